Context: an optimization exercise on an open-source flow, tuned for small area. The choices shown serve that exercise and are no tape-out recipe.
RTL that was checked went through simulation tests only; none was proved equivalent to the original.
Order is by start time. A run may have started before the one above it ended, and the first run may already hold edits.
The series may have gaps, and a smaller design here may also do less where the tests do not look.
Function not checked in runs 3 to 5, 8 to 13, 18, 19 and 25: the RTL went through the layout flow alone.
In runs 15 to 29 the design's own scripts or RTL, not TritonCTS, make the clock network.
The flow treats the clock pin as an ideal source. Dropping or thinning the clock tree relies on that and would not hold on a real chip.

File: flow/design.v
module debouncer (
    input wire i_clk,   
    input wire i_rst,   
    output wire o_rst
  );
  reg r_rst;
  reg rst_en;
  reg [15:0] r_debouncer_counter;
  assign o_rst = rst_en;
  always @( posedge i_clk ) begin
    r_rst <= i_rst; 
    if(r_rst == 0) begin
      rst_en <= 1;
      r_debouncer_counter <= 65535;
    end else if(rst_en) begin
      if ( r_debouncer_counter == 0) begin
        r_debouncer_counter <= 65535;
        rst_en <= 0;
      end else begin
        r_debouncer_counter <= r_debouncer_counter - 1;
      end
    end
  end
endmodule
module const_frequency_divider 
 #(parameter C_BITS = 8, C_N = 16, C_OFFSET = 0) (
    input wire i_clk,   
    input wire i_rst,
    output reg o_clk
  );
  reg [C_BITS-1:0] r_counter;
  always @(posedge i_clk) begin
    if (i_rst) begin
      r_counter <= (C_N >> 1) - 1;
      o_clk <= 0;
    end else begin
      if(r_counter == 1) begin
        r_counter <= (C_N / 2);
        o_clk <= ~o_clk;
      end else begin 
        r_counter <= r_counter - 1;
      end
    end
  end
endmodule
module var_frequency_divider #(parameter C_BITS = 8) (
    input wire i_clk,   
    input wire i_rst,
    input wire [C_BITS-1:0] i_N,
    output reg o_clk
  );
  reg [C_BITS-1:0] r_counter;
  reg [C_BITS-1:0] last_N;
  wire [C_BITS-2:0] r_div;
  assign r_div = (i_N >> 1);
  always @(posedge i_clk) begin
    last_N <= i_N;
    if((last_N != i_N) || i_rst) begin
      r_counter <= r_div - 1;
      o_clk <= 0;
    end else begin
      if(r_counter == 1) begin
        r_counter <= r_div;
        o_clk <= ~o_clk;
      end else begin 
        r_counter <= r_counter - 1;
      end
    end
    end
endmodule
module var_time_interval #(parameter C_BITS = 8) (
    input i_clk,   
    input i_rst,     
    input i_en,
    input [C_BITS-1:0] i_f,      
    output o_timer
  );
  reg r_state;
  reg[C_BITS-1:0] r_pwn_counter;
  reg[C_BITS-1:0] last_f;
  assign o_timer = r_state && i_en;
  always @(posedge i_clk) begin
      last_f <= i_f;
      if((last_f != i_f) || i_rst) begin
        r_pwn_counter <= i_f - 1;
        r_state <= 0;
      end else begin
        if(r_pwn_counter == 1) begin
          r_state <= ~r_state;
          r_pwn_counter <= r_state ? i_f - 1: 1;
        end else begin
          r_pwn_counter <= r_pwn_counter - 1;
        end
      end          
  end
endmodule
module var_pwm_module 
#(parameter C_RES = 8)(
		input i_clk,   
		input i_rst,   
		input i_en,
		input [C_RES-1:0] i_duty_cycle,
		output wire o_clk
	);
	wire [C_RES-1:0] w_duty_cycle;
	assign w_duty_cycle = i_duty_cycle == 0 ? 1 : i_duty_cycle;
	wire [C_RES-1:0] w_comp_duty_cycle;
	assign w_comp_duty_cycle = ~w_duty_cycle;
	reg r_state;
	reg[C_RES-1:0] r_pwn_counter;
	reg[C_RES-1:0] r_last_duty_cycle;
	assign o_clk = r_state && i_en;
	always @(posedge i_clk) begin    
		if (i_rst) begin
			r_state <= 0;
			r_pwn_counter <= 1;
			r_last_duty_cycle <= 1;
		end else begin
		r_last_duty_cycle <= w_duty_cycle;
		if(r_last_duty_cycle != w_duty_cycle) begin
			r_pwn_counter <= w_comp_duty_cycle - 1;
			r_state <= 0;
		end else begin
			if(r_pwn_counter == 1) begin
				r_state <= ~r_state;
				r_pwn_counter <= r_state ? w_comp_duty_cycle : w_duty_cycle;
			end else begin
				r_pwn_counter <= r_pwn_counter - 1;
			end
		end     
		end
	end
endmodule
module lcd_driver (
		input wire i_clk,				 
		input wire i_rst,				 
		input  wire [7:0] i_data_in,	 
		output reg [9:0] o_addr_out,	 
		output wire o_ready,			 
		input wire i_standby,			 
		output reg o_rst,					 
		output reg o_rw,					 
		output wire o_en,						 
		output reg[7:0] o_lcd_d	 
	);
localparam c_INIT        = 4'b0000;
localparam c_INIT_WRITE  = 4'b0001;
localparam c_STANDBY     = 4'b0010;
localparam c_WAIT        = 4'b0011;
localparam c_READ		 = 4'b0100;
reg [3:0] r_state;
reg [3:0] r_prog_counter;
localparam LINE_SET    = 8'b11000000;   
localparam FUNC_SET    = 8'b00111000;   
localparam CURSOR_SET  = 8'b00011100;   
localparam DISPLAY_SET = 8'b00001110;   
localparam ENTRY_SET   = 8'b00000110;   
localparam HOME_SET    = 8'b00000010;   
localparam CLEAR_SET   = 8'b00000001;   
localparam SIZE_BUFFER = 16;
localparam [(8*SIZE_BUFFER-1):0] r_buffer = "Hello world, uwu";
reg [7:0] r_curr_pos;
wire w_curr_line;
assign w_curr_line = r_curr_pos[6];
localparam C_CLK_FREQ = 50000;
localparam C_LCD_FREQ = C_CLK_FREQ;
localparam C_TIMER_LENGTH = 28;
localparam C_INT_37US = C_LCD_FREQ/5000;    
localparam C_INT_1MS52 = C_LCD_FREQ/200; 
localparam C_INT_5S = C_LCD_FREQ*5;
localparam C_INT_1S = C_LCD_FREQ*1;
localparam C_REFRESH_RATE = C_LCD_FREQ/25;
reg [C_TIMER_LENGTH-1:0] r_timer_freq;
wire w_timer_en, w_code_en;
wire r_toggle;
var_frequency_divider #(C_TIMER_LENGTH) m_fq (i_clk, i_rst, r_timer_freq, r_toggle);
var_time_interval     #(C_TIMER_LENGTH) m_ti (i_clk, i_rst, 1, r_timer_freq, w_code_en);
assign o_ready = (r_state == c_READ) ;
assign o_en = ~r_toggle;
always @(posedge i_clk) begin
	o_rw <= 0;
	if (i_rst) begin
		o_rst <= 0;
		o_lcd_d <= 8'b00000000;
		r_state <= c_INIT;
		r_prog_counter <= 4'b1111;
		r_timer_freq <= C_INT_1S;
		r_curr_pos <= 0;
	end else begin
		if(w_code_en) begin
			case (r_state)
			c_INIT : begin
				o_rst <= 0;
				o_addr_out <= 0;
				case (r_prog_counter)
					4'b1111: begin
						o_lcd_d <= CLEAR_SET;
						r_timer_freq <= C_INT_1MS52;
					end 4'b1110: begin
						o_lcd_d <= FUNC_SET;
						r_timer_freq <= C_INT_37US;
					end 4'b1101: begin
						o_lcd_d <= DISPLAY_SET;
						r_timer_freq <= C_INT_37US;
					end 4'b1100: begin
						o_lcd_d <= ENTRY_SET;
						r_timer_freq <= C_INT_37US;
					end default: begin
						o_lcd_d <= 0;
						r_timer_freq <= C_INT_37US;
					end
				endcase	
				if (r_prog_counter == 4'b1100) begin
					r_state <= c_INIT_WRITE;
					r_prog_counter <= 4'b1111;
				end else begin
					r_prog_counter <= r_prog_counter - 1;
				end
			end c_INIT_WRITE : begin
				o_rst <= 1;
				o_addr_out <= 0;
				o_lcd_d <= r_buffer[r_prog_counter*8+: 8];
				r_timer_freq <= C_INT_37US;
				r_curr_pos <= r_curr_pos + 1;
				if (r_prog_counter == 0) begin
					r_prog_counter <= 4'b1111;
					r_state <= c_WAIT;
				end else begin
					r_prog_counter <= r_prog_counter - 1;
				end
			end c_WAIT : begin
				r_curr_pos <= 8'b00000000;
				o_rst <= 0;
				o_addr_out <= 0;
		  		if(r_prog_counter ==  4'b1111) begin
		  			o_lcd_d <= 0;
		  			r_timer_freq <= C_INT_1S;
		  			r_prog_counter <= 4'b1110;
		  		end else begin
		  			r_prog_counter <= 4'b1111;
		  			o_lcd_d <= CLEAR_SET;
		  			r_timer_freq <= C_INT_1MS52;
		  			r_state <= i_standby ? c_STANDBY : c_READ;
		  		end
		  	end c_STANDBY: begin
		  		o_rst <= 0;
		  		o_lcd_d <= 0;
		  		r_timer_freq <= C_INT_5S;
		  		o_addr_out <= 0;
			end c_READ: begin
				case (r_prog_counter)
					4'b1111: begin
						o_rst <= 0;
						o_lcd_d <= 0;
						r_timer_freq <= C_INT_37US;
						o_addr_out <= {2'b00, r_curr_pos};
					end 4'b1110: begin
						o_rst <= 1;
						o_lcd_d <= i_data_in;
						r_timer_freq <= C_INT_37US;
					end 4'b1101: begin
						o_rst <= 0;
						if(r_curr_pos == 31) begin
							o_lcd_d <= HOME_SET;
							r_curr_pos <= 0;
							r_timer_freq <= C_REFRESH_RATE;
						end else if(r_curr_pos == 15) begin
							o_lcd_d <= LINE_SET;
							r_curr_pos <= r_curr_pos + 1;
							r_timer_freq <= C_INT_37US;
						end else begin
							o_lcd_d <= 0;
							r_curr_pos <= r_curr_pos + 1;
							r_timer_freq <= C_INT_37US;
						end
					end default: begin
						o_rst <= 0;
						o_lcd_d <= 0;
						r_timer_freq <= C_INT_37US;
					end
				endcase	
				if (r_prog_counter == 4'b1101) begin
					r_prog_counter <= 4'b1111;
				end else begin
					r_prog_counter <= r_prog_counter - 1;
				end
			end
			endcase 
		end
	end
end
endmodule
module weather_box (
	input clk,
	input rst_n,
	output[7:0]led,
	output [9:0] lcd_ram_addr,
	output lcd_ram_en,
	input  [7:0] lcd_ram_data,
	output LCD_RS,
	output LCD_RW,
	output LCD_EN,
	output[7:0] LCD_D
	);
wire rst;
wire w_half_sec_sq;
wire pwm_clk;
debouncer inst_rst_debouncer(clk, rst_n, rst);
const_frequency_divider #(32, 25000) inst_divider(clk, rst, w_half_sec_sq);
wire w_lcd_en, w_not_lcd_en;
wire [9:0] w_lcd_addr_out;
wire [7:0] w_lcd_data_in;
assign lcd_ram_addr = w_lcd_addr_out;
assign lcd_ram_en = w_lcd_en;
assign w_lcd_data_in = lcd_ram_data;
lcd_driver inst_lcd_driver
	(
		.i_clk      (clk),
		.i_rst      (rst),
		.i_data_in  ( w_lcd_data_in ),
		.o_addr_out ( w_lcd_addr_out ),
		.o_ready    ( w_lcd_en ),
		.i_standby  (1'b0),
		.o_rst      (LCD_RS),
		.o_rw       (LCD_RW),
		.o_en       (LCD_EN),
		.o_lcd_d    (LCD_D)
	);
reg[7:0] r_duty_cycle;
localparam [7:0] duty_cycle_low = 8'b00010000;
wire w_flashy;
reg r_flashy_last;
wire [7:0] led0, led1, led2, led3, led4, led5, led6, led7;
const_frequency_divider #(32, 10000) inst_divider_01(clk, rst, w_flashy);
assign led0 = r_duty_cycle % 8'b00100000;
var_pwm_module pwm_00(clk, rst, 1'b1, led0, led[0]);
assign led1 = (r_duty_cycle - 5) % 8'b00100000 ;
var_pwm_module pwm_01(clk, rst, 1'b1, led1, led[1]);
assign led2 = (r_duty_cycle - 10) % 8'b00100000 ;
var_pwm_module pwm_02(clk, rst, 1'b1, led2, led[2]);
assign led3 = (r_duty_cycle - 15) % 8'b00100000 ;
var_pwm_module pwm_03(clk, rst, 1'b1, led3, led[3]);
assign led4 = (r_duty_cycle - 20) % 8'b00100000 ;
var_pwm_module pwm_04(clk, rst, 1'b1, led4, led[4]);
assign led5 = (r_duty_cycle - 25) % 8'b00100000 ;
var_pwm_module pwm_05(clk, rst, 1'b1, led5, led[5]);
assign led[6] = 0;
var_pwm_module pwm_07(clk, rst, w_half_sec_sq, duty_cycle_low, led[7]);
always @(posedge clk) begin
	r_flashy_last <= w_flashy;
	if(rst) begin
		r_duty_cycle <= 8'b00100000;
	end else if(w_flashy && !r_flashy_last) begin
		if(r_duty_cycle == 0) begin
			r_duty_cycle <= 8'b00100000;
		end else begin
			r_duty_cycle <= r_duty_cycle - 1;
		end
	end
end
endmodule
File: flow/run.sh
#!/bin/bash
# synth_recipe.tcl (not shown) runs the flow's synth.tcl, then flattens the netlist and writes it again
# the make line also repeats each setting of config.mk as NAME=value (left out here)
make -C /OpenROAD-flow-scripts/flow DESIGN_CONFIG=/design/flow/config.mk WORK_HOME=/design/flow/orfs CLKGATE_MAP_FILE= SYNTH_SCRIPT=/design/flow/synth_recipe.tcl finish
File: flow/config.mk
export PLATFORM = sky130hd
export DESIGN_NAME = weather_box
export DESIGN_NICKNAME = weather_box
export VERILOG_FILES = /design/flow/design.v
export SDC_FILE = /design/flow/constraint.sdc
export NUM_CORES = 4
export LEC_CHECK = 0
export CAP_MARGIN = 20
export CORE_MARGIN = 2
export CORE_UTILIZATION = 40
export SLEW_MARGIN = 20
File: flow/constraint.sdc
create_clock -name core_clock -period 10.0 [get_ports {clk}]
set_input_delay 2.0000 -clock core_clock [delete_from_list [all_inputs] [get_ports {clk}]]
set_output_delay 2.0000 -clock core_clock [all_outputs]
set_load 0.01 [all_outputs]
==> impl_results.rst, run 1 <==
.. list-table::
   :header-rows: 1

   * - Metric
     - Value
   * - TritonCTS Sinks
     - 296
   * - Number of post-CTS setup repair buffers
     - 0
   * - Final max-slew violation count
     - 0
   * - Core region area
     - 0.0387 mm^2
   * - Final critical delay including setup and external delays
     - 4570 ps
   * - Most common cell after layout, fill and taps aside
     - sky130_fd_sc_hd__dfxtp_1
   * - Number of instances in the synthesized netlist
     - 1873
   * - # nets final
     - 1916
   * - Mean post-synth cell area
     - 8.42 um^2
   * - Vias in the first global route
     - 12200
   * - Routability Congestion
     - 0.836
   * - Type of the setup path with the least slack
     - register to primary output
   * - Detailed-route vias per instance
     - 5.32
   * - GRT overflow
     - 0
   * - Cell at the root of the clock tree
     - sky130_fd_sc_hd__clkbuf_16
   * - Remaining antenna violation count
     - 0
   * - Largest net degree at the start of global routing
     - 48
   * - Number of H-tree levels
     - 2
   * - Cell area after synthesis
     - 0.0158 mm^2
   * - Number of flops mapped to enable cells by yosys
     - 8
   * - Number of gates given a new drive strength after cts
     - 0
   * - Family with the most delay on the worst path
     - flip-flops
   * - Total buffers and inverters traversed by the critical path
     - 2
   * - Final setup viols
     - 0
   * - Routed wire per std cell
     - 14.8 um
   * - Initial core utilization
     - 40.7%
   * - Via count
     - 12800
   * - Overall die height
     - 203 um
   * - Number of search-and-repair iterations in the first detailed-routing pass
     - 5
   * - Primary flip-flop cell chosen by synthesis mapping
     - sky130_fd_sc_hd__dfxtp_1
   * - Number of core rows
     - 72
   * - Final Hold Viols
     - 0
   * - Count of state elements after synthesis
     - 296
   * - Total CTS buffers
     - 36
   * - Class of the tightest hold or removal check
     - register to register
   * - Critical-path cell list
     - or3b_2 > inv_1 > clkdlybuf4s50_1
   * - Area growth from synthesis to final layout
     - 11.7%
   * - GRT Util Overall
     - 17.1%
   * - Worst endpoint required time
     - 8000 ps
   * - Rel. slew slack
     - 39.2%
   * - Measured slew at the worst slew-check pin
     - 904 ps
   * - Result of the run
     - finished clean
   * - Total wirelength of the detailed-routed design
     - 35.5 mm
   * - # IOs
     - 40
   * - Clock latency at the later pin of the worst-skew pair
     - 540 ps
   * - Floorplan die area
     - 0.0410 mm^2
   * - Register clock-pin slew on the reported worst setup and hold paths
     - 60 ps
   * - Number of port buffers
     - 35
   * - Arrival @ worst endpoint
     - 2570 ps
   * - Fin Clk Skew
     - 14.7 ps
   * - Fraction of final layout cells with drive strength greater than 1
     - 5.32%
   * - Antenna violations before repair
     - 1
   * - Met1 wire length
     - 17.0 mm
   * - Sequential fraction of the synthesis area
     - 38.1%
   * - Smallest hold slack
     - 366 ps
   * - Worst setup SP type
     - register
   * - Width of the die
     - 203 um
   * - Slowest cell delay on critical path
     - 730 ps
   * - Highest-delay cell along the critical path
     - sky130_fd_sc_hd__dfxtp_1
   * - Sum of met2 wire segment lengths after detailed routing
     - 16.4 mm
   * - Number of design-rule violations left by the first detailed-router iteration
     - 700
   * - Number of design rule violations left after detail routing
     - 0
   * - Wire length of the first global-routing pass
     - 59.8 mm
   * - Maximum buffer depth of the clock tree
     - 3
   * - CP Max Fanout
     - 22
   * - Setup repair after global routing missed its margin
     - no
   * - Critical Path End Type
     - primary output
   * - Achievable frequency
     - 0.219 GHz
   * - Share of flip-flops with an asynchronous set or reset
     - 0%
   * - Share of the clock period used by the worst path
     - 45.7%
   * - Yosys warns
     - 9
   * - Setup TNS Final
     - 0 ps
   * - Met3 WL
     - 1.27 mm
   * - CTS tree
     - yes
   * - Top Layer Used
     - met4
   * - Count of hold-fix buffers inserted at cts
     - 0
   * - Max Cap Viol
     - 0
   * - Commonest non-fill, non-tap cells in the layout
     - sky130_fd_sc_hd__dfxtp_1, sky130_fd_sc_hd__nor2_1, sky130_fd_sc_hd__nand2_1, sky130_fd_sc_hd__xnor2_1, sky130_fd_sc_hd__xor2_1
   * - Post-synth cell types
     - 80
   * - HPWL after DPL
     - 24.0 mm
[worst paths after layout]
path / from / end / slack (ps) / depth (start not counted)
worst max-delay path: inst_lcd_driver.r_state[2]$_SDFFE_PP0P_ / lcd_ram_en / 5430 / 3
worst min-delay path: inst_divider_01.o_clk$_SDFFE_PP0P_ / r_flashy_last$_DFF_P_ / 370 / 0
worst max register to register: r_duty_cycle[3]$_SDFFE_PP0P_ / pwm_04.r_pwn_counter[0]$_SDFF_PP1_ / 6100 / 8
worst min register to register: inst_divider_01.o_clk$_SDFFE_PP0P_ / r_flashy_last$_DFF_P_ / 370 / 0
[per-layer routing]
metal  vias to the layer above  GRT usage [%]
li1                       6497              -
met1                      6025           22.7
met2                       195           28.4
met3                        52           3.10
met4                         0           4.95
met5                         -              0
[registers in the layout, indices dropped and copies added, names as in the netlist, 9 cells and up]
signal	cells
inst_divider.r_counter	32
inst_divider_01.r_counter	32
inst_lcd_driver.m_fq.r_counter	28
inst_lcd_driver.m_ti.r_pwn_counter	28
inst_rst_debouncer.r_debouncer_counter	16
inst_lcd_driver.m_ti.last_f	9
inst_lcd_driver.r_timer_freq	9
[cells by family (layout without fill, tap and decap cells)]
| logic type | after synthesis | in the layout | synth area share [%] |
|---|---|---|---|
| other | 1 | 5 | 0.0238 |
| adders and majority gates | 51 | 51 | 4.05 |
| and+or+nand+nor | 751 | 751 | 23.8 |
| DFF | 296 | 296 | 38.1 |
| AOI/OAI and AO/OA | 338 | 338 | 13.8 |
| buffers and inverters | 161 | 165 | 4.37 |
| muxes | 14 | 14 | 0.929 |
| xor gates and xnor gates | 261 | 261 | 14.9 |
[metrics by stage]
stage               setup slack, ps  cells  area, um^2  utilization, %
CTS                            5450   2397       17600            45.4
floorplan                      6800   1876       15800               -
detailed placement             6030   2334       16400            42.3
global placement               5970   2334       16400            42.3
finish                         5430   2399       17600            45.5
global route                   5370   2398       17600            45.5
[worst register-to-register path, delay by kind of cell (launching register included)]
family          cells  cell delay [ps]
fa+ha+maj           1              420
compound gates      2              360
xor+xnor            2              660
flops               1              910
simple gates        2              860
buf+inv             1              540
[cell usage after synthesis, drive strengths merged, types with 9 or more instances]
master,n,area [um^2]
o21a,9,67.6
and3,21,131
a31oi,16,100
nor2b,14,87.6
nand2,157,589
xor2,105,920
nand3b,16,120
o21ai,82,410
clkbuf,75,282
a211oi,21,158
nor3,78,390
nand4,11,68.8
o22ai,33,231
nor4b,14,144
o31ai,11,82.6
mux2i,9,90.1
or4,22,173
nor2,231,867
dfxtp,288,5770
inv,53,199
a21oi,88,444
buf,30,198
nor4,42,263
or3,33,211
and2,16,100
nor3b,9,67.6
xnor2,151,1320
nand2b,25,156
nand3,41,205
ha,51,638
[layout make-up]
cell class / count / area [um^2]
fill: 3801 / 21100
multi-input combinational: 1419 / 9110
sequential: 296 / 6010
clock buffer: 51 / 1090
tap: 518 / 648
timing repair buffer: 46 / 437
inverter: 56 / 210
clock inverter: 12 / 103
antenna: 1 / 2.50
Power of run 1 is not shown: the default activity estimate is doubtful for this run.
==> run 2: changes to the inputs <==
==> flow/design.v (replaced) <==
module weather_box (
	input clk,
	input rst_n,
	output [7:0] led,
	output [9:0] lcd_ram_addr,
	output lcd_ram_en,
	input  [7:0] lcd_ram_data,
	output LCD_RS,
	output LCD_RW,
	output LCD_EN,
	output [7:0] LCD_D
	);
reg r_rst;
reg rst;
reg [15:0] r_t;
wire w_t_zero = (r_t == 16'd0);
wire w_step = w_t_zero & ~rst;      
reg r_mode;           
reg [4:0] r_s;        
reg [1:0] r_p;        
reg [7:0] r_data;     
reg r_en;             
localparam P_E = 2'd0;  
localparam P_B = 2'd1;  
localparam P_C = 2'd2;  
localparam P_A = 2'd3;  
wire w_last = (r_s == 5'd31);
reg [15:0] w_load;
always @(*) begin
	if (!r_mode) begin
		case (r_s)
			5'd21:   w_load = 16'd250;
			5'd20:   w_load = 16'd10;
			5'd1:    w_load = 16'd50000;
			5'd0:    w_load = 16'd250;
			default: w_load = 16'd9;
		endcase
	end else begin
		case (r_p)
			P_E:     w_load = 16'd10;
			P_A:     w_load = w_last ? 16'd10 : 16'd9;
			P_C:     w_load = w_last ? 16'd2000 : 16'd9;
			default: w_load = 16'd9;
		endcase
	end
end
reg [15:0] w_half1;
always @(*) begin
	if (!r_mode) begin
		case (r_s)
			5'd21, 5'd0: w_half1 = 16'd25001;
			5'd20:       w_half1 = 16'd126;
			default:     w_half1 = 16'd6;
		endcase
	end else begin
		case (r_p)
			P_E:     w_half1 = 16'd126;
			P_A:     w_half1 = w_last ? 16'd1001 : 16'd6;
			default: w_half1 = 16'd6;
		endcase
	end
end
always @(posedge clk) begin
	r_rst <= rst_n;
	if (!r_rst) begin
		rst <= 1'b1;
		r_t <= 16'hffff;
	end else if (w_t_zero) begin
		rst <= 1'b0;
		r_t <= rst ? 16'd49999 : w_load;
	end else begin
		r_t <= r_t - 16'd1;
	end
end
always @(posedge clk) begin
	if (rst)
		r_en <= 1'b1;
	else if (r_t == 16'd1)
		r_en <= 1'b1;
	else if (r_t == w_half1)
		r_en <= 1'b0;
end
always @(posedge clk) begin
	if (rst) begin
		r_mode <= 1'b0;
		r_s <= 5'd21;
		r_p <= P_E;
	end else if (w_step) begin
		if (!r_mode) begin
			if (r_s == 5'd0)
				r_mode <= 1'b1;
			else
				r_s <= r_s - 5'd1;
			r_p <= P_E;
		end else begin
			case (r_p)
				P_E: r_p <= P_B;
				P_A: begin r_p <= P_B; r_s <= r_s + 5'd1; end
				P_B: r_p <= P_C;
				default: r_p <= P_A;
			endcase
		end
	end
end
always @(posedge clk)
	if (w_step && r_mode && r_p == P_B)
		r_data <= lcd_ram_data;
reg [7:0] w_rom;
always @(*) begin
	case (r_s)
		5'd20: w_rom = 8'h01;
		5'd19: w_rom = 8'h38;
		5'd18: w_rom = 8'h0e;
		5'd17: w_rom = 8'h06;
		5'd16: w_rom = "H";
		5'd15: w_rom = "e";
		5'd14: w_rom = "l";
		5'd13: w_rom = "l";
		5'd12: w_rom = "o";
		5'd11: w_rom = " ";
		5'd10: w_rom = "w";
		5'd9:  w_rom = "o";
		5'd8:  w_rom = "r";
		5'd7:  w_rom = "l";
		5'd6:  w_rom = "d";
		5'd5:  w_rom = ",";
		5'd4:  w_rom = " ";
		5'd3:  w_rom = "u";
		5'd2:  w_rom = "w";
		5'd1:  w_rom = "u";
		default: w_rom = 8'h00;
	endcase
end
reg [7:0] w_d;
always @(*) begin
	if (!r_mode)
		w_d = w_rom;
	else begin
		case (r_p)
			P_E: w_d = 8'h01;
			P_B: w_d = 8'h00;
			P_C: w_d = r_data;
			default: w_d = w_last ? 8'h02 : (r_s == 5'd15) ? 8'hc0 : 8'h00;
		endcase
	end
end
assign LCD_D = w_d;
assign LCD_RS = r_mode ? (r_p == P_C) : (r_s != 5'd0 && r_s <= 5'd16);
assign LCD_RW = 1'b0;
assign LCD_EN = r_en;
assign lcd_ram_en = r_mode;
assign lcd_ram_addr = {5'b00000, r_s};
reg [11:0] r_c;       
reg [7:0] r_x;        
reg [2:0] r_y;        
reg r_half;           
reg [7:0] r_v;        
reg [7:0] r_w;        
reg r_first;          
wire w_tick = (r_c == 12'd0);
wire [5:0] w_duty = r_x[7:2];
wire w_restart = (r_c == 12'd2499) && (r_x[1:0] == 2'd3) && !w_duty[5];
always @(posedge clk) begin
	if (rst) begin
		r_c <= 12'd2499;
		r_x <= 8'd129;
		r_y <= 3'd0;
		r_half <= 1'b0;
		r_v <= 8'd254;
		r_w <= 8'd254;
		r_first <= 1'b1;
	end else begin
		r_c <= w_tick ? 12'd2499 : r_c - 12'd1;
		if (w_tick) begin
			r_x <= (r_x == 8'd0) ? 8'd131 : r_x - 8'd1;
			r_y <= (r_y == 3'd4) ? 3'd0 : r_y + 3'd1;
		end
		if (r_c == 12'd1 && r_y == 3'd4)
			r_half <= ~r_half;
		if (w_restart) begin
			r_v <= 8'd253;
			r_first <= 1'b0;
		end else
			r_v <= (r_v == 8'd0) ? 8'd254 : r_v - 8'd1;
		r_w <= (r_w == 8'd0) ? 8'd254 : r_w - 8'd1;
	end
end
wire w_low = (r_v[7:5] == 3'd0);
wire w_hit = r_first ? (r_v == 8'd253) : (r_v == 8'd55);
genvar i;
generate
	for (i = 0; i < 6; i = i + 1) begin : g_led
		wire [4:0] a = w_duty[4:0] - (5 * i);
		wire special = (i == 0) ? (w_duty == 6'd0 || w_duty == 6'd32)
		                        : (w_duty == 5 * i);
		assign led[i] = special ? ((i == 0) ? w_hit : (r_v == 8'd55))
		                        : (w_low && (r_v[4:0] < a));
	end
endgenerate
assign led[6] = 1'b0;
assign led[7] = r_half && (r_w[7:4] == 4'd0);
endmodule
==> run 2 against run 1 <==
Net effect:
- hold slack gained 90 ps
- maximum frequency shrank 9.5%
- first-iteration DRC count shrank 54%
- sequential cell count shrank 213
- global-route usage grew 0.30 points
==> impl_results.rst, run 2 <==
.. list-table::
   :header-rows: 1

   * - Metric
     - Value
   * - Count of state elements after synthesis
     - 83 (-72%)
   * - Cell types with the largest area share after synthesis
     - sky130_fd_sc_hd__dfxtp_1, sky130_fd_sc_hd__ha_1, sky130_fd_sc_hd__xnor2_1, sky130_fd_sc_hd__nand2_1, sky130_fd_sc_hd__edfxtp_1
   * - Type of the setup path with the least slack
     - register to primary output
   * - Clock latency at the later pin of the worst-skew pair
     - 340 ps (-200 ps)
   * - Final max-slew violation count
     - 0 (unchanged)
   * - Final critical delay including setup and external delays
     - 5050 ps (+482 ps)
   * - HPWL after DPL
     - 9.06 mm (-62%)
   * - Total wirelength of the detailed-routed design
     - 12.2 mm (-66%)
   * - Most common cell after layout, fill and taps aside
     - sky130_fd_sc_hd__dfxtp_1
   * - CTS tree
     - yes
   * - Vias in the first global route
     - 4431 (-64%)
   * - Floorplan die area
     - 0.0148 mm^2 (-64%)
   * - # nets final
     - 752 (-61%)
   * - Yosys warns
     - 1 (-8)
   * - Top register by number of flip-flops
     - r_t
   * - Largest net degree at the start of global routing
     - 40 (-17%)
   * - Cell at the root of the clock tree
     - sky130_fd_sc_hd__clkbuf_16
   * - Remaining antenna violation count
     - 0 (unchanged)
   * - Class of the tightest hold or removal check
     - register to register
   * - Sum of met2 wire segment lengths after detailed routing
     - 5.69 mm (-65%)
   * - Area growth from synthesis to final layout
     - 13.6%
   * - Cell type with the largest total area after synthesis
     - sky130_fd_sc_hd__dfxtp_1
   * - Arrival @ worst endpoint
     - 3050 ps (+480 ps)
   * - Wire length of the first global-routing pass
     - 20.9 mm (-65%)
   * - Number of instances in the synthesized netlist
     - 646 (-66%)
   * - Critical-path cell list
     - inv_1 > ha_1 > xnor2_1 > inv_1 > ha_1 > a21oi_1 > nor2b_1 > o21ai_0 > nand4b_1 > o21ai_0 > clkdlybuf4s50_1
   * - Routed wire per std cell
     - 14.3 um (-3.5%)
   * - Overall die height
     - 122 um (-40%)
   * - Final Hold Viols
     - 0 (unchanged)
   * - TritonCTS Sinks
     - 83 (-72%)
   * - Number of flops mapped to enable cells by yosys
     - 8 (unchanged)
   * - Max Cap Viol
     - 0 (unchanged)
   * - Setup repair after global routing missed its margin
     - no
   * - Met1 wire length
     - 5.91 mm (-65%)
   * - Primary flip-flop cell chosen by synthesis mapping
     - sky130_fd_sc_hd__dfxtp_1
   * - Commonest non-fill, non-tap cells in the layout
     - sky130_fd_sc_hd__dfxtp_1, sky130_fd_sc_hd__ha_1, sky130_fd_sc_hd__nand2_1, sky130_fd_sc_hd__nor2_1, sky130_fd_sc_hd__xnor2_1
   * - Achievable frequency
     - 0.198 GHz (-9.5%)
   * - Measured slew at the worst slew-check pin
     - 780 ps (-125 ps)
   * - CP Max Fanout
     - 12 (-45%)
   * - Number of post-CTS setup repair buffers
     - 0 (unchanged)
   * - Filler cells
     - 1285 (-66%)
   * - Cell area after synthesis
     - 0.00554 mm^2 (-65%)
   * - Post-placement cell count
     - 836 (-64%)
   * - Routability Congestion
     - 0.878 (+5.0%)
   * - Critical Path End Type
     - primary output
   * - Biggest registers after layout
     - r_t: 16 flops, r_c: 12 flops
   * - Met3 WL
     - 335 um (-74%)
   * - Number of H-tree levels
     - 3 (+1)
   * - Number of design-rule violations left by the first detailed-router iteration
     - 322 (-54%)
   * - Detailed-route vias per instance
     - 5.27 (-0.97%)
   * - Highest-delay cell along the critical path
     - sky130_fd_sc_hd__clkdlybuf4s50_1
   * - Antenna violations before repair
     - 0 (-1)
   * - Fin Clk Skew
     - 7.93 ps (-6.78 ps)
   * - Slowest cell delay on critical path
     - 560 ps (-170 ps)
   * - Share of the clock period used by the worst path
     - 50.5% (+4.8 points)
   * - Register clock-pin slew on the reported worst setup and hold paths
     - 60 ps (about the same)
   * - Count of hold-fix buffers inserted at cts
     - 0 (unchanged)
   * - Worst endpoint required time
     - 8000 ps (about the same)
   * - Most frequent cell after synthesis
     - sky130_fd_sc_hd__dfxtp_1
   * - Rel. slew slack
     - 47.6% (+8.5 points)
   * - Core region area
     - 0.0134 mm^2 (-65%)
   * - Fraction of final layout cells with drive strength greater than 1
     - 6.21% (+0.89 points)
   * - Most used standard cells in the synthesized netlist
     - sky130_fd_sc_hd__dfxtp_1, sky130_fd_sc_hd__ha_1, sky130_fd_sc_hd__nand2_1
   * - Width of the die
     - 122 um (-40%)
   * - Total CTS buffers
     - 9 (-75%)
   * - Number of design rule violations left after detail routing
     - 0 (unchanged)
   * - # IOs
     - 40 (unchanged)
   * - Worst setup SP type
     - register
   * - Setup TNS Final
     - 0 ps (unchanged)
   * - Maximum buffer depth of the clock tree
     - 2 (-1)
   * - Mean post-synth cell area
     - 8.57 um^2 (+1.8%)
   * - Final non-filler cell area
     - 0.00629 mm^2 (-64%)
   * - Ant. Diodes
     - 0 (-1)
   * - Number of port buffers
     - 32 (-8.6%)
   * - GRT overflow
     - 0 (unchanged)
   * - Area share of the largest cell type after synthesis
     - 27.1% (-9.5 points)
   * - GRT Util Overall
     - 17.4% (+0.30 points)
   * - Via count
     - 4491 (-65%)
   * - Number of gates given a new drive strength after cts
     - 0 (unchanged)
   * - Placement Cell Area
     - 0.00597 mm^2 (-64%)
   * - Share of flip-flops with an asynchronous set or reset
     - 0% (unchanged)
   * - Result of the run
     - finished clean
   * - Initial core utilization
     - 41.3% (+0.62 points)
   * - Sequential fraction of the synthesis area
     - 31.5% (-6.6 points)
   * - Number of search-and-repair iterations in the first detailed-routing pass
     - 5 (unchanged)
   * - Post-layout instance count excluding filler cells
     - 852 (-64%)
   * - Number of core rows
     - 42 (-42%)
   * - Post-synth cell types
     - 76 (-5.0%)
   * - Max FFs per register
     - 16
   * - Final setup viols
     - 0 (unchanged)
   * - Top Layer Used
     - met4
-- run 2: final timing paths --
path	from	end	slack (ps)	cells past startpoint
max	r_x[2]$_SDFFE_PP0P_	led[1]	4950	11
min	r_c[0]$_SDFF_PP1_	r_c[0]$_SDFF_PP1_	460	1
max reg2reg	r_s[0]$_SDFFE_PP1N_	w_rom[0]$_DFF_P_	6590	14
min reg2reg	r_c[0]$_SDFF_PP1_	r_c[0]$_SDFF_PP1_	460	1
-- run 2: area by class of cell --
cell class	count	area, um^2	area share [%]
multi-input cells	506	3530	56.1
flip-flops and latches	83	1740	27.7
repair buffers	34	335	5.33
clock buffers	10	229	3.64
well taps	176	220	3.50
inverters	37	146	2.33
clock inverters	6	88.8	1.41
-- run 2: worst max-delay path: cells and delay by family (launching register included) --
family | cells | cell delay [ps]
fa+ha+maj | 2 | 600
compound gates | 3 | 390
buf+inv | 3 | 790
xor+xnor | 1 | 240
flops | 1 | 540
simple gates | 2 | 160
-- run 2: logic make-up after synthesis --
family | synth area share (%)
other cells | 0.0677
flops | 31.5
buf+inv | 5.31
fa+ha+maj | 16.0
compound gates | 13.3
mux | 1.22
simple gates | 23.5
xor+xnor | 9.18
-- run 2: stage by stage --
step | hold slack [ps] | worst slack [ps] | utilization [%]
after floorplan | 396 | 5880 | -
after global placement | 435 | 5370 | 44.5
after detailed placement | 447 | 5310 | 44.5
after CTS | 459 | 4950 | 46.9
after global routing | 474 | 4690 | 46.9
final | 457 | 4950 | 46.9
-- run 2: per-layer routing --
layer,global-route usage (%),up-vias
met4,5.10,0
met3,4.49,22
met5,0,-
met2,27.9,72
met1,23.1,2098
li1,-,2299
Power of run 2 is not shown: the default activity estimate is doubtful for this run.
==> run 3: changes to the inputs <==
==> flow/design.v (replaced) <==
module weather_box (
	input clk,
	input rst_n,
	output [7:0] led,
	output [9:0] lcd_ram_addr,
	output lcd_ram_en,
	input  [7:0] lcd_ram_data,
	output LCD_RS,
	output LCD_RW,
	output LCD_EN,
	output [7:0] LCD_D
	);
reg r_rst;
reg rst;
reg [15:0] r_t;
wire w_t_low0 = (r_t[14:0] == 15'd0);
wire w_t_zero = w_t_low0 & ~r_t[15];    
wire w_t_one  = w_t_low0 &  r_t[15];    
wire w_t_fb = r_t[15] ^ r_t[13] ^ r_t[12] ^ r_t[10] ^ w_t_low0;
wire w_step = w_t_zero & ~rst;          
reg r_mode;           
reg [4:0] r_s;        
reg [1:0] r_p;        
reg [7:0] r_data;     
reg r_en;             
localparam P_E = 2'd0;  
localparam P_B = 2'd1;  
localparam P_C = 2'd2;  
localparam P_A = 2'd3;  
wire w_last = (r_s == 5'd31);
reg [15:0] w_load;
always @(*) begin
	if (!r_mode) begin
		case (r_s)
			5'd10:   w_load = 16'h79d6;
			5'd11:   w_load = 16'h2f40;
			5'd30:   w_load = 16'h4ae3;
			5'd31:   w_load = 16'h79d6;
			default: w_load = 16'h5e80;
		endcase
	end else begin
		case (r_p)
			P_E:     w_load = 16'h2f40;
			P_A:     w_load = w_last ? 16'h2f40 : 16'h5e80;
			P_C:     w_load = w_last ? 16'hd30e : 16'h5e80;
			default: w_load = 16'h5e80;
		endcase
	end
end
wire w_n_long = !r_mode && (r_s == 5'd10 || r_s == 5'd31);
wire w_n_250  = (!r_mode && r_s == 5'd11) || (r_mode && r_p == P_E);
wire w_n_2000 = r_mode && r_p == P_A && w_last;
wire w_half_hit = w_n_long ? (r_t[0] & r_t[1] & ~r_t[2] & r_t[3] & ~r_t[4] & ~r_t[5] & r_t[6] & r_t[7] & ~r_t[8] & r_t[9] & ~r_t[10] & r_t[11] & r_t[12] & r_t[13] & r_t[14] & r_t[15]) :
                  w_n_250  ? (r_t[0] & ~r_t[1] & ~r_t[3] & r_t[5] & ~r_t[7] & r_t[10]) :
                  w_n_2000 ? (r_t[0] & ~r_t[1] & r_t[2] & ~r_t[4] & ~r_t[7] & ~r_t[9] & r_t[12] & ~r_t[13] & ~r_t[14]) :
                             (r_t[10] & ~r_t[11]);
always @(posedge clk) begin
	r_rst <= rst_n;
	if (!r_rst) begin
		rst <= 1'b1;
		r_t <= 16'h0001;
	end else if (w_t_zero) begin
		rst <= 1'b0;
		r_t <= rst ? 16'h95c6 : w_load;
	end else begin
		r_t <= {r_t[14:0], w_t_fb};
	end
end
always @(posedge clk) begin
	if (rst)
		r_en <= 1'b1;
	else if (w_t_one)
		r_en <= 1'b1;
	else if (w_half_hit)
		r_en <= 1'b0;
end
always @(posedge clk) begin
	if (rst) begin
		r_mode <= 1'b0;
		r_s <= 5'd10;
		r_p <= P_E;
	end else if (w_step) begin
		if (!r_mode) begin
			if (r_s == 5'd31)
				r_mode <= 1'b1;
			r_s <= r_s + 5'd1;
			r_p <= P_E;
		end else begin
			case (r_p)
				P_E: r_p <= P_B;
				P_A: begin r_p <= P_B; r_s <= r_s + 5'd1; end
				P_B: r_p <= P_C;
				default: r_p <= P_A;
			endcase
		end
	end
end
always @(posedge clk)
	if (w_step && r_mode && r_p == P_B)
		r_data <= lcd_ram_data;
reg [7:0] w_rom;
always @(*) begin
	case (r_s)
		5'd11: w_rom = 8'h01;
		5'd12: w_rom = 8'h38;
		5'd13: w_rom = 8'h0e;
		5'd14: w_rom = 8'h06;
		5'd15: w_rom = "H";
		5'd16: w_rom = "e";
		5'd17: w_rom = "l";
		5'd18: w_rom = "l";
		5'd19: w_rom = "o";
		5'd20: w_rom = " ";
		5'd21: w_rom = "w";
		5'd22: w_rom = "o";
		5'd23: w_rom = "r";
		5'd24: w_rom = "l";
		5'd25: w_rom = "d";
		5'd26: w_rom = ",";
		5'd27: w_rom = " ";
		5'd28: w_rom = "u";
		5'd29: w_rom = "w";
		5'd30: w_rom = "u";
		default: w_rom = 8'h00;
	endcase
end
reg [7:0] w_d;
always @(*) begin
	if (!r_mode)
		w_d = w_rom;
	else begin
		case (r_p)
			P_E: w_d = 8'h01;
			P_B: w_d = 8'h00;
			P_C: w_d = r_data;
			default: w_d = w_last ? 8'h02 : (r_s == 5'd15) ? 8'hc0 : 8'h00;
		endcase
	end
end
assign LCD_D = w_d;
assign LCD_RS = r_mode ? (r_p == P_C) : (r_s >= 5'd15 && r_s <= 5'd30);
assign LCD_RW = 1'b0;
assign LCD_EN = r_en;
assign lcd_ram_en = r_mode;
assign lcd_ram_addr = {5'b00000, r_s};
reg [11:0] r_c;       
reg [7:0] r_x;        
reg [2:0] r_y;        
reg r_half;           
reg [7:0] r_v;        
reg [7:0] r_w;        
reg r_first;          
wire w_c_low0 = (r_c[10:0] == 11'd0);
wire w_tick = w_c_low0 & ~r_c[11];
wire w_c_one = w_c_low0 & r_c[11];
wire w_c_fb = r_c[11] ^ r_c[5] ^ r_c[3] ^ r_c[0] ^ w_c_low0;
wire [5:0] w_duty = r_x[7:2];
wire w_x_zero = (r_x == 8'd0);
wire w_restart = w_tick && (r_x[1:0] == 2'd0) && !w_x_zero;
always @(posedge clk) begin
	if (rst) begin
		r_x <= 8'd129;
		r_y <= 3'd0;
		r_half <= 1'b0;
		r_first <= 1'b1;
	end else begin
		if (w_tick) begin
			r_x <= w_x_zero ? 8'd131 : r_x - 8'd1;
			r_y <= (r_y == 3'd4) ? 3'd0 : r_y + 3'd1;
		end
		if (w_c_one && r_y == 3'd4)
			r_half <= ~r_half;
		if (w_restart)
			r_first <= 1'b0;
	end
	r_c <= (rst || w_tick) ? 12'hed1 : {r_c[10:0], w_c_fb};
	r_v <= (rst || w_restart || r_v == 8'd0) ? 8'd254 : r_v - 8'd1;
	r_w <= (rst || r_w == 8'd0) ? 8'd254 : r_w - 8'd1;
end
wire w_low = (r_v[7:5] == 3'd0);
wire w_hit = r_first ? (r_v == 8'd253) : (r_v == 8'd55);
wire w_hit55 = (r_v == 8'd55);
wire [4:0] w_d5 = w_duty[4:0];
wire signed [6:0] w_sd = $signed({2'b00, r_v[4:0]}) - $signed({2'b00, w_d5});
genvar i;
generate
	for (i = 0; i < 6; i = i + 1) begin : g_led
		wire b = (w_d5 < 5 * i);
		wire normal = b ? (w_sd < 32 - 5 * i) : (w_sd < -5 * i);
		wire special = (i == 0) ? (w_d5 == 5'd0) : (w_duty == 5 * i);
		assign led[i] = (w_low && normal) || (special && ((i == 0) ? w_hit : w_hit55));
	end
endgenerate
assign led[6] = 1'b0;
assign led[7] = r_half && (r_w[7:4] == 4'd0);
endmodule
--- a/flow/config.mk
+++ b/flow/config.mk
@@ -9,3 +9,4 @@
 export CORE_MARGIN = 2
 export CORE_UTILIZATION = 40
+export CTS_BUF_LIST = sky130_fd_sc_hd__clkbuf_8
 export SLEW_MARGIN = 20
==> run 3 against run 2 <==
Net effect:
- sequential cell count did not move
- global-route usage fell by 1.5 points
- die area fell by 17%
- register-to-register slack improved by 260 ps
- worst setup slack got worse by 300 ps
- clock-buffer cell count fell by 1
- hold slack got worse by 12 ps
- wire length fell by 21%
==> impl_results.rst, run 3 <==
.. list-table::
   :header-rows: 1

   * - Metric
     - Value
   * - Result of the run
     - finished clean
   * - Measured slew at the worst slew-check pin
     - 851 ps (+71.5 ps)
   * - Max FFs per register
     - 16 (unchanged)
   * - Remaining antenna violation count
     - 0 (unchanged)
   * - Biggest registers after layout
     - r_t: 16 flops, r_c: 12 flops
   * - Wire length of the first global-routing pass
     - 16.3 mm (-22%)
   * - Top register by number of flip-flops
     - r_t
   * - Initial core utilization
     - 40.5% (-0.77 points)
   * - Number of design rule violations left after detail routing
     - 0 (unchanged)
   * - Clock latency at the later pin of the worst-skew pair
     - 360 ps (+20 ps)
   * - Yosys warns
     - 1 (unchanged)
   * - # nets final
     - 600 (-20%)
   * - Number of H-tree levels
     - 3 (unchanged)
   * - Register clock-pin slew on the reported worst setup and hold paths
     - 90 ps (+30 ps)
   * - Critical Path End Type
     - primary output
   * - Routed wire per std cell
     - 13.6 um (-4.8%)
   * - Arrival @ worst endpoint
     - 3350 ps (+300 ps)
   * - Share of flip-flops with an asynchronous set or reset
     - 0% (unchanged)
   * - Vias in the first global route
     - 3481 (-21%)
   * - Antenna violations before repair
     - 0 (unchanged)
   * - Mean post-synth cell area
     - 8.46 um^2 (-1.2%)
   * - Largest net degree at the start of global routing
     - 27 (-33%)
   * - Core region area
     - 0.0113 mm^2 (-16%)
   * - Count of state elements after synthesis
     - 83 (unchanged)
   * - Cell at the root of the clock tree
     - sky130_fd_sc_hd__clkbuf_8
   * - Share of the clock period used by the worst path
     - 53.5% (+3.0 points)
   * - Setup repair after global routing missed its margin
     - no
   * - Most common cell after layout, fill and taps aside
     - sky130_fd_sc_hd__dfxtp_1
   * - Total CTS buffers
     - 9 (unchanged)
   * - Ant. Diodes
     - 0 (unchanged)
   * - Maximum buffer depth of the clock tree
     - 2 (unchanged)
   * - Overall die height
     - 111 um (-8.8%)
   * - Count of hold-fix buffers inserted at cts
     - 0 (unchanged)
   * - Number of instances in the synthesized netlist
     - 540 (-16%)
   * - Rel. slew slack
     - 41.6% (-6.0 points)
   * - Final max-slew violation count
     - 0 (unchanged)
   * - Fraction of final layout cells with drive strength greater than 1
     - 5.48% (-0.74 points)
   * - Via count
     - 3774 (-16%)
   * - Area share of the largest cell type after synthesis
     - 32.8% (+5.7 points)
   * - Achievable frequency
     - 0.187 GHz (-5.6%)
   * - CTS tree
     - yes
   * - Detailed-route vias per instance
     - 5.32 (+0.98%)
   * - Number of post-CTS setup repair buffers
     - 0 (unchanged)
   * - Number of gates given a new drive strength after cts
     - 0 (unchanged)
   * - Total wirelength of the detailed-routed design
     - 9.64 mm (-21%)
   * - Number of search-and-repair iterations in the first detailed-routing pass
     - 4 (-1)
   * - Primary flip-flop cell chosen by synthesis mapping
     - sky130_fd_sc_hd__dfxtp_1
   * - Worst endpoint required time
     - 8000 ps (about the same)
   * - GRT Util Overall
     - 15.9% (-1.5 points)
   * - # IOs
     - 40 (unchanged)
   * - Number of flops mapped to enable cells by yosys
     - 8 (unchanged)
   * - Floorplan die area
     - 0.0123 mm^2 (-17%)
   * - Most used standard cells in the synthesized netlist
     - sky130_fd_sc_hd__dfxtp_1, sky130_fd_sc_hd__nand2_1, sky130_fd_sc_hd__nor2_1
   * - Number of design-rule violations left by the first detailed-router iteration
     - 122 (-62%)
   * - Post-synth cell types
     - 65 (-14%)
   * - HPWL after DPL
     - 7.01 mm (-23%)
   * - Routability Congestion
     - 0.873 (-0.55%)
   * - Number of core rows
     - 39 (-7.1%)
   * - Sequential fraction of the synthesis area
     - 38.1% (+6.6 points)
   * - Worst setup SP type
     - register
   * - Number of port buffers
     - 32 (unchanged)
   * - Final setup viols
     - 0 (unchanged)
   * - Most frequent cell after synthesis
     - sky130_fd_sc_hd__dfxtp_1
   * - Max Cap Viol
     - 0 (unchanged)
   * - Setup TNS Final
     - 0 ps (unchanged)
   * - Fin Clk Skew
     - 12.8 ps (+4.87 ps)
   * - Final critical delay including setup and external delays
     - 5350 ps (+301 ps)
   * - Cell types with the largest area share after synthesis
     - sky130_fd_sc_hd__dfxtp_1, sky130_fd_sc_hd__ha_1, sky130_fd_sc_hd__edfxtp_1, sky130_fd_sc_hd__nand2_1, sky130_fd_sc_hd__a21oi_1
   * - TritonCTS Sinks
     - 83 (unchanged)
   * - Cell type with the largest total area after synthesis
     - sky130_fd_sc_hd__dfxtp_1
   * - Final Hold Viols
     - 0 (unchanged)
   * - CP Max Fanout
     - 11 (-1)
   * - GRT overflow
     - 0 (unchanged)
   * - Width of the die
     - 111 um (-8.8%)
   * - Class of the tightest hold or removal check
     - register to register
   * - Commonest non-fill, non-tap cells in the layout
     - sky130_fd_sc_hd__dfxtp_1, sky130_fd_sc_hd__nand2_1, sky130_fd_sc_hd__nor2_1, sky130_fd_sc_hd__a21oi_1, sky130_fd_sc_hd__inv_1
   * - Cell area after synthesis
     - 0.00457 mm^2 (-17%)
   * - Type of the setup path with the least slack
     - register to primary output
   * - Area growth from synthesis to final layout
     - 13.2%
-- run 3: cell count changes after synthesis, sizes merged, moves of 7 or more --
cell    change
ha         -43
xnor2      -25
nor2       -19
nand2      -15
nor2b      +11
o21ai      -10
nor3        -8
o21a        +8
nand4b      -7
xor2        -7
-- run 3: path summary, 6_finish.rpt --
path	end	startpoint	slack, ps	cells after the start
setup / recovery	led[4]	r_x[2]$_SDFFE_PP0P_	4650	11
hold / removal	r_c[9]$_SDFF_PP1_	r_c[8]$_SDFF_PP0_	440	1
hold reg to reg	r_c[9]$_SDFF_PP1_	r_c[8]$_SDFF_PP0_	440	1
setup reg to reg	w_rom[0]$_DFF_P_	r_p[0]$_SDFFE_PP0N_	6850	8
-- run 3: through the flow --
step | cells | instance area (um^2) | util, % | hold slack, ps | worst slack, ps
finish | 709 | 5170 | 45.9 | 445 | 4650
detailed placement | 693 | 4950 | 43.9 | 427 | 5010
CTS | 709 | 5170 | 45.9 | 450 | 4610
global placement | 693 | 4950 | 43.9 | 424 | 5100
floorplan | 546 | 4590 | - | 416 | 5690
global route | 709 | 5170 | 45.9 | 469 | 4370
-- run 3: cells by family after synthesis --
group | synth area share [%]
buffers and inverters | 6.35
other | 0.0820
flip-flops | 38.1
adder cells (fa/ha/maj) | 8.98
AND/OR/NAND/NOR | 25.3
multiplexers | 1.64
XOR/XNOR | 4.98
AO/OA/AOI/OAI | 14.6
-- run 3: metal layers --
metal | track usage, % | wire length [um] | up-vias
met2 | 25.6 | 4330 | 85
li1 | - | - | 1900
met5 | 0 | 0 | -
met1 | 21.3 | 4780 | 1775
met4 | 6.17 | 161 | 0
met3 | 2.73 | 356 | 14
-- run 3: final cells by class --
class | instances | area, um^2
Clock inverter | 7 | 103
Clock buffer | 9 | 124
Sequential cell | 83 | 1740
Fill cell | 1079 | 6100
Tap cell | 143 | 179
Timing Repair Buffer | 34 | 335
Inverter | 34 | 130
Multi-Input combinational cell | 399 | 2560
-- run 3: worst max-delay path, cell delays in order, from the launching register on --
cell and delay (ps):
sky130_fd_sc_hd__dfxtp_1 510, sky130_fd_sc_hd__ha_1 230, sky130_fd_sc_hd__inv_1 50, sky130_fd_sc_hd__fa_1 390
sky130_fd_sc_hd__nand2_1 80, sky130_fd_sc_hd__nand2_1 50, sky130_fd_sc_hd__a21oi_1 170, sky130_fd_sc_hd__xor2_1 310
sky130_fd_sc_hd__o21ai_0 160, sky130_fd_sc_hd__maj3_1 340, sky130_fd_sc_hd__o22ai_1 150, sky130_fd_sc_hd__clkdlybuf4s50_1 560
Power of run 3 is not shown: the default activity estimate is doubtful for this run.
==> run 4: changes to the inputs <==
--- a/flow/design.v
+++ b/flow/design.v
@@ -96,33 +96,25 @@
 	end
 end
-always @(posedge clk)
-	if (w_step && r_mode && r_p == P_B)
-		r_data <= lcd_ram_data;
-reg [7:0] w_rom;
-always @(*) begin
-	case (r_s)
-		5'd11: w_rom = 8'h01;
-		5'd12: w_rom = 8'h38;
-		5'd13: w_rom = 8'h0e;
-		5'd14: w_rom = 8'h06;
-		5'd15: w_rom = "H";
-		5'd16: w_rom = "e";
-		5'd17: w_rom = "l";
-		5'd18: w_rom = "l";
-		5'd19: w_rom = "o";
-		5'd20: w_rom = " ";
-		5'd21: w_rom = "w";
-		5'd22: w_rom = "o";
-		5'd23: w_rom = "r";
-		5'd24: w_rom = "l";
-		5'd25: w_rom = "d";
-		5'd26: w_rom = ",";
-		5'd27: w_rom = " ";
-		5'd28: w_rom = "u";
-		5'd29: w_rom = "w";
-		5'd30: w_rom = "u";
-		default: w_rom = 8'h00;
-	endcase
-end
+wire [7:0] w_rom =
+	({8{r_s == 5'd11}} & 8'h01) |
+	({8{r_s == 5'd12}} & 8'h38) |
+	({8{r_s == 5'd13}} & 8'h0e) |
+	({8{r_s == 5'd14}} & 8'h06) |
+	({8{r_s == 5'd15}} & 8'h48) |
+	({8{r_s == 5'd16}} & 8'h65) |
+	({8{r_s == 5'd17}} & 8'h6c) |
+	({8{r_s == 5'd18}} & 8'h6c) |
+	({8{r_s == 5'd19}} & 8'h6f) |
+	({8{r_s == 5'd20}} & 8'h20) |
+	({8{r_s == 5'd21}} & 8'h77) |
+	({8{r_s == 5'd22}} & 8'h6f) |
+	({8{r_s == 5'd23}} & 8'h72) |
+	({8{r_s == 5'd24}} & 8'h6c) |
+	({8{r_s == 5'd25}} & 8'h64) |
+	({8{r_s == 5'd26}} & 8'h2c) |
+	({8{r_s == 5'd27}} & 8'h20) |
+	({8{r_s == 5'd28}} & 8'h75) |
+	({8{r_s == 5'd29}} & 8'h77) |
+	({8{r_s == 5'd30}} & 8'h75);
 reg [7:0] w_d;
 always @(*) begin
@@ -138,4 +130,7 @@
 	end
 end
+always @(posedge clk)
+	if (w_step && r_mode && r_p == P_B)
+		r_data <= lcd_ram_data;
 assign LCD_D = w_d;
 assign LCD_RS = r_mode ? (r_p == P_C) : (r_s >= 5'd15 && r_s <= 5'd30);
@@ -179,15 +174,21 @@
 end
 wire w_low = (r_v[7:5] == 3'd0);
-wire w_hit = r_first ? (r_v == 8'd253) : (r_v == 8'd55);
+wire w_v_zero = (r_v == 8'd0);
 wire w_hit55 = (r_v == 8'd55);
+wire w_hit0 = r_first ? (r_v == 8'd253) : w_hit55;
 wire [4:0] w_d5 = w_duty[4:0];
-wire signed [6:0] w_sd = $signed({2'b00, r_v[4:0]}) - $signed({2'b00, w_d5});
+wire [4:0] w_vd = r_v[4:0] - w_d5;
+reg [5:0] r_on;
 genvar i;
 generate
 	for (i = 0; i < 6; i = i + 1) begin : g_led
-		wire b = (w_d5 < 5 * i);
-		wire normal = b ? (w_sd < 32 - 5 * i) : (w_sd < -5 * i);
+		wire set = w_low && (w_vd == ((32 - 5 * i) % 32));
+		always @(posedge clk)
+			if (rst || w_v_zero)
+				r_on[i] <= 1'b0;
+			else if (set)
+				r_on[i] <= 1'b1;
 		wire special = (i == 0) ? (w_d5 == 5'd0) : (w_duty == 5 * i);
-		assign led[i] = (w_low && normal) || (special && ((i == 0) ? w_hit : w_hit55));
+		assign led[i] = r_on[i] || (special && ((i == 0) ? w_hit0 : w_hit55));
 	end
 endgenerate
--- a/flow/config.mk
+++ b/flow/config.mk
@@ -10,3 +10,4 @@
 export CORE_UTILIZATION = 40
 export CTS_BUF_LIST = sky130_fd_sc_hd__clkbuf_8
+export CTS_CLUSTER_SIZE = 20
 export SLEW_MARGIN = 20
==> run 4 against run 3 <==
Net effect:
- still clean on timing, DRC and antenna
- global-route usage grew 1.8 points
- register-to-register slack gained 90 ps
- cell area shrank 3.7%
- critical path type unchanged
- highest routed layer unchanged
==> impl_results.rst, run 4 <==
.. list-table::
   :header-rows: 1

   * - Metric
     - Value
   * - Result of the run
     - finished clean
   * - Final Hold Viols
     - 0 (unchanged)
   * - Overall die height
     - 109 um (-1.3%)
   * - Cell at the root of the clock tree
     - sky130_fd_sc_hd__clkbuf_8
   * - Total wirelength of the detailed-routed design
     - 10.1 mm (+4.7%)
   * - Cell types with the largest area share after synthesis
     - sky130_fd_sc_hd__dfxtp_1, sky130_fd_sc_hd__ha_1, sky130_fd_sc_hd__edfxtp_1, sky130_fd_sc_hd__nand2_1, sky130_fd_sc_hd__xnor2_1
   * - Pre-CTS setup slack
     - 5260 ps (+249 ps)
   * - Top register by number of flip-flops
     - r_t
   * - Worst setup SP type
     - register
   * - Total CTS buffers
     - 9 (unchanged)
   * - Clock latency at the later pin of the worst-skew pair
     - 370 ps (about the same)
   * - Routed wire per std cell
     - 14.8 um (+9.0%)
   * - Routability Congestion
     - 0.921 (+5.5%)
   * - Cell type with the largest total area after synthesis
     - sky130_fd_sc_hd__dfxtp_1
   * - Detailed-route vias per instance
     - 5.62 (+5.6%)
   * - Filler cells
     - 1086 (+0.65%)
   * - Initial core utilization
     - 41.0% (+0.50 points)
   * - Commonest non-fill, non-tap cells in the layout
     - sky130_fd_sc_hd__dfxtp_1, sky130_fd_sc_hd__nand2_1, sky130_fd_sc_hd__nor2_1, sky130_fd_sc_hd__clkdlybuf4s50_1, sky130_fd_sc_hd__inv_1
   * - Layout Utilization
     - 45.9% (+0.050 points)
   * - TritonCTS Sinks
     - 82 (-1.2%)
   * - Family with the most delay on the worst path
     - simple AND/OR/NAND/NOR gates
   * - Rel. slew slack
     - 46.0% (+4.4 points)
   * - Remaining antenna violation count
     - 0 (unchanged)
   * - # nets final
     - 570 (-5.0%)
   * - Setup TNS Final
     - 0 ps (unchanged)
   * - Most frequent cell after synthesis
     - sky130_fd_sc_hd__dfxtp_1
   * - Critical Path End Type
     - primary output
   * - Sequential fraction of the synthesis area
     - 38.7% (+0.59 points)
   * - Share of the clock period used by the worst path
     - 51.3% (-2.2 points)
   * - Max Cap Viol
     - 0 (unchanged)
   * - Number of post-CTS setup repair buffers
     - 0 (unchanged)
   * - Number of core rows
     - 38 (-2.6%)
   * - CP Max Fanout
     - 6 (-5)
   * - Type of the setup path with the least slack
     - register to primary output
   * - Final worst setup slack
     - 4870 ps (+220 ps)
   * - Final critical delay including setup and external delays
     - 5130 ps (-220 ps)
   * - # IOs
     - 40 (unchanged)
   * - Number of design-rule violations left by the first detailed-router iteration
     - 244 (+100%)
   * - Area share of the largest cell type after synthesis
     - 33.3% (+0.45 points)
   * - Biggest registers after layout
     - r_t: 16 flops, r_c: 12 flops
   * - Count of state elements after synthesis
     - 82 (-1.2%)
   * - Number of flops mapped to enable cells by yosys
     - 8 (unchanged)
   * - Post-synth cell types
     - 66 (+1.5%)
   * - Fraction of final layout cells with drive strength greater than 1
     - 5.55% (+0.068 points)
   * - Antenna violations before repair
     - 0 (unchanged)
   * - GRT Util Overall
     - 17.7% (+1.8 points)
   * - Yosys warns
     - 1 (unchanged)
   * - Area growth from synthesis to final layout
     - 12.0%
   * - Final max-slew violation count
     - 0 (unchanged)
   * - Smallest hold slack
     - 449 ps (+3.75 ps)
   * - Vias in the first global route
     - 3524 (+1.2%)
   * - Number of gates given a new drive strength after cts
     - 0 (unchanged)
   * - Most used standard cells in the synthesized netlist
     - sky130_fd_sc_hd__dfxtp_1, sky130_fd_sc_hd__nand2_1, sky130_fd_sc_hd__nor2_1
   * - Slowest cell delay on critical path
     - 600 ps (+40 ps)
   * - Share of flip-flops with an asynchronous set or reset
     - 0% (unchanged)
   * - Number of design rule violations left after detail routing
     - 0 (unchanged)
   * - CTS tree
     - yes
   * - Primary flip-flop cell chosen by synthesis mapping
     - sky130_fd_sc_hd__dfxtp_1
   * - Number of instances in the synthesized netlist
     - 523 (-3.1%)
   * - Setup repair after global routing missed its margin
     - no
   * - Arrival @ worst endpoint
     - 3130 ps (-220 ps)
   * - Total buffers and inverters traversed by the critical path
     - 1 (-1)
   * - Core region area
     - 0.0108 mm^2 (-3.8%)
   * - Achievable frequency
     - 0.195 GHz (+4.3%)
   * - Highest-delay cell along the critical path
     - sky130_fd_sc_hd__or4b_2
   * - Number of search-and-repair iterations in the first detailed-routing pass
     - 5 (+1)
   * - Fin Clk Skew
     - 11.9 ps (-0.891 ps)
   * - Floorplan die area
     - 0.0120 mm^2 (-2.6%)
   * - Class of the tightest hold or removal check
     - register to register
   * - Cell area after synthesis
     - 0.00445 mm^2 (-2.7%)
   * - Via count
     - 3829 (+1.5%)
   * - Number of port buffers
     - 32 (unchanged)
   * - Maximum buffer depth of the clock tree
     - 2 (unchanged)
   * - Critical-path cell list
     - ha_1 > or4b_2 > nor3_1 > nor4b_1 > a31o_2 > clkdlybuf4s50_1
   * - Most common cell after layout, fill and taps aside
     - sky130_fd_sc_hd__dfxtp_1
   * - Count of hold-fix buffers inserted at cts
     - 0 (unchanged)
   * - HPWL after DPL
     - 7.20 mm (+2.7%)
   * - Register clock-pin slew on the reported worst setup and hold paths
     - 90 ps (about the same)
   * - Measured slew at the worst slew-check pin
     - 809 ps (-42.3 ps)
   * - Ant. Diodes
     - 0 (unchanged)
   * - Max FFs per register
     - 16 (unchanged)
   * - Number of H-tree levels
     - 3 (unchanged)
   * - Wire length of the first global-routing pass
     - 16.6 mm (+1.7%)
   * - Width of the die
     - 109 um (-1.3%)
   * - Final setup viols
     - 0 (unchanged)
   * - Largest net degree at the start of global routing
     - 39 (+44%)
   * - Sequential cell area
     - 0.00172 mm^2 (-1.1%)
   * - Mean post-synth cell area
     - 8.51 um^2 (+0.51%)
   * - GRT overflow
     - 0 (unchanged)
   * - Worst endpoint required time
     - 8000 ps (about the same)
   * - Multi-input logic area
     - 0.00246 mm^2 (-4.1%)
## run 4: cell count changes in the layout (fill, tap and decap cells not counted), sizes merged, moves of 5 or more
cell and delta:
a21oi -11, a31oi +5, ha -5, mux2i -6, nand2 -6, nand2b -5
nor2b -7, nor4 +8, o31ai +5
## run 4: path summary, 6_finish.rpt
path	slack, ps	to	cells past startpoint	from
min	450	r_c[10]$_SDFF_PP1_	1	r_c[9]$_SDFF_PP1_
max reg2reg	6940	r_data[7]$_DFFE_PP_	4	r_t[2]$_SDFF_PN0_
max	4870	led[3]	6	r_v[1]$_SDFF_PP1_
min reg2reg	450	r_c[10]$_SDFF_PP1_	1	r_c[9]$_SDFF_PP1_
## run 4: worst register-to-register path, stage by stage, from the launching register on
cell and delay, ps:
sky130_fd_sc_hd__dfxtp_1 330, sky130_fd_sc_hd__or4_1 560, sky130_fd_sc_hd__or4_1 730, sky130_fd_sc_hd__nor3_1 600, sky130_fd_sc_hd__and3_1 510
## run 4: area by class of cell
class,count,share of cell area (%)
Clock buffer,9,2.49
Inverter,30,2.26
Tap cell,140,3.52
Multi-Input combinational cell,379,49.3
Clock inverter,7,1.11
Timing Repair Buffer,34,6.73
Sequential cell,82,34.6
## run 4: metrics by stage
step	area, um^2	instances
final	4980	681
after global routing	4980	681
after CTS	4980	681
after detailed placement	4800	665
after global placement	4800	665
after floorplan	4470	529
## run 4: cells by family after synthesis
family / count (synthesis) / synth area share, %
simple gates: 196 / 23.3
compound gates: 127 / 19.4
flops: 82 / 38.7
buf+inv: 68 / 6.58
fa+ha+maj: 24 / 6.92
xor+xnor: 24 / 4.72
other cells: 1 / 0.0843
mux: 1 / 0.253
## run 4: layer usage
layer | part of all wire [%] | vias to the layer above | track usage [%]
met5 | 0 | - | 0
met4 | 1.9 | 0 | 8.05
met3 | 4.4 | 17 | 3.62
met2 | 46 | 96 | 27.3
met1 | 48 | 1810 | 23.8
li1 | - | 1906 | -
Power of run 4 is not shown: the default activity estimate is doubtful for this run.
==> run 5: changes to the inputs <==
--- a/flow/config.mk
+++ b/flow/config.mk
@@ -9,5 +9,5 @@
 export CORE_MARGIN = 2
 export CORE_UTILIZATION = 40
-export CTS_BUF_LIST = sky130_fd_sc_hd__clkbuf_8
-export CTS_CLUSTER_SIZE = 20
+export CTS_BUF_LIST = sky130_fd_sc_hd__clkbuf_16
+export CTS_CLUSTER_SIZE = 40
 export SLEW_MARGIN = 20
==> run 5 against run 4 <==
Net effect:
- synthesized area unchanged
- sequential share of layout area decreased by 0.69 points
- still clean
- global-route usage grew 0.075 points
- non-clock buffer count unchanged
- maximum frequency increased by 0.66%
- via count decreased by 0.44%
- first-iteration DRC count is 0.82% lower
==> impl_results.rst, run 5 <==
.. list-table::
   :header-rows: 1

   * - Metric
     - Value
   * - Most frequent cell after synthesis
     - sky130_fd_sc_hd__dfxtp_1
   * - GRT Util Overall
     - 17.8% (+0.075 points)
   * - TritonCTS Sinks
     - 82 (unchanged)
   * - Primary flip-flop cell chosen by synthesis mapping
     - sky130_fd_sc_hd__dfxtp_1
   * - Critical Path End Type
     - primary output
   * - Number of post-CTS setup repair buffers
     - 0 (unchanged)
   * - Number of flops mapped to enable cells by yosys
     - 8 (unchanged)
   * - Cell at the root of the clock tree
     - sky130_fd_sc_hd__clkbuf_16
   * - Final setup viols
     - 0 (unchanged)
   * - Setup repair after global routing missed its margin
     - no
   * - Via count
     - 3812 (-0.44%)
   * - Core region area
     - 0.0108 mm^2 (unchanged)
   * - Setup TNS Final
     - 0 ps (unchanged)
   * - Register clock-pin slew on the reported worst setup and hold paths
     - 60 ps (-30 ps)
   * - Result of the run
     - finished clean
   * - Biggest registers after layout
     - r_t: 16 flops, r_c: 12 flops
   * - Area growth from synthesis to final layout
     - 14.2%
   * - Initial core utilization
     - 41.0% (unchanged)
   * - Final non-filler cell area
     - 0.00508 mm^2 (+2.0%)
   * - Number of gates given a new drive strength after cts
     - 0 (unchanged)
   * - # IOs
     - 40 (unchanged)
   * - Worst setup SP type
     - register
   * - GRT overflow
     - 0 (unchanged)
   * - # nets final
     - 570 (unchanged)
   * - Pre-CTS setup slack
     - 5260 ps (unchanged)
   * - Rel. slew slack
     - 44.1% (-1.9 points)
   * - Routability Congestion
     - 0.921 (unchanged)
   * - Cell types with the largest area share after synthesis
     - sky130_fd_sc_hd__dfxtp_1, sky130_fd_sc_hd__ha_1, sky130_fd_sc_hd__edfxtp_1, sky130_fd_sc_hd__nand2_1, sky130_fd_sc_hd__xnor2_1
   * - Most common cell after layout, fill and taps aside
     - sky130_fd_sc_hd__dfxtp_1
   * - Maximum buffer depth of the clock tree
     - 2 (unchanged)
   * - Post-synth cell types
     - 66 (unchanged)
   * - Wire length of the first global-routing pass
     - 16.7 mm (+0.63%)
   * - Number of design-rule violations left by the first detailed-router iteration
     - 242 (-0.82%)
   * - Antenna violations before repair
     - 0 (unchanged)
   * - Total wirelength of the detailed-routed design
     - 10.1 mm (+0.37%)
   * - Class of the tightest hold or removal check
     - register to register
   * - Area share of the largest cell type after synthesis
     - 33.3% (unchanged)
   * - Final worst setup slack
     - 4900 ps (+33.6 ps)
   * - Count of state elements after synthesis
     - 82 (unchanged)
   * - Total CTS buffers
     - 9 (unchanged)
   * - Fin Clk Skew
     - 8.15 ps (-3.75 ps)
   * - Final Hold Viols
     - 0 (unchanged)
   * - Max Cap Viol
     - 0 (unchanged)
   * - Final max-slew violation count
     - 0 (unchanged)
   * - Number of instances in the synthesized netlist
     - 523 (unchanged)
   * - Mean post-synth cell area
     - 8.51 um^2 (unchanged)
   * - Width of the die
     - 109 um (unchanged)
   * - Most used standard cells in the synthesized netlist
     - sky130_fd_sc_hd__dfxtp_1, sky130_fd_sc_hd__nand2_1, sky130_fd_sc_hd__nor2_1
   * - Top register by number of flip-flops
     - r_t
   * - Clock latency at the later pin of the worst-skew pair
     - 350 ps (-20 ps)
   * - Arrival @ worst endpoint
     - 3100 ps (-30 ps)
   * - Share of the clock period used by the worst path
     - 51.0% (-0.34 points)
   * - Final critical delay including setup and external delays
     - 5100 ps (-33.6 ps)
   * - Number of H-tree levels
     - 3 (unchanged)
   * - Measured slew at the worst slew-check pin
     - 837 ps (+28.1 ps)
   * - Cell type with the largest total area after synthesis
     - sky130_fd_sc_hd__dfxtp_1
   * - Count of hold-fix buffers inserted at cts
     - 0 (unchanged)
   * - Largest net degree at the start of global routing
     - 39 (unchanged)
   * - Cell area after synthesis
     - 0.00445 mm^2 (unchanged)
   * - Overall die height
     - 109 um (unchanged)
   * - Routed wire per std cell
     - 14.9 um (+0.37%)
   * - CP Max Fanout
     - 6 (unchanged)
   * - Number of search-and-repair iterations in the first detailed-routing pass
     - 5 (unchanged)
   * - Type of the setup path with the least slack
     - register to primary output
   * - Sequential fraction of the synthesis area
     - 38.7% (unchanged)
   * - Placement Cell Area
     - 0.00480 mm^2 (unchanged)
   * - Vias in the first global route
     - 3538 (+0.40%)
   * - HPWL after DPL
     - 7.20 mm (unchanged)
   * - Max FFs per register
     - 16 (unchanged)
   * - Fraction of final layout cells with drive strength greater than 1
     - 5.55% (unchanged)
   * - Number of core rows
     - 38 (unchanged)
   * - Remaining antenna violation count
     - 0 (unchanged)
   * - CTS tree
     - yes
   * - Commonest non-fill, non-tap cells in the layout
     - sky130_fd_sc_hd__dfxtp_1, sky130_fd_sc_hd__nand2_1, sky130_fd_sc_hd__nor2_1, sky130_fd_sc_hd__clkdlybuf4s50_1, sky130_fd_sc_hd__inv_1
   * - Share of flip-flops with an asynchronous set or reset
     - 0% (unchanged)
   * - Ant. Diodes
     - 0 (unchanged)
   * - Worst endpoint required time
     - 8000 ps (about the same)
   * - Floorplan die area
     - 0.0120 mm^2 (unchanged)
   * - Number of design rule violations left after detail routing
     - 0 (unchanged)
   * - Yosys warns
     - 1 (unchanged)
   * - Detailed-route vias per instance
     - 5.60 (-0.44%)
   * - Achievable frequency
     - 0.196 GHz (+0.66%)
   * - Number of port buffers
     - 32 (unchanged)
## run 5: cell counts after synthesis
No cell type changed its count.
## run 5: cell type report
type / instances / area [um^2]
Sequential cell: 82 / 1720
Inverter: 30 / 113
Clock inverter: 7 / 55.1
Multi-Input combinational cell: 379 / 2460
Timing Repair Buffer: 34 / 335
Fill cell: 1071 / 5760
Clock buffer: 9 / 225
Tap cell: 140 / 175
## run 5: path summary, 6_finish.rpt
path / endpoint / slack (ps) / startpoint / cells after the start
max: led[3] / 4900 / r_v[1]$_SDFF_PP1_ / 6
min: r_c[11]$_SDFF_PP1_ / 440 / r_c[10]$_SDFF_PP1_ / 1
max reg2reg: r_data[5]$_DFFE_PP_ / 6960 / r_t[2]$_SDFF_PN0_ / 4
min reg2reg: r_c[11]$_SDFF_PP1_ / 440 / r_c[10]$_SDFF_PP1_ / 1
## run 5: logic make-up after synthesis
| group | after synthesis | share of synthesized area (%) |
|---|---|---|
| other | 1 | 0.0843 |
| buffers and inverters | 68 | 6.58 |
| adders and majority gates | 24 | 6.92 |
| muxes | 1 | 0.253 |
| xor gates and xnor gates | 24 | 4.72 |
| AOI/OAI and AO/OA | 127 | 19.4 |
| and+or+nand+nor | 196 | 23.3 |
| DFF | 82 | 38.7 |
## run 5: metal layers
layer  global-route usage [%]  vias to the layer above  part of all wire [%]
met5                        0                        -                     0
met4                     7.69                        0                   1.8
met3                     3.62                       12                   4.2
met2                     27.7                       85                    46
met1                     23.9                     1804                    48
li1                         -                     1911                     -
## run 5: metrics by stage
step	util (%)	std cells	hold WS [ps]
after floorplan	-	529	416
after global placement	44.3	665	425
after detailed placement	44.3	665	434
after CTS	46.9	681	444
after global routing	46.9	681	468
final	46.9	681	439
## run 5: worst max-delay path: stages, from the launching register on
cell and delay (ps):
sky130_fd_sc_hd__dfxtp_1 440, sky130_fd_sc_hd__ha_1 180, sky130_fd_sc_hd__or4b_2 600, sky130_fd_sc_hd__nor3_1 390, sky130_fd_sc_hd__nor4b_1 410, sky130_fd_sc_hd__a31o_2 210, sky130_fd_sc_hd__clkdlybuf4s50_1 530
Power of run 5 is not shown: the default activity estimate is doubtful for this run.
==> run 6: changes to the inputs <==
--- a/flow/design.v
+++ b/flow/design.v
@@ -15,8 +15,6 @@
 reg [15:0] r_t;
 wire w_t_low0 = (r_t[14:0] == 15'd0);
-wire w_t_zero = w_t_low0 & ~r_t[15];    
-wire w_t_one  = w_t_low0 &  r_t[15];    
+wire w_t_zero = w_t_low0 & ~r_t[15];
 wire w_t_fb = r_t[15] ^ r_t[13] ^ r_t[12] ^ r_t[10] ^ w_t_low0;
-wire w_step = w_t_zero & ~rst;          
 reg r_mode;           
 reg [4:0] r_s;        
@@ -29,30 +27,13 @@
 localparam P_A = 2'd3;  
 wire w_last = (r_s == 5'd31);
-reg [15:0] w_load;
-always @(*) begin
-	if (!r_mode) begin
-		case (r_s)
-			5'd10:   w_load = 16'h79d6;
-			5'd11:   w_load = 16'h2f40;
-			5'd30:   w_load = 16'h4ae3;
-			5'd31:   w_load = 16'h79d6;
-			default: w_load = 16'h5e80;
-		endcase
-	end else begin
-		case (r_p)
-			P_E:     w_load = 16'h2f40;
-			P_A:     w_load = w_last ? 16'h2f40 : 16'h5e80;
-			P_C:     w_load = w_last ? 16'hd30e : 16'h5e80;
-			default: w_load = 16'h5e80;
-		endcase
-	end
-end
-wire w_n_long = !r_mode && (r_s == 5'd10 || r_s == 5'd31);
+wire w_n_long = !r_mode && (r_s == 5'd10 || r_s == 5'd31);          
 wire w_n_250  = (!r_mode && r_s == 5'd11) || (r_mode && r_p == P_E);
 wire w_n_2000 = r_mode && r_p == P_A && w_last;
-wire w_half_hit = w_n_long ? (r_t[0] & r_t[1] & ~r_t[2] & r_t[3] & ~r_t[4] & ~r_t[5] & r_t[6] & r_t[7] & ~r_t[8] & r_t[9] & ~r_t[10] & r_t[11] & r_t[12] & r_t[13] & r_t[14] & r_t[15]) :
-                  w_n_250  ? (r_t[0] & ~r_t[1] & ~r_t[3] & r_t[5] & ~r_t[7] & r_t[10]) :
-                  w_n_2000 ? (r_t[0] & ~r_t[1] & r_t[2] & ~r_t[4] & ~r_t[7] & ~r_t[9] & r_t[12] & ~r_t[13] & ~r_t[14]) :
-                             (r_t[10] & ~r_t[11]);
+wire w_chg = !r_mode ? (r_s == 5'd10 || r_s == 5'd11 || r_s == 5'd30 || r_s == 5'd31)
+                     : (r_p == P_E || ((r_p == P_A || r_p == P_C) && w_last));
+wire w_end  = w_n_long ? (~r_t[0] & r_t[1] & r_t[2] & r_t[3] & ~r_t[4] & ~r_t[5] & ~r_t[6] & ~r_t[7] & r_t[8] & ~r_t[9] & ~r_t[10] & ~r_t[11] & r_t[12] & r_t[13] & ~r_t[14]) : w_n_250 ? (~r_t[0] & ~r_t[5] & ~r_t[7] & ~r_t[8] & ~r_t[9] & r_t[14]) : w_n_2000 ? (r_t[0] & ~r_t[3] & ~r_t[4] & ~r_t[5] & ~r_t[8] & r_t[9] & r_t[10] & ~r_t[14] & r_t[15]) : r_t[10];
+wire w_pre  = w_n_long ? (r_t[0] & r_t[1] & r_t[2] & ~r_t[3] & ~r_t[4] & ~r_t[5] & ~r_t[6] & r_t[7] & ~r_t[8] & ~r_t[9] & ~r_t[10] & r_t[11] & r_t[12] & ~r_t[13] & r_t[14] & r_t[15]) : w_n_250 ? (r_t[0] & r_t[1] & ~r_t[2] & ~r_t[4] & ~r_t[7] & ~r_t[8] & r_t[13]) : w_n_2000 ? (~r_t[0] & ~r_t[2] & ~r_t[3] & ~r_t[4] & r_t[8] & ~r_t[11] & ~r_t[13] & r_t[14] & ~r_t[15]) : r_t[9];
+wire w_fall = w_n_long ? (r_t[0] & ~r_t[1] & ~r_t[2] & r_t[3] & r_t[4] & ~r_t[5] & r_t[6] & ~r_t[7] & ~r_t[8] & ~r_t[9] & ~r_t[10] & ~r_t[11] & r_t[12] & ~r_t[13] & r_t[14] & ~r_t[15]) : w_n_250 ? (~r_t[2] & r_t[3] & ~r_t[5] & r_t[6] & ~r_t[13] & r_t[15]) : w_n_2000 ? (~r_t[1] & ~r_t[4] & r_t[5] & ~r_t[11] & r_t[12] & ~r_t[13] & r_t[14] & ~r_t[15]) : r_t[4];
+wire w_step = w_end & ~rst;
 always @(posedge clk) begin
 	r_rst <= rst_n;
@@ -60,7 +41,9 @@
 		rst <= 1'b1;
 		r_t <= 16'h0001;
-	end else if (w_t_zero) begin
+	end else if (rst && w_t_zero) begin
 		rst <= 1'b0;
-		r_t <= rst ? 16'h95c6 : w_load;
+		r_t <= 16'h0002;
+	end else if (w_step) begin
+		r_t <= w_chg ? 16'h0001 : 16'h0002;
 	end else begin
 		r_t <= {r_t[14:0], w_t_fb};
@@ -70,7 +53,7 @@
 	if (rst)
 		r_en <= 1'b1;
-	else if (w_t_one)
+	else if (w_pre)
 		r_en <= 1'b1;
-	else if (w_half_hit)
+	else if (w_fall)
 		r_en <= 1'b0;
 end
--- a/flow/config.mk
+++ b/flow/config.mk
@@ -9,5 +9,4 @@
 export CORE_MARGIN = 2
 export CORE_UTILIZATION = 40
-export CTS_BUF_LIST = sky130_fd_sc_hd__clkbuf_16
-export CTS_CLUSTER_SIZE = 40
+export CTS_BUF_LIST = sky130_fd_sc_hd__clkbuf_8
 export SLEW_MARGIN = 20
==> run 6 against run 5 <==
Net effect:
- wire length fell by 11%
- cell area fell by 3.4%
- global-route usage decreased by 1.4 points
- synthesized area is 2.4% lower
- register-to-register slack barely moved
- cell count is 3.7% lower
- utilization is 1.0 points lower
- clock skew increased by 3.1 ps
- maximum frequency is 2.0% higher
- via count shrank 9.8%
- hold slack improved by 3.3 ps
- synthesized cell count down 5.7%
- critical path type unchanged
==> impl_results.rst, run 6 <==
.. list-table::
   :header-rows: 1

   * - Metric
     - Value
   * - Maximum buffer depth of the clock tree
     - 2 (unchanged)
   * - Slowest cell delay on critical path
     - 610 ps (about the same)
   * - Post-synth cell types
     - 67 (+1.5%)
   * - Cell area after synthesis
     - 0.00434 mm^2 (-2.4%)
   * - Floorplan die area
     - 0.0117 mm^2 (-2.4%)
   * - # IOs
     - 40 (unchanged)
   * - Most frequent cell after synthesis
     - sky130_fd_sc_hd__dfxtp_1
   * - Max Cap Viol
     - 0 (unchanged)
   * - Routed wire per std cell
     - 13.7 um (-7.8%)
   * - Worst setup SP type
     - register
   * - GRT overflow
     - 0 (unchanged)
   * - Overall die height
     - 108 um (-1.2%)
   * - Worst endpoint required time
     - 8000 ps (about the same)
   * - Fraction of final layout cells with drive strength greater than 1
     - 5.62% (+0.075 points)
   * - Yosys warns
     - 1 (unchanged)
   * - Type of the setup path with the least slack
     - register to primary output
   * - Share of flip-flops with an asynchronous set or reset
     - 0% (unchanged)
   * - Share of the clock period used by the worst path
     - 50.0% (-0.99 points)
   * - Clock latency at the later pin of the worst-skew pair
     - 350 ps (about the same)
   * - Via count
     - 3438 (-9.8%)
   * - Primary flip-flop cell chosen by synthesis mapping
     - sky130_fd_sc_hd__dfxtp_1
   * - Number of port buffers
     - 32 (unchanged)
   * - Cell types with the largest area share after synthesis
     - sky130_fd_sc_hd__dfxtp_1, sky130_fd_sc_hd__ha_1, sky130_fd_sc_hd__edfxtp_1, sky130_fd_sc_hd__xnor2_1, sky130_fd_sc_hd__nand2_1
   * - Class of the tightest hold or removal check
     - register to register
   * - Antenna violations before repair
     - 0 (unchanged)
   * - Core region area
     - 0.0107 mm^2 (-1.3%)
   * - Family with the most delay on the worst path
     - simple AND/OR/NAND/NOR gates
   * - Setup TNS Final
     - 0 ps (unchanged)
   * - Total buffers and inverters traversed by the critical path
     - 1 (unchanged)
   * - Number of flops mapped to enable cells by yosys
     - 8 (unchanged)
   * - Number of design rule violations left after detail routing
     - 0 (unchanged)
   * - Rel. slew slack
     - 45.2% (+1.1 points)
   * - Cell at the root of the clock tree
     - sky130_fd_sc_hd__clkbuf_8
   * - Area share of the largest cell type after synthesis
     - 34.1% (+0.84 points)
   * - Initial core utilization
     - 40.6% (-0.47 points)
   * - Final max-slew violation count
     - 0 (unchanged)
   * - Highest-delay cell along the critical path
     - sky130_fd_sc_hd__or4b_2
   * - Most used standard cells in the synthesized netlist
     - sky130_fd_sc_hd__dfxtp_1, sky130_fd_sc_hd__nand2_1, sky130_fd_sc_hd__nor2_1
   * - Register clock-pin slew on the reported worst setup and hold paths
     - 90 ps (+30 ps)
   * - Total CTS buffers
     - 9 (unchanged)
   * - Final setup viols
     - 0 (unchanged)
   * - Vias in the first global route
     - 3339 (-5.6%)
   * - Wire length of the first global-routing pass
     - 15.6 mm (-6.6%)
   * - Top register by number of flip-flops
     - r_t
   * - Post-layout instance count excluding filler cells
     - 656 (-3.7%)
   * - Cell type with the largest total area after synthesis
     - sky130_fd_sc_hd__dfxtp_1
   * - Number of gates given a new drive strength after cts
     - 0 (unchanged)
   * - Critical-path cell list
     - ha_1 > or4b_2 > nor3_1 > nand2_1 > o41ai_1 > clkdlybuf4s50_1
   * - Measured slew at the worst slew-check pin
     - 820 ps (-16.7 ps)
   * - Count of hold-fix buffers inserted at cts
     - 0 (unchanged)
   * - TritonCTS Sinks
     - 82 (unchanged)
   * - Largest net degree at the start of global routing
     - 29 (-26%)
   * - Area growth from synthesis to final layout
     - 13.1%
   * - CTS tree
     - yes
   * - Most common cell after layout, fill and taps aside
     - sky130_fd_sc_hd__dfxtp_1
   * - Number of instances in the synthesized netlist
     - 493 (-5.7%)
   * - Fin Clk Skew
     - 11.2 ps (+3.05 ps)
   * - Remaining antenna violation count
     - 0 (unchanged)
   * - GRT Util Overall
     - 16.4% (-1.4 points)
   * - Setup repair after global routing missed its margin
     - no
   * - Ant. Diodes
     - 0 (unchanged)
   * - Post-placement cell count
     - 640 (-3.8%)
   * - Routability Congestion
     - 0.892 (-3.2%)
   * - Mean post-synth cell area
     - 8.80 um^2 (+3.5%)
   * - HPWL after DPL
     - 6.30 mm (-12%)
   * - Final critical delay including setup and external delays
     - 5000 ps (-99.0 ps)
   * - Number of design-rule violations left by the first detailed-router iteration
     - 153 (-37%)
   * - Arrival @ worst endpoint
     - 3000 ps (-100 ps)
   * - Biggest registers after layout
     - r_t: 16 flops, r_c: 12 flops
   * - Sequential fraction of the synthesis area
     - 39.7% (+0.97 points)
   * - Achievable frequency
     - 0.200 GHz (+2.0%)
   * - Number of post-CTS setup repair buffers
     - 0 (unchanged)
   * - Number of core rows
     - 38 (unchanged)
   * - Final Hold Viols
     - 0 (unchanged)
   * - CP Max Fanout
     - 5 (-1)
   * - Critical Path End Type
     - primary output
   * - Max FFs per register
     - 16 (unchanged)
   * - Width of the die
     - 108 um (-1.2%)
   * - Number of search-and-repair iterations in the first detailed-routing pass
     - 4 (-1)
   * - Detailed-route vias per instance
     - 5.24 (-6.4%)
   * - Result of the run
     - finished clean
   * - Number of H-tree levels
     - 3 (unchanged)
   * - Commonest non-fill, non-tap cells in the layout
     - sky130_fd_sc_hd__dfxtp_1, sky130_fd_sc_hd__nand2_1, sky130_fd_sc_hd__nor2_1, sky130_fd_sc_hd__clkdlybuf4s50_1, sky130_fd_sc_hd__inv_1
   * - # nets final
     - 545 (-4.4%)
   * - Total wirelength of the detailed-routed design
     - 8.99 mm (-11%)
   * - Count of state elements after synthesis
     - 82 (unchanged)
run 6: worst register-to-register path, cell delays in order (launching register included):
cell,delay (ps)
sky130_fd_sc_hd__dfxtp_1,380
sky130_fd_sc_hd__ha_1,360
sky130_fd_sc_hd__and3_1,260
sky130_fd_sc_hd__ha_1,230
sky130_fd_sc_hd__and3_1,240
sky130_fd_sc_hd__o21ai_1,120
sky130_fd_sc_hd__nand3_2,150
sky130_fd_sc_hd__a211oi_4,480
sky130_fd_sc_hd__and3_1,480
run 6: through the flow:
stage          setup WS, ps  hold WS (ps)  utilization (%)  cell area [um^2]
2_1_floorplan          5940           376                -              4360
3_3_place_gp           5400           405             44.1              4720
3_5_place_dp           5370           403             44.1              4720
4_1_cts                4970           434             45.8              4900
5_1_grt                4770           448             45.9              4910
6_report               5000           443             45.9              4910
run 6: per-layer routing:
metal	track usage, %	up-vias	wire length (um)
met1	22.6	1611	4530
met5	0	-	0
met3	3.38	9	296
met2	25.4	55	4060
met4	6.04	0	104
li1	-	1763	-
run 6: layout make-up:
type	count	area [um^2]
Inverter	25	93.8
Fill cell	1050	5790
Clock inverter	5	37.5
Clock buffer	11	151
Multi-Input combinational cell	360	2400
Timing Repair Buffer	33	328
Sequential cell	82	1720
Tap cell	140	175
run 6: path summary, 6_finish.rpt:
check                                         start             endpoint  slack [ps]  cells past startpoint
worst min-delay path                  r_rst$_DFF_P_     rst$_SDFFE_PN1P_         440                      1
worst max-delay path              r_v[1]$_SDFF_PP1_               led[5]        5000                      6
worst min register to register        r_rst$_DFF_P_     rst$_SDFFE_PN1P_         440                      1
worst max register to register  r_s[0]$_SDFFE_PP0P_  r_data[1]$_DFFE_PP_        6970                      8
run 6: kinds of logic (layout without fill, tap and decap cells):
group,count (synthesis),in the layout,synth area share [%]
multiplexers,2,2,0.461
flip-flops,82,82,39.7
XOR/XNOR,29,29,5.85
AND/OR/NAND/NOR,200,200,25.4
adder cells (fa/ha/maj),24,24,7.09
buffers and inverters,57,74,5.62
other,1,7,0.0864
AO/OA/AOI/OAI,98,98,15.9
Power of run 6 is not shown: the default activity estimate is doubtful for this run.
==> run 7: changes to the inputs <==
==> flow/flow/run.sh (new file) <==
#!/bin/bash
# Layout: the standard flow (standard.sh), with two changes to how the
# layout is built: port buffers use the smallest buffer, and clock tree
# synthesis uses clkbuf_8/16 without dummy loads.
set -euo pipefail
cat >> config.mk <<'CFG'
export BUFFER_PORTS_ARGS = -buffer_cell sky130_fd_sc_hd__buf_1
export CTS_ARGS = -sink_clustering_enable -repair_clock_nets -dont_use_dummy_load -buf_list {sky130_fd_sc_hd__clkbuf_8 sky130_fd_sc_hd__clkbuf_16}
CFG
bash standard.sh > standard.log 2>&1
==> flow/standard.sh (new file) <==
#!/bin/bash
# synth_recipe.tcl (not shown) runs the flow's synth.tcl, then flattens the netlist and writes it again
# the make line also repeats each setting of config.mk as NAME=value (left out here)
make -C /OpenROAD-flow-scripts/flow DESIGN_CONFIG=/design/flow/config.mk WORK_HOME=/design/flow/orfs CLKGATE_MAP_FILE= SYNTH_SCRIPT=/design/flow/synth_recipe.tcl "${@:-finish}"
--- a/flow/config.mk
+++ b/flow/config.mk
@@ -9,4 +9,5 @@
 export CORE_MARGIN = 2
 export CORE_UTILIZATION = 40
-export CTS_BUF_LIST = sky130_fd_sc_hd__clkbuf_8
 export SLEW_MARGIN = 20
+export BUFFER_PORTS_ARGS = -buffer_cell sky130_fd_sc_hd__buf_1
+export CTS_ARGS = -sink_clustering_enable -repair_clock_nets -dont_use_dummy_load -buf_list {sky130_fd_sc_hd__clkbuf_8 sky130_fd_sc_hd__clkbuf_16}
removed: flow/run.sh
==> run 7 against run 6 <==
Net effect:
- still clean
- non-clock buffer count up 1
- cell area down 5.3%
- die area unchanged
- maximum frequency up 8.4%
- clock-buffer cell count down 2
- synthesized cell count unchanged
- cell count down 0.91%
- clock skew up 8.1 ps
- synthesized area unchanged
- highest routed layer unchanged
==> impl_results.rst, run 7 <==
.. list-table::
   :header-rows: 1

   * - Metric
     - Value
   * - Most common cell after layout, fill and taps aside
     - sky130_fd_sc_hd__dfxtp_1
   * - Cell area after synthesis
     - 0.00434 mm^2 (unchanged)
   * - Count of state elements after synthesis
     - 82 (unchanged)
   * - Share of the clock period used by the worst path
     - 46.1% (-3.9 points)
   * - Final max-slew violation count
     - 0 (unchanged)
   * - Arrival @ worst endpoint
     - 2610 ps (-390 ps)
   * - Detailed-route vias per instance
     - 5.32 (+1.5%)
   * - Smallest hold slack
     - 439 ps (-3.44 ps)
   * - Number of search-and-repair iterations in the first detailed-routing pass
     - 6 (+2)
   * - Number of design rule violations left after detail routing
     - 0 (unchanged)
   * - Number of instances in the synthesized netlist
     - 493 (unchanged)
   * - Via count
     - 3459 (+0.61%)
   * - Reg2reg end
     - r_data[6]$_DFFE_PP_
   * - Most used standard cells in the synthesized netlist
     - sky130_fd_sc_hd__dfxtp_1, sky130_fd_sc_hd__nand2_1, sky130_fd_sc_hd__nor2_1
   * - Top register by number of flip-flops
     - r_t
   * - Worst endpoint required time
     - 8000 ps (about the same)
   * - Max Cap Viol
     - 0 (unchanged)
   * - CTS tree
     - yes
   * - Final Hold Viols
     - 0 (unchanged)
   * - Final setup viols
     - 0 (unchanged)
   * - Remaining antenna violation count
     - 0 (unchanged)
   * - Floorplan die area
     - 0.0117 mm^2 (unchanged)
   * - Worst setup SP type
     - register
   * - Mean post-synth cell area
     - 8.80 um^2 (unchanged)
   * - GRT Util Overall
     - 16.7% (+0.28 points)
   * - Number of gates given a new drive strength after cts
     - 0 (unchanged)
   * - Cell type with the largest total area after synthesis
     - sky130_fd_sc_hd__dfxtp_1
   * - # IOs
     - 40 (unchanged)
   * - Total CTS buffers
     - 9 (unchanged)
   * - CP Max Fanout
     - 5 (unchanged)
   * - Result of the run
     - finished clean
   * - Class of the tightest hold or removal check
     - register to register
   * - Multi-input logic area
     - 0.00240 mm^2 (-0.10%)
   * - Fraction of final layout cells with drive strength greater than 1
     - 4.31% (-1.3 points)
   * - Post-synth cell types
     - 67 (unchanged)
   * - GRT overflow
     - 0 (unchanged)
   * - Ant. Diodes
     - 0 (unchanged)
   * - # nets final
     - 546 (+0.18%)
   * - Commonest non-fill, non-tap cells in the layout
     - sky130_fd_sc_hd__dfxtp_1, sky130_fd_sc_hd__nand2_1, sky130_fd_sc_hd__nor2_1, sky130_fd_sc_hd__buf_1, sky130_fd_sc_hd__inv_1
   * - Sequential cell area
     - 0.00172 mm^2 (unchanged)
   * - Wire length of the first global-routing pass
     - 15.5 mm (-0.71%)
   * - Routed wire per std cell
     - 14.0 um (+2.1%)
   * - Max FFs per register
     - 16 (unchanged)
   * - Number of post-CTS setup repair buffers
     - 0 (unchanged)
   * - Register-to-Register Setup Slack
     - 7010 ps (+40 ps)
   * - Register clock-pin slew on the reported worst setup and hold paths
     - 70 ps (-20 ps)
   * - Cell at the root of the clock tree
     - sky130_fd_sc_hd__clkbuf_8
   * - Setup TNS Final
     - 0 ps (unchanged)
   * - Count of hold-fix buffers inserted at cts
     - 0 (unchanged)
   * - Beginning of the critical path
     - r_v[1]$_SDFF_PP1_
   * - Pre-CTS setup slack
     - 5740 ps (+373 ps)
   * - Post-layout instance count excluding filler cells
     - 650 (-0.91%)
   * - Setup repair after global routing missed its margin
     - no
   * - Number of design-rule violations left by the first detailed-router iteration
     - 158 (+3.3%)
   * - Primary flip-flop cell chosen by synthesis mapping
     - sky130_fd_sc_hd__dfxtp_1
   * - Count of cells along the worst register-to-register path
     - 8 (unchanged)
   * - HPWL after DPL
     - 6.45 mm (+2.4%)
   * - Initial core utilization
     - 40.6% (unchanged)
   * - Type of the setup path with the least slack
     - register to primary output
   * - Routability Congestion
     - 0.840 (-5.9%)
   * - Cell types with the largest area share after synthesis
     - sky130_fd_sc_hd__dfxtp_1, sky130_fd_sc_hd__ha_1, sky130_fd_sc_hd__edfxtp_1, sky130_fd_sc_hd__xnor2_1, sky130_fd_sc_hd__nand2_1
   * - Post-placement cell count
     - 641 (+0.16%)
   * - Antenna violations before repair
     - 0 (unchanged)
   * - Measured slew at the worst slew-check pin
     - 810 ps (-10.1 ps)
   * - Overall die height
     - 108 um (unchanged)
   * - Area growth from synthesis to final layout
     - 7.06%
   * - Final worst setup slack
     - 5390 ps (+386 ps)
   * - Clock latency at the later pin of the worst-skew pair
     - 350 ps (about the same)
   * - Final critical delay including setup and external delays
     - 4610 ps (-386 ps)
   * - Most frequent cell after synthesis
     - sky130_fd_sc_hd__dfxtp_1
   * - Number of flops mapped to enable cells by yosys
     - 8 (unchanged)
   * - Biggest registers after layout
     - r_t: 16 flops, r_c: 12 flops
   * - Achievable frequency
     - 0.217 GHz (+8.4%)
   * - Critical Path End Type
     - primary output
   * - Filler cells
     - 1075 (+2.4%)
   * - Hold Path Cell Cnt
     - 1 (unchanged)
   * - Share of flip-flops with an asynchronous set or reset
     - 0% (unchanged)
   * - Fin Clk Skew
     - 19.3 ps (+8.13 ps)
   * - Vias in the first global route
     - 3228 (-3.3%)
   * - Maximum buffer depth of the clock tree
     - 2 (unchanged)
   * - Rel. slew slack
     - 45.9% (+0.67 points)
   * - Yosys warns
     - 1 (unchanged)
   * - Number of core rows
     - 38 (unchanged)
   * - Largest net degree at the start of global routing
     - 29 (unchanged)
   * - Startpoint of the most critical register-to-register path
     - r_s[0]$_SDFFE_PP0P_
   * - Sequential fraction of the synthesis area
     - 39.7% (unchanged)
   * - Width of the die
     - 108 um (unchanged)
   * - Total wirelength of the detailed-routed design
     - 9.10 mm (+1.2%)
   * - Area share of the largest cell type after synthesis
     - 34.1% (unchanged)
   * - Capture point of the worst path
     - led[5]
   * - Number of H-tree levels
     - 3 (unchanged)
   * - TritonCTS Sinks
     - 82 (unchanged)
   * - Number of port buffers
     - 32 (unchanged)
   * - Core region area
     - 0.0107 mm^2 (unchanged)
run 7: critical path: stages (launching register included):
cell and delay, ps:
sky130_fd_sc_hd__dfxtp_1 420, sky130_fd_sc_hd__ha_1 180, sky130_fd_sc_hd__or4b_2 610, sky130_fd_sc_hd__nor3_1 450
sky130_fd_sc_hd__nand2_1 110, sky130_fd_sc_hd__o41ai_1 300, sky130_fd_sc_hd__buf_1 190
run 7: cells by family (layout without fill, tap and decap cells):
logic type,after synthesis,in the layout,synth area share (%)
AO/OA/AOI/OAI,98,98,15.9
XOR/XNOR,29,29,5.85
adder cells (fa/ha/maj),24,24,7.09
buffers and inverters,57,68,5.62
flip-flops,82,82,39.7
multiplexers,2,2,0.461
other,1,7,0.0864
AND/OR/NAND/NOR,200,200,25.4
run 7: worst min-delay path by stage:
stage	start	to
after floorplan	r_rst$_DFF_P_	rst$_SDFFE_PN1P_
after global placement	r_rst$_DFF_P_	rst$_SDFFE_PN1P_
after detailed placement	r_rst$_DFF_P_	rst$_SDFFE_PN1P_
after CTS	r_rst$_DFF_P_	rst$_SDFFE_PN1P_
after global routing	r_rst$_DFF_P_	rst$_SDFFE_PN1P_
final	r_c[9]$_SDFF_PP1_	r_c[10]$_SDFF_PP1_
run 7: routing by layer:
layer	vias to the layer above	wire [um]	global-route usage (%)
met3	11	346	3.86
met4	0	125	6.04
met1	1634	4490	22.6
met2	58	4130	26.0
met5	-	0	0
li1	1756	-	-
run 7: layout make-up:
| cell class | instances | share of cell area (%) |
|---|---|---|
| Sequential cell | 82 | 37.0 |
| Inverter | 25 | 2.02 |
| Timing Repair Buffer | 34 | 2.91 |
| Clock buffer | 9 | 2.67 |
| Multi-Input combinational cell | 360 | 51.6 |
| Tap cell | 140 | 3.77 |
run 7: metrics by stage:
| stage | cell area [um^2] | utilization, % |
|---|---|---|
| 2_1_floorplan | 4360 | - |
| 3_3_place_gp | 4520 | 42.3 |
| 3_5_place_dp | 4520 | 42.3 |
| 4_1_cts | 4650 | 43.4 |
| 5_1_grt | 4650 | 43.4 |
| 6_report | 4650 | 43.4 |
Power of run 7 is not shown: the default activity estimate is doubtful for this run.
==> run 8: changes to the inputs <==
--- a/flow/design.v
+++ b/flow/design.v
@@ -128,4 +128,5 @@
 reg [7:0] r_v;        
 reg [7:0] r_w;        
+reg r_win;            
 reg r_first;          
 wire w_c_low0 = (r_c[10:0] == 11'd0);
@@ -154,8 +155,10 @@
 	r_c <= (rst || w_tick) ? 12'hed1 : {r_c[10:0], w_c_fb};
 	r_v <= (rst || w_restart || r_v == 8'd0) ? 8'd254 : r_v - 8'd1;
-	r_w <= (rst || r_w == 8'd0) ? 8'd254 : r_w - 8'd1;
+	r_w <= rst ? 8'h02 : {r_w[6:0], r_w[7] ^ r_w[5] ^ r_w[4] ^ r_w[3]};
+	r_win <= !rst && (r_w == 8'h17 || (r_win && r_w[7:1] != 7'd0));
 end
 wire w_low = (r_v[7:5] == 3'd0);
-wire w_v_zero = (r_v == 8'd0);
+wire w_v5_zero = (r_v[4:0] == 5'd0);
+wire w_v_zero = w_low && w_v5_zero;
 wire w_hit55 = (r_v == 8'd55);
 wire w_hit0 = r_first ? (r_v == 8'd253) : w_hit55;
@@ -168,8 +171,5 @@
 		wire set = w_low && (w_vd == ((32 - 5 * i) % 32));
 		always @(posedge clk)
-			if (rst || w_v_zero)
-				r_on[i] <= 1'b0;
-			else if (set)
-				r_on[i] <= 1'b1;
+			r_on[i] <= !rst && w_low && !w_v5_zero && (set || r_on[i]);
 		wire special = (i == 0) ? (w_d5 == 5'd0) : (w_duty == 5 * i);
 		assign led[i] = r_on[i] || (special && ((i == 0) ? w_hit0 : w_hit55));
@@ -177,4 +177,4 @@
 endgenerate
 assign led[6] = 1'b0;
-assign led[7] = r_half && (r_w[7:4] == 4'd0);
+assign led[7] = r_half && r_win;
 endmodule
==> flow/flow/run.sh (replaced) <==
#!/bin/bash
# Layout: the standard flow (standard.sh) with two changes to how the
# layout is built: port buffers use the smallest buffer (buf_1), and clock
# tree synthesis uses its own buffer list and clustering, without dummy loads.
set -euo pipefail
cat >> config.mk <<'CFG'
export BUFFER_PORTS_ARGS = -buffer_cell sky130_fd_sc_hd__buf_1
export CTS_ARGS = -sink_clustering_enable -repair_clock_nets -dont_use_dummy_load -sink_clustering_size 40 -sink_clustering_max_diameter 400 -buf_list {sky130_fd_sc_hd__clkbuf_16}
CFG
bash standard.sh > standard.log 2>&1
--- a/flow/config.mk
+++ b/flow/config.mk
@@ -11,3 +11,3 @@
 export SLEW_MARGIN = 20
 export BUFFER_PORTS_ARGS = -buffer_cell sky130_fd_sc_hd__buf_1
-export CTS_ARGS = -sink_clustering_enable -repair_clock_nets -dont_use_dummy_load -buf_list {sky130_fd_sc_hd__clkbuf_8 sky130_fd_sc_hd__clkbuf_16}
+export CTS_ARGS = -sink_clustering_enable -repair_clock_nets -dont_use_dummy_load -sink_clustering_size 40 -sink_clustering_max_diameter 400 -buf_list {sky130_fd_sc_hd__clkbuf_16}
==> run 8 against run 7 <==
Net effect:
- register-to-register slack worse by 160 ps
- hold slack worse by 2.8 ps
- worst setup slack better by 140 ps
- wire length is 4.1% lower
- sequential cell count is 1 higher
- critical path depth is 3 higher
- clock skew is 3.5 ps lower
- maximum frequency is 3.1% higher
- global-route usage is 0.96 points lower
- die area is 0.48% lower
- critical path type unchanged
- highest routed layer unchanged
==> impl_results.rst, run 8 <==
.. list-table::
   :header-rows: 1

   * - Metric
     - Value
   * - Result of the run
     - finished clean
   * - Beginning of the critical path
     - r_s[1]$_SDFFE_PP1P_
   * - Maximum buffer depth of the clock tree
     - 2 (unchanged)
   * - Most common cell after layout, fill and taps aside
     - sky130_fd_sc_hd__dfxtp_1
   * - Commonest non-fill, non-tap cells in the layout
     - sky130_fd_sc_hd__dfxtp_1, sky130_fd_sc_hd__nor2_1, sky130_fd_sc_hd__nand2_1, sky130_fd_sc_hd__buf_1, sky130_fd_sc_hd__inv_1
   * - Worst setup SP type
     - register
   * - Fraction of final layout cells with drive strength greater than 1
     - 4.35% (+0.034 points)
   * - Final critical delay including setup and external delays
     - 4480 ps (-137 ps)
   * - Yosys warns
     - 1 (unchanged)
   * - Placement Cell Area
     - 0.00449 mm^2 (-0.83%)
   * - Number of flops mapped to enable cells by yosys
     - 8 (unchanged)
   * - Most used standard cells in the synthesized netlist
     - sky130_fd_sc_hd__dfxtp_1, sky130_fd_sc_hd__nor2_1, sky130_fd_sc_hd__nand2_1
   * - Top register by number of flip-flops
     - r_t
   * - Cell at the root of the clock tree
     - sky130_fd_sc_hd__clkbuf_16
   * - Final max-slew violation count
     - 0 (unchanged)
   * - Number of post-CTS setup repair buffers
     - 0 (unchanged)
   * - Final worst setup slack
     - 5520 ps (+137 ps)
   * - Width of the die
     - 108 um (-0.24%)
   * - Number of search-and-repair iterations in the first detailed-routing pass
     - 5 (-1)
   * - Wire length of the first global-routing pass
     - 14.7 mm (-4.7%)
   * - CTS tree
     - yes
   * - Number of port buffers
     - 32 (unchanged)
   * - Detailed-route vias per instance
     - 5.37 (+0.84%)
   * - Class of the tightest hold or removal check
     - register to register
   * - Cell types with the largest area share after synthesis
     - sky130_fd_sc_hd__dfxtp_1, sky130_fd_sc_hd__ha_1, sky130_fd_sc_hd__edfxtp_1, sky130_fd_sc_hd__nor2_1, sky130_fd_sc_hd__xnor2_1
   * - Worst min-delay path startpoint
     - r_rst$_DFF_P_
   * - Fin Clk Skew
     - 15.9 ps (-3.48 ps)
   * - Remaining antenna violation count
     - 0 (unchanged)
   * - Clock latency at the later pin of the worst-skew pair
     - 330 ps (-20 ps)
   * - Critical Path End Type
     - primary output
   * - Antenna violations before repair
     - 0 (unchanged)
   * - Floorplan die area
     - 0.0116 mm^2 (-0.48%)
   * - Biggest registers after layout
     - r_t: 16 flops, r_c: 12 flops
   * - Final non-filler cell area
     - 0.00471 mm^2 (+1.4%)
   * - Number of design rule violations left after detail routing
     - 0 (unchanged)
   * - Ant. Diodes
     - 0 (unchanged)
   * - Total CTS buffers
     - 9 (unchanged)
   * - CP Max Fanout
     - 8 (+3)
   * - Filler cells
     - 1002 (-6.8%)
   * - Layout Utilization
     - 45.2% (+1.8 points)
   * - Startpoint of the most critical register-to-register path
     - r_s[0]$_SDFFE_PP0P_
   * - Mean post-synth cell area
     - 8.89 um^2 (+0.94%)
   * - Setup TNS Final
     - 0 ps (unchanged)
   * - TritonCTS Sinks
     - 83 (+1.2%)
   * - Setup repair after global routing missed its margin
     - no
   * - GRT overflow
     - 0 (unchanged)
   * - Most frequent cell after synthesis
     - sky130_fd_sc_hd__dfxtp_1
   * - # IOs
     - 40 (unchanged)
   * - Post-synth cell types
     - 67 (unchanged)
   * - Area share of the largest cell type after synthesis
     - 34.8% (+0.63 points)
   * - Routability Congestion
     - 0.892 (+6.3%)
   * - Initial core utilization
     - 41.5% (+0.89 points)
   * - Count of hold-fix buffers inserted at cts
     - 0 (unchanged)
   * - Routed wire per std cell
     - 13.6 um (-2.9%)
   * - GRT Util Overall
     - 15.7% (-0.96 points)
   * - Arrival @ worst endpoint
     - 2480 ps (-130 ps)
   * - Number of instances in the synthesized netlist
     - 486 (-1.4%)
   * - Largest net degree at the start of global routing
     - 37 (+28%)
   * - Total wirelength of the detailed-routed design
     - 8.72 mm (-4.1%)
   * - Rel. slew slack
     - 43.6% (-2.3 points)
   * - Overall die height
     - 108 um (-0.24%)
   * - Via count
     - 3445 (-0.40%)
   * - Vias in the first global route
     - 3163 (-2.0%)
   * - Sequential fraction of the synthesis area
     - 40.3% (+0.66 points)
   * - Cell type with the largest total area after synthesis
     - sky130_fd_sc_hd__dfxtp_1
   * - Measured slew at the worst slew-check pin
     - 845 ps (+34.8 ps)
   * - HPWL after DPL
     - 6.30 mm (-2.3%)
   * - Share of flip-flops with an asynchronous set or reset
     - 0% (unchanged)
   * - Final setup viols
     - 0 (unchanged)
   * - Number of core rows
     - 37 (-2.6%)
   * - Primary flip-flop cell chosen by synthesis mapping
     - sky130_fd_sc_hd__dfxtp_1
   * - Worst endpoint required time
     - 8000 ps (about the same)
   * - Pre-CTS setup slack
     - 5890 ps (+148 ps)
   * - Share of the clock period used by the worst path
     - 44.8% (-1.4 points)
   * - Achievable frequency
     - 0.223 GHz (+3.1%)
   * - Core region area
     - 0.0104 mm^2 (-2.6%)
   * - Number of H-tree levels
     - 3 (unchanged)
   * - Max Cap Viol
     - 0 (unchanged)
   * - Count of state elements after synthesis
     - 83 (+1.2%)
   * - # nets final
     - 541 (-0.92%)
   * - Type of the setup path with the least slack
     - register to primary output
   * - Cell area after synthesis
     - 0.00432 mm^2 (-0.49%)
   * - Register clock-pin slew on the reported worst setup and hold paths
     - 60 ps (about the same)
   * - Final Hold Viols
     - 0 (unchanged)
   * - Number of gates given a new drive strength after cts
     - 0 (unchanged)
   * - Max FFs per register
     - 16 (unchanged)
   * - Area growth from synthesis to final layout
     - 9.07%
   * - Number of design-rule violations left by the first detailed-router iteration
     - 232 (+47%)
==> run 8: final timing paths <==
path	slack (ps)	depth (start not counted)	to
max	5520	9	LCD_D[3]
min	440	1	rst$_SDFFE_PN1P_
max reg2reg	6850	10	r_t[15]$_SDFF_PP0_
min reg2reg	440	1	rst$_SDFFE_PN1P_
==> run 8: final cells by class <==
cell class	count	area (um^2)	area share, %
Multi-Input combinational cell	355	2340	49.8
Timing Repair Buffer	34	135	2.87
Inverter	25	93.8	1.99
Clock buffer	9	225	4.78
Sequential cell	83	1740	37.0
Tap cell	136	170	3.61
==> run 8: critical path: stages (launching register included) <==
cell and delay (ps):
sky130_fd_sc_hd__dfxtp_1 380, sky130_fd_sc_hd__inv_1 130, sky130_fd_sc_hd__ha_1 290, sky130_fd_sc_hd__o21ba_2 230, sky130_fd_sc_hd__o21ai_0 140, sky130_fd_sc_hd__a21oi_1 90
sky130_fd_sc_hd__a41o_1 220, sky130_fd_sc_hd__a2111oi_0 430, sky130_fd_sc_hd__a21oi_1 70, sky130_fd_sc_hd__buf_1 160
==> run 8: logic make-up after synthesis <==
logic type,share of synthesized area (%)
mux,0.232
fa+ha+maj,6.84
other cells,0.0868
compound gates,16.3
simple gates,25.1
buf+inv,5.91
flops,40.3
xor+xnor,5.27
==> run 8: metal layers <==
metal | vias to the layer above | GRT usage, % | part of all wire (%)
met4 | 0 | 7.33 | 2.1
met3 | 16 | 2.78 | 3.1
met2 | 79 | 24.5 | 45
met5 | - | 0 | 0
li1 | 1752 | - | -
met1 | 1598 | 21.1 | 49
==> run 8: metrics by stage <==
step | std cells | hold WS [ps]
2_1_floorplan | 492 | 385
3_3_place_gp | 633 | 421
3_5_place_dp | 633 | 428
4_1_cts | 642 | 446
5_1_grt | 642 | 456
6_report | 642 | 436
Power of run 8 is not shown: the default activity estimate is doubtful for this run.
==> run 9: changes to the inputs <==
--- a/flow/flow/run.sh
+++ b/flow/flow/run.sh
@@ -6,5 +6,5 @@
 cat >> config.mk <<'CFG'
 export BUFFER_PORTS_ARGS = -buffer_cell sky130_fd_sc_hd__buf_1
-export CTS_ARGS = -sink_clustering_enable -repair_clock_nets -dont_use_dummy_load -sink_clustering_size 40 -sink_clustering_max_diameter 400 -buf_list {sky130_fd_sc_hd__clkbuf_16}
+export CTS_ARGS = -sink_clustering_enable -repair_clock_nets -dont_use_dummy_load -sink_clustering_size 25 -sink_clustering_max_diameter 400 -buf_list {sky130_fd_sc_hd__clkbuf_8}
 CFG
 bash standard.sh > standard.log 2>&1
--- a/flow/config.mk
+++ b/flow/config.mk
@@ -11,3 +11,3 @@
 export SLEW_MARGIN = 20
 export BUFFER_PORTS_ARGS = -buffer_cell sky130_fd_sc_hd__buf_1
-export CTS_ARGS = -sink_clustering_enable -repair_clock_nets -dont_use_dummy_load -sink_clustering_size 40 -sink_clustering_max_diameter 400 -buf_list {sky130_fd_sc_hd__clkbuf_16}
+export CTS_ARGS = -sink_clustering_enable -repair_clock_nets -dont_use_dummy_load -sink_clustering_size 25 -sink_clustering_max_diameter 400 -buf_list {sky130_fd_sc_hd__clkbuf_8}
==> run 9 against run 8 <==
Net effect:
- non-clock buffer count did not move
- cell area shrank 2.2%
- wire length decreased by 0.44%
- critical endpoint unchanged
- critical path depth is the same
- via count is 0.32% lower
- still clean
- register-to-register slack about the same
- critical path type unchanged
- synthesized area unchanged
- cell count did not move
- maximum frequency decreased by 0.86%
==> impl_results.rst, run 9 <==
.. list-table::
   :header-rows: 1

   * - Metric
     - Value
   * - Fraction of final layout cells with drive strength greater than 1
     - 4.35% (unchanged)
   * - Area growth from synthesis to final layout
     - 6.72%
   * - Final Hold Viols
     - 0 (unchanged)
   * - Number of instances in the synthesized netlist
     - 486 (unchanged)
   * - Number of core rows
     - 37 (unchanged)
   * - Achievable frequency
     - 0.222 GHz (-0.86%)
   * - # IOs
     - 40 (unchanged)
   * - Register-to-Register Setup Slack
     - 6850 ps (about the same)
   * - Number of search-and-repair iterations in the first detailed-routing pass
     - 6 (+1)
   * - Maximum buffer depth of the clock tree
     - 2 (unchanged)
   * - # nets final
     - 541 (unchanged)
   * - Remaining antenna violation count
     - 0 (unchanged)
   * - Class of the tightest hold or removal check
     - register to register
   * - Routed wire per std cell
     - 13.5 um (-0.44%)
   * - Wire length of the first global-routing pass
     - 14.8 mm (+0.24%)
   * - Family with the most delay on the worst path
     - compound AO/OA/AOI/OAI gates
   * - Most common cell after layout, fill and taps aside
     - sky130_fd_sc_hd__dfxtp_1
   * - Most used standard cells in the synthesized netlist
     - sky130_fd_sc_hd__dfxtp_1, sky130_fd_sc_hd__nor2_1, sky130_fd_sc_hd__nand2_1
   * - Dominant combinational cell family by area after synthesis
     - simple AND/OR/NAND/NOR gates
   * - Area share of the largest cell type after synthesis
     - 34.8% (unchanged)
   * - Total wirelength of the detailed-routed design
     - 8.69 mm (-0.44%)
   * - Critical-path cell list
     - inv_1 > ha_1 > o21ba_2 > o21ai_0 > a21oi_1 > a41o_1 > a2111oi_0 > a21oi_1 > buf_1
   * - Number of H-tree levels
     - 3 (unchanged)
   * - Final critical delay including setup and external delays
     - 4510 ps (+38.7 ps)
   * - Worst setup SP type
     - register
   * - Fin Clk Skew
     - 24.7 ps (+8.87 ps)
   * - Critical Path End Type
     - primary output
   * - Clock latency at the later pin of the worst-skew pair
     - 350 ps (+20 ps)
   * - Overall die height
     - 108 um (unchanged)
   * - Type of the setup path with the least slack
     - register to primary output
   * - Mean post-synth cell area
     - 8.89 um^2 (unchanged)
   * - GRT Util Overall
     - 15.7% (+0.025 points)
   * - Highest-delay cell along the critical path
     - sky130_fd_sc_hd__a2111oi_0
   * - Commonest non-fill, non-tap cells in the layout
     - sky130_fd_sc_hd__dfxtp_1, sky130_fd_sc_hd__nor2_1, sky130_fd_sc_hd__nand2_1, sky130_fd_sc_hd__buf_1, sky130_fd_sc_hd__inv_1
   * - Top register by number of flip-flops
     - r_t
   * - Result of the run
     - finished clean
   * - Number of design-rule violations left by the first detailed-router iteration
     - 238 (+2.6%)
   * - Detailed-route vias per instance
     - 5.35 (-0.32%)
   * - Final max-slew violation count
     - 0 (unchanged)
   * - Share of flip-flops with an asynchronous set or reset
     - 0% (unchanged)
   * - Multiplexer area fraction after synthesis
     - 0.232% (unchanged)
   * - Largest net degree at the start of global routing
     - 37 (unchanged)
   * - Post-Synth Simple-Gate Area
     - 25.1% (unchanged)
   * - Sequential fraction of the synthesis area
     - 40.3% (unchanged)
   * - Most frequent cell after synthesis
     - sky130_fd_sc_hd__dfxtp_1
   * - Count of state elements after synthesis
     - 83 (unchanged)
   * - Post-synth cell types
     - 67 (unchanged)
   * - Setup TNS Final
     - 0 ps (unchanged)
   * - Area share of xor/xnor cells in the synthesized design
     - 5.27% (unchanged)
   * - Register clock-pin slew on the reported worst setup and hold paths
     - 80 ps (+20 ps)
   * - Vias in the first global route
     - 3172 (+0.28%)
   * - Number of flops mapped to enable cells by yosys
     - 8 (unchanged)
   * - Number of gates given a new drive strength after cts
     - 0 (unchanged)
   * - TritonCTS Sinks
     - 83 (unchanged)
   * - Number of post-CTS setup repair buffers
     - 0 (unchanged)
   * - Cell occurring most often along the worst timing path
     - sky130_fd_sc_hd__a21oi_1
   * - Rel. slew slack
     - 42.5% (-1.1 points)
   * - Floorplan die area
     - 0.0116 mm^2 (unchanged)
   * - Slowest cell delay on critical path
     - 440 ps (about the same)
   * - GRT overflow
     - 0 (unchanged)
   * - Primary flip-flop cell chosen by synthesis mapping
     - sky130_fd_sc_hd__dfxtp_1
   * - Number of design rule violations left after detail routing
     - 0 (unchanged)
   * - Via count
     - 3434 (-0.32%)
   * - HPWL after DPL
     - 6.30 mm (unchanged)
   * - Number of port buffers
     - 32 (unchanged)
   * - Initial core utilization
     - 41.5% (unchanged)
   * - Yosys warns
     - 1 (unchanged)
   * - Sequential cell area
     - 0.00174 mm^2 (unchanged)
   * - Setup repair after global routing missed its margin
     - no
   * - Cell type with the largest total area after synthesis
     - sky130_fd_sc_hd__dfxtp_1
   * - Multi-input logic area
     - 0.00234 mm^2 (unchanged)
   * - Final setup viols
     - 0 (unchanged)
   * - Total CTS buffers
     - 9 (unchanged)
   * - Cell at the root of the clock tree
     - sky130_fd_sc_hd__clkbuf_8
   * - Max FFs per register
     - 16 (unchanged)
   * - Share of the clock period used by the worst path
     - 45.1% (+0.39 points)
   * - Antenna violations before repair
     - 0 (unchanged)
   * - Width of the die
     - 108 um (unchanged)
   * - Worst endpoint required time
     - 8000 ps (about the same)
   * - Measured slew at the worst slew-check pin
     - 862 ps (+16.7 ps)
   * - Cell area after synthesis
     - 0.00432 mm^2 (unchanged)
   * - Cell types with the largest area share after synthesis
     - sky130_fd_sc_hd__dfxtp_1, sky130_fd_sc_hd__ha_1, sky130_fd_sc_hd__edfxtp_1, sky130_fd_sc_hd__nor2_1, sky130_fd_sc_hd__xnor2_1
   * - CTS tree
     - yes
   * - Arrival @ worst endpoint
     - 2510 ps (+30 ps)
   * - CP Max Fanout
     - 8 (unchanged)
   * - Filler cells
     - 1018 (+1.6%)
   * - Arithmetic-cell share of the synthesized area counting full adders, half adders and majority gates
     - 6.84% (unchanged)
   * - Compound-Gate Fraction of Synth Area
     - 16.3% (unchanged)
   * - Ant. Diodes
     - 0 (unchanged)
   * - Max Cap Viol
     - 0 (unchanged)
   * - Core region area
     - 0.0104 mm^2 (unchanged)
   * - Count of hold-fix buffers inserted at cts
     - 0 (unchanged)
   * - Routability Congestion
     - 0.892 (unchanged)
   * - Biggest registers after layout
     - r_t: 16 flops, r_c: 12 flops
   * - Total buffers and inverters traversed by the critical path
     - 2 (unchanged)
## run 9: cell counts after synthesis
Identical to the previous run, type by type.
## run 9: logic make-up after synthesis
family | Yosys count
AOI/OAI and AO/OA | 100
xor gates and xnor gates | 26
muxes | 1
other | 1
adders and majority gates | 23
and+or+nand+nor | 198
buffers and inverters | 54
DFF | 83
## run 9: final cells by class
class	count	area share [%]
well taps	136	3.69
inverters	25	2.04
repair buffers	34	2.93
multi-input cells	355	50.9
flip-flops and latches	83	37.8
clock buffers	9	2.69
## run 9: metrics by stage
step	utilization (%)	area, um^2	hold slack [ps]	setup WS (ps)	cells
after CTS	44.3	4610	443	5470	642
final	44.3	4610	433	5490	642
after global placement	43.1	4490	421	5980	633
after floorplan	-	4340	385	6140	492
after detailed placement	43.1	4490	428	5890	633
after global routing	44.3	4610	452	5230	642
## run 9: layer usage
metal | GRT usage (%) | wire, um | up-vias
met5 | 0 | 0 | -
met3 | 2.42 | 324 | 17
met4 | 7.60 | 208 | 0
met2 | 24.5 | 3900 | 84
met1 | 21.3 | 4250 | 1585
li1 | - | - | 1748
## run 9: worst reg2reg max path, cell delays in order (launching register included)
cell and delay [ps]:
sky130_fd_sc_hd__dfxtp_1 430, sky130_fd_sc_hd__ha_1 380, sky130_fd_sc_hd__inv_1 140, sky130_fd_sc_hd__nor2_1 160, sky130_fd_sc_hd__ha_1 260, sky130_fd_sc_hd__and3_1 260, sky130_fd_sc_hd__a21boi_0 190, sky130_fd_sc_hd__and3b_1 210
sky130_fd_sc_hd__o211a_1 360, sky130_fd_sc_hd__nor3b_4 490, sky130_fd_sc_hd__and2_1 190
## run 9: path summary, 6_finish.rpt
| check | from | to | cells after the start |
|---|---|---|---|
| min reg2reg | r_rst$_DFF_P_ | rst$_SDFFE_PN1P_ | 1 |
| max reg2reg | r_s[0]$_SDFFE_PP0P_ | r_t[13]$_SDFF_PP0_ | 10 |
| min | r_rst$_DFF_P_ | rst$_SDFFE_PN1P_ | 1 |
| max | r_s[1]$_SDFFE_PP1P_ | LCD_D[3] | 9 |
Power of run 9 is not shown: the default activity estimate is doubtful for this run.
==> run 10: changes to the inputs <==
--- a/flow/flow/run.sh
+++ b/flow/flow/run.sh
@@ -6,5 +6,5 @@
 cat >> config.mk <<'CFG'
 export BUFFER_PORTS_ARGS = -buffer_cell sky130_fd_sc_hd__buf_1
-export CTS_ARGS = -sink_clustering_enable -repair_clock_nets -dont_use_dummy_load -sink_clustering_size 25 -sink_clustering_max_diameter 400 -buf_list {sky130_fd_sc_hd__clkbuf_8}
+export CTS_ARGS = -repair_clock_nets -dont_use_dummy_load -buf_list {sky130_fd_sc_hd__clkbuf_16}
 CFG
 bash standard.sh > standard.log 2>&1
--- a/flow/config.mk
+++ b/flow/config.mk
@@ -11,3 +11,3 @@
 export SLEW_MARGIN = 20
 export BUFFER_PORTS_ARGS = -buffer_cell sky130_fd_sc_hd__buf_1
-export CTS_ARGS = -sink_clustering_enable -repair_clock_nets -dont_use_dummy_load -sink_clustering_size 25 -sink_clustering_max_diameter 400 -buf_list {sky130_fd_sc_hd__clkbuf_8}
+export CTS_ARGS = -repair_clock_nets -dont_use_dummy_load -buf_list {sky130_fd_sc_hd__clkbuf_16}
==> run 10 against run 9 <==
Net effect:
- still clean
- register-to-register slack hardly changed
- sequential cell count stayed put
- cell area is 2.2% higher
- critical path depth stayed put
- global-route usage hardly changed
- first-iteration DRC count is 2.5% lower
- synthesized area stayed put
- clock-buffer cell count stayed put
- non-clock buffer count stayed put
- via count is 0.32% higher
- wire length is 0.44% higher
- synthesized cell count stayed put
- critical path type unchanged
- largest cell class unchanged
- highest routed layer unchanged
==> impl_results.rst, run 10 <==
.. list-table::
   :header-rows: 1

   * - Metric
     - Value
   * - Result of the run
     - finished clean
   * - Cell occurring most often along the worst timing path
     - sky130_fd_sc_hd__a21oi_1
   * - Biggest registers after layout
     - r_t: 16 flops, r_c: 12 flops
   * - CTS tree
     - yes
   * - Critical-path cell list
     - inv_1 > ha_1 > o21ba_2 > o21ai_0 > a21oi_1 > a41o_1 > a2111oi_0 > a21oi_1 > buf_1
   * - Cell at the root of the clock tree
     - sky130_fd_sc_hd__clkbuf_16
   * - Layout Utilization
     - 45.2% (+0.97 points)
   * - Slowest cell delay on critical path
     - 430 ps (about the same)
   * - Cell area after synthesis
     - 0.00432 mm^2 (unchanged)
   * - Worst setup SP type
     - register
   * - Max FFs per register
     - 16 (unchanged)
   * - Highest-delay cell along the critical path
     - sky130_fd_sc_hd__a2111oi_0
   * - Core region area
     - 0.0104 mm^2 (unchanged)
   * - Overall die height
     - 108 um (unchanged)
   * - Number of search-and-repair iterations in the first detailed-routing pass
     - 5 (-1)
   * - Width of the die
     - 108 um (unchanged)
   * - Measured slew at the worst slew-check pin
     - 845 ps (-16.7 ps)
   * - Class of the tightest hold or removal check
     - register to register
   * - Type of the setup path with the least slack
     - register to primary output
   * - Clock latency at the later pin of the worst-skew pair
     - 330 ps (-20 ps)
   * - Number of port buffers
     - 32 (unchanged)
   * - Count of state elements after synthesis
     - 83 (unchanged)
   * - Count of hold-fix buffers inserted at cts
     - 0 (unchanged)
   * - Final setup viols
     - 0 (unchanged)
   * - Post-synth cell types
     - 67 (unchanged)
   * - Pre-CTS setup slack
     - 5890 ps (unchanged)
   * - Worst endpoint required time
     - 8000 ps (about the same)
   * - Critical Path End Type
     - primary output
   * - Share of flip-flops with an asynchronous set or reset
     - 0% (unchanged)
   * - Setup TNS Final
     - 0 ps (unchanged)
   * - Cell type with the largest total area after synthesis
     - sky130_fd_sc_hd__dfxtp_1
   * - Share of the clock period used by the worst path
     - 44.8% (-0.39 points)
   * - Commonest non-fill, non-tap cells in the layout
     - sky130_fd_sc_hd__dfxtp_1, sky130_fd_sc_hd__nor2_1, sky130_fd_sc_hd__nand2_1, sky130_fd_sc_hd__buf_1, sky130_fd_sc_hd__inv_1
   * - Yosys warns
     - 1 (unchanged)
   * - Routed wire per std cell
     - 13.6 um (+0.44%)
   * - Family with the most delay on the worst path
     - compound AO/OA/AOI/OAI gates
   * - Detailed-route vias per instance
     - 5.37 (+0.32%)
   * - Final max-slew violation count
     - 0 (unchanged)
   * - Number of H-tree levels
     - 3 (unchanged)
   * - Antenna violations before repair
     - 0 (unchanged)
   * - Final critical delay including setup and external delays
     - 4480 ps (-38.7 ps)
   * - Maximum buffer depth of the clock tree
     - 2 (unchanged)
   * - Primary flip-flop cell chosen by synthesis mapping
     - sky130_fd_sc_hd__dfxtp_1
   * - Routability Congestion
     - 0.892 (unchanged)
   * - Max Cap Viol
     - 0 (unchanged)
   * - Arrival @ worst endpoint
     - 2480 ps (-30 ps)
   * - Mean post-synth cell area
     - 8.89 um^2 (unchanged)
   * - Final Hold Viols
     - 0 (unchanged)
   * - Register clock-pin slew on the reported worst setup and hold paths
     - 60 ps (-20 ps)
   * - Number of flops mapped to enable cells by yosys
     - 8 (unchanged)
   * - Area share of the largest cell type after synthesis
     - 34.8% (unchanged)
   * - Fraction of final layout cells with drive strength greater than 1
     - 4.35% (unchanged)
   * - Top register by number of flip-flops
     - r_t
   * - Sequential fraction of the synthesis area
     - 40.3% (unchanged)
   * - Post-placement cell count
     - 633 (unchanged)
   * - Achievable frequency
     - 0.223 GHz (+0.86%)
   * - Cell types with the largest area share after synthesis
     - sky130_fd_sc_hd__dfxtp_1, sky130_fd_sc_hd__ha_1, sky130_fd_sc_hd__edfxtp_1, sky130_fd_sc_hd__nor2_1, sky130_fd_sc_hd__xnor2_1
   * - Ant. Diodes
     - 0 (unchanged)
   * - Total wirelength of the detailed-routed design
     - 8.72 mm (+0.44%)
   * - Number of core rows
     - 37 (unchanged)
   * - HPWL after DPL
     - 6.30 mm (unchanged)
   * - Number of post-CTS setup repair buffers
     - 0 (unchanged)
   * - Rel. slew slack
     - 43.6% (+1.1 points)
   * - # nets final
     - 541 (unchanged)
   * - Number of design rule violations left after detail routing
     - 0 (unchanged)
   * - Remaining antenna violation count
     - 0 (unchanged)
   * - Number of design-rule violations left by the first detailed-router iteration
     - 232 (-2.5%)
   * - CP Max Fanout
     - 8 (unchanged)
   * - Largest net degree at the start of global routing
     - 37 (unchanged)
   * - Number of instances in the synthesized netlist
     - 486 (unchanged)
   * - Area growth from synthesis to final layout
     - 9.07%
   * - Floorplan die area
     - 0.0116 mm^2 (unchanged)
   * - Setup repair after global routing missed its margin
     - no
   * - Vias in the first global route
     - 3163 (-0.28%)
   * - Most used standard cells in the synthesized netlist
     - sky130_fd_sc_hd__dfxtp_1, sky130_fd_sc_hd__nor2_1, sky130_fd_sc_hd__nand2_1
   * - Total CTS buffers
     - 9 (unchanged)
   * - Most common cell after layout, fill and taps aside
     - sky130_fd_sc_hd__dfxtp_1
   * - Most frequent cell after synthesis
     - sky130_fd_sc_hd__dfxtp_1
   * - Number of gates given a new drive strength after cts
     - 0 (unchanged)
   * - Total buffers and inverters traversed by the critical path
     - 2 (unchanged)
   * - Initial core utilization
     - 41.5% (unchanged)
   * - Wire length of the first global-routing pass
     - 14.7 mm (-0.24%)
   * - Fin Clk Skew
     - 15.9 ps (-8.87 ps)
   * - GRT overflow
     - 0 (unchanged)
   * - # IOs
     - 40 (unchanged)
   * - Final worst setup slack
     - 5520 ps (+38.7 ps)
   * - GRT Util Overall
     - 15.7% (-0.025 points)
   * - TritonCTS Sinks
     - 83 (unchanged)
   * - Post-layout instance count excluding filler cells
     - 642 (unchanged)
   * - Via count
     - 3445 (+0.32%)
## run 10: cells by family after synthesis
logic type	after synthesis	synth area share [%]
AO/OA/AOI/OAI	100	16.3
XOR/XNOR	26	5.27
adder cells (fa/ha/maj)	23	6.84
buffers and inverters	54	5.91
flip-flops	83	40.3
multiplexers	1	0.232
other	1	0.0868
AND/OR/NAND/NOR	198	25.1
## run 10: layer usage
layer  part of all wire, %  global-route usage (%)  up-vias
li1                      -                       -     1752
met1                    49                    21.1     1598
met2                    45                    24.5       79
met3                   3.1                    2.78       16
met4                   2.1                    7.33        0
met5                     0                       0        -
## run 10: per-stage QoR
step	instance area (um^2)	hold slack [ps]
final	4710	436
after floorplan	4340	385
after CTS	4710	446
after global routing	4710	456
after global placement	4490	421
after detailed placement	4490	428
## run 10: worst reg2reg max path: stages (launching register included)
cell and delay [ps]:
sky130_fd_sc_hd__dfxtp_1 420, sky130_fd_sc_hd__ha_1 380, sky130_fd_sc_hd__inv_1 140, sky130_fd_sc_hd__nor2_1 160
sky130_fd_sc_hd__ha_1 260, sky130_fd_sc_hd__and3_1 260, sky130_fd_sc_hd__a21boi_0 190, sky130_fd_sc_hd__and3b_1 210
sky130_fd_sc_hd__o211a_1 360, sky130_fd_sc_hd__nor3b_4 490, sky130_fd_sc_hd__and2_1 200
## run 10: final timing paths
| kind | start | to | slack [ps] | cells past startpoint |
|---|---|---|---|---|
| max | r_s[1]$_SDFFE_PP1P_ | LCD_D[3] | 5520 | 9 |
| min | r_rst$_DFF_P_ | rst$_SDFFE_PN1P_ | 440 | 1 |
| max reg2reg | r_s[0]$_SDFFE_PP0P_ | r_t[15]$_SDFF_PP0_ | 6850 | 10 |
| min reg2reg | r_rst$_DFF_P_ | rst$_SDFFE_PN1P_ | 440 | 1 |
## run 10: cell type report
| class | count | area [um^2] |
|---|---|---|
| Clock buffer | 9 | 225 |
| Fill cell | 1002 | 5710 |
| Sequential cell | 83 | 1740 |
| Inverter | 25 | 93.8 |
| Tap cell | 136 | 170 |
| Multi-Input combinational cell | 355 | 2340 |
| Timing Repair Buffer | 34 | 135 |
Power of run 10 is not shown: the default activity estimate is doubtful for this run.
==> run 11: changes to the inputs <==
--- a/flow/flow/run.sh
+++ b/flow/flow/run.sh
@@ -6,5 +6,5 @@
 cat >> config.mk <<'CFG'
 export BUFFER_PORTS_ARGS = -buffer_cell sky130_fd_sc_hd__buf_1
-export CTS_ARGS = -repair_clock_nets -dont_use_dummy_load -buf_list {sky130_fd_sc_hd__clkbuf_16}
+export CTS_ARGS = -sink_clustering_enable -sink_clustering_size 80 -sink_clustering_max_diameter 1000 -sink_clustering_levels 1 -repair_clock_nets -dont_use_dummy_load -buf_list {sky130_fd_sc_hd__clkbuf_16}
 CFG
 bash standard.sh > standard.log 2>&1
--- a/flow/config.mk
+++ b/flow/config.mk
@@ -11,3 +11,3 @@
 export SLEW_MARGIN = 20
 export BUFFER_PORTS_ARGS = -buffer_cell sky130_fd_sc_hd__buf_1
-export CTS_ARGS = -repair_clock_nets -dont_use_dummy_load -buf_list {sky130_fd_sc_hd__clkbuf_16}
+export CTS_ARGS = -sink_clustering_enable -sink_clustering_size 80 -sink_clustering_max_diameter 1000 -sink_clustering_levels 1 -repair_clock_nets -dont_use_dummy_load -buf_list {sky130_fd_sc_hd__clkbuf_16}
==> run 11 against run 10 <==
Net effect:
- cell area unchanged
- non-clock buffer count unchanged
- first-iteration DRC count unchanged
- highest routed layer unchanged
- worst setup slack unchanged
- utilization unchanged
- still clean on timing, DRC and antenna
- hold slack unchanged
- critical path depth unchanged
- maximum frequency unchanged
- synthesized cell count unchanged
- sequential share of layout area unchanged
==> impl_results.rst, run 11 <==
.. list-table::
   :header-rows: 1

   * - Metric
     - Value
   * - # nets final
     - 541 (unchanged)
   * - Share of the clock period used by the worst path
     - 44.8% (unchanged)
   * - Count of hold-fix buffers inserted at cts
     - 0 (unchanged)
   * - Number of gates given a new drive strength after cts
     - 0 (unchanged)
   * - Highest-delay cell along the critical path
     - sky130_fd_sc_hd__a2111oi_0
   * - Worst setup SP type
     - register
   * - Register clock-pin slew on the reported worst setup and hold paths
     - 60 ps (about the same)
   * - Detailed-route vias per instance
     - 5.37 (unchanged)
   * - Cell type with the largest total area after synthesis
     - sky130_fd_sc_hd__dfxtp_1
   * - Final setup viols
     - 0 (unchanged)
   * - Count of state elements after synthesis
     - 83 (unchanged)
   * - Number of design rule violations left after detail routing
     - 0 (unchanged)
   * - Critical-path cell list
     - inv_1 > ha_1 > o21ba_2 > o21ai_0 > a21oi_1 > a41o_1 > a2111oi_0 > a21oi_1 > buf_1
   * - Achievable frequency
     - 0.223 GHz (unchanged)
   * - Floorplan die area
     - 0.0116 mm^2 (unchanged)
   * - Slowest cell delay on critical path
     - 430 ps (about the same)
   * - Area share of the largest cell type after synthesis
     - 34.8% (unchanged)
   * - Final max-slew violation count
     - 0 (unchanged)
   * - Cell at the root of the clock tree
     - sky130_fd_sc_hd__clkbuf_16
   * - Area growth from synthesis to final layout
     - 9.07% (unchanged)
   * - Sequential cell area
     - 0.00174 mm^2 (unchanged)
   * - Number of core rows
     - 37 (unchanged)
   * - Arrival @ worst endpoint
     - 2480 ps (about the same)
   * - Number of design-rule violations left by the first detailed-router iteration
     - 232 (unchanged)
   * - Number of instances in the synthesized netlist
     - 486 (unchanged)
   * - GRT overflow
     - 0 (unchanged)
   * - Wire length of the first global-routing pass
     - 14.7 mm (unchanged)
   * - CP Max Fanout
     - 8 (unchanged)
   * - Biggest registers after layout
     - r_t: 16 flops, r_c: 12 flops
   * - Total wirelength of the detailed-routed design
     - 8.72 mm (unchanged)
   * - Maximum buffer depth of the clock tree
     - 2 (unchanged)
   * - Final Hold Viols
     - 0 (unchanged)
   * - Cell area after synthesis
     - 0.00432 mm^2 (unchanged)
   * - Cell types with the largest area share after synthesis
     - sky130_fd_sc_hd__dfxtp_1, sky130_fd_sc_hd__ha_1, sky130_fd_sc_hd__edfxtp_1, sky130_fd_sc_hd__nor2_1, sky130_fd_sc_hd__xnor2_1
   * - Filler cells
     - 1002 (unchanged)
   * - # IOs
     - 40 (unchanged)
   * - GRT Util Overall
     - 15.7% (unchanged)
   * - Type of the setup path with the least slack
     - register to primary output
   * - Core region area
     - 0.0104 mm^2 (unchanged)
   * - Remaining antenna violation count
     - 0 (unchanged)
   * - Yosys warns
     - 1 (unchanged)
   * - Rel. slew slack
     - 43.6% (unchanged)
   * - Width of the die
     - 108 um (unchanged)
   * - Post-synth cell types
     - 67 (unchanged)
   * - Ant. Diodes
     - 0 (unchanged)
   * - Result of the run
     - finished clean
   * - Primary flip-flop cell chosen by synthesis mapping
     - sky130_fd_sc_hd__dfxtp_1
   * - HPWL after DPL
     - 6.30 mm (unchanged)
   * - Via count
     - 3445 (unchanged)
   * - Critical Path End Type
     - primary output
   * - Fraction of final layout cells with drive strength greater than 1
     - 4.35% (unchanged)
   * - Class of the tightest hold or removal check
     - register to register
   * - Final critical delay including setup and external delays
     - 4480 ps (unchanged)
   * - Number of port buffers
     - 32 (unchanged)
   * - Routability Congestion
     - 0.892 (unchanged)
   * - Most common cell after layout, fill and taps aside
     - sky130_fd_sc_hd__dfxtp_1
   * - Routed wire per std cell
     - 13.6 um (unchanged)
   * - Most frequent cell after synthesis
     - sky130_fd_sc_hd__dfxtp_1
   * - Number of post-CTS setup repair buffers
     - 0 (unchanged)
   * - TritonCTS Sinks
     - 83 (unchanged)
   * - Measured slew at the worst slew-check pin
     - 845 ps (unchanged)
   * - Multi-input logic area
     - 0.00234 mm^2 (unchanged)
   * - Sequential fraction of the synthesis area
     - 40.3% (unchanged)
   * - Overall die height
     - 108 um (unchanged)
   * - CTS tree
     - yes
   * - Most used standard cells in the synthesized netlist
     - sky130_fd_sc_hd__dfxtp_1, sky130_fd_sc_hd__nor2_1, sky130_fd_sc_hd__nand2_1
   * - Initial core utilization
     - 41.5% (unchanged)
   * - Number of H-tree levels
     - 3 (unchanged)
   * - Share of flip-flops with an asynchronous set or reset
     - 0% (unchanged)
   * - Worst endpoint required time
     - 8000 ps (about the same)
   * - Max FFs per register
     - 16 (unchanged)
   * - Commonest non-fill, non-tap cells in the layout
     - sky130_fd_sc_hd__dfxtp_1, sky130_fd_sc_hd__nor2_1, sky130_fd_sc_hd__nand2_1, sky130_fd_sc_hd__buf_1, sky130_fd_sc_hd__inv_1
   * - Cell occurring most often along the worst timing path
     - sky130_fd_sc_hd__a21oi_1
   * - Top register by number of flip-flops
     - r_t
   * - Number of flops mapped to enable cells by yosys
     - 8 (unchanged)
   * - Vias in the first global route
     - 3163 (unchanged)
   * - Fin Clk Skew
     - 15.9 ps (unchanged)
   * - Setup repair after global routing missed its margin
     - no
   * - Clock latency at the later pin of the worst-skew pair
     - 330 ps (about the same)
   * - Mean post-synth cell area
     - 8.89 um^2 (unchanged)
   * - Antenna violations before repair
     - 0 (unchanged)
   * - Total CTS buffers
     - 9 (unchanged)
   * - Max Cap Viol
     - 0 (unchanged)
   * - Setup TNS Final
     - 0 ps (unchanged)
   * - Number of search-and-repair iterations in the first detailed-routing pass
     - 5 (unchanged)
   * - Largest net degree at the start of global routing
     - 37 (unchanged)
-- run 11: metal layers --
metal / global-route usage, % / vias up / share of wire, %
li1: - / 1752 / -
met1: 21.1 / 1598 / 49
met2: 24.5 / 79 / 45
met3: 2.78 / 16 / 3.1
met4: 7.33 / 0 / 2.1
met5: 0 / - / 0
-- run 11: metrics by stage --
stage / utilization (%) / setup slack (ps) / cell area (um^2) / cells / hold slack [ps]
2_1_floorplan: - / 6140 / 4340 / 492 / 385
3_5_place_dp: 43.1 / 5890 / 4490 / 633 / 428
5_1_grt: 45.2 / 5260 / 4710 / 642 / 456
4_1_cts: 45.2 / 5500 / 4710 / 642 / 446
3_3_place_gp: 43.1 / 5980 / 4490 / 633 / 421
6_report: 45.2 / 5520 / 4710 / 642 / 436
-- run 11: logic make-up (layout without fill, tap and decap cells) --
group,count (synthesis),after routing,share of synthesized area (%)
AO/OA/AOI/OAI,100,100,16.3
XOR/XNOR,26,26,5.27
adder cells (fa/ha/maj),23,23,6.84
buffers and inverters,54,68,5.91
flip-flops,83,83,40.3
multiplexers,1,1,0.232
other,1,7,0.0868
AND/OR/NAND/NOR,198,198,25.1
-- run 11: worst max-delay path, delay by kind of cell, from the launching register on --
kind | cells | cell delay (ps)
AO/OA/AOI/OAI | 6 | 1180
flip-flops | 1 | 380
buffers and inverters | 2 | 290
adder cells (fa/ha/maj) | 1 | 290
-- run 11: area by class of cell --
cell class,count,area share (%)
flip-flops and latches,83,37.0
multi-input cells,355,49.8
inverters,25,1.99
clock buffers,9,4.78
repair buffers,34,2.87
well taps,136,3.61
-- run 11: worst paths after layout --
check | end | cells past startpoint | start | slack (ps)
worst min register to register | rst$_SDFFE_PN1P_ | 1 | r_rst$_DFF_P_ | 440
worst min-delay path | rst$_SDFFE_PN1P_ | 1 | r_rst$_DFF_P_ | 440
worst max-delay path | LCD_D[3] | 9 | r_s[1]$_SDFFE_PP1P_ | 5520
worst max register to register | r_t[15]$_SDFF_PP0_ | 10 | r_s[0]$_SDFFE_PP0P_ | 6850
Power of run 11 is not shown: the default activity estimate is doubtful for this run.
==> run 12: changes to the inputs <==
--- a/flow/design.v
+++ b/flow/design.v
@@ -22,8 +22,8 @@
 reg [7:0] r_data;     
 reg r_en;             
-localparam P_E = 2'd0;  
-localparam P_B = 2'd1;  
-localparam P_C = 2'd2;  
-localparam P_A = 2'd3;  
+localparam P_E = 2'd2;  
+localparam P_B = 2'd3;  
+localparam P_C = 2'd0;  
+localparam P_A = 2'd1;  
 wire w_last = (r_s == 5'd31);
 wire w_n_long = !r_mode && (r_s == 5'd10 || r_s == 5'd31);          
@@ -32,8 +32,8 @@
 wire w_chg = !r_mode ? (r_s == 5'd10 || r_s == 5'd11 || r_s == 5'd30 || r_s == 5'd31)
                      : (r_p == P_E || ((r_p == P_A || r_p == P_C) && w_last));
-wire w_end  = w_n_long ? (~r_t[0] & r_t[1] & r_t[2] & r_t[3] & ~r_t[4] & ~r_t[5] & ~r_t[6] & ~r_t[7] & r_t[8] & ~r_t[9] & ~r_t[10] & ~r_t[11] & r_t[12] & r_t[13] & ~r_t[14]) : w_n_250 ? (~r_t[0] & ~r_t[5] & ~r_t[7] & ~r_t[8] & ~r_t[9] & r_t[14]) : w_n_2000 ? (r_t[0] & ~r_t[3] & ~r_t[4] & ~r_t[5] & ~r_t[8] & r_t[9] & r_t[10] & ~r_t[14] & r_t[15]) : r_t[10];
 wire w_pre  = w_n_long ? (r_t[0] & r_t[1] & r_t[2] & ~r_t[3] & ~r_t[4] & ~r_t[5] & ~r_t[6] & r_t[7] & ~r_t[8] & ~r_t[9] & ~r_t[10] & r_t[11] & r_t[12] & ~r_t[13] & r_t[14] & r_t[15]) : w_n_250 ? (r_t[0] & r_t[1] & ~r_t[2] & ~r_t[4] & ~r_t[7] & ~r_t[8] & r_t[13]) : w_n_2000 ? (~r_t[0] & ~r_t[2] & ~r_t[3] & ~r_t[4] & r_t[8] & ~r_t[11] & ~r_t[13] & r_t[14] & ~r_t[15]) : r_t[9];
 wire w_fall = w_n_long ? (r_t[0] & ~r_t[1] & ~r_t[2] & r_t[3] & r_t[4] & ~r_t[5] & r_t[6] & ~r_t[7] & ~r_t[8] & ~r_t[9] & ~r_t[10] & ~r_t[11] & r_t[12] & ~r_t[13] & r_t[14] & ~r_t[15]) : w_n_250 ? (~r_t[2] & r_t[3] & ~r_t[5] & r_t[6] & ~r_t[13] & r_t[15]) : w_n_2000 ? (~r_t[1] & ~r_t[4] & r_t[5] & ~r_t[11] & r_t[12] & ~r_t[13] & r_t[14] & ~r_t[15]) : r_t[4];
-wire w_step = w_end & ~rst;
+reg r_end;             
+wire w_step = r_end & ~rst;
 always @(posedge clk) begin
 	r_rst <= rst_n;
@@ -50,4 +50,6 @@
 	end
 end
+always @(posedge clk)
+	r_end <= w_pre;
 always @(posedge clk) begin
 	if (rst)
==> flow/flow/run.sh (replaced) <==
#!/bin/bash
# Layout: the standard flow (standard.sh) with two changes to how the
# layout is built: port buffers use the smallest buffer (buf_1), and clock
# tree synthesis uses its own buffer list, without dummy loads.
set -euo pipefail
cat >> config.mk <<'CFG'
export BUFFER_PORTS_ARGS = -buffer_cell sky130_fd_sc_hd__buf_1
export CTS_ARGS = -sink_clustering_enable -repair_clock_nets -dont_use_dummy_load -root_buf sky130_fd_sc_hd__clkbuf_16 -buf_list {sky130_fd_sc_hd__clkbuf_4}
CFG
bash standard.sh > standard.log 2>&1
--- a/flow/config.mk
+++ b/flow/config.mk
@@ -11,3 +11,3 @@
 export SLEW_MARGIN = 20
 export BUFFER_PORTS_ARGS = -buffer_cell sky130_fd_sc_hd__buf_1
-export CTS_ARGS = -sink_clustering_enable -sink_clustering_size 80 -sink_clustering_max_diameter 1000 -sink_clustering_levels 1 -repair_clock_nets -dont_use_dummy_load -buf_list {sky130_fd_sc_hd__clkbuf_16}
+export CTS_ARGS = -sink_clustering_enable -repair_clock_nets -dont_use_dummy_load -root_buf sky130_fd_sc_hd__clkbuf_16 -buf_list {sky130_fd_sc_hd__clkbuf_4}
==> run 12 against run 11 <==
Net effect:
- hold slack better by 7.8 ps
- synthesized area about the same
- critical path depth down 2
- non-clock buffer count down 1
- cell area up 0.42%
- register-to-register slack better by 660 ps
- die area about the same
- maximum frequency down 1.9%
- cell count up 0.93%
- largest cell class unchanged
- highest routed layer unchanged
==> impl_results.rst, run 12 <==
.. list-table::
   :header-rows: 1

   * - Metric
     - Value
   * - Max Cap Viol
     - 0 (unchanged)
   * - Total wirelength of the detailed-routed design
     - 9.00 mm (+3.2%)
   * - Maximum buffer depth of the clock tree
     - 2 (unchanged)
   * - Count of cells along the worst register-to-register path
     - 7 (-3)
   * - Type of the setup path with the least slack
     - register to primary output
   * - Max FFs per register
     - 16 (unchanged)
   * - Number of gates given a new drive strength after cts
     - 0 (unchanged)
   * - Number of core rows
     - 37 (unchanged)
   * - Routability Congestion
     - 0.895 (+0.35%)
   * - TritonCTS Sinks
     - 84 (+1.2%)
   * - Register clock-pin slew on the reported worst setup and hold paths
     - 50 ps (about the same)
   * - Result of the run
     - finished clean
   * - Final max-slew violation count
     - 0 (unchanged)
   * - Placement Cell Area
     - 0.00451 mm^2 (+0.45%)
   * - Post-layout instance count excluding filler cells
     - 648 (+0.93%)
   * - Ant. Diodes
     - 0 (unchanged)
   * - Overall die height
     - 108 um (about the same)
   * - Core region area
     - 0.0104 mm^2 (unchanged)
   * - Number of flops mapped to enable cells by yosys
     - 8 (unchanged)
   * - Number of port buffers
     - 32 (unchanged)
   * - Cell type with the largest total area after synthesis
     - sky130_fd_sc_hd__dfxtp_1
   * - Class of the tightest hold or removal check
     - register to register
   * - Cell at the root of the clock tree
     - sky130_fd_sc_hd__clkbuf_16
   * - Mean post-synth cell area
     - 8.77 um^2 (-1.3%)
   * - Total CTS buffers
     - 9 (unchanged)
   * - Setup repair after global routing missed its margin
     - no
   * - Post-synth cell types
     - 61 (-9.0%)
   * - Final Hold Viols
     - 0 (unchanged)
   * - Share of the clock period used by the worst path
     - 45.6% (+0.89 points)
   * - Worst setup SP type
     - register
   * - HPWL after DPL
     - 6.41 mm (+1.6%)
   * - Arrival @ worst endpoint
     - 2560 ps (+80 ps)
   * - Reg2reg end
     - r_en$_SDFFE_PP1P_
   * - Most used standard cells in the synthesized netlist
     - sky130_fd_sc_hd__dfxtp_1, sky130_fd_sc_hd__nand2_1, sky130_fd_sc_hd__nor2_1
   * - Final non-filler cell area
     - 0.00473 mm^2 (+0.42%)
   * - Antenna violations before repair
     - 0 (unchanged)
   * - Number of search-and-repair iterations in the first detailed-routing pass
     - 5 (unchanged)
   * - Rel. slew slack
     - 46.7% (+3.1 points)
   * - Filler cells
     - 1014 (+1.2%)
   * - Layout Utilization
     - 45.4% (+0.19 points)
   * - Sequential fraction of the synthesis area
     - 40.8% (+0.43 points)
   * - Endpoint of the worst hold-timing path
     - rst$_SDFFE_PN1P_
   * - Setup TNS Final
     - 0 ps (unchanged)
   * - Number of post-CTS setup repair buffers
     - 0 (unchanged)
   * - Floorplan die area
     - 0.0117 mm^2 (about the same)
   * - Worst min-delay path startpoint
     - r_rst$_DFF_P_
   * - Number of instances in the synthesized netlist
     - 493 (+1.4%)
   * - CTS tree
     - yes
   * - Sequential cell area
     - 0.00176 mm^2 (+1.1%)
   * - Top register by number of flip-flops
     - r_t
   * - Clock latency at the later pin of the worst-skew pair
     - 330 ps (about the same)
   * - Detailed-route vias per instance
     - 5.43 (+1.1%)
   * - Remaining antenna violation count
     - 0 (unchanged)
   * - Final setup viols
     - 0 (unchanged)
   * - Multi-input logic area
     - 0.00236 mm^2 (+0.64%)
   * - Critical Path End Type
     - primary output
   * - Number of design rule violations left after detail routing
     - 0 (unchanged)
   * - Register-to-Register Setup Slack
     - 7510 ps (+660 ps)
   * - CP Max Fanout
     - 13 (+5)
   * - GRT Util Overall
     - 16.3% (+0.59 points)
   * - Initial core utilization
     - 41.5% (about the same)
   * - Number of design-rule violations left by the first detailed-router iteration
     - 218 (-6.0%)
   * - Hold Path Cell Cnt
     - 1 (unchanged)
   * - Area growth from synthesis to final layout
     - 9.44%
   * - Startpoint of the most critical register-to-register path
     - r_s[2]$_SDFFE_PP0P_
   * - Final critical delay including setup and external delays
     - 4560 ps (+89.0 ps)
   * - Achievable frequency
     - 0.219 GHz (-1.9%)
   * - Via count
     - 3517 (+2.1%)
   * - Count of hold-fix buffers inserted at cts
     - 0 (unchanged)
   * - # IOs
     - 40 (unchanged)
   * - Vias in the first global route
     - 3338 (+5.5%)
   * - Number of H-tree levels
     - 3 (unchanged)
   * - Yosys warns
     - 1 (unchanged)
   * - # nets final
     - 546 (+0.92%)
   * - Largest net degree at the start of global routing
     - 41 (+11%)
   * - Wire length of the first global-routing pass
     - 15.4 mm (+4.5%)
   * - Share of flip-flops with an asynchronous set or reset
     - 0% (unchanged)
   * - Cell types with the largest area share after synthesis
     - sky130_fd_sc_hd__dfxtp_1, sky130_fd_sc_hd__ha_1, sky130_fd_sc_hd__edfxtp_1, sky130_fd_sc_hd__xnor2_1, sky130_fd_sc_hd__nand2_1
   * - Fin Clk Skew
     - 11.2 ps (-4.68 ps)
   * - Most common cell after layout, fill and taps aside
     - sky130_fd_sc_hd__dfxtp_1
   * - Commonest non-fill, non-tap cells in the layout
     - sky130_fd_sc_hd__dfxtp_1, sky130_fd_sc_hd__nand2_1, sky130_fd_sc_hd__nor2_1, sky130_fd_sc_hd__buf_1, sky130_fd_sc_hd__inv_1
   * - Post-placement cell count
     - 639 (+0.95%)
   * - GRT overflow
     - 0 (unchanged)
   * - Area share of the largest cell type after synthesis
     - 35.2% (+0.43 points)
   * - Biggest registers after layout
     - r_t: 16 flops, r_c: 12 flops
   * - Width of the die
     - 108 um (about the same)
   * - Primary flip-flop cell chosen by synthesis mapping
     - sky130_fd_sc_hd__dfxtp_1
   * - Measured slew at the worst slew-check pin
     - 796 ps (-48.8 ps)
   * - Fraction of final layout cells with drive strength greater than 1
     - 4.30% (-0.051 points)
   * - Routed wire per std cell
     - 13.9 um (+2.2%)
   * - Count of state elements after synthesis
     - 84 (+1.2%)
   * - Most frequent cell after synthesis
     - sky130_fd_sc_hd__dfxtp_1
   * - Cell area after synthesis
     - 0.00432 mm^2 (about the same)
   * - Worst endpoint required time
     - 8000 ps (about the same)
## run 12: logic make-up (layout without fill, tap and decap cells)
| family | count (synthesis) | after routing | share of synthesized area, % |
|---|---|---|---|
| AO/OA/AOI/OAI | 100 | 100 | 15.9 |
| XOR/XNOR | 26 | 26 | 5.27 |
| adder cells (fa/ha/maj) | 22 | 22 | 6.54 |
| buffers and inverters | 52 | 65 | 5.18 |
| flip-flops | 84 | 84 | 40.8 |
| multiplexers | 2 | 2 | 0.521 |
| other | 1 | 7 | 0.0867 |
| AND/OR/NAND/NOR | 206 | 206 | 25.8 |
## run 12: worst max-delay path, stage by stage, from the launching register on
cell                       delay, ps
sky130_fd_sc_hd__dfxtp_1         450
sky130_fd_sc_hd__ha_1            470
sky130_fd_sc_hd__nor2_1          140
sky130_fd_sc_hd__or2_2           290
sky130_fd_sc_hd__a221oi_1        430
sky130_fd_sc_hd__nor4_1          110
sky130_fd_sc_hd__a31oi_1         180
sky130_fd_sc_hd__buf_1           170
## run 12: worst max path at each step
stage / start / end / slack, ps / cells after the start
after floorplan: r_s[2]$_SDFFE_PP0P_ / LCD_RS / 6140 / 7
final: r_s[1]$_SDFFE_PP1P_ / LCD_D[6] / 5440 / 7
after CTS: r_s[1]$_SDFFE_PP1P_ / LCD_D[6] / 5440 / 7
after global placement: r_s[1]$_SDFFE_PP1P_ / LCD_D[6] / 5890 / 7
after detailed placement: r_s[1]$_SDFFE_PP1P_ / LCD_D[6] / 5800 / 7
after global routing: r_s[1]$_SDFFE_PP1P_ / LCD_D[2] / 5190 / 7
## run 12: area by class of cell
type | instances | area share, %
multi-input cells | 363 | 49.9
flip-flops and latches | 84 | 37.2
clock buffers | 9 | 4.76
well taps | 136 | 3.60
repair buffers | 33 | 2.70
inverters | 23 | 1.82
## run 12: per-stage QoR
| stage | setup slack, ps | hold WS [ps] |
|---|---|---|
| after CTS | 5440 | 448 |
| after global placement | 5890 | 426 |
| after global routing | 5190 | 468 |
| after detailed placement | 5800 | 434 |
| final | 5440 | 444 |
| after floorplan | 6140 | 396 |
## run 12: per-layer routing
layer	routed length, um	part of all wire (%)	global-route usage, %
met1	4330	48	21.1
met2	4200	47	26.4
met3	381	4.2	4.34
met4	85	0.94	5.59
met5	0	0	0
Power of run 12 is not shown: the default activity estimate is doubtful for this run.
==> run 13: changes to the inputs <==
--- a/flow/flow/run.sh
+++ b/flow/flow/run.sh
@@ -6,5 +6,5 @@
 cat >> config.mk <<'CFG'
 export BUFFER_PORTS_ARGS = -buffer_cell sky130_fd_sc_hd__buf_1
-export CTS_ARGS = -sink_clustering_enable -repair_clock_nets -dont_use_dummy_load -root_buf sky130_fd_sc_hd__clkbuf_16 -buf_list {sky130_fd_sc_hd__clkbuf_4}
+export CTS_ARGS = -sink_clustering_enable -repair_clock_nets -dont_use_dummy_load -root_buf sky130_fd_sc_hd__clkbuf_16 -buf_list {sky130_fd_sc_hd__clkbuf_2}
 CFG
 bash standard.sh > standard.log 2>&1
--- a/flow/config.mk
+++ b/flow/config.mk
@@ -11,3 +11,3 @@
 export SLEW_MARGIN = 20
 export BUFFER_PORTS_ARGS = -buffer_cell sky130_fd_sc_hd__buf_1
-export CTS_ARGS = -sink_clustering_enable -repair_clock_nets -dont_use_dummy_load -root_buf sky130_fd_sc_hd__clkbuf_16 -buf_list {sky130_fd_sc_hd__clkbuf_4}
+export CTS_ARGS = -sink_clustering_enable -repair_clock_nets -dont_use_dummy_load -root_buf sky130_fd_sc_hd__clkbuf_16 -buf_list {sky130_fd_sc_hd__clkbuf_2}
==> run 13 against run 12 <==
Net effect:
- still clean on timing, DRC and antenna
- via count unchanged
- die area unchanged
- wire length unchanged
- non-clock buffer count is the same
- maximum frequency unchanged
- cell count did not move
- sequential cell count unchanged
- utilization stayed put
- hold slack did not move
- cell area is the same
- first-iteration DRC count did not move
- critical path type unchanged
==> impl_results.rst, run 13 <==
.. list-table::
   :header-rows: 1

   * - Metric
     - Value
   * - Count of state elements after synthesis
     - 84 (unchanged)
   * - Max Cap Viol
     - 0 (unchanged)
   * - Total CTS buffers
     - 9 (unchanged)
   * - Total buffers and inverters traversed by the critical path
     - 1 (unchanged)
   * - Worst path depth
     - 7 (unchanged)
   * - Hold Path Cell Cnt
     - 1 (unchanged)
   * - Pre-CTS setup slack
     - 5800 ps (unchanged)
   * - Final max-slew violation count
     - 0 (unchanged)
   * - Number of H-tree levels
     - 3 (unchanged)
   * - GRT overflow
     - 0 (unchanged)
   * - Class of the tightest hold or removal check
     - register to register
   * - Number of gates given a new drive strength after cts
     - 0 (unchanged)
   * - Clock latency at the later pin of the worst-skew pair
     - 330 ps (about the same)
   * - Yosys warns
     - 1 (unchanged)
   * - Worst endpoint required time
     - 8000 ps (about the same)
   * - Number of flops mapped to enable cells by yosys
     - 8 (unchanged)
   * - Biggest registers after layout
     - r_t: 16 flops, r_c: 12 flops
   * - Mean post-synth cell area
     - 8.77 um^2 (unchanged)
   * - Largest net degree at the start of global routing
     - 41 (unchanged)
   * - Max FFs per register
     - 16 (unchanged)
   * - Arrival @ worst endpoint
     - 2560 ps (about the same)
   * - Primary flip-flop cell chosen by synthesis mapping
     - sky130_fd_sc_hd__dfxtp_1
   * - Most common cell after layout, fill and taps aside
     - sky130_fd_sc_hd__dfxtp_1
   * - Number of search-and-repair iterations in the first detailed-routing pass
     - 5 (unchanged)
   * - Wire length of the first global-routing pass
     - 15.4 mm (unchanged)
   * - Post-placement cell count
     - 639 (unchanged)
   * - Commonest non-fill, non-tap cells in the layout
     - sky130_fd_sc_hd__dfxtp_1, sky130_fd_sc_hd__nand2_1, sky130_fd_sc_hd__nor2_1, sky130_fd_sc_hd__buf_1, sky130_fd_sc_hd__inv_1
   * - Count of cells along the worst register-to-register path
     - 7 (unchanged)
   * - Reg2reg end
     - r_en$_SDFFE_PP1P_
   * - Type of the setup path with the least slack
     - register to primary output
   * - Final Hold Viols
     - 0 (unchanged)
   * - Register clock-pin slew on the reported worst setup and hold paths
     - 50 ps (about the same)
   * - Total wirelength of the detailed-routed design
     - 9.00 mm (unchanged)
   * - Sequential fraction of the synthesis area
     - 40.8% (unchanged)
   * - Beginning of the critical path
     - r_s[1]$_SDFFE_PP1P_
   * - Width of the die
     - 108 um (unchanged)
   * - Startpoint of the most critical register-to-register path
     - r_s[2]$_SDFFE_PP0P_
   * - Number of instances in the synthesized netlist
     - 493 (unchanged)
   * - Post-synth cell types
     - 61 (unchanged)
   * - Number of post-CTS setup repair buffers
     - 0 (unchanged)
   * - # IOs
     - 40 (unchanged)
   * - Cell type with the largest total area after synthesis
     - sky130_fd_sc_hd__dfxtp_1
   * - Area growth from synthesis to final layout
     - 9.44% (unchanged)
   * - Number of port buffers
     - 32 (unchanged)
   * - Cell types with the largest area share after synthesis
     - sky130_fd_sc_hd__dfxtp_1, sky130_fd_sc_hd__ha_1, sky130_fd_sc_hd__edfxtp_1, sky130_fd_sc_hd__xnor2_1, sky130_fd_sc_hd__nand2_1
   * - Setup repair after global routing missed its margin
     - no
   * - Initial core utilization
     - 41.5% (unchanged)
   * - Count of hold-fix buffers inserted at cts
     - 0 (unchanged)
   * - Core region area
     - 0.0104 mm^2 (unchanged)
   * - Maximum buffer depth of the clock tree
     - 2 (unchanged)
   * - Result of the run
     - finished clean
   * - Cell area after synthesis
     - 0.00432 mm^2 (unchanged)
   * - Share of flip-flops with an asynchronous set or reset
     - 0% (unchanged)
   * - Number of design rule violations left after detail routing
     - 0 (unchanged)
   * - Remaining antenna violation count
     - 0 (unchanged)
   * - CP Max Fanout
     - 13 (unchanged)
   * - Fraction of final layout cells with drive strength greater than 1
     - 4.30% (unchanged)
   * - Detailed-route vias per instance
     - 5.43 (unchanged)
   * - Worst setup SP type
     - register
   * - Rel. slew slack
     - 46.7% (unchanged)
   * - Setup TNS Final
     - 0 ps (unchanged)
   * - Measured slew at the worst slew-check pin
     - 796 ps (unchanged)
   * - Filler cells
     - 1014 (unchanged)
   * - Register-to-Register Setup Slack
     - 7510 ps (about the same)
   * - Critical-path cell list
     - ha_1 > nor2_1 > or2_2 > a221oi_1 > nor4_1 > a31oi_1 > buf_1
   * - CTS tree
     - yes
   * - HPWL after DPL
     - 6.41 mm (unchanged)
   * - Floorplan die area
     - 0.0117 mm^2 (unchanged)
   * - Share of the clock period used by the worst path
     - 45.6% (unchanged)
   * - # nets final
     - 546 (unchanged)
   * - Fin Clk Skew
     - 11.2 ps (unchanged)
   * - Cell at the root of the clock tree
     - sky130_fd_sc_hd__clkbuf_16
   * - Ant. Diodes
     - 0 (unchanged)
   * - Routability Congestion
     - 0.895 (unchanged)
   * - Area share of the largest cell type after synthesis
     - 35.2% (unchanged)
   * - Post-layout instance count excluding filler cells
     - 648 (unchanged)
   * - Critical Path End Type
     - primary output
   * - Achievable frequency
     - 0.219 GHz (unchanged)
   * - Number of design-rule violations left by the first detailed-router iteration
     - 218 (unchanged)
   * - Family with the most delay on the worst path
     - compound AO/OA/AOI/OAI gates
   * - Final worst setup slack
     - 5440 ps (unchanged)
   * - Most frequent cell after synthesis
     - sky130_fd_sc_hd__dfxtp_1
   * - Final setup viols
     - 0 (unchanged)
   * - TritonCTS Sinks
     - 84 (unchanged)
   * - Antenna violations before repair
     - 0 (unchanged)
   * - Layout Utilization
     - 45.4% (unchanged)
   * - Capture point of the worst path
     - LCD_D[6]
   * - Overall die height
     - 108 um (unchanged)
   * - Final critical delay including setup and external delays
     - 4560 ps (unchanged)
   * - Number of core rows
     - 37 (unchanged)
   * - GRT Util Overall
     - 16.3% (unchanged)
   * - Most used standard cells in the synthesized netlist
     - sky130_fd_sc_hd__dfxtp_1, sky130_fd_sc_hd__nand2_1, sky130_fd_sc_hd__nor2_1
   * - Top register by number of flip-flops
     - r_t
   * - Vias in the first global route
     - 3338 (unchanged)
   * - Via count
     - 3517 (unchanged)
   * - Highest-delay cell along the critical path
     - sky130_fd_sc_hd__ha_1
   * - Slowest cell delay on critical path
     - 470 ps (about the same)
   * - Routed wire per std cell
     - 13.9 um (unchanged)
==> run 13: cells by family after synthesis <==
kind of cell / count (synthesis) / synth area share [%]
AOI/OAI and AO/OA: 100 / 15.9
adders and majority gates: 22 / 6.54
DFF: 84 / 40.8
xor gates and xnor gates: 26 / 5.27
muxes: 2 / 0.521
and+or+nand+nor: 206 / 25.8
buffers and inverters: 52 / 5.18
other: 1 / 0.0867
==> run 13: how the worst min path moves through the flow <==
stage / start / to / slack (ps)
floorplan: r_rst$_DFF_P_ / rst$_SDFFE_PN1P_ / 400
global placement: r_c[9]$_SDFF_PP1_ / r_c[10]$_SDFF_PP1_ / 430
detailed placement: r_rst$_DFF_P_ / rst$_SDFFE_PN1P_ / 430
CTS: r_rst$_DFF_P_ / rst$_SDFFE_PN1P_ / 450
global route: r_c[6]$_SDFF_PP1_ / r_c[7]$_SDFF_PP1_ / 470
finish: r_rst$_DFF_P_ / rst$_SDFFE_PN1P_ / 440
==> run 13: layout make-up <==
type                    instances  area (um^2)  share of cell area, %
flip-flops and latches         84         1760                   37.2
well taps                     136          170                   3.60
clock buffers                   9          225                   4.76
multi-input cells             363         2360                   49.9
inverters                      23         86.3                   1.82
repair buffers                 33          128                   2.70
==> run 13: per-layer routing <==
metal | part of all wire, % | vias up | GRT usage (%)
met3 | 4.2 | 9 | 4.34
met2 | 47 | 80 | 26.4
met5 | 0 | - | 0
met1 | 48 | 1644 | 21.1
met4 | 0.94 | 0 | 5.59
li1 | - | 1784 | -
==> run 13: through the flow <==
step / area (um^2) / hold WS [ps]
detailed placement: 4510 / 434
CTS: 4730 / 448
floorplan: 4350 / 396
global route: 4730 / 468
global placement: 4510 / 426
finish: 4730 / 444
Power of run 13 is not shown: the default activity estimate is doubtful for this run.
==> run 14: changes to the inputs <==
--- a/flow/design.v
+++ b/flow/design.v
@@ -32,8 +32,8 @@
 wire w_chg = !r_mode ? (r_s == 5'd10 || r_s == 5'd11 || r_s == 5'd30 || r_s == 5'd31)
                      : (r_p == P_E || ((r_p == P_A || r_p == P_C) && w_last));
+wire w_end  = w_n_long ? (~r_t[0] & r_t[1] & r_t[2] & r_t[3] & ~r_t[4] & ~r_t[5] & ~r_t[6] & ~r_t[7] & r_t[8] & ~r_t[9] & ~r_t[10] & ~r_t[11] & r_t[12] & r_t[13] & ~r_t[14]) : w_n_250 ? (~r_t[0] & ~r_t[5] & ~r_t[7] & ~r_t[8] & ~r_t[9] & r_t[14]) : w_n_2000 ? (r_t[0] & ~r_t[3] & ~r_t[4] & ~r_t[5] & ~r_t[8] & r_t[9] & r_t[10] & ~r_t[14] & r_t[15]) : r_t[10];
 wire w_pre  = w_n_long ? (r_t[0] & r_t[1] & r_t[2] & ~r_t[3] & ~r_t[4] & ~r_t[5] & ~r_t[6] & r_t[7] & ~r_t[8] & ~r_t[9] & ~r_t[10] & r_t[11] & r_t[12] & ~r_t[13] & r_t[14] & r_t[15]) : w_n_250 ? (r_t[0] & r_t[1] & ~r_t[2] & ~r_t[4] & ~r_t[7] & ~r_t[8] & r_t[13]) : w_n_2000 ? (~r_t[0] & ~r_t[2] & ~r_t[3] & ~r_t[4] & r_t[8] & ~r_t[11] & ~r_t[13] & r_t[14] & ~r_t[15]) : r_t[9];
 wire w_fall = w_n_long ? (r_t[0] & ~r_t[1] & ~r_t[2] & r_t[3] & r_t[4] & ~r_t[5] & r_t[6] & ~r_t[7] & ~r_t[8] & ~r_t[9] & ~r_t[10] & ~r_t[11] & r_t[12] & ~r_t[13] & r_t[14] & ~r_t[15]) : w_n_250 ? (~r_t[2] & r_t[3] & ~r_t[5] & r_t[6] & ~r_t[13] & r_t[15]) : w_n_2000 ? (~r_t[1] & ~r_t[4] & r_t[5] & ~r_t[11] & r_t[12] & ~r_t[13] & r_t[14] & ~r_t[15]) : r_t[4];
-reg r_end;             
-wire w_step = r_end & ~rst;
+wire w_step = w_end & ~rst;
 always @(posedge clk) begin
 	r_rst <= rst_n;
@@ -50,6 +50,4 @@
 	end
 end
-always @(posedge clk)
-	r_end <= w_pre;
 always @(posedge clk) begin
 	if (rst)
==> flow/flow/run.sh (replaced) <==
#!/bin/bash
# Layout: the standard flow (standard.sh, which logs each step under
# orfs/logs) with two changes to how the layout is built: the port buffers
# use the smallest buffer (buf_1), and clock tree synthesis uses its own
# buffer list, without dummy loads.
set -euo pipefail
cat >> config.mk <<'CFG'
export BUFFER_PORTS_ARGS = -buffer_cell sky130_fd_sc_hd__buf_1
export CTS_ARGS = -sink_clustering_enable -repair_clock_nets -dont_use_dummy_load -buf_list {sky130_fd_sc_hd__clkbuf_8}
CFG
bash standard.sh > standard.log 2>&1
--- a/flow/config.mk
+++ b/flow/config.mk
@@ -11,3 +11,3 @@
 export SLEW_MARGIN = 20
 export BUFFER_PORTS_ARGS = -buffer_cell sky130_fd_sc_hd__buf_1
-export CTS_ARGS = -sink_clustering_enable -repair_clock_nets -dont_use_dummy_load -root_buf sky130_fd_sc_hd__clkbuf_16 -buf_list {sky130_fd_sc_hd__clkbuf_2}
+export CTS_ARGS = -sink_clustering_enable -repair_clock_nets -dont_use_dummy_load -buf_list {sky130_fd_sc_hd__clkbuf_8}
==> run 14 against run 13 <==
Net effect:
- still clean
- clock-buffer cell count unchanged
- first-iteration DRC count shrank 27%
- via count is 4.3% lower
- cell count shrank 1.2%
- wire length decreased by 4.3%
- synthesized area fell by 1.8%
- register-to-register slack got worse by 830 ps
- sequential share of layout area increased by 0.74 points
- critical path type unchanged
- largest cell class unchanged
==> impl_results.rst, run 14 <==
.. list-table::
   :header-rows: 1

   * - Metric
     - Value
   * - Result of the run
     - finished clean
   * - Max Cap Viol
     - 0 (unchanged)
   * - Critical-path cell list
     - inv_1 > ha_1 > o21bai_1 > a21oi_1 > o21ai_0 > o31ai_1 > a2111oi_0 > a21oi_1 > buf_1
   * - Max FFs per register
     - 16 (unchanged)
   * - Worst endpoint required time
     - 8000 ps (about the same)
   * - Area share of the largest cell type after synthesis
     - 35.4% (+0.17 points)
   * - Count of hold-fix buffers inserted at cts
     - 0 (unchanged)
   * - Antenna violations before repair
     - 0 (unchanged)
   * - Clock latency at the later pin of the worst-skew pair
     - 350 ps (+20 ps)
   * - Yosys warns
     - 1 (unchanged)
   * - Fin Clk Skew
     - 16.2 ps (+5.06 ps)
   * - Floorplan die area
     - 0.0115 mm^2 (-1.7%)
   * - Mean post-synth cell area
     - 8.86 um^2 (+1.1%)
   * - Rel. slew slack
     - 34.2% (-13 points)
   * - Via count
     - 3366 (-4.3%)
   * - Width of the die
     - 107 um (-0.87%)
   * - Wire length of the first global-routing pass
     - 14.7 mm (-4.3%)
   * - Core region area
     - 0.0103 mm^2 (-0.89%)
   * - Cell types with the largest area share after synthesis
     - sky130_fd_sc_hd__dfxtp_1, sky130_fd_sc_hd__ha_1, sky130_fd_sc_hd__edfxtp_1, sky130_fd_sc_hd__nand2_1, sky130_fd_sc_hd__nor2_1
   * - CTS tree
     - yes
   * - Class of the tightest hold or removal check
     - register to register
   * - Register clock-pin slew on the reported worst setup and hold paths
     - 80 ps (+30 ps)
   * - Number of port buffers
     - 32 (unchanged)
   * - Family with the most delay on the worst path
     - compound AO/OA/AOI/OAI gates
   * - Highest-delay cell along the critical path
     - sky130_fd_sc_hd__a2111oi_0
   * - Number of flops mapped to enable cells by yosys
     - 8 (unchanged)
   * - Detailed-route vias per instance
     - 5.26 (-3.1%)
   * - # IOs
     - 40 (unchanged)
   * - Biggest registers after layout
     - r_t: 16 flops, r_c: 12 flops
   * - Sequential fraction of the synthesis area
     - 41.0% (+0.27 points)
   * - Type of the setup path with the least slack
     - register to primary output
   * - GRT overflow
     - 0 (unchanged)
   * - Top register by number of flip-flops
     - r_t
   * - # nets final
     - 539 (-1.3%)
   * - Number of core rows
     - 37 (unchanged)
   * - Cell occurring most often along the worst timing path
     - sky130_fd_sc_hd__a21oi_1
   * - Share of the clock period used by the worst path
     - 43.3% (-2.3 points)
   * - Cell at the root of the clock tree
     - sky130_fd_sc_hd__clkbuf_8
   * - Initial core utilization
     - 41.1% (-0.38 points)
   * - Total wirelength of the detailed-routed design
     - 8.61 mm (-4.3%)
   * - Most used standard cells in the synthesized netlist
     - sky130_fd_sc_hd__dfxtp_1, sky130_fd_sc_hd__nand2_1, sky130_fd_sc_hd__nor2_1
   * - Setup TNS Final
     - 0 ps (unchanged)
   * - Worst setup SP type
     - register
   * - Count of state elements after synthesis
     - 83 (-1.2%)
   * - Final setup viols
     - 0 (unchanged)
   * - Critical Path End Type
     - primary output
   * - Filler cells
     - 1037 (+2.3%)
   * - Area growth from synthesis to final layout
     - 8.02%
   * - Number of design rule violations left after detail routing
     - 0 (unchanged)
   * - Pre-CTS setup slack
     - 6070 ps (+266 ps)
   * - Cell area after synthesis
     - 0.00425 mm^2 (-1.8%)
   * - Maximum buffer depth of the clock tree
     - 2 (unchanged)
   * - Final critical delay including setup and external delays
     - 4330 ps (-231 ps)
   * - Setup repair after global routing missed its margin
     - no
   * - HPWL after DPL
     - 6.16 mm (-3.9%)
   * - Remaining antenna violation count
     - 0 (unchanged)
   * - Overall die height
     - 107 um (-0.87%)
   * - Post-synth cell types
     - 66 (+8.2%)
   * - Number of H-tree levels
     - 3 (unchanged)
   * - Total CTS buffers
     - 9 (unchanged)
   * - Number of design-rule violations left by the first detailed-router iteration
     - 160 (-27%)
   * - Fraction of final layout cells with drive strength greater than 1
     - 4.96% (+0.66 points)
   * - Routed wire per std cell
     - 13.5 um (-3.1%)
   * - Most common cell after layout, fill and taps aside
     - sky130_fd_sc_hd__dfxtp_1
   * - Arrival @ worst endpoint
     - 2330 ps (-230 ps)
   * - Final max-slew violation count
     - 0 (unchanged)
   * - Smallest hold slack
     - 432 ps (-12.1 ps)
   * - Final Hold Viols
     - 0 (unchanged)
   * - Number of post-CTS setup repair buffers
     - 0 (unchanged)
   * - Number of gates given a new drive strength after cts
     - 0 (unchanged)
   * - Slowest cell delay on critical path
     - 430 ps (-40 ps)
   * - Total buffers and inverters traversed by the critical path
     - 2 (+1)
   * - Vias in the first global route
     - 3087 (-7.5%)
   * - Routability Congestion
     - 0.853 (-4.8%)
   * - Ant. Diodes
     - 0 (unchanged)
   * - Cell type with the largest total area after synthesis
     - sky130_fd_sc_hd__dfxtp_1
   * - Achievable frequency
     - 0.231 GHz (+5.3%)
   * - Final worst setup slack
     - 5670 ps (+231 ps)
   * - Measured slew at the worst slew-check pin
     - 980 ps (+184 ps)
   * - CP Max Fanout
     - 7 (-6)
   * - TritonCTS Sinks
     - 83 (-1.2%)
   * - Share of flip-flops with an asynchronous set or reset
     - 0% (unchanged)
   * - Most frequent cell after synthesis
     - sky130_fd_sc_hd__dfxtp_1
   * - Largest net degree at the start of global routing
     - 32 (-22%)
   * - Commonest non-fill, non-tap cells in the layout
     - sky130_fd_sc_hd__dfxtp_1, sky130_fd_sc_hd__nand2_1, sky130_fd_sc_hd__nor2_1, sky130_fd_sc_hd__buf_1, sky130_fd_sc_hd__inv_1
   * - Number of instances in the synthesized netlist
     - 479 (-2.8%)
   * - Number of search-and-repair iterations in the first detailed-routing pass
     - 5 (unchanged)
   * - GRT Util Overall
     - 15.9% (-0.42 points)
   * - Primary flip-flop cell chosen by synthesis mapping
     - sky130_fd_sc_hd__dfxtp_1
-- run 14: cell count changes in the layout (fill, tap and decap cells not counted), moves of 5 or more --
| cell | delta |
|---|---|
| sky130_fd_sc_hd__o22ai_1 | -5 |
| sky130_fd_sc_hd__nor4_1 | -6 |
| sky130_fd_sc_hd__clkbuf_16 | -9 |
| sky130_fd_sc_hd__clkbuf_8 | +9 |
| sky130_fd_sc_hd__nor3_1 | +7 |
-- run 14: path summary, 6_finish.rpt --
check | startpoint | end | slack (ps) | cells past startpoint
max reg2reg | r_s[0]$_SDFFE_PP0P_ | r_data[3]$_DFFE_PP_ | 6680 | 7
min reg2reg | r_rst$_DFF_P_ | rst$_SDFFE_PN1P_ | 430 | 1
min | r_rst$_DFF_P_ | rst$_SDFFE_PN1P_ | 430 | 1
max | r_s[1]$_SDFFE_PP1P_ | LCD_D[3] | 5670 | 9
-- run 14: per-layer routing --
layer	up-vias	GRT usage, %	wire [um]
met5	-	0	0
met4	0	6.12	143
met3	12	3.77	288
met2	55	23.6	3790
met1	1569	22.2	4400
li1	1730	-	-
-- run 14: final cells by class --
| cell class | count | area (um^2) | share of cell area, % |
|---|---|---|---|
| clock buffer | 9 | 124 | 2.70 |
| inverter | 26 | 97.6 | 2.13 |
| multi-input combinational | 352 | 2320 | 50.5 |
| sequential | 83 | 1740 | 38.0 |
| tap | 136 | 170 | 3.71 |
| timing repair buffer | 34 | 135 | 2.95 |
-- run 14: metrics by stage --
step	cell area, um^2	std cells	util (%)
2_1_floorplan	4270	485	-
3_3_place_gp	4460	631	43.2
3_5_place_dp	4460	631	43.2
4_1_cts	4580	640	44.4
5_1_grt	4590	640	44.4
6_report	4590	640	44.4
-- run 14: cells by family after synthesis --
group / Yosys count / share of synthesized area [%]
AND/OR/NAND/NOR: 197 / 24.7
AO/OA/AOI/OAI: 96 / 16.0
flip-flops: 83 / 41.0
buffers and inverters: 50 / 5.04
XOR/XNOR: 25 / 5.16
adder cells (fa/ha/maj): 23 / 6.96
multiplexers: 4 / 0.973
other: 1 / 0.0883
Power of run 14 is not shown: the default activity estimate is doubtful for this run.
==> run 15: changes to the inputs <==
==> flow/flow/run.sh (replaced) <==
#!/bin/bash
# Layout: the standard flow (standard.sh; each step logs under orfs/logs)
# with two changes to how the layout is built: the port buffers use the
# smallest buffer (buf_1), and after clock tree synthesis flow/cts_post.tcl
# replaces the tree with the clock port driving 3 leaf buffers (sky130_fd_sc_hd__clkbuf_16),
# one per group of nearby registers.
set -euo pipefail
cat >> config.mk <<CFG
export BUFFER_PORTS_ARGS = -buffer_cell sky130_fd_sc_hd__buf_1
export CTS_ARGS = -sink_clustering_enable -repair_clock_nets -dont_use_dummy_load -buf_list {sky130_fd_sc_hd__clkbuf_8}
export POST_CTS_TCL = $PWD/flow/cts_post.tcl
export MCTS_K = 3
export MCTS_BUF = sky130_fd_sc_hd__clkbuf_16
CFG
bash standard.sh > standard.log 2>&1
==> flow/flow/cts_post.tcl (new file) <==
# Replace the clock tree that clock_tree_synthesis built with a flat one:
# the clock port drives K leaf buffers, each placed at the centre of a
# group of register clock pins (k-means on their positions).
set K $::env(MCTS_K)
set bufname $::env(MCTS_BUF)
set block [ord::get_db_block]
set clk [$block findNet clk]
# remove the buffers CTS inserted: move their sinks back onto clk
set changed 1
while {$changed} {
  set changed 0
  foreach it [$clk getITerms] {
    set inst [$it getInst]
    if {[[$inst getMaster] isSequential]} { continue }
    set out ""
    foreach t [$inst getITerms] {
      if {[$t isOutputSignal]} { set out [$t getNet] }
    }
    if {$out eq "" || $out eq "NULL"} { continue }
    foreach s [$out getITerms] {
      if {[$s getInst] ne $inst} { $s disconnect; $s connect $clk }
    }
    foreach t [$inst getITerms] { $t disconnect }
    odb::dbInst_destroy $inst
    odb::dbNet_destroy $out
    set changed 1
    break
  }
}
set pts {}
foreach it [$clk getITerms] {
  set inst [$it getInst]
  lassign [$inst getLocation] x y
  lappend pts [list $it $x $y]
}
set n [llength $pts]
puts "manual clock tree: $n sinks"
set sorted [lsort -integer -index 1 $pts]
set cs {}
for {set k 0} {$k < $K} {incr k} {
  set p [lindex $sorted [expr {int(($k + 0.5) * $n / $K)}]]
  lappend cs [list [lindex $p 1] [lindex $p 2]]
}
for {set iter 0} {$iter < 30} {incr iter} {
  set sx [lrepeat $K 0]; set sy [lrepeat $K 0]; set cnt [lrepeat $K 0]
  set asg {}
  foreach p $pts {
    set best 0; set bd 1e18
    for {set k 0} {$k < $K} {incr k} {
      lassign [lindex $cs $k] cx cy
      set d [expr {abs([lindex $p 1] - $cx) + abs([lindex $p 2] - $cy)}]
      if {$d < $bd} { set bd $d; set best $k }
    }
    lappend asg $best
    lset sx $best [expr {[lindex $sx $best] + [lindex $p 1]}]
    lset sy $best [expr {[lindex $sy $best] + [lindex $p 2]}]
    lset cnt $best [expr {[lindex $cnt $best] + 1}]
  }
  for {set k 0} {$k < $K} {incr k} {
    if {[lindex $cnt $k] > 0} {
      lset cs $k [list [expr {[lindex $sx $k] / [lindex $cnt $k]}] [expr {[lindex $sy $k] / [lindex $cnt $k]}]]
    }
  }
}
set master [[ord::get_db] findMaster $bufname]
for {set k 0} {$k < $K} {incr k} {
  set inst [odb::dbInst_create $block $master "clkleaf_$k"]
  set net [odb::dbNet_create $block "clkleaf_net_$k"]
  $net setSigType CLOCK
  [$inst findITerm A] connect $clk
  [$inst findITerm X] connect $net
  lassign [lindex $cs $k] cx cy
  $inst setLocation [expr {int($cx)}] [expr {int($cy)}]
  $inst setPlacementStatus PLACED
  set members 0
  foreach p $pts a $asg {
    if {$a == $k} {
      set it [lindex $p 0]
      $it disconnect
      $it connect $net
      incr members
    }
  }
  puts "clkleaf_$k: $members sinks at $cx $cy"
}
detailed_placement
estimate_parasitics -placement
report_check_types -max_slew -max_capacitance -violators
report_clock_skew
--- a/flow/config.mk
+++ b/flow/config.mk
@@ -12,2 +12,5 @@
 export BUFFER_PORTS_ARGS = -buffer_cell sky130_fd_sc_hd__buf_1
 export CTS_ARGS = -sink_clustering_enable -repair_clock_nets -dont_use_dummy_load -buf_list {sky130_fd_sc_hd__clkbuf_8}
+export POST_CTS_TCL = /design/flow/flow/cts_post.tcl
+export MCTS_K = 3
+export MCTS_BUF = sky130_fd_sc_hd__clkbuf_16
==> run 15 against run 14 <==
Net effect:
- largest cell class unchanged
- cell count decreased by 0.94%
- global-route usage decreased by 0.69 points
- synthesized cell count unchanged
- clock skew decreased by 8.6 ps
- still clean
- wire length decreased by 1.5%
- hold slack improved by 2.7 ps
==> impl_results.rst, run 15 <==
.. list-table::
   :header-rows: 1

   * - Metric
     - Value
   * - Number of flops mapped to enable cells by yosys
     - 8 (unchanged)
   * - Total wirelength of the detailed-routed design
     - 8.48 mm (-1.5%)
   * - Filler cells
     - 1040 (+0.29%)
   * - Type of the setup path with the least slack
     - register to primary output
   * - Final max-slew violation count
     - 0 (unchanged)
   * - Number of core rows
     - 37 (unchanged)
   * - Antenna violations before repair
     - 0 (unchanged)
   * - Worst setup SP type
     - register
   * - Ant. Diodes
     - 0 (unchanged)
   * - Area share of the largest cell type after synthesis
     - 35.4% (unchanged)
   * - Slowest cell delay on critical path
     - 410 ps (-20 ps)
   * - Top register by number of flip-flops
     - r_t
   * - Arrival @ worst endpoint
     - 2150 ps (-180 ps)
   * - # IOs
     - 40 (unchanged)
   * - Max FFs per register
     - 16 (unchanged)
   * - Most frequent cell after synthesis
     - sky130_fd_sc_hd__dfxtp_1
   * - Fin Clk Skew
     - 7.59 ps (-8.64 ps)
   * - Number of design rule violations left after detail routing
     - 0 (unchanged)
   * - Layout Utilization
     - 43.9% (-0.47 points)
   * - Post-layout instance count excluding filler cells
     - 634 (-0.94%)
   * - Pre-CTS setup slack
     - 6070 ps (unchanged)
   * - GRT overflow
     - 0 (unchanged)
   * - # nets final
     - 533 (-1.1%)
   * - Overall die height
     - 107 um (unchanged)
   * - Critical-path cell list
     - inv_1 > ha_1 > o21bai_1 > a21oi_1 > o21ai_0 > o31ai_1 > a2111oi_0 > a21oi_1 > buf_1
   * - Cell area after synthesis
     - 0.00425 mm^2 (unchanged)
   * - Number of search-and-repair iterations in the first detailed-routing pass
     - 4 (-1)
   * - Routability Congestion
     - 0.853 (unchanged)
   * - Initial core utilization
     - 41.1% (unchanged)
   * - Detailed-route vias per instance
     - 5.28 (+0.32%)
   * - Wire length of the first global-routing pass
     - 14.6 mm (-1.2%)
   * - Share of flip-flops with an asynchronous set or reset
     - 0% (unchanged)
   * - Largest net degree at the start of global routing
     - 32 (unchanged)
   * - CP Max Fanout
     - 7 (unchanged)
   * - GRT Util Overall
     - 15.2% (-0.69 points)
   * - Fraction of final layout cells with drive strength greater than 1
     - 3.82% (-1.1 points)
   * - Primary flip-flop cell chosen by synthesis mapping
     - sky130_fd_sc_hd__dfxtp_1
   * - Commonest non-fill, non-tap cells in the layout
     - sky130_fd_sc_hd__dfxtp_1, sky130_fd_sc_hd__nand2_1, sky130_fd_sc_hd__nor2_1, sky130_fd_sc_hd__buf_1, sky130_fd_sc_hd__inv_1
   * - Highest-delay cell along the critical path
     - sky130_fd_sc_hd__a2111oi_0
   * - Remaining antenna violation count
     - 0 (unchanged)
   * - Share of the clock period used by the worst path
     - 41.5% (-1.8 points)
   * - Worst endpoint required time
     - 8000 ps (about the same)
   * - Via count
     - 3345 (-0.62%)
   * - Clock latency at the later pin of the worst-skew pair
     - 170 ps (-180 ps)
   * - Yosys warns
     - 1 (unchanged)
   * - Post-placement cell count
     - 631 (unchanged)
   * - Biggest registers after layout
     - r_t: 16 flops, r_c: 12 flops
   * - Most used standard cells in the synthesized netlist
     - sky130_fd_sc_hd__dfxtp_1, sky130_fd_sc_hd__nand2_1, sky130_fd_sc_hd__nor2_1
   * - Measured slew at the worst slew-check pin
     - 980 ps (-0.281 ps)
   * - Max Cap Viol
     - 0 (unchanged)
   * - Core region area
     - 0.0103 mm^2 (unchanged)
   * - Family with the most delay on the worst path
     - compound AO/OA/AOI/OAI gates
   * - Area growth from synthesis to final layout
     - 6.87%
   * - Number of design-rule violations left by the first detailed-router iteration
     - 145 (-9.4%)
   * - Total buffers and inverters traversed by the critical path
     - 2 (unchanged)
   * - TritonCTS Sinks
     - 83 (unchanged)
   * - Setup TNS Final
     - 0 ps (unchanged)
   * - Most common cell after layout, fill and taps aside
     - sky130_fd_sc_hd__dfxtp_1
   * - Final critical delay including setup and external delays
     - 4150 ps (-179 ps)
   * - Number of port buffers
     - 32 (unchanged)
   * - Vias in the first global route
     - 3028 (-1.9%)
   * - Mean post-synth cell area
     - 8.86 um^2 (unchanged)
   * - Achievable frequency
     - 0.241 GHz (+4.3%)
   * - HPWL after DPL
     - 6.16 mm (unchanged)
   * - Floorplan die area
     - 0.0115 mm^2 (unchanged)
   * - Number of instances in the synthesized netlist
     - 479 (unchanged)
   * - Setup repair after global routing missed its margin
     - no
   * - Final Hold Viols
     - 0 (unchanged)
   * - Result of the run
     - finished clean
   * - Count of state elements after synthesis
     - 83 (unchanged)
   * - Cell types with the largest area share after synthesis
     - sky130_fd_sc_hd__dfxtp_1, sky130_fd_sc_hd__ha_1, sky130_fd_sc_hd__edfxtp_1, sky130_fd_sc_hd__nand2_1, sky130_fd_sc_hd__nor2_1
   * - Critical Path End Type
     - primary output
   * - Final worst setup slack
     - 5850 ps (+179 ps)
   * - Cell type with the largest total area after synthesis
     - sky130_fd_sc_hd__dfxtp_1
   * - Cell occurring most often along the worst timing path
     - sky130_fd_sc_hd__a21oi_1
   * - Final setup viols
     - 0 (unchanged)
   * - Width of the die
     - 107 um (unchanged)
   * - Register clock-pin slew on the reported worst setup and hold paths
     - 110 ps (+30 ps)
   * - Class of the tightest hold or removal check
     - register to register
   * - Sequential fraction of the synthesis area
     - 41.0% (unchanged)
   * - Post-synth cell types
     - 66 (unchanged)
   * - Routed wire per std cell
     - 13.4 um (-0.61%)
   * - Rel. slew slack
     - 34.2% (about the same)
## run 15: cells by family after synthesis
family | share of synthesized area (%)
and+or+nand+nor | 24.7
AOI/OAI and AO/OA | 16.0
DFF | 41.0
buffers and inverters | 5.04
xor gates and xnor gates | 5.16
adders and majority gates | 6.96
muxes | 0.973
other | 0.0883
## run 15: final timing paths
| kind | start | end | slack, ps | depth (start not counted) |
|---|---|---|---|---|
| max | r_s[1]$_SDFFE_PP1P_ | LCD_D[3] | 5850 | 9 |
| min | r_c[8]$_SDFF_PP0_ | r_c[9]$_SDFF_PP1_ | 430 | 1 |
| max reg2reg | r_s[0]$_SDFFE_PP0P_ | r_data[2]$_DFFE_PP_ | 6610 | 7 |
| min reg2reg | r_c[8]$_SDFF_PP0_ | r_c[9]$_SDFF_PP1_ | 430 | 1 |
## run 15: through the flow
step / hold slack [ps] / area [um^2]
2_1_floorplan: 377 / 4270
3_3_place_gp: 407 / 4460
3_5_place_dp: 410 / 4460
5_1_grt: 451 / 4540
6_report: 435 / 4540
## run 15: area by class of cell
class	instances	area [um^2]	share of cell area (%)
plain buffers	3	75.1	1.65
repair buffers	34	135	2.98
flip-flops and latches	83	1740	38.4
inverters	26	97.6	2.15
multi-input cells	352	2320	51.1
well taps	136	170	3.75
## run 15: worst reg2reg max path: stages, from the launching register on
cell and delay (ps):
sky130_fd_sc_hd__dfxtp_1 370, sky130_fd_sc_hd__inv_1 150, sky130_fd_sc_hd__ha_1 300, sky130_fd_sc_hd__or3b_2 470, sky130_fd_sc_hd__a211oi_1 560, sky130_fd_sc_hd__a41oi_1 230, sky130_fd_sc_hd__a211oi_4 490, sky130_fd_sc_hd__and3_1 480
## run 15: routing by layer
metal | GRT usage [%] | part of all wire (%) | up-vias
li1 | - | - | 1720
met1 | 22.1 | 51 | 1576
met2 | 23.7 | 45 | 41
met3 | 2.49 | 2.5 | 8
met4 | 3.06 | 1.0 | 0
met5 | 0 | 0 | -
Power of run 15 is not shown: the default activity estimate is doubtful for this run.
==> run 16: changes to the inputs <==
--- a/flow/design.v
+++ b/flow/design.v
@@ -79,25 +79,13 @@
 	end
 end
-wire [7:0] w_rom =
-	({8{r_s == 5'd11}} & 8'h01) |
-	({8{r_s == 5'd12}} & 8'h38) |
-	({8{r_s == 5'd13}} & 8'h0e) |
-	({8{r_s == 5'd14}} & 8'h06) |
-	({8{r_s == 5'd15}} & 8'h48) |
-	({8{r_s == 5'd16}} & 8'h65) |
-	({8{r_s == 5'd17}} & 8'h6c) |
-	({8{r_s == 5'd18}} & 8'h6c) |
-	({8{r_s == 5'd19}} & 8'h6f) |
-	({8{r_s == 5'd20}} & 8'h20) |
-	({8{r_s == 5'd21}} & 8'h77) |
-	({8{r_s == 5'd22}} & 8'h6f) |
-	({8{r_s == 5'd23}} & 8'h72) |
-	({8{r_s == 5'd24}} & 8'h6c) |
-	({8{r_s == 5'd25}} & 8'h64) |
-	({8{r_s == 5'd26}} & 8'h2c) |
-	({8{r_s == 5'd27}} & 8'h20) |
-	({8{r_s == 5'd28}} & 8'h75) |
-	({8{r_s == 5'd29}} & 8'h77) |
-	({8{r_s == 5'd30}} & 8'h75);
+wire [7:0] w_rom;
+assign w_rom[0] = (~r_s[0] & r_s[1] & r_s[2] & r_s[4]) | (~r_s[1] & r_s[2] & r_s[3] & r_s[4]) | (r_s[0] & ~r_s[2] & ~r_s[4]) | (~r_s[0] & ~r_s[1] & ~r_s[2] & ~r_s[3]) | (r_s[0] & r_s[1] & ~r_s[2] & ~r_s[3]) | (r_s[0] & ~r_s[1] & r_s[2] & ~r_s[3]);
+assign w_rom[1] = (r_s[0] & ~r_s[1] & r_s[2]) | (r_s[0] & r_s[1] & ~r_s[3]) | (r_s[1] & r_s[2] & ~r_s[3]) | (~r_s[0] & r_s[1] & r_s[2] & ~r_s[4]);
+assign w_rom[2] = (r_s[0] & ~r_s[1]) | (~r_s[0] & ~r_s[2] & r_s[4]) | (~r_s[0] & r_s[1] & r_s[2]) | (~r_s[2] & ~r_s[3]) | (~r_s[0] & r_s[3] & r_s[4]);
+assign w_rom[3] = (~r_s[1] & ~r_s[4]) | (r_s[0] & ~r_s[2] & ~r_s[3]) | (~r_s[0] & r_s[1] & ~r_s[3]) | (~r_s[0] & ~r_s[2] & r_s[3] & r_s[4]) | (r_s[0] & r_s[2] & ~r_s[4]);
+assign w_rom[4] = (r_s[0] & r_s[2] & ~r_s[3]) | (~r_s[1] & r_s[2] & r_s[3] & r_s[4]) | (~r_s[0] & ~r_s[1] & ~r_s[4]) | (~r_s[0] & r_s[2] & r_s[3] & r_s[4]);
+assign w_rom[5] = (~r_s[3]) | (~r_s[1] & r_s[4]) | (~r_s[0] & r_s[4]) | (~r_s[2] & r_s[4]) | (~r_s[0] & ~r_s[1]);
+assign w_rom[6] = (~r_s[2] & ~r_s[3]) | (~r_s[1] & r_s[3] & r_s[4]) | (r_s[1] & ~r_s[3]) | (r_s[0] & ~r_s[3]) | (~r_s[0] & r_s[1] & r_s[2] & r_s[4]) | (r_s[0] & r_s[1] & r_s[2] & ~r_s[4]);
+assign w_rom[7] = 1'b0;
 reg [7:0] w_d;
 always @(*) begin
@@ -140,5 +128,5 @@
 	if (rst) begin
 		r_x <= 8'd129;
-		r_y <= 3'd0;
+		r_y <= 3'b001;
 		r_half <= 1'b0;
 		r_first <= 1'b1;
@@ -146,7 +134,7 @@
 		if (w_tick) begin
 			r_x <= w_x_zero ? 8'd131 : r_x - 8'd1;
-			r_y <= (r_y == 3'd4) ? 3'd0 : r_y + 3'd1;
+			r_y <= {r_y[1:0], ~(r_y[2] & r_y[1])};
 		end
-		if (w_c_one && r_y == 3'd4)
+		if (w_c_one && r_y[2] && !r_y[1])
 			r_half <= ~r_half;
 		if (w_restart)
==> flow/flow/run.sh (replaced) <==
#!/bin/bash
set -euo pipefail
cat >> config.mk <<CFG
export BUFFER_PORTS_ARGS = -buffer_cell sky130_fd_sc_hd__buf_1
export CTS_ARGS = -sink_clustering_enable -repair_clock_nets -dont_use_dummy_load -buf_list {sky130_fd_sc_hd__clkbuf_8}
export POST_CTS_TCL = $PWD/flow/cts_post.tcl
export MCTS_K = 3
export MCTS_BUF = sky130_fd_sc_hd__clkbuf_16
export SKIP_REPAIR_TIE_FANOUT = 1
CFG
bash standard.sh > standard.log 2>&1
--- a/flow/config.mk
+++ b/flow/config.mk
@@ -15,2 +15,3 @@
 export MCTS_K = 3
 export MCTS_BUF = sky130_fd_sc_hd__clkbuf_16
+export SKIP_REPAIR_TIE_FANOUT = 1
==> run 16 against run 15 <==
Net effect:
- worst setup slack lost 81 ps
- via count fell by 0.90%
- wire length is 0.81% higher
- critical path depth shrank 3
- global-route usage is 0.55 points higher
- register-to-register slack better by 70 ps
- sequential share of layout area rose by 0.90 points
- critical path type unchanged
- largest cell class unchanged
==> impl_results.rst, run 16 <==
.. list-table::
   :header-rows: 1

   * - Metric
     - Value
   * - Result of the run
     - finished clean
   * - Routability Congestion
     - 0.869 (+1.9%)
   * - Initial core utilization
     - 40.9% (-0.25 points)
   * - Critical Path End Type
     - primary output
   * - Number of core rows
     - 37 (unchanged)
   * - Top register by number of flip-flops
     - r_t
   * - GRT overflow
     - 0 (unchanged)
   * - Max FFs per register
     - 16 (unchanged)
   * - Register clock-pin slew on the reported worst setup and hold paths
     - 110 ps (about the same)
   * - Setup repair after global routing missed its margin
     - no
   * - Number of port buffers
     - 32 (unchanged)
   * - Mean post-synth cell area
     - 8.97 um^2 (+1.2%)
   * - Max Cap Viol
     - 0 (unchanged)
   * - Worst endpoint required time
     - 8000 ps (about the same)
   * - Cell type with the largest total area after synthesis
     - sky130_fd_sc_hd__dfxtp_1
   * - Routed wire per std cell
     - 13.9 um (+4.1%)
   * - Total wirelength of the detailed-routed design
     - 8.55 mm (+0.81%)
   * - Capture point of the worst path
     - led[3]
   * - Number of search-and-repair iterations in the first detailed-routing pass
     - 4 (unchanged)
   * - Final max-slew violation count
     - 0 (unchanged)
   * - Cell area after synthesis
     - 0.00418 mm^2 (-1.5%)
   * - Count of state elements after synthesis
     - 83 (unchanged)
   * - Biggest registers after layout
     - r_t: 16 flops, r_c: 12 flops
   * - Filler cells
     - 1001 (-3.8%)
   * - Ant. Diodes
     - 0 (unchanged)
   * - Core region area
     - 0.0102 mm^2 (-0.90%)
   * - Largest net degree at the start of global routing
     - 34 (+6.3%)
   * - Number of design-rule violations left by the first detailed-router iteration
     - 155 (+6.9%)
   * - # IOs
     - 40 (unchanged)
   * - Class of the tightest hold or removal check
     - register to register
   * - Cell types with the largest area share after synthesis
     - sky130_fd_sc_hd__dfxtp_1, sky130_fd_sc_hd__ha_1, sky130_fd_sc_hd__edfxtp_1, sky130_fd_sc_hd__nand2_1, sky130_fd_sc_hd__xnor2_1
   * - Reg2reg end
     - r_t[10]$_SDFF_PP0_
   * - Remaining antenna violation count
     - 0 (unchanged)
   * - Beginning of the critical path
     - r_v[1]$_SDFF_PP1_
   * - Via count
     - 3315 (-0.90%)
   * - Sequential fraction of the synthesis area
     - 41.7% (+0.63 points)
   * - CP Max Fanout
     - 6 (-1)
   * - Width of the die
     - 106 um (-0.72%)
   * - Area growth from synthesis to final layout
     - 6.01%
   * - Fraction of final layout cells with drive strength greater than 1
     - 3.35% (-0.47 points)
   * - Rel. slew slack
     - 42.1% (+7.9 points)
   * - Smallest hold slack
     - 435 ps (+0.244 ps)
   * - Commonest non-fill, non-tap cells in the layout
     - sky130_fd_sc_hd__dfxtp_1, sky130_fd_sc_hd__nand2_1, sky130_fd_sc_hd__nor2_1, sky130_fd_sc_hd__buf_1, sky130_fd_sc_hd__inv_1
   * - Sequential cell area
     - 0.00174 mm^2 (unchanged)
   * - Floorplan die area
     - 0.0113 mm^2 (-1.4%)
   * - Area share of the largest cell type after synthesis
     - 35.9% (+0.54 points)
   * - Worst setup SP type
     - register
   * - Final setup viols
     - 0 (unchanged)
   * - TritonCTS Sinks
     - 83 (unchanged)
   * - Share of flip-flops with an asynchronous set or reset
     - 0% (unchanged)
   * - Overall die height
     - 106 um (-0.72%)
   * - Most used standard cells in the synthesized netlist
     - sky130_fd_sc_hd__dfxtp_1, sky130_fd_sc_hd__nand2_1, sky130_fd_sc_hd__nor2_1
   * - Most frequent cell after synthesis
     - sky130_fd_sc_hd__dfxtp_1
   * - Most common cell after layout, fill and taps aside
     - sky130_fd_sc_hd__dfxtp_1
   * - Final critical delay including setup and external delays
     - 4240 ps (+80.6 ps)
   * - Number of flops mapped to enable cells by yosys
     - 8 (unchanged)
   * - Primary flip-flop cell chosen by synthesis mapping
     - sky130_fd_sc_hd__dfxtp_1
   * - Wire length of the first global-routing pass
     - 14.7 mm (+1.3%)
   * - Number of instances in the synthesized netlist
     - 466 (-2.7%)
   * - Multi-input logic area
     - 0.00222 mm^2 (-4.2%)
   * - Register-to-Register Setup Slack
     - 6680 ps (+70 ps)
   * - GRT Util Overall
     - 15.7% (+0.55 points)
   * - Count of cells along the worst register-to-register path
     - 9 (+2)
   * - Fin Clk Skew
     - 16.1 ps (+8.47 ps)
   * - # nets final
     - 513 (-3.8%)
   * - Post-synth cell types
     - 63 (-4.5%)
   * - Antenna violations before repair
     - 0 (unchanged)
   * - Startpoint of the most critical register-to-register path
     - r_s[0]$_SDFFE_PP0P_
   * - Final Hold Viols
     - 0 (unchanged)
   * - Clock latency at the later pin of the worst-skew pair
     - 170 ps (about the same)
   * - Arrival @ worst endpoint
     - 2240 ps (+90 ps)
   * - Measured slew at the worst slew-check pin
     - 867 ps (-113 ps)
   * - HPWL after DPL
     - 6.22 mm (+1.0%)
   * - Setup TNS Final
     - 0 ps (unchanged)
   * - Detailed-route vias per instance
     - 5.40 (+2.3%)
   * - Vias in the first global route
     - 3098 (+2.3%)
   * - Yosys warns
     - 1 (unchanged)
   * - Share of the clock period used by the worst path
     - 42.4% (+0.81 points)
   * - Type of the setup path with the least slack
     - register to primary output
   * - Achievable frequency
     - 0.236 GHz (-1.9%)
   * - Number of design rule violations left after detail routing
     - 0 (unchanged)
run 16: cell count changes in the layout (fill, tap and decap cells not counted), moves of 3 or more:
cell,previous run,this run
sky130_fd_sc_hd__mux2i_1,3,7
sky130_fd_sc_hd__or3_1,12,7
sky130_fd_sc_hd__o21ai_0,18,15
sky130_fd_sc_hd__nor3_1,17,13
sky130_fd_sc_hd__o21bai_1,4,0
sky130_fd_sc_hd__conb_1,7,1
sky130_fd_sc_hd__a21oi_1,20,15
sky130_fd_sc_hd__o41ai_1,5,1
sky130_fd_sc_hd__o31ai_1,6,3
sky130_fd_sc_hd__nor4_1,4,9
sky130_fd_sc_hd__o21a_1,0,4
sky130_fd_sc_hd__nor3b_1,0,3
run 16: per-layer routing:
layer | track usage, % | part of all wire [%] | wire (um) | up-vias
met1 | 22.1 | 49 | 4170 | 1571
met4 | 4.14 | 1.4 | 123 | 0
li1 | - | - | - | 1656
met2 | 24.9 | 45 | 3860 | 75
met5 | 0 | 0 | 0 | -
met3 | 2.88 | 4.7 | 401 | 13
run 16: metrics by stage:
stage          setup slack (ps)  area [um^2]  std cells  utilization [%]
2_1_floorplan              6220         4180        466                -
3_3_place_gp               6010         4360        611             42.6
3_5_place_dp               5960         4360        611             42.6
5_1_grt                    5640         4430        614             43.3
6_report                   5760         4430        614             43.3
run 16: worst min-delay path by stage:
stage / from / endpoint / slack [ps] / depth (start not counted)
after floorplan: r_rst$_DFF_P_ / rst$_SDFFE_PN1P_ / 380 / 1
after global placement: r_rst$_DFF_P_ / rst$_SDFFE_PN1P_ / 390 / 1
after detailed placement: r_rst$_DFF_P_ / rst$_SDFFE_PN1P_ / 400 / 1
after global routing: r_rst$_DFF_P_ / rst$_SDFFE_PN1P_ / 450 / 1
final: r_rst$_DFF_P_ / rst$_SDFFE_PN1P_ / 440 / 1
run 16: critical path, stage by stage, from the launching register on:
cell	delay, ps
sky130_fd_sc_hd__dfxtp_1	460
sky130_fd_sc_hd__ha_1	180
sky130_fd_sc_hd__or4b_2	640
sky130_fd_sc_hd__nor4_1	280
sky130_fd_sc_hd__and3_1	230
sky130_fd_sc_hd__a31o_2	160
sky130_fd_sc_hd__buf_1	140
run 16: cell families after synthesis:
kind of cell | synth area share (%)
mux | 1.68
other cells | 0.0897
flops | 41.7
simple gates | 25.3
compound gates | 13.6
buf+inv | 5.24
fa+ha+maj | 7.06
xor+xnor | 5.45
run 16: layout make-up:
class / count / share of cell area, %
flip-flops and latches: 83 / 39.3
inverters: 24 / 2.03
plain buffers: 3 / 1.69
repair buffers: 34 / 3.05
well taps: 136 / 3.84
multi-input cells: 334 / 50.1
Power of run 16 is not shown: the default activity estimate is doubtful for this run.
==> run 17: changes to the inputs <==
--- a/flow/flow/run.sh
+++ b/flow/flow/run.sh
@@ -1,3 +1,11 @@
 #!/bin/bash
+# Layout: the standard flow (standard.sh; its make output goes to
+# standard.log and each ORFS step logs under orfs/logs), with these changes
+# to how the layout is built:
+#  - the port buffers use the smallest buffer (buf_1);
+#  - after clock tree synthesis, flow/cts_post.tcl replaces the tree with
+#    the clock port driving 3 leaf buffers (sky130_fd_sc_hd__clkbuf_16), one per group of nearby
+#    registers (no dummy loads);
+#  - one tie cell drives all the constant outputs.
 set -euo pipefail
 cat >> config.mk <<CFG
==> run 17 against run 16 <==
Net effect:
- still clean on timing, DRC and antenna
- sequential cell count unchanged
- wire length unchanged
- die area unchanged
- worst setup slack unchanged
- hold slack unchanged
- utilization unchanged
- clock skew unchanged
- cell count unchanged
- critical path depth unchanged
- critical path type unchanged
==> impl_results.rst, run 17 <==
.. list-table::
   :header-rows: 1

   * - Metric
     - Value
   * - Number of core rows
     - 37 (unchanged)
   * - TritonCTS Sinks
     - 83 (unchanged)
   * - Top register by number of flip-flops
     - r_t
   * - Core region area
     - 0.0102 mm^2 (unchanged)
   * - Number of design rule violations left after detail routing
     - 0 (unchanged)
   * - Final max-slew violation count
     - 0 (unchanged)
   * - Filler cells
     - 1001 (unchanged)
   * - Wire length of the first global-routing pass
     - 14.7 mm (unchanged)
   * - Max Cap Viol
     - 0 (unchanged)
   * - HPWL after DPL
     - 6.22 mm (unchanged)
   * - Final non-filler cell area
     - 0.00443 mm^2 (unchanged)
   * - Setup TNS Final
     - 0 ps (unchanged)
   * - Most common cell after layout, fill and taps aside
     - sky130_fd_sc_hd__dfxtp_1
   * - # nets final
     - 513 (unchanged)
   * - Highest-delay cell along the critical path
     - sky130_fd_sc_hd__or4b_2
   * - Width of the die
     - 106 um (unchanged)
   * - Count of state elements after synthesis
     - 83 (unchanged)
   * - Vias in the first global route
     - 3098 (unchanged)
   * - Number of flops mapped to enable cells by yosys
     - 8 (unchanged)
   * - GRT Util Overall
     - 15.7% (unchanged)
   * - Final setup viols
     - 0 (unchanged)
   * - Overall die height
     - 106 um (unchanged)
   * - Final critical delay including setup and external delays
     - 4240 ps (unchanged)
   * - Placement Cell Area
     - 0.00436 mm^2 (unchanged)
   * - Arrival @ worst endpoint
     - 2240 ps (about the same)
   * - # IOs
     - 40 (unchanged)
   * - Number of port buffers
     - 32 (unchanged)
   * - Family with the most delay on the worst path
     - simple AND/OR/NAND/NOR gates
   * - Class of the tightest hold or removal check
     - register to register
   * - Achievable frequency
     - 0.236 GHz (unchanged)
   * - Initial core utilization
     - 40.9% (unchanged)
   * - Cell types with the largest area share after synthesis
     - sky130_fd_sc_hd__dfxtp_1, sky130_fd_sc_hd__ha_1, sky130_fd_sc_hd__edfxtp_1, sky130_fd_sc_hd__nand2_1, sky130_fd_sc_hd__xnor2_1
   * - Post-synth cell types
     - 63 (unchanged)
   * - Area share of the largest cell type after synthesis
     - 35.9% (unchanged)
   * - CP Max Fanout
     - 6 (unchanged)
   * - Routability Congestion
     - 0.869 (unchanged)
   * - Floorplan die area
     - 0.0113 mm^2 (unchanged)
   * - Share of flip-flops with an asynchronous set or reset
     - 0% (unchanged)
   * - Number of design-rule violations left by the first detailed-router iteration
     - 155 (unchanged)
   * - Number of search-and-repair iterations in the first detailed-routing pass
     - 4 (unchanged)
   * - Number of instances in the synthesized netlist
     - 466 (unchanged)
   * - Area growth from synthesis to final layout
     - 6.01% (unchanged)
   * - Type of the setup path with the least slack
     - register to primary output
   * - Cell area after synthesis
     - 0.00418 mm^2 (unchanged)
   * - Rel. slew slack
     - 42.1% (unchanged)
   * - Worst endpoint required time
     - 8000 ps (about the same)
   * - Max FFs per register
     - 16 (unchanged)
   * - Total wirelength of the detailed-routed design
     - 8.55 mm (unchanged)
   * - Mean post-synth cell area
     - 8.97 um^2 (unchanged)
   * - Largest net degree at the start of global routing
     - 34 (unchanged)
   * - Remaining antenna violation count
     - 0 (unchanged)
   * - Sequential fraction of the synthesis area
     - 41.7% (unchanged)
   * - Primary flip-flop cell chosen by synthesis mapping
     - sky130_fd_sc_hd__dfxtp_1
   * - Cell type with the largest total area after synthesis
     - sky130_fd_sc_hd__dfxtp_1
   * - Most used standard cells in the synthesized netlist
     - sky130_fd_sc_hd__dfxtp_1, sky130_fd_sc_hd__nand2_1, sky130_fd_sc_hd__nor2_1
   * - Result of the run
     - finished clean
   * - Critical Path End Type
     - primary output
   * - Biggest registers after layout
     - r_t: 16 flops, r_c: 12 flops
   * - Via count
     - 3315 (unchanged)
   * - Setup repair after global routing missed its margin
     - no
   * - Slowest cell delay on critical path
     - 640 ps (about the same)
   * - Total buffers and inverters traversed by the critical path
     - 1 (unchanged)
   * - Ant. Diodes
     - 0 (unchanged)
   * - Fin Clk Skew
     - 16.1 ps (unchanged)
   * - Final Hold Viols
     - 0 (unchanged)
   * - Yosys warns
     - 1 (unchanged)
   * - Most frequent cell after synthesis
     - sky130_fd_sc_hd__dfxtp_1
   * - Worst setup SP type
     - register
   * - GRT overflow
     - 0 (unchanged)
   * - Routed wire per std cell
     - 13.9 um (unchanged)
   * - Fraction of final layout cells with drive strength greater than 1
     - 3.35% (unchanged)
   * - Detailed-route vias per instance
     - 5.40 (unchanged)
   * - Measured slew at the worst slew-check pin
     - 867 ps (unchanged)
   * - Critical-path cell list
     - ha_1 > or4b_2 > nor4_1 > and3_1 > a31o_2 > buf_1
   * - Commonest non-fill, non-tap cells in the layout
     - sky130_fd_sc_hd__dfxtp_1, sky130_fd_sc_hd__nand2_1, sky130_fd_sc_hd__nor2_1, sky130_fd_sc_hd__buf_1, sky130_fd_sc_hd__inv_1
   * - Clock latency at the later pin of the worst-skew pair
     - 170 ps (about the same)
   * - Antenna violations before repair
     - 0 (unchanged)
   * - Register clock-pin slew on the reported worst setup and hold paths
     - 110 ps (about the same)
   * - Share of the clock period used by the worst path
     - 42.4% (unchanged)
==> run 17: cell counts in the layout (fill, tap and decap cells not counted) <==
No cell type changed its count.
==> run 17: worst reg2reg max path, delay by kind of cell (launching register included) <==
family	cells	cell delay, ps
AOI/OAI and AO/OA	2	800
adders and majority gates	2	590
DFF	1	540
and+or+nand+nor	5	1330
==> run 17: layout make-up <==
class / count / area, um^2 / area share [%]
Buffer: 3 / 75.1 / 1.69
Inverter: 24 / 90.1 / 2.03
Multi-Input combinational cell: 334 / 2220 / 50.1
Sequential cell: 83 / 1740 / 39.3
Tap cell: 136 / 170 / 3.84
Timing Repair Buffer: 34 / 135 / 3.05
==> run 17: metal layers <==
layer | wire length (um) | share of wire [%] | global-route usage (%)
met3 | 401 | 4.7 | 2.88
met5 | 0 | 0 | 0
met4 | 123 | 1.4 | 4.14
met1 | 4170 | 49 | 22.1
met2 | 3860 | 45 | 24.9
==> run 17: final timing paths <==
check                                          end  slack, ps                start  depth (start not counted)
worst max-delay path                        led[3]       5760    r_v[1]$_SDFF_PP1_                          6
worst min-delay path              rst$_SDFFE_PN1P_        440        r_rst$_DFF_P_                          1
worst max register to register  r_t[10]$_SDFF_PP0_       6680  r_s[0]$_SDFFE_PP0P_                          9
worst min register to register    rst$_SDFFE_PN1P_        440        r_rst$_DFF_P_                          1
==> run 17: logic make-up (layout without fill, tap and decap cells) <==
group                    Yosys count  in the layout  share of synthesized area (%)
multiplexers                       7              7                           1.68
buffers and inverters             49             61                           5.24
flip-flops                        83             83                           41.7
AND/OR/NAND/NOR                  196            196                           25.3
AO/OA/AOI/OAI                     81             81                           13.6
other                              1              1                         0.0897
XOR/XNOR                          26             26                           5.45
adder cells (fa/ha/maj)           23             23                           7.06
==> run 17: per-stage QoR <==
| step | setup WS, ps | util, % | std cells | hold slack [ps] |
|---|---|---|---|---|
| 6_report | 5760 | 43.3 | 614 | 435 |
| 5_1_grt | 5640 | 43.3 | 614 | 454 |
| 3_5_place_dp | 5960 | 42.6 | 611 | 402 |
| 3_3_place_gp | 6010 | 42.6 | 611 | 394 |
| 2_1_floorplan | 6220 | - | 466 | 379 |
Power of run 17 is not shown: the default activity estimate is doubtful for this run.
==> run 18: changes to the inputs <==
--- a/flow/design.v
+++ b/flow/design.v
@@ -147,19 +147,15 @@
 end
 wire w_low = (r_v[7:5] == 3'd0);
-wire w_v5_zero = (r_v[4:0] == 5'd0);
-wire w_v_zero = w_low && w_v5_zero;
 wire w_hit55 = (r_v == 8'd55);
 wire w_hit0 = r_first ? (r_v == 8'd253) : w_hit55;
 wire [4:0] w_d5 = w_duty[4:0];
-wire [4:0] w_vd = r_v[4:0] - w_d5;
-reg [5:0] r_on;
+wire signed [6:0] w_sd = $signed({2'b00, r_v[4:0]}) - $signed({2'b00, w_d5});
 genvar i;
 generate
 	for (i = 0; i < 6; i = i + 1) begin : g_led
-		wire set = w_low && (w_vd == ((32 - 5 * i) % 32));
-		always @(posedge clk)
-			r_on[i] <= !rst && w_low && !w_v5_zero && (set || r_on[i]);
+		wire b = (w_d5 < 5 * i);
+		wire normal = b ? (w_sd < 32 - 5 * i) : (w_sd < -5 * i);
 		wire special = (i == 0) ? (w_d5 == 5'd0) : (w_duty == 5 * i);
-		assign led[i] = r_on[i] || (special && ((i == 0) ? w_hit0 : w_hit55));
+		assign led[i] = (w_low && normal) || (special && ((i == 0) ? w_hit0 : w_hit55));
 	end
 endgenerate
==> flow/flow/run.sh (replaced) <==
#!/bin/bash
set -euo pipefail
cat >> config.mk <<CFG
export BUFFER_PORTS_ARGS = -buffer_cell sky130_fd_sc_hd__buf_1
export CTS_ARGS = -sink_clustering_enable -repair_clock_nets -dont_use_dummy_load -buf_list {sky130_fd_sc_hd__clkbuf_8}
export POST_CTS_TCL = $PWD/flow/cts_post.tcl
export MCTS_K = 3
export MCTS_BUF = sky130_fd_sc_hd__clkbuf_16
export SKIP_REPAIR_TIE_FANOUT = 1
CFG
bash standard.sh > standard.log 2>&1
==> run 18 against run 17 <==
Net effect:
- clock skew increased by 20 ps
- die area decreased by 0.35%
- hold slack improved by 18 ps
- sequential cell count decreased by 6
- highest routed layer unchanged
==> impl_results.rst, run 18 <==
.. list-table::
   :header-rows: 1

   * - Metric
     - Value
   * - TritonCTS Sinks
     - 77 (-7.2%)
   * - Routed wire per std cell
     - 14.0 um (+0.61%)
   * - Yosys warns
     - 1 (unchanged)
   * - Startpoint of the most critical register-to-register path
     - r_s[2]$_SDFFE_PP0P_
   * - Share of the clock period used by the worst path
     - 48.8% (+6.4 points)
   * - Area growth from synthesis to final layout
     - 5.38%
   * - Floorplan die area
     - 0.0112 mm^2 (-0.35%)
   * - Setup repair after global routing missed its margin
     - no
   * - Core region area
     - 0.0102 mm^2 (unchanged)
   * - # nets final
     - 519 (+1.2%)
   * - Largest net degree at the start of global routing
     - 35 (+2.9%)
   * - Setup TNS Final
     - 0 ps (unchanged)
   * - Arrival @ worst endpoint
     - 2880 ps (+640 ps)
   * - Critical Path End Type
     - primary output
   * - Number of instances in the synthesized netlist
     - 474 (+1.7%)
   * - Number of search-and-repair iterations in the first detailed-routing pass
     - 4 (unchanged)
   * - Commonest non-fill, non-tap cells in the layout
     - sky130_fd_sc_hd__dfxtp_1, sky130_fd_sc_hd__nor2_1, sky130_fd_sc_hd__nand2_1, sky130_fd_sc_hd__buf_1, sky130_fd_sc_hd__ha_1
   * - Number of port buffers
     - 32 (unchanged)
   * - CP Max Fanout
     - 9 (+3)
   * - Total buffers and inverters traversed by the critical path
     - 2 (+1)
   * - Primary flip-flop cell chosen by synthesis mapping
     - sky130_fd_sc_hd__dfxtp_1
   * - Reg2reg end
     - r_t[2]$_SDFF_PP0_
   * - Biggest registers after layout
     - r_t: 16 flops, r_c: 12 flops
   * - Critical-path cell list
     - ha_1 > inv_1 > fa_1 > a21o_1 > a21oi_1 > xor2_1 > o31ai_1 > maj3_1 > o21ai_0 > buf_1
   * - Count of cells along the worst register-to-register path
     - 9 (unchanged)
   * - Endpoint of the worst hold-timing path
     - r_c[9]$_SDFF_PP1_
   * - Sequential fraction of the synthesis area
     - 38.9% (-2.7 points)
   * - Mean post-synth cell area
     - 8.79 um^2 (-2.0%)
   * - Final critical delay including setup and external delays
     - 4880 ps (+644 ps)
   * - Hold Path Cell Cnt
     - 1 (unchanged)
   * - Antenna violations before repair
     - 0 (unchanged)
   * - HPWL after DPL
     - 6.44 mm (+3.6%)
   * - Max FFs per register
     - 16 (unchanged)
   * - Top register by number of flip-flops
     - r_t
   * - Clock latency at the later pin of the worst-skew pair
     - 180 ps (about the same)
   * - Post-synth cell types
     - 72 (+14%)
   * - GRT Util Overall
     - 15.8% (+0.090 points)
   * - Vias in the first global route
     - 3175 (+2.5%)
   * - Width of the die
     - 106 um (-0.17%)
   * - Most common cell after layout, fill and taps aside
     - sky130_fd_sc_hd__dfxtp_1
   * - Slowest cell delay on critical path
     - 520 ps (-120 ps)
   * - Cell area after synthesis
     - 0.00417 mm^2 (-0.36%)
   * - GRT overflow
     - 0 (unchanged)
   * - Number of design rule violations left after detail routing
     - 0 (unchanged)
   * - Rel. slew slack
     - 44.6% (+2.5 points)
   * - Fin Clk Skew
     - 36.5 ps (+20.4 ps)
   * - Number of flops mapped to enable cells by yosys
     - 8 (unchanged)
   * - Via count
     - 3324 (+0.27%)
   * - Highest-delay cell along the critical path
     - sky130_fd_sc_hd__dfxtp_1
   * - Register clock-pin slew on the reported worst setup and hold paths
     - 120 ps (about the same)
   * - Fraction of final layout cells with drive strength greater than 1
     - 3.11% (-0.24 points)
   * - Max Cap Viol
     - 0 (unchanged)
   * - Worst setup SP type
     - register
   * - Worst min-delay path startpoint
     - r_c[8]$_SDFF_PP0_
   * - Ant. Diodes
     - 0 (unchanged)
   * - Measured slew at the worst slew-check pin
     - 829 ps (-38.2 ps)
   * - Overall die height
     - 106 um (-0.17%)
   * - Number of design-rule violations left by the first detailed-router iteration
     - 251 (+62%)
   * - Final setup viols
     - 0 (unchanged)
   * - Cell types with the largest area share after synthesis
     - sky130_fd_sc_hd__dfxtp_1, sky130_fd_sc_hd__ha_1, sky130_fd_sc_hd__edfxtp_1, sky130_fd_sc_hd__nor2_1, sky130_fd_sc_hd__xnor2_1
   * - # IOs
     - 40 (unchanged)
   * - Count of state elements after synthesis
     - 77 (-7.2%)
   * - Register-to-Register Setup Slack
     - 6780 ps (+100 ps)
   * - Total wirelength of the detailed-routed design
     - 8.67 mm (+1.4%)
   * - Family with the most delay on the worst path
     - adder cells
   * - Number of core rows
     - 37 (unchanged)
   * - Area share of the largest cell type after synthesis
     - 33.2% (-2.8 points)
   * - Routability Congestion
     - 0.915 (+5.3%)
   * - Detailed-route vias per instance
     - 5.37 (-0.54%)
   * - Most used standard cells in the synthesized netlist
     - sky130_fd_sc_hd__dfxtp_1, sky130_fd_sc_hd__nor2_1, sky130_fd_sc_hd__nand2_1
   * - Remaining antenna violation count
     - 0 (unchanged)
   * - Final max-slew violation count
     - 0 (unchanged)
   * - Cell type with the largest total area after synthesis
     - sky130_fd_sc_hd__dfxtp_1
   * - Achievable frequency
     - 0.205 GHz (-13%)
   * - Final Hold Viols
     - 0 (unchanged)
   * - Worst endpoint required time
     - 8000 ps (about the same)
   * - Wire length of the first global-routing pass
     - 14.9 mm (+1.3%)
   * - Initial core utilization
     - 40.7% (-0.15 points)
   * - Class of the tightest hold or removal check
     - register to register
   * - Share of flip-flops with an asynchronous set or reset
     - 0% (unchanged)
   * - Most frequent cell after synthesis
     - sky130_fd_sc_hd__dfxtp_1
   * - Type of the setup path with the least slack
     - register to primary output
   * - Result of the run
     - finished clean
run 18: cell types whose count changed after synthesis, sizes merged, moves of 3 or more:
cell	previous run	this run
a21oi	15	22
nand3	17	20
clkbuf	12	16
a41o	4	1
o211ai	0	6
nor3	13	16
nor2b	15	12
nand2	40	37
mux2i	7	4
and4	1	4
dfxtp	75	69
run 18: logic make-up after synthesis:
logic type,count (synthesis),share of synthesized area [%]
AND/OR/NAND/NOR,198,25.4
AO/OA/AOI/OAI,93,15.9
flip-flops,77,38.9
buffers and inverters,51,5.83
adder cells (fa/ha/maj),26,7.87
XOR/XNOR,24,5.05
multiplexers,4,0.961
other,1,0.0900
run 18: worst max-delay path by stage:
stage / start / end / cells past startpoint
final: r_x[2]$_SDFFE_PP0P_ / led[4] / 10
after detailed placement: r_x[2]$_SDFFE_PP0P_ / led[4] / 10
after floorplan: r_v[0]$_SDFF_PP0_ / led[4] / 10
after global routing: r_x[2]$_SDFFE_PP0P_ / led[4] / 10
after global placement: r_x[2]$_SDFFE_PP0P_ / led[5] / 10
run 18: per-layer routing:
layer  GRT usage (%)  routed length [um]  up-vias
li1                -                   -     1706
met1            22.6                4320     1544
met2            25.0                3920       72
met3            2.33                 372        2
met4            4.32                  57        0
met5               0                   0        -
run 18: worst reg2reg max path, cell delays in order (launching register included):
cell,delay [ps]
sky130_fd_sc_hd__dfxtp_1,760
sky130_fd_sc_hd__inv_1,270
sky130_fd_sc_hd__nor2_1,210
sky130_fd_sc_hd__ha_1,220
sky130_fd_sc_hd__and3_1,310
sky130_fd_sc_hd__o41ai_1,120
sky130_fd_sc_hd__and3_1,180
sky130_fd_sc_hd__o32a_4,450
sky130_fd_sc_hd__nor3b_4,440
sky130_fd_sc_hd__and2_1,190
run 18: stage by stage:
step / setup slack (ps) / area (um^2) / hold slack, ps / cells / utilization, %
after floorplan: 5650 / 4170 / 396 / 474 / -
after global placement: 5410 / 4320 / 423 / 616 / 42.2
after detailed placement: 5340 / 4320 / 425 / 616 / 42.2
after global routing: 4950 / 4390 / 479 / 619 / 42.9
final: 5120 / 4390 / 453 / 619 / 42.9
run 18: area by class of cell:
type                            count  area (um^2)
Fill cell                        1018         5840
Multi-Input combinational cell    346         2300
Sequential cell                    77         1620
Tap cell                          136          170
Timing Repair Buffer               34          135
Inverter                           23         86.3
Buffer                              3         75.1
Power of run 18 is not shown: the default activity estimate is doubtful for this run.
==> run 19: changes to the inputs <==
--- a/flow/flow/run.sh
+++ b/flow/flow/run.sh
@@ -5,6 +5,6 @@
 export CTS_ARGS = -sink_clustering_enable -repair_clock_nets -dont_use_dummy_load -buf_list {sky130_fd_sc_hd__clkbuf_8}
 export POST_CTS_TCL = $PWD/flow/cts_post.tcl
-export MCTS_K = 3
-export MCTS_BUF = sky130_fd_sc_hd__clkbuf_16
+export MCTS_K = 4
+export MCTS_BUF = sky130_fd_sc_hd__clkbuf_8
 export SKIP_REPAIR_TIE_FANOUT = 1
 CFG
--- a/flow/flow/cts_post.tcl
+++ b/flow/flow/cts_post.tcl
@@ -36,31 +36,26 @@
 set n [llength $pts]
 puts "manual clock tree: $n sinks"
-set sorted [lsort -integer -index 1 $pts]
+# balanced groups: split at the median x, then each half at its median
+# y, and so on, until there are K groups (K a power of two)
+proc split_groups {pts k axis} {
+  if {$k <= 1} { return [list $pts] }
+  set s [lsort -integer -index $axis $pts]
+  set h [expr {[llength $s] / 2}]
+  set nax [expr {$axis == 1 ? 2 : 1}]
+  return [concat [split_groups [lrange $s 0 [expr {$h - 1}]] [expr {$k / 2}] $nax] \
+                 [split_groups [lrange $s $h end] [expr {$k / 2}] $nax]]
+}
+set groups [split_groups $pts $K 1]
 set cs {}
-for {set k 0} {$k < $K} {incr k} {
-  set p [lindex $sorted [expr {int(($k + 0.5) * $n / $K)}]]
-  lappend cs [list [lindex $p 1] [lindex $p 2]]
+set asg {}
+set gi 0
+set newpts {}
+foreach g $groups {
+  set sx 0; set sy 0
+  foreach p $g { set sx [expr {$sx + [lindex $p 1]}]; set sy [expr {$sy + [lindex $p 2]}]; lappend newpts $p; lappend asg $gi }
+  lappend cs [list [expr {$sx / [llength $g]}] [expr {$sy / [llength $g]}]]
+  incr gi
 }
-for {set iter 0} {$iter < 30} {incr iter} {
-  set sx [lrepeat $K 0]; set sy [lrepeat $K 0]; set cnt [lrepeat $K 0]
-  set asg {}
-  foreach p $pts {
-    set best 0; set bd 1e18
-    for {set k 0} {$k < $K} {incr k} {
-      lassign [lindex $cs $k] cx cy
-      set d [expr {abs([lindex $p 1] - $cx) + abs([lindex $p 2] - $cy)}]
-      if {$d < $bd} { set bd $d; set best $k }
-    }
-    lappend asg $best
-    lset sx $best [expr {[lindex $sx $best] + [lindex $p 1]}]
-    lset sy $best [expr {[lindex $sy $best] + [lindex $p 2]}]
-    lset cnt $best [expr {[lindex $cnt $best] + 1}]
-  }
-  for {set k 0} {$k < $K} {incr k} {
-    if {[lindex $cnt $k] > 0} {
-      lset cs $k [list [expr {[lindex $sx $k] / [lindex $cnt $k]}] [expr {[lindex $sy $k] / [lindex $cnt $k]}]]
-    }
-  }
-}
+set pts $newpts
 set master [[ord::get_db] findMaster $bufname]
 for {set k 0} {$k < $K} {incr k} {
--- a/flow/config.mk
+++ b/flow/config.mk
@@ -13,5 +13,5 @@
 export CTS_ARGS = -sink_clustering_enable -repair_clock_nets -dont_use_dummy_load -buf_list {sky130_fd_sc_hd__clkbuf_8}
 export POST_CTS_TCL = /design/flow/flow/cts_post.tcl
-export MCTS_K = 3
-export MCTS_BUF = sky130_fd_sc_hd__clkbuf_16
+export MCTS_K = 4
+export MCTS_BUF = sky130_fd_sc_hd__clkbuf_8
 export SKIP_REPAIR_TIE_FANOUT = 1
==> run 19 against run 18 <==
Net effect:
- highest routed layer unchanged
- critical endpoint unchanged
- synthesized area stayed put
- sequential share of layout area is 0.17 points higher
- still clean on timing, DRC and antenna
- cell area is 0.46% lower
- sequential cell count stayed put
- maximum frequency hardly changed
- via count is 0.66% higher
- synthesized cell count stayed put
==> impl_results.rst, run 19 <==
.. list-table::
   :header-rows: 1

   * - Metric
     - Value
   * - Width of the die
     - 106 um (unchanged)
   * - Type of the setup path with the least slack
     - register to primary output
   * - Final setup viols
     - 0 (unchanged)
   * - Final non-filler cell area
     - 0.00437 mm^2 (-0.46%)
   * - Post-placement cell count
     - 616 (unchanged)
   * - Most frequent cell after synthesis
     - sky130_fd_sc_hd__dfxtp_1
   * - Met1 wire length
     - 4.41 mm (+2.0%)
   * - Via count
     - 3346 (+0.66%)
   * - Measured slew at the worst slew-check pin
     - 826 ps (-3.80 ps)
   * - Total wirelength of the detailed-routed design
     - 8.72 mm (+0.57%)
   * - HPWL after DPL
     - 6.44 mm (unchanged)
   * - Largest net degree at the start of global routing
     - 30 (-14%)
   * - Cell type with the largest total area after synthesis
     - sky130_fd_sc_hd__dfxtp_1
   * - Post-synth cell types
     - 72 (unchanged)
   * - # IOs
     - 40 (unchanged)
   * - Mean post-synth cell area
     - 8.79 um^2 (unchanged)
   * - Count of cells along the worst register-to-register path
     - 9 (unchanged)
   * - Primary flip-flop cell chosen by synthesis mapping
     - sky130_fd_sc_hd__dfxtp_1
   * - Fraction of final layout cells with drive strength greater than 1
     - 3.31% (+0.20 points)
   * - Post-layout instance count excluding filler cells
     - 620 (+0.16%)
   * - CP Max Fanout
     - 9 (unchanged)
   * - Cell types with the largest area share after synthesis
     - sky130_fd_sc_hd__dfxtp_1, sky130_fd_sc_hd__ha_1, sky130_fd_sc_hd__edfxtp_1, sky130_fd_sc_hd__nor2_1, sky130_fd_sc_hd__xnor2_1
   * - GRT overflow
     - 0 (unchanged)
   * - Endpoint of the worst hold-timing path
     - r_c[9]$_SDFF_PP1_
   * - Worst min-delay path startpoint
     - r_c[8]$_SDFF_PP0_
   * - Setup TNS Final
     - 0 ps (unchanged)
   * - Share of the clock period used by the worst path
     - 48.8% (about the same)
   * - Routed wire per std cell
     - 14.1 um (+0.40%)
   * - Most used standard cells in the synthesized netlist
     - sky130_fd_sc_hd__dfxtp_1, sky130_fd_sc_hd__nor2_1, sky130_fd_sc_hd__nand2_1
   * - Fin Clk Skew
     - 8.85 ps (-27.6 ps)
   * - Critical Path End Type
     - primary output
   * - Placement Cell Area
     - 0.00432 mm^2 (unchanged)
   * - Max FFs per register
     - 16 (unchanged)
   * - Number of design rule violations left after detail routing
     - 0 (unchanged)
   * - Detailed-route vias per instance
     - 5.40 (+0.50%)
   * - Met3 WL
     - 350 um (-5.9%)
   * - Area growth from synthesis to final layout
     - 4.89%
   * - Count of state elements after synthesis
     - 77 (unchanged)
   * - Most common cell after layout, fill and taps aside
     - sky130_fd_sc_hd__dfxtp_1
   * - Startpoint of the most critical register-to-register path
     - r_s[2]$_SDFFE_PP0P_
   * - Sum of met2 wire segment lengths after detailed routing
     - 3.86 mm (-1.5%)
   * - Max Cap Viol
     - 0 (unchanged)
   * - TritonCTS Sinks
     - 77 (unchanged)
   * - Result of the run
     - finished clean
   * - Top register by number of flip-flops
     - r_t
   * - Biggest registers after layout
     - r_t: 16 flops, r_c: 12 flops
   * - Vias in the first global route
     - 3158 (-0.54%)
   * - Number of core rows
     - 37 (unchanged)
   * - Rel. slew slack
     - 44.9% (+0.25 points)
   * - # nets final
     - 520 (+0.19%)
   * - Reg2reg end
     - r_t[2]$_SDFF_PP0_
   * - Share of flip-flops with an asynchronous set or reset
     - 0% (unchanged)
   * - Commonest non-fill, non-tap cells in the layout
     - sky130_fd_sc_hd__dfxtp_1, sky130_fd_sc_hd__nor2_1, sky130_fd_sc_hd__nand2_1, sky130_fd_sc_hd__buf_1, sky130_fd_sc_hd__ha_1
   * - Antenna violations before repair
     - 0 (unchanged)
   * - Routability Congestion
     - 0.915 (unchanged)
   * - Cell area after synthesis
     - 0.00417 mm^2 (unchanged)
   * - GRT Util Overall
     - 15.9% (+0.052 points)
   * - Top Layer Used
     - met4
   * - Sequential fraction of the synthesis area
     - 38.9% (unchanged)
   * - Yosys warns
     - 1 (unchanged)
   * - Final max-slew violation count
     - 0 (unchanged)
   * - Initial core utilization
     - 40.7% (unchanged)
   * - Number of design-rule violations left by the first detailed-router iteration
     - 271 (+8.0%)
   * - Overall die height
     - 106 um (unchanged)
   * - Clock latency at the later pin of the worst-skew pair
     - 170 ps (about the same)
   * - Setup repair after global routing missed its margin
     - no
   * - Worst endpoint required time
     - 8000 ps (about the same)
   * - Worst setup SP type
     - register
   * - Number of port buffers
     - 32 (unchanged)
   * - Achievable frequency
     - 0.205 GHz (about the same)
   * - Ant. Diodes
     - 0 (unchanged)
   * - Floorplan die area
     - 0.0112 mm^2 (unchanged)
   * - Register-to-Register Setup Slack
     - 6760 ps (-20 ps)
   * - Class of the tightest hold or removal check
     - register to register
   * - Final critical delay including setup and external delays
     - 4880 ps (+2.54 ps)
   * - Wire length of the first global-routing pass
     - 15.0 mm (+0.28%)
   * - Register clock-pin slew on the reported worst setup and hold paths
     - 120 ps (about the same)
   * - Area share of the largest cell type after synthesis
     - 33.2% (unchanged)
   * - Filler cells
     - 1020 (+0.20%)
   * - Number of search-and-repair iterations in the first detailed-routing pass
     - 4 (unchanged)
   * - Arrival @ worst endpoint
     - 2880 ps (about the same)
   * - Number of flops mapped to enable cells by yosys
     - 8 (unchanged)
   * - Final Hold Viols
     - 0 (unchanged)
   * - Core region area
     - 0.0102 mm^2 (unchanged)
   * - Hold Path Cell Cnt
     - 1 (unchanged)
   * - Remaining antenna violation count
     - 0 (unchanged)
   * - Number of instances in the synthesized netlist
     - 474 (unchanged)
==> run 19: cell counts after synthesis <==
Identical to the previous run, type by type.
==> run 19: final cells by class <==
class / instances / area [um^2] / area share [%]
well taps: 136 / 170 / 3.89
flip-flops and latches: 77 / 1620 / 37.1
multi-input cells: 346 / 2300 / 52.7
repair buffers: 34 / 135 / 3.09
plain buffers: 4 / 55.1 / 1.26
inverters: 23 / 86.3 / 1.98
==> run 19: cell families after synthesis <==
group	after synthesis	synth area share (%)
AND/OR/NAND/NOR	198	25.4
other	1	0.0900
buffers and inverters	51	5.83
multiplexers	4	0.961
XOR/XNOR	24	5.05
flip-flops	77	38.9
adder cells (fa/ha/maj)	26	7.87
AO/OA/AOI/OAI	93	15.9
==> run 19: worst max-delay path, stage by stage, from the launching register on <==
cell	delay (ps)
sky130_fd_sc_hd__dfxtp_1	520
sky130_fd_sc_hd__ha_1	220
sky130_fd_sc_hd__inv_1	60
sky130_fd_sc_hd__fa_1	400
sky130_fd_sc_hd__a21o_1	170
sky130_fd_sc_hd__a21oi_1	170
sky130_fd_sc_hd__xor2_1	340
sky130_fd_sc_hd__o31ai_1	130
sky130_fd_sc_hd__maj3_1	350
sky130_fd_sc_hd__o21ai_0	180
sky130_fd_sc_hd__buf_1	180
==> run 19: worst max path at each step <==
stage,slack (ps),from,cells past startpoint,to
after global routing,4930,r_x[2]$_SDFFE_PP0P_,10,led[4]
final,5120,r_x[2]$_SDFFE_PP0P_,10,led[4]
after global placement,5410,r_x[2]$_SDFFE_PP0P_,10,led[5]
after detailed placement,5340,r_x[2]$_SDFFE_PP0P_,10,led[4]
after floorplan,5650,r_v[0]$_SDFF_PP0_,10,led[4]
==> run 19: stage by stage <==
step	hold WS, ps	setup slack, ps	util, %
global placement	423	5410	42.2
detailed placement	425	5340	42.2
finish	452	5120	42.7
floorplan	396	5650	-
global route	479	4930	42.7
==> run 19: metal layers <==
layer / GRT usage [%] / up-vias
met1: 22.6 / 1567
met2: 25.3 / 72
met4: 4.32 / 0
met5: 0 / -
li1: - / 1700
met3: 2.15 / 7
Power of run 19 is not shown: the default activity estimate is doubtful for this run.
==> run 20: changes to the inputs <==
--- a/flow/design.v
+++ b/flow/design.v
@@ -150,10 +150,10 @@
 wire w_hit0 = r_first ? (r_v == 8'd253) : w_hit55;
 wire [4:0] w_d5 = w_duty[4:0];
-wire signed [6:0] w_sd = $signed({2'b00, r_v[4:0]}) - $signed({2'b00, w_d5});
+wire [5:0] w_u = {1'b1, r_v[4:0]} - {1'b0, w_d5};
 genvar i;
 generate
 	for (i = 0; i < 6; i = i + 1) begin : g_led
 		wire b = (w_d5 < 5 * i);
-		wire normal = b ? (w_sd < 32 - 5 * i) : (w_sd < -5 * i);
+		wire normal = b ? (w_u < 64 - 5 * i) : (w_u < 32 - 5 * i);
 		wire special = (i == 0) ? (w_d5 == 5'd0) : (w_duty == 5 * i);
 		assign led[i] = (w_low && normal) || (special && ((i == 0) ? w_hit0 : w_hit55));
--- a/flow/flow/run.sh
+++ b/flow/flow/run.sh
@@ -1,3 +1,11 @@
 #!/bin/bash
+# Layout: the standard flow (standard.sh; its make output goes to
+# standard.log and each ORFS step logs under orfs/logs), with these changes
+# to how the layout is built:
+#  - the port buffers use the smallest buffer (buf_1);
+#  - after clock tree synthesis, flow/cts_post.tcl replaces the tree with
+#    the clock port driving 4 leaf buffers (sky130_fd_sc_hd__clkbuf_8), each feeding one group of
+#    nearby registers (groups of equal size, split at median coordinates);
+#  - one tie cell drives all the constant outputs.
 set -euo pipefail
 cat >> config.mk <<CFG
--- a/flow/flow/cts_post.tcl
+++ b/flow/flow/cts_post.tcl
@@ -1,5 +1,5 @@
 # Replace the clock tree that clock_tree_synthesis built with a flat one:
 # the clock port drives K leaf buffers, each placed at the centre of a
-# group of register clock pins (k-means on their positions).
+# group of register clock pins (equal groups split at median coordinates).
 set K $::env(MCTS_K)
 set bufname $::env(MCTS_BUF)
==> run 20 against run 19 <==
Net effect:
- clock skew is 6.9 ps higher
- sequential cell count stayed put
- die area is 1.4% higher
- synthesized cell count stayed put
- still clean
- highest routed layer unchanged
- utilization is 0.65 points higher
- wire length is 0.30% lower
- worst setup slack better by 160 ps
- critical path depth is 1 lower
- maximum frequency is 3.5% higher
==> impl_results.rst, run 20 <==
.. list-table::
   :header-rows: 1

   * - Metric
     - Value
   * - Result of the run
     - finished clean
   * - Startpoint of the most critical register-to-register path
     - r_s[0]$_SDFFE_PP0P_
   * - Max Cap Viol
     - 0 (unchanged)
   * - Achievable frequency
     - 0.212 GHz (+3.5%)
   * - GRT overflow
     - 0 (unchanged)
   * - Total wirelength of the detailed-routed design
     - 8.69 mm (-0.30%)
   * - Number of instances in the synthesized netlist
     - 474 (unchanged)
   * - Mean post-synth cell area
     - 8.91 um^2 (+1.4%)
   * - Max FFs per register
     - 16 (unchanged)
   * - Worst min-delay path startpoint
     - r_c[8]$_SDFF_PP0_
   * - Number of design-rule violations left by the first detailed-router iteration
     - 180 (-34%)
   * - Most utilized layer in the global route result
     - met2
   * - Commonest non-fill, non-tap cells in the layout
     - sky130_fd_sc_hd__dfxtp_1, sky130_fd_sc_hd__nand2_1, sky130_fd_sc_hd__nor2_1, sky130_fd_sc_hd__buf_1, sky130_fd_sc_hd__ha_1
   * - Floorplan die area
     - 0.0114 mm^2 (+1.4%)
   * - Antenna violations before repair
     - 0 (unchanged)
   * - Clock latency at the later pin of the worst-skew pair
     - 180 ps (about the same)
   * - Primary flip-flop cell chosen by synthesis mapping
     - sky130_fd_sc_hd__dfxtp_1
   * - Detailed-route vias per instance
     - 5.47 (+1.4%)
   * - Wire length of the first global-routing pass
     - 14.8 mm (-1.1%)
   * - Ant. Diodes
     - 0 (unchanged)
   * - Fin Clk Skew
     - 15.8 ps (+6.94 ps)
   * - Vias in the first global route
     - 3212 (+1.7%)
   * - Post-synth cell types
     - 78 (+8.3%)
   * - GRT Util Overall
     - 15.7% (-0.16 points)
   * - Most common cell after layout, fill and taps aside
     - sky130_fd_sc_hd__dfxtp_1
   * - Biggest registers after layout
     - r_t: 16 flops, r_c: 12 flops
   * - CP Max Fanout
     - 8 (-1)
   * - Largest net degree at the start of global routing
     - 39 (+30%)
   * - Number of design rule violations left after detail routing
     - 0 (unchanged)
   * - Most frequent cell after synthesis
     - sky130_fd_sc_hd__dfxtp_1
   * - Final max-slew violation count
     - 0 (unchanged)
   * - Worst setup SP type
     - register
   * - Share of the clock period used by the worst path
     - 47.2% (-1.6 points)
   * - Measured slew at the worst slew-check pin
     - 1050 ps (+223 ps)
   * - Filler cells
     - 1059 (+3.8%)
   * - Routed wire per std cell
     - 14.0 um (-0.78%)
   * - Multi-input logic area
     - 0.00240 mm^2 (+4.2%)
   * - Worst endpoint required time
     - 8000 ps (about the same)
   * - Arrival @ worst endpoint
     - 2720 ps (-160 ps)
   * - TritonCTS Sinks
     - 77 (unchanged)
   * - Register clock-pin slew on the reported worst setup and hold paths
     - 110 ps (about the same)
   * - Class of the tightest hold or removal check
     - register to register
   * - Global Route met2 Usage
     - 26.1% (+0.77 points)
   * - Via count
     - 3410 (+1.9%)
   * - HPWL after DPL
     - 6.37 mm (-1.1%)
   * - Sequential fraction of the synthesis area
     - 38.4% (-0.54 points)
   * - Final setup viols
     - 0 (unchanged)
   * - Cell area after synthesis
     - 0.00423 mm^2 (+1.4%)
   * - Cell types with the largest area share after synthesis
     - sky130_fd_sc_hd__dfxtp_1, sky130_fd_sc_hd__ha_1, sky130_fd_sc_hd__edfxtp_1, sky130_fd_sc_hd__nand2_1, sky130_fd_sc_hd__xnor2_1
   * - Number of core rows
     - 37 (unchanged)
   * - Final critical delay including setup and external delays
     - 4720 ps (-164 ps)
   * - Beginning of the critical path
     - r_x[3]$_SDFFE_PP0P_
   * - Most used standard cells in the synthesized netlist
     - sky130_fd_sc_hd__dfxtp_1, sky130_fd_sc_hd__nand2_1, sky130_fd_sc_hd__nor2_1
   * - Number of port buffers
     - 32 (unchanged)
   * - Critical Path End Type
     - primary output
   * - Share of flip-flops with an asynchronous set or reset
     - 0% (unchanged)
   * - Setup repair after global routing missed its margin
     - no
   * - Area growth from synthesis to final layout
     - 5.48%
   * - # IOs
     - 40 (unchanged)
   * - Final Hold Viols
     - 0 (unchanged)
   * - Remaining antenna violation count
     - 0 (unchanged)
   * - Initial core utilization
     - 41.1% (+0.39 points)
   * - Cell type with the largest total area after synthesis
     - sky130_fd_sc_hd__dfxtp_1
   * - Register-to-Register Setup Slack
     - 6560 ps (-200 ps)
   * - Fraction of final layout cells with drive strength greater than 1
     - 4.52% (+1.2 points)
   * - Rel. slew slack
     - 29.6% (-15 points)
   * - Yosys warns
     - 1 (unchanged)
   * - Count of state elements after synthesis
     - 77 (unchanged)
   * - Setup TNS Final
     - 0 ps (unchanged)
   * - Overall die height
     - 107 um (+0.67%)
   * - Core region area
     - 0.0103 mm^2 (+0.45%)
   * - Area share of the largest cell type after synthesis
     - 32.7% (-0.46 points)
   * - Number of flops mapped to enable cells by yosys
     - 8 (unchanged)
   * - Routability Congestion
     - 0.923 (+0.95%)
   * - Met1 Usage GRT
     - 21.1% (-1.5 points)
   * - # nets final
     - 523 (+0.58%)
   * - Width of the die
     - 107 um (+0.67%)
   * - Met3 Use GR
     - 2.74% (+0.59 points)
   * - Number of search-and-repair iterations in the first detailed-routing pass
     - 4 (unchanged)
   * - Top register by number of flip-flops
     - r_t
   * - Type of the setup path with the least slack
     - register to primary output
   * - Sequential cell area
     - 0.00162 mm^2 (unchanged)
==> run 20: cell types whose count changed after synthesis, sizes merged, moves of 4 or more <==
cell	previous run	this run
nor3	16	8
nor2b	12	16
and4	4	0
nor2	40	34
nor4b	3	7
nand2	37	42
or3	7	12
==> run 20: stage by stage <==
| stage | area (um^2) | utilization (%) | hold WS, ps | cells | worst slack, ps |
|---|---|---|---|---|---|
| floorplan | 4230 | - | 396 | 474 | 5930 |
| global route | 4460 | 43.4 | 477 | 623 | 5100 |
| global placement | 4400 | 42.8 | 418 | 619 | 5660 |
| detailed placement | 4400 | 42.8 | 425 | 619 | 5580 |
| finish | 4460 | 43.4 | 448 | 623 | 5280 |
==> run 20: cell families after synthesis <==
| family | share of synthesized area (%) |
|---|---|
| compound gates | 17.1 |
| xor+xnor | 5.18 |
| fa+ha+maj | 7.28 |
| buf+inv | 4.83 |
| flops | 38.4 |
| mux | 0.948 |
| other cells | 0.0888 |
| simple gates | 26.2 |
==> run 20: area by class of cell <==
class                           instances  area share (%)
Tap cell                              136            3.82
Sequential cell                        77            36.4
Inverter                               20            1.68
Buffer                                  4            1.24
Timing Repair Buffer                   34            3.03
Multi-Input combinational cell        352            53.8
==> run 20: routing by layer <==
layer	wire length, um	vias to the layer above
met2	4150	47
li1	-	1737
met3	247	12
met5	0	-
met1	4170	1614
met4	129	0
==> run 20: worst paths after layout <==
path / endpoint / cells past startpoint
hold / removal: r_c[9]$_SDFF_PP1_ / 1
hold reg to reg: r_c[9]$_SDFF_PP1_ / 1
setup / recovery: led[3] / 9
setup reg to reg: r_data[2]$_DFFE_PP_ / 9
==> run 20: critical path, cell delays in order (launching register included) <==
cell                        delay (ps)
sky130_fd_sc_hd__dfxtp_1           470
sky130_fd_sc_hd__inv_1             120
sky130_fd_sc_hd__ha_1              300
sky130_fd_sc_hd__nor2b_1           130
sky130_fd_sc_hd__o21a_1            190
sky130_fd_sc_hd__or3_1             360
sky130_fd_sc_hd__a2111oi_0         610
sky130_fd_sc_hd__o22ai_1           150
sky130_fd_sc_hd__nand2_1            80
sky130_fd_sc_hd__buf_1             150
Power of run 20 is not shown: the default activity estimate is doubtful for this run.
==> run 21: changes to the inputs <==
==> flow/flow/run.sh (replaced) <==
#!/bin/bash
set -euo pipefail
cat >> config.mk <<CFG
export BUFFER_PORTS_ARGS = -buffer_cell sky130_fd_sc_hd__buf_1
export CTS_ARGS = -sink_clustering_enable -repair_clock_nets -dont_use_dummy_load -buf_list {sky130_fd_sc_hd__clkbuf_8}
export POST_CTS_TCL = $PWD/flow/cts_post.tcl
export PRE_RESIZE_TCL = $PWD/flow/downsize.tcl
export MCTS_K = 4
export MCTS_BUF = sky130_fd_sc_hd__clkbuf_8
export SKIP_REPAIR_TIE_FANOUT = 1
CFG
bash standard.sh > standard.log 2>&1
--- a/flow/flow/cts_post.tcl
+++ b/flow/flow/cts_post.tcl
@@ -1,5 +1,5 @@
 # Replace the clock tree that clock_tree_synthesis built with a flat one:
 # the clock port drives K leaf buffers, each placed at the centre of a
-# group of register clock pins (equal groups split at median coordinates).
+# group of register clock pins (k-means on their positions).
 set K $::env(MCTS_K)
 set bufname $::env(MCTS_BUF)
==> flow/flow/downsize.tcl (new file) <==
# Before repair_design: give every combinational cell the smallest drive
# strength of its kind (timing has ample slack); repair_design then fixes
# any slew or capacitance limit this breaks.
set db [ord::get_db]
set n 0
foreach inst [[ord::get_db_block] getInsts] {
  set m [$inst getMaster]
  set name [$m getName]
  if {[$m isSequential]} { continue }
  if {![regexp {^(sky130_fd_sc_hd__[a-z0-9]+)_([0-9]+)$} $name -> base drv]} { continue }
  if {$drv <= 1} { continue }
  if {[string match *clkbuf* $base] || [string match *conb* $base]} { continue }
  foreach k {0 1 2} {
    if {$k >= $drv} { break }
    set nm [$db findMaster ${base}_$k]
    if {$nm ne "NULL" && $nm ne ""} {
      $inst swapMaster $nm
      incr n
      break
    }
  }
}
puts "downsized $n cells"
--- a/flow/config.mk
+++ b/flow/config.mk
@@ -13,4 +13,5 @@
 export CTS_ARGS = -sink_clustering_enable -repair_clock_nets -dont_use_dummy_load -buf_list {sky130_fd_sc_hd__clkbuf_8}
 export POST_CTS_TCL = /design/flow/flow/cts_post.tcl
+export PRE_RESIZE_TCL = /design/flow/flow/downsize.tcl
 export MCTS_K = 4
 export MCTS_BUF = sky130_fd_sc_hd__clkbuf_8
==> run 21 against run 20 <==
Net effect:
- still clean on timing, DRC and antenna
- via count decreased by 0.29%
- cell count did not move
- first-iteration DRC count is 8.3% higher
- clock skew about the same
- utilization is 0.63 points lower
- sequential share of layout area grew 0.54 points
- sequential cell count did not move
- critical path depth did not move
- synthesized area unchanged
- global-route usage fell by 0.13 points
- worst setup slack improved by 27 ps
- synthesized cell count unchanged
- largest cell class unchanged
==> impl_results.rst, run 21 <==
.. list-table::
   :header-rows: 1

   * - Metric
     - Value
   * - Result of the run
     - finished clean
   * - Multiplexer area fraction after synthesis
     - 0.948% (unchanged)
   * - Achievable frequency
     - 0.213 GHz (+0.58%)
   * - TritonCTS Sinks
     - 77 (unchanged)
   * - Core region area
     - 0.0103 mm^2 (unchanged)
   * - Dominant combinational cell family by area after synthesis
     - simple AND/OR/NAND/NOR gates
   * - Vias in the first global route
     - 3223 (+0.34%)
   * - Number of core rows
     - 37 (unchanged)
   * - Cell area after synthesis
     - 0.00423 mm^2 (unchanged)
   * - Width of the die
     - 107 um (unchanged)
   * - Detailed-route vias per instance
     - 5.46 (-0.29%)
   * - CP Max Fanout
     - 8 (unchanged)
   * - Most used standard cells in the synthesized netlist
     - sky130_fd_sc_hd__dfxtp_1, sky130_fd_sc_hd__nand2_1, sky130_fd_sc_hd__nor2_1
   * - Sequential fraction of the synthesis area
     - 38.4% (unchanged)
   * - Filler cells
     - 1052 (-0.66%)
   * - # nets final
     - 523 (unchanged)
   * - Setup TNS Final
     - 0 ps (unchanged)
   * - Area share of xor/xnor cells in the synthesized design
     - 5.18% (unchanged)
   * - Most common cell after layout, fill and taps aside
     - sky130_fd_sc_hd__dfxtp_1
   * - Overall die height
     - 107 um (unchanged)
   * - Mean post-synth cell area
     - 8.91 um^2 (unchanged)
   * - Placement Cell Area
     - 0.00434 mm^2 (-1.5%)
   * - Routed wire per std cell
     - 13.8 um (-1.2%)
   * - Largest net degree at the start of global routing
     - 39 (unchanged)
   * - Initial core utilization
     - 41.1% (unchanged)
   * - Area share of the largest cell type after synthesis
     - 32.7% (unchanged)
   * - Measured slew at the worst slew-check pin
     - 1030 ps (-20.7 ps)
   * - Number of search-and-repair iterations in the first detailed-routing pass
     - 4 (unchanged)
   * - Post-Synth Simple-Gate Area
     - 26.2% (unchanged)
   * - Sequential cell area
     - 0.00162 mm^2 (unchanged)
   * - GRT Util Overall
     - 15.6% (-0.13 points)
   * - Wire length of the first global-routing pass
     - 14.7 mm (-0.51%)
   * - HPWL after DPL
     - 6.29 mm (-1.3%)
   * - Class of the tightest hold or removal check
     - register to register
   * - Share of flip-flops with an asynchronous set or reset
     - 0% (unchanged)
   * - Top register by number of flip-flops
     - r_t
   * - Share of the clock period used by the worst path
     - 46.9% (-0.27 points)
   * - Number of port buffers
     - 32 (unchanged)
   * - Biggest registers after layout
     - r_t: 16 flops, r_c: 12 flops
   * - Arithmetic-cell share of the synthesized area counting full adders, half adders and majority gates
     - 7.28% (unchanged)
   * - Floorplan die area
     - 0.0114 mm^2 (unchanged)
   * - Ant. Diodes
     - 0 (unchanged)
   * - Remaining antenna violation count
     - 0 (unchanged)
   * - Routability Congestion
     - 0.923 (unchanged)
   * - Multi-input logic area
     - 0.00234 mm^2 (-2.5%)
   * - Via count
     - 3400 (-0.29%)
   * - Area growth from synthesis to final layout
     - 3.94%
   * - Clock latency at the later pin of the worst-skew pair
     - 170 ps (about the same)
   * - Number of flops mapped to enable cells by yosys
     - 8 (unchanged)
   * - GRT overflow
     - 0 (unchanged)
   * - Final Hold Viols
     - 0 (unchanged)
   * - Rel. slew slack
     - 31.0% (+1.4 points)
   * - Compound-Gate Fraction of Synth Area
     - 17.1% (unchanged)
   * - Most frequent cell after synthesis
     - sky130_fd_sc_hd__dfxtp_1
   * - Critical Path End Type
     - primary output
   * - Number of design-rule violations left by the first detailed-router iteration
     - 195 (+8.3%)
   * - Type of the setup path with the least slack
     - register to primary output
   * - Final setup viols
     - 0 (unchanged)
   * - Commonest non-fill, non-tap cells in the layout
     - sky130_fd_sc_hd__dfxtp_1, sky130_fd_sc_hd__nand2_1, sky130_fd_sc_hd__nor2_1, sky130_fd_sc_hd__buf_1, sky130_fd_sc_hd__ha_1
   * - Final non-filler cell area
     - 0.00439 mm^2 (-1.5%)
   * - Fin Clk Skew
     - 15.6 ps (-0.145 ps)
   * - Yosys warns
     - 1 (unchanged)
   * - Setup repair after global routing missed its margin
     - no
   * - Worst endpoint required time
     - 8000 ps (about the same)
   * - Number of instances in the synthesized netlist
     - 474 (unchanged)
   * - Final max-slew violation count
     - 0 (unchanged)
   * - Cell type with the largest total area after synthesis
     - sky130_fd_sc_hd__dfxtp_1
   * - Layout Utilization
     - 42.7% (-0.63 points)
   * - Number of design rule violations left after detail routing
     - 0 (unchanged)
   * - Final critical delay including setup and external delays
     - 4690 ps (-27.4 ps)
   * - Antenna violations before repair
     - 0 (unchanged)
   * - Max Cap Viol
     - 0 (unchanged)
   * - Arrival @ worst endpoint
     - 2690 ps (-30 ps)
   * - Max FFs per register
     - 16 (unchanged)
   * - Post-synth cell types
     - 78 (unchanged)
   * - Total wirelength of the detailed-routed design
     - 8.59 mm (-1.2%)
   * - Worst setup SP type
     - register
   * - Cell types with the largest area share after synthesis
     - sky130_fd_sc_hd__dfxtp_1, sky130_fd_sc_hd__ha_1, sky130_fd_sc_hd__edfxtp_1, sky130_fd_sc_hd__nand2_1, sky130_fd_sc_hd__xnor2_1
   * - Count of state elements after synthesis
     - 77 (unchanged)
   * - # IOs
     - 40 (unchanged)
   * - Register clock-pin slew on the reported worst setup and hold paths
     - 110 ps (about the same)
   * - Primary flip-flop cell chosen by synthesis mapping
     - sky130_fd_sc_hd__dfxtp_1
   * - Fraction of final layout cells with drive strength greater than 1
     - 1.03% (-3.5 points)
==> run 21: stage by stage <==
step,worst slack [ps],hold slack [ps],std cells
2_1_floorplan,5930,396,474
3_3_place_gp,5660,418,619
3_5_place_dp,5560,425,619
5_1_grt,5100,482,623
6_report,5310,448,623
==> run 21: critical path, cell delays in order (launching register included) <==
cell,delay (ps)
sky130_fd_sc_hd__dfxtp_1,470
sky130_fd_sc_hd__inv_1,120
sky130_fd_sc_hd__ha_1,300
sky130_fd_sc_hd__nor2b_1,130
sky130_fd_sc_hd__o21a_1,190
sky130_fd_sc_hd__or3_1,360
sky130_fd_sc_hd__a2111oi_0,560
sky130_fd_sc_hd__o22ai_1,150
sky130_fd_sc_hd__nand2_1,90
sky130_fd_sc_hd__buf_1,150
==> run 21: path summary, 6_finish.rpt <==
check / startpoint / endpoint / slack, ps / cells after the start
worst min-delay path: r_c[8]$_SDFF_PP0_ / r_c[9]$_SDFF_PP1_ / 450 / 1
worst max-delay path: r_x[3]$_SDFFE_PP0P_ / led[3] / 5310 / 9
worst max register to register: r_s[0]$_SDFFE_PP0P_ / r_data[1]$_DFFE_PP_ / 6250 / 9
worst min register to register: r_c[8]$_SDFF_PP0_ / r_c[9]$_SDFF_PP1_ / 450 / 1
==> run 21: cell families (layout without fill, tap and decap cells) <==
kind of cell	after synthesis	after routing
compound gates	98	98
mux	4	4
xor+xnor	25	25
simple gates	200	200
buf+inv	45	58
flops	77	77
fa+ha+maj	24	24
other cells	1	1
==> run 21: per-layer routing <==
metal	up-vias	global-route usage [%]	wire, um
li1	1736	-	-
met1	1612	20.8	4140
met2	43	26.2	4070
met3	9	2.86	282
met4	0	3.90	95
met5	-	0	0
==> run 21: cell type report <==
cell class / count / share of cell area (%)
sequential: 77 / 36.9
timing repair buffer: 34 / 2.93
inverter: 20 / 1.71
tap: 136 / 3.87
multi-input combinational: 352 / 53.3
buffer: 4 / 1.25
Power of run 21 is not shown: the default activity estimate is doubtful for this run.
==> run 22: changes to the inputs <==
--- a/flow/design.v
+++ b/flow/design.v
@@ -147,15 +147,19 @@
 end
 wire w_low = (r_v[7:5] == 3'd0);
+wire w_v5_zero = (r_v[4:0] == 5'd0);
+wire w_v_zero = w_low && w_v5_zero;
 wire w_hit55 = (r_v == 8'd55);
 wire w_hit0 = r_first ? (r_v == 8'd253) : w_hit55;
 wire [4:0] w_d5 = w_duty[4:0];
-wire [5:0] w_u = {1'b1, r_v[4:0]} - {1'b0, w_d5};
+wire [4:0] w_vd = r_v[4:0] - w_d5;
+reg [5:0] r_on;
 genvar i;
 generate
 	for (i = 0; i < 6; i = i + 1) begin : g_led
-		wire b = (w_d5 < 5 * i);
-		wire normal = b ? (w_u < 64 - 5 * i) : (w_u < 32 - 5 * i);
+		wire set = w_low && (w_vd == ((32 - 5 * i) % 32));
+		always @(posedge clk)
+			r_on[i] <= !rst && w_low && !w_v5_zero && (set || r_on[i]);
 		wire special = (i == 0) ? (w_d5 == 5'd0) : (w_duty == 5 * i);
-		assign led[i] = (w_low && normal) || (special && ((i == 0) ? w_hit0 : w_hit55));
+		assign led[i] = r_on[i] || (special && ((i == 0) ? w_hit0 : w_hit55));
 	end
 endgenerate
--- a/flow/flow/run.sh
+++ b/flow/flow/run.sh
@@ -6,6 +6,6 @@
 export POST_CTS_TCL = $PWD/flow/cts_post.tcl
 export PRE_RESIZE_TCL = $PWD/flow/downsize.tcl
-export MCTS_K = 4
-export MCTS_BUF = sky130_fd_sc_hd__clkbuf_8
+export MCTS_K = 3
+export MCTS_BUF = sky130_fd_sc_hd__clkbuf_16
 export SKIP_REPAIR_TIE_FANOUT = 1
 CFG
--- a/flow/flow/cts_post.tcl
+++ b/flow/flow/cts_post.tcl
@@ -36,26 +36,31 @@
 set n [llength $pts]
 puts "manual clock tree: $n sinks"
-# balanced groups: split at the median x, then each half at its median
-# y, and so on, until there are K groups (K a power of two)
-proc split_groups {pts k axis} {
-  if {$k <= 1} { return [list $pts] }
-  set s [lsort -integer -index $axis $pts]
-  set h [expr {[llength $s] / 2}]
-  set nax [expr {$axis == 1 ? 2 : 1}]
-  return [concat [split_groups [lrange $s 0 [expr {$h - 1}]] [expr {$k / 2}] $nax] \
-                 [split_groups [lrange $s $h end] [expr {$k / 2}] $nax]]
+set sorted [lsort -integer -index 1 $pts]
+set cs {}
+for {set k 0} {$k < $K} {incr k} {
+  set p [lindex $sorted [expr {int(($k + 0.5) * $n / $K)}]]
+  lappend cs [list [lindex $p 1] [lindex $p 2]]
 }
-set groups [split_groups $pts $K 1]
-set cs {}
-set asg {}
-set gi 0
-set newpts {}
-foreach g $groups {
-  set sx 0; set sy 0
-  foreach p $g { set sx [expr {$sx + [lindex $p 1]}]; set sy [expr {$sy + [lindex $p 2]}]; lappend newpts $p; lappend asg $gi }
-  lappend cs [list [expr {$sx / [llength $g]}] [expr {$sy / [llength $g]}]]
-  incr gi
+for {set iter 0} {$iter < 30} {incr iter} {
+  set sx [lrepeat $K 0]; set sy [lrepeat $K 0]; set cnt [lrepeat $K 0]
+  set asg {}
+  foreach p $pts {
+    set best 0; set bd 1e18
+    for {set k 0} {$k < $K} {incr k} {
+      lassign [lindex $cs $k] cx cy
+      set d [expr {abs([lindex $p 1] - $cx) + abs([lindex $p 2] - $cy)}]
+      if {$d < $bd} { set bd $d; set best $k }
+    }
+    lappend asg $best
+    lset sx $best [expr {[lindex $sx $best] + [lindex $p 1]}]
+    lset sy $best [expr {[lindex $sy $best] + [lindex $p 2]}]
+    lset cnt $best [expr {[lindex $cnt $best] + 1}]
+  }
+  for {set k 0} {$k < $K} {incr k} {
+    if {[lindex $cnt $k] > 0} {
+      lset cs $k [list [expr {[lindex $sx $k] / [lindex $cnt $k]}] [expr {[lindex $sy $k] / [lindex $cnt $k]}]]
+    }
+  }
 }
-set pts $newpts
 set master [[ord::get_db] findMaster $bufname]
 for {set k 0} {$k < $K} {incr k} {
--- a/flow/config.mk
+++ b/flow/config.mk
@@ -14,5 +14,5 @@
 export POST_CTS_TCL = /design/flow/flow/cts_post.tcl
 export PRE_RESIZE_TCL = /design/flow/flow/downsize.tcl
-export MCTS_K = 4
-export MCTS_BUF = sky130_fd_sc_hd__clkbuf_8
+export MCTS_K = 3
+export MCTS_BUF = sky130_fd_sc_hd__clkbuf_16
 export SKIP_REPAIR_TIE_FANOUT = 1
==> run 22 against run 21 <==
Net effect:
- wire length is 1.2% lower
- sequential share of layout area up 2.6 points
- critical path depth decreased by 2
- die area fell by 0.99%
- worst setup slack better by 520 ps
- synthesized cell count down 1.7%
- register-to-register slack gained 350 ps
- sequential cell count rose by 6
- utilization rose by 0.29 points
- global-route usage rose by 0.20 points
- critical path type unchanged
==> impl_results.rst, run 22 <==
.. list-table::
   :header-rows: 1

   * - Metric
     - Value
   * - Result of the run
     - finished clean
   * - Reg2reg end
     - r_t[14]$_SDFF_PP0_
   * - Via count
     - 3322 (-2.3%)
   * - Number of core rows
     - 37 (unchanged)
   * - Share of the clock period used by the worst path
     - 41.7% (-5.2 points)
   * - HPWL after DPL
     - 6.23 mm (-1.0%)
   * - Share of flip-flops with an asynchronous set or reset
     - 0% (unchanged)
   * - Biggest registers after layout
     - r_t: 16 flops, r_c: 12 flops
   * - Primary flip-flop cell chosen by synthesis mapping
     - sky130_fd_sc_hd__dfxtp_1
   * - Critical Path End Type
     - primary output
   * - Max FFs per register
     - 16 (unchanged)
   * - Filler cells
     - 1006 (-4.4%)
   * - Clock latency at the later pin of the worst-skew pair
     - 170 ps (about the same)
   * - Max Cap Viol
     - 0 (unchanged)
   * - Antenna violations before repair
     - 0 (unchanged)
   * - Class of the tightest hold or removal check
     - register to register
   * - Routed wire per std cell
     - 13.8 um (+0.21%)
   * - Most used standard cells in the synthesized netlist
     - sky130_fd_sc_hd__dfxtp_1, sky130_fd_sc_hd__nand2_1, sky130_fd_sc_hd__nor2_1
   * - GRT overflow
     - 0 (unchanged)
   * - Wire length of the first global-routing pass
     - 14.8 mm (+0.42%)
   * - Area growth from synthesis to final layout
     - 5.27%
   * - Measured slew at the worst slew-check pin
     - 916 ps (-111 ps)
   * - Startpoint of the most critical register-to-register path
     - r_s[0]$_SDFFE_PP0P_
   * - TritonCTS Sinks
     - 83 (+7.8%)
   * - Hold Path Cell Cnt
     - 1 (unchanged)
   * - Post-synth cell types
     - 63 (-19%)
   * - Layout Utilization
     - 43.0% (+0.29 points)
   * - Number of search-and-repair iterations in the first detailed-routing pass
     - 4 (unchanged)
   * - Number of port buffers
     - 32 (unchanged)
   * - Initial core utilization
     - 40.9% (-0.24 points)
   * - Final setup viols
     - 0 (unchanged)
   * - Type of the setup path with the least slack
     - register to primary output
   * - Fin Clk Skew
     - 11.9 ps (-3.72 ps)
   * - Endpoint of the worst hold-timing path
     - rst$_SDFFE_PN1P_
   * - Vias in the first global route
     - 3152 (-2.2%)
   * - Number of instances in the synthesized netlist
     - 466 (-1.7%)
   * - Number of flops mapped to enable cells by yosys
     - 8 (unchanged)
   * - Worst endpoint required time
     - 8000 ps (about the same)
   * - Setup repair after global routing missed its margin
     - no
   * - Ant. Diodes
     - 0 (unchanged)
   * - Setup TNS Final
     - 0 ps (unchanged)
   * - # nets final
     - 513 (-1.9%)
   * - Yosys warns
     - 1 (unchanged)
   * - Rel. slew slack
     - 38.5% (+7.5 points)
   * - Worst setup SP type
     - register
   * - Mean post-synth cell area
     - 8.97 um^2 (+0.66%)
   * - Achievable frequency
     - 0.240 GHz (+12%)
   * - GRT Util Overall
     - 15.8% (+0.20 points)
   * - Detailed-route vias per instance
     - 5.41 (-0.86%)
   * - Floorplan die area
     - 0.0113 mm^2 (-0.99%)
   * - Core region area
     - 0.0102 mm^2 (-0.45%)
   * - Remaining antenna violation count
     - 0 (unchanged)
   * - Final critical delay including setup and external delays
     - 4170 ps (-519 ps)
   * - Most frequent cell after synthesis
     - sky130_fd_sc_hd__dfxtp_1
   * - Largest net degree at the start of global routing
     - 34 (-13%)
   * - Count of cells along the worst register-to-register path
     - 9 (unchanged)
   * - Arrival @ worst endpoint
     - 2170 ps (-520 ps)
   * - Top register by number of flip-flops
     - r_t
   * - CP Max Fanout
     - 11 (+3)
   * - Register-to-Register Setup Slack
     - 6600 ps (+350 ps)
   * - Cell area after synthesis
     - 0.00418 mm^2 (-1.0%)
   * - Fraction of final layout cells with drive strength greater than 1
     - 1.05% (+0.019 points)
   * - Count of state elements after synthesis
     - 83 (+7.8%)
   * - Total wirelength of the detailed-routed design
     - 8.49 mm (-1.2%)
   * - Final Hold Viols
     - 0 (unchanged)
   * - Most common cell after layout, fill and taps aside
     - sky130_fd_sc_hd__dfxtp_1
   * - # IOs
     - 40 (unchanged)
   * - Number of design-rule violations left by the first detailed-router iteration
     - 190 (-2.6%)
   * - Sequential fraction of the synthesis area
     - 41.7% (+3.3 points)
   * - Final max-slew violation count
     - 0 (unchanged)
   * - Routability Congestion
     - 0.869 (-5.9%)
   * - Cell types with the largest area share after synthesis
     - sky130_fd_sc_hd__dfxtp_1, sky130_fd_sc_hd__ha_1, sky130_fd_sc_hd__edfxtp_1, sky130_fd_sc_hd__nand2_1, sky130_fd_sc_hd__xnor2_1
   * - Worst min-delay path startpoint
     - r_rst$_DFF_P_
   * - Smallest hold slack
     - 442 ps (-6.34 ps)
   * - Register clock-pin slew on the reported worst setup and hold paths
     - 110 ps (about the same)
   * - Area share of the largest cell type after synthesis
     - 35.9% (+3.2 points)
   * - Commonest non-fill, non-tap cells in the layout
     - sky130_fd_sc_hd__dfxtp_1, sky130_fd_sc_hd__nand2_1, sky130_fd_sc_hd__nor2_1, sky130_fd_sc_hd__buf_1, sky130_fd_sc_hd__inv_1
   * - Width of the die
     - 106 um (-0.50%)
   * - Number of design rule violations left after detail routing
     - 0 (unchanged)
   * - Overall die height
     - 106 um (-0.50%)
   * - Cell type with the largest total area after synthesis
     - sky130_fd_sc_hd__dfxtp_1
## run 22: final cells by class
class / count / area [um^2] / area share, %
well taps: 136 / 170 / 3.87
repair buffers: 34 / 129 / 2.93
flip-flops and latches: 83 / 1740 / 39.6
inverters: 24 / 90.1 / 2.05
multi-input cells: 334 / 2200 / 49.9
plain buffers: 3 / 75.1 / 1.71
## run 22: worst max path at each step
stage,from,to,cells past startpoint
6_report,r_s[0]$_SDFFE_PP0P_,LCD_D[0],7
3_3_place_gp,r_v[1]$_SDFF_PP1_,led[3],6
5_1_grt,r_s[0]$_SDFFE_PP0P_,LCD_D[0],7
2_1_floorplan,r_s[2]$_SDFFE_PP0P_,LCD_D[0],7
3_5_place_dp,r_s[0]$_SDFFE_PP0P_,LCD_D[0],7
## run 22: logic make-up (layout without fill, tap and decap cells)
| group | Yosys count | after routing | synth area share (%) |
|---|---|---|---|
| simple gates | 196 | 196 | 25.3 |
| flops | 83 | 83 | 41.7 |
| compound gates | 81 | 81 | 13.6 |
| buf+inv | 49 | 61 | 5.24 |
| xor+xnor | 26 | 26 | 5.45 |
| fa+ha+maj | 23 | 23 | 7.06 |
| mux | 7 | 7 | 1.68 |
| other cells | 1 | 1 | 0.0897 |
## run 22: routing by layer
layer | part of all wire [%] | up-vias | GRT usage, %
met5 | 0 | - | 0
met4 | 1.4 | 0 | 4.32
met3 | 5.2 | 11 | 3.43
met2 | 46 | 83 | 25.3
met1 | 48 | 1569 | 21.5
li1 | - | 1659 | -
## run 22: critical path: stages (launching register included)
cell,delay [ps]
sky130_fd_sc_hd__dfxtp_1,550
sky130_fd_sc_hd__inv_1,130
sky130_fd_sc_hd__ha_1,260
sky130_fd_sc_hd__nor2b_1,140
sky130_fd_sc_hd__a211o_1,280
sky130_fd_sc_hd__a221oi_1,330
sky130_fd_sc_hd__o22ai_1,140
sky130_fd_sc_hd__buf_1,170
## run 22: stage by stage
step	std cells	worst slack [ps]	cell area [um^2]
floorplan	466	6220	4180
global placement	611	6010	4360
detailed placement	611	6050	4320
global route	614	5660	4400
finish	614	5830	4400
Power of run 22 is not shown: the default activity estimate is doubtful for this run.
==> run 23: changes to the inputs <==
==> flow/flow/run.sh (replaced) <==
#!/bin/bash
# Layout: the standard flow (standard.sh; its make output goes to
# standard.log and each ORFS step logs under orfs/logs), with these changes
# to how the layout is built:
#  - the port buffers use the smallest buffer (buf_1);
#  - before repair_design, flow/downsize.tcl gives each combinational cell
#    the smallest drive strength of its kind (repair_design fixes any limit
#    this breaks);
#  - after clock tree synthesis, flow/cts_post.tcl replaces the tree with
#    the clock port driving 3 leaf buffers (sky130_fd_sc_hd__clkbuf_16), each feeding one group of
#    nearby registers;
#  - one tie cell drives all the constant outputs.
set -euo pipefail
cat >> config.mk <<CFG
export BUFFER_PORTS_ARGS = -buffer_cell sky130_fd_sc_hd__buf_1
export CTS_ARGS = -sink_clustering_enable -repair_clock_nets -dont_use_dummy_load -buf_list {sky130_fd_sc_hd__clkbuf_8}
export PRE_RESIZE_TCL = $PWD/flow/downsize.tcl
export POST_CTS_TCL = $PWD/flow/cts_post.tcl
export MCTS_K = 3
export MCTS_BUF = sky130_fd_sc_hd__clkbuf_16
export SKIP_REPAIR_TIE_FANOUT = 1
CFG
bash standard.sh > standard.log 2>&1
--- a/flow/config.mk
+++ b/flow/config.mk
@@ -12,6 +12,6 @@
 export BUFFER_PORTS_ARGS = -buffer_cell sky130_fd_sc_hd__buf_1
 export CTS_ARGS = -sink_clustering_enable -repair_clock_nets -dont_use_dummy_load -buf_list {sky130_fd_sc_hd__clkbuf_8}
+export PRE_RESIZE_TCL = /design/flow/flow/downsize.tcl
 export POST_CTS_TCL = /design/flow/flow/cts_post.tcl
-export PRE_RESIZE_TCL = /design/flow/flow/downsize.tcl
 export MCTS_K = 3
 export MCTS_BUF = sky130_fd_sc_hd__clkbuf_16
==> run 23 against run 22 <==
Net effect:
- sequential cell count did not move
- cell count unchanged
- die area is the same
- maximum frequency did not move
- first-iteration DRC count unchanged
- sequential share of layout area did not move
- critical path depth did not move
- still clean
- synthesized area stayed put
- cell area stayed put
- global-route usage did not move
==> impl_results.rst, run 23 <==
.. list-table::
   :header-rows: 1

   * - Metric
     - Value
   * - Primary flip-flop cell chosen by synthesis mapping
     - sky130_fd_sc_hd__dfxtp_1
   * - Area share of xor/xnor cells in the synthesized design
     - 5.45% (unchanged)
   * - Share of the clock period used by the worst path
     - 41.7% (unchanged)
   * - Antenna violations before repair
     - 0 (unchanged)
   * - Commonest non-fill, non-tap cells in the layout
     - sky130_fd_sc_hd__dfxtp_1, sky130_fd_sc_hd__nand2_1, sky130_fd_sc_hd__nor2_1, sky130_fd_sc_hd__buf_1, sky130_fd_sc_hd__inv_1
   * - Area share of the largest cell type after synthesis
     - 35.9% (unchanged)
   * - Post-placement cell count
     - 611 (unchanged)
   * - Cell types with the largest area share after synthesis
     - sky130_fd_sc_hd__dfxtp_1, sky130_fd_sc_hd__ha_1, sky130_fd_sc_hd__edfxtp_1, sky130_fd_sc_hd__nand2_1, sky130_fd_sc_hd__xnor2_1
   * - Post-synth cell types
     - 63 (unchanged)
   * - Sequential fraction of the synthesis area
     - 41.7% (unchanged)
   * - HPWL after DPL
     - 6.23 mm (unchanged)
   * - Arrival @ worst endpoint
     - 2170 ps (about the same)
   * - Total buffers and inverters traversed by the critical path
     - 2 (unchanged)
   * - Largest net degree at the start of global routing
     - 34 (unchanged)
   * - # IOs
     - 40 (unchanged)
   * - Setup repair after global routing missed its margin
     - no
   * - Share of flip-flops with an asynchronous set or reset
     - 0% (unchanged)
   * - Arithmetic-cell share of the synthesized area counting full adders, half adders and majority gates
     - 7.06% (unchanged)
   * - Cell type with the largest total area after synthesis
     - sky130_fd_sc_hd__dfxtp_1
   * - Most common cell after layout, fill and taps aside
     - sky130_fd_sc_hd__dfxtp_1
   * - Family with the most delay on the worst path
     - compound AO/OA/AOI/OAI gates
   * - Rel. slew slack
     - 38.5% (unchanged)
   * - Worst setup SP type
     - register
   * - Final critical delay including setup and external delays
     - 4170 ps (unchanged)
   * - Width of the die
     - 106 um (unchanged)
   * - Measured slew at the worst slew-check pin
     - 916 ps (unchanged)
   * - Final setup viols
     - 0 (unchanged)
   * - Area growth from synthesis to final layout
     - 5.27% (unchanged)
   * - Slowest cell delay on critical path
     - 550 ps (about the same)
   * - Routability Congestion
     - 0.869 (unchanged)
   * - Fin Clk Skew
     - 11.9 ps (unchanged)
   * - Ant. Diodes
     - 0 (unchanged)
   * - Max Cap Viol
     - 0 (unchanged)
   * - Max FFs per register
     - 16 (unchanged)
   * - Number of port buffers
     - 32 (unchanged)
   * - Clock latency at the later pin of the worst-skew pair
     - 170 ps (about the same)
   * - Compound-Gate Fraction of Synth Area
     - 13.6% (unchanged)
   * - Class of the tightest hold or removal check
     - register to register
   * - Register clock-pin slew on the reported worst setup and hold paths
     - 110 ps (about the same)
   * - Via count
     - 3322 (unchanged)
   * - Critical-path cell list
     - inv_1 > ha_1 > nor2b_1 > a211o_1 > a221oi_1 > o22ai_1 > buf_1
   * - Top register by number of flip-flops
     - r_t
   * - Final max-slew violation count
     - 0 (unchanged)
   * - Final Hold Viols
     - 0 (unchanged)
   * - Detailed-route vias per instance
     - 5.41 (unchanged)
   * - CP Max Fanout
     - 11 (unchanged)
   * - Highest-delay cell along the critical path
     - sky130_fd_sc_hd__dfxtp_1
   * - Multiplexer area fraction after synthesis
     - 1.68% (unchanged)
   * - Remaining antenna violation count
     - 0 (unchanged)
   * - Layout Utilization
     - 43.0% (unchanged)
   * - Number of search-and-repair iterations in the first detailed-routing pass
     - 4 (unchanged)
   * - Yosys warns
     - 1 (unchanged)
   * - Smallest hold slack
     - 442 ps (unchanged)
   * - GRT Util Overall
     - 15.8% (unchanged)
   * - Most frequent cell after synthesis
     - sky130_fd_sc_hd__dfxtp_1
   * - Routed wire per std cell
     - 13.8 um (unchanged)
   * - Setup TNS Final
     - 0 ps (unchanged)
   * - Overall die height
     - 106 um (unchanged)
   * - Cell area after synthesis
     - 0.00418 mm^2 (unchanged)
   * - Core region area
     - 0.0102 mm^2 (unchanged)
   * - Worst endpoint required time
     - 8000 ps (about the same)
   * - Count of state elements after synthesis
     - 83 (unchanged)
   * - Wire length of the first global-routing pass
     - 14.8 mm (unchanged)
   * - GRT overflow
     - 0 (unchanged)
   * - Number of core rows
     - 37 (unchanged)
   * - Mean post-synth cell area
     - 8.97 um^2 (unchanged)
   * - Number of design-rule violations left by the first detailed-router iteration
     - 190 (unchanged)
   * - Fraction of final layout cells with drive strength greater than 1
     - 1.05% (unchanged)
   * - Biggest registers after layout
     - r_t: 16 flops, r_c: 12 flops
   * - Number of flops mapped to enable cells by yosys
     - 8 (unchanged)
   * - TritonCTS Sinks
     - 83 (unchanged)
   * - Total wirelength of the detailed-routed design
     - 8.49 mm (unchanged)
   * - Most used standard cells in the synthesized netlist
     - sky130_fd_sc_hd__dfxtp_1, sky130_fd_sc_hd__nand2_1, sky130_fd_sc_hd__nor2_1
   * - Floorplan die area
     - 0.0113 mm^2 (unchanged)
   * - Number of instances in the synthesized netlist
     - 466 (unchanged)
   * - Critical Path End Type
     - primary output
   * - # nets final
     - 513 (unchanged)
   * - Vias in the first global route
     - 3152 (unchanged)
   * - Post-Synth Simple-Gate Area
     - 25.3% (unchanged)
   * - Dominant combinational cell family by area after synthesis
     - simple AND/OR/NAND/NOR gates
   * - Result of the run
     - finished clean
   * - Type of the setup path with the least slack
     - register to primary output
   * - Post-layout instance count excluding filler cells
     - 614 (unchanged)
   * - Number of design rule violations left after detail routing
     - 0 (unchanged)
   * - Initial core utilization
     - 40.9% (unchanged)
   * - Achievable frequency
     - 0.240 GHz (unchanged)
-- run 23: cell counts after synthesis --
Identical to the previous run, type by type.
-- run 23: area by class of cell --
cell class,count,area (um^2)
plain buffers,3,75.1
repair buffers,34,129
inverters,24,90.1
fillers,1006,5830
multi-input cells,334,2200
well taps,136,170
flip-flops and latches,83,1740
-- run 23: metal layers --
metal  part of all wire [%]  vias to the layer above  global-route usage [%]
li1                       -                     1659                       -
met4                    1.4                        0                    4.32
met2                     46                       83                    25.3
met1                     48                     1569                    21.5
met5                      0                        -                       0
met3                    5.2                       11                    3.43
-- run 23: kinds of logic (layout without fill, tap and decap cells) --
group | Yosys count | count (layout)
and+or+nand+nor | 196 | 196
DFF | 83 | 83
AOI/OAI and AO/OA | 81 | 81
buffers and inverters | 49 | 61
xor gates and xnor gates | 26 | 26
adders and majority gates | 23 | 23
muxes | 7 | 7
other | 1 | 1
-- run 23: final timing paths --
| path | slack [ps] | depth (start not counted) | start | end |
|---|---|---|---|---|
| max | 5830 | 7 | r_s[0]$_SDFFE_PP0P_ | LCD_D[0] |
| min | 440 | 1 | r_rst$_DFF_P_ | rst$_SDFFE_PN1P_ |
| max reg2reg | 6600 | 9 | r_s[0]$_SDFFE_PP0P_ | r_t[14]$_SDFF_PP0_ |
| min reg2reg | 440 | 1 | r_rst$_DFF_P_ | rst$_SDFFE_PN1P_ |
-- run 23: per-stage QoR --
step	setup WS, ps	area, um^2
after floorplan	6220	4180
final	5830	4400
after global routing	5660	4400
after global placement	6010	4360
after detailed placement	6050	4320
Power of run 23 is not shown: the default activity estimate is doubtful for this run.
==> run 24: changes to the inputs <==
--- a/flow/design.v
+++ b/flow/design.v
@@ -22,8 +22,8 @@
 reg [7:0] r_data;     
 reg r_en;             
-localparam P_E = 2'd2;  
-localparam P_B = 2'd3;  
+localparam P_E = 2'd3;  
+localparam P_B = 2'd1;  
 localparam P_C = 2'd0;  
-localparam P_A = 2'd1;  
+localparam P_A = 2'd2;  
 wire w_last = (r_s == 5'd31);
 wire w_n_long = !r_mode && (r_s == 5'd10 || r_s == 5'd31);          
@@ -147,19 +147,15 @@
 end
 wire w_low = (r_v[7:5] == 3'd0);
-wire w_v5_zero = (r_v[4:0] == 5'd0);
-wire w_v_zero = w_low && w_v5_zero;
 wire w_hit55 = (r_v == 8'd55);
 wire w_hit0 = r_first ? (r_v == 8'd253) : w_hit55;
 wire [4:0] w_d5 = w_duty[4:0];
-wire [4:0] w_vd = r_v[4:0] - w_d5;
-reg [5:0] r_on;
+wire [5:0] w_u = {1'b1, r_v[4:0]} - {1'b0, w_d5};
 genvar i;
 generate
 	for (i = 0; i < 6; i = i + 1) begin : g_led
-		wire set = w_low && (w_vd == ((32 - 5 * i) % 32));
-		always @(posedge clk)
-			r_on[i] <= !rst && w_low && !w_v5_zero && (set || r_on[i]);
+		wire b = (w_d5 < 5 * i);
+		wire normal = b ? (w_u < 64 - 5 * i) : (w_u < 32 - 5 * i);
 		wire special = (i == 0) ? (w_d5 == 5'd0) : (w_duty == 5 * i);
-		assign led[i] = r_on[i] || (special && ((i == 0) ? w_hit0 : w_hit55));
+		assign led[i] = (w_low && normal) || (special && ((i == 0) ? w_hit0 : w_hit55));
 	end
 endgenerate
==> flow/flow/run.sh (replaced) <==
#!/bin/bash
set -euo pipefail
cat >> config.mk <<CFG
export BUFFER_PORTS_ARGS = -buffer_cell sky130_fd_sc_hd__buf_1
export CTS_ARGS = -sink_clustering_enable -repair_clock_nets -dont_use_dummy_load -buf_list {sky130_fd_sc_hd__clkbuf_8}
export POST_CTS_TCL = $PWD/flow/cts_post.tcl
export PRE_RESIZE_TCL = $PWD/flow/downsize.tcl
export MCTS_K = 3
export MCTS_BUF = sky130_fd_sc_hd__clkbuf_16
export SKIP_REPAIR_TIE_FANOUT = 1
CFG
bash standard.sh > standard.log 2>&1
--- a/flow/config.mk
+++ b/flow/config.mk
@@ -12,6 +12,6 @@
 export BUFFER_PORTS_ARGS = -buffer_cell sky130_fd_sc_hd__buf_1
 export CTS_ARGS = -sink_clustering_enable -repair_clock_nets -dont_use_dummy_load -buf_list {sky130_fd_sc_hd__clkbuf_8}
+export POST_CTS_TCL = /design/flow/flow/cts_post.tcl
 export PRE_RESIZE_TCL = /design/flow/flow/downsize.tcl
-export POST_CTS_TCL = /design/flow/flow/cts_post.tcl
 export MCTS_K = 3
 export MCTS_BUF = sky130_fd_sc_hd__clkbuf_16
==> run 24 against run 23 <==
Net effect:
- wire length decreased by 0.28%
- via count is 1.5% higher
- first-iteration DRC count is 1.1% lower
- worst setup slack lost 570 ps
- die area is 0.40% lower
- critical endpoint is now led[3]
- maximum frequency shrank 12%
- register-to-register slack worse by 70 ps
- global-route usage shrank 0.052 points
- critical path depth up 2
- sequential cell count decreased by 6
- sequential share of layout area shrank 2.1 points
- hold slack hardly changed
==> impl_results.rst, run 24 <==
.. list-table::
   :header-rows: 1

   * - Metric
     - Value
   * - Rel. slew slack
     - 40.8% (+2.2 points)
   * - TritonCTS Sinks
     - 77 (-7.2%)
   * - Fin Clk Skew
     - 20.2 ps (+8.31 ps)
   * - Max FFs per register
     - 16 (unchanged)
   * - Commonest non-fill, non-tap cells in the layout
     - sky130_fd_sc_hd__dfxtp_1, sky130_fd_sc_hd__nand2_1, sky130_fd_sc_hd__nor2_1, sky130_fd_sc_hd__buf_1, sky130_fd_sc_hd__and2_1
   * - Antenna violations before repair
     - 0 (unchanged)
   * - Final setup viols
     - 0 (unchanged)
   * - Critical Path End Type
     - primary output
   * - Critical-path cell list
     - inv_1 > ha_1 > nor2b_1 > o21a_1 > or3_1 > a2111oi_0 > o221a_1 > or3_1 > buf_1
   * - Clock latency at the later pin of the worst-skew pair
     - 170 ps (about the same)
   * - Area growth from synthesis to final layout
     - 4.00%
   * - Core region area
     - 0.0102 mm^2 (unchanged)
   * - Routability Congestion
     - 0.869 (unchanged)
   * - Number of port buffers
     - 32 (unchanged)
   * - Number of instances in the synthesized netlist
     - 473 (+1.5%)
   * - Final worst setup slack
     - 5260 ps (-571 ps)
   * - Area share of the largest cell type after synthesis
     - 33.2% (-2.7 points)
   * - Primary flip-flop cell chosen by synthesis mapping
     - sky130_fd_sc_hd__dfxtp_1
   * - Count of state elements after synthesis
     - 77 (-7.2%)
   * - Routed wire per std cell
     - 13.7 um (-1.1%)
   * - Register-to-Register Setup Slack
     - 6530 ps (-70 ps)
   * - Highest-delay cell along the critical path
     - sky130_fd_sc_hd__a2111oi_0
   * - Worst path depth
     - 9 (+2)
   * - Capture point of the worst path
     - led[3]
   * - Share of the clock period used by the worst path
     - 47.4% (+5.7 points)
   * - Biggest registers after layout
     - r_t: 16 flops, r_c: 12 flops
   * - Worst endpoint required time
     - 8000 ps (about the same)
   * - Cell types with the largest area share after synthesis
     - sky130_fd_sc_hd__dfxtp_1, sky130_fd_sc_hd__edfxtp_1, sky130_fd_sc_hd__ha_1, sky130_fd_sc_hd__xnor2_1, sky130_fd_sc_hd__nand2_1
   * - Count of cells along the worst register-to-register path
     - 9 (unchanged)
   * - Detailed-route vias per instance
     - 5.45 (+0.66%)
   * - Number of design-rule violations left by the first detailed-router iteration
     - 188 (-1.1%)
   * - Remaining antenna violation count
     - 0 (unchanged)
   * - Sequential fraction of the synthesis area
     - 38.9% (-2.7 points)
   * - Most common cell after layout, fill and taps aside
     - sky130_fd_sc_hd__dfxtp_1
   * - Wire length of the first global-routing pass
     - 14.9 mm (+0.37%)
   * - Slowest cell delay on critical path
     - 520 ps (-30 ps)
   * - Final max-slew violation count
     - 0 (unchanged)
   * - GRT overflow
     - 0 (unchanged)
   * - Max Cap Viol
     - 0 (unchanged)
   * - Total wirelength of the detailed-routed design
     - 8.46 mm (-0.28%)
   * - Class of the tightest hold or removal check
     - register to register
   * - Result of the run
     - finished clean
   * - Cell type with the largest total area after synthesis
     - sky130_fd_sc_hd__dfxtp_1
   * - # nets final
     - 515 (+0.39%)
   * - Overall die height
     - 106 um (-0.20%)
   * - Achievable frequency
     - 0.211 GHz (-12%)
   * - Reg2reg end
     - r_data[7]$_DFFE_PP_
   * - Mean post-synth cell area
     - 8.80 um^2 (-1.9%)
   * - Number of search-and-repair iterations in the first detailed-routing pass
     - 5 (+1)
   * - HPWL after DPL
     - 6.01 mm (-3.5%)
   * - Total buffers and inverters traversed by the critical path
     - 2 (unchanged)
   * - Measured slew at the worst slew-check pin
     - 882 ps (-34.3 ps)
   * - Beginning of the critical path
     - r_x[3]$_SDFFE_PP0P_
   * - Pre-CTS setup slack
     - 5460 ps (-586 ps)
   * - Final Hold Viols
     - 0 (unchanged)
   * - Filler cells
     - 1002 (-0.40%)
   * - Setup TNS Final
     - 0 ps (unchanged)
   * - Number of flops mapped to enable cells by yosys
     - 8 (unchanged)
   * - Initial core utilization
     - 40.7% (-0.17 points)
   * - Final critical delay including setup and external delays
     - 4740 ps (+571 ps)
   * - Vias in the first global route
     - 3242 (+2.9%)
   * - CP Max Fanout
     - 7 (-4)
   * - Top register by number of flip-flops
     - r_t
   * - Via count
     - 3371 (+1.5%)
   * - GRT Util Overall
     - 15.7% (-0.052 points)
   * - Width of the die
     - 106 um (-0.20%)
   * - Cell area after synthesis
     - 0.00416 mm^2 (-0.42%)
   * - Type of the setup path with the least slack
     - register to primary output
   * - Largest net degree at the start of global routing
     - 33 (-2.9%)
   * - Register clock-pin slew on the reported worst setup and hold paths
     - 80 ps (-30 ps)
   * - Most used standard cells in the synthesized netlist
     - sky130_fd_sc_hd__dfxtp_1, sky130_fd_sc_hd__nand2_1, sky130_fd_sc_hd__nor2_1
   * - Post-synth cell types
     - 69 (+9.5%)
   * - Number of core rows
     - 37 (unchanged)
   * - # IOs
     - 40 (unchanged)
   * - Ant. Diodes
     - 0 (unchanged)
   * - Setup repair after global routing missed its margin
     - no
   * - Cell occurring most often along the worst timing path
     - sky130_fd_sc_hd__or3_1
   * - Most frequent cell after synthesis
     - sky130_fd_sc_hd__dfxtp_1
   * - Worst setup SP type
     - register
   * - Floorplan die area
     - 0.0112 mm^2 (-0.40%)
   * - Arrival @ worst endpoint
     - 2740 ps (+570 ps)
   * - Fraction of final layout cells with drive strength greater than 1
     - 0.828% (-0.22 points)
   * - Number of design rule violations left after detail routing
     - 0 (unchanged)
   * - Family with the most delay on the worst path
     - compound AO/OA/AOI/OAI gates
   * - Startpoint of the most critical register-to-register path
     - r_s[0]$_SDFFE_PP0P_
   * - Yosys warns
     - 1 (unchanged)
   * - Share of flip-flops with an asynchronous set or reset
     - 0% (unchanged)
-- run 24: worst min-delay path by stage --
| stage | startpoint | end | slack, ps | depth (start not counted) |
|---|---|---|---|---|
| global placement | r_c[8]$_SDFF_PP0_ | r_c[9]$_SDFF_PP1_ | 420 | 1 |
| detailed placement | r_c[8]$_SDFF_PP0_ | r_c[9]$_SDFF_PP1_ | 430 | 1 |
| floorplan | r_rst$_DFF_P_ | rst$_SDFFE_PN1P_ | 370 | 1 |
| global route | r_c[8]$_SDFF_PP0_ | r_c[9]$_SDFF_PP1_ | 470 | 1 |
| finish | r_c[8]$_SDFF_PP0_ | r_c[9]$_SDFF_PP1_ | 440 | 1 |
-- run 24: cell type report --
type	instances	area, um^2	share of cell area [%]
Inverter	20	75.1	1.73
Sequential cell	77	1620	37.4
Buffer	3	75.1	1.73
Timing Repair Buffer	35	133	3.06
Tap cell	136	170	3.93
Multi-Input combinational cell	348	2260	52.1
-- run 24: kinds of logic after synthesis --
logic type / synth area share, %
xor gates and xnor gates: 5.68
DFF: 38.9
muxes: 0.962
buffers and inverters: 5.47
other: 0.0901
AOI/OAI and AO/OA: 16.7
adders and majority gates: 6.19
and+or+nand+nor: 26.0
-- run 24: metal layers --
metal / track usage (%) / share of wire [%] / vias up
met5: 0 / 0 / -
met4: 5.08 / 1.6 / 0
met3: 1.90 / 4.0 / 13
met2: 26.0 / 47 / 96
met1: 21.4 / 47 / 1552
li1: - / - / 1710
-- run 24: per-stage QoR --
| stage | std cells | hold WS [ps] | cell area, um^2 | utilization (%) |
|---|---|---|---|---|
| 3_5_place_dp | 616 | 427 | 4260 | 41.6 |
| 6_report | 619 | 442 | 4330 | 42.3 |
| 3_3_place_gp | 616 | 418 | 4320 | 42.3 |
| 2_1_floorplan | 473 | 374 | 4160 | - |
| 5_1_grt | 619 | 466 | 4330 | 42.3 |
Power of run 24 is not shown: the default activity estimate is doubtful for this run.
==> run 25: changes to the inputs <==
--- a/flow/design.v
+++ b/flow/design.v
@@ -147,15 +147,19 @@
 end
 wire w_low = (r_v[7:5] == 3'd0);
+wire w_v5_zero = (r_v[4:0] == 5'd0);
+wire w_v_zero = w_low && w_v5_zero;
 wire w_hit55 = (r_v == 8'd55);
 wire w_hit0 = r_first ? (r_v == 8'd253) : w_hit55;
 wire [4:0] w_d5 = w_duty[4:0];
-wire [5:0] w_u = {1'b1, r_v[4:0]} - {1'b0, w_d5};
+wire [4:0] w_vd = r_v[4:0] - w_d5;
+reg [5:0] r_on;
 genvar i;
 generate
 	for (i = 0; i < 6; i = i + 1) begin : g_led
-		wire b = (w_d5 < 5 * i);
-		wire normal = b ? (w_u < 64 - 5 * i) : (w_u < 32 - 5 * i);
+		wire set = w_low && (w_vd == ((32 - 5 * i) % 32));
+		always @(posedge clk)
+			r_on[i] <= !rst && w_low && !w_v5_zero && (set || r_on[i]);
 		wire special = (i == 0) ? (w_d5 == 5'd0) : (w_duty == 5 * i);
-		assign led[i] = (w_low && normal) || (special && ((i == 0) ? w_hit0 : w_hit55));
+		assign led[i] = r_on[i] || (special && ((i == 0) ? w_hit0 : w_hit55));
 	end
 endgenerate
--- a/flow/flow/cts_post.tcl
+++ b/flow/flow/cts_post.tcl
@@ -1,5 +1,5 @@
 # Replace the clock tree that clock_tree_synthesis built with a flat one:
 # the clock port drives K leaf buffers, each placed at the centre of a
-# group of register clock pins (k-means on their positions).
+# group of register clock pins (groups of equal size, cut at coordinates).
 set K $::env(MCTS_K)
 set bufname $::env(MCTS_BUF)
@@ -36,31 +36,28 @@
 set n [llength $pts]
 puts "manual clock tree: $n sinks"
-set sorted [lsort -integer -index 1 $pts]
+# balanced groups: cut the registers at a coordinate (alternately x and
+# y) into two parts sized in proportion to the groups each part gets,
+# until there are K groups
+proc split_groups {pts k axis} {
+  if {$k <= 1} { return [list $pts] }
+  set k1 [expr {$k / 2}]
+  set s [lsort -integer -index $axis $pts]
+  set h [expr {([llength $s] * $k1 + $k / 2) / $k}]
+  set nax [expr {$axis == 1 ? 2 : 1}]
+  return [concat [split_groups [lrange $s 0 [expr {$h - 1}]] $k1 $nax] \
+                 [split_groups [lrange $s $h end] [expr {$k - $k1}] $nax]]
+}
+set groups [split_groups $pts $K 1]
 set cs {}
-for {set k 0} {$k < $K} {incr k} {
-  set p [lindex $sorted [expr {int(($k + 0.5) * $n / $K)}]]
-  lappend cs [list [lindex $p 1] [lindex $p 2]]
+set asg {}
+set gi 0
+set newpts {}
+foreach g $groups {
+  set sx 0; set sy 0
+  foreach p $g { set sx [expr {$sx + [lindex $p 1]}]; set sy [expr {$sy + [lindex $p 2]}]; lappend newpts $p; lappend asg $gi }
+  lappend cs [list [expr {$sx / [llength $g]}] [expr {$sy / [llength $g]}]]
+  incr gi
 }
-for {set iter 0} {$iter < 30} {incr iter} {
-  set sx [lrepeat $K 0]; set sy [lrepeat $K 0]; set cnt [lrepeat $K 0]
-  set asg {}
-  foreach p $pts {
-    set best 0; set bd 1e18
-    for {set k 0} {$k < $K} {incr k} {
-      lassign [lindex $cs $k] cx cy
-      set d [expr {abs([lindex $p 1] - $cx) + abs([lindex $p 2] - $cy)}]
-      if {$d < $bd} { set bd $d; set best $k }
-    }
-    lappend asg $best
-    lset sx $best [expr {[lindex $sx $best] + [lindex $p 1]}]
-    lset sy $best [expr {[lindex $sy $best] + [lindex $p 2]}]
-    lset cnt $best [expr {[lindex $cnt $best] + 1}]
-  }
-  for {set k 0} {$k < $K} {incr k} {
-    if {[lindex $cnt $k] > 0} {
-      lset cs $k [list [expr {[lindex $sx $k] / [lindex $cnt $k]}] [expr {[lindex $sy $k] / [lindex $cnt $k]}]]
-    }
-  }
-}
+set pts $newpts
 set master [[ord::get_db] findMaster $bufname]
 for {set k 0} {$k < $K} {incr k} {
==> run 25 against run 24 <==
Net effect:
- die area shrank 0.43%
- global-route usage decreased by 0.23 points
- synthesized area is 0.45% lower
- first-iteration DRC count rose by 2.1%
- worst setup slack gained 590 ps
- maximum frequency up 14%
==> impl_results.rst, run 25 <==
.. list-table::
   :header-rows: 1

   * - Metric
     - Value
   * - Arrival @ worst endpoint
     - 2150 ps (-590 ps)
   * - GRT overflow
     - 0 (unchanged)
   * - Register clock-pin slew on the reported worst setup and hold paths
     - 110 ps (+30 ps)
   * - Area share of the largest cell type after synthesis
     - 36.2% (+3.0 points)
   * - Remaining antenna violation count
     - 0 (unchanged)
   * - Achievable frequency
     - 0.241 GHz (+14%)
   * - Fin Clk Skew
     - 8.24 ps (-12.0 ps)
   * - # IOs
     - 40 (unchanged)
   * - Total buffers and inverters traversed by the critical path
     - 1 (-1)
   * - Number of search-and-repair iterations in the first detailed-routing pass
     - 4 (-1)
   * - Final critical delay including setup and external delays
     - 4150 ps (-590 ps)
   * - Filler cells
     - 1018 (+1.6%)
   * - Cell types with the largest area share after synthesis
     - sky130_fd_sc_hd__dfxtp_1, sky130_fd_sc_hd__edfxtp_1, sky130_fd_sc_hd__ha_1, sky130_fd_sc_hd__xnor2_1, sky130_fd_sc_hd__nand2_1
   * - Area growth from synthesis to final layout
     - 5.10%
   * - Smallest hold slack
     - 448 ps (+5.79 ps)
   * - Primary flip-flop cell chosen by synthesis mapping
     - sky130_fd_sc_hd__dfxtp_1
   * - Setup repair after global routing missed its margin
     - no
   * - Initial core utilization
     - 40.7% (about the same)
   * - Post-synth cell types
     - 64 (-7.2%)
   * - Max FFs per register
     - 16 (unchanged)
   * - Vias in the first global route
     - 3105 (-4.2%)
   * - Final setup viols
     - 0 (unchanged)
   * - Setup TNS Final
     - 0 ps (unchanged)
   * - Via count
     - 3234 (-4.1%)
   * - Ant. Diodes
     - 0 (unchanged)
   * - Most common cell after layout, fill and taps aside
     - sky130_fd_sc_hd__dfxtp_1
   * - Critical Path End Type
     - primary output
   * - Measured slew at the worst slew-check pin
     - 968 ps (+85.8 ps)
   * - Family with the most delay on the worst path
     - adder cells
   * - Number of design rule violations left after detail routing
     - 0 (unchanged)
   * - GRT Util Overall
     - 15.5% (-0.23 points)
   * - Slowest cell delay on critical path
     - 540 ps (+20 ps)
   * - Mean post-synth cell area
     - 9.05 um^2 (+2.8%)
   * - Yosys warns
     - 1 (unchanged)
   * - Number of core rows
     - 37 (unchanged)
   * - Worst setup SP type
     - register
   * - Routability Congestion
     - 0.888 (+2.2%)
   * - Most frequent cell after synthesis
     - sky130_fd_sc_hd__dfxtp_1
   * - Most used standard cells in the synthesized netlist
     - sky130_fd_sc_hd__dfxtp_1, sky130_fd_sc_hd__nand2_1, sky130_fd_sc_hd__nor2_1
   * - Highest-delay cell along the critical path
     - sky130_fd_sc_hd__dfxtp_1
   * - Cell area after synthesis
     - 0.00415 mm^2 (-0.45%)
   * - # nets final
     - 501 (-2.7%)
   * - Detailed-route vias per instance
     - 5.34 (-2.0%)
   * - Core region area
     - 0.0102 mm^2 (-0.45%)
   * - Class of the tightest hold or removal check
     - register to register
   * - Sequential fraction of the synthesis area
     - 42.0% (+3.1 points)
   * - Biggest registers after layout
     - r_t: 16 flops, r_c: 12 flops
   * - Post-placement cell count
     - 603 (-2.1%)
   * - Top register by number of flip-flops
     - r_t
   * - Rel. slew slack
     - 35.1% (-5.7 points)
   * - Cell type with the largest total area after synthesis
     - sky130_fd_sc_hd__dfxtp_1
   * - Cell occurring most often along the worst timing path
     - sky130_fd_sc_hd__ha_1
   * - Number of port buffers
     - 32 (unchanged)
   * - Clock latency at the later pin of the worst-skew pair
     - 170 ps (about the same)
   * - Commonest non-fill, non-tap cells in the layout
     - sky130_fd_sc_hd__dfxtp_1, sky130_fd_sc_hd__nand2_1, sky130_fd_sc_hd__nor2_1, sky130_fd_sc_hd__buf_1
   * - Share of the clock period used by the worst path
     - 41.5% (-5.9 points)
   * - Wire length of the first global-routing pass
     - 14.5 mm (-2.3%)
   * - Number of flops mapped to enable cells by yosys
     - 8 (unchanged)
   * - Width of the die
     - 106 um (-0.22%)
   * - Fraction of final layout cells with drive strength greater than 1
     - 1.06% (+0.24 points)
   * - Final max-slew violation count
     - 0 (unchanged)
   * - Worst endpoint required time
     - 8000 ps (about the same)
   * - Floorplan die area
     - 0.0112 mm^2 (-0.43%)
   * - Share of flip-flops with an asynchronous set or reset
     - 0% (unchanged)
   * - TritonCTS Sinks
     - 83 (+7.8%)
   * - Routed wire per std cell
     - 13.9 um (+1.6%)
   * - Critical-path cell list
     - ha_1 > and3_1 > ha_1 > nor2_1 > o21ai_0 > o41ai_1 > a21boi_0 > buf_1
   * - CP Max Fanout
     - 11 (+4)
   * - Total wirelength of the detailed-routed design
     - 8.42 mm (-0.54%)
   * - Antenna violations before repair
     - 0 (unchanged)
   * - Number of design-rule violations left by the first detailed-router iteration
     - 192 (+2.1%)
   * - Post-layout instance count excluding filler cells
     - 606 (-2.1%)
   * - HPWL after DPL
     - 6.04 mm (+0.47%)
   * - Number of instances in the synthesized netlist
     - 458 (-3.2%)
   * - Layout Utilization
     - 42.8% (+0.45 points)
   * - Largest net degree at the start of global routing
     - 35 (+6.1%)
   * - Overall die height
     - 106 um (-0.22%)
   * - Count of state elements after synthesis
     - 83 (+7.8%)
   * - Max Cap Viol
     - 0 (unchanged)
   * - Final Hold Viols
     - 0 (unchanged)
   * - Result of the run
     - finished clean
   * - Type of the setup path with the least slack
     - register to primary output
run 25: cell count changes after synthesis, moves of 4 or more:
cell	previous run	this run
sky130_fd_sc_hd__nor3_1	18	13
sky130_fd_sc_hd__and2_1	21	15
sky130_fd_sc_hd__nand4_1	6	2
sky130_fd_sc_hd__dfxtp_1	69	75
sky130_fd_sc_hd__o21ai_0	19	15
sky130_fd_sc_hd__o211ai_1	6	0
run 25: final cells by class:
cell class / count / area (um^2) / area share [%]
inverters: 23 / 86.3 / 1.98
multi-input cells: 327 / 2150 / 49.5
repair buffers: 34 / 129 / 2.96
flip-flops and latches: 83 / 1740 / 40.0
well taps: 136 / 170 / 3.91
plain buffers: 3 / 75.1 / 1.72
run 25: logic make-up (layout without fill, tap and decap cells):
kind of cell,after synthesis,count (layout),synth area share [%]
adder cells (fa/ha/maj),19,19,5.92
XOR/XNOR,28,28,5.92
flip-flops,83,83,42.0
multiplexers,6,6,1.45
buffers and inverters,48,60,5.31
AND/OR/NAND/NOR,187,187,24.4
AO/OA/AOI/OAI,86,86,14.9
other,1,1,0.0905
run 25: stage by stage:
stage | area, um^2 | setup WS (ps)
after floorplan | 4150 | 6210
after global placement | 4320 | 5960
after detailed placement | 4280 | 6060
after global routing | 4360 | 5580
final | 4360 | 5850
run 25: per-layer routing:
layer	track usage (%)	share of wire [%]	up-vias
li1	-	-	1652
met4	3.57	1.1	0
met1	21.1	50	1537
met5	0	0	-
met2	25.0	45	37
met3	3.59	3.3	8
run 25: path summary, 6_finish.rpt:
path,from,to,slack (ps),cells after the start
worst max-delay path,r_s[0]$_SDFFE_PP0P_,LCD_RS,5850,8
worst min-delay path,r_c[9]$_SDFF_PP1_,r_c[10]$_SDFF_PP1_,450,1
worst max register to register,r_s[0]$_SDFFE_PP0P_,r_data[1]$_DFFE_PP_,6720,7
worst min register to register,r_c[9]$_SDFF_PP1_,r_c[10]$_SDFF_PP1_,450,1
run 25: worst register-to-register path, delay by kind of cell, from the launching register on:
kind	cells	cell delay, ps
DFF	1	430
AOI/OAI and AO/OA	2	750
and+or+nand+nor	3	1270
adders and majority gates	1	330
buffers and inverters	1	150
Power of run 25 is not shown: the default activity estimate is doubtful for this run.
==> run 26: changes to the inputs <==
--- a/flow/design.v
+++ b/flow/design.v
@@ -147,19 +147,15 @@
 end
 wire w_low = (r_v[7:5] == 3'd0);
-wire w_v5_zero = (r_v[4:0] == 5'd0);
-wire w_v_zero = w_low && w_v5_zero;
 wire w_hit55 = (r_v == 8'd55);
 wire w_hit0 = r_first ? (r_v == 8'd253) : w_hit55;
 wire [4:0] w_d5 = w_duty[4:0];
-wire [4:0] w_vd = r_v[4:0] - w_d5;
-reg [5:0] r_on;
+wire [5:0] w_u = {1'b1, r_v[4:0]} - {1'b0, w_d5};
 genvar i;
 generate
 	for (i = 0; i < 6; i = i + 1) begin : g_led
-		wire set = w_low && (w_vd == ((32 - 5 * i) % 32));
-		always @(posedge clk)
-			r_on[i] <= !rst && w_low && !w_v5_zero && (set || r_on[i]);
+		wire b = (w_d5 < 5 * i);
+		wire normal = b ? (w_u < 64 - 5 * i) : (w_u < 32 - 5 * i);
 		wire special = (i == 0) ? (w_d5 == 5'd0) : (w_duty == 5 * i);
-		assign led[i] = r_on[i] || (special && ((i == 0) ? w_hit0 : w_hit55));
+		assign led[i] = (w_low && normal) || (special && ((i == 0) ? w_hit0 : w_hit55));
 	end
 endgenerate
==> run 26 against run 25 <==
Net effect:
- highest routed layer unchanged
- cell area is 0.60% lower
- hold slack barely moved
- synthesized area grew 0.45%
- sequential share of layout area decreased by 2.5 points
- utilization is 0.45 points lower
- critical path depth rose by 1
- clock skew decreased by 0.62 ps
- cell count up 2.1%
- die area up 0.44%
- via count up 3.0%
- maximum frequency down 13%
- register-to-register slack lost 170 ps
==> impl_results.rst, run 26 <==
.. list-table::
   :header-rows: 1

   * - Metric
     - Value
   * - Final max-slew violation count
     - 0 (unchanged)
   * - Setup repair after global routing missed its margin
     - no
   * - Final setup viols
     - 0 (unchanged)
   * - Post-layout instance count excluding filler cells
     - 619 (+2.1%)
   * - Achievable frequency
     - 0.210 GHz (-13%)
   * - Max Cap Viol
     - 0 (unchanged)
   * - Remaining antenna violation count
     - 0 (unchanged)
   * - Final critical delay including setup and external delays
     - 4760 ps (+606 ps)
   * - Critical Path End Type
     - primary output
   * - Final Hold Viols
     - 0 (unchanged)
   * - Fraction of final layout cells with drive strength greater than 1
     - 0.828% (-0.24 points)
   * - Vias in the first global route
     - 3228 (+4.0%)
   * - Class of the tightest hold or removal check
     - register to register
   * - Cell occurring most often along the worst timing path
     - sky130_fd_sc_hd__or3_1
   * - Number of design-rule violations left by the first detailed-router iteration
     - 211 (+9.9%)
   * - Initial core utilization
     - 40.7% (about the same)
   * - Biggest registers after layout
     - r_t: 16 flops, r_c: 12 flops
   * - Multi-input logic area
     - 0.00226 mm^2 (+4.7%)
   * - Top register by number of flip-flops
     - r_t
   * - Fin Clk Skew
     - 7.61 ps (-0.621 ps)
   * - Share of flip-flops with an asynchronous set or reset
     - 0% (unchanged)
   * - Cell type with the largest total area after synthesis
     - sky130_fd_sc_hd__dfxtp_1
   * - TritonCTS Sinks
     - 77 (-7.2%)
   * - Sequential fraction of the synthesis area
     - 38.9% (-3.1 points)
   * - Max FFs per register
     - 16 (unchanged)
   * - Total wirelength of the detailed-routed design
     - 8.37 mm (-0.57%)
   * - Overall die height
     - 106 um (+0.22%)
   * - Most used standard cells in the synthesized netlist
     - sky130_fd_sc_hd__dfxtp_1, sky130_fd_sc_hd__nand2_1, sky130_fd_sc_hd__nor2_1
   * - Number of design rule violations left after detail routing
     - 0 (unchanged)
   * - Critical-path cell list
     - inv_1 > ha_1 > nor2b_1 > o21a_1 > or3_1 > a2111oi_0 > o221a_1 > or3_1 > buf_1
   * - # IOs
     - 40 (unchanged)
   * - Number of search-and-repair iterations in the first detailed-routing pass
     - 5 (+1)
   * - Register clock-pin slew on the reported worst setup and hold paths
     - 90 ps (-20 ps)
   * - Type of the setup path with the least slack
     - register to primary output
   * - Most frequent cell after synthesis
     - sky130_fd_sc_hd__dfxtp_1
   * - Slowest cell delay on critical path
     - 520 ps (-20 ps)
   * - Clock latency at the later pin of the worst-skew pair
     - 160 ps (about the same)
   * - Family with the most delay on the worst path
     - compound AO/OA/AOI/OAI gates
   * - Largest net degree at the start of global routing
     - 33 (-5.7%)
   * - Routed wire per std cell
     - 13.5 um (-2.7%)
   * - Arrival @ worst endpoint
     - 2760 ps (+610 ps)
   * - Core region area
     - 0.0102 mm^2 (+0.45%)
   * - Post-placement cell count
     - 616 (+2.2%)
   * - Number of instances in the synthesized netlist
     - 473 (+3.3%)
   * - Number of core rows
     - 37 (unchanged)
   * - Count of state elements after synthesis
     - 77 (-7.2%)
   * - Post-synth cell types
     - 69 (+7.8%)
   * - Detailed-route vias per instance
     - 5.38 (+0.81%)
   * - Cell types with the largest area share after synthesis
     - sky130_fd_sc_hd__dfxtp_1, sky130_fd_sc_hd__edfxtp_1, sky130_fd_sc_hd__ha_1, sky130_fd_sc_hd__xnor2_1, sky130_fd_sc_hd__nand2_1
   * - Worst setup SP type
     - register
   * - Highest-delay cell along the critical path
     - sky130_fd_sc_hd__a2111oi_0
   * - Cell area after synthesis
     - 0.00416 mm^2 (+0.45%)
   * - Measured slew at the worst slew-check pin
     - 880 ps (-87.9 ps)
   * - GRT Util Overall
     - 15.5% (about the same)
   * - Sequential cell area
     - 0.00162 mm^2 (-6.9%)
   * - Wire length of the first global-routing pass
     - 14.8 mm (+1.9%)
   * - Routability Congestion
     - 0.869 (-2.2%)
   * - Area share of the largest cell type after synthesis
     - 33.2% (-3.0 points)
   * - Rel. slew slack
     - 40.9% (+5.8 points)
   * - Antenna violations before repair
     - 0 (unchanged)
   * - Most common cell after layout, fill and taps aside
     - sky130_fd_sc_hd__dfxtp_1
   * - Number of port buffers
     - 32 (unchanged)
   * - Mean post-synth cell area
     - 8.80 um^2 (-2.7%)
   * - Worst endpoint required time
     - 8000 ps (about the same)
   * - Via count
     - 3330 (+3.0%)
   * - Number of flops mapped to enable cells by yosys
     - 8 (unchanged)
   * - Area growth from synthesis to final layout
     - 4.00%
   * - Yosys warns
     - 1 (unchanged)
   * - Primary flip-flop cell chosen by synthesis mapping
     - sky130_fd_sc_hd__dfxtp_1
   * - Floorplan die area
     - 0.0112 mm^2 (+0.44%)
   * - Filler cells
     - 996 (-2.2%)
   * - Setup TNS Final
     - 0 ps (unchanged)
   * - Share of the clock period used by the worst path
     - 47.6% (+6.1 points)
   * - CP Max Fanout
     - 7 (-4)
   * - Width of the die
     - 106 um (+0.22%)
   * - HPWL after DPL
     - 6.01 mm (-0.47%)
   * - Commonest non-fill, non-tap cells in the layout
     - sky130_fd_sc_hd__dfxtp_1, sky130_fd_sc_hd__nand2_1, sky130_fd_sc_hd__nor2_1, sky130_fd_sc_hd__buf_1, sky130_fd_sc_hd__and2_1
   * - Total buffers and inverters traversed by the critical path
     - 2 (+1)
   * - GRT overflow
     - 0 (unchanged)
   * - # nets final
     - 515 (+2.8%)
   * - Ant. Diodes
     - 0 (unchanged)
   * - Result of the run
     - finished clean
run 26: cell types whose count changed in the layout (fill, tap and decap cells not counted), moves of 4 or more:
cell                       delta
sky130_fd_sc_hd__dfxtp_1      -6
sky130_fd_sc_hd__and2_1       +6
sky130_fd_sc_hd__o21ai_0      +4
sky130_fd_sc_hd__o211ai_1     +6
sky130_fd_sc_hd__nor3_1       +5
sky130_fd_sc_hd__nand4_1      +4
run 26: worst reg2reg max path, stage by stage (launching register included):
cell	delay (ps)
sky130_fd_sc_hd__dfxtp_1	410
sky130_fd_sc_hd__ha_1	330
sky130_fd_sc_hd__and3_1	240
sky130_fd_sc_hd__ha_1	240
sky130_fd_sc_hd__nand4b_1	260
sky130_fd_sc_hd__a21o_1	140
sky130_fd_sc_hd__nand3_1	90
sky130_fd_sc_hd__a31oi_1	690
sky130_fd_sc_hd__nor4bb_1	360
sky130_fd_sc_hd__buf_1	350
run 26: final cells by class:
class	count	share of cell area, %
Inverter	20	1.73
Buffer	3	1.73
Sequential cell	77	37.4
Timing Repair Buffer	35	3.06
Multi-Input combinational cell	348	52.1
Tap cell	136	3.93
run 26: metal layers:
layer / vias to the layer above / part of all wire [%] / global-route usage [%]
li1: 1709 / - / -
met1: 1541 / 48 / 21.2
met2: 73 / 48 / 26.1
met3: 7 / 3.2 / 1.90
met4: 0 / 0.76 / 3.95
met5: - / 0 / 0
run 26: path summary, 6_finish.rpt:
check	start	depth (start not counted)	endpoint	slack (ps)
worst max-delay path	r_x[3]$_SDFFE_PP0P_	9	led[3]	5240
worst min-delay path	r_c[8]$_SDFF_PP0_	1	r_c[9]$_SDFF_PP1_	450
worst max register to register	r_s[0]$_SDFFE_PP0P_	9	r_data[2]$_DFFE_PP_	6550
worst min register to register	r_c[8]$_SDFF_PP0_	1	r_c[9]$_SDFF_PP1_	450
run 26: cells by family (layout without fill, tap and decap cells):
kind of cell | Yosys count | in the layout | share of synthesized area, %
AND/OR/NAND/NOR | 199 | 199 | 26.0
AO/OA/AOI/OAI | 97 | 97 | 16.7
flip-flops | 77 | 77 | 38.9
buffers and inverters | 48 | 58 | 5.47
XOR/XNOR | 27 | 27 | 5.68
adder cells (fa/ha/maj) | 20 | 20 | 6.19
multiplexers | 4 | 4 | 0.962
other | 1 | 1 | 0.0901
run 26: through the flow:
step	hold slack, ps	utilization [%]	worst slack, ps	instance area [um^2]
after floorplan	374	-	5790	4160
after global placement	418	42.3	5480	4320
after detailed placement	427	41.6	5460	4260
after global routing	469	42.3	5000	4330
final	448	42.3	5240	4330
Power of run 26 is not shown: the default activity estimate is doubtful for this run.
==> run 27: changes to the inputs <==
==> flow/flow/run.sh (replaced) <==
#!/bin/bash
# Layout: the standard flow (standard.sh; its make output goes to
# standard.log and each ORFS step logs under orfs/logs), with these changes
# to how the layout is built:
#  - the port buffers use the smallest buffer (buf_1);
#  - before repair_design, flow/downsize.tcl gives each combinational cell
#    the smallest drive strength of its kind (repair_design fixes any limit
#    this breaks);
#  - after clock tree synthesis, flow/cts_post.tcl replaces the tree with
#    the clock port driving 3 leaf buffers (sky130_fd_sc_hd__clkbuf_16), each feeding one group of
#    nearby registers (groups of equal size, cut at coordinates);
#  - one tie cell drives all the constant outputs.
set -euo pipefail
cat >> config.mk <<CFG
export BUFFER_PORTS_ARGS = -buffer_cell sky130_fd_sc_hd__buf_1
export CTS_ARGS = -sink_clustering_enable -repair_clock_nets -dont_use_dummy_load -buf_list {sky130_fd_sc_hd__clkbuf_8}
export PRE_RESIZE_TCL = $PWD/flow/downsize.tcl
export POST_CTS_TCL = $PWD/flow/cts_post.tcl
export MCTS_K = 3
export MCTS_BUF = sky130_fd_sc_hd__clkbuf_16
export SKIP_REPAIR_TIE_FANOUT = 1
CFG
bash standard.sh > standard.log 2>&1
--- a/flow/config.mk
+++ b/flow/config.mk
@@ -12,6 +12,6 @@
 export BUFFER_PORTS_ARGS = -buffer_cell sky130_fd_sc_hd__buf_1
 export CTS_ARGS = -sink_clustering_enable -repair_clock_nets -dont_use_dummy_load -buf_list {sky130_fd_sc_hd__clkbuf_8}
+export PRE_RESIZE_TCL = /design/flow/flow/downsize.tcl
 export POST_CTS_TCL = /design/flow/flow/cts_post.tcl
-export PRE_RESIZE_TCL = /design/flow/flow/downsize.tcl
 export MCTS_K = 3
 export MCTS_BUF = sky130_fd_sc_hd__clkbuf_16
==> run 27 against run 26 <==
Net effect:
- first-iteration DRC count unchanged
- clock skew unchanged
- sequential cell count is the same
- synthesized area is the same
- via count did not move
- die area did not move
- maximum frequency did not move
- sequential share of layout area is the same
- global-route usage is the same
- utilization is the same
- hold slack unchanged
- wire length unchanged
- highest routed layer unchanged
==> impl_results.rst, run 27 <==
.. list-table::
   :header-rows: 1

   * - Metric
     - Value
   * - Number of core rows
     - 37 (unchanged)
   * - Rel. slew slack
     - 40.9% (unchanged)
   * - Cell type with the largest total area after synthesis
     - sky130_fd_sc_hd__dfxtp_1
   * - Number of search-and-repair iterations in the first detailed-routing pass
     - 5 (unchanged)
   * - Final max-slew violation count
     - 0 (unchanged)
   * - Final Hold Viols
     - 0 (unchanged)
   * - Via count
     - 3330 (unchanged)
   * - Final critical delay including setup and external delays
     - 4760 ps (unchanged)
   * - Setup repair after global routing missed its margin
     - no
   * - Area growth from synthesis to final layout
     - 4.00% (unchanged)
   * - Number of flops mapped to enable cells by yosys
     - 8 (unchanged)
   * - Initial core utilization
     - 40.7% (unchanged)
   * - Count of state elements after synthesis
     - 77 (unchanged)
   * - # nets final
     - 515 (unchanged)
   * - Number of port buffers
     - 32 (unchanged)
   * - Register clock-pin slew on the reported worst setup and hold paths
     - 90 ps (about the same)
   * - Fraction of final layout cells with drive strength greater than 1
     - 0.828% (unchanged)
   * - CP Max Fanout
     - 7 (unchanged)
   * - Max Cap Viol
     - 0 (unchanged)
   * - Sequential fraction of the synthesis area
     - 38.9% (unchanged)
   * - GRT Util Overall
     - 15.5% (unchanged)
   * - Post-synth cell types
     - 69 (unchanged)
   * - Biggest registers after layout
     - r_t: 16 flops, r_c: 12 flops
   * - Most used standard cells in the synthesized netlist
     - sky130_fd_sc_hd__dfxtp_1, sky130_fd_sc_hd__nand2_1, sky130_fd_sc_hd__nor2_1
   * - Fin Clk Skew
     - 7.61 ps (unchanged)
   * - Cell types with the largest area share after synthesis
     - sky130_fd_sc_hd__dfxtp_1, sky130_fd_sc_hd__edfxtp_1, sky130_fd_sc_hd__ha_1, sky130_fd_sc_hd__xnor2_1, sky130_fd_sc_hd__nand2_1
   * - Core region area
     - 0.0102 mm^2 (unchanged)
   * - Ant. Diodes
     - 0 (unchanged)
   * - Yosys warns
     - 1 (unchanged)
   * - Worst endpoint required time
     - 8000 ps (about the same)
   * - Wire length of the first global-routing pass
     - 14.8 mm (unchanged)
   * - Type of the setup path with the least slack
     - register to primary output
   * - Final setup viols
     - 0 (unchanged)
   * - Cell area after synthesis
     - 0.00416 mm^2 (unchanged)
   * - Critical Path End Type
     - primary output
   * - Antenna violations before repair
     - 0 (unchanged)
   * - Largest net degree at the start of global routing
     - 33 (unchanged)
   * - Width of the die
     - 106 um (unchanged)
   * - Detailed-route vias per instance
     - 5.38 (unchanged)
   * - Top register by number of flip-flops
     - r_t
   * - Number of instances in the synthesized netlist
     - 473 (unchanged)
   * - Arrival @ worst endpoint
     - 2760 ps (about the same)
   * - Vias in the first global route
     - 3228 (unchanged)
   * - # IOs
     - 40 (unchanged)
   * - Clock latency at the later pin of the worst-skew pair
     - 160 ps (about the same)
   * - Achievable frequency
     - 0.210 GHz (unchanged)
   * - Total wirelength of the detailed-routed design
     - 8.37 mm (unchanged)
   * - HPWL after DPL
     - 6.01 mm (unchanged)
   * - Mean post-synth cell area
     - 8.80 um^2 (unchanged)
   * - Setup TNS Final
     - 0 ps (unchanged)
   * - Most common cell after layout, fill and taps aside
     - sky130_fd_sc_hd__dfxtp_1
   * - Most frequent cell after synthesis
     - sky130_fd_sc_hd__dfxtp_1
   * - GRT overflow
     - 0 (unchanged)
   * - Share of the clock period used by the worst path
     - 47.6% (unchanged)
   * - Commonest non-fill, non-tap cells in the layout
     - sky130_fd_sc_hd__dfxtp_1, sky130_fd_sc_hd__nand2_1, sky130_fd_sc_hd__nor2_1, sky130_fd_sc_hd__buf_1, sky130_fd_sc_hd__and2_1
   * - Routed wire per std cell
     - 13.5 um (unchanged)
   * - Floorplan die area
     - 0.0112 mm^2 (unchanged)
   * - Share of flip-flops with an asynchronous set or reset
     - 0% (unchanged)
   * - Measured slew at the worst slew-check pin
     - 880 ps (unchanged)
   * - Result of the run
     - finished clean
   * - Number of design rule violations left after detail routing
     - 0 (unchanged)
   * - Primary flip-flop cell chosen by synthesis mapping
     - sky130_fd_sc_hd__dfxtp_1
   * - Remaining antenna violation count
     - 0 (unchanged)
   * - Routability Congestion
     - 0.869 (unchanged)
   * - Max FFs per register
     - 16 (unchanged)
   * - TritonCTS Sinks
     - 77 (unchanged)
   * - Area share of the largest cell type after synthesis
     - 33.2% (unchanged)
   * - Overall die height
     - 106 um (unchanged)
   * - Worst setup SP type
     - register
   * - Class of the tightest hold or removal check
     - register to register
   * - Number of design-rule violations left by the first detailed-router iteration
     - 211 (unchanged)
[run 27: cell counts after synthesis]
No cell type changed its count.
[run 27: layout make-up]
type | count | area [um^2]
fillers | 996 | 5900
multi-input cells | 348 | 2260
inverters | 20 | 75.1
flip-flops and latches | 77 | 1620
plain buffers | 3 | 75.1
repair buffers | 35 | 133
well taps | 136 | 170
[run 27: layer usage]
metal  global-route usage (%)  part of all wire [%]  vias to the layer above
met4                     3.95                  0.76                        0
met5                        0                     0                        -
li1                         -                     -                     1709
met2                     26.1                    48                       73
met1                     21.2                    48                     1541
met3                     1.90                   3.2                        7
[run 27: through the flow]
step                      hold slack (ps)  instance area (um^2)  utilization (%)  std cells  setup WS [ps]
after detailed placement              427                  4260             41.6        616           5460
after floorplan                       374                  4160                -        473           5790
after global placement                418                  4320             42.3        616           5480
after global routing                  469                  4330             42.3        619           5000
final                                 448                  4330             42.3        619           5240
[run 27: path summary, 6_finish.rpt]
check                      startpoint                   to  slack (ps)  cells after the start
setup / recovery  r_x[3]$_SDFFE_PP0P_               led[3]        5240                      9
hold reg to reg     r_c[8]$_SDFF_PP0_    r_c[9]$_SDFF_PP1_         450                      1
setup reg to reg  r_s[0]$_SDFFE_PP0P_  r_data[2]$_DFFE_PP_        6550                      9
hold / removal      r_c[8]$_SDFF_PP0_    r_c[9]$_SDFF_PP1_         450                      1
[run 27: critical path, stage by stage, from the launching register on]
cell                        delay [ps]
sky130_fd_sc_hd__dfxtp_1           440
sky130_fd_sc_hd__inv_1             160
sky130_fd_sc_hd__ha_1              310
sky130_fd_sc_hd__nor2b_1           130
sky130_fd_sc_hd__o21a_1            180
sky130_fd_sc_hd__or3_1             360
sky130_fd_sc_hd__a2111oi_0         520
sky130_fd_sc_hd__o221a_1           270
sky130_fd_sc_hd__or3_1             100
sky130_fd_sc_hd__buf_1             140
[run 27: kinds of logic (layout without fill, tap and decap cells)]
family          count (synthesis)  in the layout  synth area share, %
compound gates                 97             97                 16.7
simple gates                  199            199                 26.0
flops                          77             77                 38.9
mux                             4              4                0.962
buf+inv                        48             58                 5.47
xor+xnor                       27             27                 5.68
other cells                     1              1               0.0901
fa+ha+maj                      20             20                 6.19
Power of run 27 is not shown: the default activity estimate is doubtful for this run.
==> run 28: changes to the inputs <==
==> flow/flow/run.sh (replaced) <==
#!/bin/bash
set -euo pipefail
cat >> config.mk <<CFG
export BUFFER_PORTS_ARGS = -buffer_cell sky130_fd_sc_hd__buf_1
export CTS_ARGS = -sink_clustering_enable -repair_clock_nets -dont_use_dummy_load -buf_list {sky130_fd_sc_hd__clkbuf_8}
export POST_CTS_TCL = $PWD/flow/cts_post.tcl
export PRE_RESIZE_TCL = $PWD/flow/downsize.tcl
export MCTS_K = 3
export MCTS_BUF = sky130_fd_sc_hd__buf_12
export SKIP_REPAIR_TIE_FANOUT = 1
CFG
bash standard.sh > standard.log 2>&1
--- a/flow/config.mk
+++ b/flow/config.mk
@@ -12,7 +12,7 @@
 export BUFFER_PORTS_ARGS = -buffer_cell sky130_fd_sc_hd__buf_1
 export CTS_ARGS = -sink_clustering_enable -repair_clock_nets -dont_use_dummy_load -buf_list {sky130_fd_sc_hd__clkbuf_8}
+export POST_CTS_TCL = /design/flow/flow/cts_post.tcl
 export PRE_RESIZE_TCL = /design/flow/flow/downsize.tcl
-export POST_CTS_TCL = /design/flow/flow/cts_post.tcl
 export MCTS_K = 3
-export MCTS_BUF = sky130_fd_sc_hd__clkbuf_16
+export MCTS_BUF = sky130_fd_sc_hd__buf_12
 export SKIP_REPAIR_TIE_FANOUT = 1
==> run 28 against run 27 <==
Net effect:
- still clean on timing, DRC and antenna
- cell area fell by 0.35%
- sequential cell count did not move
- die area did not move
- cell count did not move
- via count rose by 0.30%
- synthesized cell count did not move
- critical path depth did not move
- hold slack got worse by 3.7 ps
- register-to-register slack barely moved
- maximum frequency rose by 0.81%
- largest cell class unchanged
==> impl_results.rst, run 28 <==
.. list-table::
   :header-rows: 1

   * - Metric
     - Value
   * - Result of the run
     - finished clean
   * - Placement Cell Area
     - 0.00426 mm^2 (unchanged)
   * - Register clock-pin slew on the reported worst setup and hold paths
     - 90 ps (about the same)
   * - Count of cells along the worst register-to-register path
     - 9 (unchanged)
   * - Antenna violations before repair
     - 0 (unchanged)
   * - Most used standard cells in the synthesized netlist
     - sky130_fd_sc_hd__dfxtp_1, sky130_fd_sc_hd__nand2_1, sky130_fd_sc_hd__nor2_1
   * - Sequential cell area
     - 0.00162 mm^2 (unchanged)
   * - Post-synth cell types
     - 69 (unchanged)
   * - Via count
     - 3340 (+0.30%)
   * - HPWL after DPL
     - 6.01 mm (unchanged)
   * - Worst min-delay path startpoint
     - r_c[8]$_SDFF_PP0_
   * - Cell type with the largest total area after synthesis
     - sky130_fd_sc_hd__dfxtp_1
   * - Hold Path Cell Cnt
     - 1 (unchanged)
   * - Yosys warns
     - 1 (unchanged)
   * - # nets final
     - 515 (unchanged)
   * - Number of design rule violations left after detail routing
     - 0 (unchanged)
   * - Most common cell after layout, fill and taps aside
     - sky130_fd_sc_hd__dfxtp_1
   * - Fraction of final layout cells with drive strength greater than 1
     - 0.828% (unchanged)
   * - Critical-path cell list
     - inv_1 > ha_1 > nor2b_1 > o21a_1 > or3_1 > a2111oi_0 > o221a_1 > or3_1 > buf_1
   * - # IOs
     - 40 (unchanged)
   * - Most frequent cell after synthesis
     - sky130_fd_sc_hd__dfxtp_1
   * - Commonest non-fill, non-tap cells in the layout
     - sky130_fd_sc_hd__dfxtp_1, sky130_fd_sc_hd__nand2_1, sky130_fd_sc_hd__nor2_1, sky130_fd_sc_hd__buf_1, sky130_fd_sc_hd__and2_1
   * - Max Cap Viol
     - 0 (unchanged)
   * - Slowest cell delay on critical path
     - 520 ps (about the same)
   * - Final max-slew violation count
     - 0 (unchanged)
   * - Area share of the largest cell type after synthesis
     - 33.2% (unchanged)
   * - Top register by number of flip-flops
     - r_t
   * - GRT overflow
     - 0 (unchanged)
   * - Routability Congestion
     - 0.869 (unchanged)
   * - Arrival @ worst endpoint
     - 2720 ps (-40 ps)
   * - Ant. Diodes
     - 0 (unchanged)
   * - Core region area
     - 0.0102 mm^2 (unchanged)
   * - Clock latency at the later pin of the worst-skew pair
     - 130 ps (-30 ps)
   * - Fin Clk Skew
     - 6.63 ps (-0.984 ps)
   * - Number of design-rule violations left by the first detailed-router iteration
     - 228 (+8.1%)
   * - Filler cells
     - 1000 (+0.40%)
   * - Multi-input logic area
     - 0.00226 mm^2 (unchanged)
   * - Highest-delay cell along the critical path
     - sky130_fd_sc_hd__a2111oi_0
   * - Number of instances in the synthesized netlist
     - 473 (unchanged)
   * - Width of the die
     - 106 um (unchanged)
   * - Primary flip-flop cell chosen by synthesis mapping
     - sky130_fd_sc_hd__dfxtp_1
   * - GRT Util Overall
     - 15.5% (about the same)
   * - Cell types with the largest area share after synthesis
     - sky130_fd_sc_hd__dfxtp_1, sky130_fd_sc_hd__edfxtp_1, sky130_fd_sc_hd__ha_1, sky130_fd_sc_hd__xnor2_1, sky130_fd_sc_hd__nand2_1
   * - Initial core utilization
     - 40.7% (unchanged)
   * - Wire length of the first global-routing pass
     - 14.8 mm (about the same)
   * - Routed wire per std cell
     - 13.4 um (-0.54%)
   * - Rel. slew slack
     - 41.0% (+0.053 points)
   * - Vias in the first global route
     - 3233 (+0.15%)
   * - Overall die height
     - 106 um (unchanged)
   * - Biggest registers after layout
     - r_t: 16 flops, r_c: 12 flops
   * - Share of flip-flops with an asynchronous set or reset
     - 0% (unchanged)
   * - Sequential fraction of the synthesis area
     - 38.9% (unchanged)
   * - Share of the clock period used by the worst path
     - 47.2% (-0.38 points)
   * - Floorplan die area
     - 0.0112 mm^2 (unchanged)
   * - Count of state elements after synthesis
     - 77 (unchanged)
   * - Critical Path End Type
     - primary output
   * - Cell area after synthesis
     - 0.00416 mm^2 (unchanged)
   * - Total wirelength of the detailed-routed design
     - 8.32 mm (-0.54%)
   * - Remaining antenna violation count
     - 0 (unchanged)
   * - Measured slew at the worst slew-check pin
     - 879 ps (-0.787 ps)
   * - Achievable frequency
     - 0.212 GHz (+0.81%)
   * - Worst setup SP type
     - register
   * - Startpoint of the most critical register-to-register path
     - r_s[0]$_SDFFE_PP0P_
   * - Final critical delay including setup and external delays
     - 4720 ps (-38.4 ps)
   * - Type of the setup path with the least slack
     - register to primary output
   * - Final setup viols
     - 0 (unchanged)
   * - Register-to-Register Setup Slack
     - 6550 ps (about the same)
   * - Number of flops mapped to enable cells by yosys
     - 8 (unchanged)
   * - Endpoint of the worst hold-timing path
     - r_c[9]$_SDFF_PP1_
   * - Worst endpoint required time
     - 8000 ps (about the same)
   * - Layout Utilization
     - 42.2% (-0.15 points)
   * - Number of search-and-repair iterations in the first detailed-routing pass
     - 4 (-1)
   * - Max FFs per register
     - 16 (unchanged)
   * - Mean post-synth cell area
     - 8.80 um^2 (unchanged)
   * - Detailed-route vias per instance
     - 5.40 (+0.30%)
   * - Setup repair after global routing missed its margin
     - no
   * - TritonCTS Sinks
     - 77 (unchanged)
   * - CP Max Fanout
     - 7 (unchanged)
   * - Pre-CTS setup slack
     - 5460 ps (unchanged)
   * - Reg2reg end
     - r_data[2]$_DFFE_PP_
   * - Final Hold Viols
     - 0 (unchanged)
   * - Number of core rows
     - 37 (unchanged)
   * - Class of the tightest hold or removal check
     - register to register
   * - Setup TNS Final
     - 0 ps (unchanged)
   * - Area growth from synthesis to final layout
     - 3.64%
   * - Cell occurring most often along the worst timing path
     - sky130_fd_sc_hd__or3_1
   * - Largest net degree at the start of global routing
     - 33 (unchanged)
   * - Number of port buffers
     - 32 (unchanged)
   * - Final worst setup slack
     - 5280 ps (+38.4 ps)
   * - Final non-filler cell area
     - 0.00432 mm^2 (-0.35%)
[run 28: cell counts after synthesis]
Identical to the previous run, type by type.
[run 28: area by class of cell]
class,instances,area share [%]
buffer,3,1.39
timing repair buffer,35,3.07
multi-input combinational,348,52.3
tap,136,3.94
inverter,20,1.74
sequential,77,37.6
[run 28: metrics by stage]
stage                     hold WS, ps  std cells
after floorplan                   374        473
after global placement            418        616
after detailed placement          427        616
after global routing              470        619
final                             444        619
[run 28: how the worst max path moves through the flow]
stage / to / startpoint / slack [ps] / depth (start not counted)
after floorplan: led[3] / r_x[3]$_SDFFE_PP0P_ / 5790 / 8
after global placement: led[3] / r_x[3]$_SDFFE_PP0P_ / 5480 / 9
after detailed placement: led[3] / r_x[3]$_SDFFE_PP0P_ / 5460 / 9
after global routing: led[5] / r_x[2]$_SDFFE_PP0P_ / 5030 / 9
final: led[3] / r_x[3]$_SDFFE_PP0P_ / 5280 / 9
[run 28: cells by family after synthesis]
family          synth area share (%)
other cells                   0.0901
xor+xnor                        5.68
buf+inv                         5.47
flops                           38.9
mux                            0.962
simple gates                    26.0
fa+ha+maj                       6.19
compound gates                  16.7
[run 28: routing by layer]
| layer | share of wire (%) | global-route usage [%] |
|---|---|---|
| met4 | 0.94 | 3.95 |
| met2 | 48 | 26.1 |
| met1 | 47 | 21.2 |
| met5 | 0 | 0 |
| met3 | 3.7 | 1.90 |
[run 28: critical path, delay by kind of cell (launching register included)]
family / cells / cell delay [ps]
DFF: 1 / 450
and+or+nand+nor: 3 / 590
AOI/OAI and AO/OA: 3 / 970
buffers and inverters: 2 / 300
adders and majority gates: 1 / 300
Power of run 28 is not shown: the default activity estimate is doubtful for this run.
==> run 29: changes to the inputs <==
==> flow/flow/run.sh (replaced) <==
#!/bin/bash
# Layout: the standard flow (standard.sh; its make output goes to
# standard.log and each ORFS step logs under orfs/logs), with these changes
# to how the layout is built:
#  - the port buffers use the smallest buffer (buf_1);
#  - before repair_design, flow/downsize.tcl gives each combinational cell
#    the smallest drive strength of its kind (repair_design fixes any limit
#    this breaks);
#  - after clock tree synthesis, flow/cts_post.tcl replaces the tree with
#    the clock port driving 3 leaf buffers (sky130_fd_sc_hd__buf_12), each feeding one group of
#    nearby registers (groups of equal size, cut at coordinates);
#  - one tie cell drives all the constant outputs.
set -euo pipefail
cat >> config.mk <<CFG
export BUFFER_PORTS_ARGS = -buffer_cell sky130_fd_sc_hd__buf_1
export CTS_ARGS = -sink_clustering_enable -repair_clock_nets -dont_use_dummy_load -buf_list {sky130_fd_sc_hd__clkbuf_8}
export PRE_RESIZE_TCL = $PWD/flow/downsize.tcl
export POST_CTS_TCL = $PWD/flow/cts_post.tcl
export MCTS_K = 3
export MCTS_BUF = sky130_fd_sc_hd__buf_12
export SKIP_REPAIR_TIE_FANOUT = 1
CFG
bash standard.sh > standard.log 2>&1
==> flow/flow/downsize.tcl (replaced) <==
# Before repair_design: give every combinational cell the smallest-area
# drive strength of its kind (timing has ample slack); repair_design then
# fixes any slew or capacitance limit this breaks.
set db [ord::get_db]
set n 0
foreach inst [[ord::get_db_block] getInsts] {
  set m [$inst getMaster]
  set name [$m getName]
  if {[$m isSequential]} { continue }
  if {![regexp {^(sky130_fd_sc_hd__[a-z0-9]+)_([0-9]+)$} $name -> base drv]} { continue }
  if {[string match *clkbuf* $base] || [string match *conb* $base]} { continue }
  set best $m
  set barea [expr {[$m getWidth] * [$m getHeight]}]
  foreach k {0 1 2} {
    if {$k >= $drv} { break }
    set nm [$db findMaster ${base}_$k]
    if {$nm eq "NULL" || $nm eq ""} { continue }
    set a [expr {[$nm getWidth] * [$nm getHeight]}]
    if {$a < $barea} { set best $nm; set barea $a }
  }
  if {$best ne $m} {
    $inst swapMaster $best
    incr n
  }
}
puts "downsized $n cells"
--- a/flow/config.mk
+++ b/flow/config.mk
@@ -12,6 +12,6 @@
 export BUFFER_PORTS_ARGS = -buffer_cell sky130_fd_sc_hd__buf_1
 export CTS_ARGS = -sink_clustering_enable -repair_clock_nets -dont_use_dummy_load -buf_list {sky130_fd_sc_hd__clkbuf_8}
+export PRE_RESIZE_TCL = /design/flow/flow/downsize.tcl
 export POST_CTS_TCL = /design/flow/flow/cts_post.tcl
-export PRE_RESIZE_TCL = /design/flow/flow/downsize.tcl
 export MCTS_K = 3
 export MCTS_BUF = sky130_fd_sc_hd__buf_12
==> run 29 against run 28 <==
Net effect:
- still clean on timing, DRC and antenna
- maximum frequency fell by 2.3%
- worst setup slack worse by 110 ps
- wire length up 2.0%
- clock skew fell by 1.7 ps
- via count up 2.0%
- register-to-register slack hardly changed
- die area is the same
- global-route usage rose by 0.11 points
- cell count stayed put
- synthesized cell count unchanged
- sequential cell count unchanged
==> impl_results.rst, run 29 <==
.. list-table::
   :header-rows: 1

   * - Metric
     - Value
   * - Result of the run
     - finished clean
   * - Achievable frequency
     - 0.207 GHz (-2.3%)
   * - Number of port buffers
     - 32 (unchanged)
   * - Register-to-Register Setup Slack
     - 6560 ps (about the same)
   * - Initial core utilization
     - 40.7% (unchanged)
   * - Smallest hold slack
     - 445 ps (+0.570 ps)
   * - Total wirelength of the detailed-routed design
     - 8.49 mm (+2.0%)
   * - Ant. Diodes
     - 0 (unchanged)
   * - Most common cell after layout, fill and taps aside
     - sky130_fd_sc_hd__dfxtp_1
   * - Number of design-rule violations left by the first detailed-router iteration
     - 178 (-22%)
   * - Register clock-pin slew on the reported worst setup and hold paths
     - 100 ps (about the same)
   * - Sequential cell area
     - 0.00162 mm^2 (unchanged)
   * - Critical-path cell list
     - inv_1 > ha_1 > nor2b_1 > o21a_1 > or2_2 > a31oi_1 > nand2_1 > o211ai_1 > buf_1
   * - Yosys warns
     - 1 (unchanged)
   * - Arithmetic-cell share of the synthesized area counting full adders, half adders and majority gates
     - 6.19% (unchanged)
   * - Sequential fraction of the synthesis area
     - 38.9% (unchanged)
   * - Top register by number of flip-flops
     - r_t
   * - Max FFs per register
     - 16 (unchanged)
   * - Primary flip-flop cell chosen by synthesis mapping
     - sky130_fd_sc_hd__dfxtp_1
   * - Type of the setup path with the least slack
     - register to primary output
   * - Family with the most delay on the worst path
     - compound AO/OA/AOI/OAI gates
   * - Core region area
     - 0.0102 mm^2 (unchanged)
   * - Rel. slew slack
     - 40.4% (-0.58 points)
   * - Critical Path End Type
     - primary output
   * - Fraction of final layout cells with drive strength greater than 1
     - 2.69% (+1.9 points)
   * - HPWL after DPL
     - 6.06 mm (+0.93%)
   * - Measured slew at the worst slew-check pin
     - 887 ps (+8.57 ps)
   * - Area share of xor/xnor cells in the synthesized design
     - 5.68% (unchanged)
   * - Worst path depth
     - 9 (unchanged)
   * - Biggest registers after layout
     - r_t: 16 flops, r_c: 12 flops
   * - Wire length of the first global-routing pass
     - 14.7 mm (-0.37%)
   * - Post-synth cell types
     - 69 (unchanged)
   * - Floorplan die area
     - 0.0112 mm^2 (unchanged)
   * - Final critical delay including setup and external delays
     - 4830 ps (+109 ps)
   * - Filler cells
     - 1015 (+1.5%)
   * - Highest-delay cell along the critical path
     - sky130_fd_sc_hd__a31oi_1
   * - Worst setup SP type
     - register
   * - Cell types with the largest area share after synthesis
     - sky130_fd_sc_hd__dfxtp_1, sky130_fd_sc_hd__edfxtp_1, sky130_fd_sc_hd__ha_1, sky130_fd_sc_hd__xnor2_1, sky130_fd_sc_hd__nand2_1
   * - Vias in the first global route
     - 3176 (-1.8%)
   * - Fin Clk Skew
     - 4.88 ps (-1.75 ps)
   * - Post-Synth Simple-Gate Area
     - 26.0% (unchanged)
   * - Mean post-synth cell area
     - 8.80 um^2 (unchanged)
   * - Number of search-and-repair iterations in the first detailed-routing pass
     - 4 (unchanged)
   * - Largest net degree at the start of global routing
     - 33 (unchanged)
   * - Final setup viols
     - 0 (unchanged)
   * - Capture point of the worst path
     - led[1]
   * - CP Max Fanout
     - 7 (unchanged)
   * - # nets final
     - 515 (unchanged)
   * - Setup TNS Final
     - 0 ps (unchanged)
   * - Final max-slew violation count
     - 0 (unchanged)
   * - Via count
     - 3408 (+2.0%)
   * - Number of core rows
     - 37 (unchanged)
   * - GRT Util Overall
     - 15.6% (+0.11 points)
   * - Worst endpoint required time
     - 8000 ps (about the same)
   * - Count of state elements after synthesis
     - 77 (unchanged)
   * - Detailed-route vias per instance
     - 5.51 (+2.0%)
   * - Routability Congestion
     - 0.869 (unchanged)
   * - Cell area after synthesis
     - 0.00416 mm^2 (unchanged)
   * - Area share of the largest cell type after synthesis
     - 33.2% (unchanged)
   * - Reg2reg end
     - r_data[0]$_DFFE_PP_
   * - Clock latency at the later pin of the worst-skew pair
     - 130 ps (about the same)
   * - # IOs
     - 40 (unchanged)
   * - Beginning of the critical path
     - r_x[3]$_SDFFE_PP0P_
   * - Most used standard cells in the synthesized netlist
     - sky130_fd_sc_hd__dfxtp_1, sky130_fd_sc_hd__nand2_1, sky130_fd_sc_hd__nor2_1
   * - Setup repair after global routing missed its margin
     - no
   * - Commonest non-fill, non-tap cells in the layout
     - sky130_fd_sc_hd__dfxtp_1, sky130_fd_sc_hd__nand2_1, sky130_fd_sc_hd__nor2_1, sky130_fd_sc_hd__buf_1, sky130_fd_sc_hd__and2_1
   * - Startpoint of the most critical register-to-register path
     - r_s[0]$_SDFFE_PP0P_
   * - Multiplexer area fraction after synthesis
     - 0.962% (unchanged)
   * - Most frequent cell after synthesis
     - sky130_fd_sc_hd__dfxtp_1
   * - Total buffers and inverters traversed by the critical path
     - 2 (unchanged)
   * - TritonCTS Sinks
     - 77 (unchanged)
   * - Remaining antenna violation count
     - 0 (unchanged)
   * - Slowest cell delay on critical path
     - 510 ps (about the same)
   * - Routed wire per std cell
     - 13.7 um (+2.0%)
   * - Arrival @ worst endpoint
     - 2830 ps (+110 ps)
   * - Multi-input logic area
     - 0.00226 mm^2 (unchanged)
   * - GRT overflow
     - 0 (unchanged)
   * - Dominant combinational cell family by area after synthesis
     - simple AND/OR/NAND/NOR gates
   * - Final Hold Viols
     - 0 (unchanged)
   * - Share of the clock period used by the worst path
     - 48.3% (+1.1 points)
   * - Max Cap Viol
     - 0 (unchanged)
   * - Width of the die
     - 106 um (unchanged)
   * - Number of flops mapped to enable cells by yosys
     - 8 (unchanged)
   * - Antenna violations before repair
     - 0 (unchanged)
   * - Cell type with the largest total area after synthesis
     - sky130_fd_sc_hd__dfxtp_1
   * - Number of instances in the synthesized netlist
     - 473 (unchanged)
   * - Compound-Gate Fraction of Synth Area
     - 16.7% (unchanged)
   * - Share of flip-flops with an asynchronous set or reset
     - 0% (unchanged)
   * - Overall die height
     - 106 um (unchanged)
   * - Area growth from synthesis to final layout
     - 3.64% (unchanged)
   * - Class of the tightest hold or removal check
     - register to register
   * - Number of design rule violations left after detail routing
     - 0 (unchanged)
   * - Count of cells along the worst register-to-register path
     - 9 (unchanged)
==> run 29: area by class of cell <==
type                    instances  share of cell area, %
well taps                     136                   3.94
repair buffers                 35                   3.07
plain buffers                   3                   1.39
multi-input cells             348                   52.3
inverters                      20                   1.74
flip-flops and latches         77                   37.6
==> run 29: per-stage QoR <==
step	instances	setup slack (ps)	utilization, %	cell area (um^2)
after detailed placement	616	5420	41.6	4260
after floorplan	473	5790	-	4160
after global routing	619	5010	42.2	4320
final	619	5170	42.2	4320
after global placement	616	5480	42.3	4320
==> run 29: routing by layer <==
layer | share of wire [%] | vias to the layer above | track usage (%) | wire [um]
met4 | 1.5 | 0 | 4.51 | 127
met5 | 0 | - | 0 | 0
met2 | 47 | 90 | 26.8 | 3990
met3 | 4.3 | 11 | 1.96 | 369
li1 | - | 1713 | - | -
met1 | 47 | 1594 | 20.7 | 4010
==> run 29: cell families (layout without fill, tap and decap cells) <==
kind of cell,after synthesis,count (layout)
XOR/XNOR,27,27
multiplexers,4,4
buffers and inverters,48,58
flip-flops,77,77
AO/OA/AOI/OAI,97,97
AND/OR/NAND/NOR,199,199
adder cells (fa/ha/maj),20,20
other,1,1
==> run 29: worst register-to-register path, cell delays in order, from the launching register on <==
cell,delay [ps]
sky130_fd_sc_hd__dfxtp_1,420
sky130_fd_sc_hd__ha_1,340
sky130_fd_sc_hd__and3_1,240
sky130_fd_sc_hd__ha_1,230
sky130_fd_sc_hd__nand4b_1,270
sky130_fd_sc_hd__a21o_1,130
sky130_fd_sc_hd__nand3_1,90
sky130_fd_sc_hd__a31oi_1,680
sky130_fd_sc_hd__nor4bb_1,350
sky130_fd_sc_hd__buf_1,350
==> run 29: worst min-delay path by stage <==
stage,to,startpoint,cells past startpoint
final,r_c[9]$_SDFF_PP1_,r_c[8]$_SDFF_PP0_,1
after global routing,r_c[9]$_SDFF_PP1_,r_c[8]$_SDFF_PP0_,1
after detailed placement,r_c[7]$_SDFF_PP1_,r_c[6]$_SDFF_PP1_,1
after global placement,r_c[9]$_SDFF_PP1_,r_c[8]$_SDFF_PP0_,1
after floorplan,rst$_SDFFE_PN1P_,r_rst$_DFF_P_,1
Power of run 29 is not shown: the default activity estimate is doubtful for this run.

[re-timing with driven ports]
In the flow no input, the clock included, has a driving cell. The finished layouts below were timed again as built, in two steps. Step 1 (the two cells are an assumption about what drives the block):
set clk [get_ports {clk}]
set_driving_cell -lib_cell sky130_fd_sc_hd__clkbuf_16 $clk
set_driving_cell -lib_cell sky130_fd_sc_hd__buf_2 [delete_from_list [all_inputs] $clk]
Step 2 also shifts input and output timing later by t, the mid clock arrival at the registers, as if the neighbouring blocks saw the same clock. a / b / c = ideal ports / drivers / drivers and shift; a / b = the first two.
| run | shift t [ns] | setup WS [ns] | hold slack, ns | worst setup path after step 2 | slew at the worst register clock pin (ns) |
|---|---|---|---|---|---|
| run 1 | 0.582 | 5.433 / 5.381 / 5.963 | 0.366 / 0.366 / 0.366 | register to output | 0.06 / 0.06 |
| run 2 | 0.368 | 4.950 / 4.914 / 5.282 | 0.457 / 0.457 / 0.457 | register to output | 0.06 / 0.06 |
| run 3 | 0.387 | 4.649 / 4.616 / 5.003 | 0.445 / 0.445 / 0.445 | register to output | 0.09 / 0.09 |
| run 4 | 0.403 | 4.869 / 4.835 / 5.238 | 0.449 / 0.449 / 0.449 | register to output | 0.09 / 0.09 |
| run 5 | 0.380 | 4.902 / 4.864 / 5.244 | 0.439 / 0.439 / 0.439 | register to output | 0.07 / 0.07 |
| run 6 | 0.377 | 5.001 / 4.967 / 5.344 | 0.443 / 0.443 / 0.443 | register to output | 0.09 / 0.09 |
| run 7 | 0.382 | 5.388 / 5.351 / 5.733 | 0.439 / 0.439 / 0.439 | register to output | 0.08 / 0.08 |
| run 8 | 0.363 | 5.525 / 5.487 / 5.850 | 0.436 / 0.436 / 0.436 | register to output | 0.06 / 0.06 |
| run 9 | 0.373 | 5.486 / 5.452 / 5.825 | 0.433 / 0.433 / 0.433 | register to output | 0.08 / 0.08 |
| run 10 | 0.363 | 5.525 / 5.487 / 5.850 | 0.436 / 0.436 / 0.436 | register to output | 0.06 / 0.06 |
| run 11 | 0.363 | 5.525 / 5.487 / 5.850 | 0.436 / 0.436 / 0.436 | register to output | 0.06 / 0.06 |
| run 12 | 0.360 | 5.436 / 5.400 / 5.760 | 0.444 / 0.444 / 0.444 | register to output | 0.06 / 0.06 |
| run 13 | 0.360 | 5.436 / 5.400 / 5.760 | 0.444 / 0.444 / 0.444 | register to output | 0.06 / 0.06 |
| run 14 | 0.378 | 5.667 / 5.633 / 6.011 | 0.432 / 0.432 / 0.432 | register to output | 0.08 / 0.08 |
| run 15 | 0.229 | 5.846 / 5.779 / 6.008 | 0.435 / 0.435 / 0.435 | register to output | 0.11 / 0.11 |
| run 16 | 0.228 | 5.765 / 5.699 / 5.927 | 0.435 / 0.435 / 0.435 | register to output | 0.11 / 0.11 |
| run 17 | 0.228 | 5.765 / 5.699 / 5.927 | 0.435 / 0.435 / 0.435 | register to output | 0.11 / 0.11 |
| run 18 | 0.222 | 5.121 / 5.058 / 5.280 | 0.453 / 0.453 / 0.453 | register to output | 0.12 / 0.12 |
| run 19 | 0.227 | 5.118 / 5.057 / 5.284 | 0.452 / 0.452 / 0.452 | register to output | 0.12 / 0.12 |
| run 20 | 0.230 | 5.282 / 5.219 / 5.450 | 0.448 / 0.448 / 0.448 | register to output | 0.12 / 0.12 |
| run 21 | 0.228 | 5.309 / 5.248 / 5.476 | 0.448 / 0.448 / 0.448 | register to output | 0.12 / 0.12 |
| run 22 | 0.227 | 5.829 / 5.762 / 5.989 | 0.442 / 0.442 / 0.442 | register to output | 0.11 / 0.11 |
| run 23 | 0.227 | 5.829 / 5.762 / 5.989 | 0.442 / 0.442 / 0.442 | register to output | 0.11 / 0.11 |
| run 24 | 0.224 | 5.257 / 5.191 / 5.414 | 0.442 / 0.442 / 0.442 | register to output | 0.11 / 0.11 |
| run 25 | 0.229 | 5.848 / 5.783 / 6.012 | 0.448 / 0.448 / 0.448 | register to output | 0.11 / 0.11 |
| run 26 | 0.218 | 5.242 / 5.181 / 5.399 | 0.448 / 0.448 / 0.448 | register to output | 0.10 / 0.10 |
| run 27 | 0.218 | 5.242 / 5.181 / 5.399 | 0.448 / 0.448 / 0.448 | register to output | 0.10 / 0.10 |
| run 28 | 0.198 | 5.280 / 5.213 / 5.411 | 0.444 / 0.444 / 0.444 | register to output | 0.10 / 0.10 |
| run 29 | 0.200 | 5.171 / 5.102 / 5.301 | 0.445 / 0.445 / 0.445 | register to output | 0.10 / 0.10 |
After both steps setup and hold are still met in every run listed.
